Source: an optimization exercise on an open RTL-to-GDS flow (aim: small area, a short achievable clock period and few clock cycles). Production flows keep margins and buffers that such runs may drop.
Function was checked by simulation only, so behaviour that the tests miss may differ from the original.
Runs are listed by start time; runs that overlapped did not see each other's results, and the first one shown may already differ from the original design.
The series may have gaps, and a smaller design here may also do less where the tests do not look.
Power is estimated from default activity; no workload was simulated.

## design/flow/run.sh

```bash
#!/bin/bash
# synth_recipe.tcl (not shown) runs the flow's synth.tcl, then flattens the netlist and writes it again
# the make line also repeats each setting of config.mk as NAME=value (left out here)
make -C /OpenROAD-flow-scripts/flow DESIGN_CONFIG=/design/flow/config.mk WORK_HOME=/design/flow/orfs CLKGATE_MAP_FILE= SYNTH_SCRIPT=/design/flow/synth_recipe.tcl finish
```

## design/flow/constraint.sdc

```tcl
create_clock -name core_clock -period 10.0 [get_ports {clk}]
set_input_delay 2.0000 -clock core_clock [delete_from_list [all_inputs] [get_ports {clk}]]
set_output_delay 2.0000 -clock core_clock [all_outputs]
set_load 0.01 [all_outputs]
```

## design/flow/design.v

```verilog
module custom_spmem_wrapper_empty #(
	parameter DATA_W 	= 32,
	parameter DEPTH  	= 256,
	parameter SIM_DLY 	= 1,
	parameter ADDR_W  	= $clog2(DEPTH)
	) ( 
	input 				clk, 
	input 				rstn,
	input 				rd_req,  
	input 				wr_req,  
	input [ADDR_W-1:0] 		addr,
	input [DATA_W-1:0] 		wr_data,
	output logic 			rd_data_valid,
	output logic [DATA_W-1:0]	rd_data
	);
always_ff @ (posedge clk or negedge rstn) 
	begin
	if (~rstn)	rd_data_valid <= 1'b0;
	else
		begin
			rd_data_valid <= rd_req;
		end
	end
logic [DATA_W-1:0] 		mem_data_ary [0:DEPTH-1];
always @ (posedge clk)
	begin
	if (rd_req)
		begin
		rd_data <= mem_data_ary[addr];
		end
	else if (wr_req)
		begin
		mem_data_ary[addr] <= wr_data;
		end
	end
endmodule
module gen_bst_sorter #(
	parameter KEY_W 	= 16,  
	parameter VALUE_W 	= 32,
	parameter MAX_ELEM_NUM 	= 256,
	parameter SIM_DLY 	= 1,
	parameter MAX_ELEM_NUM_W	= $clog2(MAX_ELEM_NUM+1),
	parameter MAX_ELEM_NUM_IDX_W	= $clog2(MAX_ELEM_NUM)
	) ( 
	input 					clk, 
	input 					rstn,
	input 					sw_rst,
	input [MAX_ELEM_NUM_W-1:0]		i_cnfg_elems_num,  
	input 					i_enable,
	output logic 				o_sorter_phase,  
	input 					new_elem_valid,
	input [KEY_W-1:0] 			new_elem_key,
	input [VALUE_W-1:0] 			new_elem_value,
	output logic 				new_elem_ack,
	output logic 				sort_is_done_pls,
	output logic [KEY_W-1:0]		min_elem_key,
	output logic [VALUE_W-1:0]		min_elem_value,
	output logic [KEY_W-1:0]		max_elem_key,
	output logic [VALUE_W-1:0]		max_elem_value,
	input 					get_all_sorted_data_req_pls,
	output logic 				get_all_sorted_data_done_lvl,
	output logic [MAX_ELEM_NUM_IDX_W-1:0] 	get_elem_idx,		
	output logic				get_elem_valid,
	output logic [KEY_W-1:0] 		get_elem_key,
	output logic [VALUE_W-1:0] 		get_elem_value
	);
localparam MEM_ADDR_W = $clog2(MAX_ELEM_NUM);
localparam MEM_ROW_W  = 4*(MEM_ADDR_W+1) + VALUE_W + KEY_W + 1 + 1; 
localparam NODE_SELF_VALID_START_IDX 		= 0									; localparam NODE_SELF_VALID_W 	 	= 1;
localparam NODE_SELF_KEY_START_IDX 		= NODE_SELF_VALID_START_IDX		+ NODE_SELF_VALID_W		; localparam NODE_SELF_KEY_W 	 	= KEY_W;
localparam NODE_SELF_VALUE_START_IDX 		= NODE_SELF_KEY_START_IDX		+ NODE_SELF_KEY_W		; localparam NODE_SELF_VALUE_W 	 	= VALUE_W;
localparam NODE_RIGHT_VALID_START_IDX 		= NODE_SELF_VALUE_START_IDX		+ NODE_SELF_VALUE_W		; localparam NODE_RIGHT_VALID_W	 	= 1;
localparam NODE_RIGHT_ADDR_START_IDX 		= NODE_RIGHT_VALID_START_IDX		+ NODE_RIGHT_VALID_W		; localparam NODE_RIGHT_ADDR_W	 	= MEM_ADDR_W;
localparam NODE_LEFT_VALID_START_IDX 		= NODE_RIGHT_ADDR_START_IDX		+ NODE_RIGHT_ADDR_W		; localparam NODE_LEFT_VALID_W	 	= 1;
localparam NODE_LEFT_ADDR_START_IDX 		= NODE_LEFT_VALID_START_IDX		+ NODE_LEFT_VALID_W		; localparam NODE_LEFT_ADDR_W	 	= MEM_ADDR_W;
localparam NODE_PARENT_VALID_START_IDX 		= NODE_LEFT_ADDR_START_IDX		+ NODE_LEFT_ADDR_W		; localparam NODE_PARENT_VALID_W 	= 1;
localparam NODE_PARENT_ADDR_START_IDX 		= NODE_PARENT_VALID_START_IDX		+ NODE_PARENT_VALID_W		; localparam NODE_PARENT_ADDR_W	 	= MEM_ADDR_W;
localparam NODE_TWIN_LIST_HEAD_START_IDX 	= NODE_PARENT_ADDR_START_IDX		+ NODE_PARENT_ADDR_W		; localparam NODE_TWIN_LIST_HEAD_W 	= 1;
localparam NODE_TWIN_LIST_NX_VALID_START_IDX 	= NODE_TWIN_LIST_HEAD_START_IDX		+ NODE_TWIN_LIST_HEAD_W		; localparam NODE_TWIN_LIST_NX_VALID_W 	= 1;
localparam NODE_TWIN_LIST_NX_ADDR_START_IDX 	= NODE_TWIN_LIST_NX_VALID_START_IDX	+ NODE_TWIN_LIST_NX_VALID_W	; localparam NODE_TWIN_LIST_NX_ADDR_W	= MEM_ADDR_W;
typedef enum logic {
	SORTER_INSERT_PHASE	= 1'b0,
	SORTER_EXTRACT_PHASE	= 1'd1	
	} sorter_phase_type;
typedef enum logic [2:0] {
	SORTER_INSERT_FSM_IDLE_ST		= 3'd0,
	SORTER_INSERT_FSM_READY2START_ST	= 3'd1,	
	SORTER_INSERT_FSM_ADD_ELEM_ST		= 3'd2,
	SORTER_INSERT_FSM_FIND_PLACE_ST		= 3'd3,	
	SORTER_INSERT_FSM_UPDATE_PARENT_ST	= 3'd4	
	} sorter_insert_fsm_st_type;
typedef enum logic [2:0] {
	SORTER_EXTRACT_FSM_IDLE_ST		= 3'd0,
	SORTER_EXTRACT_FSM_READY2START_ST	= 3'd1,	
	SORTER_EXTRACT_FSM_GET_KNOWN_ELEM_ST	= 3'd2,
	SORTER_EXTRACT_FSM_CHECK_PARENT_ST	= 3'd3,	
	SORTER_EXTRACT_FSM_FIND_MIN_ST		= 3'd4	
	} sorter_extract_fsm_st_type;
logic				lo_extract_fsm_done_r_d;
sorter_phase_type 		sorter_phase_nx;
sorter_phase_type 		sorter_phase_r;
logic 				mem_rd_req ;
logic 				mem_wr_req ;
logic [MEM_ADDR_W-1:0] 		mem_addr   ;
logic [MEM_ROW_W-1:0]	 	mem_wr_data;
logic [MEM_ROW_W-1:0]	 	mem_rd_data;
logic 				mem_rd_data_valid ;
logic 				curr_rd_node_valid;
logic [KEY_W-1:0] 		curr_rd_node_key;
logic [VALUE_W-1:0]		curr_rd_node_value;
logic 				curr_rd_node_right_valid;
logic [MEM_ADDR_W-1:0]		curr_rd_node_right_addr;
logic 				curr_rd_node_left_valid;
logic [MEM_ADDR_W-1:0]		curr_rd_node_left_addr;
logic 				curr_rd_node_parent_valid;
logic [MEM_ADDR_W-1:0]		curr_rd_node_parent_addr;
logic 				curr_rd_node_twin_list_head;
logic 				curr_rd_node_twin_list_nx_valid;
logic [MEM_ADDR_W-1:0]		curr_rd_node_twin_list_nx_addr;
logic 			 	insert_fsm_mem_rd_req_nx;	
logic 			 	insert_fsm_mem_wr_req_nx;	
logic [MEM_ROW_W-1:0]	 	insert_fsm_mem_wr_data_nx;
logic [MEM_ROW_W-1:0]		insert_fsm_mem_wr_data_new_node_nx;
logic 				insert_fsm_new_node_right_valid;
logic [MEM_ADDR_W-1:0]		insert_fsm_new_node_right_addr;
logic 				insert_fsm_new_node_left_valid;
logic [MEM_ADDR_W-1:0]		insert_fsm_new_node_left_addr;
logic 				insert_fsm_new_node_parent_valid;
logic [MEM_ADDR_W-1:0]		insert_fsm_new_node_parent_addr;
logic 				insert_fsm_new_node_twin_list_nx_valid;
logic [MEM_ADDR_W-1:0]		insert_fsm_new_node_twin_list_nx_addr;
sorter_insert_fsm_st_type 	insert_fsm_ns;
logic 				insert_fsm_done_nx;
logic [KEY_W-1:0] 		insert_fsm_data_min_elem_key_nx;
logic [KEY_W-1:0] 		insert_fsm_data_max_elem_key_nx;
logic [VALUE_W-1:0] 		insert_fsm_data_min_elem_value_nx;
logic [VALUE_W-1:0] 		insert_fsm_data_max_elem_value_nx;
logic [MEM_ADDR_W-1:0]		insert_fsm_data_min_elem_addr_nx;
logic [MEM_ADDR_W-1:0]		insert_fsm_data_max_elem_addr_nx;
logic [MAX_ELEM_NUM_W-1:0] 	insert_fsm_cntr_nx;
logic 				insert_fsm_first_elem_flag_nx;
logic 				insert_fsm_found_place_flag_nx;
logic [KEY_W-1:0] 		insert_fsm_new_node_key_nx;
logic [VALUE_W-1:0]		insert_fsm_new_node_value_nx;
logic 				insert_fsm_new_node_valid_nx;
logic 				insert_fsm_new_node_twin_list_head_nx;
logic [MEM_ADDR_W-1:0] 	 	insert_fsm_mem_addr_nx;
sorter_insert_fsm_st_type 	insert_fsm_cs;
logic 				insert_fsm_done_r;
logic [KEY_W-1:0] 		insert_fsm_data_min_elem_key_r;
logic [KEY_W-1:0] 		insert_fsm_data_max_elem_key_r;
logic [VALUE_W-1:0] 		insert_fsm_data_min_elem_value_r;
logic [VALUE_W-1:0] 		insert_fsm_data_max_elem_value_r;
logic [MEM_ADDR_W-1:0]		insert_fsm_data_min_elem_addr_r;
logic [MEM_ADDR_W-1:0]		insert_fsm_data_max_elem_addr_r;
logic [MAX_ELEM_NUM_W-1:0] 	insert_fsm_cntr_r;
logic 				insert_fsm_first_elem_flag_r;
logic 				insert_fsm_found_place_flag_r;
logic [KEY_W-1:0] 		insert_fsm_new_node_key_r;
logic [VALUE_W-1:0]		insert_fsm_new_node_value_r;
logic 				insert_fsm_new_node_valid_r;
logic 				insert_fsm_new_node_twin_list_head_r;
logic [MEM_ADDR_W-1:0] 	 	insert_fsm_mem_addr_r;
logic 				dummy4fsm_new_elem_ack;
logic [KEY_W-1:0] 		dummy4fsm_new_elem_key;
logic [VALUE_W-1:0]		dummy4fsm_new_elem_value;
sorter_insert_fsm_st_type	dummy4fsm_insert_fsm_ns;
logic [KEY_W-1:0] 		dummy4fsm_insert_fsm_new_node_key_nx;
logic [VALUE_W-1:0]		dummy4fsm_insert_fsm_new_node_value_nx;
logic 				dummy4fsm_insert_fsm_new_node_valid_nx;
logic 				dummy4fsm_insert_fsm_new_node_twin_list_head_nx;
logic [KEY_W-1:0] 		dummy4fsm_insert_fsm_data_min_elem_key_nx;
logic [VALUE_W-1:0]		dummy4fsm_insert_fsm_data_min_elem_value_nx;
logic [KEY_W-1:0] 		dummy4fsm_insert_fsm_data_max_elem_key_nx;
logic [VALUE_W-1:0]		dummy4fsm_insert_fsm_data_max_elem_value_nx;
logic [MEM_ADDR_W-1:0]		dummy4fsm_insert_fsm_data_min_elem_addr_nx;
logic [MEM_ADDR_W-1:0]		dummy4fsm_insert_fsm_data_max_elem_addr_nx;
logic 				dummy4fsm_insert_fsm_mem_rd_req_nx;
logic [MEM_ADDR_W-1:0]  	dummy4fsm_insert_fsm_mem_addr_nx;
logic [MAX_ELEM_NUM_W-1:0] 	dummy4fsm_insert_fsm_cntr_r;
logic [KEY_W-1:0] 		dummy4fsm_insert_fsm_data_min_elem_key_r;
logic [KEY_W-1:0] 		dummy4fsm_insert_fsm_data_max_elem_key_r;
logic [MAX_ELEM_NUM_W-1:0] 	extract_fsm_cntr_r_prev;
logic 			 	extract_fsm_mem_rd_req_nx;
sorter_extract_fsm_st_type 	extract_fsm_ns;
logic 				extract_fsm_done_nx;
logic [MAX_ELEM_NUM_W-1:0] 	extract_fsm_cntr_nx;
logic 				extract_fsm_found_the_nx_elem_nx;
logic 				extract_fsm_out_elem_valid_nx;	
logic [MEM_ROW_W-1:0] 		extract_fsm_out_elem_nx;	
logic [MEM_ADDR_W-1:0] 	 	extract_fsm_mem_addr_nx;
logic [MEM_ROW_W-1:0] 		extract_fsm_curr_node_list_head_elem_nx;
logic [MEM_ADDR_W-1:0]		extract_fsm_child_addr_nx;
sorter_extract_fsm_st_type 	extract_fsm_cs;
logic 				extract_fsm_done_r;
logic [MAX_ELEM_NUM_W-1:0] 	extract_fsm_cntr_r;
logic 				extract_fsm_found_the_nx_elem_r;
logic 				extract_fsm_out_elem_valid_r;	
logic [MEM_ROW_W-1:0] 		extract_fsm_out_elem_r;	
logic [MEM_ADDR_W-1:0] 	 	extract_fsm_mem_addr_r;
logic [MEM_ROW_W-1:0] 		extract_fsm_curr_node_list_head_elem_r;
logic [MEM_ADDR_W-1:0]		extract_fsm_child_addr_r;
logic [MEM_ADDR_W-1:0]		extract_fsm_curr_node_list_head_addr_nx;  
logic [MEM_ADDR_W-1:0]		extract_fsm_curr_node_list_head_addr_r;
logic [MAX_ELEM_NUM_W-1:0]	dummy4fsm_i_cnfg_elems_num;
logic [MEM_ROW_W-1:0] 		dummy4fsm_mem_rd_data;
logic 				dummy4fsm_curr_rd_node_twin_list_head;
logic				dummy4fsm_curr_rd_node_twin_list_nx_valid;
logic [MEM_ADDR_W-1:0] 		dummy4fsm_curr_rd_node_twin_list_nx_addr;
sorter_extract_fsm_st_type	dummy4fsm_extract_fsm_ns;
logic				dummy4fsm_extract_fsm_done_nx; 
logic				dummy4fsm_extract_fsm_found_the_nx_elem_nx;
logic [MEM_ROW_W-1:0] 		dummy4fsm_extract_fsm_curr_node_list_head_elem_nx;
logic				dummy4fsm_extract_fsm_mem_rd_req_nx; 	
logic [MEM_ADDR_W-1:0] 		dummy4fsm_extract_fsm_mem_addr_nx; 	
logic [MAX_ELEM_NUM_W-1:0] 	dummy4fsm_extract_fsm_cntr_nx;
logic [MEM_ADDR_W-1:0] 		dummy4fsm_extract_fsm_child_addr_nx;
logic [MEM_ROW_W-1:0] 		dummy4fsm_extract_fsm_curr_node_list_head_elem_r;
logic [MAX_ELEM_NUM_W-1:0] 	dummy4fsm_extract_fsm_cntr_r;
logic [MEM_ADDR_W-1:0] 		dummy4fsm_extract_fsm_mem_addr_r;
assign sort_is_done_pls			= insert_fsm_done_r;
assign min_elem_key			= insert_fsm_data_min_elem_key_r 	;
assign min_elem_value			= insert_fsm_data_min_elem_value_r 	;
assign max_elem_key			= insert_fsm_data_max_elem_key_r 	;
assign max_elem_value			= insert_fsm_data_max_elem_value_r 	;
assign get_all_sorted_data_done_lvl	= lo_extract_fsm_done_r_d		;
assign get_elem_valid			= extract_fsm_out_elem_valid_r	;
assign get_elem_idx			= extract_fsm_cntr_r_prev[MAX_ELEM_NUM_IDX_W-1:0]; 
assign get_elem_key			= extract_fsm_out_elem_r [NODE_SELF_KEY_START_IDX	+: NODE_SELF_KEY_W	];
assign get_elem_value			= extract_fsm_out_elem_r [NODE_SELF_VALUE_START_IDX	+: NODE_SELF_VALUE_W	];
assign o_sorter_phase 			= sorter_phase_r;  
always_ff @ (posedge clk or negedge rstn) 
	begin
	if (~rstn)				lo_extract_fsm_done_r_d <= 1'b0;
	else
		begin
		if (sw_rst || ~i_enable) 	lo_extract_fsm_done_r_d <= 1'b0;
		else 				lo_extract_fsm_done_r_d <= extract_fsm_done_r;
		end
	end
always_comb  
	begin
	if (insert_fsm_done_r)  
		sorter_phase_nx = SORTER_EXTRACT_PHASE;
       	else if (extract_fsm_done_r)
       		sorter_phase_nx = SORTER_INSERT_PHASE;
	else  
	sorter_phase_nx = sorter_phase_r;			
	end
always_ff @ (posedge clk or negedge rstn) 
	begin
	if (~rstn)				sorter_phase_r <= SORTER_INSERT_PHASE;
	else
		begin
		if (sw_rst || ~i_enable) 	sorter_phase_r <= SORTER_INSERT_PHASE;
		else 				sorter_phase_r <= sorter_phase_nx;
		end
	end
assign mem_rd_req 	= (sorter_phase_r==SORTER_INSERT_PHASE) ? insert_fsm_mem_rd_req_nx 	: extract_fsm_mem_rd_req_nx;
assign mem_wr_req 	= (sorter_phase_r==SORTER_INSERT_PHASE) ? insert_fsm_mem_wr_req_nx 	: 1'b0;
assign mem_addr   	= (sorter_phase_r==SORTER_INSERT_PHASE) ? insert_fsm_mem_addr_nx	: extract_fsm_mem_addr_nx;
assign mem_wr_data 	= (sorter_phase_r==SORTER_INSERT_PHASE) ? insert_fsm_mem_wr_data_nx	: {MEM_ROW_W{1'b0}};
assign curr_rd_node_valid		= mem_rd_data [NODE_SELF_VALID_START_IDX 	 +:NODE_SELF_VALID_W 	 	];
assign curr_rd_node_key			= mem_rd_data [NODE_SELF_KEY_START_IDX 		 +:NODE_SELF_KEY_W 	 	];
assign curr_rd_node_value		= mem_rd_data [NODE_SELF_VALUE_START_IDX 	 +:NODE_SELF_VALUE_W 	 	];
assign curr_rd_node_right_valid		= mem_rd_data [NODE_RIGHT_VALID_START_IDX 	 +:NODE_RIGHT_VALID_W	 	];
assign curr_rd_node_right_addr		= mem_rd_data [NODE_RIGHT_ADDR_START_IDX 	 +:NODE_RIGHT_ADDR_W	 	];
assign curr_rd_node_left_valid		= mem_rd_data [NODE_LEFT_VALID_START_IDX 	 +:NODE_LEFT_VALID_W	 	];
assign curr_rd_node_left_addr		= mem_rd_data [NODE_LEFT_ADDR_START_IDX 	 +:NODE_LEFT_ADDR_W	 	];
assign curr_rd_node_parent_valid	= mem_rd_data [NODE_PARENT_VALID_START_IDX 	 +:NODE_PARENT_VALID_W 	 	];
assign curr_rd_node_parent_addr		= mem_rd_data [NODE_PARENT_ADDR_START_IDX 	 +:NODE_PARENT_ADDR_W	 	];
assign curr_rd_node_twin_list_head	= mem_rd_data [NODE_TWIN_LIST_HEAD_START_IDX 	 +:NODE_TWIN_LIST_HEAD_W 	];
assign curr_rd_node_twin_list_nx_valid 	= mem_rd_data [NODE_TWIN_LIST_NX_VALID_START_IDX +:NODE_TWIN_LIST_NX_VALID_W 	];
assign curr_rd_node_twin_list_nx_addr	= mem_rd_data [NODE_TWIN_LIST_NX_ADDR_START_IDX	 +:NODE_TWIN_LIST_NX_ADDR_W	];
custom_spmem_wrapper_empty #(
 		.DATA_W 	(MEM_ROW_W	),
 		.DEPTH  	(MAX_ELEM_NUM	),
 		.SIM_DLY 	(SIM_DLY	)
 		) u_sorter_mem_inst ( 
 		.clk 		(clk			), 
 		.rstn 		(rstn			),
 		.rd_req		(mem_rd_req		), 
 		.wr_req		(mem_wr_req		), 
 		.addr		(mem_addr		),
 		.wr_data	(mem_wr_data		),
 		.rd_data_valid	(mem_rd_data_valid	),
 		.rd_data	(mem_rd_data		)
 		);
assign insert_fsm_mem_wr_data_new_node_nx = {	insert_fsm_new_node_twin_list_nx_addr 	, insert_fsm_new_node_twin_list_nx_valid , insert_fsm_new_node_twin_list_head_nx,
						insert_fsm_new_node_parent_addr		, insert_fsm_new_node_parent_valid	 ,
						insert_fsm_new_node_right_addr		, insert_fsm_new_node_right_valid	 ,
						insert_fsm_new_node_left_addr		, insert_fsm_new_node_left_valid	 ,
						insert_fsm_new_node_value_nx		, insert_fsm_new_node_key_nx 		 , insert_fsm_new_node_valid_nx 	};
always_comb
	begin
	insert_fsm_ns			 	= insert_fsm_cs				;
	insert_fsm_done_nx		 	= 1'b0					;  
	insert_fsm_data_min_elem_key_nx		= insert_fsm_data_min_elem_key_r	;
	insert_fsm_data_max_elem_key_nx		= insert_fsm_data_max_elem_key_r	;
	insert_fsm_data_min_elem_value_nx	= insert_fsm_data_min_elem_value_r	;
	insert_fsm_data_max_elem_value_nx	= insert_fsm_data_max_elem_value_r	;
	insert_fsm_data_min_elem_addr_nx	= insert_fsm_data_min_elem_addr_r	;
	insert_fsm_data_max_elem_addr_nx	= insert_fsm_data_max_elem_addr_r	;
	insert_fsm_cntr_nx		 	= insert_fsm_cntr_r			;
	insert_fsm_first_elem_flag_nx	 	= insert_fsm_first_elem_flag_r		;
	insert_fsm_found_place_flag_nx	 	= 1'b0					;  
	insert_fsm_new_node_key_nx	 	= insert_fsm_new_node_key_r		;
	insert_fsm_new_node_value_nx	 	= insert_fsm_new_node_value_r		;	
	insert_fsm_new_node_valid_nx     	= insert_fsm_new_node_valid_r		;
	insert_fsm_new_node_twin_list_head_nx 	= insert_fsm_new_node_twin_list_head_r	;	
	insert_fsm_mem_addr_nx 		 	= insert_fsm_mem_addr_r 		;
	new_elem_ack 			 	= 1'b0			;  
	insert_fsm_mem_rd_req_nx	 	= 1'b0			;  
	insert_fsm_mem_wr_req_nx	 	= 1'b0			;  
	insert_fsm_mem_wr_data_nx 		= {MEM_ROW_W{1'b0}}	;	
	insert_fsm_new_node_left_valid	 	= 1'b0			;
	insert_fsm_new_node_left_addr	 	= {MEM_ADDR_W{1'b0}}	;
	insert_fsm_new_node_right_valid	 	= 1'b0			;
	insert_fsm_new_node_right_addr	 	= {MEM_ADDR_W{1'b0}}	;
	insert_fsm_new_node_parent_valid 	= 1'b0			;
	insert_fsm_new_node_parent_addr	 	= {MEM_ADDR_W{1'b0}}	;
	insert_fsm_new_node_twin_list_nx_valid 	= 1'b0			;
	insert_fsm_new_node_twin_list_nx_addr	= {MEM_ADDR_W{1'b0}}	;
	dummy4fsm_new_elem_ack				= new_elem_ack				;
	dummy4fsm_new_elem_key				= new_elem_key				;
	dummy4fsm_new_elem_value			= new_elem_value			;
	dummy4fsm_insert_fsm_ns				= insert_fsm_ns				;
	dummy4fsm_insert_fsm_new_node_key_nx		= insert_fsm_new_node_key_nx		;
	dummy4fsm_insert_fsm_new_node_value_nx		= insert_fsm_new_node_value_nx		;
	dummy4fsm_insert_fsm_new_node_valid_nx		= insert_fsm_new_node_valid_nx		;
	dummy4fsm_insert_fsm_new_node_twin_list_head_nx = insert_fsm_new_node_twin_list_head_nx	;
	dummy4fsm_insert_fsm_data_min_elem_key_nx	= insert_fsm_data_min_elem_key_nx	;
	dummy4fsm_insert_fsm_data_min_elem_value_nx	= insert_fsm_data_min_elem_value_nx	;
	dummy4fsm_insert_fsm_data_max_elem_key_nx	= insert_fsm_data_max_elem_key_nx	;
	dummy4fsm_insert_fsm_data_max_elem_value_nx	= insert_fsm_data_max_elem_value_nx	;
	dummy4fsm_insert_fsm_data_min_elem_addr_nx 	= insert_fsm_data_min_elem_addr_nx	;
	dummy4fsm_insert_fsm_data_max_elem_addr_nx	= insert_fsm_data_max_elem_addr_nx	;
	dummy4fsm_insert_fsm_mem_rd_req_nx		= insert_fsm_mem_rd_req_nx		;
	dummy4fsm_insert_fsm_mem_addr_nx		= insert_fsm_mem_addr_nx		;
	dummy4fsm_insert_fsm_cntr_r 			= insert_fsm_cntr_r			;
	dummy4fsm_insert_fsm_data_min_elem_key_r	= insert_fsm_data_min_elem_key_r	;
	dummy4fsm_insert_fsm_data_max_elem_key_r	= insert_fsm_data_max_elem_key_r	;
	case (insert_fsm_cs)
		SORTER_INSERT_FSM_IDLE_ST:
			begin
			if (i_enable && sorter_phase_nx==SORTER_INSERT_PHASE)
				begin
				insert_fsm_ns 		= SORTER_INSERT_FSM_READY2START_ST;
				end
			end  
		SORTER_INSERT_FSM_READY2START_ST:
			begin
			if (new_elem_valid)
				begin
				if (insert_fsm_first_elem_flag_r)  
					begin
					insert_fsm_ns = SORTER_INSERT_FSM_ADD_ELEM_ST;
					insert_fsm_new_node_key_nx	 	= new_elem_key;
					insert_fsm_new_node_value_nx	 	= new_elem_value;
					insert_fsm_new_node_valid_nx 	 	= 1'b1;
					insert_fsm_new_node_twin_list_head_nx 	= 1'b1;			
					new_elem_ack 			 	= 1'b1;
					insert_fsm_data_min_elem_key_nx   = new_elem_key;
					insert_fsm_data_min_elem_value_nx = new_elem_value; 
					insert_fsm_data_max_elem_key_nx   = new_elem_key; 
					insert_fsm_data_max_elem_value_nx = new_elem_value;
					insert_fsm_data_min_elem_addr_nx  = {MEM_ADDR_W{1'b0}};  
					insert_fsm_data_max_elem_addr_nx  = {MEM_ADDR_W{1'b0}};  
					insert_fsm_found_place_flag_nx 	  	= 1'b1;
					insert_fsm_mem_wr_req_nx  		= 1'b1;
					insert_fsm_mem_addr_nx    		= {MEM_ADDR_W{1'b0}};  
					insert_fsm_mem_wr_data_nx 		= insert_fsm_mem_wr_data_new_node_nx;
					insert_fsm_cntr_nx		= (insert_fsm_cntr_r + 1'b1);  
					insert_fsm_first_elem_flag_nx	= 1'b0;
					end  
				else  
					begin  
					insert_fsm_new_elem_init_seq_tsk();
					end  
				end  
			end  
		SORTER_INSERT_FSM_ADD_ELEM_ST:
			begin
			if (insert_fsm_cntr_r == i_cnfg_elems_num)  
				begin
				insert_fsm_ns		= SORTER_INSERT_FSM_IDLE_ST;
				insert_fsm_done_nx	= 1'b1;
				insert_fsm_new_node_key_nx	 	= {KEY_W{1'b0}};
				insert_fsm_new_node_value_nx	 	= {VALUE_W{1'b0}};
				insert_fsm_new_node_valid_nx 	 	= 1'b0;
				insert_fsm_new_node_twin_list_head_nx 	= 1'b0;
				end  
			else  
				begin
				if (new_elem_valid)
					begin
					insert_fsm_new_elem_init_seq_tsk();
					end  
				else  
					begin
					insert_fsm_ns = SORTER_INSERT_FSM_READY2START_ST;
					insert_fsm_new_node_key_nx	 	= {KEY_W{1'b0}};
					insert_fsm_new_node_value_nx	 	= {VALUE_W{1'b0}};
					insert_fsm_new_node_valid_nx 	 	= 1'b0;
					insert_fsm_new_node_twin_list_head_nx 	= 1'b0;					
					end  
				end  
			end  
		SORTER_INSERT_FSM_FIND_PLACE_ST:
			begin
			if (mem_rd_data_valid)
				begin
				if (curr_rd_node_key < insert_fsm_new_node_key_r)  
					begin
					if (curr_rd_node_right_valid) 
						begin
						insert_fsm_mem_rd_req_nx = 1'b1;
						insert_fsm_mem_addr_nx   = curr_rd_node_right_addr;
						end
					else
						begin
						insert_fsm_ns 		  = SORTER_INSERT_FSM_UPDATE_PARENT_ST;
						insert_fsm_found_place_flag_nx 	= 1'b1;
						insert_fsm_mem_wr_req_nx  	= 1'b1;
						insert_fsm_mem_addr_nx    	= insert_fsm_mem_addr_r;
						insert_fsm_mem_wr_data_nx 	= mem_rd_data;
						insert_fsm_mem_wr_data_nx [NODE_RIGHT_VALID_START_IDX +:NODE_RIGHT_VALID_W] = 1'b1;	 	
						insert_fsm_mem_wr_data_nx [NODE_RIGHT_ADDR_START_IDX  +:NODE_RIGHT_ADDR_W ] = insert_fsm_cntr_r[MEM_ADDR_W-1:0];
						end
					end  
				else if (curr_rd_node_key > insert_fsm_new_node_key_r)  
					begin
					if (curr_rd_node_left_valid) 
						begin
						insert_fsm_mem_rd_req_nx = 1'b1;
						insert_fsm_mem_addr_nx   = curr_rd_node_left_addr;
						end
					else
						begin
						insert_fsm_ns 		  = SORTER_INSERT_FSM_UPDATE_PARENT_ST;
						insert_fsm_found_place_flag_nx 	= 1'b1;
						insert_fsm_mem_wr_req_nx  	= 1'b1;
						insert_fsm_mem_addr_nx    	= insert_fsm_mem_addr_r;
						insert_fsm_mem_wr_data_nx 	= mem_rd_data;
						insert_fsm_mem_wr_data_nx [NODE_LEFT_VALID_START_IDX +:NODE_LEFT_VALID_W] = 1'b1;	 	
						insert_fsm_mem_wr_data_nx [NODE_LEFT_ADDR_START_IDX  +:NODE_LEFT_ADDR_W ] = insert_fsm_cntr_r[MEM_ADDR_W-1:0]; 
						end
					end  
				else  
					begin
					insert_fsm_new_node_twin_list_head_nx = 1'b0;  
					if (curr_rd_node_twin_list_nx_valid) 
						begin
						insert_fsm_mem_rd_req_nx = 1'b1;
						insert_fsm_mem_addr_nx   = curr_rd_node_twin_list_nx_addr;
						end
					else
						begin
						insert_fsm_ns 		  = SORTER_INSERT_FSM_UPDATE_PARENT_ST;
						insert_fsm_found_place_flag_nx 	= 1'b1;
						insert_fsm_mem_wr_req_nx  	= 1'b1;
						insert_fsm_mem_addr_nx    	= insert_fsm_mem_addr_r;
						insert_fsm_mem_wr_data_nx 	= mem_rd_data;
						insert_fsm_mem_wr_data_nx [NODE_TWIN_LIST_NX_VALID_START_IDX +:NODE_TWIN_LIST_NX_VALID_W] = 1'b1;	 	
						insert_fsm_mem_wr_data_nx [NODE_TWIN_LIST_NX_ADDR_START_IDX  +:NODE_TWIN_LIST_NX_ADDR_W ] = insert_fsm_cntr_r[MEM_ADDR_W-1:0]; 
						end
					end  
				end  
			end  
		SORTER_INSERT_FSM_UPDATE_PARENT_ST:
			begin
			insert_fsm_ns 		  = SORTER_INSERT_FSM_ADD_ELEM_ST;
			insert_fsm_mem_wr_req_nx  = 1'b1;
			insert_fsm_mem_addr_nx    = insert_fsm_cntr_r[MEM_ADDR_W-1:0];
			insert_fsm_new_node_parent_valid = 1'b1;
			insert_fsm_new_node_parent_addr  = insert_fsm_mem_addr_r;
			insert_fsm_mem_wr_data_nx 	 = insert_fsm_mem_wr_data_new_node_nx;
			insert_fsm_cntr_nx	= insert_fsm_cntr_r + 1'b1;
			end  
	endcase
	end  
always_ff @ (posedge clk or negedge rstn) 
	begin
	if (~rstn)				insert_fsm_cs <= SORTER_INSERT_FSM_IDLE_ST;
	else
		begin
		if (sw_rst || ~i_enable) 	insert_fsm_cs <= SORTER_INSERT_FSM_IDLE_ST;
		else 				insert_fsm_cs <= insert_fsm_ns;
		end
	end
always_ff @ (posedge clk or negedge rstn) 
	begin
	if (~rstn)				insert_fsm_done_r <= 1'b0;
	else
		begin
		if (sw_rst || ~i_enable) 	insert_fsm_done_r <= 1'b0;
		else 				insert_fsm_done_r <= insert_fsm_done_nx;
		end
	end
always_ff @ (posedge clk or negedge rstn) 
	begin
	if (~rstn)				insert_fsm_data_min_elem_key_r <= {KEY_W{1'b0}};
	else
		begin
		if (sw_rst || ~i_enable) 	insert_fsm_data_min_elem_key_r <= {KEY_W{1'b0}};
		else 				insert_fsm_data_min_elem_key_r <= insert_fsm_data_min_elem_key_nx;
		end
	end
always_ff @ (posedge clk or negedge rstn) 
	begin
	if (~rstn)				insert_fsm_data_max_elem_key_r <= {KEY_W{1'b0}};
	else
		begin
		if (sw_rst || ~i_enable) 	insert_fsm_data_max_elem_key_r <= {KEY_W{1'b0}};
		else 				insert_fsm_data_max_elem_key_r <= insert_fsm_data_max_elem_key_nx;
		end
	end
always_ff @ (posedge clk or negedge rstn) 
	begin
	if (~rstn)				insert_fsm_data_min_elem_value_r <= {VALUE_W{1'b0}};
	else
		begin
		if (sw_rst || ~i_enable) 	insert_fsm_data_min_elem_value_r <= {VALUE_W{1'b0}};
		else 				insert_fsm_data_min_elem_value_r <= insert_fsm_data_min_elem_value_nx;
		end
	end
always_ff @ (posedge clk or negedge rstn) 
	begin
	if (~rstn)				insert_fsm_data_max_elem_value_r <= {VALUE_W{1'b0}};
	else
		begin
		if (sw_rst || ~i_enable) 	insert_fsm_data_max_elem_value_r <= {VALUE_W{1'b0}};
		else 				insert_fsm_data_max_elem_value_r <= insert_fsm_data_max_elem_value_nx;
		end
	end
always_ff @ (posedge clk or negedge rstn) 
	begin
	if (~rstn)				insert_fsm_data_min_elem_addr_r <= {MEM_ADDR_W{1'b0}};
	else
		begin
		if (sw_rst || ~i_enable) 	insert_fsm_data_min_elem_addr_r <= {MEM_ADDR_W{1'b0}};
		else 				insert_fsm_data_min_elem_addr_r <= insert_fsm_data_min_elem_addr_nx;
		end
	end
always_ff @ (posedge clk or negedge rstn) 
	begin
	if (~rstn)				insert_fsm_data_max_elem_addr_r <= {MEM_ADDR_W{1'b0}};
	else
		begin
		if (sw_rst || ~i_enable) 	insert_fsm_data_max_elem_addr_r <= {MEM_ADDR_W{1'b0}};
		else 				insert_fsm_data_max_elem_addr_r <= insert_fsm_data_max_elem_addr_nx;
		end
	end
always_ff @ (posedge clk or negedge rstn) 
	begin
	if (~rstn)				insert_fsm_cntr_r <= {MAX_ELEM_NUM_W{1'b0}};
	else
		begin
		if (sw_rst || ~i_enable) 	insert_fsm_cntr_r <= {MAX_ELEM_NUM_W{1'b0}};
		else 				insert_fsm_cntr_r <= insert_fsm_cntr_nx;
		end
	end
always_ff @ (posedge clk or negedge rstn) 
	begin
	if (~rstn)				insert_fsm_first_elem_flag_r <= 1'b1;
	else
		begin
		if (sw_rst || ~i_enable) 	insert_fsm_first_elem_flag_r <= 1'b1;
		else 				insert_fsm_first_elem_flag_r <= insert_fsm_first_elem_flag_nx;
		end
	end
always_ff @ (posedge clk or negedge rstn) 
	begin
	if (~rstn)				insert_fsm_found_place_flag_r <= 1'b0;
	else
		begin
		if (sw_rst || ~i_enable) 	insert_fsm_found_place_flag_r <= 1'b0;
		else 				insert_fsm_found_place_flag_r <= insert_fsm_found_place_flag_nx;
		end
	end
always_ff @ (posedge clk or negedge rstn) 
	begin
	if (~rstn)				insert_fsm_new_node_key_r <= {KEY_W{1'b0}};
	else
		begin
		if (sw_rst || ~i_enable) 	insert_fsm_new_node_key_r <= {KEY_W{1'b0}};
		else 				insert_fsm_new_node_key_r <= insert_fsm_new_node_key_nx;
		end
	end
always_ff @ (posedge clk or negedge rstn) 
	begin
	if (~rstn)				insert_fsm_new_node_value_r <= {VALUE_W{1'b0}};
	else
		begin
		if (sw_rst || ~i_enable) 	insert_fsm_new_node_value_r <= {VALUE_W{1'b0}};
		else 				insert_fsm_new_node_value_r <= insert_fsm_new_node_value_nx;
		end
	end
always_ff @ (posedge clk or negedge rstn) 
	begin
	if (~rstn)				insert_fsm_new_node_valid_r <= 1'b0;
	else
		begin
		if (sw_rst || ~i_enable) 	insert_fsm_new_node_valid_r <= 1'b0;
		else 				insert_fsm_new_node_valid_r <= insert_fsm_new_node_valid_nx;
		end
	end
always_ff @ (posedge clk or negedge rstn) 
	begin
	if (~rstn)				insert_fsm_new_node_twin_list_head_r <= 1'b0;
	else
		begin
		if (sw_rst || ~i_enable) 	insert_fsm_new_node_twin_list_head_r <= 1'b0;
		else 				insert_fsm_new_node_twin_list_head_r <= insert_fsm_new_node_twin_list_head_nx;
		end
	end
always_ff @ (posedge clk or negedge rstn) 
	begin
	if (~rstn)				insert_fsm_mem_addr_r <= {MEM_ADDR_W{1'b0}};
	else
		begin
		if (sw_rst || ~i_enable) 	insert_fsm_mem_addr_r <= {MEM_ADDR_W{1'b0}};
		else 				insert_fsm_mem_addr_r <= insert_fsm_mem_addr_nx;
		end
	end
always_ff @ (posedge clk or negedge rstn) 
	begin
	if (~rstn)				extract_fsm_cntr_r_prev <= {MAX_ELEM_NUM_W{1'b0}};
	else
		begin
		if (sw_rst || ~i_enable) 	extract_fsm_cntr_r_prev <= {MAX_ELEM_NUM_W{1'b0}};
		else 				extract_fsm_cntr_r_prev <= extract_fsm_cntr_r;
		end
	end
always_comb
	begin
	extract_fsm_ns				= extract_fsm_cs				;
	extract_fsm_done_nx			= extract_fsm_done_r			 	;
	extract_fsm_cntr_nx			= extract_fsm_cntr_r			 	;
	extract_fsm_found_the_nx_elem_nx	= 1'b0	 					;  
	extract_fsm_out_elem_valid_nx		= 1'b0		 				;  
	extract_fsm_out_elem_nx			= extract_fsm_out_elem_r		 	;	
	extract_fsm_mem_addr_nx			= extract_fsm_mem_addr_r		 	;
	extract_fsm_curr_node_list_head_elem_nx	= extract_fsm_curr_node_list_head_elem_r	;
	extract_fsm_child_addr_nx		= extract_fsm_child_addr_r		 	;
	extract_fsm_curr_node_list_head_addr_nx	= extract_fsm_curr_node_list_head_addr_r	;
	extract_fsm_mem_rd_req_nx 		= 1'b0;  
	dummy4fsm_i_cnfg_elems_num				= i_cnfg_elems_num				;
	dummy4fsm_mem_rd_data					= mem_rd_data					;
	dummy4fsm_curr_rd_node_twin_list_head			= curr_rd_node_twin_list_head			;
	dummy4fsm_curr_rd_node_twin_list_nx_valid		= curr_rd_node_twin_list_nx_valid		;
	dummy4fsm_curr_rd_node_twin_list_nx_addr		= curr_rd_node_twin_list_nx_addr		;
	dummy4fsm_extract_fsm_ns				= extract_fsm_ns				;
	dummy4fsm_extract_fsm_done_nx				= extract_fsm_done_nx				; 
	dummy4fsm_extract_fsm_found_the_nx_elem_nx		= extract_fsm_found_the_nx_elem_nx		;
	dummy4fsm_extract_fsm_curr_node_list_head_elem_nx	= extract_fsm_curr_node_list_head_elem_nx	;
	dummy4fsm_extract_fsm_mem_rd_req_nx			= extract_fsm_mem_rd_req_nx			; 	
	dummy4fsm_extract_fsm_mem_addr_nx			= extract_fsm_mem_addr_nx			; 	
	dummy4fsm_extract_fsm_cntr_nx				= extract_fsm_cntr_nx				;
	dummy4fsm_extract_fsm_child_addr_nx			= extract_fsm_child_addr_nx			;
	dummy4fsm_extract_fsm_curr_node_list_head_elem_r	= extract_fsm_curr_node_list_head_elem_r	;
	dummy4fsm_extract_fsm_cntr_r				= extract_fsm_cntr_r				;
	dummy4fsm_extract_fsm_mem_addr_r			= extract_fsm_mem_addr_r			;
	case (extract_fsm_cs)
		SORTER_EXTRACT_FSM_IDLE_ST:
			begin
			if (i_enable && sorter_phase_nx==SORTER_EXTRACT_PHASE)
				begin
				extract_fsm_ns 		= SORTER_EXTRACT_FSM_READY2START_ST;
				end
			end  
		SORTER_EXTRACT_FSM_READY2START_ST:
			begin
			if (get_all_sorted_data_req_pls)
				begin  
				extract_fsm_found_the_nx_elem_nx = 1'b1;
				extract_fsm_ns 			 = SORTER_EXTRACT_FSM_GET_KNOWN_ELEM_ST;
				extract_fsm_mem_rd_req_nx 	 = 1'b1;
				extract_fsm_mem_addr_nx 	 = insert_fsm_data_min_elem_addr_r;
				end
			end  
		SORTER_EXTRACT_FSM_GET_KNOWN_ELEM_ST:
			begin
			if (mem_rd_data_valid)
				begin
				extract_fsm_out_elem_valid_nx	= 1'b1;	
                                extract_fsm_out_elem_nx		= mem_rd_data;
				extract_fsm_cntr_nx = extract_fsm_cntr_r + 1'b1;
				extract_fsm_init_find_nx_tsk();
				end  
			end  
		SORTER_EXTRACT_FSM_CHECK_PARENT_ST:
			begin
			if (mem_rd_data_valid)
				begin 
				if (curr_rd_node_right_valid && (curr_rd_node_right_addr==extract_fsm_child_addr_r))  
					begin
					extract_fsm_mem_rd_req_nx 	= 1'b1;
					extract_fsm_mem_addr_nx 	= curr_rd_node_parent_addr;
					extract_fsm_child_addr_nx 	= extract_fsm_mem_addr_r;
					end
				else  
					begin
					extract_fsm_found_the_nx_elem_nx = 1'b1;					
					extract_fsm_out_elem_valid_nx	 = 1'b1;	
                                	extract_fsm_out_elem_nx		 = mem_rd_data;
					extract_fsm_cntr_nx = extract_fsm_cntr_r + 1'b1;
					extract_fsm_init_find_nx_tsk();
					end
				end
			end  
		SORTER_EXTRACT_FSM_FIND_MIN_ST:
			begin
			if (mem_rd_data_valid)
				begin
				if (curr_rd_node_left_valid)  
					begin
					extract_fsm_mem_rd_req_nx 	= 1'b1;
					extract_fsm_mem_addr_nx 	= curr_rd_node_left_addr;
					end
				else  
					begin
					extract_fsm_found_the_nx_elem_nx = 1'b1;					
					extract_fsm_out_elem_valid_nx	 = 1'b1;	
                                	extract_fsm_out_elem_nx		 = mem_rd_data;
					extract_fsm_cntr_nx = extract_fsm_cntr_r + 1'b1;
					extract_fsm_init_find_nx_tsk();
					end
				end
			end  
	endcase
	end  
always_ff @ (posedge clk or negedge rstn) 
	begin
	if (~rstn)				extract_fsm_cs <= SORTER_EXTRACT_FSM_IDLE_ST;
	else
		begin
		if (sw_rst || ~i_enable) 	extract_fsm_cs <= SORTER_EXTRACT_FSM_IDLE_ST;
		else 				extract_fsm_cs <= extract_fsm_ns;
		end
	end
always_ff @ (posedge clk or negedge rstn) 
	begin
	if (~rstn)				extract_fsm_done_r <= 1'b0;
	else
		begin
		if (sw_rst || ~i_enable) 	extract_fsm_done_r <= 1'b0;
		else 				extract_fsm_done_r <= extract_fsm_done_nx;
		end
	end
always_ff @ (posedge clk or negedge rstn) 
	begin
	if (~rstn)				extract_fsm_cntr_r <= {MAX_ELEM_NUM_W{1'b0}};
	else
		begin
		if (sw_rst || ~i_enable) 	extract_fsm_cntr_r <= {MAX_ELEM_NUM_W{1'b0}};
		else 				extract_fsm_cntr_r <= extract_fsm_cntr_nx;
		end
	end
always_ff @ (posedge clk or negedge rstn) 
	begin
	if (~rstn)				extract_fsm_found_the_nx_elem_r <= 1'b0;
	else
		begin
		if (sw_rst || ~i_enable) 	extract_fsm_found_the_nx_elem_r <= 1'b0;
		else 				extract_fsm_found_the_nx_elem_r <= extract_fsm_found_the_nx_elem_nx;
		end
	end
always_ff @ (posedge clk or negedge rstn) 
	begin
	if (~rstn)				extract_fsm_out_elem_valid_r <= 1'b0;
	else
		begin
		if (sw_rst || ~i_enable) 	extract_fsm_out_elem_valid_r <= 1'b0;
		else 				extract_fsm_out_elem_valid_r <= extract_fsm_out_elem_valid_nx;
		end
	end
always_ff @ (posedge clk or negedge rstn) 
	begin
	if (~rstn)				extract_fsm_out_elem_r <= {MEM_ROW_W{1'b0}};
	else
		begin
		if (sw_rst || ~i_enable) 	extract_fsm_out_elem_r <= {MEM_ROW_W{1'b0}};
		else 				extract_fsm_out_elem_r <= extract_fsm_out_elem_nx;
		end
	end
always_ff @ (posedge clk or negedge rstn) 
	begin
	if (~rstn)				extract_fsm_mem_addr_r <= {MEM_ADDR_W{1'b0}};
	else
		begin
		if (sw_rst || ~i_enable) 	extract_fsm_mem_addr_r <= {MEM_ADDR_W{1'b0}};
		else 				extract_fsm_mem_addr_r <= extract_fsm_mem_addr_nx;
		end
	end
always_ff @ (posedge clk or negedge rstn) 
	begin
	if (~rstn)				extract_fsm_curr_node_list_head_elem_r <= {MEM_ROW_W{1'b0}};
	else
		begin
		if (sw_rst || ~i_enable) 	extract_fsm_curr_node_list_head_elem_r <= {MEM_ROW_W{1'b0}};
		else 				extract_fsm_curr_node_list_head_elem_r <= extract_fsm_curr_node_list_head_elem_nx;
		end
	end
always_ff @ (posedge clk or negedge rstn) 
	begin
	if (~rstn)				extract_fsm_child_addr_r <= {MEM_ADDR_W{1'b0}};
	else
		begin
		if (sw_rst || ~i_enable) 	extract_fsm_child_addr_r <= {MEM_ADDR_W{1'b0}};
		else 				extract_fsm_child_addr_r <= extract_fsm_child_addr_nx;
		end
	end
always_ff @ (posedge clk or negedge rstn) 
	begin
	if (~rstn)				extract_fsm_curr_node_list_head_addr_r <= {MEM_ADDR_W{1'b0}};
	else
		begin
		if (sw_rst || ~i_enable) 	extract_fsm_curr_node_list_head_addr_r <= {MEM_ADDR_W{1'b0}};
		else 				extract_fsm_curr_node_list_head_addr_r <= extract_fsm_curr_node_list_head_addr_nx;
		end
	end
task insert_fsm_new_elem_init_seq_tsk();  
	begin
	insert_fsm_ns = SORTER_INSERT_FSM_FIND_PLACE_ST;
	insert_fsm_new_node_key_nx	 	= new_elem_key	  ;
	insert_fsm_new_node_value_nx	 	= new_elem_value ;
	insert_fsm_new_node_valid_nx 	 	= 1'b1;
	insert_fsm_new_node_twin_list_head_nx 	= 1'b1;  
	new_elem_ack 			 	= 1'b1;
	if (new_elem_key < insert_fsm_data_min_elem_key_r)  
		begin
		insert_fsm_data_min_elem_key_nx   = new_elem_key	;
		insert_fsm_data_min_elem_value_nx = new_elem_value	; 
		insert_fsm_data_min_elem_addr_nx  = insert_fsm_cntr_r[MEM_ADDR_W-1:0];
		end
	if (new_elem_key > insert_fsm_data_max_elem_key_r)  
		begin
		insert_fsm_data_max_elem_key_nx   = new_elem_key 	 ; 
		insert_fsm_data_max_elem_value_nx = new_elem_value 	 ;
		insert_fsm_data_max_elem_addr_nx  = insert_fsm_cntr_r	[MEM_ADDR_W-1:0] ;
		end
	insert_fsm_mem_rd_req_nx = 1'b1;
	insert_fsm_mem_addr_nx   = {MEM_ADDR_W{1'b0}};  
	end
endtask
task extract_fsm_init_find_nx_tsk;
	extract_fsm_curr_node_list_head_elem_nx = (curr_rd_node_twin_list_head) ? mem_rd_data : extract_fsm_curr_node_list_head_elem_r;  
	extract_fsm_curr_node_list_head_addr_nx = (curr_rd_node_twin_list_head) ? extract_fsm_mem_addr_r : extract_fsm_curr_node_list_head_addr_r;  
	if (extract_fsm_cntr_r==(i_cnfg_elems_num-1'b1))  
		begin
		extract_fsm_ns 	    = SORTER_EXTRACT_FSM_IDLE_ST;					
		extract_fsm_done_nx = 1'b1;
		end
	else if (curr_rd_node_twin_list_nx_valid)  
		begin
		extract_fsm_ns 			 = SORTER_EXTRACT_FSM_GET_KNOWN_ELEM_ST;
		extract_fsm_found_the_nx_elem_nx = 1'b1;
		extract_fsm_mem_rd_req_nx 	 = 1'b1;
		extract_fsm_mem_addr_nx 	 = curr_rd_node_twin_list_nx_addr;
		end
	else if (extract_fsm_curr_node_list_head_elem_nx[NODE_RIGHT_VALID_START_IDX+:NODE_RIGHT_VALID_W])  
		begin
		extract_fsm_ns 			= SORTER_EXTRACT_FSM_FIND_MIN_ST;
		extract_fsm_mem_rd_req_nx 	= 1'b1;
		extract_fsm_mem_addr_nx 	= extract_fsm_curr_node_list_head_elem_nx[NODE_RIGHT_ADDR_START_IDX+:NODE_RIGHT_ADDR_W];
		end
	else  
		begin
		extract_fsm_ns 			= SORTER_EXTRACT_FSM_CHECK_PARENT_ST;
		extract_fsm_child_addr_nx 	= extract_fsm_curr_node_list_head_addr_nx;  
		extract_fsm_mem_rd_req_nx 	= 1'b1;
		extract_fsm_mem_addr_nx 	= extract_fsm_curr_node_list_head_elem_nx[NODE_PARENT_ADDR_START_IDX+:NODE_PARENT_ADDR_W];
		end
endtask
endmodule
module bst_sorter_top (
	input 			clk,
	input 			rstn,
	input 			sw_rst,
	input [4:0]		i_cnfg_elems_num,
	input 			i_enable,
	output logic 		o_sorter_phase,
	input 			new_elem_valid,
	input [15:0] 		new_elem_key,
	input [31:0] 		new_elem_value,
	output logic 		new_elem_ack,
	output logic 		sort_is_done_pls,
	output logic [15:0]	min_elem_key,
	output logic [31:0]	min_elem_value,
	output logic [15:0]	max_elem_key,
	output logic [31:0]	max_elem_value,
	input 			get_all_sorted_data_req_pls,
	output logic 		get_all_sorted_data_done_lvl,
	output logic [3:0] 	get_elem_idx,
	output logic		get_elem_valid,
	output logic [15:0] 	get_elem_key,
	output logic [31:0] 	get_elem_value
	);
gen_bst_sorter #(
	.KEY_W 		(16	),
	.VALUE_W 	(32	),
	.MAX_ELEM_NUM 	(16	)
	) u_sorter_inst (
	.clk				(clk				),
	.rstn				(rstn				),
	.sw_rst				(sw_rst				),
	.i_cnfg_elems_num		(i_cnfg_elems_num		),
	.i_enable			(i_enable			),
	.o_sorter_phase			(o_sorter_phase			),
	.new_elem_valid			(new_elem_valid			),
	.new_elem_key			(new_elem_key			),
	.new_elem_value			(new_elem_value			),
	.new_elem_ack			(new_elem_ack			),
	.sort_is_done_pls		(sort_is_done_pls		),
	.min_elem_key			(min_elem_key			),
	.min_elem_value			(min_elem_value			),
	.max_elem_key			(max_elem_key			),
	.max_elem_value			(max_elem_value			),
	.get_all_sorted_data_req_pls	(get_all_sorted_data_req_pls	),
	.get_all_sorted_data_done_lvl	(get_all_sorted_data_done_lvl	),
	.get_elem_idx			(get_elem_idx			),
	.get_elem_valid			(get_elem_valid			),
	.get_elem_key			(get_elem_key			),
	.get_elem_value			(get_elem_value			)
	);
endmodule
```

## design/flow/config.mk

```make
export PLATFORM = sky130hd
export DESIGN_NAME = bst_sorter_top
export DESIGN_NICKNAME = bst_sorter_top
export VERILOG_FILES = /design/flow/design.v
export SDC_FILE = /design/flow/constraint.sdc
export NUM_CORES = 4
export LEC_CHECK = 0
export CAP_MARGIN = 20
export CORE_MARGIN = 2
export CORE_UTILIZATION = 40
export SLEW_MARGIN = 20
```

==> summary.md, run 1 <==
| Metric | Value |
|---|---|
| Status | finished clean |
| Slew Viols, Final | 0 |
| Layout Nets | around 4.5k |
| First-pass detailed-route iteration total | 5 |
| CTS buffer count | approximately 150 |
| Die height | just under 400 µm |
| Wirelength per Cell | between 20 and 30 µm |
| I/O Buffers | between 200 and 250 |
| Syn avg cell area | between 10 and 15 µm² |
| Cells after synthesis | around 4.3k |
| YS warnings | 2 |
| GRT overflow | 0 |
| Initial antenna violation count | 9 |
| Share of cells above drive strength 1 | between 10% and 20% |
| Skew-Pair Late Insertion Delay | 0.78 ns |
| Most frequent cells in the layout | edfxtp_1, o211ai_1, nand2_1 |
| Hold path cells | 2 |
| Drt drc | 0 |
| Root Driver | clkbuf_16 |
| Final setup vio count | 0 |
| Hold_buf cts | 0 |
| Detail Route Antenna Nets | 0 |
| Final Skew | between 0.03 and 0.04 ns |
| Distinct cell type count after synthesis | 73 |
| Post-detail-place hpwl | around 93 mm |
| Gpl congestion | between 0.8 and 0.9 |
| # rows | 142 |
| P&R area growth vs syn | 14.63% |
| Max-cap violations | 0 |
| Drt via density | 5.686 |
| Worst Path Max Fanout | 151 |
| WL final | roughly 170 mm |
| Largest net degree at the start of global routing | around 210 |
| DP Cell Count | between 6k and 7k |
| Core area | 149800 µm² |
| DIE AREA | ~150000 µm² |
| H-tree depth | 4 |
| RSZ-0062 raised after global routing | false |
| Critical Path Source Type | register |
| Post_cts resized | 0 |
| Reg2Reg Depth | 12 |
| # fillers | between 10k and 15k |
| GRT Util Overall | between 20% and 30% |
| FFs w/ async S/R, synth | ~18% |
| Via count | approximately 37k |
| Top cell type by total area after synthesis | edfxtp_1 |
| Vias in the first global route | between 30k and 40k |
| Hold Crit Class | reg2reg |
| Crit path required time | ~10 ns |
| Seq/Total Area, Yosys | between 60% and 70% |
| Fin Setup TNS | 0 ns |
| Final Hold Viols | 0 |
| Worst Path Class, Setup | reg2reg |
| WP data arrival | roughly 7.3 ns |
| First-pass GRT wire length | between 200 and 250 mm |
| Clk slew on worst S/H paths | roughly 0.060 ns |
| Pwr dens | 176.9 nW/µm² |
| Worst Setup End Kind | register |
| Longest Clk Path Bufs | 3 |
| Top cell type's share of synthesized area | just under 60% |
| Max Fclk | ~150 MHz |
| TritonCTS clock tree | yes |
| Postcts setup bufs | 0 |
| Largest cells by area after synthesis | edfxtp_1, dfrtp_1, o211ai_1, mux2i_1, mux2_2 |
| Ports | 212 |
| Syn nets | approximately 4.4k |
| Final min period | 6.895 ns |
| Ys flop type | edfxtp_1 |
| Leak | about 25 nW |
| Die W | roughly 400 µm |
| Worst slew pin tran | 1.171 ns |
| Sink Count | ~1.4k |
| Commonest non-fill, non-tap cell in the layout | edfxtp_1 |
| Initial Utilization | about two fifths |
| Max IR drop VDD | 0.0001603 V |
| Fin util | between 40% and 50% |
| Period utilization | 68.95% |
| Synthesized flop and latch total | between 1k and 1.5k |
| Post-Syn Area | ~60000 µm² |
| DRT iter0 DRCs | between 3k and 4k |
| Slew HR | roughly 22% |
| Finished Layout Cells | 6509 |
| Number of synthesized flops with an enable pin | around 1.2k |
-- cells in the mapped netlist, types with 6 or more instances --
library cell,n
mux2_1,136
dfrtp_1,248
nor2b_1,15
nand2_1,310
buf_6,23
o211ai_1,621
clkbuf_1,235
buf_2,26
buf_1,19
xnor2_1,18
o22ai_1,10
a22o_1,49
a31oi_1,7
nand4_1,15
and3_1,8
ha_1,50
nor3_1,33
nand3_1,16
a22oi_1,63
nand2b_1,20
buf_4,17
o21ai_0,22
a21oi_1,109
mux2_2,139
o2111ai_1,70
nor2_1,129
a211oi_1,10
inv_1,276
and2_1,54
o21a_1,16
edfxtp_1,1156
nor3b_1,7
mux2i_1,244
xor2_1,6
a21o_1,13
-- final cells by class --
class                      instances  area, µm²  share of cell area [%]
inverter                         278       1044                   1.511
antenna                            2      5.005                0.007246
tap                             2016       2522                   3.652
timing repair buffer             290       2860                   4.141
sequential                      1405      40950                   59.28
clock inverter                    63      550.5                  0.7971
clock buffer                     206       4063                   5.882
multi-input combinational       2249      17080                   24.73
-- metal layers --
metal | vias to the layer above | global-route usage (%) | wire, µm
met5 | - | 0 | 37
met4 | 6 | 6.140 | 3863
met3 | 241 | 5.656 | 14900
met2 | 1378 | 32.95 | 75300
met1 | 18878 | 30.49 | 73860
li1 | 16509 | - | -
-- cell families after synthesis --
group                    after synthesis  share of synthesized area (%)
AO/OA/AOI/OAI                       1032                          12.67
XOR/XNOR                              24                         0.3488
adder cells (fa/ha/maj)               50                          1.038
buffers and inverters                599                          4.180
flip-flops                          1405                          67.95
multiplexers                         519                          9.192
AND/OR/NAND/NOR                      624                          4.614
-- through the flow --
stage / instance area (µm²) / total power, W / worst slack [ns] / hold slack (ns)
CTS: 69040 / 0.01230 / 3.179 / 0.5239
detailed placement: 64420 / 0.007058 / 2.375 / 0.5126
finish: 69070 / 0.01222 / 3.105 / 0.5194
global placement: 64420 / 0.007055 / 2.484 / 0.5074
global route: 69070 / 0.01258 / 2.910 / 0.5368
floorplan: 60260 / 0.006860 / 0.1477 / 0.4711
-- registers in the layout, summed over array words and instances, names as in the netlist, 5 cells and up --
signal / flops
u_sorter_inst.u_sorter_mem_inst.mem_data_ary: 1088
u_sorter_inst.u_sorter_mem_inst.rd_data: 68
u_sorter_inst.extract_fsm_out_elem_r: 48
u_sorter_inst.insert_fsm_data_max_elem_value_r: 32
u_sorter_inst.insert_fsm_data_min_elem_value_r: 32
u_sorter_inst.insert_fsm_new_node_value_r: 32
u_sorter_inst.insert_fsm_data_max_elem_key_r: 16
u_sorter_inst.insert_fsm_data_min_elem_key_r: 16
u_sorter_inst.insert_fsm_new_node_key_r: 16
u_sorter_inst.extract_fsm_curr_node_list_head_elem_r: 9
u_sorter_inst.extract_fsm_cntr_r: 5
u_sorter_inst.insert_fsm_cntr_r: 5
-- report_power, final --
group	internal [W]	switching, W
combinational	0.000243	0.000397
sequential	0.00628	0.0000131
clock	0.00300	0.00227
total	0.00953	0.00268
-- critical path: stages, from the launching register on --
cell	delay, ns
edfxtp_1	0.52
ha_1	0.38
nand4_2	0.21
nor2_1	0.08
nor3_1	0.79
and3_1	0.62
nor2_1	0.16
o41ai_4	0.40
buf_12	0.67
o21a_4	0.64
nand3_1	0.48
nor2_4	0.83
buf_4	0.52
-- path summary, 6_finish.rpt --
| path | from | end | slack [ns] |
|---|---|---|---|
| worst max-delay path | u_sorter_inst.u_sorter_mem_inst.rd_data[15] | register | 3.10 |
| worst min-delay path | u_sorter_inst.extract_fsm_out_elem_r[26] | u_sorter_inst.extract_fsm_out_elem_r[26] | 0.52 |
| worst max register to register | u_sorter_inst.u_sorter_mem_inst.rd_data[15] | register | 3.10 |
| worst min register to register | u_sorter_inst.extract_fsm_out_elem_r[26] | u_sorter_inst.extract_fsm_out_elem_r[26] | 0.52 |
| max in group asynchronous | rstn | async pin | 7.34 |
| min in group asynchronous | rstn | u_sorter_inst.extract_fsm_cntr_r_prev[2] | 1.22 |
Testbench counts, summed over its fixed seeds: cycles 44,108.
==> run 2: changes to the inputs <==
==> design/flow/design.v (replaced) <==
module custom_spmem_wrapper_empty #(
	parameter DATA_W 	= 32,
	parameter DEPTH  	= 256,
	parameter SIM_DLY 	= 1,
	parameter ADDR_W  	= $clog2(DEPTH)
	) ( 
	input 				clk, 
	input 				rstn,
	input 				rd_req,  
	input 				wr_req,  
	input [ADDR_W-1:0] 		addr,
	input [DATA_W-1:0] 		wr_data,
	output logic 			rd_data_valid,
	output logic [DATA_W-1:0]	rd_data
	);
always_ff @ (posedge clk or negedge rstn) 
	begin
	if (~rstn)	rd_data_valid <= 1'b0;
	else
		begin
			rd_data_valid <= rd_req;
		end
	end
logic [DATA_W-1:0] 		mem_data_ary [0:DEPTH-1];
always @ (posedge clk)
	begin
	if (rd_req)
		begin
		rd_data <= mem_data_ary[addr];
		end
	else if (wr_req)
		begin
		mem_data_ary[addr] <= wr_data;
		end
	end
endmodule
module gen_bst_sorter #(
	parameter KEY_W 	= 16,
	parameter VALUE_W 	= 32,
	parameter MAX_ELEM_NUM 	= 16,
	parameter MAX_ELEM_NUM_W	= $clog2(MAX_ELEM_NUM+1),
	parameter MAX_ELEM_NUM_IDX_W	= $clog2(MAX_ELEM_NUM)
	) (
	input 					clk,
	input 					rstn,
	input 					sw_rst,
	input [MAX_ELEM_NUM_W-1:0]		i_cnfg_elems_num,
	input 					i_enable,
	output logic 				o_sorter_phase,
	input 					new_elem_valid,
	input [KEY_W-1:0] 			new_elem_key,
	input [VALUE_W-1:0] 			new_elem_value,
	output logic 				new_elem_ack,
	output logic 				sort_is_done_pls,
	output logic [KEY_W-1:0]		min_elem_key,
	output logic [VALUE_W-1:0]		min_elem_value,
	output logic [KEY_W-1:0]		max_elem_key,
	output logic [VALUE_W-1:0]		max_elem_value,
	input 					get_all_sorted_data_req_pls,
	output logic 				get_all_sorted_data_done_lvl,
	output logic [MAX_ELEM_NUM_IDX_W-1:0] 	get_elem_idx,
	output logic				get_elem_valid,
	output logic [KEY_W-1:0] 		get_elem_key,
	output logic [VALUE_W-1:0] 		get_elem_value
	);
localparam D  = MAX_ELEM_NUM;
localparam QW = MAX_ELEM_NUM_IDX_W;
localparam CW = MAX_ELEM_NUM_W;
logic 			clr;		 
logic 			take;		 
logic 			ack_r;
logic [CW-1:0]		n_r;		 
logic [QW-1:0]		nm1_r;		 
logic [QW-1:0]		off_r;		 
logic [CW-1:0]		cnt_r;		 
logic 			cnt_eq_nm1;
logic 			cnt_eq_n;
logic 			fresh_r;	 
logic 			done_pls_r;
logic 			phase_r;
logic 			started_r;
logic 			ov_r;
logic [QW-1:0]		oidx_r;
logic 			last_out;
logic 			done_lvl_r;
logic 			sel_now;	 
assign clr  = ~i_enable | sw_rst;
assign take = new_elem_valid & ack_r;
assign cnt_eq_nm1 = (cnt_r == n_r - 1'b1);
assign cnt_eq_n   = (cnt_r == n_r);
assign last_out = ov_r & (oidx_r == nm1_r);
assign sel_now  = ~clr & ((phase_r & ~started_r & get_all_sorted_data_req_pls) |
			  (ov_r & (oidx_r != nm1_r)));
logic [D-1:0][KEY_W-1:0]	rk;
logic [D-1:0][VALUE_W-1:0]	rv;
logic [D-1:0][QW-1:0]		rq;
logic [D-1:0]			rvld;
always_ff @ (posedge clk)
	begin
	n_r   <= i_cnfg_elems_num;
	nm1_r <= QW'(i_cnfg_elems_num - 1'b1);
	off_r <= QW'(D - i_cnfg_elems_num);
	end
always_ff @ (posedge clk or negedge rstn)
	begin
	if (~rstn)
		begin
		ack_r 		<= 1'b1;
		cnt_r 		<= '0;
		fresh_r 	<= 1'b0;
		done_pls_r 	<= 1'b0;
		phase_r 	<= 1'b0;
		started_r 	<= 1'b0;
		ov_r 		<= 1'b0;
		done_lvl_r 	<= 1'b0;
		rvld 		<= '0;
		end
	else if (clr)
		begin
		ack_r 		<= 1'b1;
		cnt_r 		<= '0;
		fresh_r 	<= 1'b0;
		done_pls_r 	<= 1'b0;
		phase_r 	<= 1'b0;
		started_r 	<= 1'b0;
		ov_r 		<= 1'b0;
		done_lvl_r 	<= 1'b0;
		rvld 		<= '0;
		end
	else
		begin
		ack_r 		<= ~(take ? cnt_eq_nm1 : cnt_eq_n) & ~rvld[D-2];
		cnt_r 		<= cnt_r + CW'(take);
		fresh_r 	<= take;
		done_pls_r 	<= take & cnt_eq_nm1;
		phase_r 	<= (phase_r | done_pls_r) & ~last_out;
		started_r 	<= started_r | sel_now;
		ov_r 		<= sel_now;
		done_lvl_r 	<= done_lvl_r | last_out;
		rvld 		<= {rvld[D-2:0], take | rvld[D-1]};
		end
	end
always_ff @ (posedge clk)
	oidx_r <= ov_r ? oidx_r + 1'b1 : '0;
logic [D-1:0]		gt;	 
logic [D-1:0]		inc;
logic [QW:0]		pcnt;
logic [QW-1:0]		newq;
always_comb
	begin
	gt = '0;
	for (int i = 1; i < D; i++)
		gt[i] = rvld[i] & (rk[i] > rk[0]);
	end
always_comb
	begin
	pcnt = '0;
	for (int i = 1; i < D; i++)
		pcnt = pcnt + (QW+1)'(gt[i]);
	end
assign newq = off_r + pcnt[QW-1:0];
always_comb
	begin
	inc[0] = sel_now;
	for (int i = 1; i < D; i++)
		inc[i] = sel_now | (fresh_r & rvld[i] & ~gt[i]);
	end
always_ff @ (posedge clk)
	begin
	rk[0] <= take ? new_elem_key   : rk[D-1];
	rv[0] <= take ? new_elem_value : rv[D-1];
	rq[0] <= rq[D-1] + QW'(inc[D-1]);
	rq[1] <= fresh_r ? newq : rq[0] + QW'(inc[0]);
	for (int i = 1; i < D; i++)
		begin
		rk[i] <= rk[i-1];
		rv[i] <= rv[i-1];
		end
	for (int i = 2; i < D; i++)
		rq[i] <= rq[i-1] + QW'(inc[i-1]);
	end
logic [KEY_W-1:0]	sel_key;
logic [VALUE_W-1:0]	sel_val;
logic [KEY_W-1:0]	out_key_r;
logic [VALUE_W-1:0]	out_val_r;
always_comb
	begin
	sel_key = '0;
	sel_val = '0;
	for (int i = 0; i < D; i++)
		if (rvld[i] & (&rq[i]))
			begin
			sel_key = sel_key | rk[i];
			sel_val = sel_val | rv[i];
			end
	end
always_ff @ (posedge clk)
	begin
	out_key_r <= sel_key;
	out_val_r <= sel_val;
	end
logic [KEY_W-1:0]	mn_key_r, mx_key_r;
logic [VALUE_W-1:0]	mn_val_r, mx_val_r;
logic 			first;
assign first = (cnt_r == '0);
always_ff @ (posedge clk)
	begin
	if (take & (first | (new_elem_key < mn_key_r)))
		begin
		mn_key_r <= new_elem_key;
		mn_val_r <= new_elem_value;
		end
	if (take & (first | (new_elem_key > mx_key_r)))
		begin
		mx_key_r <= new_elem_key;
		mx_val_r <= new_elem_value;
		end
	end
assign new_elem_ack			= ack_r;
assign sort_is_done_pls			= done_pls_r;
assign min_elem_key			= mn_key_r;
assign min_elem_value			= mn_val_r;
assign max_elem_key			= mx_key_r;
assign max_elem_value			= mx_val_r;
assign o_sorter_phase			= phase_r;
assign get_all_sorted_data_done_lvl	= done_lvl_r;
assign get_elem_valid			= ov_r;
assign get_elem_idx			= oidx_r;
assign get_elem_key			= out_key_r;
assign get_elem_value			= out_val_r;
endmodule
module bst_sorter_top (
	input 			clk,
	input 			rstn,
	input 			sw_rst,
	input [4:0]		i_cnfg_elems_num,
	input 			i_enable,
	output logic 		o_sorter_phase,
	input 			new_elem_valid,
	input [15:0] 		new_elem_key,
	input [31:0] 		new_elem_value,
	output logic 		new_elem_ack,
	output logic 		sort_is_done_pls,
	output logic [15:0]	min_elem_key,
	output logic [31:0]	min_elem_value,
	output logic [15:0]	max_elem_key,
	output logic [31:0]	max_elem_value,
	input 			get_all_sorted_data_req_pls,
	output logic 		get_all_sorted_data_done_lvl,
	output logic [3:0] 	get_elem_idx,
	output logic		get_elem_valid,
	output logic [15:0] 	get_elem_key,
	output logic [31:0] 	get_elem_value
	);
gen_bst_sorter #(
	.KEY_W 		(16	),
	.VALUE_W 	(32	),
	.MAX_ELEM_NUM 	(16	)
	) u_sorter_inst (
	.clk				(clk				),
	.rstn				(rstn				),
	.sw_rst				(sw_rst				),
	.i_cnfg_elems_num		(i_cnfg_elems_num		),
	.i_enable			(i_enable			),
	.o_sorter_phase			(o_sorter_phase			),
	.new_elem_valid			(new_elem_valid			),
	.new_elem_key			(new_elem_key			),
	.new_elem_value			(new_elem_value			),
	.new_elem_ack			(new_elem_ack			),
	.sort_is_done_pls		(sort_is_done_pls		),
	.min_elem_key			(min_elem_key			),
	.min_elem_value			(min_elem_value			),
	.max_elem_key			(max_elem_key			),
	.max_elem_value			(max_elem_value			),
	.get_all_sorted_data_req_pls	(get_all_sorted_data_req_pls	),
	.get_all_sorted_data_done_lvl	(get_all_sorted_data_done_lvl	),
	.get_elem_idx			(get_elem_idx			),
	.get_elem_valid			(get_elem_valid			),
	.get_elem_key			(get_elem_key			),
	.get_elem_value			(get_elem_value			)
	);
endmodule
==> summary.md, run 2 <==
| Metric | Value |
|---|---|
| Period utilization | 59.34% (was 68.95%) |
| Share of cells above drive strength 1 | 7.719% (was 10.73%) |
| FFs w/ async S/R, synth | 2.745% (was 17.72%) |
| Number of synthesized flops with an enable pin | 96 (was 1156) |
| Post_cts resized | 0 (unchanged) |
| Longest Clk Path Bufs | 3 (unchanged) |
| Top cell type by total area after synthesis | dfxtp_1 (was edfxtp_1) |
| Most frequent cells in the layout | dfxtp_1, a22oi_1, ha_1 (was edfxtp_1, o211ai_1, nand2_1) |
| Critical Path Source Type | register (unchanged) |
| Vias in the first global route | 24.07k (was 36.54k) |
| GRT overflow | 0 (unchanged) |
| Postcts setup bufs | 0 (unchanged) |
| Largest reg by FF count | u_sorter_inst.rv (was u_sorter_inst.u_sorter_mem_inst.mem_data_ary) |
| Initial Utilization | 40.21% (was 40.23%) |
| Wirelength per Cell | 24.45 µm (was 25.81 µm) |
| Finished Layout Cells | 4333 (was 6509) |
| Sink Count | 1020 (was 1405) |
| Hold path cells | 0 (was 2) |
| WP data arrival | 6.47 ns (was 7.31 ns) |
| # rows | 108 (was 142) |
| Synthesized flop and latch total | 1020 (was 1405) |
| Post-Syn Area | 34720 µm² (was 60260 µm²) |
| Root Driver | clkbuf_16 (unchanged) |
| P&R area growth vs syn | 19.52% (was 14.63%) |
| DIE AREA | 89170 µm² (was 153800 µm²) |
| First-pass GRT wire length | 157.0 mm (was 246.3 mm) |
| Max Fclk | 168.5 MHz (was 145.0 MHz) |
| CTS buffer count | 100 (was 146) |
| Max reg flops | 512 (was 1088) |
| Largest cells by area after synthesis | dfxtp_1, ha_1, edfxtp_1, a22oi_1, nand2_1 (was edfxtp_1, dfrtp_1, o211ai_1, mux2i_1, mux2_2) |
| Seq/Total Area, Yosys | 61.99% (was 67.95%) |
| Worst slew pin tran | 1.064 ns (was 1.171 ns) |
| Slew HR | 29.06% (was 21.77%) |
| Hold Crit Class | reg2reg (unchanged) |
| Syn nets | 3237 (was 4362) |
| Cell with the most instances after synthesis | dfxtp_1 (was edfxtp_1) |
| Hold path start | u_sorter_inst.rk[5] (was u_sorter_inst.extract_fsm_out_elem_r[26]) |
| Syn avg cell area | 12.18 µm² (was 14.17 µm²) |
| Reg2Reg Depth | 19 (was 12) |
| Ys flop type | dfxtp_1 (was edfxtp_1) |
| Cells after synthesis | 2851 (was 4253) |
| FF-to-FF Start | u_sorter_inst.rk[15] (was u_sorter_inst.u_sorter_mem_inst.rd_data[15]) |
| Pwr dens | 224.3 nW/µm² (was 176.9 nW/µm²) |
| Crit path required time | 10.54 ns (was 10.41 ns) |
| Leak | 17.89 nW (was 24.72 nW) |
| Origin of the worst setup path | u_sorter_inst.rk[15] (was u_sorter_inst.u_sorter_mem_inst.rd_data[15]) |
| Worst Path Max Fanout | 15 (was 151) |
| GRT Util Overall | 23.37% (was 21.64%) |
| RSZ-0062 raised after global routing | false (unchanged) |
| Ports | 212 (unchanged) |
| Fin Setup TNS | 0 ns (unchanged) |
| Final Hold Viols | 0 (unchanged) |
| Biggest regs | u_sorter_inst.rv x512, u_sorter_inst.rk x256, u_sorter_inst.rq x64 (was u_sorter_inst.u_sorter_mem_inst.mem_data_ary x1088, u_sorter_inst.u_sorter_mem_inst.rd_data x68, u_sorter_inst.extract_fsm_out_elem_r x48) |
| Skew-Pair Late Insertion Delay | 0.69 ns (was 0.78 ns) |
| Initial antenna violation count | 0 (was 9) |
| TritonCTS clock tree | yes (unchanged) |
| Via count | 23.58k (was 37.01k) |
| Final setup vio count | 0 (unchanged) |
| WL final | 106.0 mm (was 168.0 mm) |
| Commonest cells in the netlist | dfxtp_1, a22oi_1, ha_1 (was edfxtp_1, o211ai_1, nand2_1) |
| Largest net degree at the start of global routing | 49 (was 205) |
| Slew Viols, Final | 0 (unchanged) |
| Worst Setup End Kind | register (unchanged) |
| Drt via density | 5.443 (was 5.686) |
| Die W | 298.6 µm (was 392.1 µm) |
| I/O Buffers | 211 (unchanged) |
| Placed inst area | 38160 µm² (was 64420 µm²) |
| DRT iter0 DRCs | 1814 (was 3806) |
| Layout Nets | 3479 (was 4479) |
| Commonest non-fill, non-tap cell in the layout | dfxtp_1 (was edfxtp_1) |
| Final Skew | 0.05373 ns (was 0.03065 ns) |
| Final min period | 5.934 ns (was 6.895 ns) |
| Detail Route Antenna Nets | 0 (unchanged) |
| Worst Path Class, Setup | reg2reg (unchanged) |
| Post-detail-place hpwl | 68.22 mm (was 92.91 mm) |
| Distinct cell type count after synthesis | 53 (was 73) |
| Final instance area | 41490 µm² (was 69070 µm²) |
| DP Cell Count | 4146 (was 6237) |
| First-pass detailed-route iteration total | 6 (was 5) |
| Clk slew on worst S/H paths | 0.07 ns (was 0.06 ns) |
| Status | finished clean (unchanged) |
| Top cell type's share of synthesized area | 51.66% (was 57.61%) |
| Max IR drop VDD | 0.0001287 V (was 0.0001603 V) |
| Core area | 86350 µm² (was 149800 µm²) |
| Power Total | 0.009306 W (was 0.01222 W) |
| YS warnings | 1 (was 2) |
| Max-cap violations | 0 (unchanged) |
| Gpl congestion | 0.9336 (was 0.8555) |
| H-tree depth | 3 (was 4) |
| Hold_buf cts | 0 (unchanged) |
| Die height | 298.6 µm (was 392.1 µm) |
| Drt drc | 0 (unchanged) |
run 2: changes by cell type after synthesis, sizes merged, moves of 48 or more:
cell / change
mux2i: -244
edfxtp: -1060
o211ai: -613
ha: +267
inv: -190
o2111ai: -70
nor2: -74
dfrtp: -221
mux2: -226
or4: +48
clkbuf: -197
dfxtp: +896
a22oi: +319
a22o: -49
run 2: final timing paths:
path	end	slack, ns
setup / recovery	u_sorter_inst.rq[6]	4.07
max in group asynchronous	u_sorter_inst.ack_r	7.97
setup reg to reg	u_sorter_inst.rq[6]	4.07
hold reg to reg	u_sorter_inst.rk[21]	0.32
hold / removal	u_sorter_inst.rk[21]	0.32
min in group asynchronous	u_sorter_inst.phase_r	1.71
run 2: kinds of logic (layout without fill, tap and decap cells):
family	Yosys count	after routing	synth area share [%]
buf+inv	180	503	2.130
other cells	0	4	0
compound gates	632	632	12.67
flops	1020	1020	61.99
xor+xnor	56	56	1.413
mux	49	49	1.589
simple gates	587	587	8.202
fa+ha+maj	327	327	12.00
run 2: per-layer routing:
metal	up-vias	global-route usage, %	part of all wire (%)	routed length [µm]
met1	11651	32.41	46	48210
met2	833	37.43	46	48380
met5	-	0	0	0
met3	172	3.235	5.8	6192
li1	10927	-	-	-
met4	0	8.136	3.0	3164
run 2: worst max-delay path, cell delays in order, from the launching register on:
cell	delay, ns
dfxtp_1	0.36
inv_1	0.36
ha_1	0.47
nand4_1	0.15
nor4_1	0.43
a21boi_0	0.23
o31a_1	0.21
and2_1	0.14
ha_1	0.22
inv_1	0.07
fa_1	0.46
fa_1	0.51
fa_1	0.51
fa_1	0.52
inv_1	0.05
fa_1	0.41
fa_1	0.40
xor2_1	0.15
nand2_1	0.06
o21ai_0	0.09
run 2: power breakdown:
part / leakage (nW) / switching [W] / internal (W)
combinational: 7.41 / 0.000427 / 0.000313
sequential: 8.86 / 0.000267 / 0.00452
clock: 1.62 / 0.00162 / 0.00216
run 2: cell type report:
type | instances | area [µm²]
inverter | 88 | 330.3
timing repair buffer | 232 | 2270
clock inverter | 31 | 429.2
fill | 7588 | 44850
sequential | 1020 | 21520
tap | 1155 | 1445
antenna | 4 | 10.01
multi-input combinational | 1651 | 12600
clock buffer | 152 | 2889
run 2: stage by stage:
stage | worst slack (ns) | utilization [%] | hold WS [ns]
6_report | 4.066 | 48.06 | 0.3168
3_5_place_dp | 4.149 | 44.19 | 0.3363
3_3_place_gp | 4.199 | 44.19 | 0.3324
2_1_floorplan | 4.163 | - | 0.3311
4_1_cts | 4.132 | 48.04 | 0.3200
5_1_grt | 3.781 | 48.04 | 0.3182
Testbench counts for the RTL of run 2, summed over its fixed seeds: cycles 14,738.
==> run 3: changes to the inputs <==
--- a/design/flow/design.v
+++ b/design/flow/design.v
@@ -78,2 +78,4 @@
 logic 			fresh_r;	 
+logic 			fresh2_r;	 
+logic 			first_sel;	 
 logic 			done_pls_r;
@@ -91,4 +93,4 @@
 assign last_out = ov_r & (oidx_r == nm1_r);
-assign sel_now  = ~clr & ((phase_r & ~started_r & get_all_sorted_data_req_pls) |
-			  (ov_r & (oidx_r != nm1_r)));
+assign first_sel = phase_r & ~started_r & get_all_sorted_data_req_pls;
+assign sel_now  = ~clr & (first_sel | (ov_r & (oidx_r != nm1_r)));
 logic [D-1:0][KEY_W-1:0]	rk;
@@ -110,2 +112,3 @@
 		fresh_r 	<= 1'b0;
+		fresh2_r 	<= 1'b0;
 		done_pls_r 	<= 1'b0;
@@ -122,2 +125,3 @@
 		fresh_r 	<= 1'b0;
+		fresh2_r 	<= 1'b0;
 		done_pls_r 	<= 1'b0;
@@ -134,2 +138,3 @@
 		fresh_r 	<= take;
+		fresh2_r 	<= fresh_r;
 		done_pls_r 	<= take & cnt_eq_nm1;
@@ -145,2 +150,3 @@
 logic [D-1:0]		gt;	 
+logic [D-1:0]		gt_r;
 logic [D-1:0]		inc;
@@ -154,2 +160,4 @@
 	end
+always_ff @ (posedge clk)
+	gt_r <= gt;
 always_comb
@@ -158,3 +166,3 @@
 	for (int i = 1; i < D; i++)
-		pcnt = pcnt + (QW+1)'(gt[i]);
+		pcnt = pcnt + (QW+1)'(gt_r[i]);
 	end
@@ -172,3 +180,4 @@
 	rq[0] <= rq[D-1] + QW'(inc[D-1]);
-	rq[1] <= fresh_r ? newq : rq[0] + QW'(inc[0]);
+	rq[1] <= rq[0] + QW'(inc[0]);
+	rq[2] <= (fresh2_r ? newq : rq[1]) + QW'(inc[1]);
 	for (int i = 1; i < D; i++)
@@ -178,4 +187,21 @@
 		end
-	for (int i = 2; i < D; i++)
+	for (int i = 3; i < D; i++)
 		rq[i] <= rq[i-1] + QW'(inc[i-1]);
+	end
+logic [KEY_W-1:0]	mn_key_r, mx_key_r;
+logic [VALUE_W-1:0]	mn_val_r, mx_val_r;
+logic 			first;
+assign first = (cnt_r == '0);
+always_ff @ (posedge clk)
+	begin
+	if (take & (first | (new_elem_key < mn_key_r)))
+		begin
+		mn_key_r <= new_elem_key;
+		mn_val_r <= new_elem_value;
+		end
+	if (take & (first | (new_elem_key > mx_key_r)))
+		begin
+		mx_key_r <= new_elem_key;
+		mx_val_r <= new_elem_value;
+		end
 	end
@@ -198,21 +224,4 @@
 	begin
-	out_key_r <= sel_key;
-	out_val_r <= sel_val;
-	end
-logic [KEY_W-1:0]	mn_key_r, mx_key_r;
-logic [VALUE_W-1:0]	mn_val_r, mx_val_r;
-logic 			first;
-assign first = (cnt_r == '0);
-always_ff @ (posedge clk)
-	begin
-	if (take & (first | (new_elem_key < mn_key_r)))
-		begin
-		mn_key_r <= new_elem_key;
-		mn_val_r <= new_elem_value;
-		end
-	if (take & (first | (new_elem_key > mx_key_r)))
-		begin
-		mx_key_r <= new_elem_key;
-		mx_val_r <= new_elem_value;
-		end
+	out_key_r <= first_sel ? mn_key_r : sel_key;
+	out_val_r <= first_sel ? mn_val_r : sel_val;
 	end
--- a/design/flow/config.mk
+++ b/design/flow/config.mk
@@ -7,2 +7,3 @@
 export LEC_CHECK = 0
+export ABC_CLOCK_PERIOD_IN_PS = 3000
 export CAP_MARGIN = 20
@@ -10,2 +11,3 @@
 export CORE_UTILIZATION = 40
+export SETUP_SLACK_MARGIN = 5
 export SLEW_MARGIN = 20
==> summary.md, run 3 <==
| Metric | Value |
|---|---|
| Status | finished clean (unchanged) |
| Vias in the first global route | 25.47k (was 24.07k) |
| Slew Viols, Final | 0 (unchanged) |
| Biggest regs | u_sorter_inst.rv x512, u_sorter_inst.rk x256, u_sorter_inst.rq x64 (unchanged) |
| WL final | 117.4 mm (was 106.0 mm) |
| Cells after synthesis | 2943 (was 2851) |
| Initial Utilization | 40.36% (was 40.21%) |
| Longest Clk Path Bufs | 3 (unchanged) |
| Crit path required time | 10.34 ns (was 10.54 ns) |
| Post-Syn Area | 36940 µm² (was 34720 µm²) |
| Hold_buf cts | 0 (unchanged) |
| Leak | 18.54 nW (was 17.89 nW) |
| Postcts setup bufs | 0 (unchanged) |
| Largest cells by area after synthesis | dfxtp_1, ha_1, edfxtp_1, and3_1, a22oi_1 (was dfxtp_1, ha_1, edfxtp_1, a22oi_1, nand2_1) |
| Drt drc | 0 (unchanged) |
| Final instance area | 43450 µm² (was 41490 µm²) |
| Slew HR | 23.53% (was 29.06%) |
| Seq/Total Area, Yosys | 59.15% (was 61.99%) |
| RSZ-0062 raised after global routing | false (unchanged) |
| Fin Setup TNS | 0 ns (unchanged) |
| Largest net degree at the start of global routing | 48 (was 49) |
| DIE AREA | 94790 µm² (was 89170 µm²) |
| Gpl congestion | 0.8856 (was 0.9336) |
| First-pass GRT wire length | 170.7 mm (was 157.0 mm) |
| YS warnings | 1 (unchanged) |
| Distinct cell type count after synthesis | 68 (was 53) |
| Wirelength per Cell | 26.40 µm (was 24.45 µm) |
| Ys flop type | dfxtp_1 (unchanged) |
| DRT iter0 DRCs | 2312 (was 1814) |
| Worst Path Class, Setup | in2reg (was reg2reg) |
| Die W | 307.9 µm (was 298.6 µm) |
| TritonCTS clock tree | yes (unchanged) |
| Hold Crit Class | reg2reg (unchanged) |
| Commonest non-fill, non-tap cell in the layout | dfxtp_1 (unchanged) |
| Post-detail-place hpwl | 76.88 mm (was 68.22 mm) |
| Commonest cells in the netlist | dfxtp_1, ha_1, and3_1 (was dfxtp_1, a22oi_1, ha_1) |
| # fillers | 8157 (was 7588) |
| Top cell type by total area after synthesis | dfxtp_1 (unchanged) |
| GRT overflow | 0 (unchanged) |
| Syn avg cell area | 12.55 µm² (was 12.18 µm²) |
| Worst slew pin tran | 1.138 ns (was 1.064 ns) |
| Syn nets | 3329 (was 3237) |
| First-pass detailed-route iteration total | 6 (unchanged) |
| Via count | 25.32k (was 23.58k) |
| Max-cap violations | 0 (unchanged) |
| P&R area growth vs syn | 17.64% (was 19.52%) |
| Period utilization | 46.64% (was 59.34%) |
| Die height | 307.9 µm (was 298.6 µm) |
| WP data arrival | 5.00 ns (was 6.47 ns) |
| Final Skew | 0.05288 ns (was 0.05373 ns) |
| Multi-input logic area | 13980 µm² (was 12600 µm²) |
| Ports | 212 (unchanged) |
| Critical Path Source Type | input pin (was register) |
| Power Total | 0.009499 W (was 0.009306 W) |
| Dpl ws | 4.584 ns (was 4.149 ns) |
| Layout Nets | 3561 (was 3479) |
| Post_cts resized | 0 (unchanged) |
| I/O Buffers | 211 (unchanged) |
| Root Driver | clkbuf_16 (unchanged) |
| Largest reg by FF count | u_sorter_inst.rv (unchanged) |
| Pwr dens | 218.6 nW/µm² (was 224.3 nW/µm²) |
| Max IR drop VDD | 0.0001439 V (was 0.0001287 V) |
| Clk slew on worst S/H paths | 0.06 ns (was 0.07 ns) |
| Top cell type's share of synthesized area | 49.37% (was 51.66%) |
| Sink Count | 1036 (was 1020) |
| FFs w/ async S/R, synth | 2.799% (was 2.745%) |
| Final min period | 4.664 ns (was 5.934 ns) |
| Worst Path Max Fanout | 37 (was 15) |
| CTS buffer count | 102 (was 100) |
| Reg area | 21850 µm² (was 21520 µm²) |
| Most frequent cells in the layout | dfxtp_1, ha_1, clkdlybuf4s50_1 (was dfxtp_1, a22oi_1, ha_1) |
| Drt via density | 5.693 (was 5.443) |
| Detail Route Antenna Nets | 0 (unchanged) |
| Max reg flops | 512 (unchanged) |
| H-tree depth | 3 (unchanged) |
| Final setup vio count | 0 (unchanged) |
| Worst Setup End Kind | register (unchanged) |
| GRT Util Overall | 24.39% (was 23.37%) |
| Placed inst area | 40020 µm² (was 38160 µm²) |
| Skew-Pair Late Insertion Delay | 0.70 ns (was 0.69 ns) |
| Final Hold Viols | 0 (unchanged) |
| Synthesized flop and latch total | 1036 (was 1020) |
| Initial antenna violation count | 9 (was 0) |
| # rows | 111 (was 108) |
| Cell with the most instances after synthesis | dfxtp_1 (unchanged) |
| Number of synthesized flops with an enable pin | 96 (unchanged) |
| Final WS setup | 5.336 ns (was 4.066 ns) |
| Max Fclk | 214.4 MHz (was 168.5 MHz) |
| Share of cells above drive strength 1 | 9.847% (was 7.719%) |
| Core area | 91520 µm² (was 86350 µm²) |
==> run 3: changes by cell type after synthesis, sizes merged, moves of 37 or more <==
cell     delta
a21oi      -41
a2111oi    +58
and3      +203
and4       +37
a22oi     -261
a22o       +54
a221oi     +57
nand2     -209
or4        -48
==> run 3: where the power goes <==
group          leakage (nW)  internal [W]  switching, W  total (W)
clock                  1.68       0.00222       0.00167    0.00389
combinational          7.86      0.000334      0.000442   0.000776
sequential             9.00       0.00457      0.000266    0.00484
total                  18.5       0.00712       0.00238    0.00950
==> run 3: worst max-delay path, stage by stage <==
cell and delay [ns]:
clkdlybuf4s50_1 0.50, ha_1 0.35, a211oi_1 0.20, o21ai_0 0.13, a311o_1 0.35, a2111oi_0 0.76, o21bai_4 0.26, buf_4 0.35
==> run 3: path summary, 6_finish.rpt <==
check	start	to	slack, ns	cells past startpoint
worst max-delay path	new_elem_key[5]	u_sorter_inst.mx_val_r[28]	5.34	8
worst min-delay path	u_sorter_inst.rk[42]	u_sorter_inst.rk[58]	0.33	0
worst max register to register	u_sorter_inst.gt_r[1]	u_sorter_inst.rq[11]	5.84	12
worst min register to register	u_sorter_inst.rk[42]	u_sorter_inst.rk[58]	0.33	0
max in group asynchronous	rstn	u_sorter_inst.done_pls_r	8.11	1
min in group asynchronous	rstn	u_sorter_inst.rvld[13]	1.38	1
==> run 3: routing by layer <==
| layer | vias up | routed length, µm | GRT usage (%) |
|---|---|---|---|
| li1 | 11559 | - | - |
| met4 | 4 | 4442 | 9.359 |
| met5 | - | 69 | 0 |
| met1 | 12550 | 50650 | 32.41 |
| met3 | 244 | 7856 | 4.171 |
| met2 | 967 | 54410 | 39.64 |
==> run 3: kinds of logic after synthesis <==
family,Yosys count,synth area share [%]
flops,1036,59.15
simple gates,645,10.10
compound gates,619,13.59
fa+ha+maj,327,11.28
buf+inv,213,3.123
xor+xnor,55,1.304
mux,48,1.460
==> run 3: layout make-up <==
cell class / count / area share [%]
multi-input combinational: 1694 / 32.18
tap: 1186 / 3.415
clock inverter: 36 / 0.9041
inverter: 101 / 0.8725
antenna: 2 / 0.01152
timing repair buffer: 240 / 5.350
sequential: 1036 / 50.28
clock buffer: 153 / 6.991
==> run 3: through the flow <==
stage	std cells	utilization [%]	hold WS (ns)
after global routing	4446	47.47	0.3479
after CTS	4446	47.47	0.3363
after floorplan	2943	-	0.3231
after global placement	4257	43.72	0.3237
final	4448	47.48	0.3343
after detailed placement	4257	43.72	0.3287
Testbench counts for the RTL of run 3, summed over its fixed seeds: cycles 14,738.
==> run 4: changes to the inputs <==
==> design/flow/flow/run.sh (new file) <==
#!/bin/bash
set -euo pipefail
bash standard.sh SETUP_SLACK_MARGIN=6.8 finish > standard.log 2>&1
==> design/flow/standard.sh (new file) <==
#!/bin/bash
# synth_recipe.tcl (not shown) runs the flow's synth.tcl, then flattens the netlist and writes it again
# the make line also repeats each setting of config.mk as NAME=value (left out here)
make -C /OpenROAD-flow-scripts/flow DESIGN_CONFIG=/design/flow/config.mk WORK_HOME=/design/flow/orfs CLKGATE_MAP_FILE= SYNTH_SCRIPT=/design/flow/synth_recipe.tcl "${@:-finish}"
--- a/design/flow/config.mk
+++ b/design/flow/config.mk
@@ -11,3 +11,2 @@
 export CORE_UTILIZATION = 40
-export SETUP_SLACK_MARGIN = 5
 export SLEW_MARGIN = 20
removed: design/flow/run.sh
==> summary.md, run 4 <==
| Metric | Value |
|---|---|
| Status | finished clean (unchanged) |
| Largest cells by area after synthesis | dfxtp_1, ha_1, edfxtp_1, and3_1, a22oi_1 (unchanged) |
| Fin Setup TNS | 0 ns (unchanged) |
| Final instance area | 45570 µm² (was 43450 µm²) |
| Drt drc | 0 (unchanged) |
| Commonest cells in the netlist | dfxtp_1, ha_1, and3_1 (unchanged) |
| Ports | 212 (unchanged) |
| Clk slew on worst S/H paths | 0.06 ns (about the same) |
| Max reg flops | 512 (unchanged) |
| Vias in the first global route | 26.27k (was 25.47k) |
| Final min period | 3.948 ns (was 4.664 ns) |
| Share of cells above drive strength 1 | 22.40% (was 9.847%) |
| Core area | 91520 µm² (unchanged) |
| Reg2Reg Depth | 12 (unchanged) |
| # rows | 111 (unchanged) |
| Most frequent cells in the layout | dfxtp_1, ha_1, and3_1 (was dfxtp_1, ha_1, clkdlybuf4s50_1) |
| Crit path required time | 10.61 ns (was 10.34 ns) |
| Initial Utilization | 40.36% (unchanged) |
| Period utilization | 39.48% (was 46.64%) |
| Top cell type's share of synthesized area | 49.37% (unchanged) |
| Seq/Total Area, Yosys | 59.15% (unchanged) |
| Hold path cells | 0 (unchanged) |
| Hold Slack | 0.3234 ns (was 0.3343 ns) |
| Hold path endpoint | u_sorter_inst.rv[463] (was u_sorter_inst.rk[58]) |
| Slew Viols, Final | 0 (unchanged) |
| Max stage delay on crit path | 0.55 ns (was 0.76 ns) |
| Wirelength per Cell | 26.91 µm (was 26.40 µm) |
| Worst Path Class, Setup | reg2reg (was in2reg) |
| Worst Path Max Fanout | 2 (was 37) |
| Distinct cell type count after synthesis | 68 (unchanged) |
| I/O Buffers | 211 (unchanged) |
| Commonest non-fill, non-tap cell in the layout | dfxtp_1 (unchanged) |
| Finished Layout Cells | 4609 (was 4448) |
| WP data arrival | 4.55 ns (was 5.00 ns) |
| FFs w/ async S/R, synth | 2.799% (unchanged) |
| Slowest CP cell | fa_2 (was a2111oi_0) |
| Via count | 26.13k (was 25.32k) |
| Power Total | 0.009862 W (was 0.009499 W) |
| Initial antenna violation count | 8 (was 9) |
| Hold Crit Class | reg2reg (unchanged) |
| Post-detail-place hpwl | 76.18 mm (was 76.88 mm) |
| Max-cap violations | 0 (unchanged) |
| P&R area growth vs syn | 23.36% (was 17.64%) |
| FF-to-FF Start | u_sorter_inst.gt_r[1] (unchanged) |
| Post-Syn Area | 36940 µm² (unchanged) |
| Critical Path Source Type | register (was input pin) |
| First-pass detailed-route iteration total | 5 (was 6) |
| DIE AREA | 94790 µm² (unchanged) |
| Syn nets | 3329 (unchanged) |
| DP Cell Count | 4256 (was 4257) |
| Longest Clk Path Bufs | 3 (unchanged) |
| # fillers | 8019 (was 8157) |
| H-tree depth | 3 (unchanged) |
| Synthesized flop and latch total | 1036 (unchanged) |
| YS warnings | 1 (unchanged) |
| GRT Util Overall | 25.65% (was 24.39%) |
| Detail Route Antenna Nets | 0 (unchanged) |
| DRT iter0 DRCs | 2321 (was 2312) |
| Gpl congestion | 0.8783 (was 0.8856) |
| Largest reg by FF count | u_sorter_inst.rv (unchanged) |
| Worst Setup End Kind | register (unchanged) |
| GRT overflow | 0 (unchanged) |
| R2r endpoint | u_sorter_inst.rq[10] (was u_sorter_inst.rq[11]) |
| R2R setup slack | 6.05 ns (was 5.84 ns) |
| First-pass GRT wire length | 178.0 mm (was 170.7 mm) |
| Sink Count | 1036 (unchanged) |
| Hold_buf cts | 0 (unchanged) |
| Pwr dens | 216.4 nW/µm² (was 218.6 nW/µm²) |
| Drt via density | 5.669 (was 5.693) |
| TritonCTS clock tree | yes (unchanged) |
| CTS buffer count | 104 (was 102) |
| Syn avg cell area | 12.55 µm² (unchanged) |
| WL final | 124.0 mm (was 117.4 mm) |
| Leak | 19.78 nW (was 18.54 nW) |
| Cells after synthesis | 2943 (unchanged) |
| Hold path start | u_sorter_inst.rv[431] (was u_sorter_inst.rk[42]) |
| Ys flop type | dfxtp_1 (unchanged) |
| Final Skew | 0.07882 ns (was 0.05288 ns) |
| Placed inst area | 40400 µm² (was 40020 µm²) |
| Skew-Pair Late Insertion Delay | 0.72 ns (was 0.70 ns) |
| Final Hold Viols | 0 (unchanged) |
| Critical path cell sequence | ha_4 > inv_2 > fa_2 > fa_1 > fa_1 > fa_1 > fa_2 > fa_2 > xnor2_1 > mux2i_1 > buf_4 > xnor2_1 (was clkdlybuf4s50_1 > ha_1 > a211oi_1 > o21ai_0 > a311o_1 > a2111oi_0 > o21bai_4 > buf_4) |
| Max Fclk | 253.3 MHz (was 214.4 MHz) |
| Root Driver | clkbuf_16 (unchanged) |
| Top cell type by total area after synthesis | dfxtp_1 (unchanged) |
| Worst slew pin tran | 1.071 ns (was 1.138 ns) |
| Layout Nets | 3716 (was 3561) |
| Largest net degree at the start of global routing | 48 (unchanged) |
| Die W | 307.9 µm (unchanged) |
| Max IR drop VDD | 0.0001735 V (was 0.0001439 V) |
| Die height | 307.9 µm (unchanged) |
| Final setup vio count | 0 (unchanged) |
| Number of synthesized flops with an enable pin | 96 (unchanged) |
| RSZ-0062 raised after global routing | true (was false) |
| Slew HR | 28.04% (was 23.53%) |
| Biggest regs | u_sorter_inst.rv x512, u_sorter_inst.rk x256, u_sorter_inst.rq x64 (unchanged) |
| Cell with the most instances after synthesis | dfxtp_1 (unchanged) |
## run 4: cell counts after synthesis
No cell type changed its count.
## run 4: how the worst max path moves through the flow
stage	startpoint	slack (ns)	cells after the start	endpoint
final	u_sorter_inst.gt_r[1]	6.05	12	u_sorter_inst.rq[10]
after global routing	u_sorter_inst.gt_r[1]	5.97	12	u_sorter_inst.rq[11]
after detailed placement	new_elem_valid	4.96	6	u_sorter_inst.mx_val_r[28]
after floorplan	new_elem_key[13]	5.91	6	u_sorter_inst.mn_key_r[0]
after CTS	u_sorter_inst.gt_r[1]	6.02	12	u_sorter_inst.rq[11]
after global placement	new_elem_valid	5.03	6	u_sorter_inst.mx_val_r[21]
## run 4: repair_timing
item	CTS	global route
cloned	17	1
endpoints found under the setup margin	364	231
pin swaps	22	18
buffers inserted	109	27
gates resized for setup	808	36
## run 4: stage by stage
stage                     setup slack (ns)  util (%)
final                                6.052     49.79
after global routing                 5.969     49.78
after CTS                            6.022     49.36
after detailed placement             4.964     44.14
after global placement               5.035     44.14
after floorplan                      5.909         -
## run 4: critical path: cells and delay by family (launching register included)
kind	cells	cell delay, ns
multiplexers	1	0.23
adder cells (fa/ha/maj)	7	2.90
flip-flops	1	0.33
XOR/XNOR	2	0.23
buffers and inverters	2	0.19
## run 4: cell type report
type                    instances  area, µm²  area share, %
diodes                          4      10.01        0.02197
clock buffers                 149       3178          6.975
clock inverters                46      467.9          1.027
inverters                     101      445.4         0.9775
multi-input cells            1694      14740          32.35
flip-flops and latches       1036      21870          48.01
well taps                    1186       1484          3.257
repair buffers                392       3354          7.362
repair inverters                1      8.758        0.01922
## run 4: routing by layer
metal	vias to the layer above	wire [µm]	global-route usage (%)
li1	11880	-	-
met1	12978	53400	33.77
met2	1008	56660	40.98
met3	259	8315	4.590
met4	2	5628	11.84
met5	-	13	0
## run 4: report_power, final
part	switching, W	leakage (nW)	internal [W]	total [W]
Combinational	0.000539	8.98	0.000450	0.000990
Sequential	0.000263	9.00	0.00457	0.00483
Clock	0.00175	1.80	0.00229	0.00404
Total	0.00255	19.8	0.00731	0.00986
## run 4: cells by family after synthesis
logic type / count (synthesis) / share of synthesized area (%)
buffers and inverters: 213 / 3.123
adder cells (fa/ha/maj): 327 / 11.28
AO/OA/AOI/OAI: 619 / 13.59
AND/OR/NAND/NOR: 645 / 10.10
multiplexers: 48 / 1.460
XOR/XNOR: 55 / 1.304
flip-flops: 1036 / 59.15
==> run 5: changes to the inputs <==
--- a/design/flow/design.v
+++ b/design/flow/design.v
@@ -80,2 +80,3 @@
 logic 			first_sel;	 
+logic 			cont_sel;	 
 logic 			done_pls_r;
@@ -94,3 +95,4 @@
 assign first_sel = phase_r & ~started_r & get_all_sorted_data_req_pls;
-assign sel_now  = ~clr & (first_sel | (ov_r & (oidx_r != nm1_r)));
+assign cont_sel  = ov_r & (oidx_r != nm1_r);
+assign sel_now   = ~clr & (first_sel | cont_sel);
 logic [D-1:0][KEY_W-1:0]	rk;
@@ -152,3 +154,2 @@
 logic [D-1:0]		inc;
-logic [QW:0]		pcnt;
 logic [QW-1:0]		newq;
@@ -162,9 +163,15 @@
 	gt_r <= gt;
-always_comb
-	begin
-	pcnt = '0;
-	for (int i = 1; i < D; i++)
-		pcnt = pcnt + (QW+1)'(gt_r[i]);
-	end
-assign newq = off_r + pcnt[QW-1:0];
+logic [1:0]	pc_a0, pc_a1, pc_a2, pc_a3, pc_a4;
+logic [2:0]	pc_b0, pc_b1;
+logic [QW-1:0]	pc_b2, pc_c0;
+assign pc_a0 = 2'(gt_r[1])  + 2'(gt_r[2])  + 2'(gt_r[3]);
+assign pc_a1 = 2'(gt_r[4])  + 2'(gt_r[5])  + 2'(gt_r[6]);
+assign pc_a2 = 2'(gt_r[7])  + 2'(gt_r[8])  + 2'(gt_r[9]);
+assign pc_a3 = 2'(gt_r[10]) + 2'(gt_r[11]) + 2'(gt_r[12]);
+assign pc_a4 = 2'(gt_r[13]) + 2'(gt_r[14]) + 2'(gt_r[15]);
+assign pc_b0 = 3'(pc_a0) + 3'(pc_a1);
+assign pc_b1 = 3'(pc_a2) + 3'(pc_a3);
+assign pc_b2 = QW'(pc_a4) + off_r;
+assign pc_c0 = QW'(pc_b0) + QW'(pc_b1);
+assign newq  = pc_c0 + pc_b2;
 always_comb
@@ -190,4 +197,6 @@
 	end
-logic [KEY_W-1:0]	mn_key_r, mx_key_r;
-logic [VALUE_W-1:0]	mn_val_r, mx_val_r;
+logic [KEY_W-1:0]	mx_key_r;
+logic [VALUE_W-1:0]	mx_val_r;
+logic [KEY_W-1:0]	out_key_r;
+logic [VALUE_W-1:0]	out_val_r;
 logic 			first;
@@ -196,7 +205,2 @@
 	begin
-	if (take & (first | (new_elem_key < mn_key_r)))
-		begin
-		mn_key_r <= new_elem_key;
-		mn_val_r <= new_elem_value;
-		end
 	if (take & (first | (new_elem_key > mx_key_r)))
@@ -209,4 +213,2 @@
 logic [VALUE_W-1:0]	sel_val;
-logic [KEY_W-1:0]	out_key_r;
-logic [VALUE_W-1:0]	out_val_r;
 always_comb
@@ -224,4 +226,12 @@
 	begin
-	out_key_r <= first_sel ? mn_key_r : sel_key;
-	out_val_r <= first_sel ? mn_val_r : sel_val;
+	if (cont_sel)
+		begin
+		out_key_r <= sel_key;
+		out_val_r <= sel_val;
+		end
+	else if (take & (first | (new_elem_key < out_key_r)))
+		begin
+		out_key_r <= new_elem_key;
+		out_val_r <= new_elem_value;
+		end
 	end
@@ -229,4 +239,4 @@
 assign sort_is_done_pls			= done_pls_r;
-assign min_elem_key			= mn_key_r;
-assign min_elem_value			= mn_val_r;
+assign min_elem_key			= out_key_r;
+assign min_elem_value			= out_val_r;
 assign max_elem_key			= mx_key_r;
==> design/flow/flow/run.sh (replaced) <==
#!/bin/bash
set -euo pipefail
bash standard.sh SETUP_SLACK_MARGIN=6.8 \
	BUFFER_PORTS_ARGS="-buffer_cell sky130_fd_sc_hd__buf_1" \
	finish > standard.log 2>&1
==> summary.md, run 5 <==
| Metric | Value |
|---|---|
| First-pass detailed-route iteration total | 6 (was 5) |
| Vias in the first global route | 24.68k (was 26.27k) |
| Hold Slack | 0.3355 ns (was 0.3234 ns) |
| Share of cells above drive strength 1 | 20.86% (was 22.40%) |
| Syn avg cell area | 12.11 µm² (was 12.55 µm²) |
| Crit path required time | 10.55 ns (was 10.61 ns) |
| Cell with the most instances after synthesis | dfxtp_1 (unchanged) |
| R2r endpoint | u_sorter_inst.rq[10] (unchanged) |
| DIE AREA | 90890 µm² (was 94790 µm²) |
| # fillers | 7815 (was 8019) |
| Longest Clk Path Bufs | 3 (unchanged) |
| Final Hold Viols | 0 (unchanged) |
| TritonCTS clock tree | yes (unchanged) |
| Origin of the worst setup path | u_sorter_inst.gt_r[12] (was u_sorter_inst.gt_r[1]) |
| Root Driver | clkbuf_16 (unchanged) |
| Worst Path Max Fanout | 2 (unchanged) |
| Drt via density | 5.636 (was 5.669) |
| Slew HR | 27.42% (was 28.04%) |
| Distinct cell type count after synthesis | 59 (was 68) |
| Final min period | 3.800 ns (was 3.948 ns) |
| Reg2Reg Depth | 13 (was 12) |
| Worst slew pin tran | 1.061 ns (was 1.071 ns) |
| Final Skew | 0.04179 ns (was 0.07882 ns) |
| Ports | 212 (unchanged) |
| WP buf/inv | 4 (was 2) |
| Initial antenna violation count | 7 (was 8) |
| FF-to-FF Start | u_sorter_inst.gt_r[12] (was u_sorter_inst.gt_r[1]) |
| Biggest regs | u_sorter_inst.rv x512, u_sorter_inst.rk x256, u_sorter_inst.rq x64 (unchanged) |
| DP Cell Count | 4169 (was 4256) |
| Max IR drop VDD | 0.0001733 V (was 0.0001735 V) |
| Most frequent cells in the layout | dfxtp_1, ha_1, a22oi_1 (was dfxtp_1, ha_1, and3_1) |
| Hold Crit Class | reg2reg (unchanged) |
| I/O Buffers | 211 (unchanged) |
| Top cell type's share of synthesized area | 48.81% (was 49.37%) |
| Commonest cells in the netlist | dfxtp_1, ha_1, a22oi_1 (was dfxtp_1, ha_1, and3_1) |
| R2R setup slack | 6.20 ns (was 6.05 ns) |
| Top Family by Delay on Critical Path | adder cells (unchanged) |
| Max Fclk | 263.2 MHz (was 253.3 MHz) |
| # rows | 109 (was 111) |
| Hold path start | u_sorter_inst.rv[57] (was u_sorter_inst.rv[431]) |
| Power Total | 0.009545 W (was 0.009862 W) |
| Post-detail-place hpwl | 72.67 mm (was 76.18 mm) |
| Drt drc | 0 (unchanged) |
| Period utilization | 38.00% (was 39.48%) |
| GRT Util Overall | 25.35% (was 25.65%) |
| Fin Setup TNS | 0 ns (unchanged) |
| Hold_buf cts | 0 (unchanged) |
| DRT iter0 DRCs | 2419 (was 2321) |
| Max-cap violations | 0 (unchanged) |
| Largest cells by area after synthesis | dfxtp_1, ha_1, edfxtp_1, a22oi_1, and3_1 (was dfxtp_1, ha_1, edfxtp_1, and3_1, a22oi_1) |
| Critical Path Source Type | register (unchanged) |
| Commonest non-fill, non-tap cell in the layout | dfxtp_1 (unchanged) |
| First-pass GRT wire length | 168.0 mm (was 178.0 mm) |
| Number of synthesized flops with an enable pin | 96 (unchanged) |
| Initial Utilization | 40.18% (was 40.36%) |
| Core area | 88100 µm² (was 91520 µm²) |
| Layout Nets | 3629 (was 3716) |
| WP data arrival | 4.35 ns (was 4.55 ns) |
| FFs w/ async S/R, synth | 2.935% (was 2.799%) |
| WL final | 117.9 mm (was 124.0 mm) |
| Via count | 25.35k (was 26.13k) |
| Hold path cells | 0 (unchanged) |
| Top cell type by total area after synthesis | dfxtp_1 (unchanged) |
| Final instance area | 43250 µm² (was 45570 µm²) |
| Max reg flops | 512 (unchanged) |
| Syn nets | 3308 (was 3329) |
| Critical path cell sequence | fa_1 > inv_2 > fa_1 > inv_1 > fa_1 > inv_1 > fa_1 > inv_2 > ha_4 > fa_1 > mux2_4 > ha_4 > xnor2_1 (was ha_4 > inv_2 > fa_2 > fa_1 > fa_1 > fa_1 > fa_2 > fa_2 > xnor2_1 > mux2i_1 > buf_4 > xnor2_1) |
| Clk slew on worst S/H paths | 0.07 ns (was 0.06 ns) |
| Die height | 301.5 µm (was 307.9 µm) |
| Most common cell on crit path | fa_1 |
| Cells after synthesis | 2923 (was 2943) |
| Slew Viols, Final | 0 (unchanged) |
| CTS buffer count | 101 (was 104) |
| GRT overflow | 0 (unchanged) |
| Largest net degree at the start of global routing | 63 (was 48) |
| Leak | 18.43 nW (was 19.78 nW) |
| Seq/Total Area, Yosys | 59.01% (was 59.15%) |
| Sink Count | 988 (was 1036) |
| Worst Path Class, Setup | reg2reg (unchanged) |
| Max stage delay on crit path | 0.55 ns (about the same) |
| Hold path endpoint | u_sorter_inst.rv[89] (was u_sorter_inst.rv[463]) |
| RSZ-0062 raised after global routing | true (unchanged) |
| Status | finished clean (unchanged) |
| Worst Setup End Kind | register (unchanged) |
| Die W | 301.5 µm (was 307.9 µm) |
| Largest reg by FF count | u_sorter_inst.rv (unchanged) |
| Gpl congestion | 0.9347 (was 0.8783) |
| Post-Syn Area | 35400 µm² (was 36940 µm²) |
| Pwr dens | 220.7 nW/µm² (was 216.4 nW/µm²) |
| Final setup vio count | 0 (unchanged) |
| P&R area growth vs syn | 22.20% (was 23.36%) |
| Skew-Pair Late Insertion Delay | 0.70 ns (was 0.72 ns) |
| Wirelength per Cell | 26.20 µm (was 26.91 µm) |
| Placed inst area | 37350 µm² (was 40400 µm²) |
| H-tree depth | 3 (unchanged) |
| Ys flop type | dfxtp_1 (unchanged) |
| Detail Route Antenna Nets | 0 (unchanged) |
| YS warnings | 1 (unchanged) |
| Synthesized flop and latch total | 988 (was 1036) |
| Finished Layout Cells | 4498 (was 4609) |
| Slowest CP cell | fa_1 (was fa_2) |
## run 5: how the worst max path moves through the flow
stage                            endpoint  slack, ns  cells after the start
2_1_floorplan  u_sorter_inst.out_key_r[0]       5.43                      5
3_3_place_gp    u_sorter_inst.mx_val_r[6]       5.28                      8
3_5_place_dp    u_sorter_inst.mx_val_r[6]       5.22                      8
4_1_cts              u_sorter_inst.rq[10]       6.19                     13
5_1_grt              u_sorter_inst.rq[10]       6.09                     13
6_report             u_sorter_inst.rq[10]       6.20                     13
## run 5: through the flow
stage	utilization [%]	worst slack (ns)
5_1_grt	49.09	6.092
2_1_floorplan	-	5.428
4_1_cts	48.36	6.190
6_report	49.09	6.200
3_3_place_gp	42.39	5.284
3_5_place_dp	42.39	5.217
## run 5: area by class of cell
class                   count  area (µm²)  share of cell area [%]
clock inverters            53       651.9                   1.507
diodes                      1       2.502                0.005786
flip-flops and latches    988       20910                   48.35
multi-input cells        1681       14020                   32.42
well taps                1165        1458                   3.370
inverters                  99       434.2                   1.004
clock buffers             138        2933                   6.781
repair buffers            373        2840                   6.567
## run 5: cells by family (layout without fill, tap and decap cells)
group | Yosys count | in the layout | synth area share (%)
compound gates | 659 | 659 | 13.44
xor+xnor | 55 | 55 | 1.361
fa+ha+maj | 326 | 326 | 11.76
buf+inv | 255 | 663 | 3.641
flops | 988 | 988 | 59.01
mux | 50 | 50 | 1.587
other cells | 0 | 1 | 0
simple gates | 590 | 591 | 9.208
## run 5: repair_timing
item,4_1_cts,5_1_grt
cloned,13,1
pin swaps,27,24
endpoints found under the setup margin,343,286
hold endpoints to repair,0,0
setup buffers,86,37
resized for setup,163,159
## run 5: layer usage
layer | global-route usage, % | part of all wire (%) | wire length [µm] | vias up
li1 | - | - | - | 11511
met1 | 33.45 | 42 | 49200 | 12501
met2 | 40.01 | 46 | 54200 | 1088
met3 | 4.171 | 7.3 | 8563 | 249
met4 | 13.17 | 5.0 | 5886 | 0
met5 | 0 | 0 | 0 | -
## run 5: worst register-to-register path, stage by stage, from the launching register on
cell and delay [ns]:
dfxtp_2 0.32, fa_1 0.55, inv_2 0.04, fa_1 0.47
inv_1 0.05, fa_1 0.47, inv_1 0.05, fa_1 0.50
inv_2 0.05, ha_4 0.15, fa_1 0.47, mux2_4 0.30
ha_4 0.16, xnor2_1 0.12
## run 5: power breakdown
group	internal, W	total [W]	leakage, nW	switching, W
logic	0.000402	0.000922	8.07	0.000520
registers	0.00437	0.00463	8.60	0.000263
clock network	0.00234	0.00399	1.76	0.00166
Testbench counts for the RTL of run 5, summed over its fixed seeds: cycles 14,738.
==> run 6: changes to the inputs <==
--- a/design/flow/design.v
+++ b/design/flow/design.v
@@ -152,21 +152,21 @@
 logic [D-1:0]		gt;	 
-logic [D-1:0]		gt_r;
 logic [D-1:0]		inc;
 logic [QW-1:0]		newq;
-always_comb
-	begin
-	gt = '0;
-	for (int i = 1; i < D; i++)
-		gt[i] = rvld[i] & (rk[i] > rk[0]);
+logic [D-1:0]		gt_raw;
+assign gt_raw[0] = 1'b0;
+for (genvar gi = 1; gi < D; gi++)
+	begin : g_cmp
+	gen_bst_key_gt #(.W(KEY_W)) u_cmp (.a(rk[gi]), .b(rk[0]), .gt(gt_raw[gi]));
 	end
-always_ff @ (posedge clk)
-	gt_r <= gt;
+assign gt = rvld & gt_raw;
 logic [1:0]	pc_a0, pc_a1, pc_a2, pc_a3, pc_a4;
 logic [2:0]	pc_b0, pc_b1;
-logic [QW-1:0]	pc_b2, pc_c0;
-assign pc_a0 = 2'(gt_r[1])  + 2'(gt_r[2])  + 2'(gt_r[3]);
-assign pc_a1 = 2'(gt_r[4])  + 2'(gt_r[5])  + 2'(gt_r[6]);
-assign pc_a2 = 2'(gt_r[7])  + 2'(gt_r[8])  + 2'(gt_r[9]);
-assign pc_a3 = 2'(gt_r[10]) + 2'(gt_r[11]) + 2'(gt_r[12]);
-assign pc_a4 = 2'(gt_r[13]) + 2'(gt_r[14]) + 2'(gt_r[15]);
+logic [QW-1:0]	pc_b2;
+logic [2:0]	pc_b0_r, pc_b1_r;
+logic [QW-1:0]	pc_b2_r;
+assign pc_a0 = 2'(gt[1])  + 2'(gt[2])  + 2'(gt[3]);
+assign pc_a1 = 2'(gt[4])  + 2'(gt[5])  + 2'(gt[6]);
+assign pc_a2 = 2'(gt[7])  + 2'(gt[8])  + 2'(gt[9]);
+assign pc_a3 = 2'(gt[10]) + 2'(gt[11]) + 2'(gt[12]);
+assign pc_a4 = 2'(gt[13]) + 2'(gt[14]) + 2'(gt[15]);
 assign pc_b0 = 3'(pc_a0) + 3'(pc_a1);
@@ -174,4 +174,9 @@
 assign pc_b2 = QW'(pc_a4) + off_r;
-assign pc_c0 = QW'(pc_b0) + QW'(pc_b1);
-assign newq  = pc_c0 + pc_b2;
+always_ff @ (posedge clk)
+	begin
+	pc_b0_r <= pc_b0;
+	pc_b1_r <= pc_b1;
+	pc_b2_r <= pc_b2;
+	end
+assign newq  = QW'(pc_b0_r) + QW'(pc_b1_r) + pc_b2_r;
 always_comb
@@ -202,2 +207,5 @@
 logic 			first;
+logic 			new_gt_max;
+logic 			min_gt_new;
+gen_bst_key_gt #(.W(KEY_W)) u_cmp_max (.a(new_elem_key), .b(mx_key_r), .gt(new_gt_max));
 assign first = (cnt_r == '0);
@@ -205,3 +213,3 @@
 	begin
-	if (take & (first | (new_elem_key > mx_key_r)))
+	if (take & (first | new_gt_max))
 		begin
@@ -224,2 +232,3 @@
 	end
+gen_bst_key_gt #(.W(KEY_W)) u_cmp_min (.a(out_key_r), .b(new_elem_key), .gt(min_gt_new));
 always_ff @ (posedge clk)
@@ -231,3 +240,3 @@
 		end
-	else if (take & (first | (new_elem_key < out_key_r)))
+	else if (take & (first | min_gt_new))
 		begin
@@ -250,2 +259,32 @@
 endmodule
+module gen_bst_key_gt #(
+	parameter W = 16
+	) (
+	input [W-1:0]	a,
+	input [W-1:0]	b,
+	output logic	gt
+	);
+localparam L = $clog2(W);
+logic [L:0][W-1:0]	g;
+logic [L:0][W-1:0]	l;
+assign g[0] = a & ~b;
+assign l[0] = ~a & b;
+for (genvar lv = 0; lv < L; lv++)
+	begin : g_lv
+	for (genvar i = 0; i < W; i++)
+		begin : g_bit
+		if ((i % (2 << lv)) == 0 && (i + (1 << lv)) < W)
+			begin : g_join
+			assign g[lv+1][i] = g[lv][i+(1<<lv)] | (~l[lv][i+(1<<lv)] & g[lv][i]);
+			assign l[lv+1][i] = l[lv][i+(1<<lv)] | (~g[lv][i+(1<<lv)] & l[lv][i]);
+			end
+		else
+			begin : g_pass
+			assign g[lv+1][i] = g[lv][i];
+			assign l[lv+1][i] = l[lv][i];
+			end
+		end
+	end
+assign gt = g[L][0];
+endmodule
 module bst_sorter_top (
==> summary.md, run 6 <==
| Metric | Value |
|---|---|
| Status | finished clean (unchanged) |
| Max reg flops | 512 (unchanged) |
| Crit path required time | 10.59 ns (was 10.55 ns) |
| Syn nets | 3045 (was 3308) |
| Distinct cell type count after synthesis | 62 (was 59) |
| WL met1 | 45.55 mm (was 49.20 mm) |
| Hold_buf cts | 0 (unchanged) |
| # fillers | 7351 (was 7815) |
| Top cell type by total area after synthesis | dfxtp_1 (unchanged) |
| DIE AREA | 86440 µm² (was 90890 µm²) |
| Synthesized flop and latch total | 983 (was 988) |
| Fin Setup TNS | 0 ns (unchanged) |
| Core area | 83420 µm² (was 88100 µm²) |
| Sink Count | 983 (was 988) |
| First-pass GRT wire length | 152.1 mm (was 168.0 mm) |
| Worst Setup End Kind | register (unchanged) |
| Root Driver | clkbuf_16 (unchanged) |
| H-tree depth | 3 (unchanged) |
| Max-cap violations | 0 (unchanged) |
| Clk slew on worst S/H paths | 0.06 ns (was 0.07 ns) |
| Hold path endpoint | u_sorter_inst.rv[184] (was u_sorter_inst.rv[89]) |
| TritonCTS clock tree | yes (unchanged) |
| R2R setup slack | 6.38 ns (was 6.20 ns) |
| Longest Clk Path Bufs | 3 (unchanged) |
| Pwr dens | 226.2 nW/µm² (was 220.7 nW/µm²) |
| Slew HR | 30.68% (was 27.42%) |
| FF-to-FF Start | u_sorter_inst.rk[12] (was u_sorter_inst.gt_r[12]) |
| Final min period | 3.624 ns (was 3.800 ns) |
| Ports | 212 (unchanged) |
| Met3 wire length | 5.998 mm (was 8.563 mm) |
| Max IR drop VDD | 0.0001533 V (was 0.0001733 V) |
| Drt drc | 0 (unchanged) |
| Most frequent cells in the layout | dfxtp_1, a22oi_1, nand2_1 (was dfxtp_1, ha_1, a22oi_1) |
| Number of synthesized flops with an enable pin | 96 (unchanged) |
| Largest cells by area after synthesis | dfxtp_1, edfxtp_1, a22oi_1, maj3_1, nand2_1 (was dfxtp_1, ha_1, edfxtp_1, a22oi_1, and3_1) |
| Die W | 294.0 µm (was 301.5 µm) |
| R2r endpoint | u_sorter_inst.pc_b1_r[1] (was u_sorter_inst.rq[10]) |
| P&R area growth vs syn | 22.14% (was 22.20%) |
| Top cell type's share of synthesized area | 51.05% (was 48.81%) |
| CTS buffer count | 99 (was 101) |
| Top Metal Used | met4 (unchanged) |
| First-pass detailed-route iteration total | 7 (was 6) |
| Seq/Total Area, Yosys | 61.78% (was 59.01%) |
| Worst Path Max Fanout | 9 (was 2) |
| Met2 routed WL | 47.94 mm (was 54.20 mm) |
| DRT iter0 DRCs | 2069 (was 2419) |
| Hold Crit Class | reg2reg (unchanged) |
| WP data arrival | 4.22 ns (was 4.35 ns) |
| Commonest cells in the netlist | dfxtp_1, a22oi_1, nand2_1 (was dfxtp_1, ha_1, a22oi_1) |
| Fin util | 49.26% (was 49.09%) |
| Post-detail-place hpwl | 59.92 mm (was 72.67 mm) |
| Gpl congestion | 0.9262 (was 0.9347) |
| Final Hold Viols | 0 (unchanged) |
| Initial Utilization | 40.33% (was 40.18%) |
| Vias in the first global route | 23.64k (was 24.68k) |
| I/O Buffers | 211 (unchanged) |
| Largest reg by FF count | u_sorter_inst.rv (unchanged) |
| Share of cells above drive strength 1 | 21.16% (was 20.86%) |
| Hold path start | u_sorter_inst.rv[152] (was u_sorter_inst.rv[57]) |
| # rows | 106 (was 109) |
| Ys flop type | dfxtp_1 (unchanged) |
| Leak | 16.80 nW (was 18.43 nW) |
| Wirelength per Cell | 23.77 µm (was 26.20 µm) |
| YS warnings | 1 (unchanged) |
| Multi-input logic area | 12330 µm² (was 14020 µm²) |
| Detail Route Antenna Nets | 0 (unchanged) |
| WL final | 103.6 mm (was 117.9 mm) |
| Hold path cells | 0 (unchanged) |
| Slew Viols, Final | 0 (unchanged) |
| Commonest non-fill, non-tap cell in the layout | dfxtp_1 (unchanged) |
| Skew-Pair Late Insertion Delay | 0.69 ns (was 0.70 ns) |
| Reg area | 20850 µm² (was 20910 µm²) |
| Origin of the worst setup path | u_sorter_inst.rk[12] (was u_sorter_inst.gt_r[12]) |
| Worst Path Class, Setup | reg2reg (unchanged) |
| Max Fclk | 275.9 MHz (was 263.2 MHz) |
| Die height | 294.0 µm (was 301.5 µm) |
| GRT overflow | 0 (unchanged) |
| Critical Path Source Type | register (unchanged) |
| Via count | 23.90k (was 25.35k) |
| Cells after synthesis | 2931 (was 2923) |
| Layout Nets | 3310 (was 3629) |
| Period utilization | 36.24% (was 38.00%) |
| FFs w/ async S/R, synth | 2.950% (was 2.935%) |
| Biggest regs | u_sorter_inst.rv x512, u_sorter_inst.rk x256, u_sorter_inst.rq x64 (unchanged) |
| Drt via density | 5.481 (was 5.636) |
| Syn avg cell area | 11.48 µm² (was 12.11 µm²) |
| Largest net degree at the start of global routing | 74 (was 63) |
| Reg2Reg Depth | 13 (unchanged) |
| Ant. Diodes | 0 (was 1) |
| Final Skew | 0.04806 ns (was 0.04179 ns) |
| RSZ-0062 raised after global routing | true (unchanged) |
| Initial antenna violation count | 0 (was 7) |
| GRT Util Overall | 23.40% (was 25.35%) |
| Post-Syn Area | 33640 µm² (was 35400 µm²) |
| Final setup vio count | 0 (unchanged) |
| Worst slew pin tran | 1.040 ns (was 1.061 ns) |
| Cell with the most instances after synthesis | dfxtp_1 (unchanged) |
==> run 6: cell count changes in the layout (fill, tap and decap cells not counted), moves of 42 or more <==
cell      before  now
maj3_1         0   98
ha_1         275   39
nand2_1      107  316
a22oi_1      234  344
nor2b_1        6  110
o21ai_0       36   78
maj3_2         0   71
and3_1       157    1
nor4_1         1   43
nand2b_1      15   72
nand4_1       67    6
a21oi_1      124   31
==> run 6: cells by family after synthesis <==
group,share of synthesized area (%)
XOR/XNOR,1.432
flip-flops,61.78
multiplexers,1.339
AND/OR/NAND/NOR,9.893
adder cells (fa/ha/maj),7.486
AO/OA/AOI/OAI,14.30
buffers and inverters,3.767
==> run 6: worst max-delay path by stage <==
stage                                  end  slack (ns)  cells after the start
2_1_floorplan   u_sorter_inst.out_key_r[0]        5.65                      6
3_3_place_gp   u_sorter_inst.out_val_r[24]        4.65                      7
3_5_place_dp   u_sorter_inst.out_val_r[24]        4.62                      7
4_1_cts           u_sorter_inst.pc_b1_r[1]        6.40                     12
5_1_grt           u_sorter_inst.pc_b1_r[1]        6.29                     12
6_report          u_sorter_inst.pc_b1_r[1]        6.38                     13
==> run 6: area by class of cell <==
| type | instances | area share (%) |
|---|---|---|
| multi-input combinational | 1670 | 30.01 |
| timing repair inverter | 3 | 0.05481 |
| inverter | 88 | 1.035 |
| timing repair buffer | 351 | 6.385 |
| sequential | 983 | 50.74 |
| tap | 1080 | 3.288 |
| clock buffer | 141 | 7.100 |
| clock inverter | 44 | 1.388 |
==> run 6: report_power, final <==
group / total, W / internal [W] / switching [W]
Combinational: 0.000798 / 0.000364 / 0.000435
Sequential: 0.00463 / 0.00435 / 0.000274
Clock: 0.00387 / 0.00224 / 0.00163
Total: 0.00930 / 0.00696 / 0.00234
==> run 6: worst max-delay path, cell delays in order, from the launching register on <==
cell	delay (ns)
dfxtp_4	0.37
buf_12	0.13
nor2b_1	0.05
maj3_1	0.40
maj3_1	0.42
o21ai_1	0.15
a21boi_2	0.24
a21boi_2	0.09
fa_1	0.48
inv_1	0.05
fa_1	0.47
inv_1	0.04
ha_2	0.17
fa_2	0.51
==> run 6: timing repair <==
action                     CTS  global route
cloned                      16             3
setup endpoints to repair  333           263
resized for setup          201           168
pin swaps                   38            15
buffers inserted            85            13
hold endpoints to repair     0             0
==> run 6: layer usage <==
metal	vias up	global-route usage (%)
met5	-	0
met2	828	37.81
li1	11042	-
met1	11795	31.41
met3	230	3.708
met4	0	9.159
==> run 6: stage by stage <==
| stage | hold WS [ns] | setup slack, ns | area (µm²) | std cells | total power, W |
|---|---|---|---|---|---|
| finish | 0.3292 | 6.376 | 41090 | 4360 | 0.009297 |
| global route | 0.3326 | 6.293 | 41090 | 4360 | 0.009606 |
| CTS | 0.3158 | 6.401 | 40600 | 4344 | 0.009293 |
| detailed placement | 0.3355 | 4.615 | 35340 | 4058 | 0.005269 |
| global placement | 0.3323 | 4.655 | 35340 | 4058 | 0.005268 |
| floorplan | 0.3258 | 5.648 | 33900 | 2931 | 0.005018 |
Testbench counts for the RTL of run 6, summed over its fixed seeds: cycles 14,738.
==> run 7: changes to the inputs <==
==> design/flow/flow/run.sh (replaced) <==
#!/bin/bash
set -euo pipefail
bash standard.sh SETUP_SLACK_MARGIN=6.8 \
	BUFFER_PORTS_ARGS="-buffer_cell sky130_fd_sc_hd__buf_1" \
	CTS_CLUSTER_SIZE=22 CTS_CLUSTER_DIAMETER=80 \
	finish > standard.log 2>&1
==> summary.md, run 7 <==
| Metric | Value |
|---|---|
| Status | finished clean (unchanged) |
| Initial Utilization | 40.33% (unchanged) |
| Commonest cells in the netlist | dfxtp_1, a22oi_1, nand2_1 (unchanged) |
| Slew Viols, Final | 0 (unchanged) |
| Die W | 294.0 µm (unchanged) |
| Root Driver | clkbuf_16 (unchanged) |
| Cells after synthesis | 2931 (unchanged) |
| Clk slew on worst S/H paths | 0.09 ns (was 0.06 ns) |
| Detail Route Antenna Nets | 0 (unchanged) |
| First-pass GRT wire length | 148.8 mm (was 152.1 mm) |
| DIE AREA | 86440 µm² (unchanged) |
| Sink Count | 983 (unchanged) |
| Layout Nets | 3272 (was 3310) |
| Die height | 294.0 µm (unchanged) |
| Period utilization | 36.38% (was 36.24%) |
| Top cell type by total area after synthesis | dfxtp_1 (unchanged) |
| FFs w/ async S/R, synth | 2.950% (unchanged) |
| Final Skew | 0.06355 ns (was 0.04806 ns) |
| Crit path required time | 10.61 ns (was 10.59 ns) |
| Max-cap violations | 0 (unchanged) |
| Initial antenna violation count | 0 (unchanged) |
| Placed inst area | 35340 µm² (unchanged) |
| Biggest regs | u_sorter_inst.rv x512, u_sorter_inst.rk x256, u_sorter_inst.rq x64 (unchanged) |
| TritonCTS clock tree | yes (unchanged) |
| Largest reg by FF count | u_sorter_inst.rv (unchanged) |
| Largest cells by area after synthesis | dfxtp_1, edfxtp_1, a22oi_1, maj3_1, nand2_1 (unchanged) |
| Hold Slack | 0.3304 ns (was 0.3292 ns) |
| Commonest non-fill, non-tap cell in the layout | dfxtp_1 (unchanged) |
| Syn nets | 3045 (unchanged) |
| Max stage delay on crit path | 0.51 ns (about the same) |
| Gpl congestion | 0.9262 (unchanged) |
| Power Total | 0.007825 W (was 0.009297 W) |
| YS warnings | 1 (unchanged) |
| Cell with the most instances after synthesis | dfxtp_1 (unchanged) |
| Critical path cell sequence | nor2b_4 > maj3_2 > maj3_2 > o211a_4 > o311ai_4 > a21boi_1 > fa_1 > inv_1 > fa_1 > inv_1 > ha_2 > fa_2 (was buf_12 > nor2b_1 > maj3_1 > maj3_1 > o21ai_1 > a21boi_2 > a21boi_2 > fa_1 > inv_1 > fa_1 > inv_1 > ha_2 > fa_2) |
| Pwr dens | 199.4 nW/µm² (was 226.2 nW/µm²) |
| Final instance area | 39240 µm² (was 41090 µm²) |
| GRT Util Overall | 22.79% (was 23.40%) |
| Ant. Diodes | 0 (unchanged) |
| Drt via density | 5.489 (was 5.481) |
| Post-Syn Area | 33640 µm² (unchanged) |
| Max Fclk | 274.8 MHz (was 275.9 MHz) |
| Hold path cells | 0 (unchanged) |
| Most frequent cells in the layout | dfxtp_1, a22oi_1, nand2_1 (unchanged) |
| Final setup vio count | 0 (unchanged) |
| WL final | 100.7 mm (was 103.6 mm) |
| Leak | 15.90 nW (was 16.80 nW) |
| Max IR drop VDD | 0.0001682 V (was 0.0001533 V) |
| Critical Path Stages | 12 (was 13) |
| Number of synthesized flops with an enable pin | 96 (unchanged) |
| H-tree depth | 2 (was 3) |
| Skew-Pair Late Insertion Delay | 0.67 ns (was 0.69 ns) |
| Ports | 212 (unchanged) |
| Share of cells above drive strength 1 | 18.30% (was 21.16%) |
| GRT overflow | 0 (unchanged) |
| Post-detail-place hpwl | 59.92 mm (unchanged) |
| Fin Setup TNS | 0 ns (unchanged) |
| P&R area growth vs syn | 16.65% (was 22.14%) |
| Worst Path Class, Setup | reg2reg (unchanged) |
| First-pass detailed-route iteration total | 5 (was 7) |
| WP data arrival | 4.25 ns (was 4.22 ns) |
| I/O Buffers | 211 (unchanged) |
| Max reg flops | 512 (unchanged) |
| Worst Setup End Kind | register (unchanged) |
| Ys flop type | dfxtp_1 (unchanged) |
| Wirelength per Cell | 23.58 µm (was 23.77 µm) |
| Hold_buf cts | 0 (unchanged) |
| Critical Path Source Type | register (unchanged) |
| Largest net degree at the start of global routing | 74 (unchanged) |
| Seq/Total Area, Yosys | 61.78% (unchanged) |
| Reg2Reg Depth | 12 (was 13) |
| DRT iter0 DRCs | 1916 (was 2069) |
| Drt drc | 0 (unchanged) |
| Worst slew pin tran | 1.036 ns (was 1.040 ns) |
| CTS buffer count | 54 (was 99) |
| Top cell type's share of synthesized area | 51.05% (unchanged) |
| Via count | 23.44k (was 23.90k) |
| Worst Path Max Fanout | 6 (was 9) |
| WP buf/inv | 2 (was 3) |
| Vias in the first global route | 23.04k (was 23.64k) |
| Final min period | 3.638 ns (was 3.624 ns) |
| Hold Crit Class | reg2reg (unchanged) |
| Core area | 83420 µm² (unchanged) |
| Syn avg cell area | 11.48 µm² (unchanged) |
| Slowest CP cell | fa_1 (was fa_2) |
| Slew HR | 30.96% (was 30.68%) |
| Longest Clk Path Bufs | 3 (unchanged) |
| RSZ-0062 raised after global routing | true (unchanged) |
| Final Hold Viols | 0 (unchanged) |
| Distinct cell type count after synthesis | 62 (unchanged) |
| # rows | 106 (unchanged) |
| Top Family by Delay on Critical Path | adder cells (unchanged) |
| Synthesized flop and latch total | 983 (unchanged) |
==> run 7: cell counts after synthesis <==
Identical to the previous run, type by type.
==> run 7: power breakdown <==
| part | internal, W | switching, W | leakage, nW |
|---|---|---|---|
| logic | 0.000364 | 0.000425 | 6.53 |
| registers | 0.00435 | 0.000272 | 8.57 |
| clock network | 0.00107 | 0.00135 | 0.801 |
| total | 0.00578 | 0.00204 | 15.9 |
==> run 7: final timing paths <==
path,endpoint,from,slack [ns]
worst max-delay path,u_sorter_inst.pc_b1_r[1],u_sorter_inst.rk[0],6.36
worst min register to register,u_sorter_inst.rk[114],u_sorter_inst.rk[98],0.33
min in group asynchronous,u_sorter_inst.rvld[0],rstn,1.42
max in group asynchronous,u_sorter_inst.ov_r,rstn,7.99
worst min-delay path,u_sorter_inst.rk[114],u_sorter_inst.rk[98],0.33
worst max register to register,u_sorter_inst.pc_b1_r[1],u_sorter_inst.rk[0],6.36
==> run 7: layout make-up <==
class,count,area [µm²]
repair inverters,3,22.52
well taps,1080,1351
inverters,88,427.9
repair buffers,358,2660
flip-flops and latches,983,20850
clock buffers,75,1430
fillers,7593,44180
clock inverters,14,225.2
multi-input cells,1670,12280
==> run 7: per-layer routing <==
layer / vias up / global-route usage, % / wire length (µm)
li1: 10906 / - / -
met1: 11528 / 30.75 / 44200
met2: 806 / 37.02 / 46380
met3: 203 / 3.270 / 6108
met4: 0 / 8.636 / 4025
met5: - / 0 / 0
==> run 7: through the flow <==
stage                     std cells  worst slack [ns]  utilization [%]
after floorplan                2931             5.648                -
after global placement         4058             4.655            42.37
after detailed placement       4058             4.615            42.37
after CTS                      4255             6.415            46.51
after global routing           4271             6.252            47.04
final                          4271             6.362            47.04
==> run 7: what timing repair did <==
action | 4_1_cts | 5_1_grt
endpoints found under the setup margin | 329 | 261
gates cloned | 17 | 1
resized for setup | 182 | 154
buffers inserted | 91 | 15
pin swaps | 31 | 17
==> run 7: kinds of logic (layout without fill, tap and decap cells) <==
family	Yosys count	after routing	share of synthesized area [%]
buffers and inverters	278	538	3.767
DFF	983	983	61.78
AOI/OAI and AO/OA	669	669	14.30
adders and majority gates	224	224	7.486
muxes	40	40	1.339
and+or+nand+nor	682	682	9.893
xor gates and xnor gates	55	55	1.432
==> run 8: changes to the inputs <==
==> design/flow/flow/run.sh (replaced) <==
#!/bin/bash
set -euo pipefail
bash standard.sh SETUP_SLACK_MARGIN=6.4 \
	BUFFER_PORTS_ARGS="-buffer_cell sky130_fd_sc_hd__buf_1" \
	CTS_CLUSTER_SIZE=22 CTS_CLUSTER_DIAMETER=80 \
	finish > standard.log 2>&1
==> summary.md, run 8 <==
| Metric | Value |
|---|---|
| Status | finished clean (unchanged) |
| Fin Setup TNS | 0 ns (unchanged) |
| R2R setup slack | 6.30 ns (was 6.36 ns) |
| Core area | 83420 µm² (unchanged) |
| Via count | 22.99k (was 23.44k) |
| Initial Utilization | 40.33% (unchanged) |
| Share of cells above drive strength 1 | 11.11% (was 18.30%) |
| Pwr dens | 203.4 nW/µm² (was 199.4 nW/µm²) |
| Number of synthesized flops with an enable pin | 96 (unchanged) |
| First-pass detailed-route iteration total | 6 (was 5) |
| Top cell type by total area after synthesis | dfxtp_1 (unchanged) |
| Max Fclk | 270.4 MHz (was 274.8 MHz) |
| Max IR drop VDD | 0.0001536 V (was 0.0001682 V) |
| # rows | 106 (unchanged) |
| DRT iter0 DRCs | 2210 (was 1916) |
| Leak | 14.98 nW (was 15.90 nW) |
| Largest cells by area after synthesis | dfxtp_1, edfxtp_1, a22oi_1, maj3_1, nand2_1 (unchanged) |
| Syn nets | 3045 (unchanged) |
| Slew Viols, Final | 0 (unchanged) |
| Biggest regs | u_sorter_inst.rv x512, u_sorter_inst.rk x256, u_sorter_inst.rq x64 (unchanged) |
| Commonest cells in the netlist | dfxtp_1, a22oi_1, nand2_1 (unchanged) |
| H-tree depth | 2 (unchanged) |
| GRT Util Overall | 21.47% (was 22.79%) |
| Multi-input logic area | 12090 µm² (was 12280 µm²) |
| Clk slew on worst S/H paths | 0.10 ns (was 0.09 ns) |
| Worst Path Max Fanout | 5 (was 6) |
| Final WS setup | 6.302 ns (was 6.362 ns) |
| Reg area | 20840 µm² (was 20850 µm²) |
| Top cell type's share of synthesized area | 51.05% (unchanged) |
| Gpl congestion | 0.9280 (was 0.9262) |
| FF-to-FF Start | u_sorter_inst.rk[172] (was u_sorter_inst.rk[0]) |
| Syn avg cell area | 11.48 µm² (unchanged) |
| WL final | 97.64 mm (was 100.7 mm) |
| Max-cap violations | 0 (unchanged) |
| Worst Path Class, Setup | reg2reg (unchanged) |
| XOR/XNOR Fraction of Synth Area | 1.432% (unchanged) |
| Power Total | 0.007711 W (was 0.007825 W) |
| Distinct cell type count after synthesis | 62 (unchanged) |
| Compound-cell area share of the yosys netlist | 14.30% (unchanged) |
| FFs w/ async S/R, synth | 2.950% (unchanged) |
| Wirelength per Cell | 23.27 µm (was 23.58 µm) |
| Final Hold Viols | 0 (unchanged) |
| Cells after synthesis | 2931 (unchanged) |
| Post-Synth Adder-Cell Area | 7.486% (unchanged) |
| GRT overflow | 0 (unchanged) |
| Max reg flops | 512 (unchanged) |
| Dpl ws | 4.944 ns (was 4.615 ns) |
| Slew HR | 19.95% (was 30.96%) |
| Die W | 294.0 µm (unchanged) |
| Synthesized flop and latch total | 983 (unchanged) |
| Final Skew | 0.03784 ns (was 0.06355 ns) |
| Hold Crit Class | reg2reg (unchanged) |
| RSZ-0062 raised after global routing | true (unchanged) |
| Critical Path Source Type | register (unchanged) |
| Post-Syn Area | 33640 µm² (unchanged) |
| Detail Route Antenna Nets | 0 (unchanged) |
| Most frequent cells in the layout | dfxtp_1, a22oi_1, nand2_1 (unchanged) |
| Crit path required time | 10.62 ns (was 10.61 ns) |
| Vias in the first global route | 21.95k (was 23.04k) |
| Worst Setup End Kind | register (unchanged) |
| Final min period | 3.698 ns (was 3.638 ns) |
| Hold_buf cts | 0 (unchanged) |
| Worst slew pin tran | 1.190 ns (was 1.036 ns) |
| YS warnings | 1 (unchanged) |
| Post-Synth Simple-Gate Area | 9.893% (unchanged) |
| WP buf/inv | 2 (unchanged) |
| Max stage delay on crit path | 0.57 ns (was 0.51 ns) |
| I/O Buffers | 211 (unchanged) |
| WP data arrival | 4.32 ns (was 4.25 ns) |
| TritonCTS clock tree | yes (unchanged) |
| Reg2Reg Depth | 12 (unchanged) |
| Longest Clk Path Bufs | 3 (unchanged) |
| # fillers | 7682 (was 7593) |
| R2r endpoint | u_sorter_inst.pc_b1_r[1] (unchanged) |
| Ys flop type | dfxtp_1 (unchanged) |
| First-pass GRT wire length | 140.1 mm (was 148.8 mm) |
| Sink Count | 983 (unchanged) |
| Critical path cell sequence | nor2b_1 > maj3_1 > maj3_1 > o21ai_0 > a21boi_2 > a21boi_2 > fa_1 > inv_1 > fa_1 > inv_2 > ha_4 > fa_2 (was nor2b_4 > maj3_2 > maj3_2 > o211a_4 > o311ai_4 > a21boi_1 > fa_1 > inv_1 > fa_1 > inv_1 > ha_2 > fa_2) |
| Multiplexer area fraction after synthesis | 1.339% (unchanged) |
| P&R area growth vs syn | 12.66% (was 16.65%) |
| Initial antenna violation count | 2 (was 0) |
| Largest reg by FF count | u_sorter_inst.rv (unchanged) |
| Die height | 294.0 µm (unchanged) |
| Largest family of logic cells by synthesized area | compound AO/OA/AOI/OAI gates (unchanged) |
| Largest net degree at the start of global routing | 57 (was 74) |
| Post-detail-place hpwl | 57.52 mm (was 59.92 mm) |
| Hold path cells | 0 (unchanged) |
| Root Driver | clkbuf_16 (unchanged) |
| Drt drc | 0 (unchanged) |
| Top Family by Delay on Critical Path | adder cells (unchanged) |
| Cell with the most instances after synthesis | dfxtp_1 (unchanged) |
| Skew-Pair Late Insertion Delay | 0.68 ns (was 0.67 ns) |
| Commonest non-fill, non-tap cell in the layout | dfxtp_1 (unchanged) |
| Layout Nets | 3197 (was 3272) |
| DIE AREA | 86440 µm² (unchanged) |
| Critical Path Stages | 12 (unchanged) |
| Hold path start | u_sorter_inst.rv[439] (was u_sorter_inst.rk[98]) |
| Hold path endpoint | u_sorter_inst.rv[471] (was u_sorter_inst.rk[114]) |
| Seq/Total Area, Yosys | 61.78% (unchanged) |
| CTS buffer count | 55 (was 54) |
| Final setup vio count | 0 (unchanged) |
| Period utilization | 36.98% (was 36.38%) |
| Drt via density | 5.478 (was 5.489) |
| Ports | 212 (unchanged) |
| Slowest CP cell | fa_1 (unchanged) |
-- run 8: worst max path at each step --
stage	start	end	slack, ns
after CTS	u_sorter_inst.rk[4]	u_sorter_inst.pc_b1_r[1]	6.31
after global placement	new_elem_valid	u_sorter_inst.out_val_r[6]	4.96
after floorplan	new_elem_key[0]	u_sorter_inst.out_key_r[0]	5.65
after detailed placement	new_elem_valid	u_sorter_inst.out_val_r[6]	4.94
final	u_sorter_inst.rk[172]	u_sorter_inst.pc_b1_r[1]	6.30
after global routing	u_sorter_inst.rk[12]	u_sorter_inst.pc_b1_r[1]	6.18
-- run 8: cell type report --
type                            instances  area share, %
Sequential cell                       983          54.99
Timing Repair Buffer                  284          4.136
Clock buffer                           74          3.819
Clock inverter                         14         0.5777
Multi-Input combinational cell       1670          31.90
Inverter                               88         0.9837
Tap cell                             1080          3.565
Timing Repair inverter                  1        0.01320
Antenna cell                            2        0.01320
-- run 8: power breakdown --
group          total (W)  switching [W]  leakage [nW]  internal, W
clock network    0.00242        0.00137         0.797      0.00106
registers        0.00462       0.000270          8.56      0.00435
logic           0.000672       0.000387          5.62     0.000285
-- run 8: logic make-up after synthesis --
logic type,Yosys count
mux,40
flops,983
buf+inv,278
xor+xnor,55
compound gates,669
fa+ha+maj,224
simple gates,682
-- run 8: worst register-to-register path, cell delays in order (launching register included) --
cell and delay (ns):
dfxtp_1 0.39, nor2b_1 0.16, maj3_1 0.40, maj3_1 0.40
o21ai_0 0.16, a21boi_2 0.22, a21boi_2 0.09, fa_1 0.57
inv_1 0.06, fa_1 0.50, inv_2 0.05, ha_4 0.15
fa_2 0.52
-- run 8: per-stage QoR --
step	instances	instance area, µm²	utilization, %	hold WS (ns)
global placement	4059	35270	42.28	0.3326
global route	4194	37900	45.43	0.3183
detailed placement	4059	35270	42.28	0.3355
floorplan	2931	33730	-	0.3258
finish	4196	37900	45.43	0.3318
CTS	4181	37570	45.03	0.3360
-- run 8: repair_timing --
item	in CTS	in global routing
cloned	3	6
setup endpoints to repair	138	104
gates resized for setup	100	53
buffers inserted	31	7
hold endpoints to repair	0	0
pin swaps	18	15
-- run 8: routing by layer --
metal  share of wire, %  track usage [%]  wire [µm]
met1                 46            30.93      45050
met2                 44            33.28      43370
met3                7.2            3.384       7055
met4                2.2            6.060       2159
met5                  0                0          0
==> run 9: changes to the inputs <==
==> design/flow/flow/run.sh (replaced) <==
#!/bin/bash
set -euo pipefail
bash standard.sh SETUP_SLACK_MARGIN=6.8 \
	BUFFER_PORTS_ARGS="-buffer_cell sky130_fd_sc_hd__buf_1" \
	CTS_CLUSTER_SIZE=27 CTS_CLUSTER_DIAMETER=90 \
	finish > standard.log 2>&1
==> summary.md, run 9 <==
| Metric | Value |
|---|---|
| Initial antenna violation count | 0 (was 2) |
| Largest family of logic cells by synthesized area | compound AO/OA/AOI/OAI gates (unchanged) |
| Biggest regs | u_sorter_inst.rv x512, u_sorter_inst.rk x256, u_sorter_inst.rq x64 (unchanged) |
| Largest cells by area after synthesis | dfxtp_1, edfxtp_1, a22oi_1, maj3_1, nand2_1 (unchanged) |
| Worst Path Class, Setup | reg2reg (unchanged) |
| GRT Util Overall | 22.71% (was 21.47%) |
| R2r endpoint | u_sorter_inst.pc_b1_r[1] (unchanged) |
| Top Family by Delay on Critical Path | adder cells (unchanged) |
| Critical path cell sequence | nor2b_4 > maj3_2 > maj3_2 > o211a_4 > o311ai_4 > a21boi_2 > fa_1 > inv_2 > fa_1 > inv_2 > ha_4 > fa_2 (was nor2b_1 > maj3_1 > maj3_1 > o21ai_0 > a21boi_2 > a21boi_2 > fa_1 > inv_1 > fa_1 > inv_2 > ha_4 > fa_2) |
| Final setup vio count | 0 (unchanged) |
| Finished Layout Cells | 4267 (was 4196) |
| Post-Synth Simple-Gate Area | 9.893% (unchanged) |
| Final min period | 3.582 ns (was 3.698 ns) |
| Status | finished clean (unchanged) |
| GRT overflow | 0 (unchanged) |
| Largest net degree at the start of global routing | 74 (was 57) |
| Cells after synthesis | 2931 (unchanged) |
| Worst Path Max Fanout | 6 (was 5) |
| Number of synthesized flops with an enable pin | 96 (unchanged) |
| Leak | 15.84 nW (was 14.98 nW) |
| XOR/XNOR Fraction of Synth Area | 1.432% (unchanged) |
| Max-cap violations | 0 (unchanged) |
| Cell with the most instances after synthesis | dfxtp_1 (unchanged) |
| Gpl congestion | 0.9262 (was 0.9280) |
| Drt via density | 5.514 (was 5.478) |
| Max IR drop VDD | 0.0001211 V (was 0.0001536 V) |
| Hold Crit Class | reg2reg (unchanged) |
| Distinct cell type count after synthesis | 62 (unchanged) |
| WL final | 101.7 mm (was 97.64 mm) |
| I/O Buffers | 211 (unchanged) |
| Drt drc | 0 (unchanged) |
| WP data arrival | 4.18 ns (was 4.32 ns) |
| CTS buffer count | 45 (was 55) |
| Seq/Total Area, Yosys | 61.78% (unchanged) |
| Fin Setup TNS | 0 ns (unchanged) |
| RSZ-0062 raised after global routing | true (unchanged) |
| Post-Synth Adder-Cell Area | 7.486% (unchanged) |
| Clk slew on worst S/H paths | 0.11 ns (was 0.10 ns) |
| Most frequent cells in the layout | dfxtp_1, a22oi_1, nand2_1 (unchanged) |
| Slew Viols, Final | 0 (unchanged) |
| Worst slew pin tran | 1.039 ns (was 1.190 ns) |
| DP Cell Count | 4058 (was 4059) |
| Max stage delay on crit path | 0.51 ns (was 0.57 ns) |
| DRT iter0 DRCs | 2148 (was 2210) |
| R2R setup slack | 6.42 ns (was 6.30 ns) |
| Post-detail-place hpwl | 59.92 mm (was 57.52 mm) |
| DIE AREA | 86440 µm² (unchanged) |
| Compound-cell area share of the yosys netlist | 14.30% (unchanged) |
| Power Total | 0.007657 W (was 0.007711 W) |
| Final Hold Viols | 0 (unchanged) |
| First-pass GRT wire length | 148.1 mm (was 140.1 mm) |
| Commonest cells in the netlist | dfxtp_1, a22oi_1, nand2_1 (unchanged) |
| Final Skew | 0.04724 ns (was 0.03784 ns) |
| Post-Syn Area | 33640 µm² (unchanged) |
| Crit path required time | 10.60 ns (was 10.62 ns) |
| First-pass detailed-route iteration total | 5 (was 6) |
| Syn nets | 3045 (unchanged) |
| Share of cells above drive strength 1 | 18.76% (was 11.11%) |
| Top cell type's share of synthesized area | 51.05% (unchanged) |
| Syn avg cell area | 11.48 µm² (unchanged) |
| Slowest CP cell | fa_2 (was fa_1) |
| Ys flop type | dfxtp_1 (unchanged) |
| Critical Path End | u_sorter_inst.pc_b1_r[1] (unchanged) |
| Pwr dens | 195.0 nW/µm² (was 203.4 nW/µm²) |
| Layout Nets | 3274 (was 3197) |
| Max Fclk | 279.1 MHz (was 270.4 MHz) |
| Detail Route Antenna Nets | 0 (unchanged) |
| Period utilization | 35.82% (was 36.98%) |
| Critical Path Source Type | register (unchanged) |
| FF-to-FF Start | u_sorter_inst.rk[0] (was u_sorter_inst.rk[172]) |
| Via count | 23.53k (was 22.99k) |
| Slew HR | 30.71% (was 19.95%) |
| WP buf/inv | 2 (unchanged) |
| P&R area growth vs syn | 16.72% (was 12.66%) |
| Initial Utilization | 40.33% (unchanged) |
| H-tree depth | 2 (unchanged) |
| Commonest non-fill, non-tap cell in the layout | dfxtp_1 (unchanged) |
| Ant. Diodes | 0 (was 2) |
| Die W | 294.0 µm (unchanged) |
| Root Driver | clkbuf_16 (unchanged) |
| Critical Path Stages | 12 (unchanged) |
| Sink Count | 983 (unchanged) |
| Hold_buf cts | 0 (unchanged) |
| Longest Clk Path Bufs | 3 (unchanged) |
| Vias in the first global route | 22.99k (was 21.95k) |
| Top cell type by total area after synthesis | dfxtp_1 (unchanged) |
| Multiplexer area fraction after synthesis | 1.339% (unchanged) |
| Wirelength per Cell | 23.84 µm (was 23.27 µm) |
| # rows | 106 (unchanged) |
| YS warnings | 1 (unchanged) |
| Die height | 294.0 µm (unchanged) |
| Skew-Pair Late Insertion Delay | 0.65 ns (was 0.68 ns) |
| TritonCTS clock tree | yes (unchanged) |
| Largest reg by FF count | u_sorter_inst.rv (unchanged) |
| Max reg flops | 512 (unchanged) |
| Core area | 83420 µm² (unchanged) |
| Reg2Reg Depth | 12 (unchanged) |
| FFs w/ async S/R, synth | 2.950% (unchanged) |
| Worst Setup End Kind | register (unchanged) |
| Synthesized flop and latch total | 983 (unchanged) |
| Origin of the worst setup path | u_sorter_inst.rk[0] (was u_sorter_inst.rk[172]) |
| Ports | 212 (unchanged) |
==> run 9: power breakdown <==
| group | internal, W | switching, W |
|---|---|---|
| registers | 0.00435 | 0.000274 |
| logic | 0.000380 | 0.000440 |
| clock network | 0.000909 | 0.00131 |
==> run 9: worst min path at each step <==
stage	startpoint	endpoint	cells after the start
after floorplan	u_sorter_inst.rk[6]	u_sorter_inst.rk[22]	0
after global placement	u_sorter_inst.rv[310]	u_sorter_inst.rv[342]	0
after detailed placement	u_sorter_inst.rv[456]	u_sorter_inst.rv[488]	0
after CTS	u_sorter_inst.rv[360]	u_sorter_inst.rv[392]	0
after global routing	u_sorter_inst.rv[40]	u_sorter_inst.rv[72]	0
final	u_sorter_inst.rv[360]	u_sorter_inst.rv[392]	0
==> run 9: area by class of cell <==
type / count / area, µm²
fillers: 7559 / 44150
flip-flops and latches: 983 / 20850
multi-input cells: 1670 / 12400
repair buffers: 368 / 2786
well taps: 1080 / 1351
clock buffers: 65 / 1242
inverters: 88 / 435.4
clock inverters: 9 / 172.7
repair inverters: 4 / 31.28
==> run 9: timing repair <==
| item | CTS | global route |
|---|---|---|
| pin swaps | 35 | 42 |
| setup endpoints to repair | 316 | 242 |
| buffers inserted | 88 | 28 |
| gates cloned | 16 | 3 |
| gates resized for setup | 180 | 194 |
==> run 9: stage by stage <==
step / setup slack [ns] / cell area, µm² / hold WS, ns / utilization (%)
2_1_floorplan: 5.648 / 33900 / 0.3258 / -
6_report: 6.418 / 39270 / 0.3375 / 47.07
5_1_grt: 6.352 / 39270 / 0.3411 / 47.07
4_1_cts: 6.421 / 38520 / 0.3445 / 46.17
3_3_place_gp: 4.655 / 35340 / 0.3323 / 42.37
3_5_place_dp: 4.615 / 35340 / 0.3355 / 42.37
==> run 9: layer usage <==
metal | track usage [%] | routed length, µm | part of all wire, %
met4 | 8.624 | 3965 | 3.9
met3 | 2.795 | 5464 | 5.4
met1 | 30.81 | 45200 | 44
met5 | 0 | 0 | 0
met2 | 37.04 | 47080 | 46
==> run 9: kinds of logic (layout without fill, tap and decap cells) <==
group,count (synthesis),count (layout)
AOI/OAI and AO/OA,669,669
adders and majority gates,224,224
DFF,983,983
and+or+nand+nor,682,682
muxes,40,40
xor gates and xnor gates,55,55
buffers and inverters,278,534
==> run 10: changes to the inputs <==
--- a/design/flow/design.v
+++ b/design/flow/design.v
@@ -73,3 +73,3 @@
 logic [QW-1:0]		nm1_r;		 
-logic [QW-1:0]		off_r;		 
+logic [QW-1:0]		off;		 
 logic [CW-1:0]		cnt_r;		 
@@ -91,2 +91,3 @@
 assign take = new_elem_valid & ack_r;
+assign off = QW'(D - n_r);
 assign cnt_eq_nm1 = (cnt_r == n_r - 1'b1);
@@ -105,3 +106,2 @@
 	nm1_r <= QW'(i_cnfg_elems_num - 1'b1);
-	off_r <= QW'(D - i_cnfg_elems_num);
 	end
@@ -173,3 +173,3 @@
 assign pc_b1 = 3'(pc_a2) + 3'(pc_a3);
-assign pc_b2 = QW'(pc_a4) + off_r;
+assign pc_b2 = QW'(pc_a4) + off;
 always_ff @ (posedge clk)
==> design/flow/flow/run.sh (replaced) <==
#!/bin/bash
set -euo pipefail
bash standard.sh SETUP_SLACK_MARGIN=6.4 \
	BUFFER_PORTS_ARGS="-buffer_cell sky130_fd_sc_hd__buf_1" \
	CTS_CLUSTER_SIZE=22 CTS_CLUSTER_DIAMETER=80 \
	finish > standard.log 2>&1
==> summary.md, run 10 <==
| Metric | Value |
|---|---|
| Max-cap violations | 0 (unchanged) |
| Root Driver | clkbuf_16 (unchanged) |
| Max stage delay on crit path | 0.58 ns (was 0.51 ns) |
| Reg area | 20770 µm² (was 20850 µm²) |
| Pwr dens | 202.9 nW/µm² (was 195.0 nW/µm²) |
| Clk slew on worst S/H paths | 0.09 ns (was 0.11 ns) |
| Ys flop type | dfxtp_1 (unchanged) |
| Finished Layout Cells | 4189 (was 4267) |
| Ports | 212 (unchanged) |
| TritonCTS clock tree | yes (unchanged) |
| Detail Route Antenna Nets | 0 (unchanged) |
| Drt via density | 5.577 (was 5.514) |
| Max IR drop VDD | 0.0001268 V (was 0.0001211 V) |
| Fin util | 45.14% (was 47.07%) |
| Longest Clk Path Bufs | 3 (unchanged) |
| Max reg flops | 512 (unchanged) |
| Critical path cell sequence | buf_4 > clkinvlp_2 > o21ai_0 > a2bb2oi_1 > o21ai_0 > a211o_1 > a222oi_1 > nand2_1 > fa_1 > inv_1 > ha_2 > fa_1 (was nor2b_4 > maj3_2 > maj3_2 > o211a_4 > o311ai_4 > a21boi_2 > fa_1 > inv_2 > fa_1 > inv_2 > ha_4 > fa_2) |
| Initial Utilization | 40.23% (was 40.33%) |
| Synthesized flop and latch total | 980 (was 983) |
| First-pass detailed-route iteration total | 5 (unchanged) |
| Distinct cell type count after synthesis | 72 (was 62) |
| Initial antenna violation count | 1 (was 0) |
| Core area | 83290 µm² (was 83420 µm²) |
| Top cell type's share of synthesized area | 51.08% (was 51.05%) |
| Final Hold Viols | 0 (unchanged) |
| Number of synthesized flops with an enable pin | 96 (unchanged) |
| DIE AREA | 86100 µm² (was 86440 µm²) |
| Final Skew | 0.04444 ns (was 0.04724 ns) |
| Biggest regs | u_sorter_inst.rv x512, u_sorter_inst.rk x256, u_sorter_inst.rq x64 (unchanged) |
| CTS buffer count | 54 (was 45) |
| Most frequent cells in the layout | dfxtp_1, nand2_1, buf_1 (was dfxtp_1, a22oi_1, nand2_1) |
| DP Cell Count | 4051 (was 4058) |
| # fillers | 7792 (was 7559) |
| Largest reg by FF count | u_sorter_inst.rv (unchanged) |
| Vias in the first global route | 23.22k (was 22.99k) |
| Final min period | 3.866 ns (was 3.582 ns) |
| Max Fclk | 258.7 MHz (was 279.1 MHz) |
| Worst Path Class, Setup | reg2reg (unchanged) |
| Gpl congestion | 0.8812 (was 0.9262) |
| Crit path required time | 10.52 ns (was 10.60 ns) |
| Layout Nets | 3190 (was 3274) |
| Ant. Diodes | 0 (unchanged) |
| H-tree depth | 2 (unchanged) |
| P&R area growth vs syn | 12.21% (was 16.72%) |
| Leak | 14.51 nW (was 15.84 nW) |
| Placed inst area | 35070 µm² (was 35340 µm²) |
| Hold_buf cts | 0 (unchanged) |
| WL final | 95.63 mm (was 101.7 mm) |
| Share of cells above drive strength 1 | 9.810% (was 18.76%) |
| Largest cells by area after synthesis | dfxtp_1, edfxtp_1, a22oi_1, maj3_1, a221oi_1 (was dfxtp_1, edfxtp_1, a22oi_1, maj3_1, nand2_1) |
| Die height | 293.4 µm (was 294.0 µm) |
| GRT overflow | 0 (unchanged) |
| Hold Crit Class | reg2reg (unchanged) |
| Period utilization | 38.66% (was 35.82%) |
| Syn nets | 3044 (was 3045) |
| # rows | 106 (unchanged) |
| Wirelength per Cell | 22.83 µm (was 23.84 µm) |
| Via count | 23.36k (was 23.53k) |
| Drt drc | 0 (unchanged) |
| RSZ-0062 raised after global routing | true (unchanged) |
| Fin Setup TNS | 0 ns (unchanged) |
| Slew HR | 37.53% (was 30.71%) |
| Skew-Pair Late Insertion Delay | 0.66 ns (was 0.65 ns) |
| WP data arrival | 4.39 ns (was 4.18 ns) |
| Commonest cells in the netlist | dfxtp_1, nand2_1, a22oi_1 (was dfxtp_1, a22oi_1, nand2_1) |
| Largest net degree at the start of global routing | 69 (was 74) |
| GRT Util Overall | 21.53% (was 22.71%) |
| YS warnings | 1 (unchanged) |
| Worst Path Max Fanout | 8 (was 6) |
| Sink Count | 980 (was 983) |
| Slowest CP cell | fa_1 (was fa_2) |
| Syn avg cell area | 11.43 µm² (was 11.48 µm²) |
| Top cell type by total area after synthesis | dfxtp_1 (unchanged) |
| I/O Buffers | 211 (unchanged) |
| WL met1 | 42.29 mm (was 45.20 mm) |
| Commonest non-fill, non-tap cell in the layout | dfxtp_1 (unchanged) |
| Multi-input logic area | 11880 µm² (was 12400 µm²) |
| Seq/Total Area, Yosys | 61.86% (was 61.78%) |
| Cells after synthesis | 2931 (unchanged) |
| Worst slew pin tran | 0.9348 ns (was 1.039 ns) |
| Worst Setup End Kind | register (unchanged) |
| DRT iter0 DRCs | 2052 (was 2148) |
| Final instance area | 37600 µm² (was 39270 µm²) |
| Met3 wire length | 4.412 mm (was 5.464 mm) |
| Slew Viols, Final | 0 (unchanged) |
| Post-Syn Area | 33510 µm² (was 33640 µm²) |
| Die W | 293.4 µm (was 294.0 µm) |
| Cell with the most instances after synthesis | dfxtp_1 (unchanged) |
| First-pass GRT wire length | 142.5 mm (was 148.1 mm) |
| Final WS setup | 6.134 ns (was 6.418 ns) |
| Final setup vio count | 0 (unchanged) |
| Post-detail-place hpwl | 58.69 mm (was 59.92 mm) |
| Dpl ws | 5.195 ns (was 4.615 ns) |
| Critical Path Source Type | register (unchanged) |
| Met2 routed WL | 44.56 mm (was 47.08 mm) |
| FFs w/ async S/R, synth | 2.959% (was 2.950%) |
| Top Metal Used | met4 (unchanged) |
| Status | finished clean (unchanged) |
==> run 10: changes by cell type in the layout (fill, tap and decap cells not counted), moves of 73 or more <==
cell	change
a22o_1	+73
a22oi_1	-151
buf_1	+113
clkbuf_2	-101
nand2_1	-92
nand3_1	+94
==> run 10: through the flow <==
stage / total power [W] / hold WS [ns]
2_1_floorplan: 0.004974 / 0.3308
3_3_place_gp: 0.005209 / 0.3318
3_5_place_dp: 0.005212 / 0.3356
4_1_cts: 0.007638 / 0.3360
5_1_grt: 0.007918 / 0.3527
6_report: 0.007629 / 0.3447
==> run 10: cell families after synthesis <==
family | count (synthesis) | share of synthesized area (%)
buffers and inverters | 276 | 4.044
xor gates and xnor gates | 54 | 1.411
and+or+nand+nor | 638 | 8.999
DFF | 980 | 61.86
adders and majority gates | 182 | 6.206
AOI/OAI and AO/OA | 797 | 17.36
muxes | 4 | 0.1270
==> run 10: final cells by class <==
| type | count | area share [%] |
|---|---|---|
| repair buffers | 291 | 4.320 |
| multi-input cells | 1675 | 31.59 |
| inverters | 73 | 0.8619 |
| clock buffers | 78 | 3.920 |
| flip-flops and latches | 980 | 55.24 |
| well taps | 1080 | 3.594 |
| repair inverters | 2 | 0.02662 |
| clock inverters | 10 | 0.4459 |
==> run 10: power by group <==
group | switching (W) | total (W) | internal [W]
clock | 0.00133 | 0.00239 | 0.00106
sequential | 0.000271 | 0.00459 | 0.00432
combinational | 0.000370 | 0.000656 | 0.000285
==> run 10: per-layer routing <==
layer | vias to the layer above | global-route usage, %
met5 | - | 0
met4 | 0 | 8.935
met3 | 209 | 2.670
met2 | 730 | 35.57
met1 | 11523 | 28.55
li1 | 10899 | -
==> run 10: final timing paths <==
path                                       start                        to  slack [ns]  cells after the start
max in group asynchronous                   rstn  u_sorter_inst.done_pls_r        8.02                      1
setup / recovery             u_sorter_inst.rk[4]  u_sorter_inst.pc_b0_r[1]        6.13                     12
setup reg to reg             u_sorter_inst.rk[4]  u_sorter_inst.pc_b0_r[1]        6.13                     12
hold / removal             u_sorter_inst.rv[464]     u_sorter_inst.rv[496]        0.34                      0
min in group asynchronous                   rstn     u_sorter_inst.rvld[7]        1.45                      1
hold reg to reg            u_sorter_inst.rv[464]     u_sorter_inst.rv[496]        0.34                      0
==> run 10: worst max-delay path, delay by kind of cell, from the launching register on <==
| family | cells | cell delay (ns) |
|---|---|---|
| AO/OA/AOI/OAI | 5 | 1.49 |
| adder cells (fa/ha/maj) | 3 | 1.17 |
| buffers and inverters | 3 | 0.47 |
| flip-flops | 1 | 0.40 |
| AND/OR/NAND/NOR | 1 | 0.20 |
==> run 10: what timing repair did <==
item / 4_1_cts / 5_1_grt
buffers inserted: 38 / 5
pin swaps: 28 / 10
hold endpoints to repair: 0 / 0
resized for setup: 100 / 46
endpoints found under the setup margin: 96 / 80
cloned: 5 / 2
Testbench counts for the RTL of run 10, summed over its fixed seeds: cycles 14,738.
==> run 11: changes to the inputs <==
--- a/design/flow/config.mk
+++ b/design/flow/config.mk
@@ -10,3 +10,3 @@
 export CORE_MARGIN = 2
-export CORE_UTILIZATION = 40
+export CORE_UTILIZATION = 60
 export SLEW_MARGIN = 20
==> summary.md, run 11 <==
| Metric | Value |
|---|---|
| Status | finished clean (unchanged) |
| GRT Util Overall | 32.16% (was 21.53%) |
| Core area | 55200 µm² (was 83290 µm²) |
| Ports | 212 (unchanged) |
| Final Hold Viols | 0 (unchanged) |
| # rows | 86 (was 106) |
| Max stage delay on crit path | 0.43 ns (was 0.58 ns) |
| Sw Share | 25.52% (was 25.83%) |
| Hold Crit Class | reg2reg (unchanged) |
| Slowest CP cell | fa_2 (was fa_1) |
| Largest reg by FF count | u_sorter_inst.rv (unchanged) |
| RSZ-0062 raised after global routing | true (unchanged) |
| Slew Viols, Final | 0 (unchanged) |
| Sink Count | 980 (unchanged) |
| Worst Path Class, Setup | reg2reg (unchanged) |
| Worst Path Max Fanout | 14 (was 8) |
| GRT overflow | 0 (unchanged) |
| Met3 wire length | 6.448 mm (was 4.412 mm) |
| Hold Slack | 0.3386 ns (was 0.3447 ns) |
| DP Cell Count | 3716 (was 4051) |
| DIE AREA | 57750 µm² (was 86100 µm²) |
| Fin util | 66.88% (was 45.14%) |
| R2r endpoint | u_sorter_inst.pc_b1_r[1] (was u_sorter_inst.pc_b0_r[1]) |
| # fillers | 4300 (was 7792) |
| Max-cap violations | 0 (unchanged) |
| Worst slew pin tran | 0.9304 ns (was 0.9348 ns) |
| Top Family by Delay on Critical Path | adder cells (was compound AO/OA/AOI/OAI gates) |
| Clock power share | 29.5% (was 31.3%) |
| Drt drc | 0 (unchanged) |
| Max IR drop VDD | 0.0001684 V (was 0.0001268 V) |
| Met2 routed WL | 43.48 mm (was 44.56 mm) |
| Critical Path End | u_sorter_inst.pc_b1_r[1] (was u_sorter_inst.pc_b0_r[1]) |
| Initial Utilization | 60.70% (was 40.23%) |
| Top cell type by total area after synthesis | dfxtp_1 (unchanged) |
| Top cell type's share of synthesized area | 51.08% (unchanged) |
| Slew HR | 37.98% (was 37.53%) |
| Final min period | 3.846 ns (was 3.866 ns) |
| Post-detail-place hpwl | 58.01 mm (was 58.69 mm) |
| Fin Setup TNS | 0 ns (unchanged) |
| Final Skew | 0.02268 ns (was 0.04444 ns) |
| XOR/XNOR Fraction of Synth Area | 1.412% (unchanged) |
| Cell with the most instances after synthesis | dfxtp_1 (unchanged) |
| Gpl congestion | 0.9158 (was 0.8812) |
| Hold_buf cts | 0 (unchanged) |
| Detail Route Antenna Nets | 0 (unchanged) |
| WP buf/inv | 4 (was 3) |
| Ys flop type | dfxtp_1 (unchanged) |
| R2R setup slack | 6.15 ns (was 6.13 ns) |
| Syn avg cell area | 11.43 µm² (unchanged) |
| Most frequent cells in the layout | dfxtp_1, nand2_1, buf_1 (unchanged) |
| Sequential Power Share | 61.5% (was 60.1%) |
| H-tree depth | 2 (unchanged) |
| Cells after synthesis | 2931 (unchanged) |
| Via count | 24.13k (was 23.36k) |
| Critical path cell sequence | buf_8 > nand2_4 > o21ai_0 > a2bb2oi_1 > o21ai_1 > a211o_1 > a222oi_1 > buf_4 > and2_4 > fa_1 > inv_1 > fa_1 > inv_1 > ha_2 > fa_2 (was buf_4 > clkinvlp_2 > o21ai_0 > a2bb2oi_1 > o21ai_0 > a211o_1 > a222oi_1 > nand2_1 > fa_1 > inv_1 > ha_2 > fa_1) |
| Multi-input logic area | 11920 µm² (was 11880 µm²) |
| I/O Buffers | 211 (unchanged) |
| Worst Setup End Kind | register (unchanged) |
| Share of cells above drive strength 1 | 9.284% (was 9.810%) |
| WL final | 94.66 mm (was 95.63 mm) |
| Clk slew on worst S/H paths | 0.09 ns (about the same) |
| Final setup vio count | 0 (unchanged) |
| Syn nets | 3044 (unchanged) |
| Vias in the first global route | 23.51k (was 23.22k) |
| Comb pwr share | 9.0% (was 8.6%) |
| Reg area | 20760 µm² (was 20770 µm²) |
| Period utilization | 38.46% (was 38.66%) |
| Initial antenna violation count | 0 (was 1) |
| Max reg flops | 512 (unchanged) |
| Skew-Pair Late Insertion Delay | 0.63 ns (was 0.66 ns) |
| Die W | 240.3 µm (was 293.4 µm) |
| FF-to-FF Start | u_sorter_inst.rk[4] (unchanged) |
| Critical Path Source Type | register (unchanged) |
| Root Driver | clkbuf_16 (unchanged) |
| Post-Syn Area | 33510 µm² (unchanged) |
| Synthesized flop and latch total | 980 (unchanged) |
| Pwr dens | 201.9 nW/µm² (was 202.9 nW/µm²) |
| Number of synthesized flops with an enable pin | 96 (unchanged) |
| Post-Synth Adder-Cell Area | 6.206% (unchanged) |
| FFs w/ async S/R, synth | 2.959% (unchanged) |
| Largest net degree at the start of global routing | 54 (was 69) |
| Top Metal Used | met4 (unchanged) |
| Leak | 14.37 nW (was 14.51 nW) |
| Compound-cell area share of the yosys netlist | 17.36% (unchanged) |
| Reg2Reg Depth | 15 (was 12) |
| Commonest cells in the netlist | dfxtp_1, nand2_1, a22oi_1 (unchanged) |
| Finished Layout Cells | 3850 (was 4189) |
| DRT iter0 DRCs | 2611 (was 2052) |
| Largest family of logic cells by synthesized area | compound AO/OA/AOI/OAI gates (unchanged) |
| Seq/Total Area, Yosys | 61.86% (unchanged) |
| Power Total | 0.007454 W (was 0.007629 W) |
| WP data arrival | 4.34 ns (was 4.39 ns) |
| Post-Synth Simple-Gate Area | 8.999% (unchanged) |
| Commonest non-fill, non-tap cell in the layout | dfxtp_1 (unchanged) |
| Largest cells by area after synthesis | dfxtp_1, edfxtp_1, a22oi_1, maj3_1, a221oi_1 (unchanged) |
| TritonCTS clock tree | yes (unchanged) |
| First-pass GRT wire length | 141.4 mm (was 142.5 mm) |
| Multiplexer area fraction after synthesis | 0.1270% (unchanged) |
| Wirelength per Cell | 24.59 µm (was 22.83 µm) |
| First-pass detailed-route iteration total | 6 (was 5) |
| Crit path required time | 10.50 ns (was 10.52 ns) |
| Drt via density | 6.266 (was 5.577) |
| CTS buffer count | 51 (was 54) |
| WL met1 | 40.91 mm (was 42.29 mm) |
| Distinct cell type count after synthesis | 72 (unchanged) |
| Biggest regs | u_sorter_inst.rv x512, u_sorter_inst.rk x256, u_sorter_inst.rq x64 (unchanged) |
| Max Fclk | 260.0 MHz (was 258.7 MHz) |
| Origin of the worst setup path | u_sorter_inst.rk[4] (unchanged) |
| P&R area growth vs syn | 10.18% (was 12.21%) |
| Critical Path Stages | 15 (was 12) |
| Layout Nets | 3188 (was 3190) |
| Internal power | 0.005552 W (was 0.005658 W) |
| Net Switching | 0.001903 W (was 0.001971 W) |
| Die height | 240.3 µm (was 293.4 µm) |
| Ant. Diodes | 0 (unchanged) |
| Longest Clk Path Bufs | 3 (unchanged) |
| YS warnings | 1 (unchanged) |
[run 11: how the worst min path moves through the flow]
stage | from | to | slack (ns) | cells after the start
after floorplan | u_sorter_inst.rv[69] | u_sorter_inst.rv[101] | 0.33 | 0
after CTS | u_sorter_inst.rv[426] | u_sorter_inst.rv[458] | 0.34 | 0
final | u_sorter_inst.rv[42] | u_sorter_inst.rv[74] | 0.34 | 0
after global placement | u_sorter_inst.rv[379] | u_sorter_inst.rv[411] | 0.33 | 0
after detailed placement | u_sorter_inst.rv[363] | u_sorter_inst.rv[395] | 0.34 | 0
after global routing | u_sorter_inst.rv[376] | u_sorter_inst.rv[408] | 0.34 | 0
[run 11: worst reg2reg max path, cell delays in order, from the launching register on]
cell	delay [ns]
dfxtp_4	0.40
buf_8	0.15
nand2_4	0.16
o21ai_0	0.11
a2bb2oi_1	0.17
o21ai_1	0.12
a211o_1	0.36
a222oi_1	0.35
buf_4	0.19
and2_4	0.13
fa_1	0.41
inv_1	0.08
fa_1	0.40
inv_1	0.07
ha_2	0.18
fa_2	0.43
[run 11: cells by family (layout without fill, tap and decap cells)]
family          count (synthesis)  count (layout)
xor+xnor                       54              54
mux                             4               4
fa+ha+maj                     182             182
compound gates                797             797
buf+inv                       276             443
simple gates                  638             642
flops                         980             980
[run 11: through the flow]
step           worst slack (ns)  area [µm²]
3_5_place_dp              5.238       34620
3_3_place_gp              5.360       34620
6_report                  6.154       36920
4_1_cts                   6.197       36720
2_1_floorplan             5.739       33630
5_1_grt                   6.048       36920
[run 11: what timing repair did]
action | CTS | global route
setup buffers | 38 | 6
endpoints found under the hold margin | 0 | 0
resized for setup | 89 | 34
endpoints found under the setup margin | 111 | 106
gates cloned | 7 | 3
pin swaps | 44 | 15
[run 11: area by class of cell]
type | instances | share of cell area [%]
clock inverter | 7 | 0.2000
multi-input combinational | 1679 | 32.28
inverter | 73 | 0.8575
clock buffer | 73 | 3.681
tap | 748 | 2.535
sequential | 980 | 56.23
timing repair buffer | 286 | 4.155
timing repair inverter | 4 | 0.06101
[run 11: power groups by stage]
stage	sequential (W)	clock (W)	combinational, W
2_1_floorplan	0.00458	0	0.000394
3_3_place_gp	0.00465	0	0.000544
3_5_place_dp	0.00466	0	0.000552
4_1_cts	0.00457	0.00223	0.000636
5_1_grt	0.00462	0.00237	0.000720
6_report	0.00458	0.00220	0.000670
[run 11: per-layer routing]
layer / track usage, % / up-vias
li1: - / 10903
met1: 44.92 / 11959
met3: 4.179 / 203
met2: 50.47 / 1061
met4: 13.70 / 0
met5: 0 / -
==> run 12: changes to the inputs <==
--- a/design/flow/design.v
+++ b/design/flow/design.v
@@ -154,8 +154,12 @@
 logic [QW-1:0]		newq;
+logic [D-2:0]		gtx;
+logic [D-2:0]		gtx_r;
 logic [D-1:0]		gt_raw;
-assign gt_raw[0] = 1'b0;
-for (genvar gi = 1; gi < D; gi++)
+for (genvar gi = 0; gi < D-1; gi++)
 	begin : g_cmp
-	gen_bst_key_gt #(.W(KEY_W)) u_cmp (.a(rk[gi]), .b(rk[0]), .gt(gt_raw[gi]));
+	gen_bst_key_gt #(.W(KEY_W)) u_cmp (.a(rk[gi]), .b(new_elem_key), .gt(gtx[gi]));
 	end
+always_ff @ (posedge clk)
+	gtx_r <= gtx;
+assign gt_raw = {gtx_r, 1'b0};
 assign gt = rvld & gt_raw;
--- a/design/flow/config.mk
+++ b/design/flow/config.mk
@@ -10,3 +10,3 @@
 export CORE_MARGIN = 2
-export CORE_UTILIZATION = 60
+export CORE_UTILIZATION = 40
 export SLEW_MARGIN = 20
==> summary.md, run 12 <==
| Metric | Value |
|---|---|
| GRT overflow | 0 (unchanged) |
| Final WS setup | 6.273 ns (was 6.154 ns) |
| # rows | 106 (was 86) |
| Met3 wire length | 7.092 mm (was 6.448 mm) |
| Wirelength per Cell | 24.52 µm (was 24.59 µm) |
| Layout Nets | 3172 (was 3188) |
| Ys flop type | dfxtp_1 (unchanged) |
| Max stage delay on crit path | 0.38 ns (was 0.43 ns) |
| Die W | 293.9 µm (was 240.3 µm) |
| Multi-input logic area | 11610 µm² (was 11920 µm²) |
| Post-Syn Area | 33610 µm² (was 33510 µm²) |
| Synthesized flop and latch total | 995 (was 980) |
| WL met1 | 44.99 mm (was 40.91 mm) |
| Max Fclk | 268.3 MHz (was 260.0 MHz) |
| Most frequent cells in the layout | dfxtp_1, nand2_1, a22oi_1 (was dfxtp_1, nand2_1, buf_1) |
| Max IR drop VDD | 0.0001393 V (was 0.0001684 V) |
| Slowest CP cell | maj3_2 (was fa_2) |
| DRT iter0 DRCs | 2227 (was 2611) |
| Crit path required time | 10.42 ns (was 10.50 ns) |
| Status | finished clean (unchanged) |
| Biggest regs | u_sorter_inst.rv x512, u_sorter_inst.rk x256, u_sorter_inst.rq x64 (unchanged) |
| Initial antenna violation count | 1 (was 0) |
| Period utilization | 37.27% (was 38.46%) |
| Pwr dens | 204.4 nW/µm² (was 201.9 nW/µm²) |
| First-pass GRT wire length | 148.5 mm (was 141.4 mm) |
| Max reg flops | 512 (unchanged) |
| Slew HR | 30.27% (was 37.98%) |
| Worst slew pin tran | 1.046 ns (was 0.9304 ns) |
| Syn avg cell area | 11.55 µm² (was 11.43 µm²) |
| Hold_buf cts | 0 (unchanged) |
| First-pass detailed-route iteration total | 9 (was 6) |
| Cells after synthesis | 2909 (was 2931) |
| Worst Setup End Kind | register (unchanged) |
| Skew-Pair Late Insertion Delay | 0.68 ns (was 0.63 ns) |
| YS warnings | 1 (unchanged) |
| WP data arrival | 4.15 ns (was 4.34 ns) |
| Top Metal Used | met5 (was met4) |
| Vias in the first global route | 22.66k (was 23.51k) |
| Critical Path Source Type | input pin (was register) |
| WL final | 102.4 mm (was 94.66 mm) |
| Reg area | 21030 µm² (was 20760 µm²) |
| Syn nets | 3022 (was 3044) |
| # fillers | 7547 (was 4300) |
| WP buf/inv | 4 (unchanged) |
| Post-detail-place hpwl | 60.02 mm (was 58.01 mm) |
| Largest net degree at the start of global routing | 76 (was 54) |
| Ports | 212 (unchanged) |
| Hold Crit Class | reg2reg (unchanged) |
| Final setup vio count | 0 (unchanged) |
| DIE AREA | 86360 µm² (was 57750 µm²) |
| Critical path cell sequence | buf_12 > clkinv_8 > maj3_2 > maj3_2 > maj3_2 > a31oi_4 > maj3_2 > o211ai_1 > buf_4 > clkbuf_16 (was buf_8 > nand2_4 > o21ai_0 > a2bb2oi_1 > o21ai_1 > a211o_1 > a222oi_1 > buf_4 > and2_4 > fa_1 > inv_1 > fa_1 > inv_1 > ha_2 > fa_2) |
| Number of synthesized flops with an enable pin | 96 (unchanged) |
| Leak | 14.81 nW (was 14.37 nW) |
| Most common cell on crit path | maj3_2 |
| Largest reg by FF count | u_sorter_inst.rv (unchanged) |
| Commonest cells in the netlist | dfxtp_1, nand2_1, a22oi_1 (unchanged) |
| Top Family by Delay on Critical Path | adder cells (unchanged) |
| Via count | 23.42k (was 24.13k) |
| P&R area growth vs syn | 13.70% (was 10.18%) |
| Sink Count | 995 (was 980) |
| Max-cap violations | 0 (unchanged) |
| CTS buffer count | 56 (was 51) |
| Dpl ws | 4.561 ns (was 5.238 ns) |
| Initial Utilization | 40.29% (was 60.70%) |
| Ant. Diodes | 0 (unchanged) |
| Seq/Total Area, Yosys | 62.56% (was 61.86%) |
| Distinct cell type count after synthesis | 67 (was 72) |
| H-tree depth | 2 (unchanged) |
| Commonest non-fill, non-tap cell in the layout | dfxtp_1 (unchanged) |
| Final min period | 3.727 ns (was 3.846 ns) |
| Top cell type's share of synthesized area | 51.82% (was 51.08%) |
| Final Skew | 0.04753 ns (was 0.02268 ns) |
| Fin util | 45.81% (was 66.88%) |
| Hold Slack | 0.3298 ns (was 0.3386 ns) |
| Cell with the most instances after synthesis | dfxtp_1 (unchanged) |
| Worst Path Max Fanout | 6 (was 14) |
| Fin Setup TNS | 0 ns (unchanged) |
| Clk slew on worst S/H paths | 0.09 ns (about the same) |
| RSZ-0062 raised after global routing | true (unchanged) |
| Share of cells above drive strength 1 | 8.821% (was 9.284%) |
| Longest Clk Path Bufs | 3 (unchanged) |
| Core area | 83420 µm² (was 55200 µm²) |
| Root Driver | clkbuf_16 (unchanged) |
| Final Hold Viols | 0 (unchanged) |
| Detail Route Antenna Nets | 0 (unchanged) |
| Slew Viols, Final | 0 (unchanged) |
| Worst Path Class, Setup | in2reg (was reg2reg) |
| Met2 routed WL | 46.49 mm (was 43.48 mm) |
| FFs w/ async S/R, synth | 2.915% (was 2.959%) |
| Gpl congestion | 0.8811 (was 0.9158) |
| Die height | 293.9 µm (was 240.3 µm) |
| TritonCTS clock tree | yes (unchanged) |
| Top cell type by total area after synthesis | dfxtp_1 (unchanged) |
| GRT Util Overall | 22.99% (was 32.16%) |
| Drt via density | 5.608 (was 6.266) |
| I/O Buffers | 211 (unchanged) |
| Drt drc | 0 (unchanged) |
| Largest cells by area after synthesis | dfxtp_1, edfxtp_1, a22oi_1, maj3_1, a221oi_1 (unchanged) |
## run 12: cell count changes in the layout (fill, tap and decap cells not counted), moves of 20 or more
cell      before  now
a21oi_1       78   53
dfxtp_1      842  870
maj3_1        87  120
nor2b_1       54   80
nor3_1        16   36
o21ai_1       27    2
o221ai_1      43   12
## run 12: cells by family after synthesis
kind of cell / share of synthesized area, %
AOI/OAI and AO/OA: 15.21
DFF: 62.56
buffers and inverters: 3.786
xor gates and xnor gates: 1.407
and+or+nand+nor: 9.858
muxes: 0.1266
adders and majority gates: 7.055
## run 12: layout make-up
type / instances / area share (%)
tap: 1080 / 3.536
timing repair buffer: 292 / 5.347
timing repair inverter: 6 / 0.09167
sequential: 995 / 55.02
clock inverter: 16 / 0.6941
inverter: 66 / 0.8480
clock buffer: 78 / 4.073
multi-input combinational: 1642 / 30.39
## run 12: stage by stage
stage	cells	power [W]	instance area (µm²)
floorplan	2909	0.004962	33670
global placement	4025	0.005203	35130
detailed placement	4025	0.005204	35130
CTS	4159	0.007818	37890
global route	4175	0.008080	38220
finish	4175	0.007810	38220
## run 12: timing repair
item / in CTS / in global routing
pin swaps: 16 / 11
gates cloned: 19 / 4
setup buffers: 21 / 12
endpoints found under the setup margin: 111 / 99
gates resized for setup: 109 / 30
## run 12: routing by layer
layer	GRT usage, %	vias up
li1	-	10766
met1	31.42	11541
met3	4.033	178
met5	0	-
met2	36.70	928
met4	7.964	2
## run 12: where the power goes
group          internal (W)  total (W)  switching [W]  leakage, nW
Clock               0.00118    0.00256        0.00138        0.879
Sequential          0.00439    0.00466       0.000269         8.65
Combinational      0.000262   0.000596       0.000333         5.29
## run 12: worst register-to-register path, stage by stage, from the launching register on
cell and delay (ns):
dfrtp_1 0.39, nand3_1 0.13, nor2_4 0.67, buf_4 0.69
a22o_1 0.23, a221oi_1 0.05, nand3_1 0.12, nor3_1 0.06
a21oi_1 0.41
## run 12: path summary, 6_finish.rpt
| path | from | to | slack [ns] | depth (start not counted) |
|---|---|---|---|---|
| min in group asynchronous | rstn | u_sorter_inst.done_lvl_r | 1.44 | 1 |
| worst max register to register | u_sorter_inst.rvld[12] | u_sorter_inst.out_key_r[11] | 7.03 | 8 |
| max in group asynchronous | rstn | u_sorter_inst.done_pls_r | 8.04 | 1 |
| worst min-delay path | u_sorter_inst.rv[169] | u_sorter_inst.rv[201] | 0.33 | 0 |
| worst max-delay path | new_elem_key[1] | u_sorter_inst.out_key_r[5] | 6.27 | 10 |
| worst min register to register | u_sorter_inst.rv[169] | u_sorter_inst.rv[201] | 0.33 | 0 |
Testbench counts for the RTL of run 12, summed over its fixed seeds: cycles 14,738.
==> run 13: changes to the inputs <==
--- a/design/flow/config.mk
+++ b/design/flow/config.mk
@@ -10,3 +10,3 @@
 export CORE_MARGIN = 2
-export CORE_UTILIZATION = 40
+export CORE_UTILIZATION = 60
 export SLEW_MARGIN = 20
==> summary.md, run 13 <==
| Metric | Value |
|---|---|
| Critical path cell sequence | buf_8 > buf_12 > nand2b_4 > maj3_2 > maj3_2 > a32o_2 > a21oi_4 > a211oi_2 > o2bb2ai_4 > buf_12 > buf_12 > buf_16 (was buf_12 > clkinv_8 > maj3_2 > maj3_2 > maj3_2 > a31oi_4 > maj3_2 > o211ai_1 > buf_4 > clkbuf_16) |
| Most frequent cells in the layout | dfxtp_1, nand2_1, a22oi_1 (unchanged) |
| Most common cell on crit path | buf_12 (was maj3_2) |
| GRT Util Overall | 33.27% (was 22.99%) |
| Reg2Reg Depth | 8 (unchanged) |
| DIE AREA | 57920 µm² (was 86360 µm²) |
| Clk slew on worst S/H paths | 0.09 ns (about the same) |
| Pwr dens | 199.2 nW/µm² (was 204.4 nW/µm²) |
| Slowest CP cell | maj3_2 (unchanged) |
| Cell with the most instances after synthesis | dfxtp_1 (unchanged) |
| Largest reg by FF count | u_sorter_inst.rv (unchanged) |
| H-tree depth | 2 (unchanged) |
| Commonest non-fill, non-tap cell in the layout | dfxtp_1 (unchanged) |
| Largest cells by area after synthesis | dfxtp_1, edfxtp_1, a22oi_1, maj3_1, a221oi_1 (unchanged) |
| Initial antenna violation count | 0 (was 1) |
| DP Cell Count | 3693 (was 4025) |
| Longest Clk Path Bufs | 3 (unchanged) |
| Crit path required time | 10.34 ns (was 10.42 ns) |
| Worst Setup End Kind | register (unchanged) |
| Initial Utilization | 60.89% (was 40.29%) |
| Final setup vio count | 0 (unchanged) |
| Detail Route Antenna Nets | 0 (unchanged) |
| Slew Viols, Final | 0 (unchanged) |
| WP data arrival | 4.14 ns (was 4.15 ns) |
| Biggest regs | u_sorter_inst.rv x512, u_sorter_inst.rk x256, u_sorter_inst.rq x64 (unchanged) |
| Worst slew pin tran | 1.014 ns (was 1.046 ns) |
| Post-Syn Area | 33610 µm² (unchanged) |
| WL final | 97.41 mm (was 102.4 mm) |
| First-pass detailed-route iteration total | 5 (was 9) |
| Synthesized flop and latch total | 995 (unchanged) |
| Status | finished clean (unchanged) |
| Fin Setup TNS | 0 ns (unchanged) |
| XOR/XNOR Fraction of Synth Area | 1.407% (unchanged) |
| Post-detail-place hpwl | 57.90 mm (was 60.02 mm) |
| Via count | 23.98k (was 23.42k) |
| Seq/Total Area, Yosys | 62.56% (unchanged) |
| Compound-cell area share of the yosys netlist | 15.21% (unchanged) |
| Largest net degree at the start of global routing | 82 (was 76) |
| Syn nets | 3022 (unchanged) |
| Wirelength per Cell | 25.36 µm (was 24.52 µm) |
| Cells after synthesis | 2909 (unchanged) |
| Vias in the first global route | 23.25k (was 22.66k) |
| Hold Crit Class | reg2reg (unchanged) |
| Max IR drop VDD | 0.0001642 V (was 0.0001393 V) |
| Finished Layout Cells | 3841 (was 4175) |
| YS warnings | 1 (unchanged) |
| Max-cap violations | 0 (unchanged) |
| Comb pwr share | 8.0% (was 7.6%) |
| DRT iter0 DRCs | 2523 (was 2227) |
| Max stage delay on crit path | 0.31 ns (was 0.38 ns) |
| Final min period | 3.792 ns (was 3.727 ns) |
| Clock power share | 29.7% (was 32.8%) |
| Skew-Pair Late Insertion Delay | 0.64 ns (was 0.68 ns) |
| Top cell type's share of synthesized area | 51.82% (unchanged) |
| Top cell type by total area after synthesis | dfxtp_1 (unchanged) |
| Worst Path Max Fanout | 8 (was 6) |
| Ports | 212 (unchanged) |
| Sw Share | 24.77% (was 25.40%) |
| Sequential Power Share | 62.4% (was 59.6%) |
| Drt via density | 6.244 (was 5.608) |
| Max Fclk | 263.7 MHz (was 268.3 MHz) |
| Net Switching | 0.001851 W (was 0.001983 W) |
| Worst Path Class, Setup | in2reg (unchanged) |
| Commonest cells in the netlist | dfxtp_1, nand2_1, a22oi_1 (unchanged) |
| First-pass GRT wire length | 144.2 mm (was 148.5 mm) |
| Post-Synth Adder-Cell Area | 7.055% (unchanged) |
| Die height | 240.7 µm (was 293.9 µm) |
| Max reg flops | 512 (unchanged) |
| Number of synthesized flops with an enable pin | 96 (unchanged) |
| Post-Synth Simple-Gate Area | 9.858% (unchanged) |
| Sink Count | 995 (unchanged) |
| Leak | 14.66 nW (was 14.81 nW) |
| Multiplexer area fraction after synthesis | 0.1266% (unchanged) |
| Critical Path Source Type | input pin (unchanged) |
| I/O Buffers | 211 (unchanged) |
| Slew HR | 32.38% (was 30.27%) |
| FFs w/ async S/R, synth | 2.915% (unchanged) |
| Die W | 240.7 µm (was 293.9 µm) |
| Ys flop type | dfxtp_1 (unchanged) |
| CTS buffer count | 51 (was 56) |
| Root Driver | clkbuf_16 (unchanged) |
| # rows | 86 (was 106) |
| TritonCTS clock tree | yes (unchanged) |
| Hold path cells | 0 (unchanged) |
| Largest family of logic cells by synthesized area | compound AO/OA/AOI/OAI gates (unchanged) |
| Drt drc | 0 (unchanged) |
| P&R area growth vs syn | 11.62% (was 13.70%) |
| GRT overflow | 0 (unchanged) |
| Final Skew | 0.02803 ns (was 0.04753 ns) |
| Share of cells above drive strength 1 | 8.535% (was 8.821%) |
| Internal power | 0.005621 W (was 0.005826 W) |
| Distinct cell type count after synthesis | 67 (unchanged) |
| Final Hold Viols | 0 (unchanged) |
| RSZ-0062 raised after global routing | true (unchanged) |
| Layout Nets | 3178 (was 3172) |
| Core area | 55200 µm² (was 83420 µm²) |
| Syn avg cell area | 11.55 µm² (unchanged) |
| Ant. Diodes | 0 (unchanged) |
| Gpl congestion | 0.9412 (was 0.8811) |
| Period utilization | 37.92% (was 37.27%) |
## run 13: cell count changes in the layout (fill, tap and decap cells not counted), moves of 3 or more
cell / previous run / this run
buf_6: 7 / 4
buf_16: 9 / 12
buf_4: 50 / 62
maj3_1: 120 / 117
clkbuf_16: 61 / 52
clkinvlp_4: 6 / 10
clkbuf_1: 17 / 26
maj3_2: 37 / 40
clkbuf_2: 3 / 0
## run 13: metal layers
metal / vias up / wire length, µm / GRT usage, %
met2: 1125 / 44140 / 52.58
met1: 11822 / 41290 / 45.67
met3: 253 / 7440 / 4.678
li1: 10782 / - / -
met4: 0 / 4546 / 15.11
met5: - / 0 / 0
## run 13: cell families after synthesis
logic type,Yosys count
AO/OA/AOI/OAI,692
XOR/XNOR,54
adder cells (fa/ha/maj),211
buffers and inverters,272
flip-flops,995
multiplexers,4
AND/OR/NAND/NOR,681
## run 13: critical path: cells and delay by family
kind,cells,cell delay [ns]
AO/OA/AOI/OAI,4,0.83
adder cells (fa/ha/maj),2,0.62
buffers and inverters,5,0.61
AND/OR/NAND/NOR,1,0.05
## run 13: final cells by class
cell class	count	area, µm²
flip-flops and latches	995	21030
fillers	4132	17680
multi-input cells	1642	11610
repair buffers	303	2130
clock buffers	78	1388
well taps	748	935.9
inverters	66	337.8
clock inverters	3	48.80
repair inverters	6	37.54
## run 13: what timing repair did
| item | in CTS | in global routing |
|---|---|---|
| buffers inserted | 32 | 11 |
| hold buffers | 0 | 0 |
| pin swaps | 13 | 13 |
| setup endpoints to repair | 153 | 126 |
| gates cloned | 23 | 1 |
| gates resized for setup | 117 | 31 |
## run 13: path summary, 6_finish.rpt
| kind | start | end | slack (ns) |
|---|---|---|---|
| worst max-delay path | new_elem_key[4] | u_sorter_inst.mx_val_r[3] | 6.21 |
| worst min-delay path | u_sorter_inst.rv[144] | u_sorter_inst.rv[176] | 0.34 |
| worst max register to register | u_sorter_inst.rvld[13] | u_sorter_inst.out_val_r[3] | 7.09 |
| worst min register to register | u_sorter_inst.rv[144] | u_sorter_inst.rv[176] | 0.34 |
| max in group asynchronous | rstn | u_sorter_inst.ack_r | 8.30 |
| min in group asynchronous | rstn | u_sorter_inst.done_lvl_r | 1.38 |
## run 13: metrics by stage
| stage | cell area (µm²) | total power (W) | hold WS [ns] | utilization [%] | setup slack (ns) |
|---|---|---|---|---|---|
| 2_1_floorplan | 33670 | 0.004962 | 0.3308 | - | 3.931 |
| 3_3_place_gp | 34710 | 0.005179 | 0.3328 | 62.89 | 4.683 |
| 4_1_cts | 37280 | 0.007462 | 0.3450 | 67.53 | 6.330 |
| 3_5_place_dp | 34710 | 0.005193 | 0.3355 | 62.89 | 4.609 |
| 6_report | 37520 | 0.007472 | 0.3442 | 67.96 | 6.208 |
| 5_1_grt | 37520 | 0.007711 | 0.3547 | 67.96 | 6.234 |
## run 13: power by group through the flow
stage	combinational [W]	sequential, W	clock, W
after floorplan	0.000311	0.00465	0
after global placement	0.000455	0.00472	0
after detailed placement	0.000460	0.00473	0
after CTS	0.000570	0.00465	0.00225
after global routing	0.000636	0.00469	0.00238
final	0.000597	0.00466	0.00222
==> run 14: changes to the inputs <==
--- a/design/flow/design.v
+++ b/design/flow/design.v
@@ -78,6 +78,9 @@
 logic 			fresh_r;	 
+logic 			first_r;	 
 logic 			fresh2_r;	 
+logic 			fresh3_r;	 
+logic 			done_pre_r;	 
+logic 			done_pls_r;
 logic 			first_sel;	 
 logic 			cont_sel;	 
-logic 			done_pls_r;
 logic 			phase_r;
@@ -94,3 +97,3 @@
 assign cnt_eq_n   = (cnt_r == n_r);
-assign last_out = ov_r & (oidx_r == nm1_r);
+assign last_out  = ov_r & (oidx_r == nm1_r);
 assign first_sel = phase_r & ~started_r & get_all_sorted_data_req_pls;
@@ -114,3 +117,6 @@
 		fresh_r 	<= 1'b0;
+		first_r 	<= 1'b0;
 		fresh2_r 	<= 1'b0;
+		fresh3_r 	<= 1'b0;
+		done_pre_r 	<= 1'b0;
 		done_pls_r 	<= 1'b0;
@@ -127,3 +133,6 @@
 		fresh_r 	<= 1'b0;
+		first_r 	<= 1'b0;
 		fresh2_r 	<= 1'b0;
+		fresh3_r 	<= 1'b0;
+		done_pre_r 	<= 1'b0;
 		done_pls_r 	<= 1'b0;
@@ -140,4 +149,7 @@
 		fresh_r 	<= take;
+		first_r 	<= take & (cnt_r == '0);
 		fresh2_r 	<= fresh_r;
-		done_pls_r 	<= take & cnt_eq_nm1;
+		fresh3_r 	<= fresh2_r;
+		done_pre_r 	<= take & cnt_eq_nm1;
+		done_pls_r 	<= done_pre_r;
 		phase_r 	<= (phase_r | done_pls_r) & ~last_out;
@@ -151,21 +163,17 @@
 	oidx_r <= ov_r ? oidx_r + 1'b1 : '0;
-logic [D-1:0]		gt;	 
+logic [D-1:0]		gt_raw;	 
+logic [D-1:0]		gt;
 logic [D-1:0]		inc;
-logic [QW-1:0]		newq;
-logic [D-2:0]		gtx;
-logic [D-2:0]		gtx_r;
-logic [D-1:0]		gt_raw;
-for (genvar gi = 0; gi < D-1; gi++)
+logic 			new_is_min;
+assign gt_raw[0] = 1'b0;
+for (genvar gi = 1; gi < D; gi++)
 	begin : g_cmp
-	gen_bst_key_gt #(.W(KEY_W)) u_cmp (.a(rk[gi]), .b(new_elem_key), .gt(gtx[gi]));
+	gen_bst_key_gt #(.W(KEY_W)) u_cmp (.a(rk[gi]), .b(rk[0]), .gt(gt_raw[gi]));
 	end
-always_ff @ (posedge clk)
-	gtx_r <= gtx;
-assign gt_raw = {gtx_r, 1'b0};
 assign gt = rvld & gt_raw;
+assign new_is_min = &(~rvld[D-1:1] | gt_raw[D-1:1]);
 logic [1:0]	pc_a0, pc_a1, pc_a2, pc_a3, pc_a4;
-logic [2:0]	pc_b0, pc_b1;
-logic [QW-1:0]	pc_b2;
-logic [2:0]	pc_b0_r, pc_b1_r;
-logic [QW-1:0]	pc_b2_r;
+logic [1:0]	pc_a0_r, pc_a1_r, pc_a2_r, pc_a3_r, pc_a4_r;
+logic [QW-1:0]	pc;
+logic [QW-1:0]	pc_r;
 assign pc_a0 = 2'(gt[1])  + 2'(gt[2])  + 2'(gt[3]);
@@ -175,12 +183,12 @@
 assign pc_a4 = 2'(gt[13]) + 2'(gt[14]) + 2'(gt[15]);
-assign pc_b0 = 3'(pc_a0) + 3'(pc_a1);
-assign pc_b1 = 3'(pc_a2) + 3'(pc_a3);
-assign pc_b2 = QW'(pc_a4) + off;
+assign pc = (QW'(pc_a0_r) + QW'(pc_a1_r)) + (QW'(pc_a2_r) + QW'(pc_a3_r)) + QW'(pc_a4_r);
 always_ff @ (posedge clk)
 	begin
-	pc_b0_r <= pc_b0;
-	pc_b1_r <= pc_b1;
-	pc_b2_r <= pc_b2;
+	pc_a0_r <= pc_a0;
+	pc_a1_r <= pc_a1;
+	pc_a2_r <= pc_a2;
+	pc_a3_r <= pc_a3;
+	pc_a4_r <= pc_a4;
+	pc_r 	<= pc;
 	end
-assign newq  = QW'(pc_b0_r) + QW'(pc_b1_r) + pc_b2_r;
 always_comb
@@ -189,3 +197,3 @@
 	for (int i = 1; i < D; i++)
-		inc[i] = sel_now | (fresh_r & rvld[i] & ~gt[i]);
+		inc[i] = sel_now | (fresh_r & rvld[i] & ~gt_raw[i]);
 	end
@@ -196,4 +204,5 @@
 	rq[0] <= rq[D-1] + QW'(inc[D-1]);
-	rq[1] <= rq[0] + QW'(inc[0]);
-	rq[2] <= (fresh2_r ? newq : rq[1]) + QW'(inc[1]);
+	rq[1] <= fresh_r ? off : rq[0] + QW'(inc[0]);
+	rq[2] <= rq[1] + QW'(inc[1]);
+	rq[3] <= rq[2] + (fresh3_r ? pc_r : '0) + QW'(inc[2]);
 	for (int i = 1; i < D; i++)
@@ -203,3 +212,3 @@
 		end
-	for (int i = 3; i < D; i++)
+	for (int i = 4; i < D; i++)
 		rq[i] <= rq[i-1] + QW'(inc[i-1]);
@@ -210,15 +219,10 @@
 logic [VALUE_W-1:0]	out_val_r;
-logic 			first;
 logic 			new_gt_max;
-logic 			min_gt_new;
-gen_bst_key_gt #(.W(KEY_W)) u_cmp_max (.a(new_elem_key), .b(mx_key_r), .gt(new_gt_max));
-assign first = (cnt_r == '0);
+gen_bst_key_gt #(.W(KEY_W)) u_cmp_max (.a(rk[0]), .b(mx_key_r), .gt(new_gt_max));
 always_ff @ (posedge clk)
-	begin
-	if (take & (first | new_gt_max))
+	if (fresh_r & (first_r | new_gt_max))
 		begin
-		mx_key_r <= new_elem_key;
-		mx_val_r <= new_elem_value;
+		mx_key_r <= rk[0];
+		mx_val_r <= rv[0];
 		end
-	end
 logic [KEY_W-1:0]	sel_key;
@@ -236,3 +240,2 @@
 	end
-gen_bst_key_gt #(.W(KEY_W)) u_cmp_min (.a(out_key_r), .b(new_elem_key), .gt(min_gt_new));
 always_ff @ (posedge clk)
@@ -244,6 +247,6 @@
 		end
-	else if (take & (first | min_gt_new))
+	else if (fresh_r & new_is_min)
 		begin
-		out_key_r <= new_elem_key;
-		out_val_r <= new_elem_value;
+		out_key_r <= rk[0];
+		out_val_r <= rv[0];
 		end
--- a/design/flow/config.mk
+++ b/design/flow/config.mk
@@ -10,3 +10,3 @@
 export CORE_MARGIN = 2
-export CORE_UTILIZATION = 60
+export CORE_UTILIZATION = 40
 export SLEW_MARGIN = 20
==> summary.md, run 14 <==
| Metric | Value |
|---|---|
| Status | finished clean (unchanged) |
| DIE AREA | 84580 µm² (was 57920 µm²) |
| Slew Viols, Final | 0 (unchanged) |
| I/O Buffers | 211 (unchanged) |
| Critical Path Source Type | register (was input pin) |
| First-pass GRT wire length | 150.3 mm (was 144.2 mm) |
| Max reg flops | 512 (unchanged) |
| Detail Route Antenna Nets | 0 (unchanged) |
| Biggest regs | u_sorter_inst.rv x512, u_sorter_inst.rk x256, u_sorter_inst.rq x64 (unchanged) |
| RSZ-0062 raised after global routing | true (unchanged) |
| Fin util | 45.13% (was 67.96%) |
| Root Driver | clkbuf_16 (unchanged) |
| Syn nets | 2865 (was 3022) |
| Syn avg cell area | 11.95 µm² (was 11.55 µm²) |
| Seq/Total Area, Yosys | 63.45% (was 62.56%) |
| Initial Utilization | 40.27% (was 60.89%) |
| WL met1 | 43.80 mm (was 41.29 mm) |
| Largest cells by area after synthesis | dfxtp_1, edfxtp_1, a22oi_1, maj3_1, dfrtp_1 (was dfxtp_1, edfxtp_1, a22oi_1, maj3_1, a221oi_1) |
| CTS buffer count | 52 (was 51) |
| Post-Synth Simple-Gate Area | 8.688% (was 9.858%) |
| Cell with the most instances after synthesis | dfxtp_1 (unchanged) |
| Max-cap violations | 0 (unchanged) |
| Share of cells above drive strength 1 | 9.638% (was 8.535%) |
| Drt drc | 0 (unchanged) |
| Via count | 22.98k (was 23.98k) |
| Wirelength per Cell | 25.39 µm (was 25.36 µm) |
| Core area | 81720 µm² (was 55200 µm²) |
| Worst slew pin tran | 1.171 ns (was 1.014 ns) |
| # rows | 105 (was 86) |
| Worst Path Max Fanout | 16 (was 8) |
| Distinct cell type count after synthesis | 80 (was 67) |
| Post-Syn Area | 32910 µm² (was 33610 µm²) |
| Multiplexer area fraction after synthesis | 1.677% (was 0.1266%) |
| Largest reg by FF count | u_sorter_inst.rv (unchanged) |
| Compound-cell area share of the yosys netlist | 14.38% (was 15.21%) |
| H-tree depth | 2 (unchanged) |
| Final WS setup | 6.208 ns (about the same) |
| WP data arrival | 4.13 ns (was 4.14 ns) |
| Top cell type's share of synthesized area | 52.25% (was 51.82%) |
| Top Metal Used | met5 (was met4) |
| Max IR drop VDD | 0.0001267 V (was 0.0001642 V) |
| Die height | 290.8 µm (was 240.7 µm) |
| Max Fclk | 263.7 MHz (about the same) |
| Vias in the first global route | 23.07k (was 23.25k) |
| Final setup vio count | 0 (unchanged) |
| Final Skew | 0.06124 ns (was 0.02803 ns) |
| YS warnings | 1 (unchanged) |
| Cells after synthesis | 2753 (was 2909) |
| Reg2Reg Depth | 13 (was 8) |
| Period utilization | 37.92% (about the same) |
| Fin Setup TNS | 0 ns (unchanged) |
| Largest family of logic cells by synthesized area | compound AO/OA/AOI/OAI gates (unchanged) |
| Met2 routed WL | 45.84 mm (was 44.14 mm) |
| Sink Count | 987 (was 995) |
| Dpl ws | 5.326 ns (was 4.609 ns) |
| Final Hold Viols | 0 (unchanged) |
| Final min period | 3.792 ns (about the same) |
| GRT overflow | 0 (unchanged) |
| Layout Nets | 3006 (was 3178) |
| GRT Util Overall | 23.41% (was 33.27%) |
| Skew-Pair Late Insertion Delay | 0.67 ns (was 0.64 ns) |
| First-pass detailed-route iteration total | 6 (was 5) |
| WL final | 101.5 mm (was 97.41 mm) |
| P&R area growth vs syn | 12.05% (was 11.62%) |
| Met3 wire length | 7.931 mm (was 7.440 mm) |
| Crit path required time | 10.34 ns (about the same) |
| Worst Setup End Kind | register (unchanged) |
| R2R setup slack | 6.21 ns (was 7.09 ns) |
| Hold path cells | 0 (unchanged) |
| Longest Clk Path Bufs | 3 (unchanged) |
| TritonCTS clock tree | yes (unchanged) |
| Top cell type by total area after synthesis | dfxtp_1 (unchanged) |
| Drt via density | 5.749 (was 6.244) |
| Slew HR | 21.76% (was 32.38%) |
| Commonest non-fill, non-tap cell in the layout | dfxtp_1 (unchanged) |
| Ys flop type | dfxtp_1 (unchanged) |
| Hold Crit Class | reg2reg (unchanged) |
| Synthesized flop and latch total | 987 (was 995) |
| Initial antenna violation count | 4 (was 0) |
| Pwr dens | 205.9 nW/µm² (was 199.2 nW/µm²) |
| Post-detail-place hpwl | 60.68 mm (was 57.90 mm) |
| Ports | 212 (unchanged) |
| XOR/XNOR Fraction of Synth Area | 1.464% (was 1.407%) |
| Clk slew on worst S/H paths | 0.09 ns (about the same) |
| Leak | 14.02 nW (was 14.66 nW) |
| Gpl congestion | 0.9098 (was 0.9412) |
| DRT iter0 DRCs | 2604 (was 2523) |
| Most frequent cells in the layout | dfxtp_1, a22oi_1, buf_1 (was dfxtp_1, nand2_1, a22oi_1) |
| Number of synthesized flops with an enable pin | 96 (unchanged) |
| Largest net degree at the start of global routing | 53 (was 82) |
| Worst Path Class, Setup | reg2reg (was in2reg) |
| Commonest cells in the netlist | dfxtp_1, a22oi_1, maj3_1 (was dfxtp_1, nand2_1, a22oi_1) |
| Post-Synth Adder-Cell Area | 6.589% (was 7.055%) |
| Die W | 290.8 µm (was 240.7 µm) |
| FFs w/ async S/R, synth | 3.242% (was 2.915%) |
[run 14: cell families (layout without fill, tap and decap cells)]
kind of cell,after synthesis,count (layout)
other cells,0,1
mux,49,49
buf+inv,267,437
fa+ha+maj,193,193
compound gates,635,638
xor+xnor,55,55
flops,987,987
simple gates,567,567
[run 14: metal layers]
layer,global-route usage (%),vias up
met2,37.21,1051
met5,0,-
met1,32.05,11456
li1,-,10242
met4,9.326,2
met3,3.541,228
[run 14: repair_timing]
action,in CTS,in global routing
gates resized for setup,78,17
gates cloned,14,1
setup endpoints to repair,149,106
pin swaps,9,2
hold buffers,0,0
buffers inserted,21,6
[run 14: critical path, stage by stage, from the launching register on]
cell and delay, ns:
dfxtp_2 0.44, nor2b_1 0.25, a221oi_2 0.24, o211ai_1 0.13, o211ai_1 0.54, a221oi_2 0.16, nand2_1 0.14, nand3_1 0.08
or4_1 0.54, a211o_1 0.29, o41ai_4 0.22, buf_6 0.16, buf_12 0.15, buf_12 0.16
[run 14: final timing paths]
| path | from | end |
|---|---|---|
| max in group asynchronous | rstn | u_sorter_inst.rvld[13] |
| setup / recovery | u_sorter_inst.rk[11] | u_sorter_inst.out_val_r[0] |
| setup reg to reg | u_sorter_inst.rk[11] | u_sorter_inst.out_val_r[0] |
| hold reg to reg | u_sorter_inst.rv[427] | u_sorter_inst.rv[459] |
| hold / removal | u_sorter_inst.rv[427] | u_sorter_inst.rv[459] |
| min in group asynchronous | rstn | u_sorter_inst.done_pre_r |
[run 14: final cells by class]
class	instances	area, µm²
diodes	1	2.502
clock buffers	77	1425
clock inverters	9	152.6
fillers	7467	44840
inverters	78	341.6
multi-input cells	1502	11200
flip-flops and latches	987	20920
well taps	1070	1339
repair buffers	267	1463
repair inverters	6	28.78
[run 14: where the power goes]
| part | internal [W] | total [W] | switching [W] |
|---|---|---|---|
| Sequential | 0.00435 | 0.00466 | 0.000305 |
| Combinational | 0.000260 | 0.000604 | 0.000344 |
| Clock | 0.00104 | 0.00233 | 0.00129 |
[run 14: metrics by stage]
step           cell area [µm²]  hold WS (ns)  cells  power [W]
3_3_place_gp             34460        0.3326   3867   0.005243
2_1_floorplan            33000        0.3298   2753   0.004996
6_report                 36880        0.3438   3997   0.007593
5_1_grt                  36870        0.3473   3996   0.007856
4_1_cts                  36730        0.3299   3988   0.007604
3_5_place_dp             34460        0.3349   3867   0.005256
Testbench counts for the RTL of run 14, summed over its fixed seeds: cycles 15,218.
==> run 15: changes to the inputs <==
==> design/flow/flow/run.sh (replaced) <==
#!/bin/bash
set -euo pipefail
bash standard.sh SETUP_SLACK_MARGIN=6.7 \
	BUFFER_PORTS_ARGS="-buffer_cell sky130_fd_sc_hd__buf_1" \
	CTS_CLUSTER_SIZE=22 CTS_CLUSTER_DIAMETER=80 \
	finish > standard.log 2>&1
==> summary.md, run 15 <==
| Metric | Value |
|---|---|
| Cells after synthesis | 2753 (unchanged) |
| Placed inst area | 34460 µm² (about the same) |
| Via count | 23.30k (was 22.98k) |
| Compound-cell area share of the yosys netlist | 14.38% (unchanged) |
| Hold Slack | 0.3383 ns (was 0.3438 ns) |
| # rows | 105 (unchanged) |
| Max IR drop VDD | 0.0001380 V (was 0.0001267 V) |
| Worst slew pin tran | 1.208 ns (was 1.171 ns) |
| Initial Utilization | 40.27% (unchanged) |
| Slew HR | 19.46% (was 21.76%) |
| Period utilization | 37.89% (was 37.92%) |
| Leak | 14.44 nW (was 14.02 nW) |
| Number of synthesized flops with an enable pin | 96 (unchanged) |
| Root Driver | clkbuf_16 (unchanged) |
| Ports | 212 (unchanged) |
| Max reg flops | 512 (unchanged) |
| Worst Path Max Fanout | 7 (was 16) |
| Worst Path Class, Setup | reg2reg (unchanged) |
| Core area | 81720 µm² (unchanged) |
| Top cell type by total area after synthesis | dfxtp_1 (unchanged) |
| DIE AREA | 84580 µm² (unchanged) |
| Vias in the first global route | 23.02k (was 23.07k) |
| Fin Setup TNS | 0 ns (unchanged) |
| Max Fclk | 263.9 MHz (was 263.7 MHz) |
| Skew-Pair Late Insertion Delay | 0.66 ns (was 0.67 ns) |
| Syn nets | 2865 (unchanged) |
| Slew Viols, Final | 0 (unchanged) |
| GRT overflow | 0 (unchanged) |
| CTS buffer count | 53 (was 52) |
| Commonest non-fill, non-tap cell in the layout | dfxtp_1 (unchanged) |
| Clk slew on worst S/H paths | 0.09 ns (about the same) |
| Drt via density | 5.743 (was 5.749) |
| Top cell type's share of synthesized area | 52.25% (unchanged) |
| Critical Path Source Type | register (unchanged) |
| Status | finished clean (unchanged) |
| Share of cells above drive strength 1 | 13.16% (was 9.638%) |
| Slowest CP cell | or4_4 (was o211ai_1) |
| Largest reg by FF count | u_sorter_inst.rv (unchanged) |
| FFs w/ async S/R, synth | 3.242% (unchanged) |
| Longest Clk Path Bufs | 3 (unchanged) |
| Final setup vio count | 0 (unchanged) |
| Synthesized flop and latch total | 987 (unchanged) |
| Layout Nets | 3064 (was 3006) |
| WL final | 102.6 mm (was 101.5 mm) |
| Commonest cells in the netlist | dfxtp_1, a22oi_1, maj3_1 (unchanged) |
| Multiplexer area fraction after synthesis | 1.677% (unchanged) |
| Crit path required time | 10.35 ns (was 10.34 ns) |
| Detail Route Antenna Nets | 0 (unchanged) |
| Worst Setup End Kind | register (unchanged) |
| Power Total | 0.007712 W (was 0.007593 W) |
| Largest family of logic cells by synthesized area | compound AO/OA/AOI/OAI gates (unchanged) |
| DRT iter0 DRCs | 2607 (was 2604) |
| Max stage delay on crit path | 0.55 ns (was 0.54 ns) |
| Gpl congestion | 0.8818 (was 0.9098) |
| Syn avg cell area | 11.95 µm² (unchanged) |
| Max-cap violations | 0 (unchanged) |
| Drt drc | 0 (unchanged) |
| I/O Buffers | 211 (unchanged) |
| WP data arrival | 4.14 ns (was 4.13 ns) |
| Most frequent cells in the layout | dfxtp_1, a22oi_1, buf_1 (unchanged) |
| P&R area growth vs syn | 14.62% (was 12.05%) |
| First-pass GRT wire length | 150.5 mm (was 150.3 mm) |
| Sink Count | 987 (unchanged) |
| First-pass detailed-route iteration total | 8 (was 6) |
| H-tree depth | 2 (unchanged) |
| Final instance area | 37720 µm² (was 36880 µm²) |
| Final min period | 3.789 ns (was 3.792 ns) |
| TritonCTS clock tree | yes (unchanged) |
| Largest net degree at the start of global routing | 53 (unchanged) |
| GRT Util Overall | 23.49% (was 23.41%) |
| Biggest regs | u_sorter_inst.rv x512, u_sorter_inst.rk x256, u_sorter_inst.rq x64 (unchanged) |
| Cell with the most instances after synthesis | dfxtp_1 (unchanged) |
| Ys flop type | dfxtp_1 (unchanged) |
| Most common cell on crit path | buf_12 |
| RSZ-0062 raised after global routing | true (unchanged) |
| Post-Synth Simple-Gate Area | 8.688% (unchanged) |
| XOR/XNOR Fraction of Synth Area | 1.464% (unchanged) |
| Multi-input logic area | 11430 µm² (was 11200 µm²) |
| Final Skew | 0.04005 ns (was 0.06124 ns) |
| Wirelength per Cell | 25.28 µm (was 25.39 µm) |
| Seq/Total Area, Yosys | 63.45% (unchanged) |
| # fillers | 7415 (was 7467) |
| Pwr dens | 204.4 nW/µm² (was 205.9 nW/µm²) |
| Die W | 290.8 µm (unchanged) |
| Post-detail-place hpwl | 60.13 mm (was 60.68 mm) |
| Distinct cell type count after synthesis | 80 (unchanged) |
| Critical path cell sequence | buf_12 > inv_2 > a22o_1 > a222oi_1 > nor4_2 > o211ai_1 > buf_4 > a31oi_2 > a211oi_2 > or4_4 > a211o_1 > o41ai_4 > buf_6 > buf_12 > buf_12 > buf_16 (was nor2b_1 > a221oi_2 > o211ai_1 > o211ai_1 > a221oi_2 > nand2_1 > nand3_1 > or4_1 > a211o_1 > o41ai_4 > buf_6 > buf_12 > buf_12) |
| Die height | 290.8 µm (unchanged) |
| Post-Synth Adder-Cell Area | 6.589% (unchanged) |
| Largest cells by area after synthesis | dfxtp_1, edfxtp_1, a22oi_1, maj3_1, dfrtp_1 (unchanged) |
| Initial antenna violation count | 4 (unchanged) |
| Hold Crit Class | reg2reg (unchanged) |
| Post-Syn Area | 32910 µm² (unchanged) |
| YS warnings | 1 (unchanged) |
| Final Hold Viols | 0 (unchanged) |
| Reg area | 20940 µm² (was 20920 µm²) |
run 15: repair_timing:
item / CTS / global route
hold buffers: 0 / 0
setup buffers: 59 / 24
endpoints found under the setup margin: 181 / 165
pin swaps: 18 / 50
cloned: 15 / 1
endpoints found under the hold margin: 0 / 0
gates resized for setup: 106 / 77
run 15: stage by stage:
| stage | util, % | instances | worst slack (ns) |
|---|---|---|---|
| 5_1_grt | 46.16 | 4056 | 6.189 |
| 6_report | 46.16 | 4057 | 6.211 |
| 3_5_place_dp | 42.17 | 3867 | 5.257 |
| 2_1_floorplan | - | 2753 | 5.531 |
| 3_3_place_gp | 42.17 | 3867 | 5.349 |
| 4_1_cts | 45.54 | 4030 | 6.256 |
run 15: worst paths after layout:
path | start | to | slack, ns | cells past startpoint
max in group asynchronous | rstn | u_sorter_inst.ov_r | 7.86 | 1
worst max-delay path | u_sorter_inst.rk[0] | u_sorter_inst.out_val_r[0] | 6.21 | 16
worst min register to register | u_sorter_inst.rv[144] | u_sorter_inst.rv[176] | 0.34 | 0
min in group asynchronous | rstn | u_sorter_inst.fresh3_r | 1.50 | 1
worst min-delay path | u_sorter_inst.rv[144] | u_sorter_inst.rv[176] | 0.34 | 0
worst max register to register | u_sorter_inst.rk[0] | u_sorter_inst.out_val_r[0] | 6.21 | 16
run 15: report_power, final:
part	switching (W)	internal [W]	total, W
logic	0.000378	0.000301	0.000679
clock network	0.00131	0.00107	0.00238
registers	0.000300	0.00435	0.00465
total	0.00199	0.00573	0.00771
run 15: cell families after synthesis:
kind of cell               count (synthesis)
DFF                                      987
AOI/OAI and AO/OA                        635
and+or+nand+nor                          567
buffers and inverters                    267
adders and majority gates                193
xor gates and xnor gates                  55
muxes                                     49
run 15: cell type report:
cell class,count,area share [%]
sequential,987,55.50
multi-input combinational,1502,30.29
timing repair buffer,323,5.350
clock buffer,79,3.914
tap,1070,3.549
inverter,78,0.9122
clock inverter,10,0.3649
timing repair inverter,7,0.1061
antenna,1,0.006634
run 15: layer usage:
layer  routed length, µm  global-route usage (%)  vias to the layer above  part of all wire (%)
li1                    -                       -                    10349                     -
met1               44800                   32.64                    11634                    44
met2               46500                   37.37                     1112                    45
met3                7642                   3.250                      203                   7.5
met4                3620                   8.593                        0                   3.5
met5                   0                       0                        -                     0
run 15: worst max-delay path: cells and delay by family (launching register included):
| kind | cells | cell delay (ns) |
|---|---|---|
| buf+inv | 7 | 0.97 |
| simple gates | 2 | 0.87 |
| flops | 1 | 0.39 |
| compound gates | 7 | 1.24 |
==> run 16: changes to the inputs <==
--- a/design/flow/design.v
+++ b/design/flow/design.v
@@ -166,3 +166,2 @@
 logic [D-1:0]		inc;
-logic 			new_is_min;
 assign gt_raw[0] = 1'b0;
@@ -173,3 +172,2 @@
 assign gt = rvld & gt_raw;
-assign new_is_min = &(~rvld[D-1:1] | gt_raw[D-1:1]);
 logic [1:0]	pc_a0, pc_a1, pc_a2, pc_a3, pc_a4;
@@ -220,3 +218,5 @@
 logic 			new_gt_max;
+logic 			min_gt_new;
 gen_bst_key_gt #(.W(KEY_W)) u_cmp_max (.a(rk[0]), .b(mx_key_r), .gt(new_gt_max));
+gen_bst_key_gt #(.W(KEY_W)) u_cmp_min (.a(out_key_r), .b(rk[0]), .gt(min_gt_new));
 always_ff @ (posedge clk)
@@ -247,3 +247,3 @@
 		end
-	else if (fresh_r & new_is_min)
+	else if (fresh_r & (first_r | min_gt_new))
 		begin
==> design/flow/flow/run.sh (replaced) <==
#!/bin/bash
set -euo pipefail
bash standard.sh SETUP_SLACK_MARGIN=6.4 \
	BUFFER_PORTS_ARGS="-buffer_cell sky130_fd_sc_hd__buf_1" \
	CTS_CLUSTER_SIZE=22 CTS_CLUSTER_DIAMETER=80 \
	finish > standard.log 2>&1
==> summary.md, run 16 <==
| Metric | Value |
|---|---|
| Commonest non-fill, non-tap cell in the layout | dfxtp_1 (unchanged) |
| Top Family by Delay on Critical Path | adder cells (was compound AO/OA/AOI/OAI gates) |
| Cells after synthesis | 2971 (was 2753) |
| Ys flop type | dfxtp_1 (unchanged) |
| Drt via density | 5.465 (was 5.743) |
| WP data arrival | 4.01 ns (was 4.14 ns) |
| Die height | 295.9 µm (was 290.8 µm) |
| Slowest CP cell | fa_1 (was or4_4) |
| Slew HR | 30.26% (was 19.46%) |
| Root Driver | clkbuf_16 (unchanged) |
| Worst Path Class, Setup | in2reg (was reg2reg) |
| YS warnings | 1 (unchanged) |
| P&R area growth vs syn | 9.638% (was 14.62%) |
| WL met1 | 43.43 mm (was 44.80 mm) |
| WP buf/inv | 2 (was 7) |
| Core area | 84750 µm² (was 81720 µm²) |
| Sink Count | 987 (unchanged) |
| Comb pwr share | 8.4% (was 8.8%) |
| Biggest regs | u_sorter_inst.rv x512, u_sorter_inst.rk x256, u_sorter_inst.rq x64 (unchanged) |
| Sequential Power Share | 60.8% (was 60.4%) |
| Largest net degree at the start of global routing | 56 (was 53) |
| Share of cells above drive strength 1 | 6.927% (was 13.16%) |
| Critical Path Source Type | input pin (was register) |
| Hold Crit Class | reg2reg (unchanged) |
| Seq/Total Area, Yosys | 61.27% (was 63.45%) |
| Most frequent cells in the layout | dfxtp_1, a22oi_1, buf_1 (unchanged) |
| Status | finished clean (unchanged) |
| Met3 wire length | 5.536 mm (was 7.642 mm) |
| First-pass GRT wire length | 143.0 mm (was 150.5 mm) |
| Gpl congestion | 0.8573 (was 0.8818) |
| Fin Setup TNS | 0 ns (unchanged) |
| Met2 routed WL | 46.11 mm (was 46.50 mm) |
| DRT iter0 DRCs | 2065 (was 2607) |
| Leak | 14.10 nW (was 14.44 nW) |
| Cell with the most instances after synthesis | dfxtp_1 (unchanged) |
| Max Fclk | 287.4 MHz (was 263.9 MHz) |
| Final WS setup | 6.521 ns (was 6.211 ns) |
| Slew Viols, Final | 0 (unchanged) |
| Number of synthesized flops with an enable pin | 96 (unchanged) |
| WL final | 97.07 mm (was 102.6 mm) |
| Sw Share | 26.24% (was 25.75%) |
| Syn avg cell area | 11.47 µm² (was 11.95 µm²) |
| Detail Route Antenna Nets | 0 (unchanged) |
| Initial Utilization | 40.21% (was 40.27%) |
| Layout Nets | 3183 (was 3064) |
| Max-cap violations | 0 (unchanged) |
| Largest cells by area after synthesis | dfxtp_1, edfxtp_1, a22oi_1, maj3_1, dfrtp_1 (unchanged) |
| Drt drc | 0 (unchanged) |
| Top Metal Used | met4 (unchanged) |
| Via count | 23.23k (was 23.30k) |
| Commonest cells in the netlist | dfxtp_1, a22oi_1, nand2_1 (was dfxtp_1, a22oi_1, maj3_1) |
| Clock power share | 30.8% (about the same) |
| Pwr dens | 205.8 nW/µm² (was 204.4 nW/µm²) |
| Longest Clk Path Bufs | 3 (unchanged) |
| Max stage delay on crit path | 0.41 ns (was 0.55 ns) |
| I/O Buffers | 211 (unchanged) |
| Max reg flops | 512 (unchanged) |
| Post-Syn Area | 34080 µm² (was 32910 µm²) |
| H-tree depth | 2 (unchanged) |
| Initial antenna violation count | 1 (was 4) |
| GRT overflow | 0 (unchanged) |
| Critical path cell sequence | buf_1 > nand2b_1 > buf_4 > a21oi_4 > a31oi_1 > o21ai_1 > fa_2 > fa_1 > xor2_1 (was buf_12 > inv_2 > a22o_1 > a222oi_1 > nor4_2 > o211ai_1 > buf_4 > a31oi_2 > a211oi_2 > or4_4 > a211o_1 > o41ai_4 > buf_6 > buf_12 > buf_12 > buf_16) |
| Wirelength per Cell | 22.84 µm (was 25.28 µm) |
| TritonCTS clock tree | yes (unchanged) |
| Top cell type by total area after synthesis | dfxtp_1 (unchanged) |
| Worst slew pin tran | 1.045 ns (was 1.208 ns) |
| Internal power | 0.005670 W (was 0.005726 W) |
| Vias in the first global route | 22.50k (was 23.02k) |
| Final Hold Viols | 0 (unchanged) |
| Net Switching | 0.002017 W (was 0.001986 W) |
| RSZ-0062 raised after global routing | false (was true) |
| Die W | 295.9 µm (was 290.8 µm) |
| GRT Util Overall | 21.69% (was 23.49%) |
| Ports | 212 (unchanged) |
| Clk slew on worst S/H paths | 0.09 ns (about the same) |
| Syn nets | 3083 (was 2865) |
| Period utilization | 34.79% (was 37.89%) |
| Post-detail-place hpwl | 62.12 mm (was 60.13 mm) |
| Skew-Pair Late Insertion Delay | 0.67 ns (was 0.66 ns) |
| Distinct cell type count after synthesis | 62 (was 80) |
| Crit path required time | 10.53 ns (was 10.35 ns) |
| Final min period | 3.479 ns (was 3.789 ns) |
| First-pass detailed-route iteration total | 5 (was 8) |
| DIE AREA | 87550 µm² (was 84580 µm²) |
| Worst Setup End Kind | register (unchanged) |
| Worst Path Max Fanout | 24 (was 7) |
| Dpl ws | 5.726 ns (was 5.257 ns) |
| Synthesized flop and latch total | 987 (unchanged) |
| Final setup vio count | 0 (unchanged) |
| # rows | 107 (was 105) |
| FFs w/ async S/R, synth | 3.242% (unchanged) |
| Top cell type's share of synthesized area | 50.46% (was 52.25%) |
| Final Skew | 0.05528 ns (was 0.04005 ns) |
| Largest reg by FF count | u_sorter_inst.rv (unchanged) |
| Max IR drop VDD | 0.0001279 V (was 0.0001380 V) |
| CTS buffer count | 53 (unchanged) |
==> run 16: worst paths after layout <==
| check | start | end | slack (ns) | depth (start not counted) |
|---|---|---|---|---|
| worst max-delay path | sw_rst | u_sorter_inst.rq[14] | 6.52 | 9 |
| worst min-delay path | u_sorter_inst.rv[247] | u_sorter_inst.rv[279] | 0.35 | 0 |
| worst max register to register | u_sorter_inst.rk[3] | u_sorter_inst.rq[14] | 6.55 | 9 |
| worst min register to register | u_sorter_inst.rv[247] | u_sorter_inst.rv[279] | 0.35 | 0 |
| max in group asynchronous | rstn | u_sorter_inst.rvld[11] | 7.90 | 1 |
| min in group asynchronous | rstn | u_sorter_inst.cnt_r[1] | 1.49 | 1 |
==> run 16: through the flow <==
stage	hold WS (ns)	std cells	power, W	util [%]	cell area (µm²)
floorplan	0.3298	2971	0.005111	-	34140
global placement	0.3320	4159	0.005389	42.16	35730
detailed placement	0.3355	4159	0.005396	42.16	35730
CTS	0.3487	4247	0.007735	44.06	37340
global route	0.3527	4248	0.007974	44.08	37360
finish	0.3474	4250	0.007688	44.09	37360
==> run 16: final cells by class <==
class                           count  area (µm²)
Sequential cell                   987       20890
Timing Repair inverter              1       5.005
Inverter                           97       381.6
Multi-Input combinational cell   1684       11990
Clock buffer                       78        1440
Fill cell                        7979       47380
Clock inverter                     10       161.4
Timing Repair Buffer              247        1064
Antenna cell                        2       5.005
Tap cell                         1144        1431
==> run 16: cells by family after synthesis <==
| family | synth area share, % |
|---|---|
| XOR/XNOR | 1.439 |
| multiplexers | 1.454 |
| buffers and inverters | 4.017 |
| AND/OR/NAND/NOR | 10.03 |
| adder cells (fa/ha/maj) | 7.244 |
| AO/OA/AOI/OAI | 14.54 |
| flip-flops | 61.27 |
==> run 16: per-layer routing <==
metal  vias up  global-route usage, %
met5         -                      0
met4         0                  5.410
met3       128                  2.773
met2       772                  36.30
met1     11424                  29.70
li1      10902                      -
==> run 16: power by group through the flow <==
stage          clock network [W]  registers, W  logic [W]
2_1_floorplan                  0       0.00465   0.000464
3_3_place_gp                   0       0.00475   0.000640
3_5_place_dp                   0       0.00475   0.000647
4_1_cts                  0.00242       0.00466   0.000650
5_1_grt                  0.00255       0.00472   0.000707
6_report                 0.00237       0.00467   0.000647
==> run 16: repair_timing <==
action / 4_1_cts / 5_1_grt
endpoints found under the setup margin: 1 / 48
buffers inserted: 0 / 0
resized for setup: 1 / 4
cloned: 0 / 1
hold buffers: 0 / 0
Testbench counts for the RTL of run 16, summed over its fixed seeds: cycles 15,218.
==> run 17: changes to the inputs <==
==> design/flow/flow/run.sh (replaced) <==
#!/bin/bash
set -euo pipefail
bash standard.sh SETUP_SLACK_MARGIN=6.6 \
	BUFFER_PORTS_ARGS="-buffer_cell sky130_fd_sc_hd__buf_1" \
	CTS_CLUSTER_SIZE=22 CTS_CLUSTER_DIAMETER=80 \
	finish > standard.log 2>&1
==> summary.md, run 17 <==
| Metric | Value |
|---|---|
| YS warnings | 1 (unchanged) |
| Detail Route Antenna Nets | 0 (unchanged) |
| Dpl ws | 6.003 ns (was 5.726 ns) |
| WL final | 96.77 mm (was 97.07 mm) |
| Ys flop type | dfxtp_1 (unchanged) |
| Clk slew on worst S/H paths | 0.09 ns (about the same) |
| Reg area | 20890 µm² (about the same) |
| Syn avg cell area | 11.47 µm² (unchanged) |
| Top Family by Delay on Critical Path | flip-flops (was adder cells) |
| Commonest cells in the netlist | dfxtp_1, a22oi_1, nand2_1 (unchanged) |
| WP buf/inv | 1 (was 2) |
| Final min period | 3.363 ns (was 3.479 ns) |
| First-pass detailed-route iteration total | 6 (was 5) |
| P&R area growth vs syn | 9.829% (was 9.638%) |
| I/O Buffers | 211 (unchanged) |
| DIE AREA | 87550 µm² (unchanged) |
| Drt via density | 5.467 (was 5.465) |
| Longest Clk Path Bufs | 3 (unchanged) |
| Post-Syn Area | 34080 µm² (unchanged) |
| RSZ-0062 raised after global routing | true (was false) |
| Slowest CP cell | edfxtp_1 (was fa_1) |
| # fillers | 7891 (was 7979) |
| Distinct cell type count after synthesis | 62 (unchanged) |
| DRT iter0 DRCs | 1950 (was 2065) |
| Post-detail-place hpwl | 61.39 mm (was 62.12 mm) |
| Finished Layout Cells | 4256 (was 4250) |
| Max stage delay on crit path | 0.53 ns (was 0.41 ns) |
| Top cell type by total area after synthesis | dfxtp_1 (unchanged) |
| Top cell type's share of synthesized area | 50.46% (unchanged) |
| GRT Util Overall | 21.64% (was 21.69%) |
| Max IR drop VDD | 0.0001317 V (was 0.0001279 V) |
| Layout Nets | 3187 (was 3183) |
| Share of cells above drive strength 1 | 7.269% (was 6.927%) |
| # rows | 107 (unchanged) |
| Die W | 295.9 µm (unchanged) |
| Fin Setup TNS | 0 ns (unchanged) |
| Most frequent cells in the layout | dfxtp_1, a22oi_1, buf_1 (unchanged) |
| Critical Path Source Type | register (was input pin) |
| Cells after synthesis | 2971 (unchanged) |
| TritonCTS clock tree | yes (unchanged) |
| Biggest regs | u_sorter_inst.rv x512, u_sorter_inst.rk x256, u_sorter_inst.rq x64 (unchanged) |
| Vias in the first global route | 22.37k (was 22.50k) |
| Die height | 295.9 µm (unchanged) |
| DP Cell Count | 4159 (unchanged) |
| Final WS setup | 6.637 ns (was 6.521 ns) |
| Commonest non-fill, non-tap cell in the layout | dfxtp_1 (unchanged) |
| Status | finished clean (unchanged) |
| Max reg flops | 512 (unchanged) |
| WP data arrival | 1.36 ns (was 4.01 ns) |
| H-tree depth | 2 (unchanged) |
| Number of synthesized flops with an enable pin | 96 (unchanged) |
| Final setup vio count | 0 (unchanged) |
| Worst Path Class, Setup | reg2out (was in2reg) |
| Skew-Pair Late Insertion Delay | 0.67 ns (about the same) |
| Drt drc | 0 (unchanged) |
| Max-cap violations | 0 (unchanged) |
| Initial Utilization | 40.21% (unchanged) |
| Slew HR | 31.17% (was 30.26%) |
| Wirelength per Cell | 22.74 µm (was 22.84 µm) |
| Max Fclk | 297.4 MHz (was 287.4 MHz) |
| Core area | 84750 µm² (unchanged) |
| Initial antenna violation count | 1 (unchanged) |
| Multi-input logic area | 12010 µm² (was 11990 µm²) |
| Root Driver | clkbuf_16 (unchanged) |
| Largest cells by area after synthesis | dfxtp_1, edfxtp_1, a22oi_1, maj3_1, dfrtp_1 (unchanged) |
| Critical path cell sequence | buf_1 (was buf_1 > nand2b_1 > buf_4 > a21oi_4 > a31oi_1 > o21ai_1 > fa_2 > fa_1 > xor2_1) |
| Syn nets | 3083 (unchanged) |
| FFs w/ async S/R, synth | 3.242% (unchanged) |
| Final Hold Viols | 0 (unchanged) |
| Seq/Total Area, Yosys | 61.27% (unchanged) |
| First-pass GRT wire length | 142.7 mm (was 143.0 mm) |
| Largest reg by FF count | u_sorter_inst.rv (unchanged) |
| Largest net degree at the start of global routing | 49 (was 56) |
| Crit path required time | 8.00 ns (was 10.53 ns) |
| Final Skew | 0.03680 ns (was 0.05528 ns) |
| GRT overflow | 0 (unchanged) |
| Pwr dens | 204.9 nW/µm² (was 205.8 nW/µm²) |
| Ports | 212 (unchanged) |
| Slew Viols, Final | 0 (unchanged) |
| Worst Path Max Fanout | 4 (was 24) |
| Synthesized flop and latch total | 987 (unchanged) |
| Cell with the most instances after synthesis | dfxtp_1 (unchanged) |
| Hold_buf cts | 0 (unchanged) |
| Sink Count | 987 (unchanged) |
| Gpl congestion | 0.8651 (was 0.8573) |
| Hold Crit Class | reg2reg (unchanged) |
| Via count | 23.27k (was 23.23k) |
| Period utilization | 33.63% (was 34.79%) |
| Worst slew pin tran | 1.030 ns (was 1.045 ns) |
| CTS buffer count | 53 (unchanged) |
| Leak | 14.12 nW (was 14.10 nW) |
| Worst Setup End Kind | output pin (was register) |
run 17: power breakdown:
group / internal, W / switching, W / leakage (nW)
clock: 0.00102 / 0.00132 / 0.759
combinational: 0.000268 / 0.000385 / 4.80
sequential: 0.00437 / 0.000297 / 8.55
total: 0.00566 / 0.00200 / 14.1
run 17: worst paths after layout:
kind / cells past startpoint / to / from / slack, ns
min in group asynchronous: 1 / u_sorter_inst.rvld[2] / rstn / 1.49
min: 0 / u_sorter_inst.rv[458] / u_sorter_inst.rv[426] / 0.33
max: 1 / get_elem_key[15] / u_sorter_inst.out_key_r[15] / 6.64
min reg2reg: 0 / u_sorter_inst.rv[458] / u_sorter_inst.rv[426] / 0.33
max in group asynchronous: 1 / u_sorter_inst.ov_r / rstn / 7.82
max reg2reg: 7 / u_sorter_inst.pc_a4_r[0] / u_sorter_inst.rk[4] / 6.79
run 17: repair_timing:
| action | CTS | global route |
|---|---|---|
| endpoints found under the setup margin | 108 | 60 |
| buffers inserted | 0 | 3 |
| resized for setup | 6 | 7 |
| gates cloned | 0 | 2 |
run 17: cells by family after synthesis:
| logic type | count (synthesis) | synth area share (%) |
|---|---|---|
| DFF | 987 | 61.27 |
| AOI/OAI and AO/OA | 691 | 14.54 |
| and+or+nand+nor | 670 | 10.03 |
| buffers and inverters | 300 | 4.017 |
| adders and majority gates | 223 | 7.244 |
| xor gates and xnor gates | 56 | 1.439 |
| muxes | 44 | 1.454 |
run 17: layout make-up:
type / count / share of cell area (%)
Antenna cell: 3 / 0.02006
Clock buffer: 78 / 3.821
Clock inverter: 11 / 0.4312
Inverter: 97 / 1.020
Multi-Input combinational cell: 1684 / 32.08
Sequential cell: 987 / 55.82
Tap cell: 1144 / 3.824
Timing Repair Buffer: 250 / 2.958
Timing Repair inverter: 2 / 0.02674
run 17: stage by stage:
step,hold slack (ns),instance area [µm²],util [%],total power [W]
3_5_place_dp,0.3345,35750,42.19,0.005395
2_1_floorplan,0.3298,34170,-,0.005112
5_1_grt,0.3460,37420,44.16,0.007967
3_3_place_gp,0.3325,35750,42.19,0.005391
4_1_cts,0.3199,37360,44.09,0.007711
6_report,0.3340,37430,44.17,0.007668
run 17: per-layer routing:
layer,GRT usage (%),share of wire (%),vias to the layer above
li1,-,-,10928
met1,29.86,44,11386
met2,35.09,46,802
met3,2.803,6.2,151
met4,7.218,3.0,0
met5,0,0,-
==> run 18: changes to the inputs <==
==> design/flow/flow/run.sh (replaced) <==
#!/bin/bash
set -euo pipefail
bash standard.sh SETUP_SLACK_MARGIN=6.8 \
	BUFFER_PORTS_ARGS="-buffer_cell sky130_fd_sc_hd__buf_1" \
	CTS_CLUSTER_SIZE=22 CTS_CLUSTER_DIAMETER=80 \
	finish > standard.log 2>&1
==> summary.md, run 18 <==
| Metric | Value |
|---|---|
| Die height | 295.9 µm (unchanged) |
| First-pass detailed-route iteration total | 9 (was 6) |
| Worst Path Class, Setup | reg2out (unchanged) |
| Leak | 14.66 nW (was 14.12 nW) |
| Pwr dens | 202.7 nW/µm² (was 204.9 nW/µm²) |
| Die W | 295.9 µm (unchanged) |
| YS warnings | 1 (unchanged) |
| Via count | 23.77k (was 23.27k) |
| Slowest CP cell | edfxtp_1 (unchanged) |
| Reg2Reg Depth | 7 (unchanged) |
| Layout Nets | 3225 (was 3187) |
| Net Switching | 0.002033 W (was 0.002005 W) |
| Sink Count | 987 (unchanged) |
| Finished Layout Cells | 4288 (was 4256) |
| Top cell type by total area after synthesis | dfxtp_1 (unchanged) |
| First-pass GRT wire length | 146.8 mm (was 142.7 mm) |
| Slew HR | 31.84% (was 31.17%) |
| FFs w/ async S/R, synth | 3.242% (unchanged) |
| Final setup vio count | 0 (unchanged) |
| Critical Path Source Type | register (unchanged) |
| Final Skew | 0.05038 ns (was 0.03680 ns) |
| Drt via density | 5.544 (was 5.467) |
| Max Fclk | 296.9 MHz (was 297.4 MHz) |
| GRT Util Overall | 22.31% (was 21.64%) |
| Clk slew on worst S/H paths | 0.10 ns (was 0.09 ns) |
| Critical Path Stages | 1 (unchanged) |
| I/O Buffers | 211 (unchanged) |
| RSZ-0062 raised after global routing | true (unchanged) |
| Reg area | 20900 µm² (was 20890 µm²) |
| Synthesized flop and latch total | 987 (unchanged) |
| Post-Syn Area | 34080 µm² (unchanged) |
| Clock power share | 30.3% (was 30.6%) |
| Max IR drop VDD | 0.0001383 V (was 0.0001317 V) |
| Syn nets | 3083 (unchanged) |
| DP Cell Count | 4156 (was 4159) |
| H-tree depth | 2 (unchanged) |
| Share of cells above drive strength 1 | 13.23% (was 7.269%) |
| Multi-input logic area | 12180 µm² (was 12010 µm²) |
| Fin Setup TNS | 0 ns (unchanged) |
| Gpl congestion | 0.9043 (was 0.8651) |
| Top cell type's share of synthesized area | 50.46% (unchanged) |
| Post-detail-place hpwl | 61.97 mm (was 61.39 mm) |
| DRT iter0 DRCs | 2277 (was 1950) |
| Detail Route Antenna Nets | 0 (unchanged) |
| Commonest cells in the netlist | dfxtp_1, a22oi_1, nand2_1 (unchanged) |
| TritonCTS clock tree | yes (unchanged) |
| Initial Utilization | 40.21% (unchanged) |
| Final instance area | 38070 µm² (was 37430 µm²) |
| Slew Viols, Final | 0 (unchanged) |
| Internal power | 0.005682 W (was 0.005663 W) |
| Worst Setup End Kind | output pin (unchanged) |
| Wirelength per Cell | 23.41 µm (was 22.74 µm) |
| Period utilization | 33.68% (was 33.63%) |
| Ys flop type | dfxtp_1 (unchanged) |
| Ant. Diodes | 0 (was 3) |
| Worst slew pin tran | 1.022 ns (was 1.030 ns) |
| Hold path endpoint | u_sorter_inst.rv[74] (was u_sorter_inst.rv[458]) |
| Seq/Total Area, Yosys | 61.27% (unchanged) |
| GRT overflow | 0 (unchanged) |
| Largest cells by area after synthesis | dfxtp_1, edfxtp_1, a22oi_1, maj3_1, dfrtp_1 (unchanged) |
| Max reg flops | 512 (unchanged) |
| # rows | 107 (unchanged) |
| Longest Clk Path Bufs | 3 (unchanged) |
| Initial antenna violation count | 1 (unchanged) |
| Sw Share | 26.35% (was 26.15%) |
| Placed inst area | 35890 µm² (was 35750 µm²) |
| Drt drc | 0 (unchanged) |
| Comb pwr share | 9.2% (was 8.5%) |
| R2R setup slack | 6.76 ns (was 6.79 ns) |
| Dpl ws | 5.917 ns (was 6.003 ns) |
| Commonest non-fill, non-tap cell in the layout | dfxtp_1 (unchanged) |
| Top Family by Delay on Critical Path | flip-flops (unchanged) |
| Syn avg cell area | 11.47 µm² (unchanged) |
| Hold path start | u_sorter_inst.rv[42] (was u_sorter_inst.rv[426]) |
| Origin of the worst setup path | u_sorter_inst.out_key_r[14] (was u_sorter_inst.out_key_r[15]) |
| Largest reg by FF count | u_sorter_inst.rv (unchanged) |
| Max stage delay on crit path | 0.53 ns (about the same) |
| Root Driver | clkbuf_16 (unchanged) |
| Final Hold Viols | 0 (unchanged) |
| Ports | 212 (unchanged) |
| Final WS setup | 6.632 ns (was 6.637 ns) |
| Skew-Pair Late Insertion Delay | 0.67 ns (about the same) |
| Biggest regs | u_sorter_inst.rv x512, u_sorter_inst.rk x256, u_sorter_inst.rq x64 (unchanged) |
| Max-cap violations | 0 (unchanged) |
| Number of synthesized flops with an enable pin | 96 (unchanged) |
| WP buf/inv | 1 (unchanged) |
| Largest net degree at the start of global routing | 56 (was 49) |
| Cells after synthesis | 2971 (unchanged) |
| Vias in the first global route | 22.98k (was 22.37k) |
| FF-to-FF Start | u_sorter_inst.rk[14] (was u_sorter_inst.rk[4]) |
| Hold Crit Class | reg2reg (unchanged) |
| Core area | 84750 µm² (unchanged) |
| P&R area growth vs syn | 11.71% (was 9.829%) |
| Most frequent cells in the layout | dfxtp_1, a22oi_1, nand2_1 (was dfxtp_1, a22oi_1, buf_1) |
| Hold path cells | 0 (unchanged) |
| Fin util | 44.92% (was 44.17%) |
| Worst Path Max Fanout | 3 (was 4) |
| Cell with the most instances after synthesis | dfxtp_1 (unchanged) |
| DIE AREA | 87550 µm² (unchanged) |
| Distinct cell type count after synthesis | 62 (unchanged) |
| Sequential Power Share | 60.6% (was 60.9%) |
| R2r endpoint | u_sorter_inst.out_val_r[10] (was u_sorter_inst.pc_a4_r[0]) |
| CTS buffer count | 52 (was 53) |
| Critical path cell sequence | buf_1 (unchanged) |
| Status | finished clean (unchanged) |
| Crit path required time | 8.00 ns (about the same) |
| WL final | 100.4 mm (was 96.77 mm) |
| # fillers | 7887 (was 7891) |
| WP data arrival | 1.37 ns (was 1.36 ns) |
| Final min period | 3.368 ns (was 3.363 ns) |
run 18: cell count changes in the layout (fill, tap and decap cells not counted), sizes merged:
cell / delta
clkbuf: +108
buf: -70
diode: -3
inv: -3
clkinvlp: -1
nand2b: +1
run 18: worst max-delay path by stage:
stage / slack (ns) / end
after floorplan: 5.75 / u_sorter_inst.mx_key_r[0]
after global placement: 5.98 / u_sorter_inst.rq[13]
after detailed placement: 5.92 / u_sorter_inst.rq[13]
after CTS: 6.62 / get_elem_key[14]
after global routing: 6.62 / get_elem_key[14]
final: 6.63 / get_elem_key[14]
run 18: power by group through the flow:
stage,combinational [W],clock (W),sequential (W)
after floorplan,0.000466,0,0.00465
after global placement,0.000659,0,0.00475
after detailed placement,0.000667,0,0.00475
after CTS,0.000688,0.00237,0.00467
after global routing,0.000762,0.00251,0.00472
final,0.000707,0.00234,0.00467
run 18: cells by family (layout without fill, tap and decap cells):
family          count (synthesis)  in the layout  synth area share (%)
flops                         987            987                 61.27
mux                            44             44                 1.454
xor+xnor                       56             56                 1.439
fa+ha+maj                     223            223                 7.244
simple gates                  670            671                 10.03
buf+inv                       300            472                 4.017
compound gates                691            691                 14.54
run 18: metrics by stage:
| stage | hold slack, ns | total power (W) |
|---|---|---|
| final | 0.3260 | 0.007715 |
| after global routing | 0.3386 | 0.007985 |
| after CTS | 0.3160 | 0.007726 |
| after detailed placement | 0.3355 | 0.005419 |
| after global placement | 0.3325 | 0.005413 |
| after floorplan | 0.3298 | 0.005117 |
run 18: area by class of cell:
type | instances | share of cell area (%)
Tap cell | 1144 | 3.760
Multi-Input combinational cell | 1685 | 31.98
Timing Repair inverter | 2 | 0.03944
Inverter | 97 | 1.002
Clock inverter | 7 | 0.2892
Clock buffer | 78 | 3.786
Sequential cell | 987 | 54.91
Timing Repair Buffer | 288 | 4.230
run 18: what timing repair did:
item,in CTS,in global routing
hold buffers,0,0
buffers inserted,31,13
cloned,2,1
resized for setup,44,120
setup endpoints to repair,294,266
run 18: metal layers:
| metal | share of wire, % | vias up | wire length (µm) | GRT usage, % |
|---|---|---|---|---|
| met5 | 0.0070 | - | 7 | 0 |
| met4 | 3.4 | 2 | 3442 | 7.887 |
| met3 | 6.8 | 179 | 6833 | 2.840 |
| met2 | 46 | 915 | 46010 | 36.04 |
| met1 | 44 | 11699 | 44080 | 30.74 |
| li1 | - | 10978 | - | - |
==> run 19: changes to the inputs <==
==> design/flow/flow/run.sh (replaced) <==
#!/bin/bash
set -euo pipefail
bash standard.sh SETUP_SLACK_MARGIN=6.6 \
	BUFFER_PORTS_ARGS="-buffer_cell sky130_fd_sc_hd__buf_1" \
	CTS_CLUSTER_SIZE=27 CTS_CLUSTER_DIAMETER=90 \
	finish > standard.log 2>&1
==> summary.md, run 19 <==
| Metric | Value |
|---|---|
| Status | finished clean (unchanged) |
| Max IR drop VDD | 0.0001453 V (was 0.0001383 V) |
| Final WS setup | 6.637 ns (was 6.632 ns) |
| Largest net degree at the start of global routing | 49 (was 56) |
| Cells after synthesis | 2971 (unchanged) |
| Vias in the first global route | 22.28k (was 22.98k) |
| # fillers | 7949 (was 7887) |
| Cell with the most instances after synthesis | dfxtp_1 (unchanged) |
| Number of synthesized flops with an enable pin | 96 (unchanged) |
| Fin Setup TNS | 0 ns (unchanged) |
| YS warnings | 1 (unchanged) |
| Multi-input logic area | 12010 µm² (was 12180 µm²) |
| CTS buffer count | 43 (was 52) |
| Syn nets | 3083 (unchanged) |
| Longest Clk Path Bufs | 3 (unchanged) |
| Period utilization | 33.63% (was 33.68%) |
| Dpl ws | 6.003 ns (was 5.917 ns) |
| First-pass detailed-route iteration total | 7 (was 9) |
| Reg area | 20890 µm² (was 20900 µm²) |
| Pwr dens | 200.1 nW/µm² (was 202.7 nW/µm²) |
| P&R area growth vs syn | 8.981% (was 11.71%) |
| Ports | 212 (unchanged) |
| Max reg flops | 512 (unchanged) |
| WL final | 96.37 mm (was 100.4 mm) |
| GRT overflow | 0 (unchanged) |
| RSZ-0062 raised after global routing | true (unchanged) |
| Drt drc | 0 (unchanged) |
| Core area | 84750 µm² (unchanged) |
| TritonCTS clock tree | yes (unchanged) |
| DIE AREA | 87550 µm² (unchanged) |
| Clk slew on worst S/H paths | 0.11 ns (was 0.10 ns) |
| Syn avg cell area | 11.47 µm² (unchanged) |
| First-pass GRT wire length | 142.0 mm (was 146.8 mm) |
| Top cell type's share of synthesized area | 50.46% (unchanged) |
| Detail Route Antenna Nets | 0 (unchanged) |
| Final Hold Viols | 0 (unchanged) |
| Finished Layout Cells | 4241 (was 4288) |
| Drt via density | 5.466 (was 5.544) |
| Commonest non-fill, non-tap cell in the layout | dfxtp_1 (unchanged) |
| Worst Path Class, Setup | reg2out (unchanged) |
| Distinct cell type count after synthesis | 62 (unchanged) |
| Post-Synth Adder-Cell Area | 7.244% (unchanged) |
| Post-detail-place hpwl | 61.39 mm (was 61.97 mm) |
| Synthesized flop and latch total | 987 (unchanged) |
| Largest cells by area after synthesis | dfxtp_1, edfxtp_1, a22oi_1, maj3_1, dfrtp_1 (unchanged) |
| Compound-cell area share of the yosys netlist | 14.54% (unchanged) |
| Max-cap violations | 0 (unchanged) |
| Final min period | 3.363 ns (was 3.368 ns) |
| DRT iter0 DRCs | 2057 (was 2277) |
| Largest family of logic cells by synthesized area | compound AO/OA/AOI/OAI gates (unchanged) |
| Gpl congestion | 0.8651 (was 0.9043) |
| XOR/XNOR Fraction of Synth Area | 1.439% (unchanged) |
| Root Driver | clkbuf_16 (unchanged) |
| Commonest cells in the netlist | dfxtp_1, a22oi_1, nand2_1 (unchanged) |
| Power Total | 0.007432 W (was 0.007715 W) |
| # rows | 107 (unchanged) |
| WP data arrival | 1.36 ns (was 1.37 ns) |
| Biggest regs | u_sorter_inst.rv x512, u_sorter_inst.rk x256, u_sorter_inst.rq x64 (unchanged) |
| FFs w/ async S/R, synth | 3.242% (unchanged) |
| Top cell type by total area after synthesis | dfxtp_1 (unchanged) |
| Multiplexer area fraction after synthesis | 1.454% (unchanged) |
| DP Cell Count | 4159 (was 4156) |
| Initial antenna violation count | 1 (unchanged) |
| WP buf/inv | 1 (unchanged) |
| Max Fclk | 297.3 MHz (was 296.9 MHz) |
| Worst Setup End Kind | output pin (unchanged) |
| Max stage delay on crit path | 0.53 ns (about the same) |
| Post-Syn Area | 34080 µm² (unchanged) |
| Leak | 13.99 nW (was 14.66 nW) |
| Ys flop type | dfxtp_1 (unchanged) |
| H-tree depth | 2 (unchanged) |
| Hold Crit Class | reg2reg (unchanged) |
| Via count | 23.18k (was 23.77k) |
| Post-Synth Simple-Gate Area | 10.03% (unchanged) |
| Most frequent cells in the layout | dfxtp_1, a22oi_1, buf_1 (was dfxtp_1, a22oi_1, nand2_1) |
| Critical Path Source Type | register (unchanged) |
| Top Family by Delay on Critical Path | flip-flops (unchanged) |
| Wirelength per Cell | 22.72 µm (was 23.41 µm) |
| Ant. Diodes | 0 (unchanged) |
| Layout Nets | 3179 (was 3225) |
| Largest reg by FF count | u_sorter_inst.rv (unchanged) |
| GRT Util Overall | 21.55% (was 22.31%) |
| Critical path cell sequence | buf_1 (unchanged) |
| Sink Count | 987 (unchanged) |
| Final setup vio count | 0 (unchanged) |
| Worst Path Max Fanout | 4 (was 3) |
| Skew-Pair Late Insertion Delay | 0.65 ns (was 0.67 ns) |
| Die height | 295.9 µm (unchanged) |
| Slowest CP cell | edfxtp_1 (unchanged) |
| Crit path required time | 8.00 ns (about the same) |
| Die W | 295.9 µm (unchanged) |
| Share of cells above drive strength 1 | 6.942% (was 13.23%) |
| Seq/Total Area, Yosys | 61.27% (unchanged) |
| Placed inst area | 35750 µm² (was 35890 µm²) |
| I/O Buffers | 211 (unchanged) |
| Initial Utilization | 40.21% (unchanged) |
| Slew HR | 31.61% (was 31.84%) |
| Worst slew pin tran | 1.023 ns (was 1.022 ns) |
| Slew Viols, Final | 0 (unchanged) |
| Final Skew | 0.02811 ns (was 0.05038 ns) |
| Final instance area | 37140 µm² (was 38070 µm²) |
==> run 19: cell counts after synthesis <==
No cell type changed its count.
==> run 19: repair_timing <==
action                     4_1_cts  5_1_grt
gates cloned                     0        2
gates resized for setup          5        9
hold buffers                     0        0
setup endpoints to repair      108       62
buffers inserted                 0        5
==> run 19: report_power, final <==
part	internal, W	switching [W]	total, W
sequential	0.00437	0.000296	0.00467
clock	0.000846	0.00126	0.00211
combinational	0.000268	0.000384	0.000652
total	0.00549	0.00194	0.00743
==> run 19: final cells by class <==
cell class / count / area share, %
Sequential cell: 987 / 56.25
Multi-Input combinational cell: 1684 / 32.33
Tap cell: 1144 / 3.854
Clock buffer: 68 / 3.177
Timing Repair Buffer: 252 / 2.992
Inverter: 97 / 1.028
Clock inverter: 7 / 0.3403
Timing Repair inverter: 2 / 0.02695
==> run 19: per-layer routing <==
metal	wire (µm)	part of all wire [%]	track usage (%)
met1	42760	44	29.64
met2	44390	46	34.80
met3	6025	6.3	2.960
met4	3174	3.3	7.429
met5	12	0.012	0
==> run 19: stage by stage <==
stage	utilization (%)	hold slack (ns)
after floorplan	-	0.3298
after global placement	42.19	0.3325
after detailed placement	42.19	0.3345
after CTS	43.74	0.3373
after global routing	43.82	0.3346
final	43.82	0.3418
==> run 19: cells by family after synthesis <==
group / Yosys count
flops: 987
compound gates: 691
simple gates: 670
buf+inv: 300
fa+ha+maj: 223
xor+xnor: 56
mux: 44
==> run 19: final timing paths <==
kind / from / endpoint / slack (ns) / cells past startpoint
worst max-delay path: u_sorter_inst.out_key_r[15] / get_elem_key[15] / 6.64 / 1
worst min-delay path: u_sorter_inst.rv[141] / u_sorter_inst.rv[173] / 0.34 / 0
worst max register to register: u_sorter_inst.rk[14] / u_sorter_inst.out_key_r[0] / 6.76 / 8
worst min register to register: u_sorter_inst.rv[141] / u_sorter_inst.rv[173] / 0.34 / 0
max in group asynchronous: rstn / u_sorter_inst.ov_r / 7.85 / 1
min in group asynchronous: rstn / u_sorter_inst.rvld[14] / 1.49 / 1
==> run 19: worst reg2reg max path, cell delays in order, from the launching register on <==
cell	delay [ns]
dfxtp_1	0.32
buf_4	0.22
inv_2	0.37
buf_4	0.35
nand3_1	0.11
a31oi_1	0.47
o221ai_1	0.23
o211ai_1	0.24
buf_6	0.52
==> run 20: changes to the inputs <==
--- a/design/flow/design.v
+++ b/design/flow/design.v
@@ -221,8 +221,11 @@
 gen_bst_key_gt #(.W(KEY_W)) u_cmp_min (.a(out_key_r), .b(rk[0]), .gt(min_gt_new));
+logic 			mx_upd;
+logic 			mx_hold;
+assign mx_upd  = fresh_r & (first_r | new_gt_max);
+assign mx_hold = ~mx_upd & ~phase_r;
 always_ff @ (posedge clk)
-	if (fresh_r & (first_r | new_gt_max))
-		begin
-		mx_key_r <= rk[0];
-		mx_val_r <= rv[0];
-		end
+	begin
+	mx_key_r <= (rk[0] & {KEY_W{mx_upd}})   | (mx_key_r & {KEY_W{mx_hold}});
+	mx_val_r <= (rv[0] & {VALUE_W{mx_upd}}) | (mx_val_r & {VALUE_W{mx_hold}});
+	end
 logic [KEY_W-1:0]	sel_key;
@@ -240,14 +243,10 @@
 	end
+logic 			mn_upd;
+logic 			out_hold;
+assign mn_upd   = ~cont_sel & fresh_r & (first_r | min_gt_new);
+assign out_hold = ~cont_sel & ~mn_upd;
 always_ff @ (posedge clk)
 	begin
-	if (cont_sel)
-		begin
-		out_key_r <= sel_key;
-		out_val_r <= sel_val;
-		end
-	else if (fresh_r & (first_r | min_gt_new))
-		begin
-		out_key_r <= rk[0];
-		out_val_r <= rv[0];
-		end
+	out_key_r <= (sel_key & {KEY_W{cont_sel}})   | (rk[0] & {KEY_W{mn_upd}})   | (out_key_r & {KEY_W{out_hold}});
+	out_val_r <= (sel_val & {VALUE_W{cont_sel}}) | (rv[0] & {VALUE_W{mn_upd}}) | (out_val_r & {VALUE_W{out_hold}});
 	end
==> summary.md, run 20 <==
| Metric | Value |
|---|---|
| Worst slew pin tran | 1.006 ns (was 1.023 ns) |
| Status | finished clean (unchanged) |
| Ys flop type | dfxtp_1 (unchanged) |
| DRT iter0 DRCs | 2292 (was 2057) |
| Top Family by Delay on Critical Path | compound AO/OA/AOI/OAI gates (was flip-flops) |
| Max reg flops | 512 (unchanged) |
| Syn nets | 3092 (was 3083) |
| WL final | 103.4 mm (was 96.37 mm) |
| First-pass GRT wire length | 151.8 mm (was 142.0 mm) |
| Slew Viols, Final | 0 (unchanged) |
| Drt via density | 5.729 (was 5.466) |
| TritonCTS clock tree | yes (unchanged) |
| Ant. Diodes | 0 (unchanged) |
| Leak | 14.36 nW (was 13.99 nW) |
| Post-Syn Area | 34200 µm² (was 34080 µm²) |
| DIE AREA | 87860 µm² (was 87550 µm²) |
| Syn avg cell area | 11.48 µm² (was 11.47 µm²) |
| CTS buffer count | 46 (was 43) |
| Worst Path Max Fanout | 15 (was 4) |
| Largest net degree at the start of global routing | 52 (was 49) |
| Commonest non-fill, non-tap cell in the layout | dfxtp_1 (unchanged) |
| P&R area growth vs syn | 10.57% (was 8.981%) |
| Initial antenna violation count | 1 (unchanged) |
| Cells after synthesis | 2980 (was 2971) |
| I/O Buffers | 211 (unchanged) |
| Placed inst area | 35830 µm² (was 35750 µm²) |
| Final min period | 3.388 ns (was 3.363 ns) |
| WP buf/inv | 3 (was 1) |
| Worst Setup End Kind | register (was output pin) |
| Wirelength per Cell | 24.42 µm (was 22.72 µm) |
| Hold Slack | 0.3405 ns (was 0.3418 ns) |
| Crit path required time | 10.54 ns (was 8.00 ns) |
| Period utilization | 33.88% (was 33.63%) |
| Via count | 24.26k (was 23.18k) |
| Root Driver | clkbuf_16 (unchanged) |
| Commonest cells in the netlist | dfxtp_1, a22oi_1, clkbuf_1 (was dfxtp_1, a22oi_1, nand2_1) |
| Layout Nets | 3187 (was 3179) |
| RSZ-0062 raised after global routing | true (unchanged) |
| Top cell type's share of synthesized area | 55.90% (was 50.46%) |
| Slowest CP cell | a211oi_1 (was edfxtp_1) |
| Critical path cell sequence | buf_12 > buf_12 > inv_1 > nor2_1 > o21ai_0 > or3_1 > a22oi_1 > a211oi_1 > maj3_1 > o21ai_0 > ha_1 > ha_1 > xor2_1 (was buf_1) |
| Synthesized flop and latch total | 987 (unchanged) |
| Final instance area | 37820 µm² (was 37140 µm²) |
| Final Hold Viols | 0 (unchanged) |
| Max Fclk | 295.1 MHz (was 297.3 MHz) |
| Core area | 85010 µm² (was 84750 µm²) |
| Pwr dens | 231.8 nW/µm² (was 200.1 nW/µm²) |
| Die height | 296.4 µm (was 295.9 µm) |
| # rows | 107 (unchanged) |
| GRT overflow | 0 (unchanged) |
| First-pass detailed-route iteration total | 12 (was 7) |
| Seq/Total Area, Yosys | 58.24% (was 61.27%) |
| Max-cap violations | 0 (unchanged) |
| Number of synthesized flops with an enable pin | 0 (was 96) |
| Drt drc | 0 (unchanged) |
| GRT Util Overall | 22.98% (was 21.55%) |
| Most frequent cells in the layout | dfxtp_1, buf_1, a22oi_1 (was dfxtp_1, a22oi_1, buf_1) |
| Max stage delay on crit path | 0.53 ns (about the same) |
| Die W | 296.4 µm (was 295.9 µm) |
| FFs w/ async S/R, synth | 3.242% (unchanged) |
| Largest cells by area after synthesis | dfxtp_1, a22oi_1, maj3_1, a221o_1, a221oi_1 (was dfxtp_1, edfxtp_1, a22oi_1, maj3_1, dfrtp_1) |
| Biggest regs | u_sorter_inst.rv x512, u_sorter_inst.rk x256, u_sorter_inst.rq x64 (unchanged) |
| Skew-Pair Late Insertion Delay | 0.66 ns (was 0.65 ns) |
| Max IR drop VDD | 0.0001378 V (was 0.0001453 V) |
| Largest reg by FF count | u_sorter_inst.rv (unchanged) |
| DP Cell Count | 4145 (was 4159) |
| Top cell type by total area after synthesis | dfxtp_1 (unchanged) |
| Gpl congestion | 0.8989 (was 0.8651) |
| WP data arrival | 3.93 ns (was 1.36 ns) |
| Hold Crit Class | reg2reg (unchanged) |
| Longest Clk Path Bufs | 3 (unchanged) |
| Final setup vio count | 0 (unchanged) |
| Critical Path Source Type | register (unchanged) |
| Vias in the first global route | 23.04k (was 22.28k) |
| YS warnings | 1 (unchanged) |
| Cell with the most instances after synthesis | dfxtp_1 (unchanged) |
| Distinct cell type count after synthesis | 73 (was 62) |
| Clk slew on worst S/H paths | 0.11 ns (about the same) |
| # fillers | 7933 (was 7949) |
| Worst Path Class, Setup | reg2reg (was reg2out) |
| Detail Route Antenna Nets | 0 (unchanged) |
| Slew HR | 32.92% (was 31.61%) |
| Final Skew | 0.04303 ns (was 0.02811 ns) |
| Initial Utilization | 40.23% (was 40.21%) |
| Fin Setup TNS | 0 ns (unchanged) |
| Power Total | 0.008765 W (was 0.007432 W) |
| H-tree depth | 2 (unchanged) |
| Post-detail-place hpwl | 63.70 mm (was 61.39 mm) |
| Sink Count | 987 (unchanged) |
| Share of cells above drive strength 1 | 10.06% (was 6.942%) |
| Ports | 212 (unchanged) |
| Finished Layout Cells | 4235 (was 4241) |
run 20: cell count changes in the layout (fill, tap and decap cells not counted), moves of 39 or more:
cell / before / now
a22oi_1: 285 / 179
dfxtp_1: 853 / 938
edfxtp_1: 96 / 0
maj3_1: 154 / 115
o21ai_0: 97 / 34
a221o_1: 0 / 100
a22o_1: 16 / 107
a21oi_1: 81 / 39
nand2_1: 171 / 99
a221oi_1: 9 / 107
a222oi_1: 48 / 8
run 20: final timing paths:
check,start,to,slack (ns),cells after the start
worst max-delay path,u_sorter_inst.rk[10],u_sorter_inst.rq[26],6.61,13
worst min-delay path,u_sorter_inst.rv[321],u_sorter_inst.rv[353],0.34,0
worst max register to register,u_sorter_inst.rk[10],u_sorter_inst.rq[26],6.61,13
worst min register to register,u_sorter_inst.rv[321],u_sorter_inst.rv[353],0.34,0
max in group asynchronous,rstn,u_sorter_inst.ov_r,7.95,1
min in group asynchronous,rstn,u_sorter_inst.done_pre_r,1.46,1
run 20: timing repair:
| item | 4_1_cts | 5_1_grt |
|---|---|---|
| resized for setup | 68 | 45 |
| setup buffers | 14 | 9 |
| pin swaps | 6 | 17 |
| setup endpoints to repair | 171 | 82 |
| gates cloned | 3 | 0 |
| hold buffers | 0 | 0 |
| endpoints found under the hold margin | 0 | 0 |
run 20: final cells by class:
| type | instances | area [µm²] | area share, % |
|---|---|---|---|
| Sequential cell | 987 | 19960 | 52.78 |
| Multi-Input combinational cell | 1682 | 13320 | 35.23 |
| Tap cell | 1144 | 1431 | 3.785 |
| Timing Repair Buffer | 270 | 1350 | 3.570 |
| Clock buffer | 51 | 1170 | 3.093 |
| Inverter | 86 | 367.9 | 0.9727 |
| Clock inverter | 13 | 206.4 | 0.5459 |
| Timing Repair inverter | 2 | 8.758 | 0.02316 |
run 20: per-stage QoR:
| step | setup slack [ns] | util (%) |
|---|---|---|
| after floorplan | 6.518 | - |
| after global placement | 5.602 | 42.15 |
| after detailed placement | 5.549 | 42.15 |
| after CTS | 6.539 | 44.24 |
| after global routing | 6.524 | 44.48 |
| final | 6.612 | 44.48 |
run 20: report_power, final:
part	internal, W	switching [W]	total [W]
logic	0.000717	0.000859	0.00158
clock network	0.000884	0.00133	0.00221
registers	0.00448	0.000501	0.00498
run 20: worst reg2reg max path: stages, from the launching register on:
cell      delay (ns)
dfxtp_2         0.35
buf_12          0.13
buf_12          0.13
inv_1           0.42
nor2_1          0.14
o21ai_0         0.32
or3_1           0.16
a22oi_1         0.08
a211oi_1        0.53
maj3_1          0.32
o21ai_0         0.13
ha_1            0.24
ha_1            0.20
xor2_1          0.14
run 20: cell families after synthesis:
kind of cell | share of synthesized area [%]
xor+xnor | 1.408
simple gates | 8.835
flops | 58.24
mux | 3.139
fa+ha+maj | 6.018
compound gates | 18.29
buf+inv | 4.064
run 20: layer usage:
metal	track usage [%]	wire, µm	vias up
li1	-	-	11135
met1	33.46	48190	12049
met2	35.18	45310	911
met3	3.669	7243	166
met4	6.381	2683	0
met5	0	0	-
Testbench counts for the RTL of run 20, summed over its fixed seeds: cycles 15,218.
==> run 21: changes to the inputs <==
--- a/design/flow/design.v
+++ b/design/flow/design.v
@@ -221,11 +221,8 @@
 gen_bst_key_gt #(.W(KEY_W)) u_cmp_min (.a(out_key_r), .b(rk[0]), .gt(min_gt_new));
-logic 			mx_upd;
-logic 			mx_hold;
-assign mx_upd  = fresh_r & (first_r | new_gt_max);
-assign mx_hold = ~mx_upd & ~phase_r;
 always_ff @ (posedge clk)
-	begin
-	mx_key_r <= (rk[0] & {KEY_W{mx_upd}})   | (mx_key_r & {KEY_W{mx_hold}});
-	mx_val_r <= (rv[0] & {VALUE_W{mx_upd}}) | (mx_val_r & {VALUE_W{mx_hold}});
-	end
+	if (fresh_r & (first_r | new_gt_max))
+		begin
+		mx_key_r <= rk[0];
+		mx_val_r <= rv[0];
+		end
 logic [KEY_W-1:0]	sel_key;
==> summary.md, run 21 <==
| Metric | Value |
|---|---|
| Status | finished clean (unchanged) |
| Final min period | 3.358 ns (was 3.388 ns) |
| Crit path required time | 8.00 ns (was 10.54 ns) |
| Post-Syn Area | 32930 µm² (was 34200 µm²) |
| Drt drc | 0 (unchanged) |
| Hold path cells | 0 (unchanged) |
| Power Total | 0.007941 W (was 0.008765 W) |
| GRT Util Overall | 23.35% (was 22.98%) |
| Worst Path Max Fanout | 3 (was 15) |
| Final Skew | 0.03863 ns (was 0.04303 ns) |
| Die height | 290.9 µm (was 296.4 µm) |
| Slowest CP cell | edfxtp_1 (was a211oi_1) |
| Top cell type's share of synthesized area | 55.14% (was 55.90%) |
| Leak | 13.32 nW (was 14.36 nW) |
| Pwr dens | 217.4 nW/µm² (was 231.8 nW/µm²) |
| Largest net degree at the start of global routing | 49 (was 52) |
| Longest Clk Path Bufs | 3 (unchanged) |
| FFs w/ async S/R, synth | 3.242% (unchanged) |
| Period utilization | 33.58% (was 33.88%) |
| # rows | 105 (was 107) |
| Sink Count | 987 (unchanged) |
| Initial antenna violation count | 0 (was 1) |
| Worst slew pin tran | 1.056 ns (was 1.006 ns) |
| RSZ-0062 raised after global routing | true (unchanged) |
| Hold Slack | 0.3378 ns (was 0.3405 ns) |
| DIE AREA | 84640 µm² (was 87860 µm²) |
| Largest cells by area after synthesis | dfxtp_1, maj3_1, edfxtp_1, a221oi_1, a22o_1 (was dfxtp_1, a22oi_1, maj3_1, a221o_1, a221oi_1) |
| Cell with the most instances after synthesis | dfxtp_1 (unchanged) |
| Biggest regs | u_sorter_inst.rv x512, u_sorter_inst.rk x256, u_sorter_inst.rq x64 (unchanged) |
| Wirelength per Cell | 26.23 µm (was 24.42 µm) |
| Largest reg by FF count | u_sorter_inst.rv (unchanged) |
| Met2 Use GR | 38.27% (was 35.18%) |
| Slew HR | 29.59% (was 32.92%) |
| GR Layer Usage met3 | 3.314% (was 3.669%) |
| Most frequent cells in the layout | dfxtp_1, buf_1, maj3_1 (was dfxtp_1, buf_1, a22oi_1) |
| Commonest cells in the netlist | dfxtp_1, maj3_1, a221oi_1 (was dfxtp_1, a22oi_1, clkbuf_1) |
| Critical path cell sequence | buf_1 (was buf_12 > buf_12 > inv_1 > nor2_1 > o21ai_0 > or3_1 > a22oi_1 > a211oi_1 > maj3_1 > o21ai_0 > ha_1 > ha_1 > xor2_1) |
| First-pass GRT wire length | 150.0 mm (was 151.8 mm) |
| Final setup vio count | 0 (unchanged) |
| Max-cap violations | 0 (unchanged) |
| Clk slew on worst S/H paths | 0.10 ns (was 0.11 ns) |
| Reg2Reg Depth | 11 (was 13) |
| Ys flop type | dfxtp_1 (unchanged) |
| Die W | 290.9 µm (was 296.4 µm) |
| Share of cells above drive strength 1 | 9.636% (was 10.06%) |
| Distinct cell type count after synthesis | 65 (was 73) |
| Layout Nets | 2917 (was 3187) |
| Top cell type by total area after synthesis | dfxtp_1 (unchanged) |
| Syn avg cell area | 12.25 µm² (was 11.48 µm²) |
| Skew-Pair Late Insertion Delay | 0.64 ns (was 0.66 ns) |
| Root Driver | clkbuf_16 (unchanged) |
| Slew Viols, Final | 0 (unchanged) |
| Dpl ws | 5.490 ns (was 5.549 ns) |
| Cells after synthesis | 2688 (was 2980) |
| Initial Utilization | 40.23% (about the same) |
| TritonCTS clock tree | yes (unchanged) |
| Hold_buf cts | 0 (unchanged) |
| Ports | 212 (unchanged) |
| Final WS setup | 6.642 ns (was 6.612 ns) |
| Via count | 22.91k (was 24.26k) |
| Top Family by Delay on Critical Path | flip-flops (was compound AO/OA/AOI/OAI gates) |
| Critical Path Stages | 1 (was 13) |
| Worst Setup End Kind | output pin (was register) |
| Drt via density | 5.866 (was 5.729) |
| WP data arrival | 1.36 ns (was 3.93 ns) |
| CTS buffer count | 45 (was 46) |
| YS warnings | 1 (unchanged) |
| DRT iter0 DRCs | 2082 (was 2292) |
| Post-detail-place hpwl | 60.22 mm (was 63.70 mm) |
| Worst Path Class, Setup | reg2out (was reg2reg) |
| WL final | 102.4 mm (was 103.4 mm) |
| Critical Path Source Type | register (unchanged) |
| H-tree depth | 2 (unchanged) |
| Max reg flops | 512 (unchanged) |
| Hold Crit Class | reg2reg (unchanged) |
| P&R area growth vs syn | 10.94% (was 10.57%) |
| Seq/Total Area, Yosys | 61.95% (was 58.24%) |
| Core area | 81850 µm² (was 85010 µm²) |
| Grt met1 use | 31.53% (was 33.46%) |
| Fin Setup TNS | 0 ns (unchanged) |
| Final Hold Viols | 0 (unchanged) |
| Detail Route Antenna Nets | 0 (unchanged) |
| WP buf/inv | 1 (was 3) |
| Gpl congestion | 0.9147 (was 0.8989) |
| Number of synthesized flops with an enable pin | 48 (was 0) |
| Syn nets | 2800 (was 3092) |
| GRT overflow | 0 (unchanged) |
| First-pass detailed-route iteration total | 6 (was 12) |
| GR peak layer | met2 (unchanged) |
| Vias in the first global route | 23.04k (about the same) |
| Max Fclk | 297.8 MHz (was 295.1 MHz) |
| Max stage delay on crit path | 0.48 ns (was 0.53 ns) |
| I/O Buffers | 211 (unchanged) |
| Max IR drop VDD | 0.0001242 V (was 0.0001378 V) |
| Commonest non-fill, non-tap cell in the layout | dfxtp_1 (unchanged) |
| Synthesized flop and latch total | 987 (unchanged) |
## run 21: cell families after synthesis
logic type	share of synthesized area, %
AO/OA/AOI/OAI	16.36
XOR/XNOR	1.489
adder cells (fa/ha/maj)	8.192
buffers and inverters	3.735
flip-flops	61.95
multiplexers	1.710
AND/OR/NAND/NOR	6.558
## run 21: timing repair
| action | 4_1_cts | 5_1_grt |
|---|---|---|
| resized for setup | 60 | 27 |
| pin swaps | 7 | 3 |
| endpoints found under the setup margin | 191 | 101 |
| hold endpoints to repair | 0 | 0 |
| setup buffers | 15 | 4 |
| gates cloned | 11 | 1 |
## run 21: worst paths after layout
check                                            from                    end  slack [ns]
setup reg to reg                  u_sorter_inst.rk[1]   u_sorter_inst.rq[30]        6.66
min in group asynchronous                        rstn     u_sorter_inst.ov_r        1.44
hold reg to reg                 u_sorter_inst.rv[239]  u_sorter_inst.rv[271]        0.34
setup / recovery           u_sorter_inst.mx_key_r[12]       max_elem_key[12]        6.64
hold / removal                  u_sorter_inst.rv[239]  u_sorter_inst.rv[271]        0.34
max in group asynchronous                        rstn  u_sorter_inst.rvld[3]        8.03
## run 21: power by group
part	switching [W]	leakage, nW	internal [W]	total (W)
sequential	0.000400	8.52	0.00440	0.00480
combinational	0.000536	4.13	0.000400	0.000936
clock	0.00128	0.676	0.000926	0.00221
## run 21: metal layers
| layer | vias to the layer above | share of wire, % |
|---|---|---|
| met5 | - | 0 |
| met2 | 995 | 47 |
| met1 | 11524 | 43 |
| li1 | 10148 | - |
| met3 | 238 | 6.6 |
| met4 | 0 | 3.5 |
## run 21: cell type report
cell class / count / area, µm²
timing repair inverter: 5 / 27.53
fill: 7526 / 45310
sequential: 987 / 20430
multi-input combinational: 1449 / 11760
inverter: 60 / 264.0
clock buffer: 64 / 1240
clock inverter: 11 / 166.4
tap: 1070 / 1339
antenna: 2 / 5.005
timing repair buffer: 257 / 1297
## run 21: through the flow
stage	util [%]	std cells	instance area [µm²]
floorplan	-	2688	32950
global placement	42.06	3796	34420
detailed placement	42.09	3797	34450
CTS	44.45	3898	36380
global route	44.63	3903	36530
finish	44.64	3905	36530
Testbench counts for the RTL of run 21, summed over its fixed seeds: cycles 15,218.
==> run 22: changes to the inputs <==
--- a/design/flow/design.v
+++ b/design/flow/design.v
@@ -191,8 +191,8 @@
 	end
+logic [D-1:0]		le_r;
+always_ff @ (posedge clk)
+	le_r <= clr ? '0 : ({D{fresh_r}} & rvld & ~gt_raw & {{(D-1){1'b1}}, 1'b0});
 always_comb
-	begin
-	inc[0] = sel_now;
-	for (int i = 1; i < D; i++)
-		inc[i] = sel_now | (fresh_r & rvld[i] & ~gt_raw[i]);
-	end
+	for (int i = 0; i < D; i++)
+		inc[i] = sel_now | le_r[(i+D-1)%D];
 always_ff @ (posedge clk)
==> summary.md, run 22 <==
| Metric | Value |
|---|---|
| Status | finished clean (unchanged) |
| Reg2Reg Depth | 7 (was 11) |
| Post-Syn Area | 33980 µm² (was 32930 µm²) |
| Commonest non-fill, non-tap cell in the layout | dfxtp_1 (unchanged) |
| WL final | 100.3 mm (was 102.4 mm) |
| Detail Route Antenna Nets | 0 (unchanged) |
| Die height | 295.4 µm (was 290.9 µm) |
| Skew-Pair Late Insertion Delay | 0.64 ns (about the same) |
| Synthesized flop and latch total | 1002 (was 987) |
| Via count | 23.68k (was 22.91k) |
| Clk slew on worst S/H paths | 0.11 ns (was 0.10 ns) |
| Ys flop type | dfxtp_1 (unchanged) |
| Post-detail-place hpwl | 64.18 mm (was 60.22 mm) |
| First-pass detailed-route iteration total | 6 (unchanged) |
| Initial antenna violation count | 1 (was 0) |
| FFs w/ async S/R, synth | 3.194% (was 3.242%) |
| Longest Clk Path Bufs | 3 (unchanged) |
| Biggest regs | u_sorter_inst.rv x512, u_sorter_inst.rk x256, u_sorter_inst.rq x64 (unchanged) |
| Critical Path Stages | 1 (unchanged) |
| GRT overflow | 0 (unchanged) |
| WP buf/inv | 1 (unchanged) |
| Final Hold Viols | 0 (unchanged) |
| Slowest CP cell | dfxtp_1 (was edfxtp_1) |
| YS warnings | 1 (unchanged) |
| Cell with the most instances after synthesis | dfxtp_1 (unchanged) |
| Largest net degree at the start of global routing | 51 (was 49) |
| Largest reg by FF count | u_sorter_inst.rv (unchanged) |
| Commonest cells in the netlist | dfxtp_1, a22oi_1, nand3_1 (was dfxtp_1, maj3_1, a221oi_1) |
| Worst Path Class, Setup | reg2out (unchanged) |
| Final min period | 3.360 ns (was 3.358 ns) |
| R2r endpoint | u_sorter_inst.mx_val_r[25] (was u_sorter_inst.rq[30]) |
| Hold path start | u_sorter_inst.rv[421] (was u_sorter_inst.rv[239]) |
| Sequential Power Share | 61.0% (was 60.4%) |
| Core area | 83820 µm² (was 81850 µm²) |
| Sw Share | 28.20% (was 27.92%) |
| Initial Utilization | 40.53% (was 40.23%) |
| DIE AREA | 87290 µm² (was 84640 µm²) |
| Clock power share | 27.1% (was 27.8%) |
| Die W | 295.4 µm (was 290.9 µm) |
| Share of cells above drive strength 1 | 7.702% (was 9.636%) |
| Final Skew | 0.03437 ns (was 0.03863 ns) |
| Hold Slack | 0.3322 ns (was 0.3378 ns) |
| Sink Count | 1002 (was 987) |
| FF-to-FF Start | u_sorter_inst.rk[9] (was u_sorter_inst.rk[1]) |
| Net Switching | 0.002248 W (was 0.002217 W) |
| Comb pwr share | 11.9% (was 11.8%) |
| Top cell type by total area after synthesis | dfxtp_1 (unchanged) |
| Worst slew pin tran | 1.052 ns (was 1.056 ns) |
| Slew Viols, Final | 0 (unchanged) |
| Pwr dens | 214.9 nW/µm² (was 217.4 nW/µm²) |
| Syn avg cell area | 11.66 µm² (was 12.25 µm²) |
| Max stage delay on crit path | 0.53 ns (was 0.48 ns) |
| Number of synthesized flops with an enable pin | 48 (unchanged) |
| Wirelength per Cell | 24.03 µm (was 26.23 µm) |
| Largest cells by area after synthesis | dfxtp_1, a22oi_1, edfxtp_1, maj3_1, a221oi_1 (was dfxtp_1, maj3_1, edfxtp_1, a221oi_1, a22o_1) |
| CTS buffer count | 45 (unchanged) |
| Cells after synthesis | 2913 (was 2688) |
| P&R area growth vs syn | 9.181% (was 10.94%) |
| Seq/Total Area, Yosys | 60.93% (was 61.95%) |
| Ports | 212 (unchanged) |
| TritonCTS clock tree | yes (unchanged) |
| Layout Nets | 3123 (was 2917) |
| H-tree depth | 2 (unchanged) |
| # rows | 106 (was 105) |
| Drt via density | 5.675 (was 5.866) |
| Top cell type's share of synthesized area | 54.33% (was 55.14%) |
| Internal power | 0.005724 W (about the same) |
| Top Family by Delay on Critical Path | flip-flops (unchanged) |
| WP data arrival | 1.36 ns (about the same) |
| Fin Setup TNS | 0 ns (unchanged) |
| Period utilization | 33.60% (was 33.58%) |
| RSZ-0062 raised after global routing | true (unchanged) |
| First-pass GRT wire length | 150.1 mm (was 150.0 mm) |
| Fin util | 44.26% (was 44.64%) |
| Leak | 14.14 nW (was 13.32 nW) |
| Max-cap violations | 0 (unchanged) |
| Hold_buf cts | 0 (unchanged) |
| R2R setup slack | 6.74 ns (was 6.66 ns) |
| Critical Path Source Type | register (unchanged) |
| Crit path required time | 8.00 ns (about the same) |
| Root Driver | clkbuf_16 (unchanged) |
| Slew HR | 29.85% (was 29.59%) |
| I/O Buffers | 211 (unchanged) |
| Distinct cell type count after synthesis | 75 (was 65) |
| Gpl congestion | 0.8920 (was 0.9147) |
| Worst Path Max Fanout | 6 (was 3) |
| Syn nets | 3025 (was 2800) |
| Max IR drop VDD | 0.0001303 V (was 0.0001242 V) |
| Hold path endpoint | u_sorter_inst.rv[453] (was u_sorter_inst.rv[271]) |
| Worst Setup End Kind | output pin (unchanged) |
| Final setup vio count | 0 (unchanged) |
| Critical path cell sequence | buf_1 (unchanged) |
| Vias in the first global route | 23.71k (was 23.04k) |
| Max Fclk | 297.6 MHz (was 297.8 MHz) |
| Drt drc | 0 (unchanged) |
| Max reg flops | 512 (unchanged) |
| Hold path cells | 0 (unchanged) |
| Hold Crit Class | reg2reg (unchanged) |
| Most frequent cells in the layout | dfxtp_1, a22oi_1, buf_1 (was dfxtp_1, buf_1, maj3_1) |
| DRT iter0 DRCs | 1956 (was 2082) |
| GRT Util Overall | 22.50% (was 23.35%) |
==> run 22: per-stage QoR <==
stage          worst slack (ns)  total power, W  cells  cell area, µm²
5_1_grt                   6.595        0.008299   4172           37090
2_1_floorplan             6.495        0.005527   2913           34010
6_report                  6.640        0.007972   4173           37100
4_1_cts                   6.605        0.008012   4168           37030
3_3_place_gp              5.807        0.005851   4092           35610
3_5_place_dp              5.585        0.005875   4092           35610
==> run 22: what timing repair did <==
item,CTS,global route
buffers inserted,1,4
cloned,1,0
endpoints found under the setup margin,113,71
gates resized for setup,23,13
==> run 22: area by class of cell <==
class | count | area, µm²
Fill cell | 7829 | 46720
Inverter | 83 | 337.8
Timing Repair inverter | 1 | 5.005
Tap cell | 1134 | 1419
Clock inverter | 13 | 170.2
Timing Repair Buffer | 250 | 1109
Multi-Input combinational cell | 1628 | 12140
Antenna cell | 1 | 2.502
Clock buffer | 61 | 1186
Sequential cell | 1002 | 20720
==> run 22: kinds of logic (layout without fill, tap and decap cells) <==
family | Yosys count | after routing | synth area share, %
compound gates | 720 | 720 | 15.86
xor+xnor | 56 | 56 | 1.444
fa+ha+maj | 171 | 171 | 5.752
buf+inv | 283 | 408 | 3.859
flops | 1002 | 1002 | 60.93
mux | 92 | 92 | 2.876
other cells | 0 | 1 | 0
simple gates | 589 | 589 | 9.280
==> run 22: worst max path at each step <==
stage	slack, ns	start	endpoint
2_1_floorplan	6.49	get_all_sorted_data_req_pls	u_sorter_inst.rq[14]
3_3_place_gp	5.81	u_sorter_inst.rk[11]	u_sorter_inst.mx_val_r[14]
3_5_place_dp	5.59	u_sorter_inst.rk[11]	u_sorter_inst.mx_val_r[14]
4_1_cts	6.60	u_sorter_inst.out_key_r[10]	min_elem_key[10]
5_1_grt	6.60	u_sorter_inst.rk[4]	u_sorter_inst.pc_a0_r[0]
6_report	6.64	u_sorter_inst.out_key_r[10]	get_elem_key[10]
==> run 22: power by group through the flow <==
| stage | Sequential (W) | Combinational [W] | Clock [W] |
|---|---|---|---|
| 6_report | 0.00486 | 0.000952 | 0.00216 |
| 5_1_grt | 0.00492 | 0.00103 | 0.00235 |
| 4_1_cts | 0.00486 | 0.000943 | 0.00221 |
| 3_5_place_dp | 0.00494 | 0.000933 | 0 |
| 3_3_place_gp | 0.00492 | 0.000927 | 0 |
| 2_1_floorplan | 0.00483 | 0.000700 | 0 |
==> run 22: layer usage <==
layer / wire [µm] / global-route usage [%] / vias to the layer above
met1: 44610 / 30.79 / 11859
met5: 10 / 0 / -
met2: 46360 / 36.66 / 882
met4: 3078 / 7.342 / 2
li1: - / - / 10766
met3: 6224 / 3.165 / 172
Testbench counts for the RTL of run 22, summed over its fixed seeds: cycles 15,218.
==> run 23: changes to the inputs <==
--- a/design/flow/design.v
+++ b/design/flow/design.v
@@ -191,8 +191,8 @@
 	end
-logic [D-1:0]		le_r;
-always_ff @ (posedge clk)
-	le_r <= clr ? '0 : ({D{fresh_r}} & rvld & ~gt_raw & {{(D-1){1'b1}}, 1'b0});
 always_comb
-	for (int i = 0; i < D; i++)
-		inc[i] = sel_now | le_r[(i+D-1)%D];
+	begin
+	inc[0] = sel_now;
+	for (int i = 1; i < D; i++)
+		inc[i] = sel_now | (fresh_r & rvld[i] & ~gt_raw[i]);
+	end
 always_ff @ (posedge clk)
==> design/flow/flow/run.sh (replaced) <==
#!/bin/bash
set -euo pipefail
bash standard.sh SETUP_SLACK_MARGIN=6.75 \
	BUFFER_PORTS_ARGS="-buffer_cell sky130_fd_sc_hd__buf_1" \
	CTS_CLUSTER_SIZE=27 CTS_CLUSTER_DIAMETER=90 \
	finish > standard.log 2>&1
==> summary.md, run 23 <==
| Metric | Value |
|---|---|
| Reg area | 20510 µm² (was 20720 µm²) |
| Sw Share | 28.25% (was 28.20%) |
| Distinct cell type count after synthesis | 65 (was 75) |
| Slew Viols, Final | 0 (unchanged) |
| YS warnings | 1 (unchanged) |
| Comb pwr share | 12.7% (was 11.9%) |
| Largest net degree at the start of global routing | 50 (was 51) |
| Pwr dens | 216.2 nW/µm² (was 214.9 nW/µm²) |
| Clock power share | 27.6% (was 27.1%) |
| TritonCTS clock tree | yes (unchanged) |
| P&R area growth vs syn | 12.92% (was 9.181%) |
| # rows | 105 (was 106) |
| Post-detail-place hpwl | 60.23 mm (was 64.18 mm) |
| Top cell type's share of synthesized area | 55.14% (was 54.33%) |
| Max stage delay on crit path | 0.48 ns (was 0.53 ns) |
| Largest reg by FF count | u_sorter_inst.rv (unchanged) |
| Critical path cell sequence | buf_1 (unchanged) |
| Max reg flops | 512 (unchanged) |
| H-tree depth | 2 (unchanged) |
| First-pass GRT wire length | 153.1 mm (was 150.1 mm) |
| Gpl congestion | 0.9078 (was 0.8920) |
| Detail Route Antenna Nets | 0 (unchanged) |
| Syn nets | 2800 (was 3025) |
| Period utilization | 33.05% (was 33.60%) |
| Syn avg cell area | 12.25 µm² (was 11.66 µm²) |
| Max-cap violations | 0 (unchanged) |
| Multi-input logic area | 11930 µm² (was 12140 µm²) |
| Ports | 212 (unchanged) |
| Number of synthesized flops with an enable pin | 48 (unchanged) |
| Layout Nets | 2957 (was 3123) |
| Cells after synthesis | 2688 (was 2913) |
| WL final | 105.4 mm (was 100.3 mm) |
| # fillers | 7406 (was 7829) |
| Wirelength per Cell | 26.69 µm (was 24.03 µm) |
| DIE AREA | 84640 µm² (was 87290 µm²) |
| Share of cells above drive strength 1 | 13.83% (was 7.702%) |
| Biggest regs | u_sorter_inst.rv x512, u_sorter_inst.rk x256, u_sorter_inst.rq x64 (unchanged) |
| Slowest CP cell | edfxtp_1 (was dfxtp_1) |
| Most frequent cells in the layout | dfxtp_1, buf_1, maj3_1 (was dfxtp_1, a22oi_1, buf_1) |
| Top cell type by total area after synthesis | dfxtp_1 (unchanged) |
| Internal power | 0.005768 W (was 0.005724 W) |
| CTS buffer count | 45 (unchanged) |
| Final instance area | 37190 µm² (was 37100 µm²) |
| Max IR drop VDD | 0.0001192 V (was 0.0001303 V) |
| Status | finished clean (unchanged) |
| Die W | 290.9 µm (was 295.4 µm) |
| Post-Syn Area | 32930 µm² (was 33980 µm²) |
| Core area | 81850 µm² (was 83820 µm²) |
| Sink Count | 987 (was 1002) |
| Net Switching | 0.002271 W (was 0.002248 W) |
| Initial antenna violation count | 1 (unchanged) |
| Cell with the most instances after synthesis | dfxtp_1 (unchanged) |
| WP data arrival | 1.30 ns (was 1.36 ns) |
| Drt via density | 5.877 (was 5.675) |
| Final min period | 3.305 ns (was 3.360 ns) |
| Final setup vio count | 0 (unchanged) |
| RSZ-0062 raised after global routing | true (unchanged) |
| Hold Slack | 0.3443 ns (was 0.3322 ns) |
| Power Total | 0.008039 W (was 0.007972 W) |
| Leak | 13.70 nW (was 14.14 nW) |
| Seq/Total Area, Yosys | 61.95% (was 60.93%) |
| Clk slew on worst S/H paths | 0.11 ns (about the same) |
| WP buf/inv | 1 (unchanged) |
| Skew-Pair Late Insertion Delay | 0.66 ns (was 0.64 ns) |
| Fin Setup TNS | 0 ns (unchanged) |
| DRT iter0 DRCs | 2254 (was 1956) |
| Hold Crit Class | reg2reg (unchanged) |
| Vias in the first global route | 23.07k (was 23.71k) |
| Worst Path Class, Setup | reg2out (unchanged) |
| Max Fclk | 302.6 MHz (was 297.6 MHz) |
| FFs w/ async S/R, synth | 3.242% (was 3.194%) |
| Critical Path Source Type | register (unchanged) |
| Longest Clk Path Bufs | 3 (unchanged) |
| Root Driver | clkbuf_16 (unchanged) |
| Worst Setup End Kind | output pin (unchanged) |
| Commonest cells in the netlist | dfxtp_1, maj3_1, a221oi_1 (was dfxtp_1, a22oi_1, nand3_1) |
| Placed inst area | 34430 µm² (was 35610 µm²) |
| Ys flop type | dfxtp_1 (unchanged) |
| Worst Path Max Fanout | 2 (was 6) |
| Worst slew pin tran | 1.082 ns (was 1.052 ns) |
| Final Hold Viols | 0 (unchanged) |
| Sequential Power Share | 59.7% (was 61.0%) |
| I/O Buffers | 211 (unchanged) |
| Crit path required time | 8.00 ns (about the same) |
| Via count | 23.20k (was 23.68k) |
| First-pass detailed-route iteration total | 7 (was 6) |
| Hold_buf cts | 0 (unchanged) |
| Die height | 290.9 µm (was 295.4 µm) |
| Fin util | 45.43% (was 44.26%) |
| GRT overflow | 0 (unchanged) |
| Slew HR | 27.87% (was 29.85%) |
| Synthesized flop and latch total | 987 (was 1002) |
| Commonest non-fill, non-tap cell in the layout | dfxtp_1 (unchanged) |
| Drt drc | 0 (unchanged) |
| Final Skew | 0.03939 ns (was 0.03437 ns) |
| Top Family by Delay on Critical Path | flip-flops (unchanged) |
| Initial Utilization | 40.23% (was 40.53%) |
| Largest cells by area after synthesis | dfxtp_1, maj3_1, edfxtp_1, a221oi_1, a22o_1 (was dfxtp_1, a22oi_1, edfxtp_1, maj3_1, a221oi_1) |
| GRT Util Overall | 23.94% (was 22.50%) |
[run 23: cell count changes in the layout (fill, tap and decap cells not counted), sizes merged, moves of 46 or more]
cell   change
a22oi     -99
nand3     -83
maj3      +74
nor3      -49
a221o     +47
mux2i     -47
a31oi     +46
[run 23: layout make-up]
type | count | area share, %
antenna | 1 | 0.006729
clock buffer | 65 | 3.257
clock inverter | 14 | 0.5350
inverter | 60 | 0.7335
multi-input combinational | 1449 | 32.08
sequential | 987 | 55.14
tap | 1070 | 3.600
timing repair buffer | 298 | 4.579
timing repair inverter | 4 | 0.06729
[run 23: layer usage]
layer	vias up	track usage, %	share of wire (%)
met5	-	0	0
met4	0	8.619	3.5
met3	225	4.558	7.1
met2	1009	39.62	47
met1	11746	31.21	42
li1	10222	-	-
[run 23: cell families (layout without fill, tap and decap cells)]
family                     Yosys count  in the layout  share of synthesized area (%)
AOI/OAI and AO/OA                  693            696                          16.36
and+or+nand+nor                    398            402                          6.558
adders and majority gates          245            245                          8.192
other                                0              1                              0
DFF                                987            987                          61.95
buffers and inverters              259            441                          3.735
muxes                               50             50                          1.710
xor gates and xnor gates            56             56                          1.489
[run 23: power by group through the flow]
| stage | sequential [W] | combinational (W) | clock (W) |
|---|---|---|---|
| CTS | 0.00479 | 0.000955 | 0.00225 |
| global placement | 0.00485 | 0.000861 | 0 |
| finish | 0.00480 | 0.00102 | 0.00222 |
| detailed placement | 0.00487 | 0.000865 | 0 |
| global route | 0.00485 | 0.00108 | 0.00240 |
| floorplan | 0.00475 | 0.000637 | 0 |
[run 23: timing repair]
| item | 4_1_cts | 5_1_grt |
|---|---|---|
| pin swaps | 10 | 18 |
| buffers inserted | 36 | 24 |
| endpoints found under the setup margin | 270 | 213 |
| resized for setup | 122 | 82 |
| gates cloned | 12 | 1 |
[run 23: final timing paths]
| kind | end | slack [ns] | start | depth (start not counted) |
|---|---|---|---|---|
| max | max_elem_key[15] | 6.70 | u_sorter_inst.mx_key_r[15] | 1 |
| min | u_sorter_inst.rv[235] | 0.34 | u_sorter_inst.rv[203] | 0 |
| max reg2reg | u_sorter_inst.pc_a3_r[0] | 6.77 | u_sorter_inst.rk[0] | 10 |
| min reg2reg | u_sorter_inst.rv[235] | 0.34 | u_sorter_inst.rv[203] | 0 |
| max in group asynchronous | u_sorter_inst.ov_r | 7.96 | rstn | 1 |
| min in group asynchronous | u_sorter_inst.first_r | 1.45 | rstn | 1 |
[run 23: through the flow]
stage,setup slack [ns],instances
global route,6.663,3947
CTS,6.676,3922
detailed placement,5.503,3795
floorplan,6.629,2688
global placement,5.566,3795
finish,6.695,3948
Testbench counts for the RTL of run 23, summed over its fixed seeds: cycles 15,218.
==> run 24: changes to the inputs <==
--- a/design/flow/config.mk
+++ b/design/flow/config.mk
@@ -10,3 +10,3 @@
 export CORE_MARGIN = 2
-export CORE_UTILIZATION = 40
+export CORE_UTILIZATION = 55
 export SLEW_MARGIN = 20
==> summary.md, run 24 <==
| Metric | Value |
|---|---|
| Layout Nets | 2949 (was 2957) |
| Final instance area | 36510 µm² (was 37190 µm²) |
| Number of synthesized flops with an enable pin | 48 (unchanged) |
| Pwr dens | 216.1 nW/µm² (was 216.2 nW/µm²) |
| Post-Synth Adder-Cell Area | 8.192% (unchanged) |
| Commonest cells in the netlist | dfxtp_1, maj3_1, a221oi_1 (unchanged) |
| Drt drc | 0 (unchanged) |
| Distinct cell type count after synthesis | 65 (unchanged) |
| Final WS setup | 6.734 ns (was 6.695 ns) |
| DRT iter0 DRCs | 2186 (was 2254) |
| Biggest regs | u_sorter_inst.rv x512, u_sorter_inst.rk x256, u_sorter_inst.rq x64 (unchanged) |
| Dpl ws | 5.391 ns (was 5.503 ns) |
| Syn nets | 2800 (unchanged) |
| Sequential Power Share | 60.6% (was 59.7%) |
| Reg2Reg Depth | 11 (was 10) |
| YS warnings | 1 (unchanged) |
| Via count | 22.85k (was 23.20k) |
| Comb pwr share | 12.4% (was 12.7%) |
| Hold path start | u_sorter_inst.rv[87] (was u_sorter_inst.rv[203]) |
| Status | finished clean (unchanged) |
| Share of cells above drive strength 1 | 12.60% (was 13.83%) |
| RSZ-0062 raised after global routing | true (unchanged) |
| TritonCTS clock tree | yes (unchanged) |
| Vias in the first global route | 22.73k (was 23.07k) |
| Drt via density | 6.282 (was 5.877) |
| Hold_buf cts | 0 (unchanged) |
| Critical path cell sequence | buf_6 (was buf_1) |
| Largest family of logic cells by synthesized area | compound AO/OA/AOI/OAI gates (unchanged) |
| Most frequent cells in the layout | dfxtp_1, buf_1, maj3_1 (unchanged) |
| Ports | 212 (unchanged) |
| Max reg flops | 512 (unchanged) |
| Sink Count | 987 (unchanged) |
| Crit path required time | 8.00 ns (about the same) |
| Root Driver | clkbuf_16 (unchanged) |
| Wirelength per Cell | 27.41 µm (was 26.69 µm) |
| Final setup vio count | 0 (unchanged) |
| WP buf/inv | 1 (unchanged) |
| FF-to-FF Start | u_sorter_inst.rk[0] (unchanged) |
| Worst Path Class, Setup | reg2out (unchanged) |
| R2R setup slack | 6.78 ns (was 6.77 ns) |
| Largest net degree at the start of global routing | 54 (was 50) |
| Post-Syn Area | 32930 µm² (unchanged) |
| Clock power share | 27.0% (was 27.6%) |
| Core area | 59130 µm² (was 81850 µm²) |
| Syn avg cell area | 12.25 µm² (unchanged) |
| Net Switching | 0.002185 W (was 0.002271 W) |
| Worst Path Max Fanout | 2 (unchanged) |
| Worst Setup End Kind | output pin (unchanged) |
| Top cell type's share of synthesized area | 55.14% (unchanged) |
| Compound-cell area share of the yosys netlist | 16.36% (unchanged) |
| Clk slew on worst S/H paths | 0.10 ns (was 0.11 ns) |
| Largest reg by FF count | u_sorter_inst.rv (unchanged) |
| GRT overflow | 0 (unchanged) |
| Top Family by Delay on Critical Path | flip-flops (unchanged) |
| Max Fclk | 306.2 MHz (was 302.6 MHz) |
| Max IR drop VDD | 0.0001809 V (was 0.0001192 V) |
| WL final | 99.67 mm (was 105.4 mm) |
| Commonest non-fill, non-tap cell in the layout | dfxtp_1 (unchanged) |
| Slowest CP cell | dfstp_2 (was edfxtp_1) |
| Slew HR | 27.07% (was 27.87%) |
| Longest Clk Path Bufs | 3 (unchanged) |
| Cells after synthesis | 2688 (unchanged) |
| Largest cells by area after synthesis | dfxtp_1, maj3_1, edfxtp_1, a221oi_1, a22o_1 (unchanged) |
| Hold path endpoint | u_sorter_inst.rv[119] (was u_sorter_inst.rv[235]) |
| Max-cap violations | 0 (unchanged) |
| Hold path cells | 0 (unchanged) |
| Post-detail-place hpwl | 56.82 mm (was 60.23 mm) |
| Internal power | 0.005706 W (was 0.005768 W) |
| Top cell type by total area after synthesis | dfxtp_1 (unchanged) |
| First-pass detailed-route iteration total | 22 (was 7) |
| FFs w/ async S/R, synth | 3.242% (unchanged) |
| Sw Share | 27.69% (was 28.25%) |
| Hold Slack | 0.3493 ns (was 0.3443 ns) |
| Die height | 248.7 µm (was 290.9 µm) |
| R2r endpoint | u_sorter_inst.rq[30] (was u_sorter_inst.pc_a3_r[0]) |
| Ant. Diodes | 0 (was 1) |
| Initial antenna violation count | 0 (was 1) |
| Slew Viols, Final | 0 (unchanged) |
| Detail Route Antenna Nets | 0 (unchanged) |
| First-pass GRT wire length | 145.4 mm (was 153.1 mm) |
| Multiplexer area fraction after synthesis | 1.710% (unchanged) |
| Worst slew pin tran | 1.094 ns (was 1.082 ns) |
| Ys flop type | dfxtp_1 (unchanged) |
| Synthesized flop and latch total | 987 (unchanged) |
| H-tree depth | 2 (unchanged) |
| Final Skew | 0.02571 ns (was 0.03939 ns) |
| Placed inst area | 34060 µm² (was 34430 µm²) |
| Hold Crit Class | reg2reg (unchanged) |
| Fin Setup TNS | 0 ns (unchanged) |
| XOR/XNOR Fraction of Synth Area | 1.489% (unchanged) |
| Final Hold Viols | 0 (unchanged) |
| Skew-Pair Late Insertion Delay | 0.63 ns (was 0.66 ns) |
| Post-Synth Simple-Gate Area | 6.558% (unchanged) |
| Cell with the most instances after synthesis | dfxtp_1 (unchanged) |
| Critical Path Source Type | register (unchanged) |
| Initial Utilization | 55.69% (was 40.23%) |
| I/O Buffers | 211 (unchanged) |
| Period utilization | 32.66% (was 33.05%) |
| GRT Util Overall | 31.04% (was 23.94%) |
| P&R area growth vs syn | 10.87% (was 12.92%) |
| CTS buffer count | 44 (was 45) |
| Max stage delay on crit path | 0.55 ns (was 0.48 ns) |
| DIE AREA | 61850 µm² (was 84640 µm²) |
| Seq/Total Area, Yosys | 61.95% (unchanged) |
| Die W | 248.7 µm (was 290.9 µm) |
| Gpl congestion | 0.8753 (was 0.9078) |
| # rows | 89 (was 105) |
| Final min period | 3.266 ns (was 3.305 ns) |
| Power Total | 0.007891 W (was 0.008039 W) |
| Leak | 13.54 nW (was 13.70 nW) |
| WP data arrival | 1.27 ns (was 1.30 ns) |
[run 24: changes by cell type in the layout (fill, tap and decap cells not counted), sizes merged]
| cell | previous run | this run |
|---|---|---|
| inv | 62 | 59 |
| bufbuf | 1 | 0 |
| clkinv | 7 | 8 |
| buf | 275 | 279 |
| clkinvlp | 8 | 9 |
| bufinv | 1 | 0 |
| clkbuf | 87 | 73 |
| diode | 1 | 0 |
[run 24: stage by stage]
step	std cells	util [%]
3_3_place_gp	3499	57.61
2_1_floorplan	2688	-
6_report	3637	61.74
4_1_cts	3608	60.97
5_1_grt	3637	61.74
3_5_place_dp	3499	57.61
[run 24: how the worst max path moves through the flow]
stage | startpoint | endpoint | slack (ns) | cells past startpoint
6_report | u_sorter_inst.ack_r | new_elem_ack | 6.73 | 1
5_1_grt | u_sorter_inst.mx_key_r[12] | max_elem_key[12] | 6.70 | 1
4_1_cts | u_sorter_inst.mx_key_r[11] | max_elem_key[11] | 6.69 | 1
3_5_place_dp | u_sorter_inst.rk[7] | u_sorter_inst.mx_val_r[25] | 5.39 | 7
3_3_place_gp | u_sorter_inst.rk[7] | u_sorter_inst.mx_val_r[24] | 5.53 | 7
2_1_floorplan | i_enable | u_sorter_inst.rq[14] | 6.63 | 7
[run 24: what timing repair did]
action / CTS / global route
cloned: 9 / 3
resized for setup: 100 / 65
buffers inserted: 27 / 26
pin swaps: 9 / 17
setup endpoints to repair: 214 / 162
[run 24: power groups by stage]
| stage | Sequential [W] | Combinational, W | Clock [W] |
|---|---|---|---|
| 2_1_floorplan | 0.00475 | 0.000637 | 0 |
| 5_1_grt | 0.00483 | 0.00104 | 0.00230 |
| 3_3_place_gp | 0.00484 | 0.000854 | 0 |
| 6_report | 0.00478 | 0.000977 | 0.00213 |
| 3_5_place_dp | 0.00485 | 0.000855 | 0 |
| 4_1_cts | 0.00477 | 0.000916 | 0.00216 |
[run 24: layer usage]
layer,wire [µm],track usage (%)
met5,0,0
met4,3575,11.67
met2,46350,50.86
met3,7215,4.514
met1,42540,41.92
[run 24: final cells by class]
class                   count  area, µm²
repair inverters            4      25.02
fillers                  4716      22620
inverters                  60      270.3
clock buffers              61       1206
well taps                 773      967.2
repair buffers            291       1577
clock inverters            12      123.9
flip-flops and latches    987      20480
multi-input cells        1449      11860
[run 24: kinds of logic (layout without fill, tap and decap cells)]
group | after synthesis | in the layout
DFF | 987 | 987
AOI/OAI and AO/OA | 693 | 696
and+or+nand+nor | 398 | 402
buffers and inverters | 259 | 428
adders and majority gates | 245 | 245
xor gates and xnor gates | 56 | 56
muxes | 50 | 50
==> run 25: changes to the inputs <==
==> design/flow/flow/run.sh (replaced) <==
#!/bin/bash
set -euo pipefail
bash standard.sh SETUP_SLACK_MARGIN=6.75 \
	BUFFER_PORTS_ARGS="-buffer_cell sky130_fd_sc_hd__buf_1" \
	CTS_CLUSTER_SIZE=22 CTS_CLUSTER_DIAMETER=80 \
	finish > standard.log 2>&1
--- a/design/flow/config.mk
+++ b/design/flow/config.mk
@@ -10,3 +10,3 @@
 export CORE_MARGIN = 2
-export CORE_UTILIZATION = 55
+export CORE_UTILIZATION = 40
 export SLEW_MARGIN = 20
==> summary.md, run 25 <==
| Metric | Value |
|---|---|
| Status | finished clean (unchanged) |
| Clk slew on worst S/H paths | 0.09 ns (was 0.10 ns) |
| Max-cap violations | 0 (unchanged) |
| Final min period | 3.291 ns (was 3.266 ns) |
| Slew HR | 26.79% (was 27.07%) |
| WP data arrival | 1.29 ns (was 1.27 ns) |
| Crit path required time | 8.00 ns (about the same) |
| Sink Count | 987 (unchanged) |
| Longest Clk Path Bufs | 3 (unchanged) |
| Die height | 290.9 µm (was 248.7 µm) |
| P&R area growth vs syn | 13.37% (was 10.87%) |
| Final setup vio count | 0 (unchanged) |
| First-pass detailed-route iteration total | 6 (was 22) |
| Biggest regs | u_sorter_inst.rv x512, u_sorter_inst.rk x256, u_sorter_inst.rq x64 (unchanged) |
| Worst Setup End Kind | output pin (unchanged) |
| I/O Buffers | 211 (unchanged) |
| Detail Route Antenna Nets | 0 (unchanged) |
| # fillers | 7377 (was 4716) |
| Comb pwr share | 12.3% (was 12.4%) |
| Cells after synthesis | 2688 (unchanged) |
| # rows | 105 (was 89) |
| Final Hold Viols | 0 (unchanged) |
| Gpl congestion | 0.9078 (was 0.8753) |
| Fin Setup TNS | 0 ns (unchanged) |
| Initial antenna violation count | 0 (unchanged) |
| Final Skew | 0.03405 ns (was 0.02571 ns) |
| Number of synthesized flops with an enable pin | 48 (unchanged) |
| Largest cells by area after synthesis | dfxtp_1, maj3_1, edfxtp_1, a221oi_1, a22o_1 (unchanged) |
| Net Switching | 0.002277 W (was 0.002185 W) |
| Distinct cell type count after synthesis | 65 (unchanged) |
| Commonest non-fill, non-tap cell in the layout | dfxtp_1 (unchanged) |
| Seq/Total Area, Yosys | 61.95% (unchanged) |
| Pwr dens | 219.8 nW/µm² (was 216.1 nW/µm²) |
| Layout Nets | 2954 (was 2949) |
| DRT iter0 DRCs | 2041 (was 2186) |
| Syn avg cell area | 12.25 µm² (unchanged) |
| Drt via density | 5.831 (was 6.282) |
| WL final | 104.5 mm (was 99.67 mm) |
| Sw Share | 27.76% (was 27.69%) |
| Hold_buf cts | 0 (unchanged) |
| Via count | 23.03k (was 22.85k) |
| Synthesized flop and latch total | 987 (unchanged) |
| Worst Path Class, Setup | reg2out (unchanged) |
| Origin of the worst setup path | u_sorter_inst.mx_key_r[15] (was u_sorter_inst.ack_r) |
| Most frequent cells in the layout | dfxtp_1, maj3_1, buf_1 (was dfxtp_1, buf_1, maj3_1) |
| GRT overflow | 0 (unchanged) |
| Placed inst area | 34430 µm² (was 34060 µm²) |
| Core area | 81850 µm² (was 59130 µm²) |
| Top Family by Delay on Critical Path | flip-flops (unchanged) |
| Share of cells above drive strength 1 | 14.77% (was 12.60%) |
| First-pass GRT wire length | 153.5 mm (was 145.4 mm) |
| Largest net degree at the start of global routing | 50 (was 54) |
| Max IR drop VDD | 0.0001480 V (was 0.0001809 V) |
| TritonCTS clock tree | yes (unchanged) |
| Max Fclk | 303.9 MHz (was 306.2 MHz) |
| Ports | 212 (unchanged) |
| Internal power | 0.005928 W (was 0.005706 W) |
| Period utilization | 32.91% (was 32.66%) |
| RSZ-0062 raised after global routing | true (unchanged) |
| Finished Layout Cells | 3949 (was 3637) |
| Worst Path Max Fanout | 2 (unchanged) |
| Largest reg by FF count | u_sorter_inst.rv (unchanged) |
| Max reg flops | 512 (unchanged) |
| Vias in the first global route | 23.12k (was 22.73k) |
| Sequential Power Share | 58.5% (was 60.6%) |
| Critical Path Source Type | register (unchanged) |
| Leak | 13.84 nW (was 13.54 nW) |
| GRT Util Overall | 23.95% (was 31.04%) |
| Post-Syn Area | 32930 µm² (unchanged) |
| H-tree depth | 2 (unchanged) |
| Post-detail-place hpwl | 60.23 mm (was 56.82 mm) |
| Final instance area | 37330 µm² (was 36510 µm²) |
| Slowest CP cell | edfxtp_1 (was dfstp_2) |
| Hold Crit Class | reg2reg (unchanged) |
| Skew-Pair Late Insertion Delay | 0.66 ns (was 0.63 ns) |
| FF-to-FF Start | u_sorter_inst.rk[12] (was u_sorter_inst.rk[0]) |
| Dpl ws | 5.503 ns (was 5.391 ns) |
| Root Driver | clkbuf_16 (unchanged) |
| DIE AREA | 84640 µm² (was 61850 µm²) |
| Clock power share | 29.2% (was 27.0%) |
| Ys flop type | dfxtp_1 (unchanged) |
| Critical path cell sequence | buf_1 (was buf_6) |
| CTS buffer count | 53 (was 44) |
| Commonest cells in the netlist | dfxtp_1, maj3_1, a221oi_1 (unchanged) |
| Max stage delay on crit path | 0.48 ns (was 0.55 ns) |
| Wirelength per Cell | 26.45 µm (was 27.41 µm) |
| Top cell type's share of synthesized area | 55.14% (unchanged) |
| Final WS setup | 6.709 ns (was 6.734 ns) |
| Die W | 290.9 µm (was 248.7 µm) |
| YS warnings | 1 (unchanged) |
| FFs w/ async S/R, synth | 3.242% (unchanged) |
| Slew Viols, Final | 0 (unchanged) |
| Initial Utilization | 40.23% (was 55.69%) |
| Cell with the most instances after synthesis | dfxtp_1 (unchanged) |
| Top cell type by total area after synthesis | dfxtp_1 (unchanged) |
| Drt drc | 0 (unchanged) |
| Syn nets | 2800 (unchanged) |
| Worst slew pin tran | 1.098 ns (was 1.094 ns) |
| Hold path start | u_sorter_inst.rv[233] (was u_sorter_inst.rv[87]) |
| WP buf/inv | 1 (unchanged) |
| DP Cell Count | 3795 (was 3499) |
==> run 25: cell counts after synthesis <==
No cell type changed its count.
==> run 25: layer usage <==
metal  vias up  wire (µm)  global-route usage, %
met5         -          0                      0
met4         0       3655                  8.758
met3       216       7240                  4.123
met2       925      49210                  39.41
met1     11655      44350                  31.65
li1      10231          -                      -
==> run 25: what timing repair did <==
action / 4_1_cts / 5_1_grt
cloned: 12 / 0
pin swaps: 9 / 15
setup buffers: 36 / 14
hold endpoints to repair: 0 / 0
resized for setup: 133 / 102
endpoints found under the setup margin: 281 / 223
==> run 25: area by class of cell <==
cell class	count	area, µm²	share of cell area [%]
inverters	60	272.8	0.7306
flip-flops and latches	987	20510	54.94
repair inverters	4	25.02	0.06703
multi-input cells	1449	11900	31.87
repair buffers	287	1643	4.400
diodes	1	2.502	0.006703
clock inverters	12	167.7	0.4491
well taps	1070	1339	3.586
clock buffers	79	1475	3.951
==> run 25: per-stage QoR <==
stage	hold WS (ns)	total power (W)	utilization [%]
5_1_grt	0.3442	0.008517	45.61
6_report	0.3346	0.008205	45.61
3_3_place_gp	0.3324	0.005711	42.06
3_5_place_dp	0.3363	0.005732	42.06
2_1_floorplan	0.3308	0.005385	-
4_1_cts	0.3387	0.008186	45.14
==> run 25: power by group through the flow <==
stage / sequential [W] / combinational [W] / clock (W)
after CTS: 0.00479 / 0.000954 / 0.00244
after floorplan: 0.00475 / 0.000637 / 0
after global routing: 0.00486 / 0.00107 / 0.00259
after detailed placement: 0.00487 / 0.000865 / 0
after global placement: 0.00485 / 0.000861 / 0
final: 0.00480 / 0.00101 / 0.00240
==> run 25: final timing paths <==
check / to / slack (ns) / cells past startpoint
max in group asynchronous: u_sorter_inst.ov_r / 7.95 / 1
setup / recovery: max_elem_key[15] / 6.71 / 1
hold / removal: u_sorter_inst.rv[265] / 0.33 / 0
setup reg to reg: u_sorter_inst.pc_a4_r[0] / 6.77 / 10
min in group asynchronous: u_sorter_inst.rvld[0] / 1.45 / 1
hold reg to reg: u_sorter_inst.rv[265] / 0.33 / 0
==> run 25: cell families after synthesis <==
family | after synthesis | synth area share [%]
adder cells (fa/ha/maj) | 245 | 8.192
AO/OA/AOI/OAI | 693 | 16.36
multiplexers | 50 | 1.710
AND/OR/NAND/NOR | 398 | 6.558
buffers and inverters | 259 | 3.735
flip-flops | 987 | 61.95
XOR/XNOR | 56 | 1.489
==> run 26: changes to the inputs <==
==> design/flow/flow/run.sh (replaced) <==
#!/bin/bash
set -euo pipefail
bash standard.sh SETUP_SLACK_MARGIN=6.75 \
	BUFFER_PORTS_ARGS="-buffer_cell sky130_fd_sc_hd__buf_1" \
	CTS_CLUSTER_SIZE=27 CTS_CLUSTER_DIAMETER=90 \
	finish > standard.log 2>&1
--- a/design/flow/config.mk
+++ b/design/flow/config.mk
@@ -10,3 +10,3 @@
 export CORE_MARGIN = 2
-export CORE_UTILIZATION = 40
+export CORE_UTILIZATION = 65
 export SLEW_MARGIN = 20
==> summary.md, run 26 <==
| Metric | Value |
|---|---|
| Status | finished clean (unchanged) |
| Commonest non-fill, non-tap cell in the layout | dfxtp_1 (unchanged) |
| Worst Setup End Kind | output pin (unchanged) |
| Largest net degree at the start of global routing | 54 (was 50) |
| Ports | 212 (unchanged) |
| Most frequent cells in the layout | dfxtp_1, buf_1, maj3_1 (was dfxtp_1, maj3_1, buf_1) |
| RSZ-0062 raised after global routing | true (unchanged) |
| Sink Count | 987 (unchanged) |
| DP Cell Count | 3395 (was 3795) |
| WP buf/inv | 1 (unchanged) |
| Top Metal Used | met5 (was met4) |
| Slew HR | 22.19% (was 26.79%) |
| Slowest CP cell | dfstp_2 (was edfxtp_1) |
| I/O Buffers | 211 (unchanged) |
| Biggest regs | u_sorter_inst.rv x512, u_sorter_inst.rk x256, u_sorter_inst.rq x64 (unchanged) |
| Finished Layout Cells | 3530 (was 3949) |
| Final Hold Viols | 0 (unchanged) |
| Worst slew pin tran | 1.167 ns (was 1.098 ns) |
| GRT overflow | 0 (unchanged) |
| FFs w/ async S/R, synth | 3.242% (unchanged) |
| Gpl congestion | 0.9382 (was 0.9078) |
| Initial Utilization | 65.77% (was 40.23%) |
| Leak | 13.44 nW (was 13.84 nW) |
| Hold Crit Class | reg2reg (unchanged) |
| Critical path cell sequence | buf_6 (was buf_1) |
| Layout Nets | 2941 (was 2954) |
| Max Fclk | 306.8 MHz (was 303.9 MHz) |
| Core area | 50070 µm² (was 81850 µm²) |
| Detail Route Antenna Nets | 0 (unchanged) |
| Cell with the most instances after synthesis | dfxtp_1 (unchanged) |
| Ys flop type | dfxtp_1 (unchanged) |
| Initial antenna violation count | 2 (was 0) |
| Via count | 23.20k (was 23.03k) |
| Met3 wire length | 8.314 mm (was 7.240 mm) |
| H-tree depth | 2 (unchanged) |
| Syn avg cell area | 12.25 µm² (unchanged) |
| YS warnings | 1 (unchanged) |
| Met2 routed WL | 43.57 mm (was 49.21 mm) |
| P&R area growth vs syn | 10.13% (was 13.37%) |
| Sw Share | 27.38% (was 27.76%) |
| Syn nets | 2800 (unchanged) |
| Drt drc | 0 (unchanged) |
| Die height | 229.1 µm (was 290.9 µm) |
| DIE AREA | 52480 µm² (was 84640 µm²) |
| Cells after synthesis | 2688 (unchanged) |
| Seq/Total Area, Yosys | 61.95% (unchanged) |
| Longest Clk Path Bufs | 3 (unchanged) |
| Sequential Power Share | 61.1% (was 58.5%) |
| Distinct cell type count after synthesis | 65 (unchanged) |
| Wirelength per Cell | 26.75 µm (was 26.45 µm) |
| Synthesized flop and latch total | 987 (unchanged) |
| Fin Setup TNS | 0 ns (unchanged) |
| Net Switching | 0.002146 W (was 0.002277 W) |
| Final setup vio count | 0 (unchanged) |
| Slew Viols, Final | 0 (unchanged) |
| Die W | 229.1 µm (was 290.9 µm) |
| TritonCTS clock tree | yes (unchanged) |
| Vias in the first global route | 22.66k (was 23.12k) |
| WL met1 | 38.21 mm (was 44.35 mm) |
| Top Family by Delay on Critical Path | flip-flops (unchanged) |
| # rows | 82 (was 105) |
| Internal power | 0.005693 W (was 0.005928 W) |
| Share of cells above drive strength 1 | 11.79% (was 14.77%) |
| DRT iter0 DRCs | 2476 (was 2041) |
| Largest cells by area after synthesis | dfxtp_1, maj3_1, edfxtp_1, a221oi_1, a22o_1 (unchanged) |
| Max IR drop VDD | 0.0001831 V (was 0.0001480 V) |
| GRT Util Overall | 34.89% (was 23.95%) |
| Worst Path Max Fanout | 2 (unchanged) |
| Post-detail-place hpwl | 55.01 mm (was 60.23 mm) |
| Clk slew on worst S/H paths | 0.11 ns (was 0.09 ns) |
| Worst Path Class, Setup | reg2out (unchanged) |
| Final Skew | 0.02770 ns (was 0.03405 ns) |
| Comb pwr share | 12.3% (about the same) |
| Crit path required time | 8.00 ns (about the same) |
| Top cell type by total area after synthesis | dfxtp_1 (unchanged) |
| Pwr dens | 216.1 nW/µm² (was 219.8 nW/µm²) |
| Top cell type's share of synthesized area | 55.14% (unchanged) |
| Max-cap violations | 0 (unchanged) |
| Clock power share | 26.6% (was 29.2%) |
| Number of synthesized flops with an enable pin | 48 (unchanged) |
| Largest reg by FF count | u_sorter_inst.rv (unchanged) |
| Root Driver | clkbuf_16 (unchanged) |
| First-pass detailed-route iteration total | 6 (unchanged) |
| WL final | 94.42 mm (was 104.5 mm) |
| Max stage delay on crit path | 0.55 ns (was 0.48 ns) |
| Placed inst area | 33910 µm² (was 34430 µm²) |
| Critical Path Source Type | register (unchanged) |
| WP data arrival | 1.26 ns (was 1.29 ns) |
| Drt via density | 6.571 (was 5.831) |
| Period utilization | 32.60% (was 32.91%) |
| Ant. Diodes | 0 (was 1) |
| CTS buffer count | 43 (was 53) |
| Final min period | 3.260 ns (was 3.291 ns) |
| First-pass GRT wire length | 139.8 mm (was 153.5 mm) |
| Max reg flops | 512 (unchanged) |
| Commonest cells in the netlist | dfxtp_1, maj3_1, a221oi_1 (unchanged) |
| Skew-Pair Late Insertion Delay | 0.63 ns (was 0.66 ns) |
| Final instance area | 36270 µm² (was 37330 µm²) |
| Post-Syn Area | 32930 µm² (unchanged) |
run 26: changes by cell type in the layout (fill, tap and decap cells not counted), moves of 8 or more:
cell and delta:
dfxtp_2 -9, buf_1 +55, clkbuf_16 -9, buf_2 -9, dfxtp_1 +17, dfxtp_4 -8
clkbuf_2 -42
run 26: worst paths after layout:
check	startpoint	end	slack, ns	depth (start not counted)
worst min-delay path	u_sorter_inst.rv[254]	u_sorter_inst.rv[286]	0.35	0
worst max-delay path	u_sorter_inst.ack_r	new_elem_ack	6.74	1
min in group asynchronous	rstn	u_sorter_inst.done_lvl_r	1.48	1
worst min register to register	u_sorter_inst.rv[254]	u_sorter_inst.rv[286]	0.35	0
max in group asynchronous	rstn	u_sorter_inst.ov_r	7.93	1
worst max register to register	u_sorter_inst.oidx_r[1]	u_sorter_inst.out_val_r[13]	6.77	10
run 26: repair_timing:
item,CTS,global route
pin swaps,8,14
gates resized for setup,85,67
hold buffers,0,0
buffers inserted,25,25
cloned,10,1
setup endpoints to repair,198,167
run 26: cells by family (layout without fill, tap and decap cells):
| family | after synthesis | count (layout) | synth area share, % |
|---|---|---|---|
| adders and majority gates | 245 | 245 | 8.192 |
| DFF | 987 | 987 | 61.95 |
| muxes | 50 | 50 | 1.710 |
| AOI/OAI and AO/OA | 693 | 696 | 16.36 |
| buffers and inverters | 259 | 424 | 3.735 |
| xor gates and xnor gates | 56 | 56 | 1.489 |
| and+or+nand+nor | 398 | 400 | 6.558 |
run 26: layer usage:
metal / up-vias / global-route usage, %
met3: 276 / 5.802
li1: 10197 / -
met2: 1212 / 55.32
met5: - / 0
met1: 11508 / 47.53
met4: 4 / 15.12
run 26: power groups by stage:
stage                     clock [W]  combinational, W  sequential [W]
after floorplan                   0          0.000637         0.00475
after global placement            0          0.000836         0.00484
after detailed placement          0          0.000843         0.00485
after CTS                   0.00210          0.000902         0.00477
after global routing        0.00223           0.00102         0.00483
final                       0.00209          0.000962         0.00479
run 26: area by class of cell:
class	count	area [µm²]
repair buffers	285	1534
inverters	60	275.3
fillers	3640	13800
flip-flops and latches	987	20470
clock inverters	7	67.56
clock buffers	67	1219
repair inverters	5	27.53
multi-input cells	1447	11830
well taps	672	840.8
run 26: stage by stage:
stage | worst slack [ns] | total power [W] | hold slack (ns) | utilization [%]
after floorplan | 6.629 | 0.005385 | 0.3308 | -
after global placement | 5.772 | 0.005672 | 0.3336 | 67.73
after detailed placement | 5.658 | 0.005694 | 0.3365 | 67.73
after CTS | 6.727 | 0.007771 | 0.3529 | 71.58
after global routing | 6.681 | 0.008083 | 0.3546 | 72.43
final | 6.740 | 0.007839 | 0.3465 | 72.43
==> run 27: changes to the inputs <==
==> design/flow/flow/run.sh (replaced) <==
#!/bin/bash
set -euo pipefail
bash standard.sh SETUP_SLACK_MARGIN=6.85 \
	BUFFER_PORTS_ARGS="-buffer_cell sky130_fd_sc_hd__buf_1" \
	CTS_CLUSTER_SIZE=27 CTS_CLUSTER_DIAMETER=90 \
	finish > standard.log 2>&1
--- a/design/flow/config.mk
+++ b/design/flow/config.mk
@@ -10,3 +10,3 @@
 export CORE_MARGIN = 2
-export CORE_UTILIZATION = 65
+export CORE_UTILIZATION = 55
 export SLEW_MARGIN = 20
==> summary.md, run 27 <==
| Metric | Value |
|---|---|
| Status | finished clean (unchanged) |
| # fillers | 4621 (was 3640) |
| Final WS setup | 6.727 ns (was 6.740 ns) |
| Final Skew | 0.03430 ns (was 0.02770 ns) |
| Ports | 212 (unchanged) |
| Most frequent cells in the layout | dfxtp_1, maj3_1, a221oi_1 (was dfxtp_1, buf_1, maj3_1) |
| Period utilization | 32.73% (was 32.60%) |
| Worst Path Max Fanout | 1 (was 2) |
| Pwr dens | 216.6 nW/µm² (was 216.1 nW/µm²) |
| Final Hold Viols | 0 (unchanged) |
| WP data arrival | 1.27 ns (was 1.26 ns) |
| Cell with the most instances after synthesis | dfxtp_1 (unchanged) |
| Worst Setup End Kind | output pin (unchanged) |
| P&R area growth vs syn | 14.55% (was 10.13%) |
| Distinct cell type count after synthesis | 65 (unchanged) |
| Gpl congestion | 0.8825 (was 0.9382) |
| Critical path cell sequence | clkbuf_2 (was buf_6) |
| Post-Syn Area | 32930 µm² (unchanged) |
| Commonest non-fill, non-tap cell in the layout | dfxtp_1 (unchanged) |
| Finished Layout Cells | 3682 (was 3530) |
| Ys flop type | dfxtp_1 (unchanged) |
| Top Family by Delay on Critical Path | flip-flops (unchanged) |
| GRT overflow | 0 (unchanged) |
| Largest reg by FF count | u_sorter_inst.rv (unchanged) |
| Skew-Pair Late Insertion Delay | 0.64 ns (was 0.63 ns) |
| Critical Path End | max_elem_value[28] (was new_elem_ack) |
| Max stage delay on crit path | 0.47 ns (was 0.55 ns) |
| I/O Buffers | 211 (unchanged) |
| Longest Clk Path Bufs | 3 (unchanged) |
| Worst slew pin tran | 1.099 ns (was 1.167 ns) |
| Initial antenna violation count | 2 (unchanged) |
| DRT iter0 DRCs | 2090 (was 2476) |
| Slew Viols, Final | 0 (unchanged) |
| Drt drc | 0 (unchanged) |
| TritonCTS clock tree | yes (unchanged) |
| Largest net degree at the start of global routing | 50 (was 54) |
| FF-to-FF Start | u_sorter_inst.rk[12] (was u_sorter_inst.oidx_r[1]) |
| Root Driver | clkbuf_16 (unchanged) |
| YS warnings | 1 (unchanged) |
| Post-detail-place hpwl | 57.37 mm (was 55.01 mm) |
| Critical Path Stages | 1 (unchanged) |
| Cells after synthesis | 2688 (unchanged) |
| Initial Utilization | 55.69% (was 65.77%) |
| Biggest regs | u_sorter_inst.rv x512, u_sorter_inst.rk x256, u_sorter_inst.rq x64 (unchanged) |
| Crit path required time | 8.00 ns (about the same) |
| Reg2Reg Depth | 10 (unchanged) |
| Layout Nets | 2990 (was 2941) |
| R2R setup slack | 6.82 ns (was 6.77 ns) |
| Largest cells by area after synthesis | dfxtp_1, maj3_1, edfxtp_1, a221oi_1, a22o_1 (unchanged) |
| Vias in the first global route | 22.89k (was 22.66k) |
| Origin of the worst setup path | u_sorter_inst.mx_val_r[28] (was u_sorter_inst.ack_r) |
| Slowest CP cell | edfxtp_1 (was dfstp_2) |
| Syn nets | 2800 (unchanged) |
| Max reg flops | 512 (unchanged) |
| First-pass detailed-route iteration total | 21 (was 6) |
| Final instance area | 37720 µm² (was 36270 µm²) |
| Detail Route Antenna Nets | 0 (unchanged) |
| Dpl ws | 5.458 ns (was 5.658 ns) |
| Final setup vio count | 0 (unchanged) |
| Clk slew on worst S/H paths | 0.10 ns (was 0.11 ns) |
| WL final | 100.4 mm (was 94.42 mm) |
| Die height | 248.7 µm (was 229.1 µm) |
| R2r endpoint | u_sorter_inst.pc_a4_r[0] (was u_sorter_inst.out_val_r[13]) |
| Placed inst area | 34040 µm² (was 33910 µm²) |
| Drt via density | 6.306 (was 6.571) |
| CTS buffer count | 44 (was 43) |
| Final min period | 3.273 ns (was 3.260 ns) |
| Multi-input logic area | 11970 µm² (was 11830 µm²) |
| Max-cap violations | 0 (unchanged) |
| Share of cells above drive strength 1 | 20.56% (was 11.79%) |
| Die W | 248.7 µm (was 229.1 µm) |
| Core area | 59130 µm² (was 50070 µm²) |
| Top cell type by total area after synthesis | dfxtp_1 (unchanged) |
| Worst Path Class, Setup | reg2out (unchanged) |
| Slew HR | 26.57% (was 22.19%) |
| # rows | 89 (was 82) |
| WP buf/inv | 1 (unchanged) |
| Hold_buf cts | 0 (unchanged) |
| Max Fclk | 305.5 MHz (was 306.8 MHz) |
| RSZ-0062 raised after global routing | true (unchanged) |
| H-tree depth | 2 (unchanged) |
| DP Cell Count | 3495 (was 3395) |
| Fin Setup TNS | 0 ns (unchanged) |
| Critical Path Source Type | register (unchanged) |
| Hold path cells | 0 (unchanged) |
| Via count | 23.22k (was 23.20k) |
| Leak | 14.35 nW (was 13.44 nW) |
| Commonest cells in the netlist | dfxtp_1, maj3_1, a221oi_1 (unchanged) |
| First-pass GRT wire length | 147.1 mm (was 139.8 mm) |
| Seq/Total Area, Yosys | 61.95% (unchanged) |
| Top cell type's share of synthesized area | 55.14% (unchanged) |
| Reg area | 20580 µm² (was 20470 µm²) |
| Wirelength per Cell | 27.27 µm (was 26.75 µm) |
| Syn avg cell area | 12.25 µm² (unchanged) |
| Number of synthesized flops with an enable pin | 48 (unchanged) |
| Max IR drop VDD | 0.0001766 V (was 0.0001831 V) |
| GRT Util Overall | 31.31% (was 34.89%) |
| Hold path start | u_sorter_inst.rv[252] (was u_sorter_inst.rv[254]) |
| DIE AREA | 61850 µm² (was 52480 µm²) |
| Synthesized flop and latch total | 987 (unchanged) |
| Sink Count | 987 (unchanged) |
| FFs w/ async S/R, synth | 3.242% (unchanged) |
| Hold Crit Class | reg2reg (unchanged) |
==> run 27: per-stage QoR <==
stage	hold slack (ns)	util, %	power (W)
after floorplan	0.3308	-	0.005385
after detailed placement	0.3358	57.56	0.005704
final	0.3404	63.79	0.008169
after global routing	0.3440	63.79	0.008450
after CTS	0.3458	62.34	0.008058
after global placement	0.3321	57.56	0.005690
==> run 27: layout make-up <==
type	instances	share of cell area [%]
Inverter	60	0.7430
Clock inverter	10	0.2554
Multi-Input combinational cell	1446	31.72
Tap cell	773	2.564
Clock buffer	66	3.277
Sequential cell	987	54.57
Antenna cell	1	0.006634
Timing Repair Buffer	334	6.790
Timing Repair inverter	5	0.07297
==> run 27: worst min-delay path by stage <==
| stage | to | slack, ns |
|---|---|---|
| 2_1_floorplan | u_sorter_inst.rv[100] | 0.33 |
| 3_3_place_gp | u_sorter_inst.rv[239] | 0.33 |
| 3_5_place_dp | u_sorter_inst.rv[71] | 0.34 |
| 4_1_cts | u_sorter_inst.rv[284] | 0.35 |
| 5_1_grt | u_sorter_inst.rv[284] | 0.34 |
| 6_report | u_sorter_inst.rv[284] | 0.34 |
==> run 27: timing repair <==
action	CTS	global route
hold endpoints to repair	0	0
setup buffers	55	39
pin swaps	17	53
setup endpoints to repair	321	248
resized for setup	324	143
gates cloned	12	4
==> run 27: cells by family after synthesis <==
| kind of cell | count (synthesis) | share of synthesized area [%] |
|---|---|---|
| multiplexers | 50 | 1.710 |
| flip-flops | 987 | 61.95 |
| adder cells (fa/ha/maj) | 245 | 8.192 |
| AND/OR/NAND/NOR | 398 | 6.558 |
| XOR/XNOR | 56 | 1.489 |
| buffers and inverters | 259 | 3.735 |
| AO/OA/AOI/OAI | 693 | 16.36 |
==> run 27: report_power, final <==
| group | switching (W) | leakage [nW] | internal, W | total (W) |
|---|---|---|---|---|
| Combinational | 0.000599 | 5.17 | 0.000626 | 0.00123 |
| Clock | 0.00125 | 0.642 | 0.000884 | 0.00213 |
| Sequential | 0.000380 | 8.54 | 0.00443 | 0.00481 |
==> run 27: per-layer routing <==
metal	vias to the layer above	track usage [%]	wire, µm
met5	-	0	12
met4	2	11.53	3803
met3	259	4.817	7486
met2	1040	51.03	46910
met1	11622	42.45	42210
li1	10295	-	-

static timing again, ports no longer ideal:
How much do the figures lean on ideal ports? The routed layouts below were timed once more, with nothing changed but the port constraints. Step 1, drivers: a clkbuf_16 drives clk and a buf_2 each remaining input, both assumed. Step 2 also shifts input and output timing later by t, the mid clock arrival at the registers, as if the neighbouring blocks saw the same clock. Three values: ideal ports, drivers, drivers and shift; two values: the first two.
run	shift t [ns]	setup slack, ns	hold slack, ns	slew at the worst register clock pin (ns)	cell pins on the clock port's net
run 1	0.841	3.105 / 3.105 / 2.356	0.519 / 0.519 / 0.519	0.06 / 0.06	1
run 2	0.728	4.066 / 4.066 / 4.066	0.317 / 0.317 / 0.317	0.07 / 0.07	1
run 3	0.740	5.336 / 5.386 / 4.646	0.334 / 0.334 / 0.334	0.07 / 0.07	1
run 4	0.754	6.052 / 6.052 / 5.790	0.323 / 0.323 / 0.323	0.07 / 0.07	1
run 5	0.738	6.200 / 6.200 / 5.757	0.336 / 0.336 / 0.336	0.07 / 0.07	1
run 6	0.732	6.376 / 6.376 / 5.851	0.329 / 0.329 / 0.329	0.07 / 0.07	1
run 7	0.716	6.362 / 6.362 / 5.754	0.330 / 0.330 / 0.330	0.10 / 0.10	1
run 8	0.730	6.302 / 6.302 / 5.720	0.332 / 0.332 / 0.332	0.10 / 0.10	1
run 9	0.698	6.418 / 6.418 / 5.788	0.338 / 0.338 / 0.338	0.12 / 0.12	1
run 10	0.702	6.134 / 6.134 / 5.805	0.345 / 0.345 / 0.345	0.09 / 0.09	1
run 11	0.682	6.154 / 6.154 / 5.811	0.339 / 0.339 / 0.339	0.10 / 0.10	1
run 12	0.724	6.273 / 6.231 / 5.506	0.330 / 0.330 / 0.330	0.10 / 0.10	1
run 13	0.683	6.208 / 6.219 / 5.536	0.344 / 0.344 / 0.344	0.10 / 0.10	1
run 14	0.701	6.208 / 6.208 / 5.879	0.344 / 0.344 / 0.344	0.10 / 0.10	1
run 15	0.704	6.211 / 6.211 / 6.147	0.338 / 0.338 / 0.338	0.10 / 0.10	1
run 16	0.711	6.521 / 6.547 / 5.849	0.347 / 0.347 / 0.347	0.10 / 0.10	1
run 17	0.715	6.637 / 6.569 / 6.161	0.334 / 0.334 / 0.334	0.10 / 0.10	1
run 18	0.703	6.632 / 6.569 / 6.205	0.326 / 0.326 / 0.326	0.10 / 0.10	1
run 19	0.698	6.637 / 6.566 / 6.092	0.342 / 0.342 / 0.342	0.12 / 0.12	1
run 20	0.704	6.612 / 6.600 / 6.102	0.340 / 0.340 / 0.340	0.11 / 0.11	1
run 21	0.680	6.642 / 6.577 / 6.132	0.338 / 0.338 / 0.338	0.11 / 0.11	1
run 22	0.689	6.640 / 6.572 / 6.107	0.332 / 0.332 / 0.332	0.11 / 0.11	1
run 23	0.706	6.695 / 6.626 / 6.238	0.344 / 0.344 / 0.344	0.11 / 0.11	1
run 24	0.686	6.734 / 6.670 / 6.232	0.349 / 0.349 / 0.349	0.11 / 0.11	1
run 25	0.712	6.709 / 6.643 / 6.210	0.335 / 0.335 / 0.335	0.10 / 0.10	1
run 26	0.677	6.740 / 6.680 / 6.183	0.346 / 0.346 / 0.346	0.11 / 0.11	1
run 27	0.689	6.727 / 6.660 / 6.263	0.340 / 0.340 / 0.340	0.11 / 0.11	1
After both steps every run listed still meets setup and hold. For run 12, which loses most, drivers alone change the setup slack by -0.042 ns; drivers and shift together by -0.767 ns.
